From an optimization exercise on the open Yosys and OpenROAD flow, aimed at a short achievable clock period and few clock cycles per item; shortcuts taken in it are not production practice.
RTL that was checked went through simulation tests only; none was proved equivalent to the original.
Order is by start time. A run may have started before the one above it ended, and the first run may already hold edits.
Some runs may be left out. An edit can pass the tests and still lose a function that they never use.
For runs 2 to 4 and 8 to 12, only the layout was checked, not whether the RTL still works.
Power figures rest on the tool's default switching activity, not on a simulated workload.

==> design.v <==
`timescale 1ns / 1ps
module divider#(
  parameter WIDTH    = 32,
  parameter CACHING  =  0,  
  parameter INIT_VLD =  0  
)(
  input clk, 
  input rst, 
  input start, 
  input      [WIDTH-1:0] dividend, 
  input      [WIDTH-1:0] divisor, 
  output reg [WIDTH-1:0] quotient, 
  output     [WIDTH-1:0] remainder, 
  output reg zeroErr, 
  output valid
);
  localparam IDLE = 0,
             PREP = 1,
             CALC = 2;
  reg [1:0] state;
  reg [WIDTH-1:0] dividendOp; 
  reg [WIDTH  :0] divisorOp; 
  localparam C_WIDTH = $clog2(WIDTH)+1;
  reg [C_WIDTH-1:0] shiftCounter;
  always@(posedge clk) begin
    if(state == IDLE) begin
      shiftCounter <= 0;
    end case(state)
      PREP: shiftCounter <= shiftCounter+1;
      CALC: shiftCounter <= shiftCounter-1;
    endcase
  end
  wire zeroDivide = divisor == 0;
  wire useCache;  
  wire startCalculation = !zeroDivide && start && !(CACHING && useCache);
  wire subtract  = {1'b0,dividendOp} >= divisorOp && state == CALC;
  wire stopShift = dividendOp < (divisorOp<<1);
  generate  
    if(INIT_VLD) begin
      assign valid = state == IDLE && !start;
    end else begin
      reg valid_en;
      assign valid = valid_en && !start && state == IDLE;
      always@(posedge clk) begin
        if(rst) begin
          valid_en <= 0;
        end else begin
          valid_en <= valid_en || start;
        end
      end
    end
  endgenerate
  always@(posedge clk) begin
    if(rst) begin
      zeroErr <= 0;
    end else begin
      zeroErr <= start && state == IDLE ? zeroDivide : zeroErr;
    end
  end
  always@(posedge clk) begin
    if(startCalculation) begin
      divisorOp <= divisor;
    end else case(state)
      PREP: divisorOp <= divisorOp<<1;
      CALC: divisorOp <= divisorOp>>1;
    endcase
  end
  always@(posedge clk) begin
    if(startCalculation) begin
      dividendOp <= dividend;
    end else begin
      dividendOp <= subtract ? dividendOp-divisorOp : dividendOp; 
    end
  end
  always@(posedge clk) begin
    if(state == PREP) begin
      quotient <= 0;
    end else begin
      quotient <= state == CALC ? (quotient<<1) | subtract : quotient;
    end
  end
  assign remainder = dividendOp;
  always@(posedge clk) begin
    if(rst) begin
      state <= IDLE;
    end else case(state)
      IDLE: state <=  startCalculation ? PREP : state;
      PREP: state <=         stopShift ? CALC : state;
      CALC: state <= shiftCounter == 0 ? IDLE : state;
    endcase
  end
  generate  
    if(CACHING) begin
      reg [WIDTH-1:0] dividend_cached, divisor_cached;
      assign useCache = (dividend == dividend_cached) && (divisor == divisor_cached);
      always@(posedge clk) begin
        if (rst) begin
          dividend_cached <= 0;
          divisor_cached  <= 0;
        end else begin
          dividend_cached <= startCalculation && state == IDLE ? dividend : dividend_cached;
          divisor_cached  <= startCalculation && state == IDLE ? divisor  :  divisor_cached;
        end
      end
    end
  endgenerate
endmodule
==> run.sh <==
#!/bin/bash
# synth_recipe.tcl (not shown) runs the flow's synth.tcl, then flattens the netlist and writes it again
# the make line also repeats each setting of config.mk as NAME=value (left out here)
make -C /OpenROAD-flow-scripts/flow DESIGN_CONFIG=/design/flow/config.mk WORK_HOME=/design/flow/orfs CLKGATE_MAP_FILE= SYNTH_SCRIPT=/design/flow/synth_recipe.tcl finish
==> config.mk <==
export PLATFORM = sky130hd
export DESIGN_NAME = divider
export DESIGN_NICKNAME = divider
export VERILOG_FILES = /design/flow/design.v
export SDC_FILE = /design/flow/constraint.sdc
export NUM_CORES = 4
export LEC_CHECK = 0
export CAP_MARGIN = 20
export CORE_MARGIN = 2
export CORE_UTILIZATION = 40
export SLEW_MARGIN = 20
==> constraint.sdc <==
create_clock -name core_clock -period 7.0 [get_ports {clk}]
set_input_delay 1.4000 -clock core_clock [delete_from_list [all_inputs] [get_ports {clk}]]
set_output_delay 1.4000 -clock core_clock [all_outputs]
set_load 0.01 [all_outputs]
==> results of run 1 <==
## layout make-up
| class | instances | area (um2) | area share |
|---|---|---|---|
| tap | 229 | 287 | 0.0312 |
| clock inverter | 6 | 72.6 | 0.00791 |
| timing repair buffer | 139 | 1390 | 0.152 |
| sequential | 107 | 2840 | 0.310 |
| multi-input combinational | 587 | 4140 | 0.452 |
| clock buffer | 10 | 250 | 0.0273 |
| inverter | 49 | 184 | 0.0201 |
## metrics by stage
stage,utilization,power (uW),instances,hold slack [ns]
2_1_floorplan,-,2650,774,0.434
3_3_place_gp,0.493,3310,1110,0.448
3_5_place_dp,0.493,3320,1110,0.454
4_1_cts,0.511,3890,1126,0.468
5_1_grt,0.512,4190,1127,0.493
6_report,0.512,3870,1127,0.469
## synth_stat cells (6+ instances only)
library cell,n
nor4_1,12
xor2_1,14
nor2b_1,8
nor3_1,6
nor2_1,105
nand4_1,13
nand2b_1,6
and3_1,7
a31oi_1,7
clkbuf_1,23
a21oi_1,84
mux2i_1,63
and2_1,7
a21o_1,32
nand3_1,9
edfxtp_1,70
o21ai_0,22
nand2_1,43
inv_1,49
ha_1,70
xnor2_1,12
dfxtp_1,37
## placed cells by master, fill, tap and decap left out, types with 12 or more instances in the layout
cell             instances
clkdlybuf4s50_1        132
nor2_1                 105
a21oi_1                 84
edfxtp_1                70
ha_1                    69
mux2i_1                 63
inv_1                   49
nand2_1                 43
dfxtp_1                 37
a21o_1                  32
o21ai_0                 20
xor2_1                  14
nand4_1                 13
xnor2_1                 12
nor4_1                  12
## worst min-delay path by stage
stage                                 from                          end  depth (start not counted)
2_1_floorplan  genblk1.valid_en$_SDFF_PP0_  genblk1.valid_en$_SDFF_PP0_                          2
3_3_place_gp   genblk1.valid_en$_SDFF_PP0_  genblk1.valid_en$_SDFF_PP0_                          2
3_5_place_dp          zeroErr$_SDFFE_PP0P_         zeroErr$_SDFFE_PP0P_                          2
4_1_cts               zeroErr$_SDFFE_PP0P_         zeroErr$_SDFFE_PP0P_                          2
5_1_grt               zeroErr$_SDFFE_PP0P_         zeroErr$_SDFFE_PP0P_                          2
6_report              zeroErr$_SDFFE_PP0P_         zeroErr$_SDFFE_PP0P_                          2
## kinds of logic (layout without fill, tap and decap cells)
| kind of cell | after synthesis | after routing | synth area share |
|---|---|---|---|
| xor+xnor | 26 | 26 | 0.0314 |
| mux | 64 | 64 | 0.0885 |
| fa+ha+maj | 72 | 72 | 0.126 |
| flops | 107 | 107 | 0.392 |
| buf+inv | 80 | 204 | 0.0423 |
| simple gates | 233 | 233 | 0.150 |
| compound gates | 192 | 192 | 0.170 |
## power groups by stage
stage                     clock network [uW]  logic (uW)  registers [uW]
after floorplan                            0        1580            1070
after global placement                     0        2200            1100
after detailed placement                   0        2210            1100
after CTS                                572        2220            1090
after global routing                     589        2490            1110
final                                    557        2220            1090
## per-layer routing
layer / global-route usage / wire length (um)
met5: 0 / 0
met4: 0.0431 / 212
met3: 0.0635 / 1330
met2: 0.321 / 8750
met1: 0.277 / 9340
## worst register-to-register path, stage by stage, from the launching register on
cell and delay [ns]:
edfxtp_1 0.48, inv_1 0.17, ha_1 0.35, nor2b_1 0.18, o2111ai_1 0.15, a21oi_1 0.29, o21bai_1 0.18, a31oi_2 0.45
a31o_1 0.31, a21oi_1 0.12, o21ai_4 0.52, buf_4 0.40
## state kept, by name, summed over array words and instances, names as in the netlist
signal            cells
genblk1.valid_en      1
shiftCounter          6
state                 2
quotient             32
dividendOp           32
divisorOp            33
zeroErr               1
==> results by group, run 1 <==
Synth
  – Synth Warn #: 2
  – Async S/R FF share, synth: 0
  – Post-synth top area cell: edfxtp_1
  – Synth Instances: a little under 800
  – Post-synthesis register bit count: 107
  – Synth Flop Type: edfxtp_1
  – Synth top area share: 0.290
  – Syn Std Cell Area: approximately 7300 um2
  – Largest cells by area after synthesis: edfxtp_1, ha_1, dfxtp_1
  – EDFF count, synth: 70
  – Seq/Total Area, Yosys: 0.392
  – Netlist cell types: 63
  – Mapped Avg Cell Area: between 9 and 10 um2

Timing
  – Unrepaired setup endpoints after global routing: false
  – Endpoints failing setup: 0
  – Final period utilization: 0.585
  – Setup Skew: ~0.0073 ns
  – Slew @ Worst Pin: between 0.7 and 0.8 ns
  – Slew headroom: 0.474
  – Fin. max-slew vios: 0
  – Hold Vio Cnt, Final: 0
  – Min cycle time layout: 4.09 ns
  – Setup ws final: between 2 and 3 ns
  – FMAX: between 200 and 250 MHz
  – Setup TNS: 0 ns

Critical path
  – Crit path capture: valid
  – CP Class: input port to primary output
  – CP Cell Sequence: clkdlybuf4s50_1, nor2_1, clkdlybuf4s50_1
  – Slowest-stage cell, CP: clkdlybuf4s50_1
  – FF-to-FF path depth: 11
  – Crit. Startpoint: start
  – Worst EP required: approximately 5.6 ns
  – Crit path largest cell delay: 0.57 ns
  – Critical path depth: 3
  – R2R Setup Slk: 3.07 ns
  – Top delay family on crit path: buffers and inverters
  – Crit Path Max Fanout: 6
  – Crit path capture type: primary output
  – R2r startpoint: divisorOp[1]$_DFFE_PP_
  – Reg2reg end: dividendOp[15]$_DFFE_PP_
  – Worst path most repeated cell: clkdlybuf4s50_1
  – Worst Path Arrival: roughly 2.7 ns
  – Startpoint Class: input port
  – Worst Path Buf+Inv: 2

Pwr
  – Share of total power in combinational logic: 0.574
  – Power Density: between 400 and 500 nW/um2
  – P_sw: 1680 uW
  – VDD IR-drop max: about 0.19 mV
  – Clock power share: 0.144
  – Internal: between 2000 and 2500 uW
  – Register share of total power: 0.282
  – Sw Share: 0.435
  – Leak: between 0.003 and 0.004 uW

Route
  – Via Count: about 6,000
  – Residual DRC count: 0
  – WL final: slightly below 20 mm
  – DRT antenna net count: 0
  – Vias per cell: between 5 and 6
  – Initial drt markers: ~370
  – Routed length per instance: approximately 17 um
  – DR pass1 iterations: 5

Clock tree
  – Maximum buffer depth of the clock tree: 2
  – CTS tree: yes
  – Clk root buf: clkbuf_16
  – Clock sink count: 107
  – Clk slew on worst S/H paths: 0.08 ns
  – Worst-skew pair later-pin latency: between 0.3 and 0.4 ns
  – H-tree Lvls: 3
  – Num CTS Buffers: 9
  – Post-CTS setup buffers: 0
  – PostCTS Resize Cnt: 0
  – Hold Buf Count CTS: 0

GRT
  – Via count of the first global-routing pass: about 6,000
  – Grt ovf: 0
  – First-pass GRT wire length: between 30 and 40 mm
  – GRT Util Overall: 0.203
  – Initial antenna violation count: 1
  – Largest net degree at the start of global routing: 64

Die
  – Die area: ~19,000 um2
  – Initial core utilization: 0.405
  – Placement Rows: 49
  – Number of I/O pins: between 100 and 150
  – Chip width: between 100 and 150 um
  – Core ar.: 17,900 um2
  – Die Ht: ~140 um

Hold path
  – Hold Crit Class: register to register

Flow run
  – Max Cap Viol: 0

Final layout
  – Area grow syn2layout: 26.4%
  – Ratio of cells with drive above 1 in the final layout: 0.0490
  – Ant. Diodes: 0
  – Final net count: around 1,000
  – Fill count: 1,730
  – Final instance area: about 9200 um2

Place
  – Post-DP HPWL: between 10 and 15 mm
  – Post-DP Area: 8820 um2
  – Pre-CTS WS: between 2 and 2.5 ns
  – Port bufs: 132
  – Gpl congestion: 0.855

Run status
  – Outcome: finished clean
Testbench counts, summed over its fixed seeds: cycles 50,286, items 3,200.
==> run 2: changes to the inputs <==
==> design.v (replaced) <==
`timescale 1ns / 1ps
module divider#(
  parameter WIDTH    = 32,
  parameter CACHING  =  0,
  parameter INIT_VLD =  0
)(
  input clk,
  input rst,
  input start,
  input      [WIDTH-1:0] dividend,
  input      [WIDTH-1:0] divisor,
  output     [WIDTH-1:0] quotient,
  output     [WIDTH-1:0] remainder,
  output reg zeroErr,
  output valid
);
  localparam K  = 4;
  localparam ND = 32 / K;       
  localparam NM = (1 << K) - 1;  
  localparam MW = 32 + K;        
  reg        vld;
  reg        align;
  reg  [3:0] cnt;
  reg [31:0] opA;
  reg [31:0] opD;
  reg [ND:0] csel;               
  reg [31:0] P;                  
  reg [31:0] AQ;                 
  reg [MW*NM-1:0] M;             
  assign valid     = vld;
  assign quotient  = AQ;
  assign remainder = P;
  wire [ND:0] lt;                
  genvar c, j;
  generate
    for (c = 0; c <= ND; c = c + 1) begin : g_lt
      if (c == ND) begin : g_last
        assign lt[c] = divisor != 0;
      end else begin : g_mid
        assign lt[c] = (dividend >> (K*c)) < divisor;
      end
    end
  endgenerate
  wire [ND:0] first = lt & ~{lt[ND-1:0], 1'b0};
  wire zeroDivide = divisor == 0;
  wire quick = zeroDivide | lt[0];
  reg [31:0] alP, alAQ;
  reg [3:0]  alCnt;
  integer i;
  always @* begin
    alP = 0; alAQ = 0; alCnt = 0;
    for (i = 1; i <= ND; i = i + 1) begin
      if (csel[i]) begin
        alP   = alP  | (opA >> (K*i));
        alAQ  = alAQ | (opA << (32 - K*i));
        alCnt = alCnt | i[3:0];
      end
    end
  end
  wire [MW-1:0] PS = {P, AQ[31:32-K]};
  wire [NM:0]   ge;              
  wire [31:0]   diff [0:NM];
  assign ge[0] = 1'b1;
  assign diff[0] = PS[31:0];
  generate
    for (j = 1; j <= NM; j = j + 1) begin : g_sub
      wire [MW:0] d = {1'b0, PS} - {1'b0, M[MW*(j-1) +: MW]};
      assign ge[j]   = ~d[MW];
      assign diff[j] = d[31:0];
    end
  endgenerate
  wire [NM:0] sel = ge & ~{1'b0, ge[NM:1]};
  reg [31:0] nextP;
  reg [K-1:0] digit;
  always @* begin
    nextP = 0; digit = 0;
    for (i = 0; i <= NM; i = i + 1) begin
      if (sel[i]) begin
        nextP = nextP | diff[i];
        digit = digit | i[K-1:0];
      end
    end
  end
  always @(posedge clk) begin
    if (rst) begin
      vld   <= 1'b0;
      align <= 1'b0;
      cnt   <= 0;
    end else if (start) begin
      vld   <= quick;
      align <= ~quick;
      cnt   <= 0;
    end else if (align) begin
      align <= 1'b0;
      cnt   <= alCnt;
    end else if (cnt != 0) begin
      cnt   <= cnt - 1'b1;
      if (cnt == 1) vld <= 1'b1;
    end
  end
  always @(posedge clk) begin
    if (rst) zeroErr <= 1'b0;
    else if (start) zeroErr <= zeroDivide;
  end
  always @(posedge clk) begin
    if (start) begin
      opA  <= dividend;
      opD  <= divisor;
      csel <= first;
    end
  end
  integer m;
  always @(posedge clk) begin
    if (align) begin
      for (m = 1; m <= NM; m = m + 1)
        M[MW*(m-1) +: MW] <= opD * m;
    end
  end
  always @(posedge clk) begin
    if (start) begin
      P  <= dividend;
      AQ <= 0;
    end else if (align) begin
      P  <= alP;
      AQ <= alAQ;
    end else if (cnt != 0) begin
      P  <= nextP;
      AQ <= {AQ[31-K:0], digit};
    end
  end
endmodule
==> run 2 against run 1 <==
Net effect:
- global-route usage up 12 points
- worst hold slack better by 0.021 ns
- clock skew up 0.044 ns
- synthesized area rose to 7.9 times the previous value
- highest routed layer unchanged
- first-iteration DRC count rose to 16 times the previous value
==> results by group, run 2 <==
Synth
  – Async S/R FF share, synth: 0 (unchanged)
  – Synth Instances: 6,657 (+760%)
  – Synth Warn #: 1 (-1)
  – Post-synthesis register bit count: 406 (+280%)
  – Post-synth top area cell: ha_1
  – Synth top area share: 0.200 (-0.0896)
  – Top cells by count, synth: ha_1, inv_1, a21oi_1
  – Synth Flop Type: edfxtp_1
  – Most numerous cell in the Yosys netlist: ha_1
  – Largest cells by area after synthesis: ha_1, edfxtp_1, xnor2_1
  – Syn Std Cell Area: 57,100 um2 (+690%)
  – Mapped Avg Cell Area: 8.58 um2 (-8.4%)
  – EDFF count, synth: 367 (+420%)
  – Netlist cell types: 98 (+56%)
  – Seq/Total Area, Yosys: 0.207 (-0.185)

Die
  – Number of I/O pins: 133 (unchanged)
  – Initial core utilization: 0.403 (-0.00174)
  – Die Ht: 382 um (+180%)
  – Chip width: 382 um (+180%)
  – Die area: 146,000 um2 (+660%)
  – Placement Rows: 138 (+180%)
  – Core ar.: 142,000 um2 (+690%)

Clock tree
  – Clk slew on worst S/H paths: 0.07 ns (about the same)
  – Hold Buf Count CTS: 0 (unchanged)
  – Maximum buffer depth of the clock tree: 3 (+1)
  – Clock sink count: 406 (+280%)
  – Worst-skew pair later-pin latency: 0.71 ns (+0.34 ns)
  – Num CTS Buffers: 54 (+45)
  – H-tree Lvls: 2 (-1)
  – Post-CTS setup buffers: 0 (unchanged)
  – CTS tree: yes
  – PostCTS Resize Cnt: 0 (unchanged)
  – Clk root buf: clkbuf_16

GRT
  – Largest net degree at the start of global routing: 149 (+130%)
  – First-pass GRT wire length: 348 mm (+1000%)
  – Initial antenna violation count: 2 (+1)
  – GRT Util Overall: 0.321 (+0.117)
  – Via count of the first global-routing pass: 50,500 (+750%)
  – Grt ovf: 0 (unchanged)

Place
  – Port bufs: 132 (unchanged)
  – Post-DP Area: 61,400 um2 (+600%)
  – Post-DP HPWL: 197 mm (+1200%)
  – Gpl congestion: 1.05 (+22%)

Critical path
  – Worst path most repeated cell: nand4_1
  – Crit path largest cell delay: 0.66 ns (+0.09 ns)
  – Reg2reg end: P[14]$_DFFE_PP_
  – Startpoint Class: register
  – R2r startpoint: AQ[30]$_SDFFE_PP0P_
  – Crit path capture type: register
  – R2R Setup Slk: 0.48 ns (-2.59 ns)
  – Critical path depth: 18 (+15)
  – Worst EP required: 7.44 ns (+1.84 ns)
  – Worst Path Buf+Inv: 2 (unchanged)
  – FF-to-FF path depth: 18 (+7)
  – Crit path capture: P[14]$_DFFE_PP_
  – CP Class: register to register
  – CP Cell Sequence: inv_1, ha_1, fa_1, nand2b_1, a21oi_1, o21ai_1, a211oi_1, a31oi_1, nor3_1, nor4_1, o41ai_2, or2_1, buf_4, o32a_1, nand4_1, a221oi_1, nand4_1, a22o_1
  – Crit. Startpoint: AQ[30]$_SDFFE_PP0P_
  – Worst Path Arrival: 6.96 ns (+4.27 ns)
  – Slowest-stage cell, CP: o41ai_2
  – Crit Path Max Fanout: 9 (+3)
  – Top delay family on crit path: compound AO/OA/AOI/OAI gates

Timing
  – Endpoints failing setup: 0 (unchanged)
  – Min cycle time layout: 6.52 ns (+2.43 ns)
  – FMAX: 153 MHz (-37%)
  – Setup Skew: 0.0517 ns (+0.0444 ns)
  – Fin. max-slew vios: 0 (unchanged)
  – Slew headroom: 0.248 (-0.225)
  – Unrepaired setup endpoints after global routing: false
  – Setup TNS: 0 ns (unchanged)
  – Hold Vio Cnt, Final: 0 (unchanged)
  – Slew @ Worst Pin: 1.12 ns (+0.326 ns)
  – Final period utilization: 0.931 (+0.347)

Final layout
  – Fill count: 14,000 (+710%)
  – Largest reg by FF count: M
  – Final instance area: 63,300 um2 (+590%)
  – Flip-flop count of the largest register after layout: 263 (+700%)
  – Final net count: 7,980 (+670%)
  – Area grow syn2layout: 10.8%
  – Commonest non-fill, non-tap cell in the layout: ha_1
  – Most frequent cells in the layout: ha_1, inv_1, a21oi_1
  – Ratio of cells with drive above 1 in the final layout: 0.0430 (-0.00600)
  – Final core utilization: 0.447 (-0.0654)

Route
  – DRT antenna net count: 0 (unchanged)
  – Residual DRC count: 0 (unchanged)
  – Vias per cell: 6.11 (+15%)
  – Initial drt markers: 6,107 (+1500%)
  – DR pass1 iterations: 14 (+9)
  – WL final: 240 mm (+1100%)
  – Via Count: 53,600 (+800%)
  – Routed length per instance: 27.4 um (+57%)

Run status
  – Outcome: finished clean

Pwr
  – VDD IR-drop max: 0.290 mV (+56%)
  – Leak: 0.0282 uW (+640%)
  – Power Density: 456 nW/um2 (+8.1%)

Hold path
  – Hold Crit Class: register to register

Flow run
  – Max Cap Viol: 0 (unchanged)
[run 2: cell count changes after synthesis, moves of 297 or more]
cell	previous run	this run
ha_1	70	914
inv_1	49	678
a21oi_1	84	591
xnor2_1	12	396
nand2_1	43	413
o21ai_0	22	326
edfxtp_1	70	367
[run 2: where the power goes]
group          switching [uW]  internal [uW]  total [uW]
registers                 555           3320        3870
clock network            1290           1760        3050
logic                   13700           8230       21900
total                   15500          13300       28900
[run 2: worst min path at each step]
stage | cells after the start | from | slack [ns] | endpoint
3_5_place_dp | 2 | AQ[16]$_SDFFE_PP0P_ | 0.48 | AQ[20]$_SDFFE_PP0P_
3_3_place_gp | 2 | AQ[12]$_SDFFE_PP0P_ | 0.47 | AQ[12]$_SDFFE_PP0P_
5_1_grt | 2 | AQ[22]$_SDFFE_PP0P_ | 0.51 | AQ[26]$_SDFFE_PP0P_
2_1_floorplan | 2 | AQ[14]$_SDFFE_PP0P_ | 0.50 | AQ[14]$_SDFFE_PP0P_
6_report | 2 | AQ[12]$_SDFFE_PP0P_ | 0.49 | AQ[12]$_SDFFE_PP0P_
4_1_cts | 2 | AQ[16]$_SDFFE_PP0P_ | 0.49 | AQ[20]$_SDFFE_PP0P_
[run 2: worst reg2reg max path, cell delays in order (launching register included)]
cell and delay (ns):
dfxtp_1 0.59, inv_1 0.22, ha_1 0.31, fa_1 0.43, nand2b_1 0.21, a21oi_1 0.28
o21ai_1 0.20, a211oi_1 0.49, a31oi_1 0.41, nor3_1 0.54, nor4_1 0.12, o41ai_2 0.66
or2_1 0.60, buf_4 0.29, o32a_1 0.19, nand4_1 0.09, a221oi_1 0.33, nand4_1 0.14
a22o_1 0.20
[run 2: cells by family after synthesis]
kind of cell / count (synthesis) / share of synthesized area
buf+inv: 831 / 0.0552
simple gates: 1561 / 0.133
fa+ha+maj: 1075 / 0.257
flops: 406 / 0.207
compound gates: 2206 / 0.259
mux: 14 / 0.00245
xor+xnor: 564 / 0.0865
[run 2: layout make-up]
type | instances | area [um2] | share of cell area
diodes | 4 | 10.0 | 0.000158
clock buffers | 63 | 1390 | 0.0219
clock inverters | 39 | 485 | 0.00767
inverters | 679 | 2550 | 0.0403
multi-input cells | 5420 | 42200 | 0.667
flip-flops and latches | 406 | 11800 | 0.187
well taps | 1890 | 2360 | 0.0374
repair buffers | 277 | 2450 | 0.0387
[run 2: per-stage QoR]
stage,power (uW),setup WS (ns),instances,hold slack (ns)
2_1_floorplan,17800,1.42,6657,0.501
3_3_place_gp,25100,0.801,8670,0.474
3_5_place_dp,25100,0.788,8670,0.483
4_1_cts,28300,0.777,8772,0.489
5_1_grt,30500,0.250,8774,0.512
6_report,28900,0.481,8778,0.489
[run 2: metal layers]
metal	track usage	up-vias	routed length (um)
met5	0	-	0
met4	0.237	0	21500
met3	0.0376	565	15700
met2	0.493	2293	103000
met1	0.414	25700	99600
li1	-	25000	-
==> run 3: changes to the inputs <==
--- a/design.v
+++ b/design.v
@@ -111,8 +111,31 @@
   end
   integer m;
+  function [MW-1:0] mult(input [31:0] d, input integer jj);
+    reg [MW-1:0] x;
+    begin
+      x = {{K{1'b0}}, d};
+      case (jj)
+        1:  mult = x;
+        2:  mult = x << 1;
+        3:  mult = (x << 1) + x;
+        4:  mult = x << 2;
+        5:  mult = (x << 2) + x;
+        6:  mult = (x << 2) + (x << 1);
+        7:  mult = (x << 3) - x;
+        8:  mult = x << 3;
+        9:  mult = (x << 3) + x;
+        10: mult = (x << 3) + (x << 1);
+        11: mult = (x << 3) + (x << 1) + x;
+        12: mult = (x << 3) + (x << 2);
+        13: mult = (x << 3) + (x << 2) + x;
+        14: mult = (x << 4) - (x << 1);
+        default: mult = (x << 4) - x;
+      endcase
+    end
+  endfunction
   always @(posedge clk) begin
     if (align) begin
       for (m = 1; m <= NM; m = m + 1)
-        M[MW*(m-1) +: MW] <= opD * m;
+        M[MW*(m-1) +: MW] <= mult(opD, m);
     end
   end
--- a/config.mk
+++ b/config.mk
@@ -6,6 +6,8 @@
 export NUM_CORES = 4
 export LEC_CHECK = 0
+export ABC_CLOCK_PERIOD_IN_PS = 2500
 export CAP_MARGIN = 20
 export CORE_MARGIN = 2
 export CORE_UTILIZATION = 40
+export SETUP_SLACK_MARGIN = 4.5
 export SLEW_MARGIN = 20
==> run 3 against run 2 <==
Net effect:
- cell count up 6.0%
- register-to-register slack better by 1.4 ns
- non-clock buffer count up 751
- maximum frequency up 28%
- routed wire length up 19%
- largest power group unchanged
- synthesized area down 3.6%
- sequential share of layout area down 2.8 points
- highest routed layer is now met5
- clock power down 18%
- critical path type unchanged
==> results by group, run 3 <==
Run status
  – Outcome: finished clean

Route
  – DR pass1 iterations: 8 (-6)
  – WL final: 286 mm (+19%)
  – Vias per cell: 6.53 (+6.8%)
  – Initial drt markers: 7,433 (+22%)
  – Residual DRC count: 0 (unchanged)
  – Routed length per instance: 30.7 um (+12%)
  – DRT antenna net count: 0 (unchanged)
  – Via Count: 60,700 (+13%)

Synth
  – Synth Flop Type: edfxtp_1
  – Synth top area share: 0.201 (+0.000470)
  – Largest cells by area after synthesis: edfxtp_1, ha_1, xnor2_1
  – Async S/R FF share, synth: 0 (unchanged)
  – EDFF count, synth: 368 (+0.27%)
  – Post-synthesis register bit count: 407 (+0.25%)
  – Synth Instances: 6,593 (-0.96%)
  – Mapped Avg Cell Area: 8.35 um2 (-2.7%)
  – Seq/Total Area, Yosys: 0.215 (+0.00825)
  – Top cells by count, synth: ha_1, a21oi_1, inv_1
  – Syn Std Cell Area: 55,100 um2 (-3.6%)
  – Netlist cell types: 114 (+16%)
  – Synth Warn #: 1 (unchanged)
  – Most numerous cell in the Yosys netlist: ha_1
  – Post-synth top area cell: edfxtp_1

GRT
  – Largest net degree at the start of global routing: 74 (-50%)
  – First-pass GRT wire length: 395 mm (+13%)
  – GRT Util Overall: 0.382 (+0.0618)
  – Via count of the first global-routing pass: 57,100 (+13%)
  – Initial antenna violation count: 14 (+12)
  – Grt ovf: 0 (unchanged)

Critical path
  – Startpoint Class: register
  – Worst EP required: 7.37 ns (-0.07 ns)
  – Crit path capture type: register
  – CP Class: register to register
  – Worst Path Arrival: 5.46 ns (-1.50 ns)
  – Crit Path Max Fanout: 4 (-5)

Clock tree
  – Clock sink count: 407 (+0.25%)
  – Clk slew on worst S/H paths: 0.07 ns (about the same)
  – Num CTS Buffers: 46 (-15%)
  – Worst-skew pair later-pin latency: 0.62 ns (-0.09 ns)
  – CTS tree: yes
  – H-tree Lvls: 2 (unchanged)
  – Clk root buf: clkbuf_16
  – Maximum buffer depth of the clock tree: 3 (unchanged)

Final layout
  – Largest reg by FF count: M
  – Final Non-Filler Cells: 9,303 (+6.0%)
  – Commonest non-fill, non-tap cell in the layout: ha_1
  – Ratio of cells with drive above 1 in the final layout: 0.285 (+0.242)
  – Fill count: 12,500 (-11%)
  – Register area: 11,900 um2 (+1.0%)
  – Most frequent cells in the layout: ha_1, buf_4, a21oi_1
  – Area grow syn2layout: 36.6%
  – Flip-flop count of the largest register after layout: 264 (+0.38%)
  – Final net count: 8,396 (+5.2%)
  – Multi-input logic area: 47,700 um2 (+13%)

Die
  – Number of I/O pins: 133 (unchanged)
  – Chip width: 375 um (-1.8%)
  – Placement Rows: 136 (-1.4%)
  – Core ar.: 137,000 um2 (-3.1%)
  – Initial core utilization: 0.402 (-0.00193)
  – Die area: 141,000 um2 (-3.6%)
  – Die Ht: 375 um (-1.8%)

Timing
  – Setup Skew: 0.0238 ns (-0.0279 ns)
  – Endpoints failing setup: 0 (unchanged)
  – Slew @ Worst Pin: 1.32 ns (+0.201 ns)
  – Final period utilization: 0.727 (-0.204)
  – Hold Vio Cnt, Final: 0 (unchanged)
  – FMAX: 196 MHz (+28%)
  – Unrepaired setup endpoints after global routing: true
  – Min cycle time layout: 5.09 ns (-1.43 ns)
  – Slew headroom: 0.113 (-0.135)
  – Fin. max-slew vios: 0 (unchanged)
  – Setup TNS: 0 ns (unchanged)

Place
  – Gpl congestion: 1.05 (+0.72%)
  – Post-DP HPWL: 214 mm (+8.5%)
  – # placed instances: 8,441 (-2.6%)
  – Port bufs: 132 (unchanged)

Pwr
  – Share of total power in combinational logic: 0.826 (+0.066)
  – VDD IR-drop max: 0.255 mV (-12%)
  – Leak: 0.0315 uW (+12%)
  – Internal: 16,300 uW (+23%)
  – Clock power share: 0.071 (-0.035)
  – Sw Share: 0.534 (-0.00427)
  – Register share of total power: 0.103 (-0.031)
  – P_sw: 18,800 uW (+21%)
  – Power Density: 467 nW/um2 (+2.4%)

Flow run
  – Max Cap Viol: 0 (unchanged)

Hold path
  – Hold Crit Class: register to register
## run 3: cell count changes after synthesis, moves of 23 or more
cell      delta
a211oi_1    +43
inv_1      -216
o21ai_0     +25
ha_1        -69
nor2_1      +69
nand3_1     +23
clkbuf_1    +42
fa_1       -150
## run 3: what timing repair did
item                       in CTS  in global routing
resized for setup            1544                481
setup endpoints to repair     475                401
hold buffers                    0                  0
pin swaps                     463                404
cloned                         10                  0
setup buffers                 579                189
## run 3: per-stage QoR
step / util / setup WS [ns] / hold slack, ns / total power (uW) / instance area (um2)
final: 0.548 / 1.91 / 0.496 / 35100 / 75200
after global routing: 0.548 / 1.76 / 0.516 / 36300 / 75200
after CTS: 0.522 / 1.97 / 0.502 / 32300 / 71600
after detailed placement: 0.437 / 1.21 / 0.495 / 25300 / 60000
after global placement: 0.437 / 1.20 / 0.500 / 25400 / 59900
after floorplan: - / 2.33 / 0.485 / 17800 / 56500
## run 3: layout make-up
cell class | count | area share
well taps | 1794 | 0.0298
repair buffers | 1028 | 0.134
multi-input cells | 5524 | 0.634
clock buffers | 58 | 0.0165
diodes | 3 | 0.0000998
inverters | 466 | 0.0238
clock inverters | 23 | 0.00303
flip-flops and latches | 407 | 0.159
## run 3: power groups by stage
stage	registers, uW	logic [uW]	clock network, uW
floorplan	3810	13900	0
global placement	4000	21400	0
detailed placement	4010	21300	0
CTS	3580	26200	2520
global route	3620	30100	2590
finish	3610	29000	2510
## run 3: final timing paths
check / slack (ns) / endpoint / from / cells past startpoint
max: 1.91 / M[461]$_DFFE_PP_ / opD[1]$_DFFE_PP_ / 24
min: 0.50 / zeroErr$_SDFFE_PP0P_ / zeroErr$_SDFFE_PP0P_ / 2
max reg2reg: 1.91 / M[461]$_DFFE_PP_ / opD[1]$_DFFE_PP_ / 24
min reg2reg: 0.50 / zeroErr$_SDFFE_PP0P_ / zeroErr$_SDFFE_PP0P_ / 2
## run 3: worst max-delay path, stage by stage (launching register included)
cell	delay [ns]
edfxtp_1	0.51
buf_6	0.19
fa_2	0.42
a211oi_2	0.29
nor2_2	0.10
o22ai_2	0.20
nand2b_4	0.21
a31oi_4	0.11
a211o_4	0.38
a21oi_4	0.14
xnor2_2	0.13
ha_1	0.28
buf_6	0.13
or3_4	0.35
o2111ai_2	0.07
o211ai_1	0.22
buf_4	0.20
buf_6	0.10
o21a_1	0.19
nor2_2	0.12
o21ai_2	0.08
a21oi_1	0.16
nor2b_1	0.06
nor3_1	0.13
nor2_1	0.05
## run 3: cells by family after synthesis
kind of cell / after synthesis / synth area share
compound gates: 2370 / 0.296
simple gates: 1711 / 0.154
fa+ha+maj: 856 / 0.196
buf+inv: 666 / 0.0464
xor+xnor: 575 / 0.0917
flops: 407 / 0.215
mux: 8 / 0.00152
## run 3: routing by layer
layer,vias up,track usage,part of all wire
met5,-,0,0.00012
met4,6,0.173,0.058
met3,760,0.0727,0.10
met2,3520,0.596,0.43
met1,29600,0.512,0.41
li1,26800,-,-
==> run 4: changes to the inputs <==
==> design.v (replaced) <==
`timescale 1ns / 1ps
module divider#(
  parameter WIDTH    = 32,
  parameter CACHING  =  0,
  parameter INIT_VLD =  0
)(
  input clk,
  input rst,
  input start,
  input      [WIDTH-1:0] dividend,
  input      [WIDTH-1:0] divisor,
  output     [WIDTH-1:0] quotient,
  output     [WIDTH-1:0] remainder,
  output reg zeroErr,
  output valid
);
  reg          vld;
  reg [2:0]    cnt;
  reg [31:0]   P;                
  reg [34:0]   AQ;               
  reg [36:0]   M1;               
  reg [36:0]   M2;               
  reg [36:0]   M3;               
  reg [36:0]   M4;               
  reg [36:0]   M5;               
  reg [36:0]   M6;               
  reg [36:0]   M7;               
  reg [36:0]   M8;               
  reg [36:0]   M9;               
  reg [36:0]   M10;               
  reg [36:0]   M11;               
  reg [36:0]   M12;               
  reg [36:0]   M13;               
  reg [36:0]   M14;               
  reg [36:0]   M15;               
  reg [36:0]   M16;               
  reg [36:0]   M17;               
  reg [36:0]   M18;               
  reg [36:0]   M19;               
  reg [36:0]   M20;               
  reg [36:0]   M21;               
  reg [36:0]   M22;               
  reg [36:0]   M23;               
  reg [36:0]   M24;               
  reg [36:0]   M25;               
  reg [36:0]   M26;               
  reg [36:0]   M27;               
  reg [36:0]   M28;               
  reg [36:0]   M29;               
  reg [36:0]   M30;               
  reg [36:0]   M31;               
  assign valid     = vld;
  assign quotient  = AQ[31:0];
  assign remainder = P;
  wire [7:0] lt;
  assign lt[0] = dividend < divisor;
  assign lt[1] = dividend[31:5] < divisor;
  assign lt[2] = dividend[31:10] < divisor;
  assign lt[3] = dividend[31:15] < divisor;
  assign lt[4] = dividend[31:20] < divisor;
  assign lt[5] = dividend[31:25] < divisor;
  assign lt[6] = dividend[31:30] < divisor;
  assign lt[7] = divisor != 0;
  wire [7:0] first = lt & ~{lt[6:0], 1'b0};
  wire zeroDivide = divisor == 0;
  wire [31:0] alP;
  wire [34:0] alAQ;
  wire [2:0] alCnt;
  assign alP = ({32{first[0]}} & dividend) |
               ({32{first[1]}} & {5'd0, dividend[31:5]}) |
               ({32{first[2]}} & {10'd0, dividend[31:10]}) |
               ({32{first[3]}} & {15'd0, dividend[31:15]}) |
               ({32{first[4]}} & {20'd0, dividend[31:20]}) |
               ({32{first[5]}} & {25'd0, dividend[31:25]}) |
               ({32{first[6]}} & {30'd0, dividend[31:30]});
  assign alAQ = ({35{first[1]}} & {dividend[4:0], 30'd0}) |
                ({35{first[2]}} & {dividend[9:0], 25'd0}) |
                ({35{first[3]}} & {dividend[14:0], 20'd0}) |
                ({35{first[4]}} & {dividend[19:0], 15'd0}) |
                ({35{first[5]}} & {dividend[24:0], 10'd0}) |
                ({35{first[6]}} & {dividend[29:0], 5'd0}) |
                ({35{first[7]}} & {3'd0, dividend[31:0]});
  assign alCnt = ({3{first[1]}} & 3'd1) |
                 ({3{first[2]}} & 3'd2) |
                 ({3{first[3]}} & 3'd3) |
                 ({3{first[4]}} & 3'd4) |
                 ({3{first[5]}} & 3'd5) |
                 ({3{first[6]}} & 3'd6) |
                 ({3{first[7]}} & 3'd7);
  wire [36:0] X = {5'd0, divisor};
  wire [36:0] mul1 = X;
  wire [36:0] mul2 = (X << 1);
  wire [36:0] mul3 = (X << 1) + X;
  wire [36:0] mul4 = (X << 2);
  wire [36:0] mul5 = (X << 2) + X;
  wire [36:0] mul6 = (X << 2) + (X << 1);
  wire [36:0] mul7 = (X << 3) - X;
  wire [36:0] mul8 = (X << 3);
  wire [36:0] mul9 = (X << 3) + X;
  wire [36:0] mul10 = (X << 3) + (X << 1);
  wire [36:0] mul11_s0 = (X << 3) ^ (X << 1) ^ X;
  wire [36:0] mul11_c0 = (((X << 3) & (X << 1)) | ((X << 3) & X) | ((X << 1) & X)) << 1;
  wire [36:0] mul11 = mul11_s0 + mul11_c0;
  wire [36:0] mul12 = (X << 3) + (X << 2);
  wire [36:0] mul13_s0 = (X << 3) ^ (X << 2) ^ X;
  wire [36:0] mul13_c0 = (((X << 3) & (X << 2)) | ((X << 3) & X) | ((X << 2) & X)) << 1;
  wire [36:0] mul13 = mul13_s0 + mul13_c0;
  wire [36:0] mul14 = (X << 4) - (X << 1);
  wire [36:0] mul15 = (X << 4) - X;
  wire [36:0] mul16 = (X << 4);
  wire [36:0] mul17 = (X << 4) + X;
  wire [36:0] mul18 = (X << 4) + (X << 1);
  wire [36:0] mul19_s0 = (X << 4) ^ (X << 1) ^ X;
  wire [36:0] mul19_c0 = (((X << 4) & (X << 1)) | ((X << 4) & X) | ((X << 1) & X)) << 1;
  wire [36:0] mul19 = mul19_s0 + mul19_c0;
  wire [36:0] mul20 = (X << 4) + (X << 2);
  wire [36:0] mul21_s0 = (X << 4) ^ (X << 2) ^ X;
  wire [36:0] mul21_c0 = (((X << 4) & (X << 2)) | ((X << 4) & X) | ((X << 2) & X)) << 1;
  wire [36:0] mul21 = mul21_s0 + mul21_c0;
  wire [36:0] mul22_s0 = (X << 4) ^ (X << 2) ^ (X << 1);
  wire [36:0] mul22_c0 = (((X << 4) & (X << 2)) | ((X << 4) & (X << 1)) | ((X << 2) & (X << 1))) << 1;
  wire [36:0] mul22 = mul22_s0 + mul22_c0;
  wire [36:0] mul23_s0 = (X << 4) ^ (X << 3) ^ ~X;
  wire [36:0] mul23_c0 = (((X << 4) & (X << 3)) | ((X << 4) & ~X) | ((X << 3) & ~X)) << 1;
  wire [36:0] mul23 = mul23_s0 + (mul23_c0 | 37'd1);
  wire [36:0] mul24 = (X << 4) + (X << 3);
  wire [36:0] mul25_s0 = (X << 4) ^ (X << 3) ^ X;
  wire [36:0] mul25_c0 = (((X << 4) & (X << 3)) | ((X << 4) & X) | ((X << 3) & X)) << 1;
  wire [36:0] mul25 = mul25_s0 + mul25_c0;
  wire [36:0] mul26_s0 = (X << 4) ^ (X << 3) ^ (X << 1);
  wire [36:0] mul26_c0 = (((X << 4) & (X << 3)) | ((X << 4) & (X << 1)) | ((X << 3) & (X << 1))) << 1;
  wire [36:0] mul26 = mul26_s0 + mul26_c0;
  wire [36:0] mul27_s0 = (X << 5) ^ ~(X << 2) ^ ~X;
  wire [36:0] mul27_c0 = (((X << 5) & ~(X << 2)) | ((X << 5) & ~X) | (~(X << 2) & ~X)) << 1;
  wire [36:0] mul27 = mul27_s0 + (mul27_c0 | 37'd1) + 37'd1;
  wire [36:0] mul28 = (X << 5) - (X << 2);
  wire [36:0] mul29_s0 = (X << 5) ^ ~(X << 2) ^ X;
  wire [36:0] mul29_c0 = (((X << 5) & ~(X << 2)) | ((X << 5) & X) | (~(X << 2) & X)) << 1;
  wire [36:0] mul29 = mul29_s0 + (mul29_c0 | 37'd1);
  wire [36:0] mul30 = (X << 5) - (X << 1);
  wire [36:0] mul31 = (X << 5) - X;
  wire [36:0] PS = {P, AQ[34:30]};
  wire [31:0] ge;
  assign ge[0] = 1'b1;
  wire [37:0] t1 = {1'b0, PS} - {1'b0, M1};
  wire [31:0] d1 = t1[31:0];
  assign ge[1] = ~t1[37];
  wire [37:0] t2 = {1'b0, PS} - {1'b0, M2};
  wire [31:0] d2 = t2[31:0];
  assign ge[2] = ~t2[37];
  wire [37:0] t3 = {1'b0, PS} - {1'b0, M3};
  wire [31:0] d3 = t3[31:0];
  assign ge[3] = ~t3[37];
  wire [37:0] t4 = {1'b0, PS} - {1'b0, M4};
  wire [31:0] d4 = t4[31:0];
  assign ge[4] = ~t4[37];
  wire [37:0] t5 = {1'b0, PS} - {1'b0, M5};
  wire [31:0] d5 = t5[31:0];
  assign ge[5] = ~t5[37];
  wire [37:0] t6 = {1'b0, PS} - {1'b0, M6};
  wire [31:0] d6 = t6[31:0];
  assign ge[6] = ~t6[37];
  wire [37:0] t7 = {1'b0, PS} - {1'b0, M7};
  wire [31:0] d7 = t7[31:0];
  assign ge[7] = ~t7[37];
  wire [37:0] t8 = {1'b0, PS} - {1'b0, M8};
  wire [31:0] d8 = t8[31:0];
  assign ge[8] = ~t8[37];
  wire [37:0] t9 = {1'b0, PS} - {1'b0, M9};
  wire [31:0] d9 = t9[31:0];
  assign ge[9] = ~t9[37];
  wire [37:0] t10 = {1'b0, PS} - {1'b0, M10};
  wire [31:0] d10 = t10[31:0];
  assign ge[10] = ~t10[37];
  wire [37:0] t11 = {1'b0, PS} - {1'b0, M11};
  wire [31:0] d11 = t11[31:0];
  assign ge[11] = ~t11[37];
  wire [37:0] t12 = {1'b0, PS} - {1'b0, M12};
  wire [31:0] d12 = t12[31:0];
  assign ge[12] = ~t12[37];
  wire [37:0] t13 = {1'b0, PS} - {1'b0, M13};
  wire [31:0] d13 = t13[31:0];
  assign ge[13] = ~t13[37];
  wire [37:0] t14 = {1'b0, PS} - {1'b0, M14};
  wire [31:0] d14 = t14[31:0];
  assign ge[14] = ~t14[37];
  wire [37:0] t15 = {1'b0, PS} - {1'b0, M15};
  wire [31:0] d15 = t15[31:0];
  assign ge[15] = ~t15[37];
  wire [37:0] t16 = {1'b0, PS} - {1'b0, M16};
  wire [31:0] d16 = t16[31:0];
  assign ge[16] = ~t16[37];
  wire [37:0] t17 = {1'b0, PS} - {1'b0, M17};
  wire [31:0] d17 = t17[31:0];
  assign ge[17] = ~t17[37];
  wire [37:0] t18 = {1'b0, PS} - {1'b0, M18};
  wire [31:0] d18 = t18[31:0];
  assign ge[18] = ~t18[37];
  wire [37:0] t19 = {1'b0, PS} - {1'b0, M19};
  wire [31:0] d19 = t19[31:0];
  assign ge[19] = ~t19[37];
  wire [37:0] t20 = {1'b0, PS} - {1'b0, M20};
  wire [31:0] d20 = t20[31:0];
  assign ge[20] = ~t20[37];
  wire [37:0] t21 = {1'b0, PS} - {1'b0, M21};
  wire [31:0] d21 = t21[31:0];
  assign ge[21] = ~t21[37];
  wire [37:0] t22 = {1'b0, PS} - {1'b0, M22};
  wire [31:0] d22 = t22[31:0];
  assign ge[22] = ~t22[37];
  wire [37:0] t23 = {1'b0, PS} - {1'b0, M23};
  wire [31:0] d23 = t23[31:0];
  assign ge[23] = ~t23[37];
  wire [37:0] t24 = {1'b0, PS} - {1'b0, M24};
  wire [31:0] d24 = t24[31:0];
  assign ge[24] = ~t24[37];
  wire [37:0] t25 = {1'b0, PS} - {1'b0, M25};
  wire [31:0] d25 = t25[31:0];
  assign ge[25] = ~t25[37];
  wire [37:0] t26 = {1'b0, PS} - {1'b0, M26};
  wire [31:0] d26 = t26[31:0];
  assign ge[26] = ~t26[37];
  wire [37:0] t27 = {1'b0, PS} - {1'b0, M27};
  wire [31:0] d27 = t27[31:0];
  assign ge[27] = ~t27[37];
  wire [37:0] t28 = {1'b0, PS} - {1'b0, M28};
  wire [31:0] d28 = t28[31:0];
  assign ge[28] = ~t28[37];
  wire [37:0] t29 = {1'b0, PS} - {1'b0, M29};
  wire [31:0] d29 = t29[31:0];
  assign ge[29] = ~t29[37];
  wire [37:0] t30 = {1'b0, PS} - {1'b0, M30};
  wire [31:0] d30 = t30[31:0];
  assign ge[30] = ~t30[37];
  wire [37:0] t31 = {1'b0, PS} - {1'b0, M31};
  wire [31:0] d31 = t31[31:0];
  assign ge[31] = ~t31[37];
  wire [31:0] sel = ge & ~{1'b0, ge[31:1]};
  wire [31:0] nextP = ({32{sel[0]}} & PS[31:0]) |
                       ({32{sel[1]}} & d1) |
                       ({32{sel[2]}} & d2) |
                       ({32{sel[3]}} & d3) |
                       ({32{sel[4]}} & d4) |
                       ({32{sel[5]}} & d5) |
                       ({32{sel[6]}} & d6) |
                       ({32{sel[7]}} & d7) |
                       ({32{sel[8]}} & d8) |
                       ({32{sel[9]}} & d9) |
                       ({32{sel[10]}} & d10) |
                       ({32{sel[11]}} & d11) |
                       ({32{sel[12]}} & d12) |
                       ({32{sel[13]}} & d13) |
                       ({32{sel[14]}} & d14) |
                       ({32{sel[15]}} & d15) |
                       ({32{sel[16]}} & d16) |
                       ({32{sel[17]}} & d17) |
                       ({32{sel[18]}} & d18) |
                       ({32{sel[19]}} & d19) |
                       ({32{sel[20]}} & d20) |
                       ({32{sel[21]}} & d21) |
                       ({32{sel[22]}} & d22) |
                       ({32{sel[23]}} & d23) |
                       ({32{sel[24]}} & d24) |
                       ({32{sel[25]}} & d25) |
                       ({32{sel[26]}} & d26) |
                       ({32{sel[27]}} & d27) |
                       ({32{sel[28]}} & d28) |
                       ({32{sel[29]}} & d29) |
                       ({32{sel[30]}} & d30) |
                       ({32{sel[31]}} & d31);
  wire [4:0] digit = ({5{sel[1]}} & 5'd1) |
                      ({5{sel[2]}} & 5'd2) |
                      ({5{sel[3]}} & 5'd3) |
                      ({5{sel[4]}} & 5'd4) |
                      ({5{sel[5]}} & 5'd5) |
                      ({5{sel[6]}} & 5'd6) |
                      ({5{sel[7]}} & 5'd7) |
                      ({5{sel[8]}} & 5'd8) |
                      ({5{sel[9]}} & 5'd9) |
                      ({5{sel[10]}} & 5'd10) |
                      ({5{sel[11]}} & 5'd11) |
                      ({5{sel[12]}} & 5'd12) |
                      ({5{sel[13]}} & 5'd13) |
                      ({5{sel[14]}} & 5'd14) |
                      ({5{sel[15]}} & 5'd15) |
                      ({5{sel[16]}} & 5'd16) |
                      ({5{sel[17]}} & 5'd17) |
                      ({5{sel[18]}} & 5'd18) |
                      ({5{sel[19]}} & 5'd19) |
                      ({5{sel[20]}} & 5'd20) |
                      ({5{sel[21]}} & 5'd21) |
                      ({5{sel[22]}} & 5'd22) |
                      ({5{sel[23]}} & 5'd23) |
                      ({5{sel[24]}} & 5'd24) |
                      ({5{sel[25]}} & 5'd25) |
                      ({5{sel[26]}} & 5'd26) |
                      ({5{sel[27]}} & 5'd27) |
                      ({5{sel[28]}} & 5'd28) |
                      ({5{sel[29]}} & 5'd29) |
                      ({5{sel[30]}} & 5'd30) |
                      ({5{sel[31]}} & 5'd31);
  always @(posedge clk) begin
    if (rst) begin
      vld <= 1'b0;
      cnt <= 0;
    end else if (start) begin
      vld <= zeroDivide | lt[0];
      cnt <= zeroDivide ? 3'd0 : alCnt;
    end else if (cnt != 0) begin
      cnt <= cnt - 1'b1;
      if (cnt == 1) vld <= 1'b1;
    end
  end
  always @(posedge clk) begin
    if (rst) zeroErr <= 1'b0;
    else if (start) zeroErr <= zeroDivide;
  end
  always @(posedge clk) begin
    if (start) begin
      M1 <= mul1;
      M2 <= mul2;
      M3 <= mul3;
      M4 <= mul4;
      M5 <= mul5;
      M6 <= mul6;
      M7 <= mul7;
      M8 <= mul8;
      M9 <= mul9;
      M10 <= mul10;
      M11 <= mul11;
      M12 <= mul12;
      M13 <= mul13;
      M14 <= mul14;
      M15 <= mul15;
      M16 <= mul16;
      M17 <= mul17;
      M18 <= mul18;
      M19 <= mul19;
      M20 <= mul20;
      M21 <= mul21;
      M22 <= mul22;
      M23 <= mul23;
      M24 <= mul24;
      M25 <= mul25;
      M26 <= mul26;
      M27 <= mul27;
      M28 <= mul28;
      M29 <= mul29;
      M30 <= mul30;
      M31 <= mul31;
    end
  end
  always @(posedge clk) begin
    if (start) begin
      P  <= alP;
      AQ <= alAQ;
    end else if (cnt != 0) begin
      P  <= nextP;
      AQ <= {AQ[29:0], digit};
    end
  end
endmodule
==> run 4 against run 3 <==
Net effect:
- power rose by 46%
- clock skew is 0.047 ns higher
- register-to-register slack lost 0.37 ns
- critical endpoint is now P[30]$_DFFE_PP_
- sequential power rose by 52%
- cell count is 90% higher
- count of clock-buffer cells in the layout up 41
- utilization up 0.51 points
- synthesized cell count grew 89%
- routed wire length is 110% higher
- sequential cell count up 200
==> results by group, run 4 <==
Route
  – Routed length per instance: 34.3 um (+12%)
  – DRT antenna net count: 0 (unchanged)
  – Routed wl met2: 242 mm (+97%)
  – Vias per cell: 6.52 (-0.15%)
  – M1 WL: 231 mm (+98%)
  – Via Count: 115,000 (+89%)
  – Initial drt markers: 15,600 (+110%)
  – Highest metal used: met5
  – DR pass1 iterations: 7 (-1)
  – WL final: 605 mm (+110%)
  – Met3 WL: 84.9 mm (+200%)
  – Residual DRC count: 0 (unchanged)

Synth
  – Syn Std Cell Area: 103,000 um2 (+87%)
  – Seq/Total Area, Yosys: 0.176 (-0.0387)
  – Mapped Avg Cell Area: 8.30 um2 (-0.62%)
  – Synth Flop Type: edfxtp_1
  – Netlist cell types: 109 (-4.4%)
  – Largest cells by area after synthesis: ha_1, edfxtp_1, xnor2_1
  – EDFF count, synth: 602 (+64%)
  – Synth Warn #: 1 (unchanged)
  – Synth Instances: 12,400 (+89%)
  – Post-synthesis register bit count: 607 (+49%)
  – Post-synth top area cell: ha_1
  – Synth top area share: 0.201 (+0.000255)
  – Most numerous cell in the Yosys netlist: ha_1
  – Top cells by count, synth: ha_1, a21oi_1, inv_1
  – Async S/R FF share, synth: 0 (unchanged)

Die
  – Core ar.: 257,000 um2 (+87%)
  – Die area: 262,000 um2 (+86%)
  – Chip width: 512 um (+36%)
  – Initial core utilization: 0.402 (+0.000461)
  – Die Ht: 512 um (+36%)
  – Number of I/O pins: 133 (unchanged)
  – Placement Rows: 186 (+37%)

Final layout
  – Final net count: 16,100 (+92%)
  – Commonest non-fill, non-tap cell in the layout: ha_1
  – Ratio of cells with drive above 1 in the final layout: 0.274 (-0.0112)
  – Largest reg by FF count: M31
  – Fill count: 23,500 (+88%)
  – Flip-flop count of the largest register after layout: 37 (-86%)
  – Largest registers: M31 (37), M25 (36), M29 (36)
  – Most frequent cells in the layout: ha_1, buf_4, inv_1
  – Area grow syn2layout: 37.7%

Clock tree
  – Maximum buffer depth of the clock tree: 3 (unchanged)
  – Hold Buf Count CTS: 0 (unchanged)
  – Clk root buf: clkbuf_16
  – CTS tree: yes
  – Num CTS Buffers: 86 (+87%)
  – Clk slew on worst S/H paths: 0.07 ns (about the same)
  – Worst-skew pair later-pin latency: 0.81 ns (+0.19 ns)
  – Clock sink count: 607 (+49%)
  – H-tree Lvls: 3 (+1)

Timing
  – Setup Skew: 0.0704 ns (+0.0465 ns)
  – FMAX: 183 MHz (-6.9%)
  – Final period utilization: 0.781 (+0.0535)
  – Slew @ Worst Pin: 1.30 ns (-0.0165 ns)
  – Min cycle time layout: 5.46 ns (+0.374 ns)
  – Slew headroom: 0.127 (+0.0140)
  – Hold Vio Cnt, Final: 0 (unchanged)
  – Endpoints failing setup: 0 (unchanged)
  – Min Hold Slack: 0.533 ns (+0.0362 ns)
  – Setup TNS: 0 ns (unchanged)
  – Unrepaired setup endpoints after global routing: true
  – Fin. max-slew vios: 0 (unchanged)

Place
  – Port bufs: 132 (unchanged)
  – Post-DP HPWL: 466 mm (+120%)
  – Gpl congestion: 1.14 (+7.8%)

GRT
  – Via count of the first global-routing pass: 107,000 (+88%)
  – First-pass GRT wire length: 810 mm (+110%)
  – Grt ovf: 0 (unchanged)
  – Initial antenna violation count: 41 (+27)
  – Largest net degree at the start of global routing: 72 (-2.7%)
  – GRT Util Overall: 0.436 (+0.0532)

Critical path
  – Crit path capture type: register
  – CP Class: register to register
  – Crit path largest cell delay: 0.52 ns (about the same)
  – Worst EP required: 7.50 ns (+0.13 ns)
  – Top delay family on crit path: compound AO/OA/AOI/OAI gates
  – Slowest-stage cell, CP: edfxtp_1
  – Startpoint Class: register
  – Worst path most repeated cell: a21oi_2
  – Worst Path Buf+Inv: 3 (-1)
  – Crit Path Max Fanout: 4 (unchanged)
  – CP Cell Sequence: inv_2, ha_2, inv_1, fa_1, a21oi_2, o211ai_1, o211ai_1, nand3_2, a221o_1, a21oi_2, a21oi_2, and4b_1, nor3_4, o22ai_2, nor4_1, nand4_1, a2111oi_4, buf_4, a32oi_1
  – Worst Path Arrival: 5.96 ns (+0.50 ns)

Hold path
  – Hold Crit Class: register to register

Pwr
  – Share of total power in combinational logic: 0.800 (-0.026)
  – Internal: 23,000 uW (+41%)
  – Clock power share: 0.093 (+0.022)
  – Leak: 0.0618 uW (+96%)
  – Register share of total power: 0.107 (+0.004)
  – Power Density: 360 nW/um2 (-23%)
  – Sw Share: 0.551 (+0.0168)
  – P_sw: 28,200 uW (+50%)
  – VDD IR-drop max: 0.211 mV (-17%)

Run status
  – Outcome: finished clean

Flow run
  – Max Cap Viol: 0 (unchanged)
[run 4: cell count changes after synthesis, moves of 320 or more]
cell / before / now
xnor2_1: 384 / 805
inv_1: 462 / 1091
a21oi_1: 612 / 1217
ha_1: 845 / 1657
o21ai_0: 351 / 671
nand2_1: 402 / 754
nor2_1: 447 / 790
a21o_1: 301 / 680
[run 4: metrics by stage]
step | cells | area, um2 | total power (uW) | utilization | setup slack [ns]
floorplan | 12400 | 105000 | 24000 | - | 1.60
global placement | 16300 | 115000 | 37900 | 0.448 | 0.167
detailed placement | 16300 | 115000 | 37800 | 0.448 | 0.154
CTS | 17300 | 135000 | 47000 | 0.527 | 1.71
global route | 17600 | 142000 | 52300 | 0.553 | 1.58
finish | 17600 | 142000 | 51200 | 0.553 | 1.54
[run 4: final cells by class]
type,count,area (um2),share of cell area
clock inverters,56,608,0.00428
multi-input cells,10400,92600,0.652
repair inverters,1,7.51,0.0000528
well taps,3384,4230,0.0298
diodes,17,42.5,0.000299
flip-flops and latches,607,18200,0.128
inverters,1092,4290,0.0302
repair buffers,1942,19900,0.140
clock buffers,99,2200,0.0155
[run 4: final timing paths]
path	start	end	slack, ns	depth (start not counted)
setup / recovery	AQ[32]$_DFFE_PP_	P[30]$_DFFE_PP_	1.54	19
hold / removal	cnt[1]$_SDFFE_PP0P_	cnt[1]$_SDFFE_PP0P_	0.53	2
setup reg to reg	AQ[32]$_DFFE_PP_	P[30]$_DFFE_PP_	1.54	19
hold reg to reg	cnt[1]$_SDFFE_PP0P_	cnt[1]$_SDFFE_PP0P_	0.53	2
[run 4: timing repair]
action,CTS,global route
pin swaps,756,663
resized for setup,2363,781
setup endpoints to repair,800,709
setup buffers,764,348
cloned,28,4
[run 4: power by group through the flow]
stage / Clock (uW) / Combinational [uW] / Sequential [uW]
after floorplan: 0 / 18500 / 5540
after global placement: 0 / 32300 / 5620
after detailed placement: 0 / 32200 / 5640
after CTS: 4720 / 36800 / 5450
after global routing: 4840 / 41900 / 5530
final: 4750 / 41000 / 5480
[run 4: tightest hold or removal path, cell delays in order, from the launching register on]
cell and delay [ns]:
dfxtp_1 0.29, inv_1 0.11, a211oi_2 0.08
[run 4: metal layers]
metal  GRT usage  vias to the layer above
met5           0                        -
met4       0.253                       24
met3       0.145                     1629
met2       0.626                     7523
met1       0.566                    56300
li1            -                    49500
[run 4: cell families after synthesis]
| group | synth area share |
|---|---|
| AOI/OAI and AO/OA | 0.276 |
| and+or+nand+nor | 0.144 |
| adders and majority gates | 0.250 |
| buffers and inverters | 0.0520 |
| xor gates and xnor gates | 0.101 |
| DFF | 0.176 |
| muxes | 0.00104 |
==> run 5: changes to the inputs <==
==> design.v (replaced) <==
`timescale 1ns / 1ps
module divider#(
  parameter WIDTH    = 32,
  parameter CACHING  =  0,
  parameter INIT_VLD =  0
)(
  input clk,
  input rst,
  input start,
  input      [WIDTH-1:0] dividend,
  input      [WIDTH-1:0] divisor,
  output     [WIDTH-1:0] quotient,
  output     [WIDTH-1:0] remainder,
  output reg zeroErr,
  output valid
);
  localparam K  = 4;
  localparam ND = 32 / K;        
  localparam NM = (1 << K) - 1;  
  localparam MW = 32 + K;        
  reg          vld;
  reg    [3:0] cnt;
  reg   [31:0] P;                
  reg   [31:0] AQ;               
  reg [MW*NM-1:0] M;             
  assign valid     = vld;
  assign quotient  = AQ;
  assign remainder = P;
  wire [ND:0] lt;                
  genvar c, j;
  generate
    for (c = 0; c <= ND; c = c + 1) begin : g_lt
      if (c == ND) begin : g_last
        assign lt[c] = divisor != 0;
      end else begin : g_mid
        assign lt[c] = (dividend >> (K*c)) < divisor;
      end
    end
  endgenerate
  wire [ND:0] first = lt & ~{lt[ND-1:0], 1'b0};
  wire zeroDivide = divisor == 0;
  reg [31:0] alP, alAQ;
  reg [3:0]  alCnt;
  integer i;
  always @* begin
    alP = 0; alAQ = 0; alCnt = 0;
    for (i = 0; i <= ND; i = i + 1) begin
      if (first[i]) begin
        alP   = alP  | (dividend >> (K*i));
        alAQ  = alAQ | (dividend << (32 - K*i));
        alCnt = alCnt | i[3:0];
      end
    end
  end
  function [MW-1:0] mult(input [31:0] d, input integer jj);
    reg [MW-1:0] x, a, b, e, s, cy;
    begin
      x = {{K{1'b0}}, d};
      case (jj)
        11: begin a = x << 3; b = x << 1; e = x; end
        13: begin a = x << 3; b = x << 2; e = x; end
        default: begin a = 0; b = 0; e = 0; end
      endcase
      s  = a ^ b ^ e;
      cy = ((a & b) | (a & e) | (b & e)) << 1;
      case (jj)
        1:  mult = x;
        2:  mult = x << 1;
        3:  mult = (x << 1) + x;
        4:  mult = x << 2;
        5:  mult = (x << 2) + x;
        6:  mult = (x << 2) + (x << 1);
        7:  mult = (x << 3) - x;
        8:  mult = x << 3;
        9:  mult = (x << 3) + x;
        10: mult = (x << 3) + (x << 1);
        12: mult = (x << 3) + (x << 2);
        14: mult = (x << 4) - (x << 1);
        15: mult = (x << 4) - x;
        default: mult = s + cy;
      endcase
    end
  endfunction
  wire [MW-1:0] PS = {P, AQ[31:32-K]};
  wire [NM:0]   ge;              
  wire [31:0]   diff [0:NM];
  assign ge[0] = 1'b1;
  assign diff[0] = PS[31:0];
  generate
    for (j = 1; j <= NM; j = j + 1) begin : g_sub
      wire [MW:0] d = {1'b0, PS} - {1'b0, M[MW*(j-1) +: MW]};
      assign ge[j]   = ~d[MW];
      assign diff[j] = d[31:0];
    end
  endgenerate
  wire [NM:0] sel = ge & ~{1'b0, ge[NM:1]};
  reg [31:0] nextP;
  reg [K-1:0] digit;
  always @* begin
    nextP = 0; digit = 0;
    for (i = 0; i <= NM; i = i + 1) begin
      if (sel[i]) begin
        nextP = nextP | diff[i];
        digit = digit | i[K-1:0];
      end
    end
  end
  always @(posedge clk) begin
    if (rst) begin
      vld <= 1'b0;
      cnt <= 0;
    end else if (start) begin
      vld <= zeroDivide | lt[0];
      cnt <= zeroDivide ? 4'd0 : alCnt;
    end else if (cnt != 0) begin
      cnt <= cnt - 1'b1;
      if (cnt == 1) vld <= 1'b1;
    end
  end
  always @(posedge clk) begin
    if (rst) zeroErr <= 1'b0;
    else if (start) zeroErr <= zeroDivide;
  end
  integer m;
  always @(posedge clk) begin
    if (start) begin
      for (m = 1; m <= NM; m = m + 1)
        M[MW*(m-1) +: MW] <= mult(divisor, m);
    end
  end
  always @(posedge clk) begin
    if (start) begin
      P  <= alP;
      AQ <= alAQ;
    end else if (cnt != 0) begin
      P  <= nextP;
      AQ <= {AQ[31-K:0], digit};
    end
  end
endmodule
==> run 5 against run 4 <==
Net effect:
- non-clock buffer count is 802 lower
- sequential share of layout area is 0.37 points higher
- die area is 47% lower
- critical path depth is 1 lower
- sequential cell count is 273 lower
- register-to-register slack better by 0.48 ns
- design area is 47% lower
- routed wire length is 52% lower
- via count is 46% lower
- synthesized cell count is 47% lower
- utilization is 1.4 points higher
- largest power group unchanged
==> results by group, run 5 <==
Clock tree
  – H-tree Lvls: 2 (-1)
  – CTS tree: yes
  – Clk root buf: clkbuf_16
  – Worst-skew pair later-pin latency: 0.65 ns (-0.16 ns)
  – Clk slew on worst S/H paths: 0.06 ns (about the same)
  – Num CTS Buffers: 46 (-47%)
  – Hold Buf Count CTS: 0 (unchanged)
  – Clock sink count: 334 (-45%)
  – Maximum buffer depth of the clock tree: 3 (unchanged)

Route
  – Routed length per instance: 31.2 um (-9.0%)
  – Vias per cell: 6.64 (+2.0%)
  – Initial drt markers: 8,313 (-47%)
  – WL final: 291 mm (-52%)
  – DR pass1 iterations: 7 (unchanged)
  – Via Count: 62,000 (-46%)
  – Residual DRC count: 0 (unchanged)
  – DRT antenna net count: 0 (unchanged)

Final layout
  – Largest reg by FF count: M
  – Most frequent cells in the layout: ha_1, buf_4, a21oi_1
  – Fill count: 11,400 (-51%)
  – Commonest non-fill, non-tap cell in the layout: ha_1
  – Area grow syn2layout: 40.7%
  – Largest registers: M (264), AQ (32), P (32)
  – Ratio of cells with drive above 1 in the final layout: 0.293 (+0.0185)
  – Flip-flop count of the largest register after layout: 264 (+610%)
  – Final net count: 8,519 (-47%)

Synth
  – Syn Std Cell Area: 53,900 um2 (-48%)
  – Synth Flop Type: edfxtp_1
  – Post-synthesis register bit count: 334 (-45%)
  – Most numerous cell in the Yosys netlist: ha_1
  – Largest cells by area after synthesis: ha_1, edfxtp_1, xnor2_1
  – Synth Instances: 6,529 (-47%)
  – Mapped Avg Cell Area: 8.25 um2 (-0.62%)
  – Async S/R FF share, synth: 0 (unchanged)
  – Top cells by count, synth: ha_1, a21oi_1, nor2_1
  – Synth top area share: 0.200 (-0.000668)
  – Seq/Total Area, Yosys: 0.185 (+0.00895)
  – Post-synth top area cell: ha_1
  – Synth Warn #: 1 (unchanged)
  – EDFF count, synth: 328 (-46%)
  – Netlist cell types: 107 (-1.8%)

Timing
  – Setup TNS: 0 ns (unchanged)
  – FMAX: 200 MHz (+9.5%)
  – Final period utilization: 0.713 (-0.0679)
  – Setup ws final: 2.01 ns (+0.476 ns)
  – Setup Skew: 0.0443 ns (-0.0260 ns)
  – Hold Vio Cnt, Final: 0 (unchanged)
  – Unrepaired setup endpoints after global routing: true
  – Slew headroom: 0.317 (+0.191)
  – Fin. max-slew vios: 0 (unchanged)
  – Slew @ Worst Pin: 1.01 ns (-0.287 ns)
  – Min cycle time layout: 4.99 ns (-0.476 ns)
  – Endpoints failing setup: 0 (unchanged)

GRT
  – Via count of the first global-routing pass: 57,500 (-46%)
  – GRT Util Overall: 0.390 (-0.0451)
  – Largest net degree at the start of global routing: 70 (-2.8%)
  – First-pass GRT wire length: 393 mm (-51%)
  – Grt ovf: 0 (unchanged)
  – Initial antenna violation count: 19 (-54%)

Critical path
  – Crit Path Max Fanout: 5 (+1)
  – Worst Path Arrival: 5.37 ns (-0.59 ns)
  – Startpoint Class: register
  – CP Cell Sequence: buf_6, inv_4, ha_4, inv_2, fa_2, a211oi_4, o211ai_1, a221o_1, o2111a_2, o211a_4, o2111ai_4, a21boi_4, buf_12, buf_4, buf_12, a221oi_4, nand4_1, a2bb2oi_1
  – Crit path capture type: register
  – CP Class: register to register
  – Worst path most repeated cell: buf_12
  – Worst Path Buf+Inv: 6 (+3)
  – Worst EP required: 7.38 ns (-0.12 ns)
  – Top delay family on crit path: compound AO/OA/AOI/OAI gates
  – Slowest-stage cell, CP: nand4_1
  – Crit path largest cell delay: 0.53 ns (about the same)

Place
  – Post-DP HPWL: 205 mm (-56%)
  – Pre-CTS WS: 0.577 ns (+0.423 ns)
  – Gpl congestion: 1.04 (-8.0%)
  – Port bufs: 132 (unchanged)

Hold path
  – Hold Crit Class: register to register

Die
  – Chip width: 371 um (-28%)
  – Core ar.: 134,000 um2 (-48%)
  – Initial core utilization: 0.403 (+0.00107)
  – Placement Rows: 134 (-28%)
  – Die Ht: 371 um (-28%)
  – Number of I/O pins: 133 (unchanged)
  – Die area: 138,000 um2 (-47%)

Pwr
  – VDD IR-drop max: 0.238 mV (+12%)
  – Leak: 0.0323 uW (-48%)
  – Power Density: 472 nW/um2 (+31%)

Flow run
  – Max Cap Viol: 0 (unchanged)

Run status
  – Outcome: finished clean
[run 5: path summary, 6_finish.rpt]
path | startpoint | end | depth (start not counted) | slack (ns)
min | zeroErr$_SDFFE_PP0P_ | zeroErr$_SDFFE_PP0P_ | 2 | 0.53
max reg2reg | AQ[28]$_DFFE_PP_ | P[11]$_DFFE_PP_ | 18 | 2.01
max | AQ[28]$_DFFE_PP_ | P[11]$_DFFE_PP_ | 18 | 2.01
min reg2reg | zeroErr$_SDFFE_PP0P_ | zeroErr$_SDFFE_PP0P_ | 2 | 0.53
[run 5: layer usage]
metal | up-vias | part of all wire | global-route usage
li1 | 26600 | - | -
met1 | 29800 | 0.38 | 0.513
met2 | 4294 | 0.42 | 0.601
met3 | 1177 | 0.13 | 0.0913
met4 | 14 | 0.071 | 0.188
met5 | - | 0.00034 | 0
[run 5: kinds of logic after synthesis]
group | synth area share
buf+inv | 0.0484
xor+xnor | 0.0930
fa+ha+maj | 0.227
flops | 0.185
compound gates | 0.291
simple gates | 0.155
mux | 0.00114
[run 5: report_power, final]
group	total [uW]	switching, uW	internal (uW)
Combinational	30200	18200	12000
Sequential	3120	319	2800
Clock	2480	1080	1400
[run 5: timing repair]
item	in CTS	in global routing
pin swaps	492	406
endpoints found under the hold margin	0	0
gates resized for setup	1693	422
endpoints found under the setup margin	597	423
setup buffers	591	196
cloned	22	2
[run 5: cell type report]
cell class                      instances  area (um2)  area share
Multi-Input combinational cell       5526       48300       0.638
Timing Repair Buffer                 1140       11800       0.156
Sequential cell                       334        9970       0.132
Tap cell                             1768        2210      0.0292
Inverter                              470        1920      0.0254
Clock buffer                           50        1210      0.0160
Clock inverter                         30         299     0.00395
Antenna cell                            7        17.5    0.000231
Timing Repair inverter                  1        7.51   0.0000991
[run 5: metrics by stage]
step                utilization  total power (uW)  hold slack [ns]  instances  area, um2
floorplan                     -             17700            0.510       6529      55200
detailed placement        0.445             25900            0.480       8428      59500
CTS                       0.540             33100            0.497       9121      72200
global route              0.567             36800            0.555       9321      75800
finish                    0.567             35800            0.527       9326      75800
global placement          0.445             25900            0.484       8428      59500
[run 5: tightest hold or removal path, cell delays in order (launching register included)]
cell and delay, ns:
dfxtp_2 0.33, nor2_1 0.05, nor3_2 0.10
Testbench counts for the RTL of run 5, summed over its fixed seeds: cycles 8,936, items 3,200.
==> run 6: changes to the inputs <==
--- a/config.mk
+++ b/config.mk
@@ -6,8 +6,8 @@
 export NUM_CORES = 4
 export LEC_CHECK = 0
-export ABC_CLOCK_PERIOD_IN_PS = 2500
 export CAP_MARGIN = 20
 export CORE_MARGIN = 2
-export CORE_UTILIZATION = 40
+export CORE_UTILIZATION = 70
+export PLACE_DENSITY = 0.8
 export SETUP_SLACK_MARGIN = 4.5
 export SLEW_MARGIN = 20
==> run 6 against run 5 <==
Net effect:
- the flow now stops in global routing (5_1_grt)
- synthesized cell count stayed put
- synthesized area unchanged
==> results by group, run 6 <==
Clock tree
  – H-tree Lvls: 2 (unchanged)
  – Maximum buffer depth of the clock tree: 3 (unchanged)
  – Clock sink count: 334 (unchanged)
  – Clk root buf: clkbuf_16
  – Num CTS Buffers: 38 (-17%)
  – Hold Buf Count CTS: 0 (unchanged)

GRT
  – Grt ovf: a little over 4,000
  – Largest net degree at the start of global routing: roughly 100
  – First-pass GRT wire length: a little over 600 mm
  – Via count of the first global-routing pass: 86,900
  – GRT Util Overall: 1.02

Die
  – Initial core utilization: 0.708 (+0.305)
  – Die Ht: 281 um (-24%)
  – Chip width: 281 um (-24%)
  – Placement Rows: 101 (-25%)
  – Number of I/O pins: 133 (unchanged)

Synth
  – Post-synth top area cell: ha_1
  – Synth Warn #: 1 (unchanged)
  – Netlist cell types: 107 (unchanged)
  – Syn Std Cell Area: 53,900 um2 (unchanged)
  – Async S/R FF share, synth: 0 (unchanged)
  – Synth Instances: 6,529 (unchanged)
  – Post-synthesis register bit count: 334 (unchanged)
  – EDFF count, synth: 328 (unchanged)
  – Most numerous cell in the Yosys netlist: ha_1
  – Synth Flop Type: edfxtp_1
  – Top cells by count, synth: ha_1, a21oi_1, nor2_1
  – Mapped Avg Cell Area: 8.25 um2 (unchanged)
  – Synth top area share: 0.200 (unchanged)
  – Seq/Total Area, Yosys: 0.185 (unchanged)
  – Largest cells by area after synthesis: ha_1, edfxtp_1, xnor2_1

Place
  – Gpl congestion: 1.14 (+9.2%)
  – Port bufs: 132 (unchanged)
  – Post-DP HPWL: 183 mm (-11%)
  – Pre-CTS WS: 0.440 ns (-0.137 ns)

Run status
  – Outcome: stopped before the end
  – Stop stage: global routing (5_1_grt)
  – Halt Reason: [ERROR GRT-0116] Global routing finished with congestion. Check the congestion regions in the DRC Viewer.
[run 6: per-stage QoR]
step           instance area, um2  power [uW]  instances  hold slack (ns)   util
3_5_place_dp                58000       24600       7630            0.485  0.763
4_1_cts                     70500       31300       8350            0.499  0.927
3_3_place_gp                58000       24100       7630            0.485  0.763
2_1_floorplan               55200       17700       6529            0.510      -
[run 6: how the worst max path moves through the flow]
stage / from / to / slack (ns) / depth (start not counted)
after CTS: divisor[1] / M[394]$_DFFE_PP_ / 2.36 / 18
after detailed placement: divisor[2] / M[394]$_DFFE_PP_ / 0.44 / 17
after global placement: divisor[2] / M[394]$_DFFE_PP_ / 0.51 / 17
after floorplan: divisor[1] / M[394]$_DFFE_PP_ / 2.25 / 16
[run 6: what timing repair did]
action	4_1_cts
pin swaps	472
resized for setup	1771
setup buffers	630
gates cloned	22
endpoints found under the setup margin	594
[run 6: power groups by stage]
stage          registers (uW)  clock network, uW  logic (uW)
2_1_floorplan            3310                  0       14400
3_3_place_gp             3330                  0       20800
3_5_place_dp             3350                  0       21200
4_1_cts                  3100               1990       26200
[run 6: metal layers]
metal  overflow  track usage
met3        447        0.946
met2       2179         1.12
met4        935         1.06
met1        505        0.967
met5         73        0.849
[run 6: cells by family after synthesis]
group,count (synthesis),share of synthesized area
multiplexers,6,0.00114
flip-flops,334,0.185
XOR/XNOR,572,0.0930
AO/OA/AOI/OAI,2307,0.291
adder cells (fa/ha/maj),933,0.227
buffers and inverters,671,0.0484
AND/OR/NAND/NOR,1706,0.155
==> run 7: changes to the inputs <==
--- a/config.mk
+++ b/config.mk
@@ -8,6 +8,5 @@
 export CAP_MARGIN = 20
 export CORE_MARGIN = 2
-export CORE_UTILIZATION = 70
-export PLACE_DENSITY = 0.8
+export CORE_UTILIZATION = 55
 export SETUP_SLACK_MARGIN = 4.5
 export SLEW_MARGIN = 20
==> run 7 against run 6 <==
Net effect:
- the flow again stops in global routing (5_1_grt)
- synthesized area unchanged
- synthesized cell count is the same
==> results by group, run 7 <==
Synth
  – Synth Flop Type: edfxtp_1
  – Post-synth top area cell: ha_1
  – Synth top area share: 0.200 (unchanged)
  – Most numerous cell in the Yosys netlist: ha_1
  – Main combinational cell family by area after synthesis: compound AO/OA/AOI/OAI gates
  – Synth Warn #: 1 (unchanged)
  – Post-synthesis register bit count: 334 (unchanged)
  – Post-Synth Adder-Cell Area: 0.227 (unchanged)
  – Async S/R FF share, synth: 0 (unchanged)
  – Netlist cell types: 107 (unchanged)
  – Post-Synth Simple-Gate Area: 0.155 (unchanged)
  – Synth Instances: 6,529 (unchanged)
  – Mapped Avg Cell Area: 8.25 um2 (unchanged)
  – Top cells by count, synth: ha_1, a21oi_1, nor2_1
  – Seq/Total Area, Yosys: 0.185 (unchanged)
  – Largest cells by area after synthesis: ha_1, edfxtp_1, xnor2_1
  – Syn Std Cell Area: 53,900 um2 (unchanged)
  – Synth Area in Compound Gates: 0.291 (unchanged)
  – Mux contribution to synthesized area: 0.00114 (unchanged)
  – Post-Synth XOR/XNOR Area: 0.0930 (unchanged)
  – EDFF count, synth: 328 (unchanged)

GRT
  – Initial antenna violation count: 56
  – GRT Util Overall: 0.707
  – Largest net degree at the start of global routing: 62
  – Grt ovf: between 80 and 90

Place
  – Port bufs: 132 (unchanged)
  – Post-DP HPWL: 195 mm (+6.9%)
  – Gpl congestion: 1.12 (-2.1%)
  – Post-DP Area: 58,600 um2 (+1.0%)

Clock tree
  – Hold Buf Count CTS: 0 (unchanged)
  – Maximum buffer depth of the clock tree: 3 (unchanged)
  – Clk root buf: clkbuf_16
  – Clock sink count: 334 (unchanged)
  – Num CTS Buffers: 41 (+7.9%)
  – H-tree Lvls: 2 (unchanged)

Run status
  – Halt Reason: [ERROR GRT-0232] Routing congestion too high. Check the congestion heatmap in the GUI.
  – Outcome: stopped before the end
  – Stop stage: global routing (5_1_grt)

Die
  – Chip width: 317 um (+13%)
  – Initial core utilization: 0.556 (-0.152)
  – Placement Rows: 114 (+13%)
  – Number of I/O pins: 133 (unchanged)
  – Die Ht: 317 um (+13%)

Timing
  – WEP type: sequential cell input
  – GR repair worst EP: P[27]$_DFFE_PP_/D
==> run 7: cell counts after synthesis <==
Identical to the previous run, type by type.
==> run 7: worst max-delay path by stage <==
stage / start / endpoint / slack (ns) / depth (start not counted)
3_5_place_dp: divisor[2] / M[394]$_DFFE_PP_ / 0.12 / 17
4_1_cts: M[504]$_DFFE_PP_ / P[16]$_DFFE_PP_ / 2.37 / 20
2_1_floorplan: divisor[1] / M[394]$_DFFE_PP_ / 2.25 / 16
3_3_place_gp: divisor[2] / M[394]$_DFFE_PP_ / 0.22 / 17
==> run 7: cells by family after synthesis <==
kind of cell	after synthesis
AO/OA/AOI/OAI	2307
XOR/XNOR	572
adder cells (fa/ha/maj)	933
buffers and inverters	671
flip-flops	334
multiplexers	6
AND/OR/NAND/NOR	1706
==> run 7: timing repair <==
action	CTS
cloned	16
pin swaps	460
hold endpoints to repair	0
gates resized for setup	1663
setup endpoints to repair	556
setup buffers	580
==> run 7: through the flow <==
step | setup WS [ns] | utilization | cells | power, uW
floorplan | 2.25 | - | 6529 | 17700
global placement | 0.216 | 0.605 | 7909 | 25000
detailed placement | 0.119 | 0.605 | 7909 | 25200
CTS | 2.37 | 0.729 | 8578 | 32100
==> run 7: power groups by stage <==
stage | clock, uW | combinational [uW] | sequential, uW
floorplan | 0 | 14400 | 3310
CTS | 2290 | 26700 | 3100
global placement | 0 | 21600 | 3390
detailed placement | 0 | 21800 | 3400
==> run 7: per-layer routing <==
layer | global-route usage | overflow
met5 | 0.320 | 0
met4 | 0.589 | 37
met3 | 0.533 | 1
met2 | 0.881 | 49
met1 | 0.751 | 1
==> run 8: changes to the inputs <==
==> design.v (replaced) <==
`timescale 1ns / 1ps
module divider#(
  parameter WIDTH    = 32,
  parameter CACHING  =  0,
  parameter INIT_VLD =  0
)(
  input clk,
  input rst,
  input start,
  input      [WIDTH-1:0] dividend,
  input      [WIDTH-1:0] divisor,
  output     [WIDTH-1:0] quotient,
  output     [WIDTH-1:0] remainder,
  output reg zeroErr,
  output valid
);
  reg          vld;
  reg [2:0]    cnt;
  reg [31:0]   P;                
  reg [34:0]   AQ;               
  reg [36:0]   M1;               
  reg [36:0]   M2;               
  reg [36:0]   M3;               
  reg [36:0]   M4;               
  reg [36:0]   M5;               
  reg [36:0]   M6;               
  reg [36:0]   M7;               
  reg [36:0]   M8;               
  reg [36:0]   M9;               
  reg [36:0]   M10;               
  reg [36:0]   M11;               
  reg [36:0]   M12;               
  reg [36:0]   M13;               
  reg [36:0]   M14;               
  reg [36:0]   M15;               
  reg [36:0]   M16;               
  reg [36:0]   M17;               
  reg [36:0]   M18;               
  reg [36:0]   M19;               
  reg [36:0]   M20;               
  reg [36:0]   M21;               
  reg [36:0]   M22;               
  reg [36:0]   M23;               
  reg [36:0]   M24;               
  reg [36:0]   M25;               
  reg [36:0]   M26;               
  reg [36:0]   M27;               
  reg [36:0]   M28;               
  reg [36:0]   M29;               
  reg [36:0]   M30;               
  reg [36:0]   M31;               
  assign valid = vld;
  wire [7:0] lt;
  assign lt[0] = dividend[31:1] < divisor;
  assign lt[1] = dividend[31:6] < divisor;
  assign lt[2] = dividend[31:11] < divisor;
  assign lt[3] = dividend[31:16] < divisor;
  assign lt[4] = dividend[31:21] < divisor;
  assign lt[5] = dividend[31:26] < divisor;
  assign lt[6] = dividend[31:31] < divisor;
  assign lt[7] = divisor != 0;
  wire [7:0] first = lt & ~{lt[6:0], 1'b0};
  wire zeroDivide = divisor == 0;
  wire [31:0] alP;
  wire [34:0] alAQ;
  wire [2:0] alCnt;
  wire [32:0] s0 = {1'b0, dividend} - {1'b0, divisor};
  wire [31:0] cand0 = s0[32] ? dividend : s0[31:0];
  wire [32:0] s1 = {1'b0, {5'd0, dividend[31:5]}} - {1'b0, divisor};
  wire [31:0] cand1 = s1[32] ? {5'd0, dividend[31:5]} : s1[31:0];
  wire [32:0] s2 = {1'b0, {10'd0, dividend[31:10]}} - {1'b0, divisor};
  wire [31:0] cand2 = s2[32] ? {10'd0, dividend[31:10]} : s2[31:0];
  wire [32:0] s3 = {1'b0, {15'd0, dividend[31:15]}} - {1'b0, divisor};
  wire [31:0] cand3 = s3[32] ? {15'd0, dividend[31:15]} : s3[31:0];
  wire [32:0] s4 = {1'b0, {20'd0, dividend[31:20]}} - {1'b0, divisor};
  wire [31:0] cand4 = s4[32] ? {20'd0, dividend[31:20]} : s4[31:0];
  wire [32:0] s5 = {1'b0, {25'd0, dividend[31:25]}} - {1'b0, divisor};
  wire [31:0] cand5 = s5[32] ? {25'd0, dividend[31:25]} : s5[31:0];
  wire [32:0] s6 = {1'b0, {30'd0, dividend[31:30]}} - {1'b0, divisor};
  wire [31:0] cand6 = s6[32] ? {30'd0, dividend[31:30]} : s6[31:0];
  assign alP = ({32{first[0]}} & cand0) |
               ({32{first[1]}} & cand1) |
               ({32{first[2]}} & cand2) |
               ({32{first[3]}} & cand3) |
               ({32{first[4]}} & cand4) |
               ({32{first[5]}} & cand5) |
               ({32{first[6]}} & cand6);
  assign alAQ = ({35{first[1]}} & {dividend[4:0], 30'd0}) |
                ({35{first[2]}} & {dividend[9:0], 25'd0}) |
                ({35{first[3]}} & {dividend[14:0], 20'd0}) |
                ({35{first[4]}} & {dividend[19:0], 15'd0}) |
                ({35{first[5]}} & {dividend[24:0], 10'd0}) |
                ({35{first[6]}} & {dividend[29:0], 5'd0}) |
                ({35{first[7]}} & {3'd0, dividend[31:0]}) |
                {34'd0, (first[0] & ~s0[32]) | (first[1] & ~s1[32]) | (first[2] & ~s2[32]) | (first[3] & ~s3[32]) | (first[4] & ~s4[32]) | (first[5] & ~s5[32]) | (first[6] & ~s6[32])};
  assign alCnt = ({3{first[1]}} & 3'd1) |
                 ({3{first[2]}} & 3'd2) |
                 ({3{first[3]}} & 3'd3) |
                 ({3{first[4]}} & 3'd4) |
                 ({3{first[5]}} & 3'd5) |
                 ({3{first[6]}} & 3'd6) |
                 ({3{first[7]}} & 3'd7);
  wire [36:0] X = {5'd0, divisor};
  wire [36:0] mul1 = X;
  wire [36:0] mul2 = (X << 1);
  wire [36:0] mul3 = X + (X << 1);
  wire [36:0] mul4 = (X << 2);
  wire [36:0] mul5 = X + (X << 2);
  wire [36:0] mul6 = (X << 1) + (X << 2);
  wire [36:0] mul7 = (X << 3) - X;
  wire [36:0] mul8 = (X << 3);
  wire [36:0] mul9 = X + (X << 3);
  wire [36:0] mul10 = (X << 1) + (X << 3);
  wire [36:0] mul11_s0 = X ^ (X << 1) ^ (X << 3);
  wire [36:0] mul11_c0 = ((X & (X << 1)) | (X & (X << 3)) | ((X << 1) & (X << 3))) << 1;
  wire [36:0] mul11 = mul11_s0 + mul11_c0;
  wire [36:0] mul12 = (X << 2) + (X << 3);
  wire [36:0] mul13_s0 = X ^ (X << 2) ^ (X << 3);
  wire [36:0] mul13_c0 = ((X & (X << 2)) | (X & (X << 3)) | ((X << 2) & (X << 3))) << 1;
  wire [36:0] mul13 = mul13_s0 + mul13_c0;
  wire [36:0] mul14 = (X << 4) - (X << 1);
  wire [36:0] mul15 = (X << 4) - X;
  wire [36:0] mul16 = (X << 4);
  wire [36:0] mul17 = X + (X << 4);
  wire [36:0] mul18 = (X << 1) + (X << 4);
  wire [36:0] mul19_s0 = X ^ (X << 1) ^ (X << 4);
  wire [36:0] mul19_c0 = ((X & (X << 1)) | (X & (X << 4)) | ((X << 1) & (X << 4))) << 1;
  wire [36:0] mul19 = mul19_s0 + mul19_c0;
  wire [36:0] mul20 = (X << 2) + (X << 4);
  wire [36:0] mul21_s0 = X ^ (X << 2) ^ (X << 4);
  wire [36:0] mul21_c0 = ((X & (X << 2)) | (X & (X << 4)) | ((X << 2) & (X << 4))) << 1;
  wire [36:0] mul21 = mul21_s0 + mul21_c0;
  wire [36:0] mul22_s0 = (X << 1) ^ (X << 2) ^ (X << 4);
  wire [36:0] mul22_c0 = (((X << 1) & (X << 2)) | ((X << 1) & (X << 4)) | ((X << 2) & (X << 4))) << 1;
  wire [36:0] mul22 = mul22_s0 + mul22_c0;
  wire [36:0] mul23_s0 = ~X ^ (X << 3) ^ (X << 4);
  wire [36:0] mul23_c0 = ((~X & (X << 3)) | (~X & (X << 4)) | ((X << 3) & (X << 4))) << 1;
  wire [36:0] mul23_s1 = mul23_s0 ^ mul23_c0 ^ 37'd1;
  wire [36:0] mul23_c1 = ((mul23_s0 & mul23_c0) | (mul23_s0 & 37'd1) | (mul23_c0 & 37'd1)) << 1;
  wire [36:0] mul23 = mul23_s1 + mul23_c1;
  wire [36:0] mul24 = (X << 3) + (X << 4);
  wire [36:0] mul25_s0 = X ^ (X << 3) ^ (X << 4);
  wire [36:0] mul25_c0 = ((X & (X << 3)) | (X & (X << 4)) | ((X << 3) & (X << 4))) << 1;
  wire [36:0] mul25 = mul25_s0 + mul25_c0;
  wire [36:0] mul26_s0 = (X << 1) ^ (X << 3) ^ (X << 4);
  wire [36:0] mul26_c0 = (((X << 1) & (X << 3)) | ((X << 1) & (X << 4)) | ((X << 3) & (X << 4))) << 1;
  wire [36:0] mul26 = mul26_s0 + mul26_c0;
  wire [36:0] mul27_s0 = ~X ^ ~(X << 2) ^ (X << 5);
  wire [36:0] mul27_c0 = ((~X & ~(X << 2)) | (~X & (X << 5)) | (~(X << 2) & (X << 5))) << 1;
  wire [36:0] mul27_s1 = mul27_s0 ^ mul27_c0 ^ 37'd2;
  wire [36:0] mul27_c1 = ((mul27_s0 & mul27_c0) | (mul27_s0 & 37'd2) | (mul27_c0 & 37'd2)) << 1;
  wire [36:0] mul27 = mul27_s1 + mul27_c1;
  wire [36:0] mul28 = (X << 5) - (X << 2);
  wire [36:0] mul29_s0 = X ^ ~(X << 2) ^ (X << 5);
  wire [36:0] mul29_c0 = ((X & ~(X << 2)) | (X & (X << 5)) | (~(X << 2) & (X << 5))) << 1;
  wire [36:0] mul29_s1 = mul29_s0 ^ mul29_c0 ^ 37'd1;
  wire [36:0] mul29_c1 = ((mul29_s0 & mul29_c0) | (mul29_s0 & 37'd1) | (mul29_c0 & 37'd1)) << 1;
  wire [36:0] mul29 = mul29_s1 + mul29_c1;
  wire [36:0] mul30 = (X << 5) - (X << 1);
  wire [36:0] mul31 = (X << 5) - X;
  wire [36:0] PS = {P, AQ[34:30]};
  wire [31:0] ge;
  assign ge[0] = 1'b1;
  wire [37:0] t1 = {1'b0, PS} - {1'b0, M1};
  assign ge[1] = ~t1[37];
  wire [37:0] t2 = {1'b0, PS} - {1'b0, M2};
  assign ge[2] = ~t2[37];
  wire [37:0] t3 = {1'b0, PS} - {1'b0, M3};
  assign ge[3] = ~t3[37];
  wire [37:0] t4 = {1'b0, PS} - {1'b0, M4};
  assign ge[4] = ~t4[37];
  wire [37:0] t5 = {1'b0, PS} - {1'b0, M5};
  assign ge[5] = ~t5[37];
  wire [37:0] t6 = {1'b0, PS} - {1'b0, M6};
  assign ge[6] = ~t6[37];
  wire [37:0] t7 = {1'b0, PS} - {1'b0, M7};
  assign ge[7] = ~t7[37];
  wire [37:0] t8 = {1'b0, PS} - {1'b0, M8};
  assign ge[8] = ~t8[37];
  wire [37:0] t9 = {1'b0, PS} - {1'b0, M9};
  assign ge[9] = ~t9[37];
  wire [37:0] t10 = {1'b0, PS} - {1'b0, M10};
  assign ge[10] = ~t10[37];
  wire [37:0] t11 = {1'b0, PS} - {1'b0, M11};
  assign ge[11] = ~t11[37];
  wire [37:0] t12 = {1'b0, PS} - {1'b0, M12};
  assign ge[12] = ~t12[37];
  wire [37:0] t13 = {1'b0, PS} - {1'b0, M13};
  assign ge[13] = ~t13[37];
  wire [37:0] t14 = {1'b0, PS} - {1'b0, M14};
  assign ge[14] = ~t14[37];
  wire [37:0] t15 = {1'b0, PS} - {1'b0, M15};
  assign ge[15] = ~t15[37];
  wire [37:0] t16 = {1'b0, PS} - {1'b0, M16};
  assign ge[16] = ~t16[37];
  wire [37:0] t17 = {1'b0, PS} - {1'b0, M17};
  assign ge[17] = ~t17[37];
  wire [37:0] t18 = {1'b0, PS} - {1'b0, M18};
  assign ge[18] = ~t18[37];
  wire [37:0] t19 = {1'b0, PS} - {1'b0, M19};
  assign ge[19] = ~t19[37];
  wire [37:0] t20 = {1'b0, PS} - {1'b0, M20};
  assign ge[20] = ~t20[37];
  wire [37:0] t21 = {1'b0, PS} - {1'b0, M21};
  assign ge[21] = ~t21[37];
  wire [37:0] t22 = {1'b0, PS} - {1'b0, M22};
  assign ge[22] = ~t22[37];
  wire [37:0] t23 = {1'b0, PS} - {1'b0, M23};
  assign ge[23] = ~t23[37];
  wire [37:0] t24 = {1'b0, PS} - {1'b0, M24};
  assign ge[24] = ~t24[37];
  wire [37:0] t25 = {1'b0, PS} - {1'b0, M25};
  assign ge[25] = ~t25[37];
  wire [37:0] t26 = {1'b0, PS} - {1'b0, M26};
  assign ge[26] = ~t26[37];
  wire [37:0] t27 = {1'b0, PS} - {1'b0, M27};
  assign ge[27] = ~t27[37];
  wire [37:0] t28 = {1'b0, PS} - {1'b0, M28};
  assign ge[28] = ~t28[37];
  wire [37:0] t29 = {1'b0, PS} - {1'b0, M29};
  assign ge[29] = ~t29[37];
  wire [37:0] t30 = {1'b0, PS} - {1'b0, M30};
  assign ge[30] = ~t30[37];
  wire [37:0] t31 = {1'b0, PS} - {1'b0, M31};
  assign ge[31] = ~t31[37];
  wire [31:0] sel = ge & ~{1'b0, ge[31:1]};
  wire [31:0] nextP = ({32{sel[0]}} & PS[31:0]) |
                       ({32{sel[1]}} & t1[31:0]) |
                       ({32{sel[2]}} & t2[31:0]) |
                       ({32{sel[3]}} & t3[31:0]) |
                       ({32{sel[4]}} & t4[31:0]) |
                       ({32{sel[5]}} & t5[31:0]) |
                       ({32{sel[6]}} & t6[31:0]) |
                       ({32{sel[7]}} & t7[31:0]) |
                       ({32{sel[8]}} & t8[31:0]) |
                       ({32{sel[9]}} & t9[31:0]) |
                       ({32{sel[10]}} & t10[31:0]) |
                       ({32{sel[11]}} & t11[31:0]) |
                       ({32{sel[12]}} & t12[31:0]) |
                       ({32{sel[13]}} & t13[31:0]) |
                       ({32{sel[14]}} & t14[31:0]) |
                       ({32{sel[15]}} & t15[31:0]) |
                       ({32{sel[16]}} & t16[31:0]) |
                       ({32{sel[17]}} & t17[31:0]) |
                       ({32{sel[18]}} & t18[31:0]) |
                       ({32{sel[19]}} & t19[31:0]) |
                       ({32{sel[20]}} & t20[31:0]) |
                       ({32{sel[21]}} & t21[31:0]) |
                       ({32{sel[22]}} & t22[31:0]) |
                       ({32{sel[23]}} & t23[31:0]) |
                       ({32{sel[24]}} & t24[31:0]) |
                       ({32{sel[25]}} & t25[31:0]) |
                       ({32{sel[26]}} & t26[31:0]) |
                       ({32{sel[27]}} & t27[31:0]) |
                       ({32{sel[28]}} & t28[31:0]) |
                       ({32{sel[29]}} & t29[31:0]) |
                       ({32{sel[30]}} & t30[31:0]) |
                       ({32{sel[31]}} & t31[31:0]);
  wire [4:0] digit = ({5{sel[1]}} & 5'd1) |
                      ({5{sel[2]}} & 5'd2) |
                      ({5{sel[3]}} & 5'd3) |
                      ({5{sel[4]}} & 5'd4) |
                      ({5{sel[5]}} & 5'd5) |
                      ({5{sel[6]}} & 5'd6) |
                      ({5{sel[7]}} & 5'd7) |
                      ({5{sel[8]}} & 5'd8) |
                      ({5{sel[9]}} & 5'd9) |
                      ({5{sel[10]}} & 5'd10) |
                      ({5{sel[11]}} & 5'd11) |
                      ({5{sel[12]}} & 5'd12) |
                      ({5{sel[13]}} & 5'd13) |
                      ({5{sel[14]}} & 5'd14) |
                      ({5{sel[15]}} & 5'd15) |
                      ({5{sel[16]}} & 5'd16) |
                      ({5{sel[17]}} & 5'd17) |
                      ({5{sel[18]}} & 5'd18) |
                      ({5{sel[19]}} & 5'd19) |
                      ({5{sel[20]}} & 5'd20) |
                      ({5{sel[21]}} & 5'd21) |
                      ({5{sel[22]}} & 5'd22) |
                      ({5{sel[23]}} & 5'd23) |
                      ({5{sel[24]}} & 5'd24) |
                      ({5{sel[25]}} & 5'd25) |
                      ({5{sel[26]}} & 5'd26) |
                      ({5{sel[27]}} & 5'd27) |
                      ({5{sel[28]}} & 5'd28) |
                      ({5{sel[29]}} & 5'd29) |
                      ({5{sel[30]}} & 5'd30) |
                      ({5{sel[31]}} & 5'd31);
  assign quotient  = AQ[31:0];
  assign remainder = P;
  always @(posedge clk) begin
    if (rst) begin
      vld <= 1'b0;
      cnt <= 0;
    end else if (start) begin
      vld <= zeroDivide | lt[0];
      cnt <= zeroDivide ? 3'd0 : alCnt;
    end else if (cnt != 0) begin
      cnt <= cnt - 1'b1;
      if (cnt == 1) vld <= 1'b1;
    end
  end
  always @(posedge clk) begin
    if (rst) zeroErr <= 1'b0;
    else if (start) zeroErr <= zeroDivide;
  end
  always @(posedge clk) begin
    if (start) begin
      M1 <= mul1;
      M2 <= mul2;
      M3 <= mul3;
      M4 <= mul4;
      M5 <= mul5;
      M6 <= mul6;
      M7 <= mul7;
      M8 <= mul8;
      M9 <= mul9;
      M10 <= mul10;
      M11 <= mul11;
      M12 <= mul12;
      M13 <= mul13;
      M14 <= mul14;
      M15 <= mul15;
      M16 <= mul16;
      M17 <= mul17;
      M18 <= mul18;
      M19 <= mul19;
      M20 <= mul20;
      M21 <= mul21;
      M22 <= mul22;
      M23 <= mul23;
      M24 <= mul24;
      M25 <= mul25;
      M26 <= mul26;
      M27 <= mul27;
      M28 <= mul28;
      M29 <= mul29;
      M30 <= mul30;
      M31 <= mul31;
    end
  end
  always @(posedge clk) begin
    if (start) begin
      P  <= alP;
      AQ <= alAQ;
    end else if (cnt != 0) begin
      P  <= nextP;
      AQ <= {AQ[29:0], digit};
    end
  end
endmodule
--- a/config.mk
+++ b/config.mk
@@ -6,7 +6,8 @@
 export NUM_CORES = 4
 export LEC_CHECK = 0
+export ABC_CLOCK_PERIOD_IN_PS = 2500
 export CAP_MARGIN = 20
 export CORE_MARGIN = 2
-export CORE_UTILIZATION = 55
+export CORE_UTILIZATION = 40
 export SETUP_SLACK_MARGIN = 4.5
 export SLEW_MARGIN = 20
==> run 8 against run 7 <==
Net effect:
- the run now finishes clean
- synthesized cell count up 110%
- synthesized area is 110% higher
==> results by group, run 8 <==
Synth
  – Top cells by count, synth: ha_1, a21oi_1, inv_1
  – Netlist cell types: 107 (unchanged)
  – Seq/Total Area, Yosys: 0.162 (-0.0228)
  – Mapped Avg Cell Area: 8.20 um2 (-0.65%)
  – Synth Instances: 13,700 (+110%)
  – Most numerous cell in the Yosys netlist: ha_1
  – EDFF count, synth: 603 (+84%)
  – Synth Flop Type: edfxtp_1
  – Syn Std Cell Area: 112,000 um2 (+110%)
  – Synth Warn #: 1 (unchanged)
  – Largest cells by area after synthesis: ha_1, edfxtp_1, xnor2_1
  – Async S/R FF share, synth: 0 (unchanged)
  – Synth top area share: 0.210 (+0.00968)
  – Post-synthesis register bit count: 608 (+82%)
  – Post-synth top area cell: ha_1

Die
  – Die area: between 200,000 and 300,000 um2
  – Core ar.: roughly 280,000 um2
  – Placement Rows: 194 (+70%)
  – Number of I/O pins: 133 (unchanged)
  – Initial core utilization: 0.402 (-0.154)
  – Chip width: 534 um (+68%)
  – Die Ht: 534 um (+68%)

Clock tree
  – Clk root buf: clkbuf_16
  – Clock sink count: 608 (+82%)
  – Maximum buffer depth of the clock tree: 4 (+1)
  – CTS tree: yes
  – Hold Buf Count CTS: 0 (unchanged)
  – Worst-skew pair later-pin latency: roughly 0.91 ns
  – Num CTS Buffers: 91 (+120%)
  – H-tree Lvls: 3 (+1)
  – Clk slew on worst S/H paths: 0.06 ns

Hold path
  – Hold Crit Class: register to register
  – Hold Path Stages: 2
  – Hold path startpoint: zeroErr$_SDFFE_PP0P_
  – Hold Path Sink: zeroErr$_SDFFE_PP0P_

Critical path
  – CP Cell Sequence: buf_4, buf_6, ha_4, and2b_2, buf_6, o2111ai_4, a31o_4, a31oi_2, buf_6, o21ai_2, buf_6, o31a_1, a21boi_4, buf_12, a221oi_2, nand4_1, a221oi_2, o2111ai_2, a221oi_2, buf_4, a21oi_2
  – Reg2reg end: P[11]$_DFFE_PP_
  – FF-to-FF path depth: 21
  – Worst Path Arrival: 6.27 ns
  – Worst path most repeated cell: buf_6
  – R2r startpoint: AQ[31]$_DFFE_PP_
  – Startpoint Class: register
  – Crit path largest cell delay: roughly 0.56 ns
  – Crit path capture type: register
  – R2R Setup Slk: 1.34 ns
  – Worst EP required: approximately 7.6 ns
  – CP Class: register to register
  – Slowest-stage cell, CP: edfxtp_1
  – Crit Path Max Fanout: 11

Pwr
  – Clock power share: 0.088
  – Internal: between 20,000 and 25,000 uW
  – P_sw: approximately 31,000 uW
  – Sw Share: 0.558
  – Leak: about 0.066 uW
  – Share of total power in combinational logic: 0.812
  – Power Density: between 300 and 400 nW/um2
  – VDD IR-drop max: roughly 0.23 mV
  – Register share of total power: 0.100

Timing
  – Setup TNS: 0 ns
  – FMAX: roughly 180 MHz
  – Unrepaired setup endpoints after global routing: true
  – Slew @ Worst Pin: between 1 and 1.5 ns
  – Setup Skew: about 0.077 ns
  – Endpoints failing setup: 0
  – Slew headroom: 0.144
  – Hold Vio Cnt, Final: 0
  – Final period utilization: 0.809
  – Min cycle time layout: between 5 and 6 ns
  – Fin. max-slew vios: 0

GRT
  – GRT Util Overall: 0.439
  – First-pass GRT wire length: around 890 mm
  – Grt ovf: 0
  – Largest net degree at the start of global routing: 71
  – Initial antenna violation count: 55
  – Via count of the first global-routing pass: about 120k

Final layout
  – Ratio of cells with drive above 1 in the final layout: 0.248
  – Largest registers: M31 (37), M25 (36), M29 (36)
  – Final instance area: between 150,000 and 200,000 um2
  – Most frequent cells in the layout: ha_1, buf_4, a21oi_1
  – Commonest non-fill, non-tap cell in the layout: ha_1
  – Final Non-Filler Cells: between 15,000 and 20,000
  – Fill count: between 20,000 and 30,000
  – Largest reg by FF count: M31
  – Flip-flop count of the largest register after layout: 37
  – Final net count: ~18,000
  – Area grow syn2layout: 34.8%
  – Final core utilization: 0.542

Place
  – Port bufs: 132 (unchanged)
  – Post-DP Area: 125,000 um2 (+110%)
  – Gpl congestion: 1.14 (+2.3%)
  – # placed instances: 18,000 (+130%)
  – Post-DP HPWL: 510 mm (+160%)

Route
  – Initial drt markers: roughly 17,000
  – Via Count: 127,000
  – DRT antenna net count: 0
  – Vias per cell: 6.60
  – Routed length per instance: around 35 um
  – DR pass1 iterations: 8
  – WL final: between 600 and 700 mm
  – Residual DRC count: 0

Flow run
  – Max Cap Viol: 0

Run status
  – Outcome: finished clean
[run 8: changes by cell type after synthesis, sizes merged, moves of 446 or more]
cell,previous run,this run
a21oi,612,1335
ha,862,1882
inv,467,1123
nand2,410,899
nor2,472,918
o21ai,356,837
xnor2,381,935
[run 8: cells by family (layout without fill, tap and decap cells)]
| family | after synthesis | after routing | synth area share |
|---|---|---|---|
| AO/OA/AOI/OAI | 4674 | 4674 | 0.275 |
| XOR/XNOR | 1341 | 1341 | 0.105 |
| adder cells (fa/ha/maj) | 2141 | 2141 | 0.256 |
| buffers and inverters | 1447 | 3311 | 0.0503 |
| flip-flops | 608 | 608 | 0.162 |
| multiplexers | 51 | 51 | 0.00467 |
| other | 0 | 32 | 0 |
| AND/OR/NAND/NOR | 3425 | 3426 | 0.147 |
[run 8: worst max-delay path by stage]
stage                        end             start  slack [ns]  depth (start not counted)
2_1_floorplan  M23[35]$_DFFE_PP_        divisor[1]        1.16                         18
3_3_place_gp    M7[34]$_DFFE_PP_        divisor[1]        0.09                         20
3_5_place_dp    M7[34]$_DFFE_PP_        divisor[1]        0.08                         20
4_1_cts          P[23]$_DFFE_PP_  AQ[31]$_DFFE_PP_        1.53                         22
5_1_grt          P[23]$_DFFE_PP_  AQ[31]$_DFFE_PP_        1.40                         21
6_report         P[11]$_DFFE_PP_  AQ[31]$_DFFE_PP_        1.34                         21
[run 8: cell type report]
class,count,area (um2),area share
multi-input cells,11600,99800,0.660
repair buffers,2024,21200,0.140
flip-flops and latches,608,18200,0.120
well taps,3724,4660,0.0308
inverters,1128,4400,0.0291
clock buffers,100,2310,0.0153
clock inverters,59,564,0.00373
diodes,32,80.1,0.000530
[run 8: power groups by stage]
stage	clock network (uW)	logic (uW)	registers (uW)
after detailed placement	0	36000	5720
after global placement	0	36100	5710
after CTS	4880	40500	5510
final	4890	45000	5550
after global routing	4980	45900	5600
after floorplan	0	20800	5680
[run 8: critical path, delay by kind of cell, from the launching register on]
kind | cells | cell delay [ns]
buf+inv | 7 | 1.24
compound gates | 11 | 2.63
simple gates | 2 | 0.63
flops | 1 | 0.56
fa+ha+maj | 1 | 0.25
[run 8: per-layer routing]
layer	routed length [um]	GRT usage
met5	240	0
met4	54000	0.271
met3	91000	0.131
met2	274000	0.647
met1	250000	0.559
[run 8: metrics by stage]
stage | power, uW | setup slack, ns | hold WS [ns]
CTS | 50900 | 1.53 | 0.500
global route | 56400 | 1.40 | 0.516
detailed placement | 41700 | 0.0814 | 0.487
floorplan | 26500 | 1.16 | 0.483
global placement | 41800 | 0.0920 | 0.481
finish | 55400 | 1.34 | 0.506
[run 8: what timing repair did]
action / 4_1_cts / 5_1_grt
resized for setup: 2139 / 848
setup endpoints to repair: 878 / 701
buffers inserted: 734 / 344
pin swaps: 696 / 686
cloned: 32 / 8
==> run 9: changes to the inputs <==
==> design.v (replaced) <==
`timescale 1ns / 1ps
module divider#(
  parameter WIDTH    = 32,
  parameter CACHING  =  0,
  parameter INIT_VLD =  0
)(
  input clk,
  input rst,
  input start,
  input      [WIDTH-1:0] dividend,
  input      [WIDTH-1:0] divisor,
  output     [WIDTH-1:0] quotient,
  output     [WIDTH-1:0] remainder,
  output reg zeroErr,
  output valid
);
  reg          vld;
  reg [3:0]    cnt;
  reg [31:0]   P;                
  reg [31:0]   AQ;               
  reg [35:0]   M1;               
  reg [35:0]   M2;               
  reg [35:0]   M3;               
  reg [35:0]   M4;               
  reg [35:0]   M5;               
  reg [35:0]   M6;               
  reg [35:0]   M7;               
  reg [35:0]   M8;               
  reg [35:0]   M9;               
  reg [35:0]   M10;               
  reg [35:0]   M11;               
  reg [35:0]   M12;               
  reg [35:0]   M13;               
  reg [35:0]   M14;               
  reg [35:0]   M15;               
  assign valid = vld;
  wire [8:0] lt;
  assign lt[0] = dividend[31:1] < divisor;
  assign lt[1] = dividend[31:5] < divisor;
  assign lt[2] = dividend[31:9] < divisor;
  assign lt[3] = dividend[31:13] < divisor;
  assign lt[4] = dividend[31:17] < divisor;
  assign lt[5] = dividend[31:21] < divisor;
  assign lt[6] = dividend[31:25] < divisor;
  assign lt[7] = dividend[31:29] < divisor;
  assign lt[8] = divisor != 0;
  wire [8:0] first = lt & ~{lt[7:0], 1'b0};
  wire zeroDivide = divisor == 0;
  wire [31:0] alP;
  wire [31:0] alAQ;
  wire [3:0] alCnt;
  wire [32:0] s0 = {1'b0, dividend} - {1'b0, divisor};
  wire [31:0] cand0 = s0[32] ? dividend : s0[31:0];
  wire [32:0] s1 = {1'b0, {4'd0, dividend[31:4]}} - {1'b0, divisor};
  wire [31:0] cand1 = s1[32] ? {4'd0, dividend[31:4]} : s1[31:0];
  wire [32:0] s2 = {1'b0, {8'd0, dividend[31:8]}} - {1'b0, divisor};
  wire [31:0] cand2 = s2[32] ? {8'd0, dividend[31:8]} : s2[31:0];
  wire [32:0] s3 = {1'b0, {12'd0, dividend[31:12]}} - {1'b0, divisor};
  wire [31:0] cand3 = s3[32] ? {12'd0, dividend[31:12]} : s3[31:0];
  wire [32:0] s4 = {1'b0, {16'd0, dividend[31:16]}} - {1'b0, divisor};
  wire [31:0] cand4 = s4[32] ? {16'd0, dividend[31:16]} : s4[31:0];
  wire [32:0] s5 = {1'b0, {20'd0, dividend[31:20]}} - {1'b0, divisor};
  wire [31:0] cand5 = s5[32] ? {20'd0, dividend[31:20]} : s5[31:0];
  wire [32:0] s6 = {1'b0, {24'd0, dividend[31:24]}} - {1'b0, divisor};
  wire [31:0] cand6 = s6[32] ? {24'd0, dividend[31:24]} : s6[31:0];
  wire [32:0] s7 = {1'b0, {28'd0, dividend[31:28]}} - {1'b0, divisor};
  wire [31:0] cand7 = s7[32] ? {28'd0, dividend[31:28]} : s7[31:0];
  assign alP = ({32{first[0]}} & cand0) |
               ({32{first[1]}} & cand1) |
               ({32{first[2]}} & cand2) |
               ({32{first[3]}} & cand3) |
               ({32{first[4]}} & cand4) |
               ({32{first[5]}} & cand5) |
               ({32{first[6]}} & cand6) |
               ({32{first[7]}} & cand7);
  assign alAQ = ({32{first[1]}} & {dividend[3:0], 28'd0}) |
                ({32{first[2]}} & {dividend[7:0], 24'd0}) |
                ({32{first[3]}} & {dividend[11:0], 20'd0}) |
                ({32{first[4]}} & {dividend[15:0], 16'd0}) |
                ({32{first[5]}} & {dividend[19:0], 12'd0}) |
                ({32{first[6]}} & {dividend[23:0], 8'd0}) |
                ({32{first[7]}} & {dividend[27:0], 4'd0}) |
                ({32{first[8]}} & {dividend[31:0]}) |
                {31'd0, (first[0] & ~s0[32]) | (first[1] & ~s1[32]) | (first[2] & ~s2[32]) | (first[3] & ~s3[32]) | (first[4] & ~s4[32]) | (first[5] & ~s5[32]) | (first[6] & ~s6[32]) | (first[7] & ~s7[32])};
  assign alCnt = ({4{first[1]}} & 4'd1) |
                 ({4{first[2]}} & 4'd2) |
                 ({4{first[3]}} & 4'd3) |
                 ({4{first[4]}} & 4'd4) |
                 ({4{first[5]}} & 4'd5) |
                 ({4{first[6]}} & 4'd6) |
                 ({4{first[7]}} & 4'd7) |
                 ({4{first[8]}} & 4'd8);
  wire [35:0] X = {4'd0, divisor};
  wire [35:0] mul1 = X;
  wire [35:0] mul2 = (X << 1);
  wire [35:0] mul3 = X + (X << 1);
  wire [35:0] mul4 = (X << 2);
  wire [35:0] mul5 = X + (X << 2);
  wire [35:0] mul6 = (X << 1) + (X << 2);
  wire [35:0] mul7 = (X << 3) - X;
  wire [35:0] mul8 = (X << 3);
  wire [35:0] mul9 = X + (X << 3);
  wire [35:0] mul10 = (X << 1) + (X << 3);
  wire [35:0] mul11_s0 = X ^ (X << 1) ^ (X << 3);
  wire [35:0] mul11_c0 = ((X & (X << 1)) | (X & (X << 3)) | ((X << 1) & (X << 3))) << 1;
  wire [35:0] mul11 = mul11_s0 + mul11_c0;
  wire [35:0] mul12 = (X << 2) + (X << 3);
  wire [35:0] mul13_s0 = X ^ (X << 2) ^ (X << 3);
  wire [35:0] mul13_c0 = ((X & (X << 2)) | (X & (X << 3)) | ((X << 2) & (X << 3))) << 1;
  wire [35:0] mul13 = mul13_s0 + mul13_c0;
  wire [35:0] mul14 = (X << 4) - (X << 1);
  wire [35:0] mul15 = (X << 4) - X;
  wire [35:0] PS = {P, AQ[31:28]};
  wire [15:0] ge;
  assign ge[0] = 1'b1;
  wire [36:0] t1 = {1'b0, PS} - {1'b0, M1};
  assign ge[1] = ~t1[36];
  wire [36:0] t2 = {1'b0, PS} - {1'b0, M2};
  assign ge[2] = ~t2[36];
  wire [36:0] t3 = {1'b0, PS} - {1'b0, M3};
  assign ge[3] = ~t3[36];
  wire [36:0] t4 = {1'b0, PS} - {1'b0, M4};
  assign ge[4] = ~t4[36];
  wire [36:0] t5 = {1'b0, PS} - {1'b0, M5};
  assign ge[5] = ~t5[36];
  wire [36:0] t6 = {1'b0, PS} - {1'b0, M6};
  assign ge[6] = ~t6[36];
  wire [36:0] t7 = {1'b0, PS} - {1'b0, M7};
  assign ge[7] = ~t7[36];
  wire [36:0] t8 = {1'b0, PS} - {1'b0, M8};
  assign ge[8] = ~t8[36];
  wire [36:0] t9 = {1'b0, PS} - {1'b0, M9};
  assign ge[9] = ~t9[36];
  wire [36:0] t10 = {1'b0, PS} - {1'b0, M10};
  assign ge[10] = ~t10[36];
  wire [36:0] t11 = {1'b0, PS} - {1'b0, M11};
  assign ge[11] = ~t11[36];
  wire [36:0] t12 = {1'b0, PS} - {1'b0, M12};
  assign ge[12] = ~t12[36];
  wire [36:0] t13 = {1'b0, PS} - {1'b0, M13};
  assign ge[13] = ~t13[36];
  wire [36:0] t14 = {1'b0, PS} - {1'b0, M14};
  assign ge[14] = ~t14[36];
  wire [36:0] t15 = {1'b0, PS} - {1'b0, M15};
  assign ge[15] = ~t15[36];
  wire [15:0] sel = ge & ~{1'b0, ge[15:1]};
  wire [31:0] nextP = ({32{sel[0]}} & PS[31:0]) |
                       ({32{sel[1]}} & t1[31:0]) |
                       ({32{sel[2]}} & t2[31:0]) |
                       ({32{sel[3]}} & t3[31:0]) |
                       ({32{sel[4]}} & t4[31:0]) |
                       ({32{sel[5]}} & t5[31:0]) |
                       ({32{sel[6]}} & t6[31:0]) |
                       ({32{sel[7]}} & t7[31:0]) |
                       ({32{sel[8]}} & t8[31:0]) |
                       ({32{sel[9]}} & t9[31:0]) |
                       ({32{sel[10]}} & t10[31:0]) |
                       ({32{sel[11]}} & t11[31:0]) |
                       ({32{sel[12]}} & t12[31:0]) |
                       ({32{sel[13]}} & t13[31:0]) |
                       ({32{sel[14]}} & t14[31:0]) |
                       ({32{sel[15]}} & t15[31:0]);
  wire [3:0] digit = ({4{sel[1]}} & 4'd1) |
                      ({4{sel[2]}} & 4'd2) |
                      ({4{sel[3]}} & 4'd3) |
                      ({4{sel[4]}} & 4'd4) |
                      ({4{sel[5]}} & 4'd5) |
                      ({4{sel[6]}} & 4'd6) |
                      ({4{sel[7]}} & 4'd7) |
                      ({4{sel[8]}} & 4'd8) |
                      ({4{sel[9]}} & 4'd9) |
                      ({4{sel[10]}} & 4'd10) |
                      ({4{sel[11]}} & 4'd11) |
                      ({4{sel[12]}} & 4'd12) |
                      ({4{sel[13]}} & 4'd13) |
                      ({4{sel[14]}} & 4'd14) |
                      ({4{sel[15]}} & 4'd15);
  assign quotient  = AQ[31:0];
  assign remainder = P;
  always @(posedge clk) begin
    if (rst) begin
      vld <= 1'b0;
      cnt <= 0;
    end else if (start) begin
      vld <= zeroDivide | lt[0];
      cnt <= zeroDivide ? 4'd0 : alCnt;
    end else if (cnt != 0) begin
      cnt <= cnt - 1'b1;
      if (cnt == 1) vld <= 1'b1;
    end
  end
  always @(posedge clk) begin
    if (rst) zeroErr <= 1'b0;
    else if (start) zeroErr <= zeroDivide;
  end
  always @(posedge clk) begin
    if (start) begin
      M1 <= mul1;
      M2 <= mul2;
      M3 <= mul3;
      M4 <= mul4;
      M5 <= mul5;
      M6 <= mul6;
      M7 <= mul7;
      M8 <= mul8;
      M9 <= mul9;
      M10 <= mul10;
      M11 <= mul11;
      M12 <= mul12;
      M13 <= mul13;
      M14 <= mul14;
      M15 <= mul15;
    end
  end
  always @(posedge clk) begin
    if (start) begin
      P  <= alP;
      AQ <= alAQ;
    end else if (cnt != 0) begin
      P  <= nextP;
      AQ <= {AQ[27:0], digit};
    end
  end
endmodule
==> run 9 against run 8 <==
Net effect:
- clock skew down 0.041 ns
- via count down 44%
- non-clock buffer count fell by 684
- sequential share of layout area down 0.57 points
- still clean
- routed wire length down 51%
- sequential power decreased by 45%
- sequential cell count shrank 274
- count of clock-buffer cells in the layout shrank 47
- critical endpoint is now P[16]$_DFFE_PP_
- maximum frequency increased by 13%
- largest power group unchanged
- synthesized area is 45% lower
- synthesized cell count fell by 44%
- clock power shrank 43%
==> results by group, run 9 <==
Run status
  – Outcome: finished clean

Synth
  – Most numerous cell in the Yosys netlist: ha_1
  – Synth Flop Type: edfxtp_1
  – Synth top area share: 0.205 (-0.00521)
  – Netlist cell types: 94 (-12%)
  – Mux contribution to synthesized area: 0.00849 (+0.00382)
  – Post-synthesis register bit count: 334 (-45%)
  – Synth Area in Compound Gates: 0.303 (+0.0284)
  – Post-Synth Simple-Gate Area: 0.150 (+0.00286)
  – Seq/Total Area, Yosys: 0.161 (-0.000818)
  – Largest cells by area after synthesis: ha_1, edfxtp_1, xnor2_1
  – Async S/R FF share, synth: 0 (unchanged)
  – Syn Std Cell Area: 61,700 um2 (-45%)
  – Main combinational cell family by area after synthesis: compound AO/OA/AOI/OAI gates
  – Post-synth top area cell: ha_1
  – Post-Synth Adder-Cell Area: 0.230 (-0.0258)
  – Mapped Avg Cell Area: 8.07 um2 (-1.5%)
  – Synth Warn #: 1 (unchanged)
  – Post-Synth XOR/XNOR Area: 0.103 (-0.00213)
  – EDFF count, synth: 328 (-46%)
  – Synth Instances: 7,647 (-44%)
  – Top cells by count, synth: ha_1, a21oi_1, nand2_1

Route
  – DRT antenna net count: 0 (unchanged)
  – Routed length per instance: 30.0 um (-13%)
  – Via Count: 71,600 (-44%)
  – Vias per cell: 6.55 (-0.66%)
  – WL final: 328 mm (-51%)
  – DR pass1 iterations: 8 (unchanged)
  – Initial drt markers: 8,618 (-50%)
  – Residual DRC count: 0 (unchanged)

Final layout
  – Final Non-Filler Cells: 10,900 (-43%)
  – Most frequent cells in the layout: ha_1, buf_4, a21oi_1
  – Final net count: 9,994 (-44%)
  – Fill count: 13,300 (-48%)
  – Register area: 9970 um2 (-45%)
  – Ratio of cells with drive above 1 in the final layout: 0.292 (+0.0439)
  – Largest registers: M15 (36), M13 (35)
  – Final core utilization: 0.566 (+0.0240)
  – Final instance area: 86,900 um2 (-43%)
  – Area grow syn2layout: 40.8%
  – Largest reg by FF count: M15
  – Multi-input logic area: 56,900 um2 (-43%)
  – Flip-flop count of the largest register after layout: 36 (-2.7%)
  – Commonest non-fill, non-tap cell in the layout: ha_1

GRT
  – Largest net degree at the start of global routing: 61 (-14%)
  – Initial antenna violation count: 19 (-65%)
  – Via count of the first global-routing pass: 68,000 (-43%)
  – GRT Util Overall: 0.390 (-0.0490)
  – First-pass GRT wire length: 454 mm (-49%)
  – Grt ovf: 0 (unchanged)

Pwr
  – Leak: 0.0368 uW (-44%)
  – Power Density: 415 nW/um2 (+13%)
  – VDD IR-drop max: 0.290 mV (+26%)

Clock tree
  – H-tree Lvls: 2 (-1)
  – Worst-skew pair later-pin latency: 0.68 ns (-0.23 ns)
  – Hold Buf Count CTS: 0 (unchanged)
  – Clk root buf: clkbuf_16
  – Num CTS Buffers: 47 (-48%)
  – Clk slew on worst S/H paths: 0.07 ns (about the same)
  – Maximum buffer depth of the clock tree: 3 (-1)
  – CTS tree: yes
  – Clock sink count: 334 (-45%)

Timing
  – FMAX: 200 MHz (+13%)
  – Slew headroom: 0.359 (+0.214)
  – Slew @ Worst Pin: 0.962 ns (-0.312 ns)
  – Setup TNS: 0 ns (unchanged)
  – Fin. max-slew vios: 0 (unchanged)
  – Endpoints failing setup: 0 (unchanged)
  – Final period utilization: 0.713 (-0.0961)
  – Setup Skew: 0.0360 ns (-0.0410 ns)
  – Hold Vio Cnt, Final: 0 (unchanged)
  – Min cycle time layout: 4.99 ns (-0.673 ns)
  – Unrepaired setup endpoints after global routing: true

Place
  – # placed instances: 9,937 (-45%)
  – Post-DP Area: 68,500 um2 (-45%)
  – Post-DP HPWL: 238 mm (-53%)
  – Gpl congestion: 1.07 (-6.4%)
  – Port bufs: 132 (unchanged)

Critical path
  – Worst Path Buf+Inv: 4 (-3)
  – Worst path most repeated cell: buf_6
  – CP Cell Sequence: buf_6, buf_4, ha_1, nor4_1, a21oi_1, nand4_1, nand3_2, a31oi_4, nor2_2, nor2_1, buf_6, nand2b_4, buf_12, a211oi_1, or4b_4, a221oi_4, a41oi_2
  – Crit path capture type: register
  – Crit path largest cell delay: 0.54 ns (-0.02 ns)
  – Startpoint Class: register
  – Top delay family on crit path: simple AND/OR/NAND/NOR gates
  – CP Class: register to register
  – Worst EP required: 7.39 ns (-0.21 ns)
  – Slowest-stage cell, CP: or4b_4
  – Worst Path Arrival: 5.38 ns (-0.89 ns)
  – Crit Path Max Fanout: 11 (unchanged)

Die
  – Initial core utilization: 0.402 (about the same)
  – Chip width: 397 um (-26%)
  – Core ar.: 154,000 um2 (-45%)
  – Number of I/O pins: 133 (unchanged)
  – Placement Rows: 144 (-26%)
  – Die area: 157,000 um2 (-45%)
  – Die Ht: 397 um (-26%)

Hold path
  – Hold Crit Class: register to register

Flow run
  – Max Cap Viol: 0 (unchanged)
run 9: power breakdown:
group          internal (uW)  switching (uW)
clock network           1590            1190
logic                  12000           18300
registers               2800             257
total                  16400           19700
run 9: worst min-delay path, stage by stage (launching register included):
cell and delay [ns]:
dfxtp_2 0.33, nor2_1 0.10, nor3_1 0.05
run 9: final cells by class:
class                   count  share of cell area
repair buffers           1340               0.158
well taps                2044              0.0294
clock buffers              53              0.0138
inverters                 515              0.0240
flip-flops and latches    334               0.115
clock inverters            34             0.00560
multi-input cells        6599               0.654
diodes                      8            0.000230
repair inverters            1           0.0000864
run 9: stage by stage:
stage / hold slack [ns] / power, uW / setup WS, ns
finish: 0.512 / 36100 / 2.01
global placement: 0.477 / 26600 / -1.02
CTS: 0.510 / 33500 / 2.15
global route: 0.550 / 37300 / 2.02
detailed placement: 0.487 / 26600 / -0.104
floorplan: 0.510 / 17700 / 1.83
run 9: metal layers:
| layer | global-route usage | vias up | share of wire |
|---|---|---|---|
| met5 | 0 | - | 0.00092 |
| met4 | 0.223 | 20 | 0.073 |
| met3 | 0.0731 | 1168 | 0.11 |
| met2 | 0.611 | 4364 | 0.43 |
| met1 | 0.500 | 34700 | 0.38 |
| li1 | - | 31400 | - |
run 9: worst paths after layout:
path              slack [ns]  cells past startpoint                 start                   end
setup / recovery        2.01                     17        P[1]$_DFFE_PP_       P[16]$_DFFE_PP_
hold / removal          0.51                      2  zeroErr$_SDFFE_PP0P_  zeroErr$_SDFFE_PP0P_
setup reg to reg        2.01                     17        P[1]$_DFFE_PP_       P[16]$_DFFE_PP_
hold reg to reg         0.51                      2  zeroErr$_SDFFE_PP0P_  zeroErr$_SDFFE_PP0P_
run 9: kinds of logic (layout without fill, tap and decap cells):
family / after synthesis / count (layout)
compound gates: 2795 / 2795
simple gates: 1941 / 1943
fa+ha+maj: 1089 / 1089
xor+xnor: 723 / 723
buf+inv: 716 / 1943
flops: 334 / 334
mux: 49 / 49
other cells: 0 / 8
run 9: timing repair:
| action | CTS | global route |
|---|---|---|
| buffers inserted | 661 | 217 |
| endpoints found under the setup margin | 560 | 451 |
| pin swaps | 507 | 403 |
| gates cloned | 15 | 3 |
| gates resized for setup | 1920 | 525 |
==> run 10: changes to the inputs <==
==> design.v (replaced) <==
`timescale 1ns / 1ps
module divider#(
  parameter WIDTH    = 32,
  parameter CACHING  =  0,
  parameter INIT_VLD =  0
)(
  input clk,
  input rst,
  input start,
  input      [WIDTH-1:0] dividend,
  input      [WIDTH-1:0] divisor,
  output     [WIDTH-1:0] quotient,
  output     [WIDTH-1:0] remainder,
  output reg zeroErr,
  output valid
);
  reg          vld;
  reg [2:0]    cnt;
  reg [31:0]   P;                
  reg [34:0]   AQ;               
  reg [36:0]   M1;               
  reg [36:0]   M2;               
  reg [36:0]   M3;               
  reg [36:0]   M4;               
  reg [36:0]   M5;               
  reg [36:0]   M6;               
  reg [36:0]   M7;               
  reg [36:0]   M8;               
  reg [36:0]   M9;               
  reg [36:0]   M10;               
  reg [36:0]   M11;               
  reg [36:0]   M12;               
  reg [36:0]   M13;               
  reg [36:0]   M14;               
  reg [36:0]   M15;               
  reg [36:0]   M16;               
  reg [36:0]   M17;               
  reg [36:0]   M18;               
  reg [36:0]   M19;               
  reg [36:0]   M20;               
  reg [36:0]   M21;               
  reg [36:0]   M22;               
  reg [36:0]   M23;               
  reg [36:0]   M24;               
  reg [36:0]   M25;               
  reg [36:0]   M26;               
  reg [36:0]   M27;               
  reg [36:0]   M28;               
  reg [36:0]   M29;               
  reg [36:0]   M30;               
  reg [36:0]   M31;               
  assign valid = vld;
  wire [7:0] lt;
  assign lt[0] = dividend[31:1] < divisor;
  assign lt[1] = dividend[31:6] < divisor;
  assign lt[2] = dividend[31:11] < divisor;
  assign lt[3] = dividend[31:16] < divisor;
  assign lt[4] = dividend[31:21] < divisor;
  assign lt[5] = dividend[31:26] < divisor;
  assign lt[6] = dividend[31:31] < divisor;
  assign lt[7] = divisor != 0;
  wire [7:0] first = lt & ~{lt[6:0], 1'b0};
  wire zeroDivide = divisor == 0;
  wire [31:0] alP;
  wire [34:0] alAQ;
  wire [2:0] alCnt;
  wire [32:0] s0 = {1'b0, dividend} - {1'b0, divisor};
  wire [31:0] cand0 = s0[32] ? dividend : s0[31:0];
  wire [32:0] s1 = {1'b0, {5'd0, dividend[31:5]}} - {1'b0, divisor};
  wire [31:0] cand1 = s1[32] ? {5'd0, dividend[31:5]} : s1[31:0];
  wire [32:0] s2 = {1'b0, {10'd0, dividend[31:10]}} - {1'b0, divisor};
  wire [31:0] cand2 = s2[32] ? {10'd0, dividend[31:10]} : s2[31:0];
  wire [32:0] s3 = {1'b0, {15'd0, dividend[31:15]}} - {1'b0, divisor};
  wire [31:0] cand3 = s3[32] ? {15'd0, dividend[31:15]} : s3[31:0];
  wire [32:0] s4 = {1'b0, {20'd0, dividend[31:20]}} - {1'b0, divisor};
  wire [31:0] cand4 = s4[32] ? {20'd0, dividend[31:20]} : s4[31:0];
  wire [32:0] s5 = {1'b0, {25'd0, dividend[31:25]}} - {1'b0, divisor};
  wire [31:0] cand5 = s5[32] ? {25'd0, dividend[31:25]} : s5[31:0];
  wire [32:0] s6 = {1'b0, {30'd0, dividend[31:30]}} - {1'b0, divisor};
  wire [31:0] cand6 = s6[32] ? {30'd0, dividend[31:30]} : s6[31:0];
  assign alP = ({32{first[0]}} & cand0) |
               ({32{first[1]}} & cand1) |
               ({32{first[2]}} & cand2) |
               ({32{first[3]}} & cand3) |
               ({32{first[4]}} & cand4) |
               ({32{first[5]}} & cand5) |
               ({32{first[6]}} & cand6);
  assign alAQ = ({35{first[1]}} & {dividend[4:0], 30'd0}) |
                ({35{first[2]}} & {dividend[9:0], 25'd0}) |
                ({35{first[3]}} & {dividend[14:0], 20'd0}) |
                ({35{first[4]}} & {dividend[19:0], 15'd0}) |
                ({35{first[5]}} & {dividend[24:0], 10'd0}) |
                ({35{first[6]}} & {dividend[29:0], 5'd0}) |
                ({35{first[7]}} & {3'd0, dividend[31:0]}) |
                {34'd0, (first[0] & ~s0[32]) | (first[1] & ~s1[32]) | (first[2] & ~s2[32]) | (first[3] & ~s3[32]) | (first[4] & ~s4[32]) | (first[5] & ~s5[32]) | (first[6] & ~s6[32])};
  assign alCnt = ({3{first[1]}} & 3'd1) |
                 ({3{first[2]}} & 3'd2) |
                 ({3{first[3]}} & 3'd3) |
                 ({3{first[4]}} & 3'd4) |
                 ({3{first[5]}} & 3'd5) |
                 ({3{first[6]}} & 3'd6) |
                 ({3{first[7]}} & 3'd7);
  wire [36:0] X = {5'd0, divisor};
  wire [36:0] mul1 = X;
  wire [36:0] mul2 = (X << 1);
  wire [36:0] mul3 = X + (X << 1);
  wire [36:0] mul4 = (X << 2);
  wire [36:0] mul5 = X + (X << 2);
  wire [36:0] mul6 = (X << 1) + (X << 2);
  wire [36:0] mul7 = (X << 3) - X;
  wire [36:0] mul8 = (X << 3);
  wire [36:0] mul9 = X + (X << 3);
  wire [36:0] mul10 = (X << 1) + (X << 3);
  wire [36:0] mul11_s0 = X ^ (X << 1) ^ (X << 3);
  wire [36:0] mul11_c0 = ((X & (X << 1)) | (X & (X << 3)) | ((X << 1) & (X << 3))) << 1;
  wire [36:0] mul11 = mul11_s0 + mul11_c0;
  wire [36:0] mul12 = (X << 2) + (X << 3);
  wire [36:0] mul13_s0 = X ^ (X << 2) ^ (X << 3);
  wire [36:0] mul13_c0 = ((X & (X << 2)) | (X & (X << 3)) | ((X << 2) & (X << 3))) << 1;
  wire [36:0] mul13 = mul13_s0 + mul13_c0;
  wire [36:0] mul14 = (X << 4) - (X << 1);
  wire [36:0] mul15 = (X << 4) - X;
  wire [36:0] mul16 = (X << 4);
  wire [36:0] mul17 = X + (X << 4);
  wire [36:0] mul18 = (X << 1) + (X << 4);
  wire [36:0] mul19_s0 = X ^ (X << 1) ^ (X << 4);
  wire [36:0] mul19_c0 = ((X & (X << 1)) | (X & (X << 4)) | ((X << 1) & (X << 4))) << 1;
  wire [36:0] mul19 = mul19_s0 + mul19_c0;
  wire [36:0] mul20 = (X << 2) + (X << 4);
  wire [36:0] mul21_s0 = X ^ (X << 2) ^ (X << 4);
  wire [36:0] mul21_c0 = ((X & (X << 2)) | (X & (X << 4)) | ((X << 2) & (X << 4))) << 1;
  wire [36:0] mul21 = mul21_s0 + mul21_c0;
  wire [36:0] mul22_s0 = (X << 1) ^ (X << 2) ^ (X << 4);
  wire [36:0] mul22_c0 = (((X << 1) & (X << 2)) | ((X << 1) & (X << 4)) | ((X << 2) & (X << 4))) << 1;
  wire [36:0] mul22 = mul22_s0 + mul22_c0;
  wire [36:0] mul23_s0 = ~X ^ (X << 3) ^ (X << 4);
  wire [36:0] mul23_c0 = ((~X & (X << 3)) | (~X & (X << 4)) | ((X << 3) & (X << 4))) << 1;
  wire [36:0] mul23_s1 = mul23_s0 ^ mul23_c0 ^ 37'd1;
  wire [36:0] mul23_c1 = ((mul23_s0 & mul23_c0) | (mul23_s0 & 37'd1) | (mul23_c0 & 37'd1)) << 1;
  wire [36:0] mul23 = mul23_s1 + mul23_c1;
  wire [36:0] mul24 = (X << 3) + (X << 4);
  wire [36:0] mul25_s0 = X ^ (X << 3) ^ (X << 4);
  wire [36:0] mul25_c0 = ((X & (X << 3)) | (X & (X << 4)) | ((X << 3) & (X << 4))) << 1;
  wire [36:0] mul25 = mul25_s0 + mul25_c0;
  wire [36:0] mul26_s0 = (X << 1) ^ (X << 3) ^ (X << 4);
  wire [36:0] mul26_c0 = (((X << 1) & (X << 3)) | ((X << 1) & (X << 4)) | ((X << 3) & (X << 4))) << 1;
  wire [36:0] mul26 = mul26_s0 + mul26_c0;
  wire [36:0] mul27_s0 = ~X ^ ~(X << 2) ^ (X << 5);
  wire [36:0] mul27_c0 = ((~X & ~(X << 2)) | (~X & (X << 5)) | (~(X << 2) & (X << 5))) << 1;
  wire [36:0] mul27_s1 = mul27_s0 ^ mul27_c0 ^ 37'd2;
  wire [36:0] mul27_c1 = ((mul27_s0 & mul27_c0) | (mul27_s0 & 37'd2) | (mul27_c0 & 37'd2)) << 1;
  wire [36:0] mul27 = mul27_s1 + mul27_c1;
  wire [36:0] mul28 = (X << 5) - (X << 2);
  wire [36:0] mul29_s0 = X ^ ~(X << 2) ^ (X << 5);
  wire [36:0] mul29_c0 = ((X & ~(X << 2)) | (X & (X << 5)) | (~(X << 2) & (X << 5))) << 1;
  wire [36:0] mul29_s1 = mul29_s0 ^ mul29_c0 ^ 37'd1;
  wire [36:0] mul29_c1 = ((mul29_s0 & mul29_c0) | (mul29_s0 & 37'd1) | (mul29_c0 & 37'd1)) << 1;
  wire [36:0] mul29 = mul29_s1 + mul29_c1;
  wire [36:0] mul30 = (X << 5) - (X << 1);
  wire [36:0] mul31 = (X << 5) - X;
  wire [36:0] PS = {P, AQ[34:30]};
  wire [31:0] ge;
  assign ge[0] = 1'b1;
  wire [37:0] t1 = {1'b0, PS} - {1'b0, M1};
  assign ge[1] = ~t1[37];
  wire [37:0] t2 = {1'b0, PS} - {1'b0, M2};
  assign ge[2] = ~t2[37];
  wire [37:0] t3 = {1'b0, PS} - {1'b0, M3};
  assign ge[3] = ~t3[37];
  wire [37:0] t4 = {1'b0, PS} - {1'b0, M4};
  assign ge[4] = ~t4[37];
  wire [37:0] t5 = {1'b0, PS} - {1'b0, M5};
  assign ge[5] = ~t5[37];
  wire [37:0] t6 = {1'b0, PS} - {1'b0, M6};
  assign ge[6] = ~t6[37];
  wire [37:0] t7 = {1'b0, PS} - {1'b0, M7};
  assign ge[7] = ~t7[37];
  wire [37:0] t8 = {1'b0, PS} - {1'b0, M8};
  assign ge[8] = ~t8[37];
  wire [37:0] t9 = {1'b0, PS} - {1'b0, M9};
  assign ge[9] = ~t9[37];
  wire [37:0] t10 = {1'b0, PS} - {1'b0, M10};
  assign ge[10] = ~t10[37];
  wire [37:0] t11 = {1'b0, PS} - {1'b0, M11};
  assign ge[11] = ~t11[37];
  wire [37:0] t12 = {1'b0, PS} - {1'b0, M12};
  assign ge[12] = ~t12[37];
  wire [37:0] t13 = {1'b0, PS} - {1'b0, M13};
  assign ge[13] = ~t13[37];
  wire [37:0] t14 = {1'b0, PS} - {1'b0, M14};
  assign ge[14] = ~t14[37];
  wire [37:0] t15 = {1'b0, PS} - {1'b0, M15};
  assign ge[15] = ~t15[37];
  wire [37:0] t16 = {1'b0, PS} - {1'b0, M16};
  assign ge[16] = ~t16[37];
  wire [37:0] t17 = {1'b0, PS} - {1'b0, M17};
  assign ge[17] = ~t17[37];
  wire [37:0] t18 = {1'b0, PS} - {1'b0, M18};
  assign ge[18] = ~t18[37];
  wire [37:0] t19 = {1'b0, PS} - {1'b0, M19};
  assign ge[19] = ~t19[37];
  wire [37:0] t20 = {1'b0, PS} - {1'b0, M20};
  assign ge[20] = ~t20[37];
  wire [37:0] t21 = {1'b0, PS} - {1'b0, M21};
  assign ge[21] = ~t21[37];
  wire [37:0] t22 = {1'b0, PS} - {1'b0, M22};
  assign ge[22] = ~t22[37];
  wire [37:0] t23 = {1'b0, PS} - {1'b0, M23};
  assign ge[23] = ~t23[37];
  wire [37:0] t24 = {1'b0, PS} - {1'b0, M24};
  assign ge[24] = ~t24[37];
  wire [37:0] t25 = {1'b0, PS} - {1'b0, M25};
  assign ge[25] = ~t25[37];
  wire [37:0] t26 = {1'b0, PS} - {1'b0, M26};
  assign ge[26] = ~t26[37];
  wire [37:0] t27 = {1'b0, PS} - {1'b0, M27};
  assign ge[27] = ~t27[37];
  wire [37:0] t28 = {1'b0, PS} - {1'b0, M28};
  assign ge[28] = ~t28[37];
  wire [37:0] t29 = {1'b0, PS} - {1'b0, M29};
  assign ge[29] = ~t29[37];
  wire [37:0] t30 = {1'b0, PS} - {1'b0, M30};
  assign ge[30] = ~t30[37];
  wire [37:0] t31 = {1'b0, PS} - {1'b0, M31};
  assign ge[31] = ~t31[37];
  wire [31:0] mx0_0 = ge[1] ? t1[31:0] : PS[31:0];
  wire [4:0] dx0_0 = ge[1] ? 5'd1 : 5'd0;
  wire [31:0] mx0_1 = ge[3] ? t3[31:0] : t2[31:0];
  wire [4:0] dx0_1 = ge[3] ? 5'd3 : 5'd2;
  wire [31:0] mx0_2 = ge[5] ? t5[31:0] : t4[31:0];
  wire [4:0] dx0_2 = ge[5] ? 5'd5 : 5'd4;
  wire [31:0] mx0_3 = ge[7] ? t7[31:0] : t6[31:0];
  wire [4:0] dx0_3 = ge[7] ? 5'd7 : 5'd6;
  wire [31:0] mx0_4 = ge[9] ? t9[31:0] : t8[31:0];
  wire [4:0] dx0_4 = ge[9] ? 5'd9 : 5'd8;
  wire [31:0] mx0_5 = ge[11] ? t11[31:0] : t10[31:0];
  wire [4:0] dx0_5 = ge[11] ? 5'd11 : 5'd10;
  wire [31:0] mx0_6 = ge[13] ? t13[31:0] : t12[31:0];
  wire [4:0] dx0_6 = ge[13] ? 5'd13 : 5'd12;
  wire [31:0] mx0_7 = ge[15] ? t15[31:0] : t14[31:0];
  wire [4:0] dx0_7 = ge[15] ? 5'd15 : 5'd14;
  wire [31:0] mx0_8 = ge[17] ? t17[31:0] : t16[31:0];
  wire [4:0] dx0_8 = ge[17] ? 5'd17 : 5'd16;
  wire [31:0] mx0_9 = ge[19] ? t19[31:0] : t18[31:0];
  wire [4:0] dx0_9 = ge[19] ? 5'd19 : 5'd18;
  wire [31:0] mx0_10 = ge[21] ? t21[31:0] : t20[31:0];
  wire [4:0] dx0_10 = ge[21] ? 5'd21 : 5'd20;
  wire [31:0] mx0_11 = ge[23] ? t23[31:0] : t22[31:0];
  wire [4:0] dx0_11 = ge[23] ? 5'd23 : 5'd22;
  wire [31:0] mx0_12 = ge[25] ? t25[31:0] : t24[31:0];
  wire [4:0] dx0_12 = ge[25] ? 5'd25 : 5'd24;
  wire [31:0] mx0_13 = ge[27] ? t27[31:0] : t26[31:0];
  wire [4:0] dx0_13 = ge[27] ? 5'd27 : 5'd26;
  wire [31:0] mx0_14 = ge[29] ? t29[31:0] : t28[31:0];
  wire [4:0] dx0_14 = ge[29] ? 5'd29 : 5'd28;
  wire [31:0] mx0_15 = ge[31] ? t31[31:0] : t30[31:0];
  wire [4:0] dx0_15 = ge[31] ? 5'd31 : 5'd30;
  wire [31:0] mx1_0 = ge[2] ? mx0_1 : mx0_0;
  wire [4:0] dx1_0 = ge[2] ? dx0_1 : dx0_0;
  wire [31:0] mx1_1 = ge[6] ? mx0_3 : mx0_2;
  wire [4:0] dx1_1 = ge[6] ? dx0_3 : dx0_2;
  wire [31:0] mx1_2 = ge[10] ? mx0_5 : mx0_4;
  wire [4:0] dx1_2 = ge[10] ? dx0_5 : dx0_4;
  wire [31:0] mx1_3 = ge[14] ? mx0_7 : mx0_6;
  wire [4:0] dx1_3 = ge[14] ? dx0_7 : dx0_6;
  wire [31:0] mx1_4 = ge[18] ? mx0_9 : mx0_8;
  wire [4:0] dx1_4 = ge[18] ? dx0_9 : dx0_8;
  wire [31:0] mx1_5 = ge[22] ? mx0_11 : mx0_10;
  wire [4:0] dx1_5 = ge[22] ? dx0_11 : dx0_10;
  wire [31:0] mx1_6 = ge[26] ? mx0_13 : mx0_12;
  wire [4:0] dx1_6 = ge[26] ? dx0_13 : dx0_12;
  wire [31:0] mx1_7 = ge[30] ? mx0_15 : mx0_14;
  wire [4:0] dx1_7 = ge[30] ? dx0_15 : dx0_14;
  wire [31:0] mx2_0 = ge[4] ? mx1_1 : mx1_0;
  wire [4:0] dx2_0 = ge[4] ? dx1_1 : dx1_0;
  wire [31:0] mx2_1 = ge[12] ? mx1_3 : mx1_2;
  wire [4:0] dx2_1 = ge[12] ? dx1_3 : dx1_2;
  wire [31:0] mx2_2 = ge[20] ? mx1_5 : mx1_4;
  wire [4:0] dx2_2 = ge[20] ? dx1_5 : dx1_4;
  wire [31:0] mx2_3 = ge[28] ? mx1_7 : mx1_6;
  wire [4:0] dx2_3 = ge[28] ? dx1_7 : dx1_6;
  wire [31:0] mx3_0 = ge[8] ? mx2_1 : mx2_0;
  wire [4:0] dx3_0 = ge[8] ? dx2_1 : dx2_0;
  wire [31:0] mx3_1 = ge[24] ? mx2_3 : mx2_2;
  wire [4:0] dx3_1 = ge[24] ? dx2_3 : dx2_2;
  wire [31:0] mx4_0 = ge[16] ? mx3_1 : mx3_0;
  wire [4:0] dx4_0 = ge[16] ? dx3_1 : dx3_0;
  wire [31:0] nextP = mx4_0;
  wire [4:0] digit = dx4_0;
  assign quotient  = AQ[31:0];
  assign remainder = P;
  always @(posedge clk) begin
    if (rst) begin
      vld <= 1'b0;
      cnt <= 0;
    end else if (start) begin
      vld <= zeroDivide | lt[0];
      cnt <= zeroDivide ? 3'd0 : alCnt;
    end else if (cnt != 0) begin
      cnt <= cnt - 1'b1;
      if (cnt == 1) vld <= 1'b1;
    end
  end
  always @(posedge clk) begin
    if (rst) zeroErr <= 1'b0;
    else if (start) zeroErr <= zeroDivide;
  end
  always @(posedge clk) begin
    if (start) begin
      M1 <= mul1;
      M2 <= mul2;
      M3 <= mul3;
      M4 <= mul4;
      M5 <= mul5;
      M6 <= mul6;
      M7 <= mul7;
      M8 <= mul8;
      M9 <= mul9;
      M10 <= mul10;
      M11 <= mul11;
      M12 <= mul12;
      M13 <= mul13;
      M14 <= mul14;
      M15 <= mul15;
      M16 <= mul16;
      M17 <= mul17;
      M18 <= mul18;
      M19 <= mul19;
      M20 <= mul20;
      M21 <= mul21;
      M22 <= mul22;
      M23 <= mul23;
      M24 <= mul24;
      M25 <= mul25;
      M26 <= mul26;
      M27 <= mul27;
      M28 <= mul28;
      M29 <= mul29;
      M30 <= mul30;
      M31 <= mul31;
    end
  end
  always @(posedge clk) begin
    if (start) begin
      P  <= alP;
      AQ <= alAQ;
    end else if (cnt != 0) begin
      P  <= nextP;
      AQ <= {AQ[29:0], digit};
    end
  end
endmodule
==> run 10 against run 9 <==
Net effect:
- still clean on timing, DRC and antenna
- setup slack worse by 0.49 ns
- synthesized area rose by 86%
- register-to-register slack worse by 0.22 ns
- sequential power up about 90%
- utilization decreased by 1.1 points
- critical path depth rose by 6
- first-iteration DRC count rose by 100%
- global-route usage rose by 4.1 points
- cell count increased by 83%
==> results by group, run 10 <==
Run status
  – Outcome: finished clean

Timing
  – Hold Vio Cnt, Final: 0 (unchanged)
  – Unrepaired setup endpoints after global routing: true
  – Final period utilization: 0.783 (+0.0698)
  – Min cycle time layout: 5.48 ns (+0.489 ns)
  – Slew headroom: 0.163 (-0.195)
  – FMAX: 183 MHz (-8.9%)
  – Endpoints failing setup: 0 (unchanged)
  – Setup Skew: 0.0414 ns (+0.00540 ns)
  – Setup TNS: 0 ns (unchanged)
  – Slew @ Worst Pin: 1.25 ns (+0.290 ns)
  – Fin. max-slew vios: 0 (unchanged)

Route
  – Via Count: 131,000 (+82%)
  – Routed length per instance: 33.6 um (+12%)
  – Residual DRC count: 0 (unchanged)
  – Initial drt markers: 17,400 (+100%)
  – DRT antenna net count: 0 (unchanged)
  – WL final: 672 mm (+100%)
  – DR pass1 iterations: 9 (+1)
  – Vias per cell: 6.54 (-0.22%)

Hold path
  – Hold Crit Class: register to register

Synth
  – Synth top area share: 0.205 (+0.000376)
  – Async S/R FF share, synth: 0 (unchanged)
  – Syn Std Cell Area: 115,000 um2 (+86%)
  – Largest cells by area after synthesis: ha_1, edfxtp_1, xnor2_1
  – Synth Flop Type: edfxtp_1
  – Top cells by count, synth: ha_1, a21oi_1, inv_1
  – Post-synth top area cell: ha_1
  – Netlist cell types: 111 (+18%)
  – EDFF count, synth: 603 (+84%)
  – Seq/Total Area, Yosys: 0.159 (-0.00292)
  – Post-synthesis register bit count: 608 (+82%)
  – Synth Instances: 14,200 (+85%)
  – Synth Warn #: 1 (unchanged)
  – Mapped Avg Cell Area: 8.10 um2 (+0.34%)
  – Most numerous cell in the Yosys netlist: ha_1

Die
  – Chip width: 540 um (+36%)
  – Initial core utilization: 0.402 (+0.000559)
  – Core ar.: 285,000 um2 (+86%)
  – Number of I/O pins: 133 (unchanged)
  – Die area: 291,000 um2 (+85%)
  – Placement Rows: 196 (+36%)
  – Die Ht: 540 um (+36%)

Final layout
  – Final net count: 18,300 (+83%)
  – Final instance area: 158,000 um2 (+82%)
  – Area grow syn2layout: 37.8%
  – Commonest non-fill, non-tap cell in the layout: ha_1
  – Final core utilization: 0.554 (-0.0114)
  – Largest reg by FF count: M31
  – Most frequent cells in the layout: ha_1, buf_4, inv_1
  – Flip-flop count of the largest register after layout: 37 (+2.8%)
  – Largest registers: M31 (37), M25 (36), M29 (36)
  – Fill count: 25,700 (+94%)
  – Ratio of cells with drive above 1 in the final layout: 0.265 (-0.0277)

Pwr
  – VDD IR-drop max: 0.275 mV (-5.4%)
  – Total power: 82,800 uW (+130%)
  – Power Density: 524 nW/um2 (+26%)
  – Leak: 0.0701 uW (+91%)

Flow run
  – Max Cap Viol: 0 (unchanged)

GRT
  – GRT Util Overall: 0.430 (+0.0405)
  – Initial antenna violation count: 53 (+34)
  – Grt ovf: 0 (unchanged)
  – Via count of the first global-routing pass: 123,000 (+80%)
  – Largest net degree at the start of global routing: 141 (+130%)
  – First-pass GRT wire length: 898 mm (+98%)

Critical path
  – CP Class: input port to register
  – Worst EP required: 7.50 ns (+0.11 ns)
  – Crit path capture type: register
  – Crit Path Max Fanout: 4 (-7)
  – Startpoint Class: input port
  – Worst Path Arrival: 5.98 ns (+0.60 ns)

Place
  – Post-DP Area: 127,000 um2 (+86%)
  – Gpl congestion: 1.08 (+0.84%)
  – Port bufs: 132 (unchanged)
  – Post-DP HPWL: 500 mm (+110%)

Clock tree
  – Clk root buf: clkbuf_16
  – Clock sink count: 608 (+82%)
  – Worst-skew pair later-pin latency: 0.78 ns (+0.10 ns)
  – Clk slew on worst S/H paths: 0.06 ns (about the same)
  – H-tree Lvls: 3 (+1)
  – Maximum buffer depth of the clock tree: 3 (unchanged)
  – Hold Buf Count CTS: 0 (unchanged)
  – CTS tree: yes
  – Num CTS Buffers: 84 (+79%)
## run 10: timing repair
item	CTS	global route
pin swaps	728	705
gates cloned	54	6
gates resized for setup	2694	931
hold endpoints to repair	0	0
buffers inserted	876	402
endpoints found under the setup margin	1038	826
## run 10: kinds of logic after synthesis
kind of cell | synth area share
adder cells (fa/ha/maj) | 0.250
buffers and inverters | 0.0510
AO/OA/AOI/OAI | 0.277
multiplexers | 0.0124
AND/OR/NAND/NOR | 0.153
XOR/XNOR | 0.0978
flip-flops | 0.159
## run 10: metal layers
layer  global-route usage  up-vias  part of all wire
li1                     -    56200                 -
met3                0.132     2629              0.13
met5                    0        -           0.00056
met2                0.646     8876              0.41
met1                0.526    62900              0.37
met4                0.294       34             0.091
## run 10: worst paths after layout
| path | startpoint | end | slack (ns) | cells after the start |
|---|---|---|---|---|
| hold reg to reg | cnt[1]$_SDFFE_PP0P_ | cnt[1]$_SDFFE_PP0P_ | 0.50 | 2 |
| setup / recovery | divisor[1] | M29[36]$_DFFE_PP_ | 1.52 | 23 |
| setup reg to reg | P[25]$_DFFE_PP_ | P[20]$_DFFE_PP_ | 1.79 | 21 |
| hold / removal | cnt[1]$_SDFFE_PP0P_ | cnt[1]$_SDFFE_PP0P_ | 0.50 | 2 |
## run 10: area by class of cell
type | instances | area [um2] | area share
Antenna cell | 25 | 62.6 | 0.000395
Sequential cell | 608 | 18200 | 0.115
Clock inverter | 58 | 693 | 0.00438
Tap cell | 3762 | 4710 | 0.0298
Clock buffer | 96 | 2180 | 0.0138
Inverter | 1125 | 4480 | 0.0283
Timing Repair Buffer | 2218 | 23600 | 0.149
Multi-Input combinational cell | 12100 | 104000 | 0.659
## run 10: stage by stage
stage	instances	hold slack, ns	setup WS [ns]
final	20000	0.498	1.52
after global routing	20000	0.558	1.48
after CTS	19500	0.502	1.67
after detailed placement	18500	0.485	0.168
after global placement	18500	0.480	0.235
after floorplan	14200	0.468	1.22
## run 10: report_power, final
part	switching [uW]	internal, uW	total [uW]	leakage [uW]
Sequential	504	5300	5800	0.00599
Clock	2150	2700	4850	0.00138
Combinational	44200	28000	72200	0.0627
## run 10: critical path, cell delays in order
cell and delay, ns:
buf_8 0.08, clkinvlp_4 0.17, buf_6 0.18, buf_6 0.10, buf_6 0.11, buf_6 0.12, fa_2 0.57, inv_2 0.06
ha_4 0.26, ha_4 0.19, o21a_1 0.10, o21a_1 0.23, o311ai_4 0.10, a31oi_4 0.23, a311o_1 0.50, nand2_2 0.13
o221ai_4 0.14, a211o_1 0.32, a31o_4 0.24, a311o_1 0.34, a21o_1 0.20, a21oi_2 0.13, xnor2_1 0.08
==> run 11: changes to the inputs <==
==> design.v (replaced) <==
`timescale 1ns / 1ps
module divider#(
  parameter WIDTH    = 32,
  parameter CACHING  =  0,
  parameter INIT_VLD =  0
)(
  input clk,
  input rst,
  input start,
  input      [WIDTH-1:0] dividend,
  input      [WIDTH-1:0] divisor,
  output     [WIDTH-1:0] quotient,
  output     [WIDTH-1:0] remainder,
  output reg zeroErr,
  output valid
);
  reg          vld;
  reg [2:0]    cnt;
  reg [31:0]   P;                
  reg [34:0]   AQ;               
  reg [1146:0]  M;               
  assign valid     = vld;
  assign quotient  = AQ[31:0];
  assign remainder = P;
  wire          quick, zeroDivide;
  wire [31:0]   alP;
  wire [34:0]   alAQ;
  wire [2:0]    alCnt;
  wire [1146:0]  mul;
  wire [31:0]   nextP;
  wire [4:0]    digit;
  divider_align u_align (.dividend(dividend), .divisor(divisor), .quick(quick),
    .zeroDivide(zeroDivide), .alP(alP), .alAQ(alAQ), .alCnt(alCnt));
  divider_mults u_mults (.d(divisor), .m(mul));
  divider_step u_step (.ps({P, AQ[34:30]}), .m(M), .nextP(nextP), .digit(digit));
  always @(posedge clk) begin
    if (rst) begin
      vld <= 1'b0;
      cnt <= 0;
    end else if (start) begin
      vld <= quick;
      cnt <= quick ? 3'd0 : alCnt;
    end else if (cnt != 0) begin
      cnt <= cnt - 1'b1;
      if (cnt == 1) vld <= 1'b1;
    end
  end
  always @(posedge clk) begin
    if (rst) zeroErr <= 1'b0;
    else if (start) zeroErr <= zeroDivide;
  end
  always @(posedge clk) begin
    if (start) M <= mul;
  end
  always @(posedge clk) begin
    if (start) begin
      P  <= alP;
      AQ <= alAQ;
    end else if (cnt != 0) begin
      P  <= nextP;
      AQ <= {AQ[29:0], digit};
    end
  end
endmodule
module divider_align (
  input  [31:0] dividend,
  input  [31:0] divisor,
  output        quick,
  output        zeroDivide,
  output [31:0] alP,
  output [34:0] alAQ,
  output [2:0] alCnt
);
  wire [7:0] lt;    
  assign lt[0] = dividend[31:1] < divisor;
  assign lt[1] = dividend[31:6] < divisor;
  assign lt[2] = dividend[31:11] < divisor;
  assign lt[3] = dividend[31:16] < divisor;
  assign lt[4] = dividend[31:21] < divisor;
  assign lt[5] = dividend[31:26] < divisor;
  assign lt[6] = dividend[31:31] < divisor;
  assign lt[7] = divisor != 0;
  wire [7:0] first = lt & ~{lt[6:0], 1'b0};
  assign zeroDivide = divisor == 0;
  assign quick = zeroDivide | lt[0];
  wire [32:0] s0 = {1'b0, dividend} - {1'b0, divisor};
  wire [31:0] cand0 = s0[32] ? dividend : s0[31:0];
  wire [32:0] s1 = {1'b0, {5'd0, dividend[31:5]}} - {1'b0, divisor};
  wire [31:0] cand1 = s1[32] ? {5'd0, dividend[31:5]} : s1[31:0];
  wire [32:0] s2 = {1'b0, {10'd0, dividend[31:10]}} - {1'b0, divisor};
  wire [31:0] cand2 = s2[32] ? {10'd0, dividend[31:10]} : s2[31:0];
  wire [32:0] s3 = {1'b0, {15'd0, dividend[31:15]}} - {1'b0, divisor};
  wire [31:0] cand3 = s3[32] ? {15'd0, dividend[31:15]} : s3[31:0];
  wire [32:0] s4 = {1'b0, {20'd0, dividend[31:20]}} - {1'b0, divisor};
  wire [31:0] cand4 = s4[32] ? {20'd0, dividend[31:20]} : s4[31:0];
  wire [32:0] s5 = {1'b0, {25'd0, dividend[31:25]}} - {1'b0, divisor};
  wire [31:0] cand5 = s5[32] ? {25'd0, dividend[31:25]} : s5[31:0];
  wire [32:0] s6 = {1'b0, {30'd0, dividend[31:30]}} - {1'b0, divisor};
  wire [31:0] cand6 = s6[32] ? {30'd0, dividend[31:30]} : s6[31:0];
  assign alP = ({32{first[0]}} & cand0) |
               ({32{first[1]}} & cand1) |
               ({32{first[2]}} & cand2) |
               ({32{first[3]}} & cand3) |
               ({32{first[4]}} & cand4) |
               ({32{first[5]}} & cand5) |
               ({32{first[6]}} & cand6);
  assign alAQ = ({35{first[1]}} & {dividend[4:0], 30'd0}) |
                ({35{first[2]}} & {dividend[9:0], 25'd0}) |
                ({35{first[3]}} & {dividend[14:0], 20'd0}) |
                ({35{first[4]}} & {dividend[19:0], 15'd0}) |
                ({35{first[5]}} & {dividend[24:0], 10'd0}) |
                ({35{first[6]}} & {dividend[29:0], 5'd0}) |
                ({35{first[7]}} & {3'd0, dividend[31:0]}) |
                {34'd0, (first[0] & ~s0[32]) | (first[1] & ~s1[32]) | (first[2] & ~s2[32]) | (first[3] & ~s3[32]) | (first[4] & ~s4[32]) | (first[5] & ~s5[32]) | (first[6] & ~s6[32])};
  assign alCnt = ({3{first[1]}} & 3'd1) |
                 ({3{first[2]}} & 3'd2) |
                 ({3{first[3]}} & 3'd3) |
                 ({3{first[4]}} & 3'd4) |
                 ({3{first[5]}} & 3'd5) |
                 ({3{first[6]}} & 3'd6) |
                 ({3{first[7]}} & 3'd7);
endmodule
module divider_mults (
  input  [31:0] d,
  output [1146:0] m
);
  wire [36:0] X = {5'd0, d};
  wire [36:0] mul1 = X;
  assign m[36:0] = mul1;
  wire [36:0] mul2 = (X << 1);
  assign m[73:37] = mul2;
  wire [36:0] mul3 = X + (X << 1);
  assign m[110:74] = mul3;
  wire [36:0] mul4 = (X << 2);
  assign m[147:111] = mul4;
  wire [36:0] mul5 = X + (X << 2);
  assign m[184:148] = mul5;
  wire [36:0] mul6 = (X << 1) + (X << 2);
  assign m[221:185] = mul6;
  wire [36:0] mul7 = (X << 3) - X;
  assign m[258:222] = mul7;
  wire [36:0] mul8 = (X << 3);
  assign m[295:259] = mul8;
  wire [36:0] mul9 = X + (X << 3);
  assign m[332:296] = mul9;
  wire [36:0] mul10 = (X << 1) + (X << 3);
  assign m[369:333] = mul10;
  wire [36:0] mul11_s0 = X ^ (X << 1) ^ (X << 3);
  wire [36:0] mul11_c0 = ((X & (X << 1)) | (X & (X << 3)) | ((X << 1) & (X << 3))) << 1;
  wire [36:0] mul11 = mul11_s0 + mul11_c0;
  assign m[406:370] = mul11;
  wire [36:0] mul12 = (X << 2) + (X << 3);
  assign m[443:407] = mul12;
  wire [36:0] mul13_s0 = X ^ (X << 2) ^ (X << 3);
  wire [36:0] mul13_c0 = ((X & (X << 2)) | (X & (X << 3)) | ((X << 2) & (X << 3))) << 1;
  wire [36:0] mul13 = mul13_s0 + mul13_c0;
  assign m[480:444] = mul13;
  wire [36:0] mul14 = (X << 4) - (X << 1);
  assign m[517:481] = mul14;
  wire [36:0] mul15 = (X << 4) - X;
  assign m[554:518] = mul15;
  wire [36:0] mul16 = (X << 4);
  assign m[591:555] = mul16;
  wire [36:0] mul17 = X + (X << 4);
  assign m[628:592] = mul17;
  wire [36:0] mul18 = (X << 1) + (X << 4);
  assign m[665:629] = mul18;
  wire [36:0] mul19_s0 = X ^ (X << 1) ^ (X << 4);
  wire [36:0] mul19_c0 = ((X & (X << 1)) | (X & (X << 4)) | ((X << 1) & (X << 4))) << 1;
  wire [36:0] mul19 = mul19_s0 + mul19_c0;
  assign m[702:666] = mul19;
  wire [36:0] mul20 = (X << 2) + (X << 4);
  assign m[739:703] = mul20;
  wire [36:0] mul21_s0 = X ^ (X << 2) ^ (X << 4);
  wire [36:0] mul21_c0 = ((X & (X << 2)) | (X & (X << 4)) | ((X << 2) & (X << 4))) << 1;
  wire [36:0] mul21 = mul21_s0 + mul21_c0;
  assign m[776:740] = mul21;
  wire [36:0] mul22_s0 = (X << 1) ^ (X << 2) ^ (X << 4);
  wire [36:0] mul22_c0 = (((X << 1) & (X << 2)) | ((X << 1) & (X << 4)) | ((X << 2) & (X << 4))) << 1;
  wire [36:0] mul22 = mul22_s0 + mul22_c0;
  assign m[813:777] = mul22;
  wire [36:0] mul23_s0 = ~X ^ (X << 3) ^ (X << 4);
  wire [36:0] mul23_c0 = ((~X & (X << 3)) | (~X & (X << 4)) | ((X << 3) & (X << 4))) << 1;
  wire [36:0] mul23_s1 = mul23_s0 ^ mul23_c0 ^ 37'd1;
  wire [36:0] mul23_c1 = ((mul23_s0 & mul23_c0) | (mul23_s0 & 37'd1) | (mul23_c0 & 37'd1)) << 1;
  wire [36:0] mul23 = mul23_s1 + mul23_c1;
  assign m[850:814] = mul23;
  wire [36:0] mul24 = (X << 3) + (X << 4);
  assign m[887:851] = mul24;
  wire [36:0] mul25_s0 = X ^ (X << 3) ^ (X << 4);
  wire [36:0] mul25_c0 = ((X & (X << 3)) | (X & (X << 4)) | ((X << 3) & (X << 4))) << 1;
  wire [36:0] mul25 = mul25_s0 + mul25_c0;
  assign m[924:888] = mul25;
  wire [36:0] mul26_s0 = (X << 1) ^ (X << 3) ^ (X << 4);
  wire [36:0] mul26_c0 = (((X << 1) & (X << 3)) | ((X << 1) & (X << 4)) | ((X << 3) & (X << 4))) << 1;
  wire [36:0] mul26 = mul26_s0 + mul26_c0;
  assign m[961:925] = mul26;
  wire [36:0] mul27_s0 = ~X ^ ~(X << 2) ^ (X << 5);
  wire [36:0] mul27_c0 = ((~X & ~(X << 2)) | (~X & (X << 5)) | (~(X << 2) & (X << 5))) << 1;
  wire [36:0] mul27_s1 = mul27_s0 ^ mul27_c0 ^ 37'd2;
  wire [36:0] mul27_c1 = ((mul27_s0 & mul27_c0) | (mul27_s0 & 37'd2) | (mul27_c0 & 37'd2)) << 1;
  wire [36:0] mul27 = mul27_s1 + mul27_c1;
  assign m[998:962] = mul27;
  wire [36:0] mul28 = (X << 5) - (X << 2);
  assign m[1035:999] = mul28;
  wire [36:0] mul29_s0 = X ^ ~(X << 2) ^ (X << 5);
  wire [36:0] mul29_c0 = ((X & ~(X << 2)) | (X & (X << 5)) | (~(X << 2) & (X << 5))) << 1;
  wire [36:0] mul29_s1 = mul29_s0 ^ mul29_c0 ^ 37'd1;
  wire [36:0] mul29_c1 = ((mul29_s0 & mul29_c0) | (mul29_s0 & 37'd1) | (mul29_c0 & 37'd1)) << 1;
  wire [36:0] mul29 = mul29_s1 + mul29_c1;
  assign m[1072:1036] = mul29;
  wire [36:0] mul30 = (X << 5) - (X << 1);
  assign m[1109:1073] = mul30;
  wire [36:0] mul31 = (X << 5) - X;
  assign m[1146:1110] = mul31;
endmodule
module divider_sub (
  input  [36:0] ps,
  input  [36:0] m,
  output        ge,
  output [31:0] diff
);
  wire [37:0] t = {1'b0, ps} - {1'b0, m};
  assign ge = ~t[37];
  assign diff = t[31:0];
endmodule
module divider_step (
  input  [36:0] ps,
  input  [1146:0] m,
  output [31:0] nextP,
  output [4:0] digit
);
  wire [31:0] ge;
  wire [1023:0] t;
  assign ge[0] = 1'b1;
  assign t[31:0] = ps[31:0];
  divider_sub u_sub1 (.ps(ps), .m(m[36:0]), .ge(ge[1]), .diff(t[63:32]));
  divider_sub u_sub2 (.ps(ps), .m(m[73:37]), .ge(ge[2]), .diff(t[95:64]));
  divider_sub u_sub3 (.ps(ps), .m(m[110:74]), .ge(ge[3]), .diff(t[127:96]));
  divider_sub u_sub4 (.ps(ps), .m(m[147:111]), .ge(ge[4]), .diff(t[159:128]));
  divider_sub u_sub5 (.ps(ps), .m(m[184:148]), .ge(ge[5]), .diff(t[191:160]));
  divider_sub u_sub6 (.ps(ps), .m(m[221:185]), .ge(ge[6]), .diff(t[223:192]));
  divider_sub u_sub7 (.ps(ps), .m(m[258:222]), .ge(ge[7]), .diff(t[255:224]));
  divider_sub u_sub8 (.ps(ps), .m(m[295:259]), .ge(ge[8]), .diff(t[287:256]));
  divider_sub u_sub9 (.ps(ps), .m(m[332:296]), .ge(ge[9]), .diff(t[319:288]));
  divider_sub u_sub10 (.ps(ps), .m(m[369:333]), .ge(ge[10]), .diff(t[351:320]));
  divider_sub u_sub11 (.ps(ps), .m(m[406:370]), .ge(ge[11]), .diff(t[383:352]));
  divider_sub u_sub12 (.ps(ps), .m(m[443:407]), .ge(ge[12]), .diff(t[415:384]));
  divider_sub u_sub13 (.ps(ps), .m(m[480:444]), .ge(ge[13]), .diff(t[447:416]));
  divider_sub u_sub14 (.ps(ps), .m(m[517:481]), .ge(ge[14]), .diff(t[479:448]));
  divider_sub u_sub15 (.ps(ps), .m(m[554:518]), .ge(ge[15]), .diff(t[511:480]));
  divider_sub u_sub16 (.ps(ps), .m(m[591:555]), .ge(ge[16]), .diff(t[543:512]));
  divider_sub u_sub17 (.ps(ps), .m(m[628:592]), .ge(ge[17]), .diff(t[575:544]));
  divider_sub u_sub18 (.ps(ps), .m(m[665:629]), .ge(ge[18]), .diff(t[607:576]));
  divider_sub u_sub19 (.ps(ps), .m(m[702:666]), .ge(ge[19]), .diff(t[639:608]));
  divider_sub u_sub20 (.ps(ps), .m(m[739:703]), .ge(ge[20]), .diff(t[671:640]));
  divider_sub u_sub21 (.ps(ps), .m(m[776:740]), .ge(ge[21]), .diff(t[703:672]));
  divider_sub u_sub22 (.ps(ps), .m(m[813:777]), .ge(ge[22]), .diff(t[735:704]));
  divider_sub u_sub23 (.ps(ps), .m(m[850:814]), .ge(ge[23]), .diff(t[767:736]));
  divider_sub u_sub24 (.ps(ps), .m(m[887:851]), .ge(ge[24]), .diff(t[799:768]));
  divider_sub u_sub25 (.ps(ps), .m(m[924:888]), .ge(ge[25]), .diff(t[831:800]));
  divider_sub u_sub26 (.ps(ps), .m(m[961:925]), .ge(ge[26]), .diff(t[863:832]));
  divider_sub u_sub27 (.ps(ps), .m(m[998:962]), .ge(ge[27]), .diff(t[895:864]));
  divider_sub u_sub28 (.ps(ps), .m(m[1035:999]), .ge(ge[28]), .diff(t[927:896]));
  divider_sub u_sub29 (.ps(ps), .m(m[1072:1036]), .ge(ge[29]), .diff(t[959:928]));
  divider_sub u_sub30 (.ps(ps), .m(m[1109:1073]), .ge(ge[30]), .diff(t[991:960]));
  divider_sub u_sub31 (.ps(ps), .m(m[1146:1110]), .ge(ge[31]), .diff(t[1023:992]));
  wire [31:0] mx0_0 = ge[1] ? t[63:32] : t[31:0];
  wire [4:0] dx0_0 = ge[1] ? 5'd1 : 5'd0;
  wire [31:0] mx0_1 = ge[3] ? t[127:96] : t[95:64];
  wire [4:0] dx0_1 = ge[3] ? 5'd3 : 5'd2;
  wire [31:0] mx0_2 = ge[5] ? t[191:160] : t[159:128];
  wire [4:0] dx0_2 = ge[5] ? 5'd5 : 5'd4;
  wire [31:0] mx0_3 = ge[7] ? t[255:224] : t[223:192];
  wire [4:0] dx0_3 = ge[7] ? 5'd7 : 5'd6;
  wire [31:0] mx0_4 = ge[9] ? t[319:288] : t[287:256];
  wire [4:0] dx0_4 = ge[9] ? 5'd9 : 5'd8;
  wire [31:0] mx0_5 = ge[11] ? t[383:352] : t[351:320];
  wire [4:0] dx0_5 = ge[11] ? 5'd11 : 5'd10;
  wire [31:0] mx0_6 = ge[13] ? t[447:416] : t[415:384];
  wire [4:0] dx0_6 = ge[13] ? 5'd13 : 5'd12;
  wire [31:0] mx0_7 = ge[15] ? t[511:480] : t[479:448];
  wire [4:0] dx0_7 = ge[15] ? 5'd15 : 5'd14;
  wire [31:0] mx0_8 = ge[17] ? t[575:544] : t[543:512];
  wire [4:0] dx0_8 = ge[17] ? 5'd17 : 5'd16;
  wire [31:0] mx0_9 = ge[19] ? t[639:608] : t[607:576];
  wire [4:0] dx0_9 = ge[19] ? 5'd19 : 5'd18;
  wire [31:0] mx0_10 = ge[21] ? t[703:672] : t[671:640];
  wire [4:0] dx0_10 = ge[21] ? 5'd21 : 5'd20;
  wire [31:0] mx0_11 = ge[23] ? t[767:736] : t[735:704];
  wire [4:0] dx0_11 = ge[23] ? 5'd23 : 5'd22;
  wire [31:0] mx0_12 = ge[25] ? t[831:800] : t[799:768];
  wire [4:0] dx0_12 = ge[25] ? 5'd25 : 5'd24;
  wire [31:0] mx0_13 = ge[27] ? t[895:864] : t[863:832];
  wire [4:0] dx0_13 = ge[27] ? 5'd27 : 5'd26;
  wire [31:0] mx0_14 = ge[29] ? t[959:928] : t[927:896];
  wire [4:0] dx0_14 = ge[29] ? 5'd29 : 5'd28;
  wire [31:0] mx0_15 = ge[31] ? t[1023:992] : t[991:960];
  wire [4:0] dx0_15 = ge[31] ? 5'd31 : 5'd30;
  wire [31:0] mx1_0 = ge[2] ? mx0_1 : mx0_0;
  wire [4:0] dx1_0 = ge[2] ? dx0_1 : dx0_0;
  wire [31:0] mx1_1 = ge[6] ? mx0_3 : mx0_2;
  wire [4:0] dx1_1 = ge[6] ? dx0_3 : dx0_2;
  wire [31:0] mx1_2 = ge[10] ? mx0_5 : mx0_4;
  wire [4:0] dx1_2 = ge[10] ? dx0_5 : dx0_4;
  wire [31:0] mx1_3 = ge[14] ? mx0_7 : mx0_6;
  wire [4:0] dx1_3 = ge[14] ? dx0_7 : dx0_6;
  wire [31:0] mx1_4 = ge[18] ? mx0_9 : mx0_8;
  wire [4:0] dx1_4 = ge[18] ? dx0_9 : dx0_8;
  wire [31:0] mx1_5 = ge[22] ? mx0_11 : mx0_10;
  wire [4:0] dx1_5 = ge[22] ? dx0_11 : dx0_10;
  wire [31:0] mx1_6 = ge[26] ? mx0_13 : mx0_12;
  wire [4:0] dx1_6 = ge[26] ? dx0_13 : dx0_12;
  wire [31:0] mx1_7 = ge[30] ? mx0_15 : mx0_14;
  wire [4:0] dx1_7 = ge[30] ? dx0_15 : dx0_14;
  wire [31:0] mx2_0 = ge[4] ? mx1_1 : mx1_0;
  wire [4:0] dx2_0 = ge[4] ? dx1_1 : dx1_0;
  wire [31:0] mx2_1 = ge[12] ? mx1_3 : mx1_2;
  wire [4:0] dx2_1 = ge[12] ? dx1_3 : dx1_2;
  wire [31:0] mx2_2 = ge[20] ? mx1_5 : mx1_4;
  wire [4:0] dx2_2 = ge[20] ? dx1_5 : dx1_4;
  wire [31:0] mx2_3 = ge[28] ? mx1_7 : mx1_6;
  wire [4:0] dx2_3 = ge[28] ? dx1_7 : dx1_6;
  wire [31:0] mx3_0 = ge[8] ? mx2_1 : mx2_0;
  wire [4:0] dx3_0 = ge[8] ? dx2_1 : dx2_0;
  wire [31:0] mx3_1 = ge[24] ? mx2_3 : mx2_2;
  wire [4:0] dx3_1 = ge[24] ? dx2_3 : dx2_2;
  wire [31:0] mx4_0 = ge[16] ? mx3_1 : mx3_0;
  wire [4:0] dx4_0 = ge[16] ? dx3_1 : dx3_0;
  assign nextP = mx4_0;
  assign digit = dx4_0;
endmodule
--- a/config.mk
+++ b/config.mk
@@ -6,5 +6,4 @@
 export NUM_CORES = 4
 export LEC_CHECK = 0
-export ABC_CLOCK_PERIOD_IN_PS = 2500
 export CAP_MARGIN = 20
 export CORE_MARGIN = 2
@@ -12,2 +11,3 @@
 export SETUP_SLACK_MARGIN = 4.5
 export SLEW_MARGIN = 20
+export SYNTH_HIERARCHICAL = 1
==> run 11 against run 10 <==
Net effect:
- setup slack worse by 0.071 ns
- clock skew increased by 0.047 ns
- count of clock-buffer cells in the layout is 105 higher
- sequential share of layout area grew 7.1 points
- synthesized cell count rose by 22%
- non-clock buffer count shrank 224
- global-route usage shrank 6.5 points
- design area rose by 24%
- critical endpoint is now P[8]$_DFFE_PP_
==> results by group, run 11 <==
Clock tree
  – Clk root buf: clkbuf_16
  – Num CTS Buffers: 173 (+110%)
  – H-tree Lvls: 4 (+1)
  – Clk slew on worst S/H paths: 0.07 ns (about the same)
  – Worst-skew pair later-pin latency: 0.97 ns (+0.19 ns)
  – Clock sink count: 1,219 (+100%)
  – CTS tree: yes
  – Hold Buf Count CTS: 0 (unchanged)
  – Maximum buffer depth of the clock tree: 4 (+1)

GRT
  – First-pass GRT wire length: 1010 mm (+13%)
  – Via count of the first global-routing pass: 132,000 (+7.8%)
  – Grt ovf: 0 (unchanged)
  – Largest net degree at the start of global routing: 152 (+7.8%)
  – Initial antenna violation count: 22 (-58%)
  – GRT Util Overall: 0.365 (-0.0655)

Synth
  – Post-synth top area cell: edfxtp_1
  – Main combinational cell family by area after synthesis: compound AO/OA/AOI/OAI gates
  – Mapped Avg Cell Area: 8.80 um2 (+8.7%)
  – Synth Area in Compound Gates: 0.241 (-0.0355)
  – Post-Synth XOR/XNOR Area: 0.0741 (-0.0237)
  – Syn Std Cell Area: 153,000 um2 (+33%)
  – Top cells by count, synth: ha_1, inv_1, a21oi_1
  – Async S/R FF share, synth: 0 (unchanged)
  – Synth top area share: 0.239 (+0.0338)
  – Seq/Total Area, Yosys: 0.240 (+0.0810)
  – Post-Synth Adder-Cell Area: 0.200 (-0.0507)
  – Mux contribution to synthesized area: 0.0297 (+0.0173)
  – EDFF count, synth: 1,214 (+100%)
  – Largest cells by area after synthesis: edfxtp_1, ha_1, a21oi_1
  – Synth Flop Type: edfxtp_1
  – Most numerous cell in the Yosys netlist: ha_1
  – Synth Warn #: 7 (+6)
  – Netlist cell types: 127 (+14%)
  – Post-synthesis register bit count: 1,219 (+100%)
  – Synth Instances: 17,300 (+22%)
  – Post-Synth Simple-Gate Area: 0.124 (-0.0294)

Hold path
  – Hold Crit Class: register to register

Critical path
  – Worst EP required: 7.81 ns (+0.31 ns)
  – Worst Path Arrival: 6.36 ns (+0.38 ns)
  – Crit Path Max Fanout: 16 (+12)
  – Crit path capture type: register
  – CP Class: register to register
  – Startpoint Class: register

Place
  – Post-DP HPWL: 536 mm (+7.1%)
  – Gpl congestion: 1.03 (-4.0%)
  – Pre-CTS WS: 0.472 ns (+0.304 ns)
  – Port bufs: 132 (unchanged)

Final layout
  – Most frequent cells in the layout: inv_1, ha_1, a21oi_1
  – Area grow syn2layout: 28.9%
  – Ratio of cells with drive above 1 in the final layout: 0.249 (-0.0159)
  – Commonest non-fill, non-tap cell in the layout: inv_1
  – Flip-flop count of the largest register after layout: 1,147 (+3000%)
  – Largest registers: M (1147), AQ (35), P (32)
  – Final net count: 20,800 (+13%)
  – Largest reg by FF count: M
  – Fill count: 34,200 (+33%)

Timing
  – Min cycle time layout: 5.55 ns (+0.0707 ns)
  – Slew headroom: 0.258 (+0.0943)
  – Hold Vio Cnt, Final: 0 (unchanged)
  – Endpoints failing setup: 0 (unchanged)
  – FMAX: 180 MHz (-1.3%)
  – Setup Skew: 0.0888 ns (+0.0474 ns)
  – Setup TNS: 0 ns (unchanged)
  – Unrepaired setup endpoints after global routing: true
  – Setup ws final: 1.45 ns (-0.0707 ns)
  – Slew @ Worst Pin: 1.11 ns (-0.138 ns)
  – Fin. max-slew vios: 0 (unchanged)
  – Final period utilization: 0.793 (+0.0101)

Route
  – Vias per cell: 6.24 (-4.6%)
  – WL final: 754 mm (+12%)
  – DRT antenna net count: 0 (unchanged)
  – Residual DRC count: 0 (unchanged)
  – Routed length per instance: 31.9 um (-5.1%)
  – Via Count: 147,000 (+13%)
  – DR pass1 iterations: 9 (unchanged)
  – Initial drt markers: 20,400 (+17%)

Run status
  – Outcome: finished clean

Pwr
  – Power Density: 514 nW/um2 (-1.9%)
  – Leak: 0.0856 uW (+22%)
  – VDD IR-drop max: 0.318 mV (+16%)

Die
  – Die Ht: 622 um (+15%)
  – Chip width: 622 um (+15%)
  – Placement Rows: 226 (+15%)
  – Number of I/O pins: 133 (unchanged)
  – Core ar.: 379,000 um2 (+33%)
  – Die area: 386,000 um2 (+33%)
  – Initial core utilization: 0.402 (about the same)

Flow run
  – Max Cap Viol: 0 (unchanged)
run 11: cell types whose count changed after synthesis, moves of 205 or more:
cell	previous run	this run
inv_1	1122	1847
buf_4	38	710
edfxtp_1	603	1214
a21oi_1	1342	1590
mux2i_1	125	334
a211oi_1	265	470
run 11: per-module statistics from Yosys (local to each module, per instance):
module | flops+latches | cells inside | copies in the design
divider | 1219 | 1353 | 1
divider_mults | 0 | 4595 | 1
divider_align | 0 | 1667 | 1
divider_step | 0 | 1349 | 1
divider_sub | 0 | 270 | 31
run 11: metrics by stage:
stage	std cells	hold WS, ns	power (uW)	utilization	area [um2]
2_1_floorplan	17400	0.470	52800	-	157000
3_3_place_gp	21900	0.490	74100	0.426	162000
3_5_place_dp	21900	0.486	74200	0.426	162000
4_1_cts	23200	0.502	93100	0.498	189000
5_1_grt	23600	0.534	104000	0.518	197000
6_report	23600	0.514	101000	0.519	197000
run 11: final timing paths:
check	from	to	slack, ns	cells after the start
worst min-delay path	zeroErr$_SDFFE_PP0P_	zeroErr$_SDFFE_PP0P_	0.51	2
worst max-delay path	AQ[34]$_DFFE_PP_	P[8]$_DFFE_PP_	1.45	21
worst min register to register	zeroErr$_SDFFE_PP0P_	zeroErr$_SDFFE_PP0P_	0.51	2
worst max register to register	AQ[34]$_DFFE_PP_	P[8]$_DFFE_PP_	1.45	21
run 11: cell type report:
| class | instances | area, um2 | area share |
|---|---|---|---|
| antenna | 14 | 35.0 | 0.000178 |
| clock inverter | 112 | 1250 | 0.00633 |
| inverter | 1855 | 7170 | 0.0364 |
| tap | 5016 | 6280 | 0.0319 |
| sequential | 1219 | 36600 | 0.186 |
| multi-input combinational | 13200 | 118000 | 0.600 |
| timing repair buffer | 1994 | 23000 | 0.117 |
| clock buffer | 201 | 4480 | 0.0228 |
run 11: power by group:
part	internal, uW	switching [uW]	total, uW	leakage (uW)
sequential	10000	582	10600	0.0120
combinational	31100	49900	81000	0.0708
clock	5380	4110	9500	0.00278
run 11: worst max-delay path, cell delays in order (launching register included):
cell       delay [ns]
edfxtp_1         0.45
buf_12           0.19
buf_12           0.13
buf_16           0.15
ha_4             0.28
o211ai_1         0.10
a21oi_2          0.15
o22a_2           0.25
o211ai_4         0.15
o31ai_4          0.50
a41oi_4          0.26
a21oi_2          0.24
a41oi_2          0.16
o31ai_4          0.42
buf_12           0.17
nand2_8          0.10
buf_12           0.20
a211oi_2         0.81
a2111oi_4        0.08
buf_6            0.19
a21oi_4          0.14
mux2_4           0.16
run 11: routing by layer:
| layer | vias up | global-route usage | wire (um) | share of wire |
|---|---|---|---|---|
| met5 | - | 0 | 98 | 0.00013 |
| met4 | 16 | 0.254 | 64700 | 0.086 |
| met3 | 1869 | 0.106 | 97600 | 0.13 |
| met2 | 9231 | 0.489 | 286000 | 0.38 |
| met1 | 71700 | 0.498 | 306000 | 0.41 |
| li1 | 64500 | - | - | - |
run 11: cell families (layout without fill, tap and decap cells):
logic type | Yosys count | after routing
muxes | 437 | 437
buffers and inverters | 2965 | 4162
DFF | 1219 | 1219
adders and majority gates | 2267 | 2267
xor gates and xnor gates | 1291 | 1291
and+or+nand+nor | 3778 | 3779
other | 1 | 67
AOI/OAI and AO/OA | 5376 | 5376
run 11: repair_timing:
item	in CTS	in global routing
setup buffers	914	392
resized for setup	2568	836
endpoints found under the hold margin	0	0
gates cloned	63	12
setup endpoints to repair	1118	1013
pin swaps	704	650
==> run 12: changes to the inputs <==
==> design.v (replaced) <==
`timescale 1ns / 1ps
module divider#(
  parameter WIDTH    = 32,
  parameter CACHING  =  0,
  parameter INIT_VLD =  0
)(
  input clk,
  input rst,
  input start,
  input      [WIDTH-1:0] dividend,
  input      [WIDTH-1:0] divisor,
  output     [WIDTH-1:0] quotient,
  output     [WIDTH-1:0] remainder,
  output reg zeroErr,
  output valid
);
  reg          vld;
  reg [2:0]    cnt;
  reg [31:0]   P;                
  reg [34:0]   AQ;               
  reg [1146:0]  M;               
  assign valid     = vld;
  assign quotient  = AQ[31:0];
  assign remainder = P;
  wire          quick, zeroDivide;
  wire [31:0]   alP;
  wire [34:0]   alAQ;
  wire [2:0]    alCnt;
  wire [1146:0]  mul;
  wire [31:0]   nextP;
  wire [4:0]    digit;
  divider_align u_align (.dividend(dividend), .divisor(divisor), .quick(quick),
    .zeroDivide(zeroDivide), .alP(alP), .alAQ(alAQ), .alCnt(alCnt));
  divider_mults u_mults (.d(divisor), .m(mul));
  wire [36:0] ps = {P, AQ[34:30]};
  wire [1146:0] m = M;
  wire [31:0] ge;
  wire [1023:0] t;
  assign ge[0] = 1'b1;
  assign t[31:0] = ps[31:0];
  wire [37:0] tt1 = {1'b0, ps} + {1'b0, m[36:0]};
  assign ge[1] = tt1[37];
  assign t[63:32] = tt1[31:0];
  wire [37:0] tt2 = {1'b0, ps} + {1'b0, m[73:37]};
  assign ge[2] = tt2[37];
  assign t[95:64] = tt2[31:0];
  wire [37:0] tt3 = {1'b0, ps} + {1'b0, m[110:74]};
  assign ge[3] = tt3[37];
  assign t[127:96] = tt3[31:0];
  wire [37:0] tt4 = {1'b0, ps} + {1'b0, m[147:111]};
  assign ge[4] = tt4[37];
  assign t[159:128] = tt4[31:0];
  wire [37:0] tt5 = {1'b0, ps} + {1'b0, m[184:148]};
  assign ge[5] = tt5[37];
  assign t[191:160] = tt5[31:0];
  wire [37:0] tt6 = {1'b0, ps} + {1'b0, m[221:185]};
  assign ge[6] = tt6[37];
  assign t[223:192] = tt6[31:0];
  wire [37:0] tt7 = {1'b0, ps} + {1'b0, m[258:222]};
  assign ge[7] = tt7[37];
  assign t[255:224] = tt7[31:0];
  wire [37:0] tt8 = {1'b0, ps} + {1'b0, m[295:259]};
  assign ge[8] = tt8[37];
  assign t[287:256] = tt8[31:0];
  wire [37:0] tt9 = {1'b0, ps} + {1'b0, m[332:296]};
  assign ge[9] = tt9[37];
  assign t[319:288] = tt9[31:0];
  wire [37:0] tt10 = {1'b0, ps} + {1'b0, m[369:333]};
  assign ge[10] = tt10[37];
  assign t[351:320] = tt10[31:0];
  wire [37:0] tt11 = {1'b0, ps} + {1'b0, m[406:370]};
  assign ge[11] = tt11[37];
  assign t[383:352] = tt11[31:0];
  wire [37:0] tt12 = {1'b0, ps} + {1'b0, m[443:407]};
  assign ge[12] = tt12[37];
  assign t[415:384] = tt12[31:0];
  wire [37:0] tt13 = {1'b0, ps} + {1'b0, m[480:444]};
  assign ge[13] = tt13[37];
  assign t[447:416] = tt13[31:0];
  wire [37:0] tt14 = {1'b0, ps} + {1'b0, m[517:481]};
  assign ge[14] = tt14[37];
  assign t[479:448] = tt14[31:0];
  wire [37:0] tt15 = {1'b0, ps} + {1'b0, m[554:518]};
  assign ge[15] = tt15[37];
  assign t[511:480] = tt15[31:0];
  wire [37:0] tt16 = {1'b0, ps} + {1'b0, m[591:555]};
  assign ge[16] = tt16[37];
  assign t[543:512] = tt16[31:0];
  wire [37:0] tt17 = {1'b0, ps} + {1'b0, m[628:592]};
  assign ge[17] = tt17[37];
  assign t[575:544] = tt17[31:0];
  wire [37:0] tt18 = {1'b0, ps} + {1'b0, m[665:629]};
  assign ge[18] = tt18[37];
  assign t[607:576] = tt18[31:0];
  wire [37:0] tt19 = {1'b0, ps} + {1'b0, m[702:666]};
  assign ge[19] = tt19[37];
  assign t[639:608] = tt19[31:0];
  wire [37:0] tt20 = {1'b0, ps} + {1'b0, m[739:703]};
  assign ge[20] = tt20[37];
  assign t[671:640] = tt20[31:0];
  wire [37:0] tt21 = {1'b0, ps} + {1'b0, m[776:740]};
  assign ge[21] = tt21[37];
  assign t[703:672] = tt21[31:0];
  wire [37:0] tt22 = {1'b0, ps} + {1'b0, m[813:777]};
  assign ge[22] = tt22[37];
  assign t[735:704] = tt22[31:0];
  wire [37:0] tt23 = {1'b0, ps} + {1'b0, m[850:814]};
  assign ge[23] = tt23[37];
  assign t[767:736] = tt23[31:0];
  wire [37:0] tt24 = {1'b0, ps} + {1'b0, m[887:851]};
  assign ge[24] = tt24[37];
  assign t[799:768] = tt24[31:0];
  wire [37:0] tt25 = {1'b0, ps} + {1'b0, m[924:888]};
  assign ge[25] = tt25[37];
  assign t[831:800] = tt25[31:0];
  wire [37:0] tt26 = {1'b0, ps} + {1'b0, m[961:925]};
  assign ge[26] = tt26[37];
  assign t[863:832] = tt26[31:0];
  wire [37:0] tt27 = {1'b0, ps} + {1'b0, m[998:962]};
  assign ge[27] = tt27[37];
  assign t[895:864] = tt27[31:0];
  wire [37:0] tt28 = {1'b0, ps} + {1'b0, m[1035:999]};
  assign ge[28] = tt28[37];
  assign t[927:896] = tt28[31:0];
  wire [37:0] tt29 = {1'b0, ps} + {1'b0, m[1072:1036]};
  assign ge[29] = tt29[37];
  assign t[959:928] = tt29[31:0];
  wire [37:0] tt30 = {1'b0, ps} + {1'b0, m[1109:1073]};
  assign ge[30] = tt30[37];
  assign t[991:960] = tt30[31:0];
  wire [37:0] tt31 = {1'b0, ps} + {1'b0, m[1146:1110]};
  assign ge[31] = tt31[37];
  assign t[1023:992] = tt31[31:0];
  wire [31:0] mx0_0 = ge[1] ? t[63:32] : t[31:0];
  wire [4:0] dx0_0 = ge[1] ? 5'd1 : 5'd0;
  wire [31:0] mx0_1 = ge[3] ? t[127:96] : t[95:64];
  wire [4:0] dx0_1 = ge[3] ? 5'd3 : 5'd2;
  wire [31:0] mx0_2 = ge[5] ? t[191:160] : t[159:128];
  wire [4:0] dx0_2 = ge[5] ? 5'd5 : 5'd4;
  wire [31:0] mx0_3 = ge[7] ? t[255:224] : t[223:192];
  wire [4:0] dx0_3 = ge[7] ? 5'd7 : 5'd6;
  wire [31:0] mx0_4 = ge[9] ? t[319:288] : t[287:256];
  wire [4:0] dx0_4 = ge[9] ? 5'd9 : 5'd8;
  wire [31:0] mx0_5 = ge[11] ? t[383:352] : t[351:320];
  wire [4:0] dx0_5 = ge[11] ? 5'd11 : 5'd10;
  wire [31:0] mx0_6 = ge[13] ? t[447:416] : t[415:384];
  wire [4:0] dx0_6 = ge[13] ? 5'd13 : 5'd12;
  wire [31:0] mx0_7 = ge[15] ? t[511:480] : t[479:448];
  wire [4:0] dx0_7 = ge[15] ? 5'd15 : 5'd14;
  wire [31:0] mx0_8 = ge[17] ? t[575:544] : t[543:512];
  wire [4:0] dx0_8 = ge[17] ? 5'd17 : 5'd16;
  wire [31:0] mx0_9 = ge[19] ? t[639:608] : t[607:576];
  wire [4:0] dx0_9 = ge[19] ? 5'd19 : 5'd18;
  wire [31:0] mx0_10 = ge[21] ? t[703:672] : t[671:640];
  wire [4:0] dx0_10 = ge[21] ? 5'd21 : 5'd20;
  wire [31:0] mx0_11 = ge[23] ? t[767:736] : t[735:704];
  wire [4:0] dx0_11 = ge[23] ? 5'd23 : 5'd22;
  wire [31:0] mx0_12 = ge[25] ? t[831:800] : t[799:768];
  wire [4:0] dx0_12 = ge[25] ? 5'd25 : 5'd24;
  wire [31:0] mx0_13 = ge[27] ? t[895:864] : t[863:832];
  wire [4:0] dx0_13 = ge[27] ? 5'd27 : 5'd26;
  wire [31:0] mx0_14 = ge[29] ? t[959:928] : t[927:896];
  wire [4:0] dx0_14 = ge[29] ? 5'd29 : 5'd28;
  wire [31:0] mx0_15 = ge[31] ? t[1023:992] : t[991:960];
  wire [4:0] dx0_15 = ge[31] ? 5'd31 : 5'd30;
  wire [31:0] mx1_0 = ge[2] ? mx0_1 : mx0_0;
  wire [4:0] dx1_0 = ge[2] ? dx0_1 : dx0_0;
  wire [31:0] mx1_1 = ge[6] ? mx0_3 : mx0_2;
  wire [4:0] dx1_1 = ge[6] ? dx0_3 : dx0_2;
  wire [31:0] mx1_2 = ge[10] ? mx0_5 : mx0_4;
  wire [4:0] dx1_2 = ge[10] ? dx0_5 : dx0_4;
  wire [31:0] mx1_3 = ge[14] ? mx0_7 : mx0_6;
  wire [4:0] dx1_3 = ge[14] ? dx0_7 : dx0_6;
  wire [31:0] mx1_4 = ge[18] ? mx0_9 : mx0_8;
  wire [4:0] dx1_4 = ge[18] ? dx0_9 : dx0_8;
  wire [31:0] mx1_5 = ge[22] ? mx0_11 : mx0_10;
  wire [4:0] dx1_5 = ge[22] ? dx0_11 : dx0_10;
  wire [31:0] mx1_6 = ge[26] ? mx0_13 : mx0_12;
  wire [4:0] dx1_6 = ge[26] ? dx0_13 : dx0_12;
  wire [31:0] mx1_7 = ge[30] ? mx0_15 : mx0_14;
  wire [4:0] dx1_7 = ge[30] ? dx0_15 : dx0_14;
  wire [31:0] mx2_0 = ge[4] ? mx1_1 : mx1_0;
  wire [4:0] dx2_0 = ge[4] ? dx1_1 : dx1_0;
  wire [31:0] mx2_1 = ge[12] ? mx1_3 : mx1_2;
  wire [4:0] dx2_1 = ge[12] ? dx1_3 : dx1_2;
  wire [31:0] mx2_2 = ge[20] ? mx1_5 : mx1_4;
  wire [4:0] dx2_2 = ge[20] ? dx1_5 : dx1_4;
  wire [31:0] mx2_3 = ge[28] ? mx1_7 : mx1_6;
  wire [4:0] dx2_3 = ge[28] ? dx1_7 : dx1_6;
  wire [31:0] mx3_0 = ge[8] ? mx2_1 : mx2_0;
  wire [4:0] dx3_0 = ge[8] ? dx2_1 : dx2_0;
  wire [31:0] mx3_1 = ge[24] ? mx2_3 : mx2_2;
  wire [4:0] dx3_1 = ge[24] ? dx2_3 : dx2_2;
  wire [31:0] mx4_0 = ge[16] ? mx3_1 : mx3_0;
  wire [4:0] dx4_0 = ge[16] ? dx3_1 : dx3_0;
  assign nextP = mx4_0;
  assign digit = dx4_0;
  always @(posedge clk) begin
    if (rst) begin
      vld <= 1'b0;
      cnt <= 0;
    end else if (start) begin
      vld <= quick;
      cnt <= quick ? 3'd0 : alCnt;
    end else if (cnt != 0) begin
      cnt <= cnt - 1'b1;
      if (cnt == 1) vld <= 1'b1;
    end
  end
  always @(posedge clk) begin
    if (rst) zeroErr <= 1'b0;
    else if (start) zeroErr <= zeroDivide;
  end
  always @(posedge clk) begin
    if (start) M <= mul;
  end
  always @(posedge clk) begin
    if (start) begin
      P  <= alP;
      AQ <= alAQ;
    end else if (cnt != 0) begin
      P  <= nextP;
      AQ <= {AQ[29:0], digit};
    end
  end
endmodule
module divider_align (
  input  [31:0] dividend,
  input  [31:0] divisor,
  output        quick,
  output        zeroDivide,
  output [31:0] alP,
  output [34:0] alAQ,
  output [2:0] alCnt
);
  wire [7:0] lt;    
  assign lt[0] = dividend[31:1] < divisor;
  assign lt[1] = dividend[31:6] < divisor;
  assign lt[2] = dividend[31:11] < divisor;
  assign lt[3] = dividend[31:16] < divisor;
  assign lt[4] = dividend[31:21] < divisor;
  assign lt[5] = dividend[31:26] < divisor;
  assign lt[6] = dividend[31:31] < divisor;
  assign lt[7] = divisor != 0;
  wire [7:0] first = lt & ~{lt[6:0], 1'b0};
  assign zeroDivide = divisor == 0;
  assign quick = zeroDivide | lt[0];
  wire [32:0] s0 = {1'b0, dividend} - {1'b0, divisor};
  wire [31:0] cand0 = s0[32] ? dividend : s0[31:0];
  wire [32:0] s1 = {1'b0, {5'd0, dividend[31:5]}} - {1'b0, divisor};
  wire [31:0] cand1 = s1[32] ? {5'd0, dividend[31:5]} : s1[31:0];
  wire [32:0] s2 = {1'b0, {10'd0, dividend[31:10]}} - {1'b0, divisor};
  wire [31:0] cand2 = s2[32] ? {10'd0, dividend[31:10]} : s2[31:0];
  wire [32:0] s3 = {1'b0, {15'd0, dividend[31:15]}} - {1'b0, divisor};
  wire [31:0] cand3 = s3[32] ? {15'd0, dividend[31:15]} : s3[31:0];
  wire [32:0] s4 = {1'b0, {20'd0, dividend[31:20]}} - {1'b0, divisor};
  wire [31:0] cand4 = s4[32] ? {20'd0, dividend[31:20]} : s4[31:0];
  wire [32:0] s5 = {1'b0, {25'd0, dividend[31:25]}} - {1'b0, divisor};
  wire [31:0] cand5 = s5[32] ? {25'd0, dividend[31:25]} : s5[31:0];
  wire [32:0] s6 = {1'b0, {30'd0, dividend[31:30]}} - {1'b0, divisor};
  wire [31:0] cand6 = s6[32] ? {30'd0, dividend[31:30]} : s6[31:0];
  assign alP = ({32{first[0]}} & cand0) |
               ({32{first[1]}} & cand1) |
               ({32{first[2]}} & cand2) |
               ({32{first[3]}} & cand3) |
               ({32{first[4]}} & cand4) |
               ({32{first[5]}} & cand5) |
               ({32{first[6]}} & cand6);
  assign alAQ = ({35{first[1]}} & {dividend[4:0], 30'd0}) |
                ({35{first[2]}} & {dividend[9:0], 25'd0}) |
                ({35{first[3]}} & {dividend[14:0], 20'd0}) |
                ({35{first[4]}} & {dividend[19:0], 15'd0}) |
                ({35{first[5]}} & {dividend[24:0], 10'd0}) |
                ({35{first[6]}} & {dividend[29:0], 5'd0}) |
                ({35{first[7]}} & {3'd0, dividend[31:0]}) |
                {34'd0, (first[0] & ~s0[32]) | (first[1] & ~s1[32]) | (first[2] & ~s2[32]) | (first[3] & ~s3[32]) | (first[4] & ~s4[32]) | (first[5] & ~s5[32]) | (first[6] & ~s6[32])};
  assign alCnt = ({3{first[1]}} & 3'd1) |
                 ({3{first[2]}} & 3'd2) |
                 ({3{first[3]}} & 3'd3) |
                 ({3{first[4]}} & 3'd4) |
                 ({3{first[5]}} & 3'd5) |
                 ({3{first[6]}} & 3'd6) |
                 ({3{first[7]}} & 3'd7);
endmodule
module divider_mults (
  input  [31:0] d,
  output [1146:0] m
);
  wire [36:0] X = {5'd0, d};
  wire [36:0] mul1 = -X;
  assign m[36:0] = mul1;
  wire [36:0] mul2 = -(X << 1);
  assign m[73:37] = mul2;
  wire [36:0] mul3 = X - (X << 2);
  assign m[110:74] = mul3;
  wire [36:0] mul4 = -(X << 2);
  assign m[147:111] = mul4;
  wire [36:0] mul5_s0 = ~X ^ ~(X << 2) ^ 37'd2;
  wire [36:0] mul5_c0 = ((~X & ~(X << 2)) | (~X & 37'd2) | (~(X << 2) & 37'd2)) << 1;
  wire [36:0] mul5 = mul5_s0 + mul5_c0;
  assign m[184:148] = mul5;
  wire [36:0] mul6 = (X << 1) - (X << 3);
  assign m[221:185] = mul6;
  wire [36:0] mul7 = X - (X << 3);
  assign m[258:222] = mul7;
  wire [36:0] mul8 = -(X << 3);
  assign m[295:259] = mul8;
  wire [36:0] mul9_s0 = ~X ^ ~(X << 3) ^ 37'd2;
  wire [36:0] mul9_c0 = ((~X & ~(X << 3)) | (~X & 37'd2) | (~(X << 3) & 37'd2)) << 1;
  wire [36:0] mul9 = mul9_s0 + mul9_c0;
  assign m[332:296] = mul9;
  wire [36:0] mul10_s0 = ~(X << 1) ^ ~(X << 3) ^ 37'd2;
  wire [36:0] mul10_c0 = ((~(X << 1) & ~(X << 3)) | (~(X << 1) & 37'd2) | (~(X << 3) & 37'd2)) << 1;
  wire [36:0] mul10 = mul10_s0 + mul10_c0;
  assign m[369:333] = mul10;
  wire [36:0] mul11_s0 = X ^ (X << 2) ^ ~(X << 4);
  wire [36:0] mul11_c0 = ((X & (X << 2)) | (X & ~(X << 4)) | ((X << 2) & ~(X << 4))) << 1;
  wire [36:0] mul11_s1 = mul11_s0 ^ mul11_c0 ^ 37'd1;
  wire [36:0] mul11_c1 = ((mul11_s0 & mul11_c0) | (mul11_s0 & 37'd1) | (mul11_c0 & 37'd1)) << 1;
  wire [36:0] mul11 = mul11_s1 + mul11_c1;
  assign m[406:370] = mul11;
  wire [36:0] mul12 = (X << 2) - (X << 4);
  assign m[443:407] = mul12;
  wire [36:0] mul13_s0 = X ^ (X << 1) ^ ~(X << 4);
  wire [36:0] mul13_c0 = ((X & (X << 1)) | (X & ~(X << 4)) | ((X << 1) & ~(X << 4))) << 1;
  wire [36:0] mul13_s1 = mul13_s0 ^ mul13_c0 ^ 37'd1;
  wire [36:0] mul13_c1 = ((mul13_s0 & mul13_c0) | (mul13_s0 & 37'd1) | (mul13_c0 & 37'd1)) << 1;
  wire [36:0] mul13 = mul13_s1 + mul13_c1;
  assign m[480:444] = mul13;
  wire [36:0] mul14 = (X << 1) - (X << 4);
  assign m[517:481] = mul14;
  wire [36:0] mul15 = X - (X << 4);
  assign m[554:518] = mul15;
  wire [36:0] mul16 = -(X << 4);
  assign m[591:555] = mul16;
  wire [36:0] mul17_s0 = ~X ^ ~(X << 4) ^ 37'd2;
  wire [36:0] mul17_c0 = ((~X & ~(X << 4)) | (~X & 37'd2) | (~(X << 4) & 37'd2)) << 1;
  wire [36:0] mul17 = mul17_s0 + mul17_c0;
  assign m[628:592] = mul17;
  wire [36:0] mul18_s0 = ~(X << 1) ^ ~(X << 4) ^ 37'd2;
  wire [36:0] mul18_c0 = ((~(X << 1) & ~(X << 4)) | (~(X << 1) & 37'd2) | (~(X << 4) & 37'd2)) << 1;
  wire [36:0] mul18 = mul18_s0 + mul18_c0;
  assign m[665:629] = mul18;
  wire [36:0] mul19_s0 = X ^ ~(X << 2) ^ ~(X << 4);
  wire [36:0] mul19_c0 = ((X & ~(X << 2)) | (X & ~(X << 4)) | (~(X << 2) & ~(X << 4))) << 1;
  wire [36:0] mul19_s1 = mul19_s0 ^ mul19_c0 ^ 37'd2;
  wire [36:0] mul19_c1 = ((mul19_s0 & mul19_c0) | (mul19_s0 & 37'd2) | (mul19_c0 & 37'd2)) << 1;
  wire [36:0] mul19 = mul19_s1 + mul19_c1;
  assign m[702:666] = mul19;
  wire [36:0] mul20_s0 = ~(X << 2) ^ ~(X << 4) ^ 37'd2;
  wire [36:0] mul20_c0 = ((~(X << 2) & ~(X << 4)) | (~(X << 2) & 37'd2) | (~(X << 4) & 37'd2)) << 1;
  wire [36:0] mul20 = mul20_s0 + mul20_c0;
  assign m[739:703] = mul20;
  wire [36:0] mul21_s0 = ~X ^ ~(X << 2) ^ ~(X << 4);
  wire [36:0] mul21_c0 = ((~X & ~(X << 2)) | (~X & ~(X << 4)) | (~(X << 2) & ~(X << 4))) << 1;
  wire [36:0] mul21_s1 = mul21_s0 ^ mul21_c0 ^ 37'd3;
  wire [36:0] mul21_c1 = ((mul21_s0 & mul21_c0) | (mul21_s0 & 37'd3) | (mul21_c0 & 37'd3)) << 1;
  wire [36:0] mul21 = mul21_s1 + mul21_c1;
  assign m[776:740] = mul21;
  wire [36:0] mul22_s0 = (X << 1) ^ (X << 3) ^ ~(X << 5);
  wire [36:0] mul22_c0 = (((X << 1) & (X << 3)) | ((X << 1) & ~(X << 5)) | ((X << 3) & ~(X << 5))) << 1;
  wire [36:0] mul22_s1 = mul22_s0 ^ mul22_c0 ^ 37'd1;
  wire [36:0] mul22_c1 = ((mul22_s0 & mul22_c0) | (mul22_s0 & 37'd1) | (mul22_c0 & 37'd1)) << 1;
  wire [36:0] mul22 = mul22_s1 + mul22_c1;
  assign m[813:777] = mul22;
  wire [36:0] mul23_s0 = X ^ (X << 3) ^ ~(X << 5);
  wire [36:0] mul23_c0 = ((X & (X << 3)) | (X & ~(X << 5)) | ((X << 3) & ~(X << 5))) << 1;
  wire [36:0] mul23_s1 = mul23_s0 ^ mul23_c0 ^ 37'd1;
  wire [36:0] mul23_c1 = ((mul23_s0 & mul23_c0) | (mul23_s0 & 37'd1) | (mul23_c0 & 37'd1)) << 1;
  wire [36:0] mul23 = mul23_s1 + mul23_c1;
  assign m[850:814] = mul23;
  wire [36:0] mul24 = (X << 3) - (X << 5);
  assign m[887:851] = mul24;
  wire [36:0] mul25_s0 = ~X ^ (X << 3) ^ ~(X << 5);
  wire [36:0] mul25_c0 = ((~X & (X << 3)) | (~X & ~(X << 5)) | ((X << 3) & ~(X << 5))) << 1;
  wire [36:0] mul25_s1 = mul25_s0 ^ mul25_c0 ^ 37'd2;
  wire [36:0] mul25_c1 = ((mul25_s0 & mul25_c0) | (mul25_s0 & 37'd2) | (mul25_c0 & 37'd2)) << 1;
  wire [36:0] mul25 = mul25_s1 + mul25_c1;
  assign m[924:888] = mul25;
  wire [36:0] mul26_s0 = (X << 1) ^ (X << 2) ^ ~(X << 5);
  wire [36:0] mul26_c0 = (((X << 1) & (X << 2)) | ((X << 1) & ~(X << 5)) | ((X << 2) & ~(X << 5))) << 1;
  wire [36:0] mul26_s1 = mul26_s0 ^ mul26_c0 ^ 37'd1;
  wire [36:0] mul26_c1 = ((mul26_s0 & mul26_c0) | (mul26_s0 & 37'd1) | (mul26_c0 & 37'd1)) << 1;
  wire [36:0] mul26 = mul26_s1 + mul26_c1;
  assign m[961:925] = mul26;
  wire [36:0] mul27_s0 = X ^ (X << 2) ^ ~(X << 5);
  wire [36:0] mul27_c0 = ((X & (X << 2)) | (X & ~(X << 5)) | ((X << 2) & ~(X << 5))) << 1;
  wire [36:0] mul27_s1 = mul27_s0 ^ mul27_c0 ^ 37'd1;
  wire [36:0] mul27_c1 = ((mul27_s0 & mul27_c0) | (mul27_s0 & 37'd1) | (mul27_c0 & 37'd1)) << 1;
  wire [36:0] mul27 = mul27_s1 + mul27_c1;
  assign m[998:962] = mul27;
  wire [36:0] mul28 = (X << 2) - (X << 5);
  assign m[1035:999] = mul28;
  wire [36:0] mul29_s0 = X ^ (X << 1) ^ ~(X << 5);
  wire [36:0] mul29_c0 = ((X & (X << 1)) | (X & ~(X << 5)) | ((X << 1) & ~(X << 5))) << 1;
  wire [36:0] mul29_s1 = mul29_s0 ^ mul29_c0 ^ 37'd1;
  wire [36:0] mul29_c1 = ((mul29_s0 & mul29_c0) | (mul29_s0 & 37'd1) | (mul29_c0 & 37'd1)) << 1;
  wire [36:0] mul29 = mul29_s1 + mul29_c1;
  assign m[1072:1036] = mul29;
  wire [36:0] mul30 = (X << 1) - (X << 5);
  assign m[1109:1073] = mul30;
  wire [36:0] mul31 = X - (X << 5);
  assign m[1146:1110] = mul31;
endmodule
==> run 12 against run 11 <==
Net effect:
- the flow now stops in detailed routing (5_2_route)
- global-route usage rose by 10 points
- synthesized area barely moved
- synthesized cell count fell by 0.37%
==> results by group, run 12 <==
Run status
  – Outcome: stopped before the end
  – Stop stage: detailed routing (5_2_route)
  – Halt Reason: [ERROR DRT-0218] Guide is not connected to design for net _04780_

Synth
  – Synth Flop Type: edfxtp_1
  – Post-synth top area cell: edfxtp_1
  – Seq/Total Area, Yosys: 0.239 (about the same)
  – Mux contribution to synthesized area: 0.0131 (-0.0166)
  – EDFF count, synth: 1,214 (unchanged)
  – Most numerous cell in the Yosys netlist: ha_1
  – Synth top area share: 0.239 (about the same)
  – Synth Area in Compound Gates: 0.253 (+0.0117)
  – Netlist cell types: 122 (-3.9%)
  – Post-Synth Adder-Cell Area: 0.222 (+0.0226)
  – Post-Synth Simple-Gate Area: 0.129 (+0.00459)
  – Synth Warn #: 7 (unchanged)
  – Top cells by count, synth: ha_1, a21oi_1, edfxtp_1
  – Synth Instances: 17,300 (-0.37%)
  – Main combinational cell family by area after synthesis: compound AO/OA/AOI/OAI gates
  – Largest cells by area after synthesis: edfxtp_1, ha_1, a21oi_1
  – Post-Synth XOR/XNOR Area: 0.0872 (+0.0131)
  – Mapped Avg Cell Area: 8.84 um2 (+0.40%)
  – Async S/R FF share, synth: 0 (unchanged)
  – Syn Std Cell Area: 153,000 um2 (about the same)
  – Post-synthesis register bit count: 1,219 (unchanged)

Clock tree
  – Num CTS Buffers: 170 (-1.7%)
  – Maximum buffer depth of the clock tree: 4 (unchanged)
  – Clock sink count: 1,219 (unchanged)
  – H-tree Lvls: 4 (unchanged)
  – Hold Buf Count CTS: 0 (unchanged)
  – Clk root buf: clkbuf_16

Place
  – Gpl congestion: 1.12 (+8.6%)
  – Port bufs: 132 (unchanged)
  – Post-DP HPWL: 714 mm (+33%)
  – Pre-CTS WS: -0.148 ns (-0.620 ns)

GRT
  – First-pass GRT wire length: 1250 mm (+23%)
  – Largest net degree at the start of global routing: 142 (-6.6%)
  – Via count of the first global-routing pass: 153,000 (+16%)
  – Grt ovf: 0 (unchanged)
  – GRT Util Overall: 0.466 (+0.101)
  – Initial antenna violation count: 116 (+430%)

Timing
  – GR repair worst EP: P[30]$_DFFE_PP_/D
  – WEP type: sequential cell input

Die
  – Placement Rows: 226 (unchanged)
  – Die Ht: 622 um (about the same)
  – Number of I/O pins: 133 (unchanged)
  – Initial core utilization: 0.402 (about the same)
  – Chip width: 622 um (about the same)
-- run 12: worst min path at each step --
stage,startpoint,end,slack (ns),cells after the start
floorplan,zeroErr$_SDFFE_PP0P_,zeroErr$_SDFFE_PP0P_,0.53,2
global placement,zeroErr$_SDFFE_PP0P_,zeroErr$_SDFFE_PP0P_,0.53,2
detailed placement,zeroErr$_SDFFE_PP0P_,zeroErr$_SDFFE_PP0P_,0.54,2
CTS,zeroErr$_SDFFE_PP0P_,zeroErr$_SDFFE_PP0P_,0.54,2
global route,zeroErr$_SDFFE_PP0P_,zeroErr$_SDFFE_PP0P_,0.58,2
-- run 12: timing repair --
item,in CTS,in global routing
gates cloned,45,16
pin swaps,1039,1029
hold endpoints to repair,0,0
resized for setup,4155,1764
setup endpoints to repair,1656,1370
buffers inserted,1319,636
-- run 12: kinds of logic after synthesis --
| group | count (synthesis) |
|---|---|
| and+or+nand+nor | 4115 |
| other | 1 |
| muxes | 191 |
| DFF | 1219 |
| adders and majority gates | 2548 |
| xor gates and xnor gates | 1518 |
| buffers and inverters | 1763 |
| AOI/OAI and AO/OA | 5914 |
-- run 12: metrics by stage --
step,utilization,hold slack [ns],total power (uW),area (um2),instances
2_1_floorplan,-,0.528,52500,158000,17300
4_1_cts,0.540,0.540,105000,205000,24100
3_3_place_gp,0.441,0.530,83700,167000,22400
3_5_place_dp,0.441,0.540,83500,167000,22400
5_1_grt,0.578,0.576,119000,220000,24800
-- run 12: routing by layer --
| layer | track usage |
|---|---|
| met3 | 0.142 |
| met5 | 0 |
| met2 | 0.682 |
| met1 | 0.552 |
| met4 | 0.406 |
-- run 12: power groups by stage --
stage          clock, uW  combinational, uW  sequential (uW)
3_3_place_gp           0              71600            12100
2_1_floorplan          0              41000            11500
4_1_cts             9410              84200            11700
3_5_place_dp           0              71300            12100
5_1_grt             9680              97900            11900
-- run 12: modules after synthesis (local to each module, per instance) --
module	flops+latches	area, um2	cells inside
divider_mults	0	42400	5486
divider	1219	98700	10100
divider_align	0	11600	1642
==> run 13: changes to the inputs <==
==> design.v (replaced) <==
`timescale 1ns / 1ps
module divider#(
  parameter WIDTH    = 32,
  parameter CACHING  =  0,
  parameter INIT_VLD =  0
)(
  input clk,
  input rst,
  input start,
  input      [WIDTH-1:0] dividend,
  input      [WIDTH-1:0] divisor,
  output     [WIDTH-1:0] quotient,
  output     [WIDTH-1:0] remainder,
  output reg zeroErr,
  output valid
);
  reg          vld;
  reg [2:0]    cnt;
  reg [31:0]   P;                
  reg [34:0]   AQ;               
  reg [1146:0]  M;               
  assign valid     = vld;
  assign quotient  = AQ[31:0];
  assign remainder = P;
  wire          quick, zeroDivide;
  wire [31:0]   alP;
  wire [34:0]   alAQ;
  wire [2:0]    alCnt;
  wire [1146:0]  mul;
  wire [31:0]   nextP;
  wire [4:0]    digit;
  divider_align u_align (.dividend(dividend), .divisor(divisor), .quick(quick),
    .zeroDivide(zeroDivide), .alP(alP), .alAQ(alAQ), .alCnt(alCnt));
  divider_mults u_mults (.d(divisor), .m(mul));
  wire [36:0] ps = {P, AQ[34:30]};
  wire [1146:0] m = M;
  wire [31:0] ge;
  wire [1023:0] t;
  assign ge[0] = 1'b1;
  assign t[31:0] = ps[31:0];
  wire [37:0] tt1 = {1'b0, ps} - {1'b0, m[36:0]};
  assign ge[1] = ~tt1[37];
  assign t[63:32] = tt1[31:0];
  wire [37:0] tt2 = {1'b0, ps} - {1'b0, m[73:37]};
  assign ge[2] = ~tt2[37];
  assign t[95:64] = tt2[31:0];
  wire [37:0] tt3 = {1'b0, ps} - {1'b0, m[110:74]};
  assign ge[3] = ~tt3[37];
  assign t[127:96] = tt3[31:0];
  wire [37:0] tt4 = {1'b0, ps} - {1'b0, m[147:111]};
  assign ge[4] = ~tt4[37];
  assign t[159:128] = tt4[31:0];
  wire [37:0] tt5 = {1'b0, ps} - {1'b0, m[184:148]};
  assign ge[5] = ~tt5[37];
  assign t[191:160] = tt5[31:0];
  wire [37:0] tt6 = {1'b0, ps} - {1'b0, m[221:185]};
  assign ge[6] = ~tt6[37];
  assign t[223:192] = tt6[31:0];
  wire [37:0] tt7 = {1'b0, ps} - {1'b0, m[258:222]};
  assign ge[7] = ~tt7[37];
  assign t[255:224] = tt7[31:0];
  wire [37:0] tt8 = {1'b0, ps} - {1'b0, m[295:259]};
  assign ge[8] = ~tt8[37];
  assign t[287:256] = tt8[31:0];
  wire [37:0] tt9 = {1'b0, ps} - {1'b0, m[332:296]};
  assign ge[9] = ~tt9[37];
  assign t[319:288] = tt9[31:0];
  wire [37:0] tt10 = {1'b0, ps} - {1'b0, m[369:333]};
  assign ge[10] = ~tt10[37];
  assign t[351:320] = tt10[31:0];
  wire [37:0] tt11 = {1'b0, ps} - {1'b0, m[406:370]};
  assign ge[11] = ~tt11[37];
  assign t[383:352] = tt11[31:0];
  wire [37:0] tt12 = {1'b0, ps} - {1'b0, m[443:407]};
  assign ge[12] = ~tt12[37];
  assign t[415:384] = tt12[31:0];
  wire [37:0] tt13 = {1'b0, ps} - {1'b0, m[480:444]};
  assign ge[13] = ~tt13[37];
  assign t[447:416] = tt13[31:0];
  wire [37:0] tt14 = {1'b0, ps} - {1'b0, m[517:481]};
  assign ge[14] = ~tt14[37];
  assign t[479:448] = tt14[31:0];
  wire [37:0] tt15 = {1'b0, ps} - {1'b0, m[554:518]};
  assign ge[15] = ~tt15[37];
  assign t[511:480] = tt15[31:0];
  wire [37:0] tt16 = {1'b0, ps} - {1'b0, m[591:555]};
  assign ge[16] = ~tt16[37];
  assign t[543:512] = tt16[31:0];
  wire [37:0] tt17 = {1'b0, ps} - {1'b0, m[628:592]};
  assign ge[17] = ~tt17[37];
  assign t[575:544] = tt17[31:0];
  wire [37:0] tt18 = {1'b0, ps} - {1'b0, m[665:629]};
  assign ge[18] = ~tt18[37];
  assign t[607:576] = tt18[31:0];
  wire [37:0] tt19 = {1'b0, ps} - {1'b0, m[702:666]};
  assign ge[19] = ~tt19[37];
  assign t[639:608] = tt19[31:0];
  wire [37:0] tt20 = {1'b0, ps} - {1'b0, m[739:703]};
  assign ge[20] = ~tt20[37];
  assign t[671:640] = tt20[31:0];
  wire [37:0] tt21 = {1'b0, ps} - {1'b0, m[776:740]};
  assign ge[21] = ~tt21[37];
  assign t[703:672] = tt21[31:0];
  wire [37:0] tt22 = {1'b0, ps} - {1'b0, m[813:777]};
  assign ge[22] = ~tt22[37];
  assign t[735:704] = tt22[31:0];
  wire [37:0] tt23 = {1'b0, ps} - {1'b0, m[850:814]};
  assign ge[23] = ~tt23[37];
  assign t[767:736] = tt23[31:0];
  wire [37:0] tt24 = {1'b0, ps} - {1'b0, m[887:851]};
  assign ge[24] = ~tt24[37];
  assign t[799:768] = tt24[31:0];
  wire [37:0] tt25 = {1'b0, ps} - {1'b0, m[924:888]};
  assign ge[25] = ~tt25[37];
  assign t[831:800] = tt25[31:0];
  wire [37:0] tt26 = {1'b0, ps} - {1'b0, m[961:925]};
  assign ge[26] = ~tt26[37];
  assign t[863:832] = tt26[31:0];
  wire [37:0] tt27 = {1'b0, ps} - {1'b0, m[998:962]};
  assign ge[27] = ~tt27[37];
  assign t[895:864] = tt27[31:0];
  wire [37:0] tt28 = {1'b0, ps} - {1'b0, m[1035:999]};
  assign ge[28] = ~tt28[37];
  assign t[927:896] = tt28[31:0];
  wire [37:0] tt29 = {1'b0, ps} - {1'b0, m[1072:1036]};
  assign ge[29] = ~tt29[37];
  assign t[959:928] = tt29[31:0];
  wire [37:0] tt30 = {1'b0, ps} - {1'b0, m[1109:1073]};
  assign ge[30] = ~tt30[37];
  assign t[991:960] = tt30[31:0];
  wire [37:0] tt31 = {1'b0, ps} - {1'b0, m[1146:1110]};
  assign ge[31] = ~tt31[37];
  assign t[1023:992] = tt31[31:0];
  wire [31:0] mx0_0 = ge[1] ? t[63:32] : t[31:0];
  wire [4:0] dx0_0 = ge[1] ? 5'd1 : 5'd0;
  wire [31:0] mx0_1 = ge[3] ? t[127:96] : t[95:64];
  wire [4:0] dx0_1 = ge[3] ? 5'd3 : 5'd2;
  wire [31:0] mx0_2 = ge[5] ? t[191:160] : t[159:128];
  wire [4:0] dx0_2 = ge[5] ? 5'd5 : 5'd4;
  wire [31:0] mx0_3 = ge[7] ? t[255:224] : t[223:192];
  wire [4:0] dx0_3 = ge[7] ? 5'd7 : 5'd6;
  wire [31:0] mx0_4 = ge[9] ? t[319:288] : t[287:256];
  wire [4:0] dx0_4 = ge[9] ? 5'd9 : 5'd8;
  wire [31:0] mx0_5 = ge[11] ? t[383:352] : t[351:320];
  wire [4:0] dx0_5 = ge[11] ? 5'd11 : 5'd10;
  wire [31:0] mx0_6 = ge[13] ? t[447:416] : t[415:384];
  wire [4:0] dx0_6 = ge[13] ? 5'd13 : 5'd12;
  wire [31:0] mx0_7 = ge[15] ? t[511:480] : t[479:448];
  wire [4:0] dx0_7 = ge[15] ? 5'd15 : 5'd14;
  wire [31:0] mx0_8 = ge[17] ? t[575:544] : t[543:512];
  wire [4:0] dx0_8 = ge[17] ? 5'd17 : 5'd16;
  wire [31:0] mx0_9 = ge[19] ? t[639:608] : t[607:576];
  wire [4:0] dx0_9 = ge[19] ? 5'd19 : 5'd18;
  wire [31:0] mx0_10 = ge[21] ? t[703:672] : t[671:640];
  wire [4:0] dx0_10 = ge[21] ? 5'd21 : 5'd20;
  wire [31:0] mx0_11 = ge[23] ? t[767:736] : t[735:704];
  wire [4:0] dx0_11 = ge[23] ? 5'd23 : 5'd22;
  wire [31:0] mx0_12 = ge[25] ? t[831:800] : t[799:768];
  wire [4:0] dx0_12 = ge[25] ? 5'd25 : 5'd24;
  wire [31:0] mx0_13 = ge[27] ? t[895:864] : t[863:832];
  wire [4:0] dx0_13 = ge[27] ? 5'd27 : 5'd26;
  wire [31:0] mx0_14 = ge[29] ? t[959:928] : t[927:896];
  wire [4:0] dx0_14 = ge[29] ? 5'd29 : 5'd28;
  wire [31:0] mx0_15 = ge[31] ? t[1023:992] : t[991:960];
  wire [4:0] dx0_15 = ge[31] ? 5'd31 : 5'd30;
  wire [31:0] mx1_0 = ge[2] ? mx0_1 : mx0_0;
  wire [4:0] dx1_0 = ge[2] ? dx0_1 : dx0_0;
  wire [31:0] mx1_1 = ge[6] ? mx0_3 : mx0_2;
  wire [4:0] dx1_1 = ge[6] ? dx0_3 : dx0_2;
  wire [31:0] mx1_2 = ge[10] ? mx0_5 : mx0_4;
  wire [4:0] dx1_2 = ge[10] ? dx0_5 : dx0_4;
  wire [31:0] mx1_3 = ge[14] ? mx0_7 : mx0_6;
  wire [4:0] dx1_3 = ge[14] ? dx0_7 : dx0_6;
  wire [31:0] mx1_4 = ge[18] ? mx0_9 : mx0_8;
  wire [4:0] dx1_4 = ge[18] ? dx0_9 : dx0_8;
  wire [31:0] mx1_5 = ge[22] ? mx0_11 : mx0_10;
  wire [4:0] dx1_5 = ge[22] ? dx0_11 : dx0_10;
  wire [31:0] mx1_6 = ge[26] ? mx0_13 : mx0_12;
  wire [4:0] dx1_6 = ge[26] ? dx0_13 : dx0_12;
  wire [31:0] mx1_7 = ge[30] ? mx0_15 : mx0_14;
  wire [4:0] dx1_7 = ge[30] ? dx0_15 : dx0_14;
  wire [31:0] mx2_0 = ge[4] ? mx1_1 : mx1_0;
  wire [4:0] dx2_0 = ge[4] ? dx1_1 : dx1_0;
  wire [31:0] mx2_1 = ge[12] ? mx1_3 : mx1_2;
  wire [4:0] dx2_1 = ge[12] ? dx1_3 : dx1_2;
  wire [31:0] mx2_2 = ge[20] ? mx1_5 : mx1_4;
  wire [4:0] dx2_2 = ge[20] ? dx1_5 : dx1_4;
  wire [31:0] mx2_3 = ge[28] ? mx1_7 : mx1_6;
  wire [4:0] dx2_3 = ge[28] ? dx1_7 : dx1_6;
  wire [31:0] mx3_0 = ge[8] ? mx2_1 : mx2_0;
  wire [4:0] dx3_0 = ge[8] ? dx2_1 : dx2_0;
  wire [31:0] mx3_1 = ge[24] ? mx2_3 : mx2_2;
  wire [4:0] dx3_1 = ge[24] ? dx2_3 : dx2_2;
  wire [31:0] mx4_0 = ge[16] ? mx3_1 : mx3_0;
  wire [4:0] dx4_0 = ge[16] ? dx3_1 : dx3_0;
  assign nextP = mx4_0;
  assign digit = dx4_0;
  always @(posedge clk) begin
    if (rst) begin
      vld <= 1'b0;
      cnt <= 0;
    end else if (start) begin
      vld <= quick;
      cnt <= quick ? 3'd0 : alCnt;
    end else if (cnt != 0) begin
      cnt <= cnt - 1'b1;
      if (cnt == 1) vld <= 1'b1;
    end
  end
  always @(posedge clk) begin
    if (rst) zeroErr <= 1'b0;
    else if (start) zeroErr <= zeroDivide;
  end
  always @(posedge clk) begin
    if (start) M <= mul;
  end
  always @(posedge clk) begin
    if (start) begin
      P  <= alP;
      AQ <= alAQ;
    end else if (cnt != 0) begin
      P  <= nextP;
      AQ <= {AQ[29:0], digit};
    end
  end
endmodule
module divider_align (
  input  [31:0] dividend,
  input  [31:0] divisor,
  output        quick,
  output        zeroDivide,
  output [31:0] alP,
  output [34:0] alAQ,
  output [2:0] alCnt
);
  wire [7:0] lt;    
  assign lt[0] = dividend[31:1] < divisor;
  assign lt[1] = dividend[31:6] < divisor;
  assign lt[2] = dividend[31:11] < divisor;
  assign lt[3] = dividend[31:16] < divisor;
  assign lt[4] = dividend[31:21] < divisor;
  assign lt[5] = dividend[31:26] < divisor;
  assign lt[6] = dividend[31:31] < divisor;
  assign lt[7] = divisor != 0;
  wire [7:0] first = lt & ~{lt[6:0], 1'b0};
  assign zeroDivide = divisor == 0;
  assign quick = zeroDivide | lt[0];
  wire [32:0] s0 = {1'b0, dividend} - {1'b0, divisor};
  wire [31:0] cand0 = s0[32] ? dividend : s0[31:0];
  wire [32:0] s1 = {1'b0, {5'd0, dividend[31:5]}} - {1'b0, divisor};
  wire [31:0] cand1 = s1[32] ? {5'd0, dividend[31:5]} : s1[31:0];
  wire [32:0] s2 = {1'b0, {10'd0, dividend[31:10]}} - {1'b0, divisor};
  wire [31:0] cand2 = s2[32] ? {10'd0, dividend[31:10]} : s2[31:0];
  wire [32:0] s3 = {1'b0, {15'd0, dividend[31:15]}} - {1'b0, divisor};
  wire [31:0] cand3 = s3[32] ? {15'd0, dividend[31:15]} : s3[31:0];
  wire [32:0] s4 = {1'b0, {20'd0, dividend[31:20]}} - {1'b0, divisor};
  wire [31:0] cand4 = s4[32] ? {20'd0, dividend[31:20]} : s4[31:0];
  wire [32:0] s5 = {1'b0, {25'd0, dividend[31:25]}} - {1'b0, divisor};
  wire [31:0] cand5 = s5[32] ? {25'd0, dividend[31:25]} : s5[31:0];
  wire [32:0] s6 = {1'b0, {30'd0, dividend[31:30]}} - {1'b0, divisor};
  wire [31:0] cand6 = s6[32] ? {30'd0, dividend[31:30]} : s6[31:0];
  assign alP = ({32{first[0]}} & cand0) |
               ({32{first[1]}} & cand1) |
               ({32{first[2]}} & cand2) |
               ({32{first[3]}} & cand3) |
               ({32{first[4]}} & cand4) |
               ({32{first[5]}} & cand5) |
               ({32{first[6]}} & cand6);
  assign alAQ = ({35{first[1]}} & {dividend[4:0], 30'd0}) |
                ({35{first[2]}} & {dividend[9:0], 25'd0}) |
                ({35{first[3]}} & {dividend[14:0], 20'd0}) |
                ({35{first[4]}} & {dividend[19:0], 15'd0}) |
                ({35{first[5]}} & {dividend[24:0], 10'd0}) |
                ({35{first[6]}} & {dividend[29:0], 5'd0}) |
                ({35{first[7]}} & {3'd0, dividend[31:0]}) |
                {34'd0, (first[0] & ~s0[32]) | (first[1] & ~s1[32]) | (first[2] & ~s2[32]) | (first[3] & ~s3[32]) | (first[4] & ~s4[32]) | (first[5] & ~s5[32]) | (first[6] & ~s6[32])};
  assign alCnt = ({3{first[1]}} & 3'd1) |
                 ({3{first[2]}} & 3'd2) |
                 ({3{first[3]}} & 3'd3) |
                 ({3{first[4]}} & 3'd4) |
                 ({3{first[5]}} & 3'd5) |
                 ({3{first[6]}} & 3'd6) |
                 ({3{first[7]}} & 3'd7);
endmodule
module divider_mults (
  input  [31:0] d,
  output [1146:0] m
);
  wire [36:0] X = {5'd0, d};
  wire [36:0] mul1 = X;
  assign m[36:0] = mul1;
  wire [36:0] mul2 = (X << 1);
  assign m[73:37] = mul2;
  wire [36:0] mul3 = X + (X << 1);
  assign m[110:74] = mul3;
  wire [36:0] mul4 = (X << 2);
  assign m[147:111] = mul4;
  wire [36:0] mul5 = X + (X << 2);
  assign m[184:148] = mul5;
  wire [36:0] mul6 = (X << 1) + (X << 2);
  assign m[221:185] = mul6;
  wire [36:0] mul7 = (X << 3) - X;
  assign m[258:222] = mul7;
  wire [36:0] mul8 = (X << 3);
  assign m[295:259] = mul8;
  wire [36:0] mul9 = X + (X << 3);
  assign m[332:296] = mul9;
  wire [36:0] mul10 = (X << 1) + (X << 3);
  assign m[369:333] = mul10;
  wire [36:0] mul11_s0 = X ^ (X << 1) ^ (X << 3);
  wire [36:0] mul11_c0 = ((X & (X << 1)) | (X & (X << 3)) | ((X << 1) & (X << 3))) << 1;
  wire [36:0] mul11 = mul11_s0 + mul11_c0;
  assign m[406:370] = mul11;
  wire [36:0] mul12 = (X << 2) + (X << 3);
  assign m[443:407] = mul12;
  wire [36:0] mul13_s0 = X ^ (X << 2) ^ (X << 3);
  wire [36:0] mul13_c0 = ((X & (X << 2)) | (X & (X << 3)) | ((X << 2) & (X << 3))) << 1;
  wire [36:0] mul13 = mul13_s0 + mul13_c0;
  assign m[480:444] = mul13;
  wire [36:0] mul14 = (X << 4) - (X << 1);
  assign m[517:481] = mul14;
  wire [36:0] mul15 = (X << 4) - X;
  assign m[554:518] = mul15;
  wire [36:0] mul16 = (X << 4);
  assign m[591:555] = mul16;
  wire [36:0] mul17 = X + (X << 4);
  assign m[628:592] = mul17;
  wire [36:0] mul18 = (X << 1) + (X << 4);
  assign m[665:629] = mul18;
  wire [36:0] mul19_s0 = X ^ (X << 1) ^ (X << 4);
  wire [36:0] mul19_c0 = ((X & (X << 1)) | (X & (X << 4)) | ((X << 1) & (X << 4))) << 1;
  wire [36:0] mul19 = mul19_s0 + mul19_c0;
  assign m[702:666] = mul19;
  wire [36:0] mul20 = (X << 2) + (X << 4);
  assign m[739:703] = mul20;
  wire [36:0] mul21_s0 = X ^ (X << 2) ^ (X << 4);
  wire [36:0] mul21_c0 = ((X & (X << 2)) | (X & (X << 4)) | ((X << 2) & (X << 4))) << 1;
  wire [36:0] mul21 = mul21_s0 + mul21_c0;
  assign m[776:740] = mul21;
  wire [36:0] mul22_s0 = (X << 1) ^ (X << 2) ^ (X << 4);
  wire [36:0] mul22_c0 = (((X << 1) & (X << 2)) | ((X << 1) & (X << 4)) | ((X << 2) & (X << 4))) << 1;
  wire [36:0] mul22 = mul22_s0 + mul22_c0;
  assign m[813:777] = mul22;
  wire [36:0] mul23_s0 = ~X ^ (X << 3) ^ (X << 4);
  wire [36:0] mul23_c0 = ((~X & (X << 3)) | (~X & (X << 4)) | ((X << 3) & (X << 4))) << 1;
  wire [36:0] mul23_s1 = mul23_s0 ^ mul23_c0 ^ 37'd1;
  wire [36:0] mul23_c1 = ((mul23_s0 & mul23_c0) | (mul23_s0 & 37'd1) | (mul23_c0 & 37'd1)) << 1;
  wire [36:0] mul23 = mul23_s1 + mul23_c1;
  assign m[850:814] = mul23;
  wire [36:0] mul24 = (X << 3) + (X << 4);
  assign m[887:851] = mul24;
  wire [36:0] mul25_s0 = X ^ (X << 3) ^ (X << 4);
  wire [36:0] mul25_c0 = ((X & (X << 3)) | (X & (X << 4)) | ((X << 3) & (X << 4))) << 1;
  wire [36:0] mul25 = mul25_s0 + mul25_c0;
  assign m[924:888] = mul25;
  wire [36:0] mul26_s0 = (X << 1) ^ (X << 3) ^ (X << 4);
  wire [36:0] mul26_c0 = (((X << 1) & (X << 3)) | ((X << 1) & (X << 4)) | ((X << 3) & (X << 4))) << 1;
  wire [36:0] mul26 = mul26_s0 + mul26_c0;
  assign m[961:925] = mul26;
  wire [36:0] mul27_s0 = ~X ^ ~(X << 2) ^ (X << 5);
  wire [36:0] mul27_c0 = ((~X & ~(X << 2)) | (~X & (X << 5)) | (~(X << 2) & (X << 5))) << 1;
  wire [36:0] mul27_s1 = mul27_s0 ^ mul27_c0 ^ 37'd2;
  wire [36:0] mul27_c1 = ((mul27_s0 & mul27_c0) | (mul27_s0 & 37'd2) | (mul27_c0 & 37'd2)) << 1;
  wire [36:0] mul27 = mul27_s1 + mul27_c1;
  assign m[998:962] = mul27;
  wire [36:0] mul28 = (X << 5) - (X << 2);
  assign m[1035:999] = mul28;
  wire [36:0] mul29_s0 = X ^ ~(X << 2) ^ (X << 5);
  wire [36:0] mul29_c0 = ((X & ~(X << 2)) | (X & (X << 5)) | (~(X << 2) & (X << 5))) << 1;
  wire [36:0] mul29_s1 = mul29_s0 ^ mul29_c0 ^ 37'd1;
  wire [36:0] mul29_c1 = ((mul29_s0 & mul29_c0) | (mul29_s0 & 37'd1) | (mul29_c0 & 37'd1)) << 1;
  wire [36:0] mul29 = mul29_s1 + mul29_c1;
  assign m[1072:1036] = mul29;
  wire [36:0] mul30 = (X << 5) - (X << 1);
  assign m[1109:1073] = mul30;
  wire [36:0] mul31 = (X << 5) - X;
  assign m[1146:1110] = mul31;
endmodule
==> run 13 against run 12 <==
Net effect:
- global-route usage is 2.5 points lower
- synthesized cell count up 2.0%
- the run now finishes clean
- synthesized area decreased by 0.94%
==> results by group, run 13 <==
Run status
  – Outcome: finished clean

Synth
  – Seq/Total Area, Yosys: 0.242 (+0.00228)
  – Synth top area share: 0.241 (+0.00227)
  – Mux contribution to synthesized area: 0.0151 (+0.00205)
  – Top cells by count, synth: ha_1, inv_1, a21oi_1
  – Synth Flop Type: edfxtp_1
  – Post-synthesis register bit count: 1,219 (unchanged)
  – Main combinational cell family by area after synthesis: compound AO/OA/AOI/OAI gates
  – Post-Synth XOR/XNOR Area: 0.0756 (-0.0115)
  – Synth Warn #: 7 (unchanged)
  – Synth Area in Compound Gates: 0.242 (-0.0104)
  – Post-Synth Adder-Cell Area: 0.201 (-0.0207)
  – Synth Instances: 17,600 (+2.0%)
  – Largest cells by area after synthesis: edfxtp_1, ha_1, a21oi_1
  – Netlist cell types: 134 (+9.8%)
  – Syn Std Cell Area: 151,000 um2 (-0.94%)
  – Most numerous cell in the Yosys netlist: ha_1
  – Post-Synth Simple-Gate Area: 0.133 (+0.00481)
  – EDFF count, synth: 1,214 (unchanged)
  – Mapped Avg Cell Area: 8.59 um2 (-2.9%)
  – Async S/R FF share, synth: 0 (unchanged)
  – Post-synth top area cell: edfxtp_1

Clock tree
  – Clock sink count: 1,219 (unchanged)
  – Num CTS Buffers: 174 (+2.4%)
  – CTS tree: yes
  – Worst-skew pair later-pin latency: 0.95 ns
  – Hold Buf Count CTS: 0 (unchanged)
  – Maximum buffer depth of the clock tree: 4 (unchanged)
  – H-tree Lvls: 4 (unchanged)
  – Clk slew on worst S/H paths: roughly 0.06 ns
  – Clk root buf: clkbuf_16

Critical path
  – Worst EP required: 7.66 ns
  – Worst Path Arrival: about 5.7 ns
  – Slowest-stage cell, CP: a21oi_1
  – CP Class: register to register
  – Crit Path Max Fanout: 17
  – Worst Path Buf+Inv: 2
  – Crit path capture: P[30]$_DFFE_PP_
  – Crit path largest cell delay: approximately 0.6 ns
  – Crit path capture type: register
  – Critical path depth: 15
  – R2r startpoint: P[16]$_DFFE_PP_
  – Reg2reg end: P[30]$_DFFE_PP_
  – Top delay family on crit path: compound AO/OA/AOI/OAI gates
  – Crit. Startpoint: P[16]$_DFFE_PP_
  – CP Cell Sequence: buf_12, buf_12, ha_1, a21oi_1, o21ai_0, a21o_1, a21oi_1, o21ai_0, a21oi_2, o21ai_0, a21oi_1, mux2i_1, o211ai_1, and4_4, o211ai_1
  – FF-to-FF path depth: 15
  – R2R Setup Slk: about 2 ns
  – Startpoint Class: register

Route
  – DR pass1 iterations: 10
  – WL final: between 800 and 900 mm
  – Vias per cell: 6.38
  – Routed length per instance: 36.2 um
  – DRT antenna net count: 0
  – Residual DRC count: 0
  – Via Count: around 160k
  – Initial drt markers: between 15,000 and 20,000

Final layout
  – Commonest non-fill, non-tap cell in the layout: inv_1
  – Ratio of cells with drive above 1 in the final layout: 0.281
  – Final Non-Filler Cells: roughly 24,000
  – Area grow syn2layout: 35.2%
  – Largest reg by FF count: M
  – Most frequent cells in the layout: inv_1, ha_1, buf_4
  – Final instance area: 204,000 um2
  – Flip-flop count of the largest register after layout: 1,147
  – Final net count: 21,600
  – Largest registers: M (1147), AQ (35), P (32)
  – Fill count: about 34,000
  – Register area: about 37,000 um2
  – Multi-input logic area: between 100,000 and 150,000 um2

Timing
  – Slew @ Worst Pin: between 1 and 1.5 ns
  – FMAX: 198 MHz
  – Endpoints failing setup: 0
  – Slew headroom: 0.215
  – Min Hold Slack: a little under 0.5 ns
  – Min cycle time layout: 5.05 ns
  – Fin. max-slew vios: 0
  – Setup Skew: around 0.068 ns
  – Setup TNS: 0 ns
  – Unrepaired setup endpoints after global routing: true
  – Final period utilization: 0.721
  – Hold Vio Cnt, Final: 0

GRT
  – Via count of the first global-routing pass: 150,000 (-2.0%)
  – Initial antenna violation count: 81 (-30%)
  – GRT Util Overall: 0.440 (-0.0254)
  – First-pass GRT wire length: 1170 mm (-6.0%)
  – Grt ovf: 0 (unchanged)
  – Largest net degree at the start of global routing: 99 (-30%)

Place
  – # placed instances: 22,500 (+0.54%)
  – Post-DP Area: 163,000 um2 (-2.9%)
  – Gpl congestion: 1.07 (-5.0%)
  – Post-DP HPWL: 660 mm (-7.6%)
  – Port bufs: 132 (unchanged)

Die
  – Initial core utilization: 0.402 (about the same)
  – Core ar.: roughly 380,000 um2
  – Die Ht: 619 um (-0.47%)
  – Chip width: 619 um (-0.47%)
  – Number of I/O pins: 133 (unchanged)
  – Die area: approximately 380,000 um2
  – Placement Rows: 225 (-0.44%)

Pwr
  – Power Density: between 500 and 600 nW/um2
  – Leak: between 0.08 and 0.09 uW
  – VDD IR-drop max: around 0.27 mV

Flow run
  – Max Cap Viol: 0

Hold path
  – Hold Crit Class: register to register
-- run 13: where the power goes --
group	leakage, uW	switching [uW]	internal, uW
Clock	0.00273	4150	5260
Combinational	0.0735	54400	32900
Sequential	0.0119	768	10000
-- run 13: cells by family (layout without fill, tap and decap cells) --
logic type,after synthesis,in the layout
and+or+nand+nor,4169,4173
adders and majority gates,2267,2267
xor gates and xnor gates,1306,1306
other,1,86
buffers and inverters,2891,4634
AOI/OAI and AO/OA,5538,5538
muxes,220,220
DFF,1219,1219
-- run 13: tightest hold or removal path, cell delays in order, from the launching register on --
cell and delay, ns:
dfxtp_2 0.33, mux2i_1 0.06, nor2_1 0.07
-- run 13: metrics by stage --
stage / setup WS, ns / util / total power (uW)
4_1_cts: 2.02 / 0.520 / 99600
5_1_grt: 1.93 / 0.544 / 110000
2_1_floorplan: 1.85 / - / 49800
6_report: 1.95 / 0.544 / 107000
3_5_place_dp: 0.442 / 0.433 / 78200
3_3_place_gp: 0.474 / 0.433 / 78500
-- run 13: Yosys stat by module, one instance, submodules excluded --
module         cells inside  flip-flops and latches  area (um2)  copies in the design
divider_mults          4496                       0       35200                     1
divider_align          1642                       0       11600                     1
divider               11500                    1219      104000                     1
-- run 13: timing repair --
action,in CTS,in global routing
buffers inserted,1049,438
pin swaps,873,742
gates cloned,62,9
endpoints found under the hold margin,0,0
resized for setup,3484,1103
setup endpoints to repair,1673,1482
-- run 13: final cells by class --
type                       instances  share of cell area
tap                             4994              0.0306
inverter                        1746              0.0332
clock inverter                   106             0.00573
sequential                      1219               0.179
multi-input combinational      13600               0.589
timing repair buffer            2575               0.141
antenna                           33            0.000404
clock buffer                     207              0.0219
-- run 13: how the worst min path moves through the flow --
stage / startpoint / end / slack, ns / depth (start not counted)
global placement: zeroErr$_SDFFE_PP0P_ / zeroErr$_SDFFE_PP0P_ / 0.48 / 2
finish: zeroErr$_SDFFE_PP0P_ / zeroErr$_SDFFE_PP0P_ / 0.49 / 2
global route: zeroErr$_SDFFE_PP0P_ / zeroErr$_SDFFE_PP0P_ / 0.52 / 2
floorplan: zeroErr$_SDFFE_PP0P_ / zeroErr$_SDFFE_PP0P_ / 0.53 / 2
CTS: zeroErr$_SDFFE_PP0P_ / zeroErr$_SDFFE_PP0P_ / 0.50 / 2
detailed placement: zeroErr$_SDFFE_PP0P_ / zeroErr$_SDFFE_PP0P_ / 0.49 / 2
-- run 13: per-layer routing --
layer / vias up / wire [um] / share of wire / global-route usage
met1: 76400 / 316000 / 0.36 / 0.513
met4: 14 / 97700 / 0.11 / 0.375
met2: 9376 / 380000 / 0.43 / 0.681
met5: - / 89 / 0.00010 / 0
li1: 67100 / - / - / -
met3: 3055 / 92000 / 0.10 / 0.106
Testbench counts for the RTL of run 13, summed over its fixed seeds: cycles 7,569, items 3,200.
==> run 14: changes to the inputs <==
--- a/config.mk
+++ b/config.mk
@@ -9,5 +9,5 @@
 export CORE_MARGIN = 2
 export CORE_UTILIZATION = 40
-export SETUP_SLACK_MARGIN = 4.5
+export SETUP_SLACK_MARGIN = 3.0
 export SLEW_MARGIN = 20
 export SYNTH_HIERARCHICAL = 1
==> run 14 against run 13 <==
Net effect:
- global-route usage is 4.0 points lower
- maximum frequency increased by 0.80%
- worst hold slack lost 0.0042 ns
- critical path depth decreased by 1
- via count shrank 2.5%
- register-to-register slack better by 0.18 ns
- combinational power decreased by 8.0%
- critical endpoint is now P[31]$_DFFE_PP_
- largest cell class unchanged
==> results by group, run 14 <==
Final layout
  – Most frequent cells in the layout: inv_1, ha_1, a21oi_1
  – Final Non-Filler Cells: 23,800 (-2.4%)
  – Final net count: 21,000 (-2.8%)
  – Largest reg by FF count: M
  – Flip-flop count of the largest register after layout: 1,147 (unchanged)
  – Ratio of cells with drive above 1 in the final layout: 0.232 (-0.0495)
  – Commonest non-fill, non-tap cell in the layout: inv_1
  – Area grow syn2layout: 27.2%
  – Largest registers: M (1147), AQ (35), P (32)

Route
  – Initial drt markers: 18,700 (-3.1%)
  – Vias per cell: 6.38 (about the same)
  – Routed length per instance: 33.8 um (-6.6%)
  – Via Count: 152,000 (-2.5%)
  – DR pass1 iterations: 10 (unchanged)
  – WL final: 806 mm (-8.9%)
  – DRT antenna net count: 0 (unchanged)
  – Residual DRC count: 0 (unchanged)

Critical path
  – Worst Path Buf+Inv: 2 (unchanged)
  – CP Cell Sequence: buf_8, or4_4, or4_4, or3_4, a211oi_4, nand2b_4, nor3_2, a21o_4, a221oi_4, o211ai_1, nand2b_4, o41a_1, buf_6, o41a_1
  – Crit path capture type: register
  – Slowest-stage cell, CP: or4_4
  – Worst EP required: 7.72 ns (+0.06 ns)
  – Crit path largest cell delay: 0.58 ns (about the same)
  – Startpoint Class: input port
  – Worst Path Arrival: 5.72 ns (about the same)
  – Top delay family on crit path: simple AND/OR/NAND/NOR gates
  – Crit Path Max Fanout: 5 (-12)
  – CP Class: input port to register

Flow run
  – Max Cap Viol: 0 (unchanged)

Hold path
  – Hold Crit Class: register to register

Die
  – Chip width: 619 um (unchanged)
  – Initial core utilization: 0.402 (unchanged)
  – Core ar.: 376,000 um2 (unchanged)
  – Placement Rows: 225 (unchanged)
  – Die area: 383,000 um2 (unchanged)
  – Die Ht: 619 um (unchanged)
  – Number of I/O pins: 133 (unchanged)

Clock tree
  – Clock sink count: 1,219 (unchanged)
  – Num CTS Buffers: 171 (-1.7%)
  – Clk root buf: clkbuf_16
  – Maximum buffer depth of the clock tree: 4 (unchanged)
  – CTS tree: yes
  – Worst-skew pair later-pin latency: 0.98 ns (+0.03 ns)
  – H-tree Lvls: 4 (unchanged)
  – Clk slew on worst S/H paths: 0.06 ns (about the same)

Timing
  – Min cycle time layout: 5.01 ns (-0.0400 ns)
  – Fin. max-slew vios: 0 (unchanged)
  – Min Hold Slack: 0.489 ns (-0.00420 ns)
  – Setup TNS: 0 ns (unchanged)
  – Final period utilization: 0.715 (-0.00571)
  – Slew headroom: 0.133 (-0.0815)
  – Slew @ Worst Pin: 1.29 ns (+0.117 ns)
  – Setup Skew: 0.107 ns (+0.0396 ns)
  – FMAX: 200 MHz (+0.80%)
  – Endpoints failing setup: 0 (unchanged)
  – Unrepaired setup endpoints after global routing: true
  – Hold Vio Cnt, Final: 0 (unchanged)

GRT
  – Initial antenna violation count: 69 (-15%)
  – Grt ovf: 0 (unchanged)
  – Via count of the first global-routing pass: 145,000 (-3.3%)
  – Largest net degree at the start of global routing: 158 (+60%)
  – First-pass GRT wire length: 1080 mm (-7.9%)
  – GRT Util Overall: 0.400 (-0.0403)

Pwr
  – Internal: 45,200 uW (-6.0%)
  – VDD IR-drop max: 0.306 mV (+15%)
  – Clock power share: 0.097 (+0.009)
  – Share of total power in combinational logic: 0.797 (-0.015)
  – Power Density: 523 nW/um2 (-0.34%)
  – Leak: 0.0826 uW (-6.3%)
  – P_sw: 55,400 uW (-6.5%)
  – Total power: 101,000 uW (-6.3%)
  – Register share of total power: 0.106 (+0.006)
  – Sw Share: 0.550 (-0.00137)

Synth
  – Syn Std Cell Area: 151,000 um2 (unchanged)
  – EDFF count, synth: 1,214 (unchanged)
  – Top cells by count, synth: ha_1, inv_1, a21oi_1
  – Mapped Avg Cell Area: 8.59 um2 (unchanged)
  – Synth Warn #: 7 (unchanged)
  – Largest cells by area after synthesis: edfxtp_1, ha_1, a21oi_1
  – Async S/R FF share, synth: 0 (unchanged)
  – Synth top area share: 0.241 (unchanged)
  – Synth Instances: 17,600 (unchanged)
  – Post-synth top area cell: edfxtp_1
  – Post-synthesis register bit count: 1,219 (unchanged)
  – Most numerous cell in the Yosys netlist: ha_1
  – Netlist cell types: 134 (unchanged)
  – Seq/Total Area, Yosys: 0.242 (unchanged)
  – Synth Flop Type: edfxtp_1

Place
  – Post-DP HPWL: 615 mm (-6.8%)
  – Port bufs: 132 (unchanged)
  – Gpl congestion: 1.12 (+4.7%)
  – # placed instances: 22,400 (-0.52%)

Run status
  – Outcome: finished clean
==> run 14: cell count changes in the layout (fill, tap and decap cells not counted), moves of 47 or more <==
cell | previous run | this run
xor2_1 | 367 | 416
a21oi_2 | 212 | 150
nor2_1 | 986 | 1033
a21oi_1 | 1270 | 1354
clkdlybuf4s50_1 | 8 | 69
xnor2_4 | 77 | 16
xnor2_2 | 121 | 73
buf_6 | 689 | 304
xnor2_1 | 664 | 773
buf_12 | 308 | 229
buf_4 | 1305 | 1224
==> run 14: Yosys stat by module (local to each module, per instance) <==
module | cell area (um2) | flip-flops and latches
divider | 104000 | 1219
divider_mults | 35200 | 0
divider_align | 11600 | 0
==> run 14: metrics by stage <==
step / setup slack, ns / instance area [um2] / util
2_1_floorplan: 1.82 / 154000 / -
3_3_place_gp: 0.139 / 161000 / 0.428
3_5_place_dp: 0.0434 / 161000 / 0.428
4_1_cts: 2.25 / 182000 / 0.483
5_1_grt: 2.08 / 192000 / 0.511
6_report: 1.99 / 192000 / 0.512
==> run 14: path summary, 6_finish.rpt <==
path	start	to	slack [ns]	depth (start not counted)
min reg2reg	zeroErr$_SDFFE_PP0P_	zeroErr$_SDFFE_PP0P_	0.49	2
max reg2reg	P[3]$_DFFE_PP_	P[31]$_DFFE_PP_	2.13	17
max	divisor[20]	P[31]$_DFFE_PP_	1.99	14
min	zeroErr$_SDFFE_PP0P_	zeroErr$_SDFFE_PP0P_	0.49	2
==> run 14: logic make-up after synthesis <==
group / count (synthesis) / synth area share
and+or+nand+nor: 4169 / 0.133
other: 1 / 0.0000248
buffers and inverters: 2891 / 0.0902
AOI/OAI and AO/OA: 5538 / 0.242
adders and majority gates: 2267 / 0.201
muxes: 220 / 0.0151
DFF: 1219 / 0.242
xor gates and xnor gates: 1306 / 0.0756
==> run 14: metal layers <==
layer  global-route usage  routed length, um  up-vias
li1                     -                  -    65800
met1                0.473             290000    73900
met2                0.617             344000     9471
met3               0.0973              89900     2784
met4                0.326              82400       18
met5             0.000505                112        -
==> run 14: power by group through the flow <==
stage          registers, uW  clock network (uW)  logic (uW)
6_report               10700                9770       80200
4_1_cts                10700                9760       71900
3_3_place_gp           11300                   0       64500
3_5_place_dp           11300                   0       64400
5_1_grt                10800                9990       82400
2_1_floorplan          11100                   0       38600
==> run 14: tightest hold or removal path: stages (launching register included) <==
cell and delay, ns:
dfxtp_1 0.32, mux2i_1 0.06, nor2_1 0.07
==> run 14: layout make-up <==
class | instances | area [um2]
clock buffer | 186 | 4370
timing repair buffer | 1979 | 20900
multi-input combinational | 13600 | 116000
tap | 4994 | 6250
inverter | 1746 | 6760
fill | 34800 | 184000
clock inverter | 126 | 1510
sequential | 1219 | 36600
antenna | 34 | 85.1
==> run 14: repair_timing <==
action / CTS / global route
gates resized for setup: 1753 / 1363
gates cloned: 31 / 9
setup endpoints to repair: 653 / 402
setup buffers: 602 / 435
hold buffers: 0 / 0
pin swaps: 395 / 706
==> run 15: changes to the inputs <==
--- a/config.mk
+++ b/config.mk
@@ -8,6 +8,6 @@
 export CAP_MARGIN = 20
 export CORE_MARGIN = 2
-export CORE_UTILIZATION = 40
-export SETUP_SLACK_MARGIN = 3.0
+export CORE_UTILIZATION = 45
+export SETUP_SLACK_MARGIN = 4.5
 export SLEW_MARGIN = 20
 export SYNTH_HIERARCHICAL = 1
==> run 15 against run 14 <==
Net effect:
- sequential share of layout area down 1.1 points
- cell count about the same
- clock power decreased by 5.8%
- sequential power barely moved
- power grew 3.8%
- routed wire length up 3.2%
- design area increased by 5.9%
- synthesized cell count stayed put
- register-to-register slack lost 0.23 ns
- first-iteration DRC count grew 6.2%
- sequential cell count is the same
- highest routed layer unchanged
==> results by group, run 15 <==
Hold path
  – Hold Crit Class: register to register

Synth
  – Post-synthesis register bit count: 1,219 (unchanged)
  – EDFF count, synth: 1,214 (unchanged)
  – Most numerous cell in the Yosys netlist: ha_1
  – Synth top area share: 0.241 (unchanged)
  – Synth Instances: 17,600 (unchanged)
  – Synth Warn #: 7 (unchanged)
  – Netlist cell types: 134 (unchanged)
  – Top cells by count, synth: ha_1, inv_1, a21oi_1
  – Largest cells by area after synthesis: edfxtp_1, ha_1, a21oi_1
  – Syn Std Cell Area: 151,000 um2 (unchanged)
  – Synth Flop Type: edfxtp_1
  – Mapped Avg Cell Area: 8.59 um2 (unchanged)
  – Async S/R FF share, synth: 0 (unchanged)
  – Post-synth top area cell: edfxtp_1
  – Seq/Total Area, Yosys: 0.242 (unchanged)

Place
  – Gpl congestion: 1.13 (+0.79%)
  – Post-DP HPWL: 615 mm (+0.12%)
  – Port bufs: 132 (unchanged)

Timing
  – Endpoints failing setup: 0 (unchanged)
  – Fin. max-slew vios: 0 (unchanged)
  – FMAX: 196 MHz (-1.9%)
  – Setup Skew: 0.0516 ns (-0.0555 ns)
  – Slew @ Worst Pin: 1.29 ns (-0.00508 ns)
  – Setup TNS: 0 ns (unchanged)
  – Unrepaired setup endpoints after global routing: true
  – Min cycle time layout: 5.10 ns (+0.0959 ns)
  – Final period utilization: 0.729 (+0.0137)
  – Hold Vio Cnt, Final: 0 (unchanged)
  – Slew headroom: 0.142 (+0.00870)

GRT
  – First-pass GRT wire length: 1110 mm (+3.0%)
  – Largest net degree at the start of global routing: 115 (-27%)
  – GRT Util Overall: 0.463 (+0.0631)
  – Via count of the first global-routing pass: 150,000 (+3.3%)
  – Grt ovf: 0 (unchanged)
  – Initial antenna violation count: 92 (+33%)

Route
  – Via Count: 157,000 (+3.3%)
  – DR pass1 iterations: 10 (unchanged)
  – Initial drt markers: 19,800 (+6.2%)
  – Routed length per instance: 34.9 um (+3.2%)
  – Vias per cell: 6.59 (+3.3%)
  – WL final: 832 mm (+3.2%)
  – DRT antenna net count: 0 (unchanged)
  – Residual DRC count: 0 (unchanged)

Clock tree
  – Clk root buf: clkbuf_16
  – Clock sink count: 1,219 (unchanged)
  – Maximum buffer depth of the clock tree: 4 (unchanged)
  – CTS tree: yes
  – H-tree Lvls: 4 (unchanged)
  – Hold Buf Count CTS: 0 (unchanged)
  – Num CTS Buffers: 169 (-1.2%)
  – Worst-skew pair later-pin latency: 0.95 ns (-0.03 ns)
  – Clk slew on worst S/H paths: 0.07 ns (about the same)

Die
  – Core ar.: 334,000 um2 (-11%)
  – Die area: 341,000 um2 (-11%)
  – Number of I/O pins: 133 (unchanged)
  – Initial core utilization: 0.453 (+0.0504)
  – Chip width: 584 um (-5.7%)
  – Die Ht: 584 um (-5.7%)
  – Placement Rows: 212 (-5.8%)

Final layout
  – Area grow syn2layout: 34.6%
  – Most frequent cells in the layout: inv_1, ha_1, buf_4
  – Largest registers: M (1147), AQ (35), P (32)
  – Ratio of cells with drive above 1 in the final layout: 0.281 (+0.0491)
  – Largest reg by FF count: M
  – Flip-flop count of the largest register after layout: 1,147 (unchanged)
  – Commonest non-fill, non-tap cell in the layout: inv_1
  – Final net count: 21,600 (+2.9%)

Critical path
  – Worst Path Buf+Inv: 6 (+4)
  – Startpoint Class: register
  – Worst path most repeated cell: buf_4
  – Worst EP required: 7.61 ns (-0.11 ns)
  – Top delay family on crit path: compound AO/OA/AOI/OAI gates
  – Worst Path Arrival: 5.72 ns (about the same)
  – Slowest-stage cell, CP: a221oi_4
  – CP Cell Sequence: buf_4, buf_12, ha_2, a21o_1, a21oi_2, o21ai_1, a31o_2, a221o_1, o21ai_2, buf_4, nand2_2, buf_12, buf_4, nand2_2, nand2_1, a211oi_2, o211ai_1, clkbuf_16, a221oi_4
  – Crit Path Max Fanout: 16 (+11)
  – Crit path capture type: register
  – Crit path largest cell delay: 0.76 ns (+0.18 ns)
  – CP Class: register to register

Flow run
  – Max Cap Viol: 0 (unchanged)

Pwr
  – Leak: 0.0881 uW (+6.6%)
  – Total power: 104,000 uW (+3.8%)
  – Power Density: 513 nW/um2 (-2.0%)
  – VDD IR-drop max: 0.327 mV (+6.8%)

Run status
  – Outcome: finished clean
## run 15: worst paths after layout
| check | startpoint | end | slack, ns | depth (start not counted) |
|---|---|---|---|---|
| worst max-delay path | P[17]$_DFFE_PP_ | AQ[0]$_DFFE_PP_ | 1.90 | 19 |
| worst min-delay path | zeroErr$_SDFFE_PP0P_ | zeroErr$_SDFFE_PP0P_ | 0.50 | 2 |
| worst max register to register | P[17]$_DFFE_PP_ | AQ[0]$_DFFE_PP_ | 1.90 | 19 |
| worst min register to register | zeroErr$_SDFFE_PP0P_ | zeroErr$_SDFFE_PP0P_ | 0.50 | 2 |
## run 15: Yosys stat by module, one instance, submodules excluded
module         flops+latches  times used  cells  cell area, um2
divider_mults              0           1   4496           35200
divider                 1219           1  11500          104000
divider_align              0           1   1642           11600
## run 15: kinds of logic (layout without fill, tap and decap cells)
group | count (synthesis) | after routing | share of synthesized area
other | 1 | 93 | 0.0000248
flip-flops | 1219 | 1219 | 0.242
AND/OR/NAND/NOR | 4169 | 4173 | 0.133
XOR/XNOR | 1306 | 1306 | 0.0756
buffers and inverters | 2891 | 4640 | 0.0902
adder cells (fa/ha/maj) | 2267 | 2267 | 0.201
AO/OA/AOI/OAI | 5538 | 5539 | 0.242
multiplexers | 220 | 220 | 0.0151
## run 15: cell type report
type / count / area (um2)
fillers: 28200 / 130000
multi-input cells: 13600 / 121000
flip-flops and latches: 1219 / 36600
repair buffers: 2597 / 28600
inverters: 1746 / 6750
well taps: 4387 / 5490
clock buffers: 195 / 4390
clock inverters: 102 / 1070
diodes: 40 / 100
## run 15: through the flow
step | cell area [um2] | hold WS (ns) | util | instances | worst slack (ns)
after global routing | 203000 | 0.558 | 0.609 | 23800 | 1.88
after CTS | 193000 | 0.507 | 0.579 | 23300 | 2.09
after detailed placement | 161000 | 0.489 | 0.482 | 21800 | 0.241
after floorplan | 155000 | 0.528 | - | 17700 | 1.85
after global placement | 161000 | 0.476 | 0.482 | 21800 | 0.274
final | 204000 | 0.505 | 0.609 | 23800 | 1.90
## run 15: what timing repair did
item / in CTS / in global routing
gates resized for setup: 3371 / 1200
hold endpoints to repair: 0 / 0
cloned: 50 / 6
pin swaps: 864 / 816
setup endpoints to repair: 1560 / 1363
buffers inserted: 1090 / 543
## run 15: power by group
part / internal (uW) / switching (uW)
Clock: 5220 / 3980
Combinational: 32400 / 52100
Sequential: 10000 / 693
## run 15: worst register-to-register path, cell delays in order (launching register included)
cell and delay [ns]:
edfxtp_1 0.45, buf_4 0.17, buf_12 0.24, ha_2 0.42, a21o_1 0.26, a21oi_2 0.18
o21ai_1 0.15, a31o_2 0.31, a221o_1 0.33, o21ai_2 0.19, buf_4 0.15, nand2_2 0.07
buf_12 0.17, buf_4 0.15, nand2_2 0.07, nand2_1 0.07, a211oi_2 0.20, o211ai_1 0.20
clkbuf_16 0.23, a221oi_4 0.77
## run 15: layer usage
layer,up-vias,part of all wire,global-route usage,routed length [um]
met5,-,0.00017,0,140
li1,67200,-,-,-
met4,20,0.12,0.413,96800
met1,76100,0.35,0.539,289000
met2,10200,0.42,0.704,350000
met3,3561,0.12,0.117,96500
==> run 16: changes to the inputs <==
--- a/config.mk
+++ b/config.mk
@@ -8,6 +8,6 @@
 export CAP_MARGIN = 20
 export CORE_MARGIN = 2
-export CORE_UTILIZATION = 45
-export SETUP_SLACK_MARGIN = 4.5
+export CORE_UTILIZATION = 40
+export SETUP_SLACK_MARGIN = 2.0
 export SLEW_MARGIN = 20
 export SYNTH_HIERARCHICAL = 1
==> run 16 against run 15 <==
Net effect:
- critical path depth decreased by 2
- combinational power decreased by 19%
- sequential share of layout area increased by 3.6 points
- non-clock buffer count decreased by 1470
- synthesized area unchanged
- maximum frequency about the same
- setup slack improved by 0.0045 ns
- synthesized cell count unchanged
- via count decreased by 7.7%
- sequential power about the same
- worst hold slack got worse by 0.0093 ns
- die area increased by 12%
- largest cell class unchanged
==> results by group, run 16 <==
Run status
  – Outcome: finished clean

Critical path
  – Crit path largest cell delay: 0.55 ns (-0.21 ns)
  – Worst Path Arrival: 5.72 ns (about the same)
  – Critical path depth: 17 (-2)
  – Startpoint Class: input port
  – CP Cell Sequence: buf_12, clkinvlp_4, buf_6, fa_1, inv_2, ha_4, fa_2, a21oi_4, o211ai_1, a2111o_1, a41o_4, a311oi_4, o21ai_1, a21o_1, and3_4, a221oi_4, a21oi_1
  – R2r startpoint: P[2]$_DFFE_PP_
  – Crit path capture type: register
  – Worst EP required: 7.62 ns (about the same)
  – Top delay family on crit path: compound AO/OA/AOI/OAI gates
  – Worst Path Buf+Inv: 4 (-2)
  – Crit. Startpoint: divisor[1]
  – CP Class: input port to register
  – FF-to-FF path depth: 17 (-2)
  – Crit Path Max Fanout: 3 (-13)
  – Slowest-stage cell, CP: fa_1

GRT
  – Routing usage on met3: 0.0785 (-0.0390)
  – Initial antenna violation count: 82 (-11%)
  – GRT busiest layer: met2
  – First-pass GRT wire length: 1000 mm (-9.8%)
  – GRT Util Overall: 0.369 (-0.0944)
  – GRT met1 Usage: 0.446 (-0.0924)
  – GRT met2 Usage: 0.572 (-0.132)
  – Via count of the first global-routing pass: 138,000 (-7.9%)
  – Largest net degree at the start of global routing: 144 (+25%)
  – Grt ovf: 0 (unchanged)

Die
  – Core ar.: 376,000 um2 (+13%)
  – Chip width: 619 um (+6.0%)
  – Die area: 383,000 um2 (+12%)
  – Initial core utilization: 0.402 (-0.0504)
  – Number of I/O pins: 133 (unchanged)
  – Placement Rows: 225 (+6.1%)
  – Die Ht: 619 um (+6.0%)

Timing
  – Setup Skew: 0.112 ns (+0.0599 ns)
  – Final period utilization: 0.728 (about the same)
  – Slew @ Worst Pin: 1.27 ns (-0.0179 ns)
  – Setup TNS: 0 ns (unchanged)
  – Slew headroom: 0.149 (+0.00674)
  – Hold Vio Cnt, Final: 0 (unchanged)
  – Unrepaired setup endpoints after global routing: true
  – Fin. max-slew vios: 0 (unchanged)
  – FMAX: 196 MHz (about the same)
  – Endpoints failing setup: 0 (unchanged)
  – Min cycle time layout: 5.10 ns (-0.00451 ns)

Synth
  – Post-synth top area cell: edfxtp_1
  – Seq/Total Area, Yosys: 0.242 (unchanged)
  – Async S/R FF share, synth: 0 (unchanged)
  – Syn Std Cell Area: 151,000 um2 (unchanged)
  – Synth Flop Type: edfxtp_1
  – Synth Warn #: 7 (unchanged)
  – Mapped Avg Cell Area: 8.59 um2 (unchanged)
  – Largest cells by area after synthesis: edfxtp_1, ha_1, a21oi_1
  – Top cells by count, synth: ha_1, inv_1, a21oi_1
  – Synth top area share: 0.241 (unchanged)
  – Post-synthesis register bit count: 1,219 (unchanged)
  – EDFF count, synth: 1,214 (unchanged)
  – Netlist cell types: 134 (unchanged)
  – Most numerous cell in the Yosys netlist: ha_1
  – Synth Instances: 17,600 (unchanged)

Pwr
  – Power Density: 523 nW/um2 (+2.0%)
  – Leak: 0.0751 uW (-15%)
  – VDD IR-drop max: 0.338 mV (+3.5%)

Clock tree
  – Num CTS Buffers: 168 (-0.59%)
  – Hold Buf Count CTS: 0 (unchanged)
  – Clk slew on worst S/H paths: 0.06 ns (about the same)
  – Clk root buf: clkbuf_16
  – Maximum buffer depth of the clock tree: 4 (unchanged)
  – H-tree Lvls: 4 (unchanged)
  – Worst-skew pair later-pin latency: 0.96 ns (about the same)
  – Clock sink count: 1,219 (unchanged)
  – CTS tree: yes

Flow run
  – Max Cap Viol: 0 (unchanged)

Final layout
  – Fill count: 37,300 (+32%)
  – Largest registers: M (1147), AQ (35), P (32)
  – Ratio of cells with drive above 1 in the final layout: 0.110 (-0.171)
  – Final Non-Filler Cells: 23,000 (-3.7%)
  – Commonest non-fill, non-tap cell in the layout: ha_1
  – Flip-flop count of the largest register after layout: 1,147 (unchanged)
  – Largest reg by FF count: M
  – Most frequent cells in the layout: ha_1, inv_1, a21oi_1
  – Final net count: 20,100 (-6.8%)
  – Area grow syn2layout: 11.9%

Route
  – Routed length per instance: 32.1 um (-8.1%)
  – Residual DRC count: 0 (unchanged)
  – Vias per cell: 6.31 (-4.2%)
  – Initial drt markers: 17,700 (-11%)
  – Via Count: 145,000 (-7.7%)
  – WL final: 737 mm (-11%)
  – DRT antenna net count: 0 (unchanged)
  – DR pass1 iterations: 9 (-1)

Hold path
  – Hold Crit Class: register to register
  – Hold Path Stages: 2 (unchanged)
  – Hold path startpoint: zeroErr$_SDFFE_PP0P_

Place
  – Post-DP HPWL: 592 mm (-3.8%)
  – Gpl congestion: 1.13 (+0.57%)
  – # placed instances: 22,400 (+2.7%)
  – Port bufs: 132 (unchanged)
-- run 16: cell types whose count changed in the layout (fill, tap and decap cells not counted), moves of 86 or more --
cell / change
a21oi_4: -96
a211oi_1: +86
clkdlybuf4s50_1: +90
xnor2_1: +192
xnor2_2: -110
buf_4: -469
buf_6: -668
ha_1: +344
a21oi_1: +255
buf_12: -197
a21oi_2: -159
o21ai_0: +179
ha_4: -262
nor2_1: +102
-- run 16: worst register-to-register path: stages (launching register included) --
cell and delay [ns]:
edfxtp_1 0.44, buf_4 0.18, buf_4 0.20, ha_1 0.44
and4_1 0.27, nand3_1 0.09, a31oi_1 0.26, a2111o_2 0.36
o22ai_4 0.20, o21ba_4 0.34, or2_2 0.34, buf_12 0.17
buf_4 0.24, o21ai_1 0.25, o21ai_1 0.08, a2111o_1 0.37
o41a_1 0.47, o41a_1 0.16
-- run 16: cell families after synthesis --
kind of cell / after synthesis / share of synthesized area
AOI/OAI and AO/OA: 5538 / 0.242
and+or+nand+nor: 4169 / 0.133
buffers and inverters: 2891 / 0.0902
adders and majority gates: 2267 / 0.201
xor gates and xnor gates: 1306 / 0.0756
DFF: 1219 / 0.242
muxes: 220 / 0.0151
other: 1 / 0.0000248
-- run 16: worst paths after layout --
check                         end  slack [ns]
min reg2reg  zeroErr$_SDFFE_PP0P_        0.50
max reg2reg       P[31]$_DFFE_PP_        1.92
min          zeroErr$_SDFFE_PP0P_        0.50
max              M[924]$_DFFE_PP_        1.90
-- run 16: modules after synthesis, one instance, submodules excluded --
module,cells,cell area [um2]
divider,11500,104000
divider_align,1642,11600
divider_mults,4496,35200
-- run 16: routing by layer --
layer,vias to the layer above,share of wire
li1,64100,-
met1,70500,0.37
met2,8170,0.43
met3,2199,0.10
met4,22,0.094
met5,-,0.00022
-- run 16: layout make-up --
type,instances,area (um2),area share
Antenna cell,20,50.0,0.000296
Timing Repair Buffer,1127,10500,0.0620
Sequential cell,1219,36600,0.216
Tap cell,4994,6250,0.0369
Clock inverter,102,1080,0.00641
Inverter,1746,6620,0.0391
Multi-Input combinational cell,13600,104000,0.613
Clock buffer,201,4370,0.0258
-- run 16: power breakdown --
| part | switching [uW] | total [uW] | internal, uW |
|---|---|---|---|
| Combinational | 44800 | 68700 | 23900 |
| Sequential | 709 | 10700 | 10000 |
| Clock | 4010 | 9090 | 5080 |
-- run 16: stage by stage --
stage                     hold slack [ns]  power, uW  utilization  setup slack, ns  area [um2]
final                               0.496      88500        0.450             1.90      169000
after global routing                0.553      91500        0.450             1.87      169000
after CTS                           0.505      84500        0.444             1.87      167000
after detailed placement            0.491      73700        0.422            0.271      159000
after global placement              0.487      73700        0.422            0.276      159000
after floorplan                     0.528      49300            -             1.79      152000
-- run 16: timing repair --
| action | 4_1_cts | 5_1_grt |
|---|---|---|
| pin swaps | 41 | 92 |
| gates cloned | 0 | 8 |
| setup endpoints to repair | 169 | 150 |
| endpoints found under the hold margin | 0 | 0 |
| buffers inserted | 145 | 86 |
| gates resized for setup | 270 | 336 |
==> run 17: changes to the inputs <==
==> design.v (replaced) <==
`timescale 1ns / 1ps
module divider#(
  parameter WIDTH    = 32,
  parameter CACHING  =  0,
  parameter INIT_VLD =  0
)(
  input clk,
  input rst,
  input start,
  input      [WIDTH-1:0] dividend,
  input      [WIDTH-1:0] divisor,
  output     [WIDTH-1:0] quotient,
  output     [WIDTH-1:0] remainder,
  output reg zeroErr,
  output valid
);
  reg          vld;
  reg [3:0]    cnt;
  reg [31:0]   P;                
  reg [31:0]   AQ;               
  reg [539:0]  M;               
  assign valid     = vld;
  assign quotient  = AQ[31:0];
  assign remainder = P;
  wire          quick, zeroDivide;
  wire [31:0]   alP;
  wire [31:0]   alAQ;
  wire [3:0]    alCnt;
  wire [539:0]  mul;
  wire [31:0]   nextP;
  wire [3:0]    digit;
  divider_align u_align (.dividend(dividend), .divisor(divisor), .quick(quick),
    .zeroDivide(zeroDivide), .alP(alP), .alAQ(alAQ), .alCnt(alCnt));
  divider_mults u_mults (.d(divisor), .m(mul));
  wire [35:0] ps = {P, AQ[31:28]};
  wire [539:0] m = M;
  wire [15:0] ge;
  wire [511:0] t;
  assign ge[0] = 1'b1;
  assign t[31:0] = ps[31:0];
  wire [36:0] tt1 = {1'b0, ps} - {1'b0, m[35:0]};
  assign ge[1] = ~tt1[36];
  assign t[63:32] = tt1[31:0];
  wire [36:0] tt2 = {1'b0, ps} - {1'b0, m[71:36]};
  assign ge[2] = ~tt2[36];
  assign t[95:64] = tt2[31:0];
  wire [36:0] tt3 = {1'b0, ps} - {1'b0, m[107:72]};
  assign ge[3] = ~tt3[36];
  assign t[127:96] = tt3[31:0];
  wire [36:0] tt4 = {1'b0, ps} - {1'b0, m[143:108]};
  assign ge[4] = ~tt4[36];
  assign t[159:128] = tt4[31:0];
  wire [36:0] tt5 = {1'b0, ps} - {1'b0, m[179:144]};
  assign ge[5] = ~tt5[36];
  assign t[191:160] = tt5[31:0];
  wire [36:0] tt6 = {1'b0, ps} - {1'b0, m[215:180]};
  assign ge[6] = ~tt6[36];
  assign t[223:192] = tt6[31:0];
  wire [36:0] tt7 = {1'b0, ps} - {1'b0, m[251:216]};
  assign ge[7] = ~tt7[36];
  assign t[255:224] = tt7[31:0];
  wire [36:0] tt8 = {1'b0, ps} - {1'b0, m[287:252]};
  assign ge[8] = ~tt8[36];
  assign t[287:256] = tt8[31:0];
  wire [36:0] tt9 = {1'b0, ps} - {1'b0, m[323:288]};
  assign ge[9] = ~tt9[36];
  assign t[319:288] = tt9[31:0];
  wire [36:0] tt10 = {1'b0, ps} - {1'b0, m[359:324]};
  assign ge[10] = ~tt10[36];
  assign t[351:320] = tt10[31:0];
  wire [36:0] tt11 = {1'b0, ps} - {1'b0, m[395:360]};
  assign ge[11] = ~tt11[36];
  assign t[383:352] = tt11[31:0];
  wire [36:0] tt12 = {1'b0, ps} - {1'b0, m[431:396]};
  assign ge[12] = ~tt12[36];
  assign t[415:384] = tt12[31:0];
  wire [36:0] tt13 = {1'b0, ps} - {1'b0, m[467:432]};
  assign ge[13] = ~tt13[36];
  assign t[447:416] = tt13[31:0];
  wire [36:0] tt14 = {1'b0, ps} - {1'b0, m[503:468]};
  assign ge[14] = ~tt14[36];
  assign t[479:448] = tt14[31:0];
  wire [36:0] tt15 = {1'b0, ps} - {1'b0, m[539:504]};
  assign ge[15] = ~tt15[36];
  assign t[511:480] = tt15[31:0];
  wire [31:0] mx0_0 = ge[1] ? t[63:32] : t[31:0];
  wire [3:0] dx0_0 = ge[1] ? 4'd1 : 4'd0;
  wire [31:0] mx0_1 = ge[3] ? t[127:96] : t[95:64];
  wire [3:0] dx0_1 = ge[3] ? 4'd3 : 4'd2;
  wire [31:0] mx0_2 = ge[5] ? t[191:160] : t[159:128];
  wire [3:0] dx0_2 = ge[5] ? 4'd5 : 4'd4;
  wire [31:0] mx0_3 = ge[7] ? t[255:224] : t[223:192];
  wire [3:0] dx0_3 = ge[7] ? 4'd7 : 4'd6;
  wire [31:0] mx0_4 = ge[9] ? t[319:288] : t[287:256];
  wire [3:0] dx0_4 = ge[9] ? 4'd9 : 4'd8;
  wire [31:0] mx0_5 = ge[11] ? t[383:352] : t[351:320];
  wire [3:0] dx0_5 = ge[11] ? 4'd11 : 4'd10;
  wire [31:0] mx0_6 = ge[13] ? t[447:416] : t[415:384];
  wire [3:0] dx0_6 = ge[13] ? 4'd13 : 4'd12;
  wire [31:0] mx0_7 = ge[15] ? t[511:480] : t[479:448];
  wire [3:0] dx0_7 = ge[15] ? 4'd15 : 4'd14;
  wire [31:0] mx1_0 = ge[2] ? mx0_1 : mx0_0;
  wire [3:0] dx1_0 = ge[2] ? dx0_1 : dx0_0;
  wire [31:0] mx1_1 = ge[6] ? mx0_3 : mx0_2;
  wire [3:0] dx1_1 = ge[6] ? dx0_3 : dx0_2;
  wire [31:0] mx1_2 = ge[10] ? mx0_5 : mx0_4;
  wire [3:0] dx1_2 = ge[10] ? dx0_5 : dx0_4;
  wire [31:0] mx1_3 = ge[14] ? mx0_7 : mx0_6;
  wire [3:0] dx1_3 = ge[14] ? dx0_7 : dx0_6;
  wire [31:0] mx2_0 = ge[4] ? mx1_1 : mx1_0;
  wire [3:0] dx2_0 = ge[4] ? dx1_1 : dx1_0;
  wire [31:0] mx2_1 = ge[12] ? mx1_3 : mx1_2;
  wire [3:0] dx2_1 = ge[12] ? dx1_3 : dx1_2;
  wire [31:0] mx3_0 = ge[8] ? mx2_1 : mx2_0;
  wire [3:0] dx3_0 = ge[8] ? dx2_1 : dx2_0;
  assign nextP = mx3_0;
  assign digit = dx3_0;
  always @(posedge clk) begin
    if (rst) begin
      vld <= 1'b0;
      cnt <= 0;
    end else if (start) begin
      vld <= quick;
      cnt <= quick ? 4'd0 : alCnt;
    end else if (cnt != 0) begin
      cnt <= cnt - 1'b1;
      if (cnt == 1) vld <= 1'b1;
    end
  end
  always @(posedge clk) begin
    if (rst) zeroErr <= 1'b0;
    else if (start) zeroErr <= zeroDivide;
  end
  always @(posedge clk) begin
    if (start) M <= mul;
  end
  always @(posedge clk) begin
    if (start) begin
      P  <= alP;
      AQ <= alAQ;
    end else if (cnt != 0) begin
      P  <= nextP;
      AQ <= {AQ[27:0], digit};
    end
  end
endmodule
module divider_align (
  input  [31:0] dividend,
  input  [31:0] divisor,
  output        quick,
  output        zeroDivide,
  output [31:0] alP,
  output [31:0] alAQ,
  output [3:0] alCnt
);
  wire [8:0] lt;    
  assign lt[0] = dividend[31:1] < divisor;
  assign lt[1] = dividend[31:5] < divisor;
  assign lt[2] = dividend[31:9] < divisor;
  assign lt[3] = dividend[31:13] < divisor;
  assign lt[4] = dividend[31:17] < divisor;
  assign lt[5] = dividend[31:21] < divisor;
  assign lt[6] = dividend[31:25] < divisor;
  assign lt[7] = dividend[31:29] < divisor;
  assign lt[8] = divisor != 0;
  wire [8:0] first = lt & ~{lt[7:0], 1'b0};
  assign zeroDivide = divisor == 0;
  assign quick = zeroDivide | lt[0];
  wire [32:0] s0 = {1'b0, dividend} - {1'b0, divisor};
  wire [31:0] cand0 = s0[32] ? dividend : s0[31:0];
  wire [32:0] s1 = {1'b0, {4'd0, dividend[31:4]}} - {1'b0, divisor};
  wire [31:0] cand1 = s1[32] ? {4'd0, dividend[31:4]} : s1[31:0];
  wire [32:0] s2 = {1'b0, {8'd0, dividend[31:8]}} - {1'b0, divisor};
  wire [31:0] cand2 = s2[32] ? {8'd0, dividend[31:8]} : s2[31:0];
  wire [32:0] s3 = {1'b0, {12'd0, dividend[31:12]}} - {1'b0, divisor};
  wire [31:0] cand3 = s3[32] ? {12'd0, dividend[31:12]} : s3[31:0];
  wire [32:0] s4 = {1'b0, {16'd0, dividend[31:16]}} - {1'b0, divisor};
  wire [31:0] cand4 = s4[32] ? {16'd0, dividend[31:16]} : s4[31:0];
  wire [32:0] s5 = {1'b0, {20'd0, dividend[31:20]}} - {1'b0, divisor};
  wire [31:0] cand5 = s5[32] ? {20'd0, dividend[31:20]} : s5[31:0];
  wire [32:0] s6 = {1'b0, {24'd0, dividend[31:24]}} - {1'b0, divisor};
  wire [31:0] cand6 = s6[32] ? {24'd0, dividend[31:24]} : s6[31:0];
  wire [32:0] s7 = {1'b0, {28'd0, dividend[31:28]}} - {1'b0, divisor};
  wire [31:0] cand7 = s7[32] ? {28'd0, dividend[31:28]} : s7[31:0];
  assign alP = ({32{first[0]}} & cand0) |
               ({32{first[1]}} & cand1) |
               ({32{first[2]}} & cand2) |
               ({32{first[3]}} & cand3) |
               ({32{first[4]}} & cand4) |
               ({32{first[5]}} & cand5) |
               ({32{first[6]}} & cand6) |
               ({32{first[7]}} & cand7);
  assign alAQ = ({32{first[1]}} & {dividend[3:0], 28'd0}) |
                ({32{first[2]}} & {dividend[7:0], 24'd0}) |
                ({32{first[3]}} & {dividend[11:0], 20'd0}) |
                ({32{first[4]}} & {dividend[15:0], 16'd0}) |
                ({32{first[5]}} & {dividend[19:0], 12'd0}) |
                ({32{first[6]}} & {dividend[23:0], 8'd0}) |
                ({32{first[7]}} & {dividend[27:0], 4'd0}) |
                ({32{first[8]}} & {dividend[31:0]}) |
                {31'd0, (first[0] & ~s0[32]) | (first[1] & ~s1[32]) | (first[2] & ~s2[32]) | (first[3] & ~s3[32]) | (first[4] & ~s4[32]) | (first[5] & ~s5[32]) | (first[6] & ~s6[32]) | (first[7] & ~s7[32])};
  assign alCnt = ({4{first[1]}} & 4'd1) |
                 ({4{first[2]}} & 4'd2) |
                 ({4{first[3]}} & 4'd3) |
                 ({4{first[4]}} & 4'd4) |
                 ({4{first[5]}} & 4'd5) |
                 ({4{first[6]}} & 4'd6) |
                 ({4{first[7]}} & 4'd7) |
                 ({4{first[8]}} & 4'd8);
endmodule
module divider_mults (
  input  [31:0] d,
  output [539:0] m
);
  wire [35:0] X = {4'd0, d};
  wire [35:0] mul1 = X;
  assign m[35:0] = mul1;
  wire [35:0] mul2 = (X << 1);
  assign m[71:36] = mul2;
  wire [35:0] mul3 = X + (X << 1);
  assign m[107:72] = mul3;
  wire [35:0] mul4 = (X << 2);
  assign m[143:108] = mul4;
  wire [35:0] mul5 = X + (X << 2);
  assign m[179:144] = mul5;
  wire [35:0] mul6 = (X << 1) + (X << 2);
  assign m[215:180] = mul6;
  wire [35:0] mul7 = (X << 3) - X;
  assign m[251:216] = mul7;
  wire [35:0] mul8 = (X << 3);
  assign m[287:252] = mul8;
  wire [35:0] mul9 = X + (X << 3);
  assign m[323:288] = mul9;
  wire [35:0] mul10 = (X << 1) + (X << 3);
  assign m[359:324] = mul10;
  wire [35:0] mul11_s0 = X ^ (X << 1) ^ (X << 3);
  wire [35:0] mul11_c0 = ((X & (X << 1)) | (X & (X << 3)) | ((X << 1) & (X << 3))) << 1;
  wire [35:0] mul11 = mul11_s0 + mul11_c0;
  assign m[395:360] = mul11;
  wire [35:0] mul12 = (X << 2) + (X << 3);
  assign m[431:396] = mul12;
  wire [35:0] mul13_s0 = X ^ (X << 2) ^ (X << 3);
  wire [35:0] mul13_c0 = ((X & (X << 2)) | (X & (X << 3)) | ((X << 2) & (X << 3))) << 1;
  wire [35:0] mul13 = mul13_s0 + mul13_c0;
  assign m[467:432] = mul13;
  wire [35:0] mul14 = (X << 4) - (X << 1);
  assign m[503:468] = mul14;
  wire [35:0] mul15 = (X << 4) - X;
  assign m[539:504] = mul15;
endmodule
--- a/config.mk
+++ b/config.mk
@@ -9,5 +9,5 @@
 export CORE_MARGIN = 2
 export CORE_UTILIZATION = 40
-export SETUP_SLACK_MARGIN = 2.0
+export SETUP_SLACK_MARGIN = 4.5
 export SLEW_MARGIN = 20
 export SYNTH_HIERARCHICAL = 1
==> run 17 against run 16 <==
Net effect:
- die area decreased by 48%
- sequential cell count fell by 609
- utilization increased by 9.3 points
- cell count shrank 44%
- global-route usage is 0.16 points higher
- sequential power is 51% lower
- synthesized cell count fell by 47%
- sequential share of layout area down 4.3 points
- critical endpoint is now P[31]$_DFFE_PP_
- largest cell class unchanged
- largest power group unchanged
- highest routed layer unchanged
==> results by group, run 17 <==
Synth
  – Async S/R FF share, synth: 0 (unchanged)
  – Netlist cell types: 113 (-16%)
  – Synth Area in Compound Gates: 0.262 (+0.0193)
  – EDFF count, synth: 604 (-50%)
  – Post-synthesis register bit count: 610 (-50%)
  – Syn Std Cell Area: 78,000 um2 (-48%)
  – Mapped Avg Cell Area: 8.39 um2 (-2.3%)
  – Synth Warn #: 7 (unchanged)
  – Most numerous cell in the Yosys netlist: ha_1
  – Synth top area share: 0.233 (-0.00859)
  – Synth Flop Type: edfxtp_1
  – Largest cells by area after synthesis: edfxtp_1, ha_1, a21oi_1
  – Top cells by count, synth: ha_1, a21oi_1, inv_1
  – Synth Instances: 9,300 (-47%)
  – Seq/Total Area, Yosys: 0.234 (-0.00771)
  – Post-synth top area cell: edfxtp_1
  – Post-Synth Simple-Gate Area: 0.138 (+0.00454)
  – Main combinational cell family by area after synthesis: compound AO/OA/AOI/OAI gates
  – Post-Synth XOR/XNOR Area: 0.0786 (+0.00294)
  – Mux contribution to synthesized area: 0.0166 (+0.00148)
  – Post-Synth Adder-Cell Area: 0.188 (-0.0134)

Final layout
  – Ratio of cells with drive above 1 in the final layout: 0.278 (+0.168)
  – Area grow syn2layout: 35.3%
  – Final instance area: 106,000 um2 (-38%)
  – Largest registers: M (540), AQ (32), P (32)
  – Flip-flop count of the largest register after layout: 540 (-53%)
  – Most frequent cells in the layout: ha_1, buf_4, inv_1
  – Largest reg by FF count: M
  – Final net count: 11,500 (-43%)
  – Commonest non-fill, non-tap cell in the layout: ha_1

Die
  – Chip width: 446 um (-28%)
  – Number of I/O pins: 133 (unchanged)
  – Initial core utilization: 0.401 (-0.00102)
  – Die area: 199,000 um2 (-48%)
  – Placement Rows: 162 (-28%)
  – Core ar.: 194,000 um2 (-48%)
  – Die Ht: 446 um (-28%)

Critical path
  – Top delay family on crit path: compound AO/OA/AOI/OAI gates
  – CP Cell Sequence: buf_4, buf_8, ha_1, nor2b_1, o31ai_1, o21ai_0, a21bo_2, a31oi_1, o31ai_1, o31ai_1, xnor2_1, a31oi_1, a31oi_1, a211o_1
  – Worst EP required: 7.47 ns (-0.15 ns)
  – R2R Setup Slk: 2.21 ns (+0.29 ns)
  – CP Class: register to register
  – Crit path capture type: register
  – Startpoint Class: register
  – Slowest-stage cell, CP: a31oi_1
  – Worst Path Buf+Inv: 2 (-2)
  – Worst Path Arrival: 5.26 ns (-0.46 ns)
  – Crit Path Max Fanout: 17 (+14)
  – Crit path largest cell delay: 0.55 ns (about the same)

Route
  – WL final: 384 mm (-48%)
  – Vias per cell: 6.23 (-1.2%)
  – DR pass1 iterations: 9 (unchanged)
  – Routed length per instance: 29.8 um (-7.1%)
  – Initial drt markers: 8,688 (-51%)
  – Via Count: 80,400 (-45%)
  – DRT antenna net count: 0 (unchanged)
  – Residual DRC count: 0 (unchanged)

Clock tree
  – Clock sink count: 610 (-50%)
  – H-tree Lvls: 3 (-1)
  – Num CTS Buffers: 82 (-51%)
  – Hold Buf Count CTS: 0 (unchanged)
  – Maximum buffer depth of the clock tree: 3 (-1)
  – Clk slew on worst S/H paths: 0.06 ns (about the same)
  – Clk root buf: clkbuf_16
  – CTS tree: yes
  – Worst-skew pair later-pin latency: 0.73 ns (-0.23 ns)

Pwr
  – P_sw: 24,100 uW (-51%)
  – Sw Share: 0.521 (-0.0383)
  – Power Density: 438 nW/um2 (-16%)
  – Internal: 22,100 uW (-43%)
  – Register share of total power: 0.113 (-0.008)
  – VDD IR-drop max: 0.266 mV (-21%)
  – Leak: 0.0457 uW (-39%)
  – Share of total power in combinational logic: 0.789 (+0.013)
  – Clock power share: 0.097 (-0.006)

Place
  – Post-DP HPWL: 275 mm (-53%)
  – Port bufs: 132 (unchanged)
  – Gpl congestion: 1.04 (-8.2%)
  – Post-DP Area: 83,700 um2 (-47%)

Timing
  – Min Hold Slack: 0.570 ns (+0.0743 ns)
  – FMAX: 209 MHz (+6.4%)
  – Endpoints failing setup: 0 (unchanged)
  – Hold Vio Cnt, Final: 0 (unchanged)
  – Setup TNS: 0 ns (unchanged)
  – Setup Skew: 0.0481 ns (-0.0635 ns)
  – Min cycle time layout: 4.79 ns (-0.306 ns)
  – Slew headroom: 0.117 (-0.0318)
  – Slew @ Worst Pin: 1.31 ns (+0.0430 ns)
  – Fin. max-slew vios: 0 (unchanged)
  – Unrepaired setup endpoints after global routing: true
  – Final period utilization: 0.685 (-0.0437)

Hold path
  – Hold Crit Class: register to register

GRT
  – Initial antenna violation count: 12 (-85%)
  – GRT Util Overall: 0.370 (+0.00161)
  – Largest net degree at the start of global routing: 135 (-6.3%)
  – Grt ovf: 0 (unchanged)
  – First-pass GRT wire length: 535 mm (-47%)
  – Via count of the first global-routing pass: 78,500 (-43%)

Run status
  – Outcome: finished clean

Flow run
  – Max Cap Viol: 0 (unchanged)
==> run 17: cell type report <==
class / instances / area (um2)
diodes: 1 / 2.50
well taps: 2542 / 3180
fillers: 17400 / 88800
repair buffers: 1470 / 16000
clock buffers: 95 / 2140
inverters: 797 / 3190
flip-flops and latches: 610 / 18300
clock inverters: 54 / 584
multi-input cells: 7327 / 62200
==> run 17: path summary, 6_finish.rpt <==
| kind | to | cells after the start | startpoint |
|---|---|---|---|
| setup / recovery | P[31]$_DFFE_PP_ | 14 | AQ[29]$_DFFE_PP_ |
| setup reg to reg | P[31]$_DFFE_PP_ | 14 | AQ[29]$_DFFE_PP_ |
| hold / removal | vld$_SDFFE_PP0P_ | 2 | vld$_SDFFE_PP0P_ |
| hold reg to reg | vld$_SDFFE_PP0P_ | 2 | vld$_SDFFE_PP0P_ |
==> run 17: per-module statistics from Yosys (local to each module, per instance) <==
| module | area, um2 | cells | flops+latches | copies in the design |
|---|---|---|---|---|
| divider | 50100 | 5456 | 610 | 1 |
| divider_align | 13400 | 1901 | 0 | 1 |
| divider_mults | 14600 | 1943 | 0 | 1 |
==> run 17: kinds of logic (layout without fill, tap and decap cells) <==
logic type | after synthesis | in the layout
other cells | 1 | 26
fa+ha+maj | 1120 | 1120
simple gates | 2252 | 2253
flops | 610 | 610
buf+inv | 1391 | 2416
compound gates | 3103 | 3106
xor+xnor | 700 | 700
mux | 123 | 123
==> run 17: power groups by stage <==
stage | sequential, uW | combinational (uW) | clock [uW]
detailed placement | 5800 | 27900 | 0
finish | 5230 | 36400 | 4500
global route | 5290 | 38200 | 4640
global placement | 5790 | 27700 | 0
floorplan | 5580 | 18200 | 0
CTS | 5220 | 33600 | 4530
==> run 17: routing by layer <==
layer | GRT usage | vias up | share of wire | wire, um
li1 | - | 36000 | - | -
met1 | 0.460 | 39200 | 0.38 | 148000
met2 | 0.607 | 4129 | 0.45 | 174000
met3 | 0.0534 | 1125 | 0.086 | 33100
met4 | 0.225 | 4 | 0.076 | 29200
met5 | 0 | - | 0.000060 | 23
==> run 17: worst min-delay path, delay by kind of cell, from the launching register on <==
kind / cells / cell delay [ns]
DFF: 1 / 0.33
and+or+nand+nor: 1 / 0.14
AOI/OAI and AO/OA: 1 / 0.06
==> run 17: through the flow <==
stage / total power [uW] / utilization / std cells / setup slack [ns]
6_report: 46200 / 0.543 / 12900 / 2.21
2_1_floorplan: 23800 / - / 9324 / 2.33
4_1_cts: 43400 / 0.519 / 12600 / 2.27
5_1_grt: 48100 / 0.543 / 12900 / 2.17
3_5_place_dp: 33700 / 0.430 / 11700 / 0.433
3_3_place_gp: 33500 / 0.430 / 11700 / 0.416
==> run 17: what timing repair did <==
item / in CTS / in global routing
setup endpoints to repair: 605 / 520
cloned: 38 / 4
pin swaps: 464 / 397
buffers inserted: 725 / 257
endpoints found under the hold margin: 0 / 0
resized for setup: 1937 / 572
Testbench counts for the RTL of run 17, summed over its fixed seeds: cycles 8,486, items 3,200.

==> separate check: timing with driven ports <==
The flow's constraints put no driver on any port. The routed layouts listed below were extracted and timed again, unchanged, in two steps.
Step 1 assumes that a clkbuf_16 drives the clock port and a buf_2 every other input.
Step 2 adds t to the input delays and takes it off the output delays; t is the mean of the earliest and latest rising clock arrival at the registers after step 1. Input paths then give back, and output paths get back, about the clock's delay inside the block.
Three values: ideal ports, drivers, drivers and shift; two values: the first two.
run | t, ns | slack for setup (ns) | latest minus earliest clock arrival (ns) | slew at the worst register clock pin (ns) | cell pins on the clock port's net
run 1 | 0.409 | 2.907 / 2.873 / 2.582 | 0.010 / 0.010 | 0.08 / 0.08 | 1
run 2 | 0.770 | 0.481 / 0.481 / 0.481 | 0.052 / 0.053 | 0.07 / 0.07 | 1
run 3 | 0.692 | 1.911 / 1.911 / 1.911 | 0.024 / 0.024 | 0.07 / 0.07 | 1
run 4 | 0.880 | 1.536 / 1.536 / 1.011 | 0.071 / 0.070 | 0.07 / 0.07 | 1
run 5 | 0.717 | 2.012 / 2.012 / 1.485 | 0.044 / 0.044 | 0.07 / 0.07 | 1
run 8 | 0.975 | 1.337 / 1.337 / 0.565 | 0.078 / 0.078 | 0.08 / 0.08 | 1
run 9 | 0.758 | 2.010 / 2.010 / 1.324 | 0.044 / 0.044 | 0.08 / 0.08 | 1
run 10 | 0.859 | 1.521 / 1.571 / 0.712 | 0.044 / 0.043 | 0.08 / 0.08 | 1
run 11 | 1.045 | 1.451 / 1.451 / 0.833 | 0.089 / 0.088 | 0.07 / 0.07 | 1
run 13 | 1.048 | 1.954 / 1.954 / 1.111 | 0.076 / 0.076 | 0.08 / 0.08 | 1
run 14 | 1.044 | 1.994 / 2.017 / 0.973 | 0.109 / 0.110 | 0.07 / 0.07 | 1
run 15 | 1.036 | 1.898 / 1.898 / 1.024 | 0.057 / 0.058 | 0.07 / 0.07 | 1
run 16 | 1.030 | 1.903 / 1.924 / 0.926 | 0.115 / 0.115 | 0.07 / 0.07 | 1
run 17 | 0.800 | 2.208 / 2.208 / 1.563 | 0.053 / 0.053 | 0.07 / 0.07 | 1
After both steps setup and hold are still met in every run listed. For run 14, which loses most, drivers alone change the setup slack by +0.023 ns; drivers and shift together by -1.021 ns.
